What follows belongs to an exercise in optimizing a design on an open flow for small area, a short achievable clock period and few clock cycles; a production flow would make more cautious choices.
RTL that was checked went through simulation tests only; none was proved equivalent to the original.
Runs are listed by start time; runs that overlapped did not see each other's results, and the first one shown may already differ from the original design.
Not every run is shown, and edits may drop behaviour that the tests do not exercise.
No functional check of the RTL was part of runs 2 to 5, 8 to 11, 14 to 18, 20 to 30, 35, 37 to 43, 45, 47 to 50, 54, 59, 61 to 69 and 72 to 76.
Power and IR drop assume default switching activity.

$ cat flow/design.v
module CORDIC #(parameter integer W = 32)
(
    input wire clk,
    input wire start,
    input wire signed [31:0] x,
    input wire signed [31:0] y,
    output wire signed [W-1:0]phi,
    output wire done
);
wire sigma;
wire signed [31:0] x_shift;
wire signed [31:0] y_shift;
reg [5:0] counter;
reg signed [31:0] x_reg;
reg signed [31:0] y_reg;
reg signed [31:0] z;
wire signed [31:0] atan_table [0:27];
assign atan_table[00] = 32'h3243f6a9; 
assign atan_table[01] = 32'h1dac6705;
assign atan_table[02] = 32'h0fadbafd;
assign atan_table[03] = 32'h07f56ea7;
assign atan_table[04] = 32'h03feab77;
assign atan_table[05] = 32'h01ffd55c;
assign atan_table[06] = 32'h00fffaab;
assign atan_table[07] = 32'h007fff55;
assign atan_table[08] = 32'h003fffeb;
assign atan_table[09] = 32'h001ffffd;
assign atan_table[10] = 32'h00100000;
assign atan_table[11] = 32'h00080000;
assign atan_table[12] = 32'h00040000;
assign atan_table[13] = 32'h00020000;
assign atan_table[14] = 32'h00010000;
assign atan_table[15] = 32'h00008000;
assign atan_table[16] = 32'h00004000;
assign atan_table[17] = 32'h00002000;
assign atan_table[18] = 32'h00001000;
assign atan_table[19] = 32'h00000800;
assign atan_table[20] = 32'h00000400;
assign atan_table[21] = 32'h00000200;
assign atan_table[22] = 32'h00000100;
assign atan_table[23] = 32'h00000080;
assign atan_table[24] = 32'h00000040;
assign atan_table[25] = 32'h00000020;
assign atan_table[26] = 32'h00000010;
assign atan_table[27] = 32'h00000008;
assign sigma = y_reg[31];
assign x_shift = y_reg >>> counter; 
assign y_shift = x_reg >>> counter; 
assign phi = z[31:31-W+1];
assign done = (counter == 28);
always @(posedge clk) begin
    if(start)begin
        x_reg <= x;
        y_reg <= y;
        z <= 0;
        counter <= 0;
    end
    else begin
        if(counter == 28) begin
            x_reg <= x_reg;
            y_reg <= y_reg;
            z <= z;
            counter <= counter;
        end
        else begin
            x_reg <= sigma ? (x_reg - x_shift) : (x_reg + x_shift);
            y_reg <= sigma ? (y_reg + y_shift) : (y_reg - y_shift);
            z <= sigma ? (z - atan_table[counter]) : (z + atan_table[counter]);
            counter <= counter + 1;
        end
    end
end
endmodule
$ cat flow/run.sh
#!/bin/bash
# synth_recipe.tcl (not shown) runs the flow's synth.tcl, then flattens the netlist and writes it again
# the make line also repeats each setting of config.mk as NAME=value (left out here)
make -C /OpenROAD-flow-scripts/flow DESIGN_CONFIG=/design/flow/config.mk WORK_HOME=/design/flow/orfs CLKGATE_MAP_FILE= SYNTH_SCRIPT=/design/flow/synth_recipe.tcl finish
$ cat flow/config.mk
export PLATFORM = sky130hd
export DESIGN_NAME = CORDIC
export DESIGN_NICKNAME = CORDIC
export VERILOG_FILES = /design/flow/design.v
export SDC_FILE = /design/flow/constraint.sdc
export NUM_CORES = 4
export LEC_CHECK = 0
export CAP_MARGIN = 20
export CORE_MARGIN = 2
export CORE_UTILIZATION = 40
export SLEW_MARGIN = 20
$ cat flow/constraint.sdc
create_clock -name core_clock -period 7.5 [get_ports {clk}]
set_input_delay 1.5000 -clock core_clock [delete_from_list [all_inputs] [get_ports {clk}]]
set_output_delay 1.5000 -clock core_clock [all_outputs]
set_load 0.01 [all_outputs]
==> results of run 1 <==
-- per-stage QoR --
step / hold slack [ns] / instance area [µm²]
final: 0.483 / 18300
after global routing: 0.506 / 18300
after CTS: 0.487 / 18200
after detailed placement: 0.476 / 17900
after global placement: 0.465 / 17900
after floorplan: 0.492 / 16300
-- synthesized netlist by cell type (10+ instances only) --
library cell	instances
nand2_1	231
nor2_1	166
a21oi_1	162
o21ai_0	142
ha_1	101
xnor2_1	86
clkbuf_1	76
edfxtp_1	64
xor2_1	56
mux2i_1	53
mux4_2	50
inv_1	47
mux2_2	46
nand3_1	45
nor3_1	45
dfxtp_1	38
nand2b_1	30
o21a_1	30
buf_2	29
a211oi_1	27
a31oi_1	27
a21o_1	26
o22ai_1	26
nor2b_1	24
o211ai_1	23
and2_1	20
or3_1	20
o31ai_1	15
nand4_1	14
or2_2	14
and3_1	13
o21bai_1	13
mux4_1	12
nor3b_1	11
a2111oi_0	10
a221oi_1	10
o32ai_1	10
-- worst max-delay path by stage --
stage	start	endpoint
2_1_floorplan	counter[1]$_SDFFE_PP0N_	x_reg[31]$_DFFE_PP_
3_3_place_gp	counter[0]$_SDFFE_PP0N_	y_reg[31]$_DFFE_PP_
3_5_place_dp	counter[0]$_SDFFE_PP0N_	y_reg[31]$_DFFE_PP_
4_1_cts	counter[0]$_SDFFE_PP0N_	y_reg[31]$_DFFE_PP_
5_1_grt	counter[1]$_SDFFE_PP0N_	y_reg[31]$_DFFE_PP_
6_report	counter[1]$_SDFFE_PP0N_	y_reg[31]$_DFFE_PP_
-- area by class of cell --
cell class	instances	area share, %
multi-input cells	1736	69.9
flip-flops and latches	102	14.8
repair buffers	178	9.17
well taps	525	3.60
clock buffers	9	1.23
inverters	51	1.05
clock inverters	7	0.302
-- kinds of logic after synthesis --
kind of cell | Yosys count | share of synthesized area, %
adders and majority gates | 104 | 8.14
xor gates and xnor gates | 144 | 7.89
buffers and inverters | 182 | 5.24
AOI/OAI and AO/OA | 649 | 26.5
DFF | 102 | 16.5
muxes | 163 | 15.6
and+or+nand+nor | 676 | 20.2
-- what timing repair did --
action,4_1_cts,5_1_grt
gates resized for setup,1,3
hold buffers,0,0
setup buffers,0,3
endpoints found under the setup margin,1,6
-- critical path, cell delays in order (launching register included) --
cell and delay [ns]:
dfxtp_4 0.61, buf_4 0.43, mux4_2 0.60, mux2i_1 0.34
o21ai_0 0.13, a211oi_1 0.35, buf_4 0.19, and2_1 0.17
or4b_1 0.53, nand2b_1 0.27, nor2_1 0.22, a21oi_1 0.11
xnor2_1 0.24, ha_1 0.32, a2111oi_0 0.37, o21ai_0 0.20
o2111ai_1 0.14, nand2_1 0.15, a31oi_1 0.34, a21oi_1 0.12
a41oi_1 0.32, o21ai_0 0.24, xor2_1 0.20, o21ai_1 0.07
-- layer usage --
metal / vias to the layer above / wire length [µm]
met5: - / 0
met4: 0 / 2960
met3: 168 / 4780
met2: 777 / 29000
met1: 8067 / 27100
li1: 7794 / -
==> run summary, run 1 <==
number of flops mapped to enable cells by yosys=64; Worst Setup End Kind=flop; initial antenna violation count=1; maxcap violations=0; largest net degree at the start of global routing=85; Post-Syn Area per Cell=8.05 µm²; Detailed Place HPWL=49100 µm; first-pass GRT wire length=97000 µm; multi-input logic area=12800 µm²; met1 usage=39.2%; final worst setup slack=0.530 ns; CP startpoint kind=flop; CTS buffer count=9; busiest grt layer=met2; Row Count=73; top-area cell type share of the netlist area=11.8%; DR WL/cell=24.5 µm; part of the cycle the worst path needs=92.9%; end of the worst hold path=z[11]$_SDFFE_PP0N_; vias after detailed routing=16800; die area=42300 µm²; final setup vio count=0; Chip Height=206 µm; Starting DRT DRC Count=1536; min-delay src=z[11]$_SDFFE_PP0N_; Sink Count=102; post-route setup TNS=0 ns; final worst path period need=6.97 ns; R2R cell count=23; GRT overflow=0; clk slew on worst S/H paths=0.08 ns; worst skew pair latency=0.41 ns; met2 Resource Use GR=48.5%; # diodes=0; CTS max path bufs=2; post-DR vias/cell=6.44; H-Tree Depth=3; Final Hold Fails=0; TritonCTS clock tree=done; Placer Congestion=0.987; sequential area share after synthesis=16.5%; Pre-antenna DRT Iters=5; Starting Density=40.7%; WL final=63900 µm; launch point of the worst reg-to-reg path=counter[1]$_SDFFE_PP0N_; non-filler cells, final=2608; Worst EP arrival=7.11 ns; fin. max-slew vios=0; Most used DFF post-synth=edfxtp_1; # DRC=0; Synth area leaders=edfxtp_1 12%, ha_1 7.8%, mux4_2 6.9%; Synth-to-Final Area Change=12.2%; Post-Synthesis Cells=2020; Fmax=0.143 GHz; outcome=finished clean; CP Data Required Time=7.64 ns; commonest non-fill, non-tap cells in the layout=231 x nand2_1, 164 x nor2_1, 162 x a21oi_1; pre-CTS setup slack=0.0207 ns; RSZ-0062 raised after global routing=false; FFs w/ async S/R, synth=0%; critical path type=flop to flop; Hold Path Cell Cnt=2; Worst Tran Pin Value=1.15 ns; Final #Nets=2248; Yosys top cell by area=edfxtp_1; Tightest Hold Check Type=flop to flop; post-synthesis cell area=16300 µm²; reg2reg end=y_reg[31]$_DFFE_PP_; utilization after layout=45.7%; Sequential Area=2700 µm²; placed cell count=2589; fill count=3970; Seq cells post-synth=102; share of cells above drive strength 1=12.1%; vias in the first global route=16000; GRT Overall Usage=30.1%; synth unique cells=102; Clock Tree Root=clkbuf_16; r2r setup slk=0.53 ns; Slew HR=22.4%; total core area=39900 µm²; met3 Use GR=5.54%; Post-DRT Antenna Nets=0; commonest non-fill, non-tap cell in the layout=nand2_1; I/O pins=99; Synth Warn #=1; crit path max fanout=28; PortBufs=98; Die X=206 µm; Max Clock Skew=0.0129 ns
Testbench counts, summed over its fixed seeds: cycles 23,200.
Power of run 1 is not shown: the default activity estimate is doubtful for this run.
==> inputs of run 2 (changes only) <==
==> flow/design.v (replaced) <==
module CORDIC #(parameter integer W = 32)
(
    input wire clk,
    input wire start,
    input wire signed [31:0] x,
    input wire signed [31:0] y,
    output wire signed [W-1:0]phi,
    output wire done
);
reg signed [31:0] xr;
reg signed [31:0] yr;
reg [31:0] z;
reg [4:0] cnt;
reg dn;
function [31:0] atan2x(input [4:0] i);
    case (i)
        5'd0: atan2x = 32'h6487ed52;
        5'd1: atan2x = 32'h3b58ce0a;
        5'd2: atan2x = 32'h1f5b75fa;
        5'd3: atan2x = 32'h0feadd4e;
        5'd4: atan2x = 32'h07fd56ee;
        5'd5: atan2x = 32'h03ffaab8;
        5'd6: atan2x = 32'h01fff556;
        5'd7: atan2x = 32'h00fffeaa;
        5'd8: atan2x = 32'h007fffd6;
        5'd9: atan2x = 32'h003ffffa;
        5'd10: atan2x = 32'h00200000;
        5'd11: atan2x = 32'h00100000;
        5'd12: atan2x = 32'h00080000;
        5'd13: atan2x = 32'h00040000;
        5'd14: atan2x = 32'h00020000;
        5'd15: atan2x = 32'h00010000;
        5'd16: atan2x = 32'h00008000;
        5'd17: atan2x = 32'h00004000;
        5'd18: atan2x = 32'h00002000;
        5'd19: atan2x = 32'h00001000;
        5'd20: atan2x = 32'h00000800;
        5'd21: atan2x = 32'h00000400;
        5'd22: atan2x = 32'h00000200;
        5'd23: atan2x = 32'h00000100;
        5'd24: atan2x = 32'h00000080;
        5'd25: atan2x = 32'h00000040;
        5'd26: atan2x = 32'h00000020;
        default: atan2x = 32'h00000000;
    endcase
endfunction
wire d = yr[31];
wire signed [31:0] xs = yr >>> cnt;
wire signed [31:0] ys = xr >>> cnt;
wire [31:0] a = (d | dn) ? 32'h0 : atan2x(cnt);
assign phi = {z[31:4] + {27'd0, ~yr[31]}, z[3:0]};
assign done = dn;
always @(posedge clk) begin
    if (start) begin
        xr  <= x;
        yr  <= y;
        z   <= 32'h906dfdfb;
        cnt <= 5'd0;
        dn  <= 1'b0;
    end else if (!dn) begin
        xr  <= xr + (xs ^ {32{d}}) + {31'd0, d};
        yr  <= yr + (ys ^ {32{~d}}) + {31'd0, ~d};
        z   <= z + a;
        cnt <= cnt + 5'd1;
        dn  <= (cnt == 5'd26);
    end
end
endmodule
--- a/flow/config.mk
+++ b/flow/config.mk
@@ -8,4 +8,5 @@
 export CAP_MARGIN = 20
 export CORE_MARGIN = 2
 export CORE_UTILIZATION = 40
+export SETUP_SLACK_MARGIN = 0
 export SLEW_MARGIN = 20
==> run summary, run 2 <==
r2r setup slk=1.44 ns (was 0.53 ns); die area=37500 µm² (was 42300 µm²); Max stage delay on crit path=0.64 ns (was 0.61 ns); CP startpoint kind=flop (unchanged); fin. max-slew vios=0 (unchanged); Hold Path Cell Cnt=2 (unchanged); busiest grt layer=met2 (unchanged); Starting Density=40.5% (was 40.7%); outcome=finished clean (unchanged); Clock Tree Root=clkbuf_16 (unchanged); crit path max fanout=39 (was 28); Pre-antenna DRT Iters=5 (unchanged); final hold slack=0.529 ns (was 0.483 ns); vias in the first global route=12600 (was 16000); placed cell count=2241 (was 2589); most used cell along the critical path=o21ai_0 (unchanged); sequential area share after synthesis=22.7% (was 16.5%); launch point of the worst reg-to-reg path=cnt[0]$_SDFFE_PP0N_ (was counter[1]$_SDFFE_PP0N_); Top Layer Used=met4 (unchanged); first-pass GRT wire length=70200 µm (was 97000 µm); end of the worst hold path=z[1]$_SDFFE_PP1N_ (was z[11]$_SDFFE_PP0N_); Hold Buf Count CTS=0 (unchanged); Slew HR=32.8% (was 22.4%); CTS buffer count=17 (was 9); clk slew on worst S/H paths=0.07 ns (was 0.08 ns); Sink Count=131 (was 102); met1 usage=31.9% (was 39.2%); PortBufs=97 (was 98); Fmax=0.165 GHz (was 0.143 GHz); Synth area leaders=edfxtp_1 13%, dfxtp_1 9.3%, ha_1 9.1% (was edfxtp_1 12%, ha_1 7.8%, mux4_2 6.9%); initial antenna violation count=1 (unchanged); H-Tree Depth=4 (was 3); critical path type=flop to flop (unchanged); utilization after layout=45.6% (was 45.7%); Tightest Hold Check Type=flop to flop (unchanged); Post-Syn Area per Cell=8.10 µm² (was 8.05 µm²); Yosys top cell by area=edfxtp_1 (unchanged); Final Hold Fails=0 (unchanged); Crit. Startpoint=cnt[0]$_SDFFE_PP0N_ (was counter[1]$_SDFFE_PP0N_); total core area=35500 µm² (was 39900 µm²); WL final=44100 µm (was 63900 µm); commonest non-fill, non-tap cells in the layout=242 x nand2_1, 157 x o21ai_0, 145 x nor2_1 (was 231 x nand2_1, 164 x nor2_1, 162 x a21oi_1); Row Count=69 (was 73); Worst Tran Pin Value=0.999 ns (was 1.15 ns); Worst EP arrival=6.39 ns (was 7.11 ns); final setup vio count=0 (unchanged); final worst setup slack=1.44 ns (was 0.530 ns); synth unique cells=82 (was 102); Final #Nets=1973 (was 2248)
[run 2: changes by cell type after synthesis, sizes merged, moves of 20 or more]
cell / change
a21oi: -24
a21o: +21
mux2: -30
o21ai: +25
nor2: -20
xnor2: +48
dfxtp: +29
nor3: -28
[run 2: area by class of cell]
| type | instances | area [µm²] |
|---|---|---|
| antenna | 1 | 2.50 |
| timing repair buffer | 113 | 1100 |
| clock inverter | 14 | 140 |
| sequential | 131 | 3280 |
| inverter | 45 | 169 |
| tap | 461 | 577 |
| clock buffer | 18 | 439 |
| fill | 3528 | 19300 |
| multi-input combinational | 1491 | 10500 |
[run 2: tightest hold or removal path, delay by kind of cell (launching register included)]
kind | cells | cell delay [ns]
and+or+nand+nor | 1 | 0.06
muxes | 1 | 0.08
DFF | 1 | 0.36
[run 2: logic make-up (layout without fill, tap and decap cells)]
group           Yosys count  in the layout  synth area share, %
xor+xnor                172            172                 10.5
compound gates          514            514                 22.3
simple gates            571            571                 17.7
mux                     125            125                 12.8
other cells               1              2               0.0261
fa+ha+maj               108            108                 9.56
flops                   131            131                 22.7
buf+inv                 153            190                 4.38
[run 2: worst max path at each step]
stage                  endpoint  slack (ns)  cells past startpoint
3_3_place_gp   yr[26]$_DFFE_PP_        1.68                     20
5_1_grt        yr[26]$_DFFE_PP_        1.03                     19
6_report       yr[26]$_DFFE_PP_        1.44                     19
3_5_place_dp   yr[26]$_DFFE_PP_        1.53                     19
4_1_cts        yr[26]$_DFFE_PP_        1.45                     19
2_1_floorplan  xr[30]$_DFFE_PP_        1.98                     22
Power of run 2 is not shown: the default activity estimate is doubtful for this run.
==> inputs of run 3 (changes only) <==
--- a/flow/config.mk
+++ b/flow/config.mk
@@ -8,5 +8,5 @@
 export CAP_MARGIN = 20
 export CORE_MARGIN = 2
 export CORE_UTILIZATION = 40
-export SETUP_SLACK_MARGIN = 0
+export SETUP_SLACK_MARGIN = 3
 export SLEW_MARGIN = 20
==> run summary, run 3 <==
top-area cell type share of the netlist area=13.4% (unchanged); Hold Buf Count CTS=0 (unchanged); GRT Overall Usage=24.2% (was 23.3%); Starting DRT DRC Count=1503 (was 1056); Sink Count=131 (unchanged); # DRC=0 (unchanged); final worst setup slack=2.67 ns (was 1.44 ns); initial antenna violation count=1 (unchanged); Worst Tran Pin Value=0.759 ns (was 0.999 ns); share of cells above drive strength 1=19.3% (was 7.67%); Crit. Startpoint=cnt[0]$_SDFFE_PP0N_ (unchanged); RSZ-0062 raised after global routing=true (was false); Row Count=69 (unchanged); end of the worst hold path=z[3]$_SDFFE_PP1N_ (was z[1]$_SDFFE_PP1N_); # diodes=0 (was 1); Synth area leaders=edfxtp_1 13%, dfxtp_1 9.3%, ha_1 9.1% (unchanged); first-pass GRT wire length=72800 µm (was 70200 µm); clk slew on worst S/H paths=0.07 ns (about the same); commonest non-fill, non-tap cell in the layout=nand2_1 (unchanged); final setup vio count=0 (unchanged); fill count=3320 (was 3528); worst skew pair latency=0.46 ns (about the same); post-synthesis cell area=14400 µm² (unchanged); met1 usage=31.0% (was 31.9%); Pre-antenna DRT Iters=7 (was 5); Synth-to-Final Area Change=25.8% (was 12.6%); total core area=35500 µm² (unchanged); pre-CTS setup slack=1.87 ns (was 1.53 ns); Post-DRT Antenna Nets=0 (unchanged); worst-path cell chain=buf_12 > mux4_2 > and2_1 > a311oi_2 > a21oi_1 > nor2_2 > a21oi_1 > xnor2_1 > ha_1 > a21boi_2 > o31ai_4 > a211oi_2 > o31a_1 > o21ai_2 > a311oi_2 > o31a_1 > or3_1 > a31o_2 (was buf_4 > mux4_2 > nand2_1 > nand2_1 > o21ai_0 > a21oi_1 > xnor2_1 > ha_1 > nor2b_1 > o21ai_0 > a21boi_0 > o21a_1 > o211ai_1 > a31oi_1 > a211o_1 > a41oi_1 > o21ai_0 > or4b_2 > nand3_1); Synth Warn #=1 (unchanged); WP depth=18 (was 19); outcome=finished clean (unchanged); Fmax=0.207 GHz (was 0.165 GHz); Chip Height=194 µm (unchanged); min-delay src=z[3]$_SDFFE_PP1N_ (was z[1]$_SDFFE_PP1N_); met2 Resource Use GR=40.6% (was 37.8%); Post-synth top cells=242 x nand2_1, 157 x o21ai_0, 146 x nor2_1 (unchanged); FFs w/ async S/R, synth=0% (unchanged); Slew HR=49.4% (was 32.8%); CTS max path bufs=2 (unchanged); Die X=194 µm (unchanged); H-Tree Depth=4 (unchanged); DR WL/cell=20.1 µm (was 19.4 µm); delay-heaviest family, CP=compound AO/OA/AOI/OAI gates (unchanged); busiest grt layer=met2 (unchanged); launch point of the worst reg-to-reg path=cnt[0]$_SDFFE_PP0N_ (unchanged); Worst Setup End Kind=flop (unchanged); post-DR vias/cell=5.96 (was 5.82)
[run 3: logic make-up (layout without fill, tap and decap cells)]
logic type               count (synthesis)  in the layout  share of synthesized area, %
AND/OR/NAND/NOR                        571            571                          17.7
AO/OA/AOI/OAI                          514            514                          22.3
XOR/XNOR                               172            172                          10.5
buffers and inverters                  153            299                          4.38
flip-flops                             131            131                          22.7
multiplexers                           125            125                          12.8
adder cells (fa/ha/maj)                108            108                          9.56
other                                    1              1                        0.0261
[run 3: through the flow]
step	utilization (%)	std cells	area (µm²)	hold WS, ns
2_1_floorplan	-	1775	14500	0.473
3_3_place_gp	44.0	2241	15600	0.491
3_5_place_dp	44.0	2241	15600	0.508
4_1_cts	48.7	2343	17300	0.524
5_1_grt	51.0	2382	18100	0.547
6_report	51.0	2382	18100	0.518
[run 3: what timing repair did]
action | in CTS | in global routing
setup endpoints to repair | 71 | 47
pin swaps | 59 | 37
resized for setup | 109 | 111
buffers inserted | 65 | 34
cloned | 5 | 5
[run 3: layout make-up]
class | instances | share of cell area, %
tap | 461 | 3.19
multi-input combinational | 1491 | 62.1
timing repair inverter | 1 | 0.0415
timing repair buffer | 221 | 12.4
inverter | 45 | 1.00
sequential | 131 | 18.1
clock inverter | 13 | 0.706
clock buffer | 19 | 2.39
[run 3: layer usage]
metal / wire length [µm] / share of wire, %
met1: 20000 / 42
met2: 22900 / 48
met3: 3190 / 6.7
met4: 1610 / 3.4
met5: 13 / 0.027
Power of run 3 is not shown: the default activity estimate is doubtful for this run.
--- run 4: outline of the changes from run 3 ---
flow/design.v: 68 -> 438 lines; modules unchanged: 0
  CORDIC: edited, 68 -> 438 lines, shown in part
==> module CORDIC, changes in run 4, first 24 of 474 lines <==
@@ -7,62 +7,432 @@
     output wire signed [W-1:0]phi,
     output wire done
 );
-reg signed [31:0] xr;
-reg signed [31:0] yr;
+reg [31:0] xr;
+reg [31:0] yr;
 reg [31:0] z;
 reg [4:0] cnt;
 reg dn;
-function [31:0] atan2x(input [4:0] i);
-    case (i)
-        5'd0: atan2x = 32'h6487ed52;
-        5'd1: atan2x = 32'h3b58ce0a;
-        5'd2: atan2x = 32'h1f5b75fa;
-        5'd3: atan2x = 32'h0feadd4e;
-        5'd4: atan2x = 32'h07fd56ee;
-        5'd5: atan2x = 32'h03ffaab8;
-        5'd6: atan2x = 32'h01fff556;
-        5'd7: atan2x = 32'h00fffeaa;
-        5'd8: atan2x = 32'h007fffd6;
-        5'd9: atan2x = 32'h003ffffa;
-        5'd10: atan2x = 32'h00200000;
--- a/flow/config.mk
+++ b/flow/config.mk
@@ -8,5 +8,5 @@
 export CAP_MARGIN = 20
 export CORE_MARGIN = 2
 export CORE_UTILIZATION = 40
-export SETUP_SLACK_MARGIN = 3
+export SETUP_SLACK_MARGIN = 4
 export SLEW_MARGIN = 20
==> run summary, run 4 <==
part of the cycle the worst path needs=59.9% (was 64.4%); Hold Buf Count CTS=0 (unchanged); vias after detailed routing=11400 (was 14200); CTS buffer count=9 (was 17); Buffers & Inverters on Critical Path=3 (was 1); placed cell count=1868 (was 2241); Hold Path Cell Cnt=2 (unchanged); Slew HR=45.3% (was 49.4%); R2R cell count=20 (was 18); worst-path cell chain=buf_6 > buf_12 > buf_12 > mux4_2 > mux2i_4 > nand2_1 > o21ai_1 > nand2_1 > o21ai_2 > xnor2_2 > ha_1 > nor2_1 > a21o_1 > a211o_1 > a2111o_1 > a21oi_4 > o41a_4 > a21o_2 > a2111oi_2 > nor2_1 (was buf_12 > mux4_2 > and2_1 > a311oi_2 > a21oi_1 > nor2_2 > a21oi_1 > xnor2_1 > ha_1 > a21boi_2 > o31ai_4 > a211oi_2 > o31a_1 > o21ai_2 > a311oi_2 > o31a_1 > or3_1 > a31o_2); Starting Density=40.8% (was 40.5%); critical path type=flop to flop (unchanged); met3 Use GR=2.55% (was 4.48%); Tightest Hold Check Type=flop to flop (unchanged); xor/xnor share of the synthesized area=11.1% (was 10.5%); Row Count=61 (was 69); Post-Synthesis Cells=1479 (was 1775); Post-Syn Area per Cell=7.71 µm² (was 8.10 µm²); CTS max path bufs=2 (unchanged); CP startpoint kind=flop (unchanged); post-DR vias/cell=5.64 (was 5.96); crit path max fanout=7 (unchanged); outcome=finished clean (unchanged); Detail Route met3 WL=1990 µm (was 3190 µm); Max stage delay on crit path=0.46 ns (was 0.51 ns); post-synthesis cell area=11400 µm² (was 14400 µm²); first-pass GRT wire length=58200 µm (was 72800 µm); Post-synth top cells=219 x nand2_1, 133 x o21ai_0, 121 x nor2_1 (was 242 x nand2_1, 157 x o21ai_0, 146 x nor2_1); Max Clock Skew=0.00741 ns (was 0.0196 ns); Top Layer Used=met4 (was met5); DR WL/cell=18.9 µm (was 20.1 µm); CP Data Required Time=7.75 ns (was 7.71 ns); RSZ-0062 raised after global routing=true (unchanged); Sink Count=102 (was 131); die area=29900 µm² (was 37500 µm²); GRT Overall Usage=24.2% (about the same); largest net degree at the start of global routing=84 (was 78); placed cell areas=12600 µm² (was 15600 µm²); Synth-to-Final Area Change=35.9% (was 25.8%); Final #Nets=1827 (was 2082); WL met2=18600 µm (was 22900 µm); TritonCTS clock tree=done (unchanged); clk slew on worst S/H paths=0.07 ns (about the same); final hold slack=0.527 ns (was 0.518 ns); Synth Warn #=1 (unchanged); WP depth=20 (was 18); sequential area share after synthesis=18.0% (was 22.7%); reg2reg end=xr[30]$_DFF_P_ (was xr[30]$_DFFE_PP_); Worst EP arrival=4.74 ns (was 5.04 ns)
## run 4: cell count changes in the layout (fill, tap and decap cells not counted), moves of 30 or more
cell,previous run,this run
xnor2_1,127,90
dfxtp_1,61,91
a21oi_1,115,71
nor2_1,139,102
o21ai_0,119,73
edfxtp_1,64,1
## run 4: how the worst max path moves through the flow
stage	start	endpoint	slack [ns]
after floorplan	cnt[0]$_SDFFE_PP0N_	z[30]$_SDFF_PP0_	2.99
after global placement	cnt[0]$_SDFFE_PP0N_	z[30]$_SDFF_PP0_	2.03
after detailed placement	cnt[0]$_SDFFE_PP0N_	z[30]$_SDFF_PP0_	1.89
after CTS	cnt[1]$_SDFFE_PP0N_	z[30]$_SDFF_PP0_	3.00
after global routing	cnt[1]$_SDFFE_PP0N_	z[28]$_SDFF_PP1_	2.80
final	cnt[1]$_SDFFE_PP0N_	xr[30]$_DFF_P_	3.00
## run 4: layout make-up
class,count,area [µm²]
Timing Repair inverter,1,11.3
Timing Repair Buffer,247,2460
Sequential cell,102,2080
Inverter,43,205
Clock inverter,6,90.1
Clock buffer,10,229
Multi-Input combinational cell,1238,9940
Fill cell,2581,12400
Tap cell,378,473
## run 4: worst min-delay path, delay by kind of cell, from the launching register on
family	cells	cell delay [ns]
XOR/XNOR	1	0.08
AND/OR/NAND/NOR	1	0.06
flip-flops	1	0.36
## run 4: timing repair
item / in CTS / in global routing
setup endpoints to repair: 114 / 103
gates resized for setup: 273 / 159
pin swaps: 73 / 60
setup buffers: 91 / 42
cloned: 2 / 6
Power of run 4 is not shown: the default activity estimate is doubtful for this run.
==> run 5: too many edits to list; what changed since run 4 <==
flow/design.v: 438 -> 346 lines; modules unchanged: 0
  CORDIC: edited, 438 -> 346 lines, not shown
==> run summary, run 5 <==
outcome=finished clean (unchanged); CP startpoint kind=flop (unchanged); delay-heaviest family, CP=multiplexers (was compound AO/OA/AOI/OAI gates); Max Clock Skew=0.0109 ns (was 0.00741 ns); DR WL/cell=20.1 µm (was 18.9 µm); Crit-path slowest cell=mux4_2 (was dfxtp_4); maxcap violations=0 (unchanged); synth unique cells=70 (was 71); xor/xnor share of the synthesized area=11.0% (was 11.1%); Post-Syn Area per Cell=8.47 µm² (was 7.71 µm²); post-synthesis cell area=12100 µm² (was 11400 µm²); final worst setup slack=2.98 ns (was 3.00 ns); Worst Setup End Kind=flop (unchanged); Top Layer Used=met4 (unchanged); commonest non-fill, non-tap cell in the layout=nand2_1 (unchanged); cell area after layout=15900 µm² (was 15500 µm²); GRT overflow=0 (unchanged); Hold Buf Count CTS=0 (unchanged); initial antenna violation count=0 (unchanged); Final Hold Fails=0 (unchanged); Clock Tree Root=clkbuf_16 (unchanged); # diodes=0 (unchanged); post-synthesis compound-gate area fraction=16.6% (was 20.6%); Starting Density=40.6% (was 40.8%); post-synthesis adder-cell area fraction=17.3% (was 14.7%); Synth-to-Final Area Change=32.0% (was 35.9%); Worst Tran Pin Value=0.855 ns (was 0.820 ns); die area=31600 µm² (was 29900 µm²); post-DR vias/cell=5.78 (was 5.64); CTS max path bufs=2 (unchanged); sequential area share after synthesis=17.0% (was 18.0%); Post-CTS Resized=201 (was 273); CP Data Required Time=7.81 ns (was 7.75 ns); top-area cell type share of the netlist area=16.7% (was 17.7%); GRT Overall Usage=24.5% (was 24.2%); Post-Synthesis Cells=1425 (was 1479); Post-CTS Setup Inserts=43 (was 91); Die X=178 µm (was 173 µm); first-pass GRT wire length=59800 µm (was 58200 µm); Starting DRT DRC Count=851 (was 1114); Pre-antenna DRT Iters=5 (unchanged); M1 WL=16000 µm (was 16100 µm); H-Tree Depth=3 (unchanged); I/O pins=99 (unchanged); part of the cycle the worst path needs=60.3% (was 59.9%); non-filler cells, final=1965 (was 2025); number of flops mapped to enable cells by yosys=1 (unchanged); Post-synth top cells=184 x nand2_1, 128 x o21ai_0, 108 x xnor2_1 (was 219 x nand2_1, 133 x o21ai_0, 121 x nor2_1); Row Count=63 (was 61)
-- run 5: cell count changes in the layout (fill, tap and decap cells not counted), moves of 9 or more --
cell     change
nor2_1       -9
buf_6       +13
mux4_2      +38
mux2i_1     -19
a21oi_2     -14
a21oi_1     -24
inv_1       +25
fa_2        +20
buf_4       -26
nand3_1     -13
nand2_1     -33
-- run 5: layer usage --
metal / track usage, % / vias up
li1: - / 5314
met1: 30.1 / 5545
met2: 41.9 / 398
met3: 4.03 / 94
met4: 11.2 / 0
met5: 0 / -
-- run 5: tightest hold or removal path: cells and delay by family (launching register included) --
family / cells / cell delay (ns)
xor gates and xnor gates: 1 / 0.08
DFF: 1 / 0.37
and+or+nand+nor: 1 / 0.06
-- run 5: worst paths after layout --
path | startpoint | endpoint | slack, ns | cells after the start
max | cnt[1]$_SDFFE_PP0N_ | yr[28]$_DFF_P_ | 2.98 | 16
min | z[31]$_SDFF_PP1_ | z[31]$_SDFF_PP1_ | 0.54 | 2
max reg2reg | cnt[1]$_SDFFE_PP0N_ | yr[28]$_DFF_P_ | 2.98 | 16
min reg2reg | z[31]$_SDFF_PP1_ | z[31]$_SDFF_PP1_ | 0.54 | 2
-- run 5: final cells by class --
cell class / instances / area, µm²
clock buffers: 9 / 225
clock inverters: 7 / 80.1
fillers: 2786 / 13800
inverters: 71 / 287
multi-input cells: 1161 / 10600
flip-flops and latches: 102 / 2070
well taps: 390 / 488
repair buffers: 225 / 2190
Power of run 5 is not shown: the default activity estimate is doubtful for this run.
--- run 6: outline of the changes from run 5 ---
flow/design.v: 346 -> 321 lines; modules unchanged: 0
  CORDIC: edited, 346 -> 74 lines, not shown
  cordic_shr: new, 9 lines, not shown
  cordic_addsub: new, 6 lines, not shown
  cordic_pg: new, 4 lines
  cordic_pfx: new, 137 lines, not shown
  cordic_add: new, 91 lines, not shown
==> module cordic_pg as of run 6 <==
module cordic_pg (input wire [31:0] a, input wire [31:0] b, output wire [31:0] p, output wire [31:0] g);
assign p = a ^ b;
assign g = a & b;
endmodule
--- a/flow/config.mk
+++ b/flow/config.mk
@@ -5,8 +5,11 @@
 export SDC_FILE = /design/flow/constraint.sdc
 export NUM_CORES = 4
 export LEC_CHECK = 0
+export ABC_AREA = 0
 export CAP_MARGIN = 20
 export CORE_MARGIN = 2
 export CORE_UTILIZATION = 40
 export SETUP_SLACK_MARGIN = 4
 export SLEW_MARGIN = 20
+export SYNTH_HIERARCHICAL = 1
+export SYNTH_MINIMUM_KEEP_SIZE = 0
==> run summary, run 6 <==
outcome=finished clean (unchanged); multi-input combinational area share=68.2% (was 66.4%); maxcap violations=0 (unchanged); Die X=188 µm (was 178 µm); Detailed Place HPWL=30300 µm (was 28200 µm); Clock Tree Root=clkbuf_16 (unchanged); Top Layer Used=met4 (unchanged); pre-CTS setup slack=2.27 ns (about the same); M1 WL=19000 µm (was 16000 µm); post-DR vias/cell=6.00 (was 5.78); multi-input logic area=11600 µm² (was 10600 µm²); met3 Use GR=3.84% (was 4.03%); Multi-In Gates=1219 (was 1161); Seq area share=12.6% (was 13.0%); Max Clock Skew=0.0104 ns (was 0.0109 ns); delay-heaviest family, CP=compound AO/OA/AOI/OAI gates (was multiplexers); H-Tree Depth=3 (unchanged); met1 usage=32.6% (was 30.1%); Buffers & Inverters on Critical Path=1 (was 3); Non-clock buffers=221 (was 225); Post-Synthesis Cells=1472 (was 1425); Seq cells post-synth=103 (was 102); final worst setup slack=2.97 ns (was 2.98 ns); CTS max path bufs=2 (unchanged); total core area=33400 µm² (was 29700 µm²); GRT overflow=0 (unchanged); Post-synth top cells=112 x ha_1, 102 x dfxtp_1, 102 x nand2_1 (was 184 x nand2_1, 128 x o21ai_0, 108 x xnor2_1); cell area after layout=17000 µm² (was 15900 µm²); final setup vio count=0 (unchanged); Max stage delay on crit path=0.60 ns (about the same); Detail Route met3 WL=2640 µm (was 2140 µm); largest net degree at the start of global routing=58 (was 93); WP depth=17 (was 16); first-pass GRT wire length=67500 µm (was 59800 µm); worst-path cell chain=mux4_2 > mux2i_4 > o211ai_1 > xor2_1 > ha_1 > ha_2 > or2_4 > ha_4 > o211ai_1 > a21oi_2 > buf_4 > o21ai_4 > a21oi_4 > o21ai_2 > or4b_4 > o311ai_2 > mux2_4 (was buf_12 > mux4_2 > mux4_2 > a211oi_4 > mux2i_1 > fa_2 > nor2b_2 > o21ai_2 > o211ai_1 > a41o_1 > inv_2 > o32ai_4 > buf_6 > a2111oi_4 > fa_2 > o21ai_2); I/O pins=99 (unchanged); Sequential Area=2140 µm² (was 2070 µm²); final-layout clock buffer total=10 (was 9); fill count=3058 (was 2786); Slew HR=46.3% (was 43.0%); Starting Density=40.5% (was 40.6%); top-area cell type share of the netlist area=15.1% (was 16.7%); FFs w/ async S/R, synth=0% (unchanged); placed cell areas=14800 µm² (was 13300 µm²); WL final=43200 µm (was 39500 µm); Chip Height=188 µm (was 178 µm); Synth area leaders=dfxtp_1 15%, mux4_2 11%, ha_1 10% (was dfxtp_1 17%, mux4_2 11%, ha_1 9.5%); Yosys top cell by area=dfxtp_1 (unchanged); Tightest Hold Check Type=flop to flop (unchanged)
[run 6: cells by family (layout without fill, tap and decap cells)]
logic type	Yosys count	in the layout	synth area share, %
adders and majority gates	128	128	12.7
buffers and inverters	151	297	6.15
muxes	200	200	22.3
xor gates and xnor gates	154	154	9.95
other	1	2	0.0277
AOI/OAI and AO/OA	356	356	19.3
and+or+nand+nor	379	379	14.4
DFF	103	103	15.3
[run 6: worst max path at each step]
stage | endpoint | slack, ns | start
finish | yr[14]$_DFF_P_ | 2.97 | xr[31]$_DFF_P_
global route | yr[14]$_DFF_P_ | 2.79 | cnt[0]$_SDFFE_PP0N_
detailed placement | xr[31]$_DFF_P_ | 2.27 | cnt[1]$_SDFFE_PP0N_
global placement | xr[31]$_DFF_P_ | 2.33 | cnt[1]$_SDFFE_PP0N_
floorplan | xr[31]$_DFF_P_ | 3.25 | cnt[0]$_SDFFE_PP0N_
CTS | xr[31]$_DFF_P_ | 2.99 | cnt[0]$_SDFFE_PP0N_
[run 6: stage by stage]
step	util [%]	cells	hold WS [ns]
6_report	50.8	2067	0.574
5_1_grt	50.8	2067	0.614
4_1_cts	48.8	2029	0.580
3_5_place_dp	44.2	1937	0.552
3_3_place_gp	44.2	1937	0.555
2_1_floorplan	-	1473	0.537
[run 6: modules after synthesis, one instance, submodules excluded]
module | flip-flops and latches | copies in the design
CORDIC | 103 | 1
cordic_shr | 0 | 2
cordic_add | 0 | 1
cordic_pfx | 0 | 2
cordic_pg | 0 | 2
cordic_addsub | 0 | 2
Testbench counts for the RTL of run 6, summed over its fixed seeds: cycles 22,400.
Power of run 6 is not shown: the default activity estimate is doubtful for this run.
==> inputs of run 7 (changes only) <==
--- a/flow/config.mk
+++ b/flow/config.mk
@@ -5,7 +5,7 @@
 export SDC_FILE = /design/flow/constraint.sdc
 export NUM_CORES = 4
 export LEC_CHECK = 0
-export ABC_AREA = 0
+export ABC_AREA = 1
 export CAP_MARGIN = 20
 export CORE_MARGIN = 2
 export CORE_UTILIZATION = 40
==> run summary, run 7 <==
DR WL/cell=15.9 µm (was 20.9 µm); share of cells above drive strength 1=24.2% (was 33.6%); worst skew pair latency=0.40 ns (was 0.38 ns); I/O pins=99 (unchanged); RSZ-0062 raised after global routing=true (unchanged); Hold Path Cell Cnt=2 (unchanged); Placer Congestion=0.898 (was 0.954); Starting DRT DRC Count=1287 (was 1239); number of flops mapped to enable cells by yosys=1 (unchanged); Buffers & Inverters on Critical Path=6 (was 1); met2 Resource Use GR=41.9% (was 38.8%); GRT overflow=0 (unchanged); Post-CTS Resized=206 (was 212); Well Taps=461 (was 448); Yosys top cell by area=nand2_1 (was dfxtp_1); end of the worst hold path=z[0]$_SDFF_PP1_ (unchanged); placed cell areas=15400 µm² (was 14800 µm²); outcome=finished clean (unchanged); H-Tree Depth=3 (unchanged); part of the cycle the worst path needs=48.5% (was 60.4%); TritonCTS clock tree=done (unchanged); final worst path period need=3.64 ns (was 4.53 ns); reg2reg end=z[22]$_SDFF_PP1_ (was yr[14]$_DFF_P_); Top Layer Used=met4 (unchanged); Row Count=69 (was 67); clock network area share=1.64% (was 1.61%); maxcap violations=0 (unchanged); min-delay src=z[0]$_SDFF_PP1_ (unchanged); Tightest Hold Check Type=flop to flop (unchanged); synth unique cells=44 (was 90); vias after detailed routing=16000 (was 12400); pre-CTS setup slack=2.83 ns (was 2.27 ns); WP depth=25 (was 17); Post-CTS Setup Inserts=48 (was 73); Seq area share=11.5% (was 12.6%); Chip Height=194 µm (was 188 µm); Worst EP arrival=3.92 ns (was 4.87 ns); # DRC=0 (unchanged); multi-input logic area=12100 µm² (was 11600 µm²); Seq cells post-synth=103 (unchanged); fin. max-slew vios=0 (unchanged); crit path capture=z[22]$_SDFF_PP1_ (was yr[14]$_DFF_P_); WL final=49600 µm (was 43200 µm); fill count=3621 (was 3058); Post-DRT Antenna Nets=0 (unchanged); FF+latch count=103 (unchanged); initial antenna violation count=0 (unchanged); commonest non-fill, non-tap cell in the layout=nand2_1 (was xor2_1); crit path max fanout=7 (was 19); first-pass GRT wire length=75300 µm (was 67500 µm); Die X=194 µm (was 188 µm); CP Data Required Time=7.78 ns (was 7.84 ns); r2r setup slk=3.86 ns (was 2.97 ns); Hold Buf Count CTS=0 (unchanged); Sequential Area=2140 µm² (about the same); Signal inverters=304 (was 60); Sink Count=103 (unchanged); Synth Warn #=7 (unchanged); Post-Syn Area per Cell=5.77 µm² (was 9.21 µm²); FFs w/ async S/R, synth=0% (unchanged); Worst Setup End Kind=flop (unchanged); Detail Route met3 WL=2000 µm (was 2640 µm); PortBufs=98 (unchanged); final worst setup slack=3.86 ns (was 2.97 ns); Slew HR=53.9% (was 46.3%); met3 Use GR=3.00% (was 3.84%); Most used DFF post-synth=dfxtp_1 (unchanged); # diodes=0 (unchanged); clk slew on worst S/H paths=0.09 ns (was 0.08 ns); Worst Tran Pin Value=0.691 ns (was 0.795 ns); busiest grt layer=met2 (unchanged)
run 7: cell count changes after synthesis, moves of 43 or more:
cell	previous run	this run
nand2_1	102	1020
nand3_1	36	376
inv_1	57	283
mux2_2	75	0
xor2_1	96	28
mux4_2	66	0
nand2_2	0	65
mux2i_1	49	0
nand3_2	1	46
nor2_1	82	125
run 7: modules after synthesis, one instance, submodules excluded:
module	cells	times used	cell area, µm²	flip-flops and latches
cordic_shr	386	2	1980	0
CORDIC	695	1	4650	103
cordic_pg	32	2	400	0
cordic_add	173	1	1360	0
cordic_pfx	269	2	1280	0
cordic_addsub	136	2	597	0
run 7: kinds of logic (layout without fill, tap and decap cells):
group | count (synthesis) | after routing | synth area share, %
simple gates | 1724 | 1726 | 53.4
flops | 103 | 103 | 14.3
buf+inv | 402 | 543 | 13.1
xor+xnor | 53 | 53 | 3.20
fa+ha+maj | 128 | 128 | 11.9
other cells | 1 | 2 | 0.0258
compound gates | 103 | 103 | 4.12
run 7: worst reg2reg max path, delay by kind of cell, from the launching register on:
family | cells | cell delay (ns)
buffers and inverters | 6 | 0.48
AO/OA/AOI/OAI | 1 | 0.13
adder cells (fa/ha/maj) | 3 | 0.89
flip-flops | 1 | 0.46
AND/OR/NAND/NOR | 15 | 1.57
run 7: through the flow:
step	hold WS (ns)	utilization (%)	std cells
after detailed placement	0.554	43.2	2979
after global placement	0.552	43.2	2979
final	0.577	52.1	3119
after global routing	0.619	52.1	3119
after CTS	0.584	46.8	3051
after floorplan	0.537	-	2515
Power of run 7 is not shown: the default activity estimate is doubtful for this run.
## Run 8: large edit since run 7, in outline
flow/design.v: 321 -> 466 lines; modules unchanged: 0
  CORDIC: edited, 74 -> 48 lines, not shown
  cordic_pg: edited, 4 -> 4 lines, not shown
  cordic_sum: new, 3 lines, not shown
  cordic_sumn: new, 3 lines, not shown
  cordic_xor: new, 3 lines, not shown
  cordic_shr: edited, 9 -> 8 lines, not shown
  cordic_sk_lv0: new, 66 lines, not shown
  cordic_sk_lv1: new, 66 lines, not shown
  cordic_sk_lv2: new, 66 lines, not shown
  cordic_sk_lv3: new, 66 lines, not shown
  cordic_sk_lv4: new, 66 lines, not shown
  cordic_addsub: edited, 6 -> 17 lines, not shown
  cordic_add: edited, 91 -> 16 lines, not shown
  cordic_ztab: new, 31 lines, not shown
  cordic_fin: new, 3 lines, not shown
  removed: cordic_pfx
--- a/flow/config.mk
+++ b/flow/config.mk
@@ -5,7 +5,7 @@
 export SDC_FILE = /design/flow/constraint.sdc
 export NUM_CORES = 4
 export LEC_CHECK = 0
-export ABC_AREA = 1
+export ABC_AREA = 0
 export CAP_MARGIN = 20
 export CORE_MARGIN = 2
 export CORE_UTILIZATION = 40
==> run summary, run 8 <==
DR WL/cell=18.9 µm (was 15.9 µm); Top Layer Used=met4 (unchanged); Crit-path slowest cell=mux4_2 (was dfxtp_4); part of the cycle the worst path needs=51.3% (was 48.5%); Starting Density=40.6% (was 40.7%); Final Hold Fails=0 (unchanged); Max Clock Skew=0.0114 ns (was 0.0206 ns); GRT overflow=0 (unchanged); # DRC=0 (unchanged); CP Data Required Time=7.78 ns (about the same); PortBufs=98 (unchanged); Die X=199 µm (was 194 µm); CTS max path bufs=2 (unchanged); CTS buffer count=9 (unchanged); fill count=3567 (was 3621); fin. max-slew vios=0 (unchanged); final worst path period need=3.85 ns (was 3.64 ns); Fmax=0.260 GHz (was 0.275 GHz); met1 usage=33.0% (was 32.7%); GRT Overall Usage=24.0% (was 24.7%); Synth Warn #=7 (unchanged); initial antenna violation count=0 (unchanged); met2 Resource Use GR=39.0% (was 41.9%); Synth-to-Final Area Change=21.8% (was 28.0%); Starting DRT DRC Count=1029 (was 1287); utilization after layout=49.4% (was 52.1%); vias after detailed routing=14100 (was 16000); Post-DRT Antenna Nets=0 (unchanged); Detailed Place HPWL=33800 µm (was 35500 µm); Worst Setup End Kind=flop (unchanged); Worst Tran Pin Value=0.804 ns (was 0.691 ns); Chip Height=199 µm (was 194 µm); worst-path cell chain=buf_12 > buf_4 > mux4_2 > mux2_2 > nand2_1 > o211ai_1 > xor2_1 > ha_1 > a21o_1 > a21oi_4 > o21ai_4 > a21oi_4 > o21ai_4 > buf_12 > a21oi_4 > xnor2_1 > mux2_2; M1 WL=22000 µm (was 22400 µm); H-Tree Depth=3 (unchanged); post-route setup TNS=0 ns (unchanged); share of cells above drive strength 1=27.3% (was 24.2%); Row Count=71 (was 69); WL met2=22500 µm (was 23900 µm); die area=39800 µm² (was 37800 µm²); outcome=finished clean (unchanged); busiest grt layer=met2 (unchanged); met3 Use GR=3.24% (was 3.00%); Placer Congestion=0.908 (was 0.898); I/O pins=99 (unchanged); vias in the first global route=13500 (was 14500); Buffers & Inverters on Critical Path=3 (was 6); clk slew on worst S/H paths=0.08 ns (was 0.09 ns); Pre-antenna DRT Iters=5 (was 6)
## run 8: metrics by stage
stage	cells	setup slack, ns	area (µm²)	hold slack, ns
2_1_floorplan	1940	3.76	15400	0.439
3_3_place_gp	2461	2.54	16300	0.454
3_5_place_dp	2461	2.79	16300	0.461
4_1_cts	2540	3.73	17800	0.484
5_1_grt	2574	3.53	18600	0.539
6_report	2574	3.65	18600	0.488
## run 8: path summary, 6_finish.rpt
path | start | endpoint | slack [ns] | cells after the start
worst min register to register | cntn[4]$_SDFFE_PP1N_ | cntn[4]$_SDFFE_PP1N_ | 0.49 | 2
worst max-delay path | cnt[1]$_SDFFE_PP0N_ | xr[26]$_DFF_P_ | 3.65 | 17
worst max register to register | cnt[1]$_SDFFE_PP0N_ | xr[26]$_DFF_P_ | 3.65 | 17
worst min-delay path | cntn[4]$_SDFFE_PP1N_ | cntn[4]$_SDFFE_PP1N_ | 0.49 | 2
## run 8: final cells by class
cell class / count / area, µm² / share of cell area [%]
multi-input combinational: 1323 / 11800 / 63.2
clock buffer: 11 / 253 / 1.36
timing repair inverter: 5 / 53.8 / 0.289
clock inverter: 4 / 80.1 / 0.430
sequential: 108 / 2210 / 11.9
timing repair buffer: 204 / 2020 / 10.8
tap: 511 / 639 / 3.44
inverter: 408 / 1590 / 8.56
## run 8: repair_timing
| action | in CTS | in global routing |
|---|---|---|
| resized for setup | 217 | 133 |
| setup endpoints to repair | 111 | 92 |
| cloned | 7 | 4 |
| buffers inserted | 57 | 30 |
| pin swaps | 42 | 55 |
Power of run 8 is left out: the tool's default activity adds up to more than one toggle a clock period on the data nets, which glitch-free logic cannot reach.
## Run 9: large edit since run 8, in outline
flow/design.v: 466 -> 1071 lines; modules unchanged: 13
  CORDIC: edited, 48 -> 51 lines, not shown
  cordic_bk_lv0: new, 66 lines, not shown
  cordic_bk_lv1: new, 66 lines, not shown
  cordic_bk_lv2: new, 66 lines, not shown
  cordic_bk_lv3: new, 66 lines, not shown
  cordic_bk_lv4: new, 66 lines, not shown
  cordic_bk_lv5: new, 66 lines, not shown
  cordic_bk_lv6: new, 66 lines, not shown
  cordic_bk_lv7: new, 66 lines, not shown
  cordic_bk_lv8: new, 66 lines, not shown
  cordic_add: edited, 16 -> 24 lines, not shown
==> run summary, run 9 <==
outcome=finished clean (unchanged); Starting Density=40.8% (was 40.6%); multi-input logic area=12000 µm² (was 11800 µm²); Seq area share=11.5% (was 11.9%); commonest non-fill, non-tap cell in the layout=inv_1 (unchanged); CTS buffer count=17 (was 9); Row Count=73 (was 71); CTS max path bufs=2 (unchanged); crit path max fanout=8 (unchanged); Fmax=0.254 GHz (was 0.260 GHz); Worst EP arrival=4.27 ns (was 4.13 ns); clk slew on worst S/H paths=0.06 ns (was 0.08 ns); Buffers & Inverters on Critical Path=2 (was 3); Slew HR=33.1% (was 46.4%); worst-path cell chain=buf_8 > mux4_2 > a32oi_1 > o311a_1 > o221ai_1 > xor2_1 > ha_1 > nand2_1 > o21ai_4 > a21oi_4 > o21ai_4 > buf_12 > a21oi_2 > xnor2_1 > mux2_2 (was buf_12 > buf_4 > mux4_2 > mux2_2 > nand2_1 > o211ai_1 > xor2_1 > ha_1 > a21o_1 > a21oi_4 > o21ai_4 > a21oi_4 > o21ai_4 > buf_12 > a21oi_4 > xnor2_1 > mux2_2); TritonCTS clock tree=done (unchanged); Detailed Place HPWL=36100 µm (was 33800 µm); Post-Synthesis Cells=2183 (was 1938); pre-CTS setup slack=2.58 ns (was 2.79 ns); Signal inverters=687 (was 413); utilization after layout=50.8% (was 49.4%); Well Taps=525 (was 511); initial antenna violation count=1 (was 0); post-DR vias/cell=5.23 (was 5.48); GRT overflow=0 (unchanged); Final #Nets=2494 (was 2226); WL final=51100 µm (was 48600 µm); fill count=3850 (was 3567); Post-DRT Antenna Nets=0 (unchanged); share of cells above drive strength 1=28.0% (was 27.3%); die area=42400 µm² (was 39800 µm²); PortBufs=98 (unchanged); Synth Warn #=7 (unchanged); Multi-In Gates=1292 (was 1323); critical path type=flop to flop (unchanged); Chip Height=206 µm (was 199 µm); Clock Tree Root=clkbuf_16 (unchanged); # diodes=1 (was 0); Worst Tran Pin Value=1.00 ns (was 0.804 ns); Sequential Area=2330 µm² (was 2210 µm²); Post-Syn Area per Cell=7.48 µm² (was 7.88 µm²); final-layout clock buffer total=19 (was 11); buffering overhead=10.2% (was 10.8%); clock network area share=3.05% (was 1.79%); most used cell along the critical path=o21ai_4 (was a21oi_4); final worst path period need=3.94 ns (was 3.85 ns); Non-clock buffers=215 (was 204); worst skew pair latency=0.46 ns (was 0.40 ns); top cell category=multi-input combinational cells (unchanged)
## run 9: cell count changes in the layout (fill, tap and decap cells not counted), moves of 10 or more
cell	previous run	this run
a21oi_1	73	57
a21oi_2	69	79
inv_1	394	656
nand2_1	130	120
nor2_1	99	87
o21ai_0	43	28
xnor2_1	111	101
xnor2_2	3	14
xor2_2	2	13
## run 9: path summary, 6_finish.rpt
check                            start                    to  slack [ns]  cells past startpoint
setup / recovery   csx[0]$_SDFFE_PP0N_        xr[23]$_DFF_P_        3.56                     15
hold / removal    cntn[2]$_SDFFE_PP1N_  cntn[2]$_SDFFE_PP1N_        0.47                      1
setup reg to reg   csx[0]$_SDFFE_PP0N_        xr[23]$_DFF_P_        3.56                     15
hold reg to reg   cntn[2]$_SDFFE_PP1N_  cntn[2]$_SDFFE_PP1N_        0.47                      1
## run 9: metal layers
metal	share of wire, %	wire length (µm)	up-vias	track usage [%]
li1	-	-	7251	-
met1	44	22500	7090	31.7
met2	46	23700	544	38.0
met3	6.9	3540	101	4.16
met4	2.5	1270	0	7.30
met5	0	0	-	0
## run 9: metrics by stage
step           cells  cell area, µm²  hold slack (ns)
3_3_place_gp    2718           17300            0.453
5_1_grt         2864           20300            0.519
4_1_cts         2827           19500            0.480
2_1_floorplan   2185           16400            0.439
6_report        2865           20300            0.473
3_5_place_dp    2718           17300            0.466
## run 9: repair_timing
item	CTS	global route
pin swaps	59	57
endpoints found under the setup margin	111	91
hold buffers	0	0
cloned	9	2
setup buffers	68	35
gates resized for setup	292	164
Power of run 9 is left out for the same reason.
--- run 10: outline of the changes from run 9 ---
flow/design.v: 1071 -> 492 lines; modules unchanged: 11
  CORDIC: edited, 51 -> 45 lines, not shown
  cordic_pre: new, 5 lines, not shown
  cordic_pgx: new, 5 lines, not shown
  cordic_shl0: new, 3 lines
  cordic_shl1: new, 3 lines, not shown
  cordic_shl2: new, 3 lines, not shown
  cordic_shl3: new, 3 lines, not shown
  cordic_shl4: new, 3 lines, not shown
  cordic_shr: edited, 8 -> 13 lines, not shown
  cordic_addsub: edited, 17 -> 17 lines, not shown
  cordic_add: edited, 24 -> 15 lines, not shown
  removed: cordic_bk_lv0, cordic_bk_lv1, cordic_bk_lv2, cordic_bk_lv3, cordic_bk_lv4, cordic_bk_lv5, cordic_bk_lv6, cordic_bk_lv7, cordic_bk_lv8
==> module cordic_shl0 as of run 10 <==
module cordic_shl0 (input wire [31:0] a, input wire s, output wire [31:0] o);
assign o = ~(s ? {{1{a[31]}}, a[31:1]} : a);
endmodule
==> run summary, run 10 <==
outcome=finished clean (unchanged); Well Taps=532 (was 525); RSZ-0062 raised after global routing=true (unchanged); Max stage delay on crit path=0.47 ns (was 0.59 ns); buffering overhead=10.8% (was 10.2%); Detailed Place HPWL=30800 µm (was 36100 µm); Hold Buf Count CTS=0 (unchanged); met1 usage=24.8% (was 31.7%); WL met2=22900 µm (was 23700 µm); clk slew on worst S/H paths=0.08 ns (was 0.06 ns); die area=42800 µm² (was 42400 µm²); Crit-path slowest cell=dfxtp_4 (was mux4_2); Multi-In Gates=1354 (was 1292); CTS buffer count=9 (was 17); Final #Nets=2391 (was 2494); final-layout clock buffer total=9 (was 19); WL final=45500 µm (was 51100 µm); PortBufs=98 (unchanged); commonest non-fill, non-tap cell in the layout=inv_1 (unchanged); final worst path period need=3.71 ns (was 3.94 ns); Worst Setup End Kind=flop (unchanged); CP startpoint kind=flop (unchanged); Non-clock buffers=221 (was 215); initial antenna violation count=0 (was 1); Top Layer Used=met4 (unchanged); vias after detailed routing=13600 (was 15000); largest net degree at the start of global routing=63 (was 61); Pre-antenna DRT Iters=5 (unchanged); CTS max path bufs=2 (unchanged); clock network area share=1.47% (was 3.05%); Slew HR=45.7% (was 33.1%); multi-input combinational area share=65.6% (was 58.9%); Fmax=0.269 GHz (was 0.254 GHz); FF+latch count=103 (was 113); post-DR vias/cell=5.05 (was 5.23); Sequential Area=2100 µm² (was 2330 µm²); Synth-to-Final Area Change=25.6% (was 24.6%); part of the cycle the worst path needs=49.5% (was 52.5%); vias in the first global route=12800 (was 14000); first-pass GRT wire length=67400 µm (was 77200 µm); GRT overflow=0 (unchanged); CP Data Required Time=7.78 ns (was 7.83 ns); post-route setup TNS=0 ns (unchanged); Post-Synthesis Cells=2014 (was 2183); total core area=40700 µm² (was 40000 µm²); worst-path cell chain=buf_8 > buf_16 > mux2i_1 > mux2i_1 > mux2i_1 > buf_4 > mux2i_1 > mux2i_2 > xnor2_2 > nand2_2 > nor2_4 > nand2_1 > o21ai_4 > buf_12 > a21oi_2 > xnor2_1 > mux2_4 (was buf_8 > mux4_2 > a32oi_1 > o311a_1 > o221ai_1 > xor2_1 > ha_1 > nand2_1 > o21ai_4 > a21oi_4 > o21ai_4 > buf_12 > a21oi_2 > xnor2_1 > mux2_2); Final Hold Fails=0 (unchanged); TritonCTS clock tree=done (unchanged); busiest grt layer=met2 (unchanged)
==> run 10: worst reg2reg max path: cells and delay by family (launching register included) <==
| kind | cells | cell delay [ns] |
|---|---|---|
| AOI/OAI and AO/OA | 2 | 0.28 |
| xor gates and xnor gates | 2 | 0.38 |
| buffers and inverters | 4 | 0.69 |
| DFF | 1 | 0.47 |
| muxes | 6 | 1.37 |
| and+or+nand+nor | 3 | 0.42 |
==> run 10: worst paths after layout <==
check | start | endpoint | slack, ns | depth (start not counted)
max | cnt[0]$_SDFFE_PP0N_ | xr[18]$_DFF_P_ | 3.79 | 17
min | dn$_SDFF_PP0_ | cnt[1]$_SDFFE_PP0N_ | 0.76 | 2
max reg2reg | cnt[0]$_SDFFE_PP0N_ | xr[18]$_DFF_P_ | 3.79 | 17
min reg2reg | dn$_SDFF_PP0_ | cnt[1]$_SDFFE_PP0N_ | 0.76 | 2
==> run 10: metrics by stage <==
stage / hold WS, ns / worst slack, ns / cells / utilization, %
floorplan: 0.591 / 3.84 / 2016 / -
global placement: 0.700 / 2.78 / 2568 / 42.5
detailed placement: 0.710 / 2.71 / 2568 / 42.5
CTS: 0.745 / 3.76 / 2638 / 45.9
global route: 0.788 / 3.64 / 2699 / 50.8
finish: 0.756 / 3.79 / 2699 / 50.8
==> run 10: what timing repair did <==
| action | in CTS | in global routing |
|---|---|---|
| resized for setup | 213 | 309 |
| endpoints found under the setup margin | 111 | 86 |
| pin swaps | 27 | 49 |
| gates cloned | 4 | 6 |
| setup buffers | 50 | 55 |
Power of run 10 is left out for the same reason.
==> run 11: too many edits to list; what changed since run 10 <==
flow/design.v: 492 -> 822 lines; modules unchanged: 21
  cordic_ks_lv0: new, 66 lines, not shown
  cordic_ks_lv1: new, 66 lines, not shown
  cordic_ks_lv2: new, 66 lines, not shown
  cordic_ks_lv3: new, 66 lines, not shown
  cordic_ks_lv4: new, 66 lines, not shown
  cordic_addsub: edited, 17 -> 17 lines, not shown
==> run summary, run 11 <==
outcome=finished clean (unchanged); Final #Nets=2428 (was 2391); CP Data Required Time=7.79 ns (was 7.78 ns); I/O pins=99 (unchanged); # DRC=0 (unchanged); Synth Warn #=7 (unchanged); # diodes=0 (unchanged); Max Clock Skew=0.0171 ns (was 0.0168 ns); Die X=207 µm (about the same); RSZ-0062 raised after global routing=true (unchanged); clk slew on worst S/H paths=0.09 ns (was 0.08 ns); met2 Resource Use GR=40.1% (was 35.7%); met3 Use GR=2.54% (was 3.09%); critical path type=flop to flop (unchanged); busiest grt layer=met2 (unchanged); TritonCTS clock tree=done (unchanged); Worst Setup End Kind=flop (unchanged); Chip Height=207 µm (about the same); Tightest Hold Check Type=flop to flop (unchanged); Hold Buf Count CTS=0 (unchanged); fill count=3345 (was 3737); post-synthesis cell area=16400 µm² (was 16500 µm²); launch point of the worst reg-to-reg path=cnt[0]$_SDFFE_PP0N_ (unchanged); share of cells above drive strength 1=42.9% (was 30.3%); crit path max fanout=6 (was 8); Hold Path Cell Cnt=2 (unchanged); Post-CTS Resized=341 (was 213); CTS max path bufs=2 (unchanged); Starting DRT DRC Count=1221 (was 742); PortBufs=98 (unchanged); post-DR vias/cell=5.60 (was 5.05); Starting Density=40.4% (about the same); min-delay src=dn$_SDFF_PP0_ (unchanged); Worst EP arrival=4.08 ns (was 3.99 ns); end of the worst hold path=cnt[1]$_SDFFE_PP0N_ (unchanged); Final Hold Fails=0 (unchanged); GRT overflow=0 (unchanged); met1 usage=32.4% (was 24.8%); fin. max-slew vios=0 (unchanged); Post-Syn Area per Cell=8.19 µm² (was 8.18 µm²); Post-CTS Setup Inserts=59 (was 50); die area=42700 µm² (was 42800 µm²); GRT Overall Usage=24.3% (was 20.0%); Fmax=0.264 GHz (was 0.269 GHz); CTS buffer count=9 (unchanged); worst skew pair latency=0.40 ns (about the same); largest net degree at the start of global routing=64 (was 63); commonest non-fill, non-tap cell in the layout=inv_1 (unchanged); r2r setup slk=3.72 ns (was 3.79 ns); Slew HR=37.3% (was 45.7%); vias after detailed routing=15300 (was 13600); CP startpoint kind=flop (unchanged); crit path capture=yr[17]$_DFF_P_ (was xr[18]$_DFF_P_); Clock Tree Root=clkbuf_16 (unchanged); total core area=40700 µm² (unchanged); Placer Congestion=0.973 (was 0.850); Row Count=74 (unchanged); reg2reg end=yr[17]$_DFF_P_ (was xr[18]$_DFF_P_); initial antenna violation count=0 (unchanged); commonest non-fill, non-tap cells in the layout=253 x inv_1, 161 x ha_1, 121 x mux2i_1 (was 458 x inv_1, 201 x mux2i_1, 159 x ha_1); final setup vio count=0 (unchanged); DR WL/cell=21.5 µm (was 16.8 µm); Pre-antenna DRT Iters=6 (was 5); H-Tree Depth=3 (unchanged); maxcap violations=0 (unchanged); post-route setup TNS=0 ns (unchanged); Detailed Place HPWL=38800 µm (was 30800 µm); Worst Tran Pin Value=0.940 ns (was 0.814 ns); first-pass GRT wire length=80000 µm (was 67400 µm); part of the cycle the worst path needs=50.5% (was 49.5%); Sink Count=103 (unchanged)
## run 11: metrics by stage
stage | cells | hold WS, ns | util, % | cell area, µm² | worst slack (ns)
finish | 2736 | 0.647 | 57.1 | 23200 | 3.72
floorplan | 2010 | 0.591 | - | 16500 | 4.21
global route | 2736 | 0.684 | 57.1 | 23200 | 3.63
detailed placement | 2565 | 0.664 | 42.5 | 17300 | 2.85
CTS | 2645 | 0.678 | 48.1 | 19600 | 3.68
global placement | 2565 | 0.652 | 42.5 | 17300 | 2.80
## run 11: worst max-delay path: stages (launching register included)
cell       delay (ns)
dfxtp_4          0.44
buf_6            0.14
clkbuf_16        0.15
buf_6            0.10
mux2i_2          0.26
mux2i_1          0.17
mux2i_1          0.28
mux2i_1          0.18
mux2i_4          0.30
mux2_4           0.37
a21oi_4          0.19
o21ai_2          0.12
a21oi_2          0.26
o21ai_1          0.14
a21oi_2          0.17
xnor2_2          0.09
mux2_4           0.28
## run 11: area by class of cell
class                      instances  area (µm²)  share of cell area (%)
tap                              532         666                    2.86
timing repair buffer             258        2700                    11.6
timing repair inverter             2        15.0                  0.0646
multi-input combinational       1550       16400                    70.6
clock inverter                     7        80.1                   0.345
sequential                       103        2110                    9.06
clock buffer                       9         225                   0.969
inverter                         275        1050                    4.51
## run 11: metal layers
metal	share of wire [%]	wire length, µm
met2	48	28200
met4	5.0	2930
met3	5.3	3140
met1	42	24700
met5	0	0
Power of run 11 is left out for the same reason.
==> inputs of run 12 (changes only) <==
==> flow/design.v: back to that of run 6 <==
--- a/flow/config.mk
+++ b/flow/config.mk
@@ -5,11 +5,11 @@
 export SDC_FILE = /design/flow/constraint.sdc
 export NUM_CORES = 4
 export LEC_CHECK = 0
-export ABC_AREA = 0
+export ABC_AREA = 1
 export CAP_MARGIN = 20
 export CORE_MARGIN = 2
 export CORE_UTILIZATION = 40
-export SETUP_SLACK_MARGIN = 4
+export SETUP_SLACK_MARGIN = 3
 export SLEW_MARGIN = 20
 export SYNTH_HIERARCHICAL = 1
 export SYNTH_MINIMUM_KEEP_SIZE = 0
==> run summary, run 12 <==
PortBufs=98 (unchanged); fin. max-slew vios=0 (unchanged); Chip Height=194 µm (was 207 µm); Yosys top cell by area=nand2_1; Post-Synthesis Cells=2514 (was 2008); Final #Nets=2730 (was 2428); Clock Tree Root=clkbuf_16 (unchanged); most numerous cell in the Yosys netlist=nand2_1; pre-CTS setup slack=2.93 ns (was 2.85 ns); Worst Setup End Kind=output port (was flop); Placer Congestion=0.916 (was 0.973); TritonCTS clock tree=done (unchanged); total core area=35700 µm² (was 40700 µm²); Fmax=0.231 GHz (was 0.264 GHz); outcome=finished clean (unchanged); clk slew on worst S/H paths=0.08 ns (was 0.09 ns); vias in the first global route=14000 (was 14300); busiest grt layer=met2 (unchanged); Synth Warn #=7 (unchanged); initial antenna violation count=0 (unchanged); post-route setup TNS=0 ns (unchanged); Post-CTS Setup Inserts=0 (was 59); H-Tree Depth=3 (unchanged); # diodes=0 (unchanged); final worst setup slack=3.17 ns (was 3.72 ns); CTS max path bufs=2 (unchanged); commonest non-fill, non-tap cells in the layout=1020 x nand2_1, 376 x nand3_1, 281 x inv_1 (was 253 x inv_1, 161 x ha_1, 121 x mux2i_1); WL final=43600 µm (was 59000 µm); worst-path cell chain=ha_1 > nand3_1 > nor2_1 > nand2_1 > nor2_1 > nand3b_1 > nand2_1 > clkdlybuf4s50_1 (was buf_6 > clkbuf_16 > buf_6 > mux2i_2 > mux2i_1 > mux2i_1 > mux2i_1 > mux2i_4 > mux2_4 > a21oi_4 > o21ai_2 > a21oi_2 > o21ai_1 > a21oi_2 > xnor2_2 > mux2_4); delay-heaviest family, CP=simple AND/OR/NAND/NOR gates (was multiplexers); I/O pins=99 (unchanged); final hold slack=0.573 ns (was 0.647 ns); non-filler cells, final=3002 (was 2736); maxcap violations=0 (unchanged); met1 usage=30.8% (was 32.4%); number of flops mapped to enable cells by yosys=1; Most used DFF post-synth=dfxtp_1; Crit-path slowest cell=clkdlybuf4s50_1 (was dfxtp_4); WL met2=20100 µm (was 28200 µm); die area=37800 µm² (was 42700 µm²); placed cell count=2981 (was 2565); Tightest Hold Check Type=flop to flop (unchanged); CP Data Required Time=6.00 ns (was 7.79 ns); Top Layer Used=met4 (unchanged); utilization after layout=44.3% (was 57.1%); Hold Buf Count CTS=0 (unchanged); final worst path period need=4.33 ns (was 3.78 ns); Detailed Place HPWL=34900 µm (was 38800 µm); commonest non-fill, non-tap cell in the layout=nand2_1 (was inv_1)
[run 12: cells by family (layout without fill, tap and decap cells)]
logic type      Yosys count  count (layout)  synth area share (%)
buf+inv                 402             428                  13.1
simple gates           1724            1724                  53.4
flops                   103             103                  14.3
other cells               1               2                0.0258
compound gates          103             103                  4.12
fa+ha+maj               128             128                  11.9
xor+xnor                 53              53                  3.20
[run 12: area by class of cell]
cell class / count / area (µm²) / share of cell area [%]
sequential: 103 / 2080 / 13.2
inverter: 296 / 1140 / 7.25
multi-input combinational: 2010 / 10500 / 66.8
tap: 461 / 577 / 3.65
clock buffer: 10 / 250 / 1.58
clock inverter: 6 / 73.8 / 0.467
timing repair inverter: 1 / 7.51 / 0.0475
timing repair buffer: 115 / 1110 / 7.05
[run 12: path summary, 6_finish.rpt]
path / depth (start not counted) / endpoint / slack (ns) / from
max reg2reg: 26 / z[31]$_SDFF_PP1_ / 3.32 / cnt[0]$_SDFFE_PP0N_
min: 2 / z[0]$_SDFF_PP1_ / 0.57 / z[0]$_SDFF_PP1_
min reg2reg: 2 / z[0]$_SDFF_PP1_ / 0.57 / z[0]$_SDFF_PP1_
max: 8 / phi[21] / 3.17 / z[4]$_SDFF_PP1_
[run 12: modules after synthesis (local to each module, per instance)]
module | flip-flops and latches | cell area [µm²]
cordic_pfx | 0 | 1280
CORDIC | 103 | 4650
cordic_add | 0 | 1360
cordic_shr | 0 | 1980
cordic_addsub | 0 | 597
cordic_pg | 0 | 400
Testbench counts for the RTL of run 12, summed over its fixed seeds: cycles 22,400.
Power of run 12 is not shown: the default activity estimate is doubtful for this run.
==> inputs of run 13 (changes only) <==
--- a/flow/config.mk
+++ b/flow/config.mk
@@ -8,8 +8,8 @@
 export ABC_AREA = 1
 export CAP_MARGIN = 20
 export CORE_MARGIN = 2
-export CORE_UTILIZATION = 40
-export SETUP_SLACK_MARGIN = 3
+export CORE_UTILIZATION = 60
+export SETUP_SLACK_MARGIN = 4
 export SLEW_MARGIN = 20
 export SYNTH_HIERARCHICAL = 1
 export SYNTH_MINIMUM_KEEP_SIZE = 0
==> run summary, run 13 <==
outcome=finished clean (unchanged); Post-synth top cells=1020 x nand2_1, 376 x nand3_1, 283 x inv_1 (unchanged); PortBufs=98 (unchanged); Pre-antenna DRT Iters=6 (was 8); CTS max path bufs=2 (unchanged); most numerous cell in the Yosys netlist=nand2_1 (unchanged); WL final=49900 µm (was 43600 µm); most used cell along the critical path=nand2_1; placed cell areas=15300 µm² (was 15400 µm²); # DRC=0 (unchanged); Worst Setup End Kind=flop (was output port); synth unique cells=44 (unchanged); Synth Area in Simple Gates=53.4% (unchanged); delay-heaviest family, CP=simple AND/OR/NAND/NOR gates (unchanged); largest family of logic cells by synthesized area=simple AND/OR/NAND/NOR gates (unchanged); Max stage delay on crit path=0.39 ns (was 0.53 ns); Buffers & Inverters on Critical Path=7 (was 1); Placer Congestion=0.997 (was 0.916); commonest non-fill, non-tap cells in the layout=925 x nand2_1, 330 x nand3_1, 258 x inv_1 (was 1020 x nand2_1, 376 x nand3_1, 281 x inv_1); Tightest Hold Check Type=flop to flop (unchanged); crit path max fanout=16 (was 4); Chip Height=160 µm (was 194 µm); Max Clock Skew=0.0201 ns (was 0.0174 ns); non-filler cells, final=2956 (was 3002); # diodes=0 (unchanged); Seq cells post-synth=103 (unchanged); pre-CTS setup slack=2.82 ns (was 2.93 ns); Row Count=56 (was 69); CTS buffer count=9 (unchanged); TritonCTS clock tree=done (unchanged); initial antenna violation count=0 (unchanged); fin. max-slew vios=0 (unchanged); post-DR vias/cell=5.71 (was 5.06); vias in the first global route=15100 (was 14000); Worst EP arrival=3.97 ns (was 2.83 ns); final hold slack=0.589 ns (was 0.573 ns); vias after detailed routing=16900 (was 15200); Final Hold Fails=0 (unchanged); commonest non-fill, non-tap cell in the layout=nand2_1 (unchanged); critical path type=flop to flop (was flop to output port); final worst setup slack=3.80 ns (was 3.17 ns); post-synthesis adder-cell area fraction=11.9% (unchanged); first-pass GRT wire length=74600 µm (was 70200 µm); RSZ-0062 raised after global routing=true (unchanged); Synth area leaders=nand2_1 26%, dfxtp_1 14%, nand3_1 13% (unchanged); clk slew on worst S/H paths=0.09 ns (was 0.08 ns); largest net degree at the start of global routing=71 (was 68); final worst path period need=3.70 ns (was 4.33 ns); CP startpoint kind=flop (unchanged)
==> run 13: cell counts after synthesis <==
No cell type changed its count.
==> run 13: path summary, 6_finish.rpt <==
check	from	endpoint	slack [ns]	cells past startpoint
worst max-delay path	cnt[0]$_SDFFE_PP0N_	xr[19]$_DFF_P_	3.80	28
worst min register to register	z[0]$_SDFF_PP1_	z[0]$_SDFF_PP1_	0.59	2
worst max register to register	cnt[0]$_SDFFE_PP0N_	xr[19]$_DFF_P_	3.80	28
worst min-delay path	z[0]$_SDFF_PP1_	z[0]$_SDFF_PP1_	0.59	2
==> run 13: layout make-up <==
class                      instances  area [µm²]  area share, %
multi-input combinational       2010       12100           65.8
clock buffer                      10         229           1.25
timing repair inverter             8         115          0.627
sequential                       103        2150           11.7
inverter                         296        1200           6.53
tap                              319         399           2.17
timing repair buffer             204        2110           11.5
clock inverter                     6        86.3          0.470
==> run 13: cell families (layout without fill, tap and decap cells) <==
group / after synthesis / after routing
adders and majority gates: 128 / 128
other: 1 / 2
buffers and inverters: 402 / 524
and+or+nand+nor: 1724 / 1724
AOI/OAI and AO/OA: 103 / 103
xor gates and xnor gates: 53 / 53
DFF: 103 / 103
==> run 13: metal layers <==
layer | part of all wire (%) | wire length [µm] | vias up | track usage [%]
met2 | 46 | 23000 | 808 | 58.0
met4 | 4.3 | 2150 | 0 | 12.6
met3 | 8.4 | 4210 | 203 | 6.54
met1 | 41 | 20600 | 7739 | 46.6
met5 | 0 | 0 | - | 0
li1 | - | - | 8132 | -
Power of run 13 is not shown: the default activity estimate is doubtful for this run.
## Run 14: large edit since run 13, in outline
flow/design.v: 321 -> 313 lines; modules unchanged: 0
  CORDIC: edited, 74 -> 74 lines, not shown
  cordic_shr: edited, 9 -> 8 lines, not shown
  cordic_addsub: edited, 6 -> 6 lines, not shown
  cordic_pg: edited, 4 -> 4 lines
  cordic_pfx: edited, 137 -> 132 lines, not shown
  cordic_add: edited, 91 -> 89 lines, not shown
==> module cordic_pg as of run 14 <==
module cordic_pg (input wire [31:0] a, input wire [31:0] b, input wire cin, output wire [31:0] p, output wire [31:0] g);
assign p = a ^ b;
assign g = {a[31:1] & b[31:1], (a[0] & b[0]) | ((a[0] ^ b[0]) & cin)};
endmodule
--- a/flow/config.mk
+++ b/flow/config.mk
@@ -8,7 +8,7 @@
 export ABC_AREA = 1
 export CAP_MARGIN = 20
 export CORE_MARGIN = 2
-export CORE_UTILIZATION = 60
+export CORE_UTILIZATION = 40
 export SETUP_SLACK_MARGIN = 4
 export SLEW_MARGIN = 20
 export SYNTH_HIERARCHICAL = 1
==> run summary, run 14 <==
xor/xnor share of the synthesized area=3.32% (was 3.20%); Max stage delay on crit path=0.44 ns (was 0.39 ns); Post-Synthesis Cells=2518 (was 2514); Row Count=69 (was 56); clock network area share=1.53% (was 1.72%); post-synthesis adder-cell area fraction=11.7% (was 11.9%); # DRC=0 (unchanged); top-area cell type share of the netlist area=26.5% (was 26.4%); crit path max fanout=6 (was 16); commonest non-fill, non-tap cells in the layout=947 x nand2_1, 317 x nand3_1, 262 x inv_1 (was 925 x nand2_1, 330 x nand3_1, 258 x inv_1); WL final=49000 µm (was 49900 µm); FFs w/ async S/R, synth=0% (unchanged); Slew HR=58.1% (was 48.0%); largest net degree at the start of global routing=50 (was 71); buffering overhead=11.7% (was 11.5%); Signal inverters=309 (was 304); final setup vio count=0 (unchanged); Post-CTS Resized=137 (was 221); Starting Density=40.7% (was 61.5%); outcome=finished clean (unchanged); share of cells above drive strength 1=23.3% (was 23.8%); Sink Count=103 (unchanged); launch point of the worst reg-to-reg path=cnt[0]$_SDFFE_PP0N_ (unchanged); commonest non-fill, non-tap cell in the layout=nand2_1 (unchanged); Tightest Hold Check Type=flop to flop (unchanged); Starting DRT DRC Count=1289 (was 1829); post-synthesis cell area=14500 µm² (about the same); end of the worst hold path=z[0]$_SDFF_PP1_ (unchanged); Hold Buf Count CTS=0 (unchanged); vias in the first global route=14400 (was 15100); sequential area share after synthesis=14.3% (about the same); Placer Congestion=0.942 (was 0.997); CP Data Required Time=7.79 ns (was 7.78 ns); Max Clock Skew=0.0211 ns (was 0.0201 ns); Worst Tran Pin Value=0.628 ns (was 0.780 ns); number of flops mapped to enable cells by yosys=1 (unchanged); vias after detailed routing=16200 (was 16900); r2r setup slk=3.88 ns (was 3.80 ns); Multi-In Gates=2014 (was 2010); PortBufs=98 (unchanged); most used cell along the critical path=nand2_4 (was nand2_1); final worst path period need=3.62 ns (was 3.70 ns); final hold slack=0.575 ns (was 0.589 ns); Seq cells post-synth=103 (unchanged); RSZ-0062 raised after global routing=true (unchanged); Detailed Place HPWL=34500 µm (was 33300 µm); most numerous cell in the Yosys netlist=nand2_1 (unchanged); Synth Warn #=7 (unchanged); Post-DRT Antenna Nets=0 (unchanged); GRT overflow=0 (unchanged); Final #Nets=2847 (was 2826); Worst Setup End Kind=flop (unchanged); Fmax=0.276 GHz (was 0.271 GHz); total core area=35700 µm² (was 23600 µm²); Seq area share=11.6% (was 11.7%); multi-input logic area=11900 µm² (was 12100 µm²); # diodes=0 (unchanged); final worst setup slack=3.88 ns (was 3.80 ns); H-Tree Depth=3 (unchanged); delay-heaviest family, CP=simple AND/OR/NAND/NOR gates (unchanged); CP startpoint kind=flop (unchanged); R2R cell count=24 (was 28); fill count=3609 (was 1834); initial antenna violation count=1 (was 0); GRT Overall Usage=24.0% (was 35.4%); Post-synth top cells=1024 x nand2_1, 376 x nand3_1, 285 x inv_1 (was 1020 x nand2_1, 376 x nand3_1, 283 x inv_1); multi-input combinational area share=64.6% (was 65.8%); Synth Area in Simple Gates=53.4% (about the same); Non-clock buffers=218 (was 204); Pre-antenna DRT Iters=9 (was 6); maxcap violations=0 (unchanged)
-- run 14: cell types whose count changed in the layout (fill, tap and decap cells not counted), sizes merged --
cell           previous run  this run
clkinvlp                  7        15
clkdlybuf4s15             1         0
clkbuf                   15        20
ha                      112       110
bufinv                    1         0
bufbuf                    1         0
inv                     296       293
or2                      26        24
nand2                  1108      1114
dlygate4sd2              15        11
xor2                     28        30
buf                     105       121
-- run 14: how the worst max path moves through the flow --
| stage | start | to | depth (start not counted) |
|---|---|---|---|
| final | cnt[0]$_SDFFE_PP0N_ | z[31]$_SDFF_PP1_ | 24 |
| after global routing | cnt[0]$_SDFFE_PP0N_ | z[31]$_SDFF_PP1_ | 24 |
| after CTS | z[16]$_SDFF_PP1_ | phi[29] | 7 |
| after detailed placement | cnt[0]$_SDFFE_PP0N_ | z[31]$_SDFF_PP1_ | 23 |
| after global placement | cnt[0]$_SDFFE_PP0N_ | z[31]$_SDFF_PP1_ | 23 |
| after floorplan | cnt[0]$_SDFFE_PP0N_ | z[31]$_SDFF_PP1_ | 26 |
-- run 14: layer usage --
layer	global-route usage (%)	vias to the layer above	routed length, µm
li1	-	8170	-
met1	31.9	7398	22000
met2	39.9	532	22800
met3	3.64	85	2820
met4	7.41	2	1440
met5	0	-	10
-- run 14: tightest hold or removal path: stages, from the launching register on --
cell and delay, ns:
dfxtp_1 0.34, ha_1 0.12, or2_2 0.09
Power of run 14 is not shown: the default activity estimate is doubtful for this run.
==> inputs of run 15 (changes only) <==
--- a/flow/design.v
+++ b/flow/design.v
@@ -13,10 +13,11 @@
 reg [4:0] cnt;
 reg dn;
 reg b27;
+reg [1:0] c0;
 wire d = yr[31];
 wire [31:0] xs, ys, xn, yn, zn;
-cordic_shr u_shx (.a(yr), .s({cnt[4:1], cnt[0]}), .o(xs));
-cordic_shr u_shy (.a(xr), .s({cnt[4:1], cnt[0]}), .o(ys));
+cordic_shr u_shx (.a(yr), .s({cnt[4:1], c0[0]}), .o(xs));
+cordic_shr u_shy (.a(xr), .s({cnt[4:1], ~c0[1]}), .o(ys));
 cordic_addsub u_addx (.a(xr), .b(xs), .inv(d), .o(xn));
 cordic_addsub u_addy (.a(yr), .b(ys), .inv(~d), .o(yn));
 wire [31:0] atab =
@@ -65,10 +66,14 @@
     if (start) begin
         cnt <= 5'd0;
         dn  <= 1'b0;
+        c0[0] <= 1'b0;
+        c0[1] <= 1'b1;
     end else if (!dn) begin
         cnt <= cnt + 5'd1;
         dn  <= (cnt == 5'd26);
         b27 <= ~yn[31];
+        c0[0] <= ~c0[0];
+        c0[1] <= ~c0[1];
     end
 end
 endmodule
@@ -81,14 +86,19 @@
 assign o = l4;
 endmodule
 module cordic_addsub (input wire [31:0] a, input wire [31:0] b, input wire inv, output wire [31:0] o);
-wire [31:0] bx = b ^ {32{inv}};
+wire [31:0] ax;
+cordic_xor u_x (.a(a), .s(inv), .o(ax));
 wire [31:0] p, g;
-cordic_pg u_pg (.a(a), .b(bx), .cin(inv), .p(p), .g(g));
+cordic_pgx u_pg (.a(a), .ax(ax), .b(b), .cin(inv), .p(p), .g(g));
 cordic_pfx u_pfx (.p(p), .g(g), .cin(inv), .o(o));
 endmodule
-module cordic_pg (input wire [31:0] a, input wire [31:0] b, input wire cin, output wire [31:0] p, output wire [31:0] g);
-assign p = a ^ b;
-assign g = {a[31:1] & b[31:1], (a[0] & b[0]) | ((a[0] ^ b[0]) & cin)};
+module cordic_xor (input wire [31:0] a, input wire s, output wire [31:0] o);
+assign o = a ^ {32{s}};
+endmodule
+module cordic_pgx (input wire [31:0] a, input wire [31:0] ax, input wire [31:0] b, input wire cin, output wire [31:0] p, output wire [31:0] g);
+assign p = ax ^ b;
+wire [31:0] g1 = a & ~p;
+assign g = {g1[31:1], g1[0] | (p[0] & cin)};
 endmodule
 module cordic_pfx (input wire [31:0] p, input wire [31:0] g, input wire cin, output wire [31:0] o);
 wire G0_1 = g[1] | (p[1] & g[0]);
==> run summary, run 15 <==
vias after detailed routing=17100 (was 16200); Worst Tran Pin Value=0.807 ns (was 0.628 ns); first-pass GRT wire length=77400 µm (was 73600 µm); GRT Overall Usage=24.4% (was 24.0%); final worst path period need=3.52 ns (was 3.62 ns); Hold Path Cell Cnt=1 (was 2); Sequential Area=2180 µm² (was 2140 µm²); # diodes=0 (unchanged); multi-input logic area=11600 µm² (was 11900 µm²); Slew HR=46.2% (was 58.1%); Synth-to-Final Area Change=19.7% (was 26.8%); outcome=finished clean (unchanged); Worst Setup End Kind=output port (was flop); RSZ-0062 raised after global routing=true (unchanged); crit path max fanout=4 (was 6); commonest non-fill, non-tap cell in the layout=nand2_1 (unchanged); GRT overflow=0 (unchanged); met1 usage=33.4% (was 31.9%); largest net degree at the start of global routing=67 (was 50); r2r setup slk=3.98 ns (was 3.88 ns); critical path type=flop to output port (was flop to flop); R2R cell count=27 (was 24); DR WL/cell=14.2 µm (was 15.7 µm); CP Data Required Time=6.00 ns (was 7.79 ns); Pre-antenna DRT Iters=6 (was 9); Post-Synthesis Cells=2849 (was 2518); worst skew pair latency=0.41 ns (was 0.40 ns); Row Count=71 (was 69); Tightest Hold Check Type=flop to flop (unchanged); part of the cycle the worst path needs=46.9% (was 48.2%); Detail Route met3 WL=2540 µm (was 2820 µm); vias in the first global route=15100 (was 14400); utilization after layout=48.6% (was 51.6%); CP startpoint kind=flop (unchanged); Sink Count=105 (was 103); CTS buffer count=9 (unchanged); Fmax=0.284 GHz (was 0.276 GHz); Worst EP arrival=2.02 ns (was 3.90 ns); Starting DRT DRC Count=1178 (was 1289); PortBufs=98 (unchanged); initial antenna violation count=0 (was 1); final setup vio count=0 (unchanged); Final Hold Fails=0 (unchanged); Chip Height=200 µm (was 195 µm); Starting Density=40.6% (was 40.7%); Post-Syn Area per Cell=5.39 µm² (was 5.77 µm²); WL met2=21900 µm (was 22800 µm); Top Layer Used=met4 (was met5); met2 Resource Use GR=39.1% (was 39.9%); met3 Use GR=3.43% (was 3.64%); CTS max path bufs=2 (unchanged); Final #Nets=3074 (was 2847); share of cells above drive strength 1=17.5% (was 23.3%); # DRC=0 (unchanged); M1 WL=23100 µm (was 22000 µm); total core area=37800 µm² (was 35700 µm²); WL final=49100 µm (was 49000 µm); Placer Congestion=0.968 (was 0.942); fill count=3926 (was 3609); Post-DRT Antenna Nets=0 (unchanged); Die X=200 µm (was 195 µm); post-synthesis cell area=15300 µm² (was 14500 µm²); clk slew on worst S/H paths=0.08 ns (about the same); post-DR vias/cell=4.93 (was 5.19); maxcap violations=0 (unchanged); TritonCTS clock tree=done (unchanged); die area=39900 µm² (was 37800 µm²); final hold slack=0.487 ns (was 0.575 ns); post-route setup TNS=0 ns (unchanged); commonest non-fill, non-tap cells in the layout=1058 x nand2_1, 380 x inv_1, 368 x nand3_1 (was 947 x nand2_1, 317 x nand3_1, 262 x inv_1); Detailed Place HPWL=36500 µm (was 34500 µm)
[run 15: worst paths after layout]
path | to | from
worst min register to register | c0[1]$_SDFFE_PP1N_ | c0[1]$_SDFFE_PP1N_
worst max-delay path | phi[18] | b27$_DFFE_PP_
worst max register to register | z[31]$_SDFF_PP1_ | cnt[1]$_SDFFE_PP0N_
worst min-delay path | c0[1]$_SDFFE_PP1N_ | c0[1]$_SDFFE_PP1N_
[run 15: worst max-delay path, cell delays in order (launching register included)]
cell,delay [ns]
edfxtp_1,0.40
ha_4,0.19
ha_4,0.16
nand3_4,0.11
nor2_4,0.13
buf_6,0.11
nand2_4,0.04
nor2_4,0.12
nand2_1,0.08
xor2_1,0.14
buf_2,0.14
[run 15: layout make-up]
class,instances,area share [%]
clock inverters,5,0.252
inverters,420,9.18
well taps,511,3.48
clock buffers,11,1.27
repair inverters,7,0.293
flip-flops and latches,105,11.9
multi-input cells,2217,63.4
repair buffers,186,10.3
[run 15: stage by stage]
stage | instance area [µm²] | setup slack, ns | std cells
2_1_floorplan | 15300 | 4.10 | 2850
3_3_place_gp | 16200 | 3.08 | 3360
3_5_place_dp | 16200 | 3.04 | 3360
4_1_cts | 17300 | 3.83 | 3427
5_1_grt | 18400 | 3.77 | 3462
6_report | 18400 | 3.98 | 3462
[run 15: timing repair]
item / 4_1_cts / 5_1_grt
pin swaps: 22 / 61
gates cloned: 6 / 3
buffers inserted: 45 / 32
hold endpoints to repair: 0 / 0
setup endpoints to repair: 115 / 82
gates resized for setup: 143 / 205
hold buffers: 0 / 0
Power of run 15 is not shown: the default activity estimate is doubtful for this run.
==> inputs of run 16 (changes only) <==
--- a/flow/design.v
+++ b/flow/design.v
@@ -13,11 +13,10 @@
 reg [4:0] cnt;
 reg dn;
 reg b27;
-reg [1:0] c0;
 wire d = yr[31];
 wire [31:0] xs, ys, xn, yn, zn;
-cordic_shr u_shx (.a(yr), .s({cnt[4:1], c0[0]}), .o(xs));
-cordic_shr u_shy (.a(xr), .s({cnt[4:1], ~c0[1]}), .o(ys));
+cordic_shr u_shx (.a(yr), .s({cnt[4:1], cnt[0]}), .o(xs));
+cordic_shr u_shy (.a(xr), .s({cnt[4:1], cnt[0]}), .o(ys));
 cordic_addsub u_addx (.a(xr), .b(xs), .inv(d), .o(xn));
 cordic_addsub u_addy (.a(yr), .b(ys), .inv(~d), .o(yn));
 wire [31:0] atab =
@@ -66,14 +65,10 @@
     if (start) begin
         cnt <= 5'd0;
         dn  <= 1'b0;
-        c0[0] <= 1'b0;
-        c0[1] <= 1'b1;
     end else if (!dn) begin
         cnt <= cnt + 5'd1;
         dn  <= (cnt == 5'd26);
         b27 <= ~yn[31];
-        c0[0] <= ~c0[0];
-        c0[1] <= ~c0[1];
     end
 end
 endmodule
==> run summary, run 16 <==
CTS max path bufs=2 (unchanged); end of the worst hold path=z[0]$_SDFF_PP1_ (was c0[1]$_SDFFE_PP1N_); Starting Density=40.4% (was 40.6%); Hold Buf Count CTS=0 (unchanged); fill count=3954 (was 3926); Detailed Place HPWL=37600 µm (was 36500 µm); critical path type=flop to flop (was flop to output port); first-pass GRT wire length=79300 µm (was 77400 µm); Post-Synthesis Cells=2835 (was 2849); Synth-to-Final Area Change=23.2% (was 19.7%); RSZ-0062 raised after global routing=true (unchanged); launch point of the worst reg-to-reg path=cnt[1]$_SDFFE_PP0N_ (unchanged); Clock Tree Root=clkbuf_16 (unchanged); Max Clock Skew=0.0125 ns (was 0.0198 ns); final worst setup slack=3.90 ns (was 3.98 ns); Starting DRT DRC Count=1204 (was 1178); outcome=finished clean (unchanged); cell area after layout=18600 µm² (was 18400 µm²); Post-Syn Area per Cell=5.33 µm² (was 5.39 µm²); # DRC=0 (unchanged); commonest non-fill, non-tap cells in the layout=1050 x nand2_1, 382 x inv_1, 357 x nand3_1 (was 1058 x nand2_1, 380 x inv_1, 368 x nand3_1); Non-clock buffers=205 (was 186); worst skew pair latency=0.39 ns (was 0.41 ns); Pre-antenna DRT Iters=5 (was 6); total core area=37400 µm² (was 37800 µm²); clock network area share=1.61% (was 1.52%); maxcap violations=0 (unchanged); H-Tree Depth=3 (unchanged); WL final=51700 µm (was 49100 µm); Fmax=0.278 GHz (was 0.284 GHz); multi-input logic area=11700 µm² (was 11600 µm²); Hold Path Cell Cnt=2 (was 1); CP Data Required Time=7.78 ns (was 6.00 ns); Final #Nets=3083 (was 3074); Multi-In Gates=2204 (was 2217); Crit. Startpoint=cnt[1]$_SDFFE_PP0N_ (was b27$_DFFE_PP_); Die X=198 µm (was 200 µm); min-delay src=z[0]$_SDFF_PP1_ (was c0[1]$_SDFFE_PP1N_); final worst path period need=3.60 ns (was 3.52 ns); Placer Congestion=0.922 (was 0.968); largest net degree at the start of global routing=53 (was 67); FF+latch count=103 (was 105); R2R cell count=26 (was 27); utilization after layout=49.8% (was 48.6%); TritonCTS clock tree=done (unchanged); CTS buffer count=9 (unchanged); post-synthesis cell area=15100 µm² (was 15300 µm²); GRT overflow=0 (unchanged); DR WL/cell=14.9 µm (was 14.2 µm); r2r setup slk=3.90 ns (was 3.98 ns); Seq area share=11.5% (was 11.9%); post-route setup TNS=0 ns (unchanged); Final Hold Fails=0 (unchanged); # diodes=0 (unchanged); fin. max-slew vios=0 (unchanged); Worst Setup End Kind=flop (was output port); multi-input combinational area share=62.9% (was 63.4%); post-DR vias/cell=4.96 (was 4.93); Tightest Hold Check Type=flop to flop (unchanged); crit path max fanout=5 (was 4); Synth Warn #=7 (unchanged); buffering overhead=10.9% (was 10.3%); Worst EP arrival=3.88 ns (was 2.02 ns); Post-DRT Antenna Nets=0 (unchanged); Slew HR=59.6% (was 46.2%); share of cells above drive strength 1=18.8% (was 17.5%); PortBufs=98 (unchanged); Sequential Area=2130 µm² (was 2180 µm²); placed cell areas=16100 µm² (was 16200 µm²); crit path capture=z[31]$_SDFF_PP1_ (was phi[18]); CP startpoint kind=flop (unchanged)
[run 16: repair_timing]
action	4_1_cts	5_1_grt
buffers inserted	40	52
resized for setup	170	256
pin swaps	21	52
endpoints found under the setup margin	112	76
cloned	9	4
[run 16: through the flow]
step / hold WS, ns / std cells
final: 0.577 / 3470
after global routing: 0.623 / 3470
after detailed placement: 0.562 / 3350
after global placement: 0.556 / 3350
after floorplan: 0.537 / 2836
after CTS: 0.586 / 3414
[run 16: metal layers]
metal  routed length (µm)  GRT usage (%)  vias to the layer above
li1                     -              -                     8908
met1                23800           33.8                     7777
met2                24000           42.8                      446
met3                 2450           3.71                       95
met4                 1410           7.24                        0
met5                    0              0                        -
[run 16: critical path: stages, from the launching register on]
cell	delay, ns
dfxtp_4	0.41
clkinvlp_4	0.17
ha_4	0.22
inv_2	0.07
nor2_4	0.05
nand2_4	0.11
nand3_2	0.13
nor2_4	0.14
nand3_1	0.11
nand2_1	0.10
inv_1	0.08
ha_4	0.23
nand2_1	0.07
nand2_2	0.09
nand2_1	0.09
nand2_1	0.08
a21oi_4	0.16
nand2_4	0.10
nand2_2	0.08
nand2_4	0.06
nand2_2	0.06
nand2_2	0.06
nand2_2	0.07
nand2_2	0.05
fa_2	0.33
xnor2_1	0.12
or2_2	0.26
Power of run 16 is not shown: the default activity estimate is doubtful for this run.
==> run 17: too many edits to list; what changed since run 16 <==
flow/design.v: 318 -> 440 lines; modules unchanged: 5
  CORDIC: edited, 74 -> 82 lines, not shown
  cordic_add: edited, 89 -> 135 lines, not shown
  cordic_fin: new, 68 lines, not shown
==> run summary, run 17 <==
outcome=finished clean (unchanged); Hold Path Cell Cnt=2 (unchanged); critical path type=flop to output port (was flop to flop); crit path max fanout=5 (unchanged); post-route setup TNS=0 ns (unchanged); # DRC=0 (unchanged); Pre-antenna DRT Iters=6 (was 5); placed cell count=3479 (was 3350); die area=40600 µm² (was 39400 µm²); pre-CTS setup slack=3.36 ns (was 2.74 ns); I/O pins=99 (unchanged); largest net degree at the start of global routing=104 (was 53); part of the cycle the worst path needs=46.8% (was 48.0%); M1 WL=23000 µm (was 23800 µm); PortBufs=98 (unchanged); TritonCTS clock tree=done (unchanged); Starting DRT DRC Count=1532 (was 1204); Post-DRT Antenna Nets=0 (unchanged); CP Data Required Time=6.00 ns (was 7.78 ns); Synth Warn #=7 (unchanged); Final #Nets=3150 (was 3083); fin. max-slew vios=0 (unchanged); post-synthesis cell area=15600 µm² (was 15100 µm²); Clock Tree Root=clkbuf_16 (unchanged); Post-Synthesis Cells=2962 (was 2835); Placer Congestion=0.955 (was 0.922); cell area after layout=17800 µm² (was 18600 µm²); WL final=50100 µm (was 51700 µm); CTS buffer count=9 (unchanged); vias in the first global route=15900 (was 15200); commonest non-fill, non-tap cells in the layout=1144 x nand2_1, 415 x inv_1, 404 x nand3_1 (was 1050 x nand2_1, 382 x inv_1, 357 x nand3_1); Buffers & Inverters on Critical Path=3 (unchanged); Detail Route met3 WL=2340 µm (was 2450 µm); clk slew on worst S/H paths=0.08 ns (about the same); initial antenna violation count=0 (unchanged); delay-heaviest family, CP=simple AND/OR/NAND/NOR gates (unchanged); Post-Syn Area per Cell=5.27 µm² (was 5.33 µm²); CP startpoint kind=flop (unchanged); final worst path period need=3.51 ns (was 3.60 ns); Detailed Place HPWL=36800 µm (was 37600 µm); commonest non-fill, non-tap cell in the layout=nand2_1 (unchanged); CTS max path bufs=2 (unchanged); placed cell areas=16500 µm² (was 16100 µm²); worst skew pair latency=0.41 ns (was 0.39 ns); fill count=4302 (was 3954); Chip Height=202 µm (was 198 µm); H-Tree Depth=3 (unchanged); Worst Tran Pin Value=0.788 ns (was 0.606 ns); Max stage delay on crit path=0.37 ns (was 0.41 ns); first-pass GRT wire length=79300 µm (about the same); maxcap violations=0 (unchanged); Max Clock Skew=0.0145 ns (was 0.0125 ns); GRT Overall Usage=23.8% (was 25.5%); Sink Count=105 (was 103); final hold slack=0.523 ns (was 0.577 ns); worst-path cell chain=nand2_2 > nor2_4 > nand2_4 > buf_4 > nor2_4 > buf_4 > nand3_1 > nand2_1 > nand2_1 > dlygate4sd2_1; WP depth=10 (was 26); Top Layer Used=met4 (unchanged); Slew HR=47.5% (was 59.6%); post-DR vias/cell=4.98 (was 4.96); final setup vio count=0 (unchanged); utilization after layout=46.2% (was 49.8%); R2R cell count=15 (was 26); GRT overflow=0 (unchanged); Hold Buf Count CTS=0 (unchanged); Final Hold Fails=0 (unchanged); Tightest Hold Check Type=flop to flop (unchanged); Worst EP arrival=2.01 ns (was 3.88 ns); RSZ-0062 raised after global routing=true (unchanged); DR WL/cell=14.1 µm (was 14.9 µm); Die X=202 µm (was 198 µm)
[run 17: changes by cell type in the layout (fill, tap and decap cells not counted), sizes merged, moves of 5 or more]
cell and change:
xnor2 -10, a21oi +21, nor2 +22, nand3b -5, dlygate4sd2 +5, nand3 +27
inv +19, fa -11, buf -51, nand2 +71
[run 17: per-layer routing]
metal / GRT usage (%) / vias up
met3: 3.11 / 88
met4: 6.41 / 0
met1: 31.1 / 7959
li1: - / 9217
met5: 0 / -
met2: 41.0 / 436
[run 17: repair_timing]
item                                    in CTS  in global routing
pin swaps                                    7                  6
setup buffers                               17                 31
endpoints found under the setup margin     112                 72
cloned                                       8                  5
gates resized for setup                     81                 83
endpoints found under the hold margin        0                  0
[run 17: worst paths after layout]
check                              to           startpoint  slack, ns
setup reg to reg     z[16]$_SDFF_PP1_       yr[31]$_DFF_P_       4.04
hold / removal    cnt[0]$_SDFFE_PP0N_  cnt[0]$_SDFFE_PP0N_       0.52
setup / recovery              phi[19]      z[4]$_SDFF_PP1_       3.99
hold reg to reg   cnt[0]$_SDFFE_PP0N_  cnt[0]$_SDFFE_PP0N_       0.52
[run 17: area by class of cell]
class	instances	area, µm²	area share (%)
tap	518	648	3.64
clock buffer	10	250	1.41
timing repair inverter	6	45.0	0.253
timing repair buffer	161	1680	9.46
inverter	436	1730	9.72
clock inverter	6	57.6	0.323
multi-input combinational	2314	11200	63.0
sequential	105	2170	12.2
Power of run 17 is not shown: the default activity estimate is doubtful for this run.
--- run 18: outline of the changes from run 17 ---
flow/design.v: 440 -> 390 lines; modules unchanged: 6
  CORDIC: edited, 82 -> 78 lines, not shown
  cordic_add: edited, 135 -> 89 lines, not shown
==> run summary, run 18 <==
outcome=finished clean (unchanged); GRT Overall Usage=24.8% (was 23.8%); CTS buffer count=9 (unchanged); CP startpoint kind=flop (unchanged); Starting DRT DRC Count=1312 (was 1532); reg2reg end=z[31]$_SDFF_PP1_ (was z[16]$_SDFF_PP1_); post-DR vias/cell=5.04 (was 4.98); Fmax=0.288 GHz (was 0.285 GHz); vias after detailed routing=17500 (was 17700); Slew HR=31.1% (was 47.5%); CP Data Required Time=7.79 ns (was 6.00 ns); Hold Buf Count CTS=0 (unchanged); total core area=37600 µm² (was 38600 µm²); Max Clock Skew=0.0168 ns (was 0.0145 ns); H-Tree Depth=3 (unchanged); post-route setup TNS=0 ns (unchanged); final setup vio count=0 (unchanged); CTS max path bufs=2 (unchanged); fill count=4044 (was 4302); Crit. Startpoint=cnt[1]$_SDFFE_PP0N_ (was z[4]$_SDFF_PP1_); Hold Path Cell Cnt=1 (was 2); launch point of the worst reg-to-reg path=cnt[1]$_SDFFE_PP0N_ (was yr[31]$_DFF_P_); die area=39700 µm² (was 40600 µm²); Clock Tree Root=clkbuf_16 (unchanged); Detailed Place HPWL=36800 µm (about the same); post-synthesis cell area=15200 µm² (was 15600 µm²); DR WL/cell=14.5 µm (was 14.1 µm); commonest non-fill, non-tap cell in the layout=nand2_1 (unchanged); Chip Height=199 µm (was 202 µm); first-pass GRT wire length=79000 µm (was 79300 µm); share of cells above drive strength 1=16.8% (was 12.2%); end of the worst hold path=c0[1]$_SDFFE_PP1N_ (was cnt[0]$_SDFFE_PP0N_); clk slew on worst S/H paths=0.09 ns (was 0.08 ns); Sink Count=105 (unchanged); # DRC=0 (unchanged); GRT overflow=0 (unchanged); Worst EP arrival=3.76 ns (was 2.01 ns); Pre-antenna DRT Iters=5 (was 6); Starting Density=40.5% (about the same); part of the cycle the worst path needs=46.3% (was 46.8%); placed cell areas=16200 µm² (was 16500 µm²); Worst Setup End Kind=flop (was output port); final worst path period need=3.47 ns (was 3.51 ns); cell area after layout=18100 µm² (was 17800 µm²); PortBufs=98 (unchanged); critical path type=flop to flop (was flop to output port); min-delay src=c0[1]$_SDFFE_PP1N_ (was cnt[0]$_SDFFE_PP0N_); Post-Synthesis Cells=2842 (was 2962); I/O pins=99 (unchanged)
-- run 18: critical path: stages (launching register included) --
cell and delay (ns):
dfxtp_4 0.40, buf_4 0.16, ha_4 0.16, inv_2 0.07
nor2_4 0.05, nand2_2 0.11, buf_4 0.14, nand3_1 0.08
nor2_1 0.24, a21oi_1 0.17, ha_1 0.21, a21o_1 0.18
nand3_1 0.08, nand2_2 0.08, a21oi_2 0.19, nand2_4 0.08
nand2_2 0.06, nand2_2 0.06, nand2_2 0.06, nand2_2 0.05
fa_2 0.33, xnor2_1 0.12, or2_2 0.26
-- run 18: layer usage --
metal  wire, µm  vias up  track usage, %
met5          0        -               0
met2      23000      514            41.7
met1      22900     7922            32.6
met3       2710      111            3.36
li1           -     8925               -
met4       1700        0            8.46
-- run 18: area by class of cell --
class,instances,area [µm²],share of cell area (%)
tap,511,639,3.53
clock inverter,7,72.6,0.401
timing repair buffer,195,1840,10.2
inverter,419,1670,9.23
multi-input combinational,2212,11400,62.9
timing repair inverter,7,56.3,0.311
clock buffer,9,225,1.24
sequential,105,2200,12.2
-- run 18: repair_timing --
action	in CTS	in global routing
gates resized for setup	159	167
cloned	8	4
setup endpoints to repair	116	78
hold endpoints to repair	0	0
buffers inserted	52	32
pin swaps	15	31
-- run 18: stage by stage --
stage / worst slack (ns) / util [%] / std cells
finish: 4.03 / 48.1 / 3465
global route: 3.88 / 48.1 / 3465
CTS: 3.87 / 45.8 / 3429
detailed placement: 3.17 / 43.0 / 3353
global placement: 3.26 / 43.0 / 3353
floorplan: 4.09 / - / 2843
Power of run 18 is not shown: the default activity estimate is doubtful for this run.
==> inputs of run 19 (changes only) <==
--- a/flow/design.v
+++ b/flow/design.v
@@ -266,59 +266,105 @@
 wire P0_29 = p[29] & p[28];
 wire G0_31 = g[31] | (p[31] & g[30]);
 wire P0_31 = p[31] & p[30];
+wire G1_2 = g[2] | (p[2] & G0_1);
 wire G1_3 = G0_3 | (P0_3 & G0_1);
+wire G1_6 = g[6] | (p[6] & G0_5);
+wire P1_6 = p[6] & P0_5;
 wire G1_7 = G0_7 | (P0_7 & G0_5);
 wire P1_7 = P0_7 & P0_5;
+wire G1_10 = g[10] | (p[10] & G0_9);
+wire P1_10 = p[10] & P0_9;
 wire G1_11 = G0_11 | (P0_11 & G0_9);
 wire P1_11 = P0_11 & P0_9;
+wire G1_14 = g[14] | (p[14] & G0_13);
+wire P1_14 = p[14] & P0_13;
 wire G1_15 = G0_15 | (P0_15 & G0_13);
 wire P1_15 = P0_15 & P0_13;
+wire G1_18 = g[18] | (p[18] & G0_17);
+wire P1_18 = p[18] & P0_17;
 wire G1_19 = G0_19 | (P0_19 & G0_17);
 wire P1_19 = P0_19 & P0_17;
+wire G1_22 = g[22] | (p[22] & G0_21);
+wire P1_22 = p[22] & P0_21;
 wire G1_23 = G0_23 | (P0_23 & G0_21);
 wire P1_23 = P0_23 & P0_21;
+wire G1_26 = g[26] | (p[26] & G0_25);
+wire P1_26 = p[26] & P0_25;
 wire G1_27 = G0_27 | (P0_27 & G0_25);
 wire P1_27 = P0_27 & P0_25;
+wire G1_30 = g[30] | (p[30] & G0_29);
+wire P1_30 = p[30] & P0_29;
 wire G1_31 = G0_31 | (P0_31 & G0_29);
 wire P1_31 = P0_31 & P0_29;
+wire G2_4 = g[4] | (p[4] & G1_3);
+wire G2_5 = G0_5 | (P0_5 & G1_3);
+wire G2_6 = G1_6 | (P1_6 & G1_3);
 wire G2_7 = G1_7 | (P1_7 & G1_3);
+wire G2_12 = g[12] | (p[12] & G1_11);
+wire P2_12 = p[12] & P1_11;
+wire G2_13 = G0_13 | (P0_13 & G1_11);
+wire P2_13 = P0_13 & P1_11;
+wire G2_14 = G1_14 | (P1_14 & G1_11);
+wire P2_14 = P1_14 & P1_11;
 wire G2_15 = G1_15 | (P1_15 & G1_11);
 wire P2_15 = P1_15 & P1_11;
+wire G2_20 = g[20] | (p[20] & G1_19);
+wire P2_20 = p[20] & P1_19;
+wire G2_21 = G0_21 | (P0_21 & G1_19);
+wire P2_21 = P0_21 & P1_19;
+wire G2_22 = G1_22 | (P1_22 & G1_19);
+wire P2_22 = P1_22 & P1_19;
 wire G2_23 = G1_23 | (P1_23 & G1_19);
 wire P2_23 = P1_23 & P1_19;
+wire G2_28 = g[28] | (p[28] & G1_27);
+wire P2_28 = p[28] & P1_27;
+wire G2_29 = G0_29 | (P0_29 & G1_27);
+wire P2_29 = P0_29 & P1_27;
+wire G2_30 = G1_30 | (P1_30 & G1_27);
+wire P2_30 = P1_30 & P1_27;
 wire G2_31 = G1_31 | (P1_31 & G1_27);
 wire P2_31 = P1_31 & P1_27;
+wire G3_8 = g[8] | (p[8] & G2_7);
+wire G3_9 = G0_9 | (P0_9 & G2_7);
+wire G3_10 = G1_10 | (P1_10 & G2_7);
+wire G3_11 = G1_11 | (P1_11 & G2_7);
+wire G3_12 = G2_12 | (P2_12 & G2_7);
+wire G3_13 = G2_13 | (P2_13 & G2_7);
+wire G3_14 = G2_14 | (P2_14 & G2_7);
 wire G3_15 = G2_15 | (P2_15 & G2_7);
+wire G3_24 = g[24] | (p[24] & G2_23);
+wire P3_24 = p[24] & P2_23;
+wire G3_25 = G0_25 | (P0_25 & G2_23);
+wire P3_25 = P0_25 & P2_23;
+wire G3_26 = G1_26 | (P1_26 & G2_23);
+wire P3_26 = P1_26 & P2_23;
+wire G3_27 = G1_27 | (P1_27 & G2_23);
+wire P3_27 = P1_27 & P2_23;
+wire G3_28 = G2_28 | (P2_28 & G2_23);
+wire P3_28 = P2_28 & P2_23;
+wire G3_29 = G2_29 | (P2_29 & G2_23);
+wire P3_29 = P2_29 & P2_23;
+wire G3_30 = G2_30 | (P2_30 & G2_23);
+wire P3_30 = P2_30 & P2_23;
 wire G3_31 = G2_31 | (P2_31 & G2_23);
 wire P3_31 = P2_31 & P2_23;
+wire G4_16 = g[16] | (p[16] & G3_15);
+wire G4_17 = G0_17 | (P0_17 & G3_15);
+wire G4_18 = G1_18 | (P1_18 & G3_15);
+wire G4_19 = G1_19 | (P1_19 & G3_15);
+wire G4_20 = G2_20 | (P2_20 & G3_15);
+wire G4_21 = G2_21 | (P2_21 & G3_15);
+wire G4_22 = G2_22 | (P2_22 & G3_15);
+wire G4_23 = G2_23 | (P2_23 & G3_15);
+wire G4_24 = G3_24 | (P3_24 & G3_15);
+wire G4_25 = G3_25 | (P3_25 & G3_15);
+wire G4_26 = G3_26 | (P3_26 & G3_15);
+wire G4_27 = G3_27 | (P3_27 & G3_15);
+wire G4_28 = G3_28 | (P3_28 & G3_15);
+wire G4_29 = G3_29 | (P3_29 & G3_15);
+wire G4_30 = G3_30 | (P3_30 & G3_15);
 wire G4_31 = G3_31 | (P3_31 & G3_15);
-wire G5_23 = G2_23 | (P2_23 & G3_15);
-wire G6_11 = G1_11 | (P1_11 & G2_7);
-wire G6_19 = G1_19 | (P1_19 & G3_15);
-wire G6_27 = G1_27 | (P1_27 & G5_23);
-wire G7_5 = G0_5 | (P0_5 & G1_3);
-wire G7_9 = G0_9 | (P0_9 & G2_7);
-wire G7_13 = G0_13 | (P0_13 & G6_11);
-wire G7_17 = G0_17 | (P0_17 & G3_15);
-wire G7_21 = G0_21 | (P0_21 & G6_19);
-wire G7_25 = G0_25 | (P0_25 & G5_23);
-wire G7_29 = G0_29 | (P0_29 & G6_27);
-wire G8_2 = g[2] | (p[2] & G0_1);
-wire G8_4 = g[4] | (p[4] & G1_3);
-wire G8_6 = g[6] | (p[6] & G7_5);
-wire G8_8 = g[8] | (p[8] & G2_7);
-wire G8_10 = g[10] | (p[10] & G7_9);
-wire G8_12 = g[12] | (p[12] & G6_11);
-wire G8_14 = g[14] | (p[14] & G7_13);
-wire G8_16 = g[16] | (p[16] & G3_15);
-wire G8_18 = g[18] | (p[18] & G7_17);
-wire G8_20 = g[20] | (p[20] & G6_19);
-wire G8_22 = g[22] | (p[22] & G7_21);
-wire G8_24 = g[24] | (p[24] & G5_23);
-wire G8_26 = g[26] | (p[26] & G7_25);
-wire G8_28 = g[28] | (p[28] & G6_27);
-wire G8_30 = g[30] | (p[30] & G7_29);
-assign o = p ^ {G8_30, G7_29, G8_28, G6_27, G8_26, G7_25, G8_24, G5_23, G8_22, G7_21, G8_20, G6_19, G8_18, G7_17, G8_16, G3_15, G8_14, G7_13, G8_12, G6_11, G8_10, G7_9, G8_8, G2_7, G8_6, G7_5, G8_4, G1_3, G8_2, G0_1, g[0], cin};
+assign o = p ^ {G4_30, G4_29, G4_28, G4_27, G4_26, G4_25, G4_24, G4_23, G4_22, G4_21, G4_20, G4_19, G4_18, G4_17, G4_16, G3_15, G3_14, G3_13, G3_12, G3_11, G3_10, G3_9, G3_8, G2_7, G2_6, G2_5, G2_4, G1_3, G1_2, G0_1, g[0], cin};
 endmodule
 module cordic_fin (input wire [31:0] a, input wire b, output wire [31:0] o);
 wire [27:0] t = a[31:4];
==> run summary, run 19 <==
I/O pins=99 (unchanged); final setup vio count=0 (unchanged); part of the cycle the worst path needs=46.0% (was 46.3%); Non-clock buffers=166 (was 195); final-layout clock buffer total=10 (was 9); buffering overhead=8.68% (was 10.2%); worst-path cell chain=buf_8 > clkinvlp_4 > buf_4 > nor2_2 > nand3_2 > nor2_4 > buf_4 > xor2_1 > buf_2 (was buf_4 > ha_4 > inv_2 > nor2_4 > nand2_2 > buf_4 > nand3_1 > nor2_1 > a21oi_1 > ha_1 > a21o_1 > nand3_1 > nand2_2 > a21oi_2 > nand2_4 > nand2_2 > nand2_2 > nand2_2 > nand2_2 > fa_2 > xnor2_1 > or2_2); TritonCTS clock tree=done (unchanged); H-Tree Depth=3 (unchanged); Max Clock Skew=0.0168 ns (about the same); multi-input logic area=11300 µm² (was 11400 µm²); # diodes=0 (unchanged); vias after detailed routing=17700 (was 17500); multi-input combinational area share=63.8% (was 62.9%); post-synthesis cell area=15600 µm² (was 15200 µm²); Multi-In Gates=2326 (was 2212); GRT Overall Usage=24.1% (was 24.8%); Synth Warn #=7 (unchanged); Clock Tree Root=clkbuf_16 (unchanged); Row Count=72 (was 71); Post-Syn Area per Cell=5.26 µm² (was 5.36 µm²); Detailed Place HPWL=36800 µm (about the same); WL final=49900 µm (was 50400 µm); fill count=4262 (was 4044); Signal inverters=441 (was 426); Post-CTS Resized=86 (was 159); Max stage delay on crit path=0.37 ns (was 0.40 ns); GRT overflow=0 (unchanged); # DRC=0 (unchanged); CTS buffer count=9 (unchanged); Starting DRT DRC Count=1494 (was 1312); Post-CTS Setup Inserts=21 (was 52); RSZ-0062 raised after global routing=true (unchanged); post-DR vias/cell=4.96 (was 5.04); outcome=finished clean (unchanged); Worst Tran Pin Value=0.559 ns (was 1.03 ns); cell area after layout=17700 µm² (was 18100 µm²); CTS max path bufs=2 (unchanged); Final Hold Fails=0 (unchanged); total core area=38600 µm² (was 37600 µm²); Die X=202 µm (was 199 µm); commonest non-fill, non-tap cells in the layout=1149 x nand2_1, 409 x inv_1, 404 x nand3_1 (was 1052 x nand2_1, 386 x nand3_1, 383 x inv_1); commonest non-fill, non-tap cell in the layout=nand2_1 (unchanged); Synth-to-Final Area Change=13.4% (was 18.8%); share of cells above drive strength 1=12.9% (was 16.8%); Hold Buf Count CTS=0 (unchanged); Sequential Area=2170 µm² (was 2200 µm²); Fmax=0.290 GHz (was 0.288 GHz); top cell category=multi-input combinational cells (unchanged)
[run 19: changes by cell type in the layout (fill, tap and decap cells not counted), moves of 9 or more]
cell / change
a21oi_1: +27
a21oi_2: -11
buf_4: -17
buf_6: -9
dfxtp_4: -10
fa_1: -9
ha_4: -10
inv_1: +26
nand2_1: +97
nand3_1: +18
nor2_1: +37
nor2_2: -13
nor2_4: -10
[run 19: critical path, delay by kind of cell (launching register included)]
family                    cells  cell delay, ns
DFF                           1            0.37
buffers and inverters         5            0.67
xor gates and xnor gates      1            0.13
and+or+nand+nor               3            0.39
[run 19: final timing paths]
path,startpoint,to,slack [ns],cells past startpoint
worst max-delay path,b27$_DFFE_PP_,phi[20],4.05,9
worst min-delay path,c0[1]$_SDFFE_PP1N_,c0[1]$_SDFFE_PP1N_,0.53,1
worst min register to register,c0[1]$_SDFFE_PP1N_,c0[1]$_SDFFE_PP1N_,0.53,1
worst max register to register,cnt[1]$_SDFFE_PP0N_,z[16]$_SDFF_PP1_,4.17,21
[run 19: per-layer routing]
metal / share of wire (%) / up-vias / track usage [%] / wire length [µm]
met2: 45 / 488 / 39.9 / 22500
met4: 2.9 / 0 / 8.74 / 1430
met5: 0 / - / 0 / 0
met3: 4.8 / 80 / 2.40 / 2390
met1: 47 / 7886 / 32.4 / 23600
li1: - / 9252 / - / -
[run 19: per-stage QoR]
stage	std cells	setup WS, ns
final	3572	4.05
after global routing	3572	3.96
after CTS	3535	3.90
after detailed placement	3489	3.41
after global placement	3489	3.40
after floorplan	2972	4.15
Testbench counts for the RTL of run 19, summed over its fixed seeds: cycles 22,400.
Power of run 19 is not shown: the default activity estimate is doubtful for this run.
--- run 20: outline of the changes from run 19 ---
flow/design.v: 436 -> 314 lines; modules unchanged: 5
  CORDIC: edited, 78 -> 51 lines, shown in part
  cordic_add: edited, 135 -> 5 lines
  cordic_pgz: new, 4 lines
  cordic_ztab: new, 31 lines, not shown
  cordic_fin: edited, 68 -> 68 lines, not shown
==> module CORDIC as of run 20, first 18 of 51 lines <==
module CORDIC #(parameter integer W = 32)
(
    input wire clk,
    input wire start,
    input wire signed [31:0] x,
    input wire signed [31:0] y,
    output wire signed [W-1:0]phi,
    output wire done
);
reg [31:0] xr;
reg [31:0] yr;
reg [31:0] z;
reg [4:0] cnt;
reg dn;
reg [0:0] b27;   
reg [1:0] c0;
wire d = yr[31];
wire [31:0] xs, ys, xn, yn, zn;
==> module cordic_add as of run 20 <==
module cordic_add (input wire [31:0] a, input wire [31:0] b, output wire [31:0] o);
wire [31:0] p, g;
cordic_pgz u_pg (.a(a), .b(b), .p(p), .g(g));
cordic_pfx u_pfx (.p(p), .g(g), .cin(1'b0), .o(o));
endmodule
==> module cordic_pgz as of run 20 <==
module cordic_pgz (input wire [31:0] a, input wire [31:0] b, output wire [31:0] p, output wire [31:0] g);
assign p = a ^ b;
assign g = a & b;
endmodule
==> run summary, run 20 <==
outcome=finished clean (unchanged); delay-heaviest family, CP=simple AND/OR/NAND/NOR gates (was buffers and inverters); worst-path cell chain=nand2_4 > nor2_4 > nand2_4 > buf_4 > nor2_4 > nand3_1 > nand2_1 > nand2_1 > clkdlybuf4s15_1 (was buf_8 > clkinvlp_4 > buf_4 > nor2_2 > nand3_2 > nor2_4 > buf_4 > xor2_1 > buf_2); crit path max fanout=5 (unchanged); Crit-path slowest cell=dfxtp_4 (was edfxtp_1); Detailed Place HPWL=37100 µm (was 36800 µm); # DRC=0 (unchanged); Synth Warn #=7 (unchanged); GRT overflow=0 (unchanged); CP startpoint kind=flop (unchanged); total core area=38600 µm² (about the same); share of cells above drive strength 1=12.3% (was 12.9%); Synth-to-Final Area Change=13.1% (was 13.4%); worst skew pair latency=0.41 ns (was 0.40 ns); RSZ-0062 raised after global routing=true (unchanged); Worst Tran Pin Value=0.774 ns (was 0.559 ns); clk slew on worst S/H paths=0.08 ns (about the same); Post-Syn Area per Cell=5.30 µm² (was 5.26 µm²); Max stage delay on crit path=0.38 ns (was 0.37 ns); Worst EP arrival=1.91 ns (was 1.95 ns); post-DR vias/cell=4.93 (was 4.96); post-synthesis cell area=15700 µm² (was 15600 µm²); CTS max path bufs=2 (unchanged); WL final=50100 µm (was 49900 µm); Buffers & Inverters on Critical Path=2 (was 5); Pre-antenna DRT Iters=5 (was 6); H-Tree Depth=3 (unchanged); I/O pins=99 (unchanged); final worst path period need=3.41 ns (was 3.45 ns); M1 WL=23800 µm (was 23600 µm); Detail Route met3 WL=2890 µm (was 2390 µm); Starting Density=40.6% (was 40.5%); Die X=202 µm (about the same); Post-DRT Antenna Nets=0 (unchanged); Final Hold Fails=0 (unchanged); Max Clock Skew=0.0239 ns (was 0.0168 ns); maxcap violations=0 (unchanged); Row Count=72 (unchanged); fin. max-slew vios=0 (unchanged); part of the cycle the worst path needs=45.4% (was 46.0%); Top Layer Used=met4 (unchanged); Slew HR=48.4% (was 62.8%); Fmax=0.293 GHz (was 0.290 GHz); first-pass GRT wire length=79100 µm (was 80300 µm); die area=40800 µm² (was 40700 µm²); post-route setup TNS=0 ns (unchanged); vias after detailed routing=17600 (was 17700); WL met2=22300 µm (was 22500 µm); Placer Congestion=0.958 (was 0.940)
## run 20: final timing paths
path	startpoint	to	slack, ns	cells after the start
min reg2reg	c0[1]$_SDFFE_PP1N_	c0[1]$_SDFFE_PP1N_	0.51	1
max	z[5]$_SDFF_PP1_	phi[24]	4.09	9
max reg2reg	cnt[1]$_SDFFE_PP0N_	z[31]$_SDFF_PP1_	4.25	19
min	c0[1]$_SDFFE_PP1N_	c0[1]$_SDFFE_PP1N_	0.51	1
## run 20: area by class of cell
type / count / area [µm²] / area share [%]
timing repair buffer: 171 / 1690 / 9.52
tap: 518 / 648 / 3.65
multi-input combinational: 2314 / 11200 / 62.9
timing repair inverter: 9 / 73.8 / 0.416
clock inverter: 6 / 65.1 / 0.367
inverter: 427 / 1690 / 9.54
clock buffer: 10 / 239 / 1.35
sequential: 105 / 2170 / 12.2
## run 20: metal layers
layer,track usage [%],vias up
met5,0,-
met4,5.78,0
met3,3.53,64
met2,38.1,505
met1,33.6,7729
li1,-,9270
## run 20: what timing repair did
action,in CTS,in global routing
resized for setup,66,106
buffers inserted,22,38
pin swaps,9,11
setup endpoints to repair,99,87
cloned,7,6
## run 20: stage by stage
step	worst slack (ns)	utilization, %	std cells	hold WS (ns)	area [µm²]
after global routing	3.97	45.9	3560	0.550	17700
final	4.09	45.9	3560	0.509	17700
after floorplan	4.55	-	2959	0.434	15700
after global placement	3.36	42.6	3471	0.448	16500
after detailed placement	3.32	42.6	3471	0.465	16500
after CTS	3.95	44.2	3516	0.587	17100
Power of run 20 is not shown: the default activity estimate is doubtful for this run.
==> inputs of run 21 (changes only) <==
--- a/flow/design.v
+++ b/flow/design.v
@@ -12,7 +12,7 @@
 reg [31:0] z;
 reg [4:0] cnt;
 reg dn;
-reg [0:0] b27;   
+reg [1:0] b27;   
 reg [1:0] c0;
 wire d = yr[31];
 wire [31:0] xs, ys, xn, yn, zn;
@@ -43,7 +43,7 @@
     end else if (!dn) begin
         cnt <= cnt + 5'd1;
         dn  <= (cnt == 5'd26);
-        b27 <= {~yn[31]};
+        b27 <= {yn[31], ~yn[31]};
         c0[0] <= ~c0[0];
         c0[1] <= ~c0[1];
     end
@@ -244,7 +244,7 @@
     ({32{i == 5'd26}} & 32'h00000020);
 assign o = (d | dn) ? 32'h0 : t;
 endmodule
-module cordic_fin (input wire [31:0] a, input wire [0:0] b, output wire [31:0] o);
+module cordic_fin (input wire [31:0] a, input wire [1:0] b, output wire [31:0] o);
 wire [27:0] t = a[31:4];
 wire a0_1 = t[1] & t[0];
 wire a0_3 = t[3] & t[2];
@@ -310,5 +310,5 @@
 wire a4_25 = a3_25 & a3_15;
 wire a4_26 = a3_26 & a3_15;
 wire a4_27 = a3_27 & a3_15;
-assign o = {t ^ {(b[0] & a4_26), (b[0] & a4_25), (b[0] & a4_24), (b[0] & a4_23), (b[0] & a4_22), (b[0] & a4_21), (b[0] & a4_20), (b[0] & a4_19), (b[0] & a4_18), (b[0] & a4_17), (b[0] & a4_16), (b[0] & a3_15), (b[0] & a3_14), (b[0] & a3_13), (b[0] & a3_12), (b[0] & a3_11), (b[0] & a3_10), (b[0] & a3_9), (b[0] & a3_8), (b[0] & a2_7), (b[0] & a2_6), (b[0] & a2_5), (b[0] & a2_4), (b[0] & a1_3), (b[0] & a1_2), (b[0] & a0_1), (b[0] & t[0]), b[0]}, a[3:0]};
+assign o = {t ^ {(~b[1] & a4_26), (~b[1] & a4_25), (~b[1] & a4_24), (~b[1] & a4_23), (~b[1] & a4_22), (~b[1] & a4_21), (~b[1] & a4_20), (~b[1] & a4_19), (~b[1] & a4_18), (~b[1] & a4_17), (~b[1] & a4_16), (~b[1] & a3_15), (~b[1] & a3_14), (~b[1] & a3_13), (b[0] & a3_12), (b[0] & a3_11), (b[0] & a3_10), (b[0] & a3_9), (b[0] & a3_8), (b[0] & a2_7), (b[0] & a2_6), (b[0] & a2_5), (b[0] & a2_4), (b[0] & a1_3), (b[0] & a1_2), (b[0] & a0_1), (b[0] & t[0]), b[0]}, a[3:0]};
 endmodule
==> run summary, run 21 <==
placed cell count=3467 (was 3471); Fmax=0.287 GHz (was 0.293 GHz); CP startpoint kind=flop (unchanged); Detailed Place HPWL=36500 µm (was 37100 µm); R2R cell count=23 (was 19); crit path max fanout=4 (was 5); commonest non-fill, non-tap cell in the layout=nand2_1 (unchanged); maxcap violations=0 (unchanged); Slew HR=59.8% (was 48.4%); Row Count=72 (unchanged); outcome=finished clean (unchanged); Tightest Hold Check Type=flop to flop (unchanged); WP depth=7 (was 9); non-filler cells, final=3545 (was 3560); CP Data Required Time=6.00 ns (about the same); Max stage delay on crit path=0.56 ns (was 0.38 ns); part of the cycle the worst path needs=46.4% (was 45.4%); vias after detailed routing=17500 (was 17600); post-route setup TNS=0 ns (unchanged); pre-CTS setup slack=3.55 ns (was 3.32 ns); first-pass GRT wire length=76600 µm (was 79100 µm); r2r setup slk=4.23 ns (was 4.25 ns); fin. max-slew vios=0 (unchanged); Chip Height=202 µm (unchanged); GRT overflow=0 (unchanged); Crit-path slowest cell=edfxtp_1 (was dfxtp_4); reg2reg end=yr[17]$_DFF_P_ (was z[31]$_SDFF_PP1_); Post-DRT Antenna Nets=0 (unchanged); share of cells above drive strength 1=11.6% (was 12.3%); Starting Density=40.6% (unchanged); Post-Syn Area per Cell=5.31 µm² (was 5.30 µm²); worst skew pair latency=0.39 ns (was 0.41 ns); Final Hold Fails=0 (unchanged); Crit. Startpoint=b27[0]$_DFFE_PP_ (was z[5]$_SDFF_PP1_); clk slew on worst S/H paths=0.08 ns (about the same); fill count=4287 (was 4147); Pre-antenna DRT Iters=6 (was 5); die area=40800 µm² (unchanged); Clock Tree Root=clkbuf_16 (unchanged); total core area=38600 µm² (unchanged); WL final=47700 µm (was 50100 µm); final worst setup slack=4.02 ns (was 4.09 ns); CTS max path bufs=2 (unchanged); Die X=202 µm (unchanged); # diodes=0 (unchanged); DR WL/cell=13.5 µm (was 14.1 µm); RSZ-0062 raised after global routing=true (unchanged); commonest non-fill, non-tap cells in the layout=1156 x nand2_1, 401 x inv_1, 397 x nand3_1 (was 1148 x nand2_1, 399 x inv_1, 395 x nand3_1); Worst EP arrival=1.98 ns (was 1.91 ns)
==> run 21: cell count changes in the layout (fill, tap and decap cells not counted), moves of 6 or more <==
cell / delta
buf_4: -6
clkdlybuf4s15_1: -7
clkdlybuf4s50_1: +6
nand2_1: +8
nand3_2: -6
nor2_1: -7
nor2_2: +6
==> run 21: layout make-up <==
cell class	count	area, µm²	share of cell area [%]
clock buffer	10	250	1.42
clock inverter	6	77.6	0.440
inverter	429	1690	9.59
multi-input combinational	2307	11100	63.0
sequential	106	2190	12.4
tap	518	648	3.67
timing repair buffer	162	1630	9.21
timing repair inverter	7	52.6	0.298
==> run 21: metrics by stage <==
step	hold slack (ns)	area, µm²	utilization (%)
after global placement	0.446	16500	42.7
final	0.479	17600	45.6
after detailed placement	0.470	16500	42.7
after floorplan	0.434	15700	-
after CTS	0.482	17100	44.2
after global routing	0.503	17600	45.6
==> run 21: routing by layer <==
metal / vias up / GRT usage [%] / share of wire, % / wire [µm]
met5: - / 0 / 0 / 0
met3: 84 / 2.81 / 4.4 / 2110
met2: 395 / 39.2 / 47 / 22300
met4: 0 / 8.80 / 3.3 / 1580
li1: 9202 / - / - / -
met1: 7821 / 29.2 / 45 / 21700
==> run 21: repair_timing <==
| item | in CTS | in global routing |
|---|---|---|
| gates cloned | 7 | 4 |
| setup endpoints to repair | 99 | 79 |
| resized for setup | 59 | 84 |
| buffers inserted | 17 | 34 |
| pin swaps | 6 | 10 |
Power of run 21 is not shown: the default activity estimate is doubtful for this run.
==> inputs of run 22 (changes only) <==
--- a/flow/config.mk
+++ b/flow/config.mk
@@ -5,7 +5,7 @@
 export SDC_FILE = /design/flow/constraint.sdc
 export NUM_CORES = 4
 export LEC_CHECK = 0
-export ABC_AREA = 1
+export ABC_AREA = 0
 export CAP_MARGIN = 20
 export CORE_MARGIN = 2
 export CORE_UTILIZATION = 40
==> run summary, run 22 <==
die area=36700 µm² (was 40800 µm²); crit path max fanout=7 (was 4); Detailed Place HPWL=31900 µm (was 36500 µm); Starting DRT DRC Count=1164 (was 1151); R2R cell count=16 (was 23); end of the worst hold path=c0[1]$_SDFFE_PP1N_ (unchanged); RSZ-0062 raised after global routing=true (unchanged); Synth-to-Final Area Change=26.2% (was 12.5%); commonest non-fill, non-tap cell in the layout=nor2_1 (was nand2_1); # diodes=0 (unchanged); Row Count=68 (was 72); Post-DRT Antenna Nets=0 (unchanged); largest net degree at the start of global routing=71 (was 59); initial antenna violation count=0 (unchanged); part of the cycle the worst path needs=58.2% (was 46.4%); Slew HR=47.9% (was 59.8%); Worst Setup End Kind=flop (was output port); outcome=finished clean (unchanged); H-Tree Depth=3 (unchanged); r2r setup slk=3.13 ns (was 4.23 ns); placed cell areas=15000 µm² (was 16500 µm²); most used cell along the critical path=a221o_1 (was nand2_1); Sink Count=106 (unchanged); Pre-antenna DRT Iters=6 (unchanged); non-filler cells, final=2250 (was 3545); reg2reg end=xr[30]$_DFF_P_ (was yr[17]$_DFF_P_); clk slew on worst S/H paths=0.09 ns (was 0.08 ns); PortBufs=98 (unchanged); final worst path period need=4.37 ns (was 3.48 ns); GRT Overall Usage=24.3% (was 22.9%); share of cells above drive strength 1=31.3% (was 11.6%); I/O pins=99 (unchanged); # DRC=0 (unchanged); Final #Nets=1906 (was 3138); worst-path cell chain=buf_6 > buf_4 > mux4_2 > mux2i_4 > o22a_1 > nand3_2 > xor2_2 > nor2_1 > a21o_1 > a31o_1 > a221o_1 > o21a_1 > o21ba_4 > a221o_1 > xor2_1 > mux2_2 (was nand2_4 > nor2_4 > buf_4 > nand2_1 > nand2_1 > inv_1 > clkdlybuf4s50_1); DR WL/cell=20.3 µm (was 13.5 µm); CP Data Required Time=7.79 ns (was 6.00 ns); vias after detailed routing=13300 (was 17500); Max stage delay on crit path=0.52 ns (was 0.56 ns); CTS buffer count=9 (unchanged); Worst Tran Pin Value=0.782 ns (was 0.602 ns); final worst setup slack=3.13 ns (was 4.02 ns); placed cell count=2093 (was 3467); commonest non-fill, non-tap cells in the layout=137 x nor2_1, 126 x xor2_1, 108 x inv_1 (was 1156 x nand2_1, 401 x inv_1, 397 x nand3_1); Worst EP arrival=4.65 ns (was 1.98 ns); Die X=192 µm (was 202 µm); total core area=34600 µm² (was 38600 µm²); final setup vio count=0 (unchanged); worst skew pair latency=0.40 ns (was 0.39 ns)
==> run 22: per-layer routing <==
metal | wire, µm | track usage, % | share of wire, %
met1 | 18800 | 30.4 | 41
met2 | 22200 | 41.4 | 49
met3 | 3190 | 4.31 | 7.0
met4 | 1570 | 9.59 | 3.4
met5 | 0 | 0 | 0
==> run 22: area by class of cell <==
class / count / area, µm²
repair buffers: 251 / 2500
flip-flops and latches: 106 / 2190
clock inverters: 7 / 80.1
clock buffers: 9 / 225
fillers: 3241 / 16900
inverters: 113 / 440
well taps: 455 / 569
multi-input cells: 1309 / 11800
==> run 22: worst max-delay path by stage <==
stage                              from        endpoint  slack, ns
floorplan           cnt[1]$_SDFFE_PP0N_  xr[30]$_DFF_P_       3.43
global placement    cnt[2]$_SDFFE_PP0N_  xr[30]$_DFF_P_       2.35
detailed placement  cnt[2]$_SDFFE_PP0N_  xr[30]$_DFF_P_       2.30
CTS                 cnt[1]$_SDFFE_PP0N_  yr[30]$_DFF_P_       3.18
global route        cnt[3]$_SDFFE_PP0N_  yr[30]$_DFF_P_       2.99
finish              cnt[1]$_SDFFE_PP0N_  xr[30]$_DFF_P_       3.13
==> run 22: what timing repair did <==
item | in CTS | in global routing
gates cloned | 6 | 1
setup buffers | 86 | 48
hold buffers | 0 | 0
gates resized for setup | 199 | 145
hold endpoints to repair | 0 | 0
setup endpoints to repair | 112 | 98
pin swaps | 65 | 71
Power of run 22 is left out: the tool's default activity adds up to more than one toggle a clock period on the data nets, which glitch-free logic cannot reach.
==> inputs of run 23 (changes only) <==
--- a/flow/design.v
+++ b/flow/design.v
@@ -12,7 +12,7 @@
 reg [31:0] z;
 reg [4:0] cnt;
 reg dn;
-reg [1:0] b27;   
+reg [0:0] b27;   
 reg [1:0] c0;
 wire d = yr[31];
 wire [31:0] xs, ys, xn, yn, zn;
@@ -43,7 +43,7 @@
     end else if (!dn) begin
         cnt <= cnt + 5'd1;
         dn  <= (cnt == 5'd26);
-        b27 <= {yn[31], ~yn[31]};
+        b27 <= {~yn[31]};
         c0[0] <= ~c0[0];
         c0[1] <= ~c0[1];
     end
@@ -244,7 +244,7 @@
     ({32{i == 5'd26}} & 32'h00000020);
 assign o = (d | dn) ? 32'h0 : t;
 endmodule
-module cordic_fin (input wire [31:0] a, input wire [1:0] b, output wire [31:0] o);
+module cordic_fin (input wire [31:0] a, input wire [0:0] b, output wire [31:0] o);
 wire [27:0] t = a[31:4];
 wire a0_1 = t[1] & t[0];
 wire a0_3 = t[3] & t[2];
@@ -310,5 +310,5 @@
 wire a4_25 = a3_25 & a3_15;
 wire a4_26 = a3_26 & a3_15;
 wire a4_27 = a3_27 & a3_15;
-assign o = {t ^ {(~b[1] & a4_26), (~b[1] & a4_25), (~b[1] & a4_24), (~b[1] & a4_23), (~b[1] & a4_22), (~b[1] & a4_21), (~b[1] & a4_20), (~b[1] & a4_19), (~b[1] & a4_18), (~b[1] & a4_17), (~b[1] & a4_16), (~b[1] & a3_15), (~b[1] & a3_14), (~b[1] & a3_13), (b[0] & a3_12), (b[0] & a3_11), (b[0] & a3_10), (b[0] & a3_9), (b[0] & a3_8), (b[0] & a2_7), (b[0] & a2_6), (b[0] & a2_5), (b[0] & a2_4), (b[0] & a1_3), (b[0] & a1_2), (b[0] & a0_1), (b[0] & t[0]), b[0]}, a[3:0]};
+assign o = {t ^ {(b[0] & a4_26), (b[0] & a4_25), (b[0] & a4_24), (b[0] & a4_23), (b[0] & a4_22), (b[0] & a4_21), (b[0] & a4_20), (b[0] & a4_19), (b[0] & a4_18), (b[0] & a4_17), (b[0] & a4_16), (b[0] & a3_15), (b[0] & a3_14), (b[0] & a3_13), (b[0] & a3_12), (b[0] & a3_11), (b[0] & a3_10), (b[0] & a3_9), (b[0] & a3_8), (b[0] & a2_7), (b[0] & a2_6), (b[0] & a2_5), (b[0] & a2_4), (b[0] & a1_3), (b[0] & a1_2), (b[0] & a0_1), (b[0] & t[0]), b[0]}, a[3:0]};
 endmodule
--- a/flow/config.mk
+++ b/flow/config.mk
@@ -5,11 +5,11 @@
 export SDC_FILE = /design/flow/constraint.sdc
 export NUM_CORES = 4
 export LEC_CHECK = 0
-export ABC_AREA = 0
+export ABC_AREA = 1
 export CAP_MARGIN = 20
 export CORE_MARGIN = 2
 export CORE_UTILIZATION = 40
-export SETUP_SLACK_MARGIN = 4
+export SETUP_SLACK_MARGIN = 4.5
 export SLEW_MARGIN = 20
 export SYNTH_HIERARCHICAL = 1
 export SYNTH_MINIMUM_KEEP_SIZE = 0
==> run summary, run 23 <==
crit path max fanout=4 (was 7); non-filler cells, final=3736 (was 2250); placed cell areas=16500 µm² (was 15000 µm²); share of cells above drive strength 1=32.2% (was 31.3%); Synth Warn #=7 (unchanged); Chip Height=202 µm (was 192 µm); crit path capture=phi[29] (was xr[30]$_DFF_P_); die area=40800 µm² (was 36700 µm²); vias after detailed routing=19500 (was 13300); maxcap violations=0 (unchanged); worst skew pair latency=0.41 ns (was 0.40 ns); CTS buffer count=9 (unchanged); Detailed Place HPWL=37100 µm (was 31900 µm); first-pass GRT wire length=84100 µm (was 69700 µm); Synth-to-Final Area Change=42.2% (was 26.2%); CP Data Required Time=6.00 ns (was 7.79 ns); reg2reg end=xr[17]$_DFF_P_ (was xr[30]$_DFF_P_); Slew HR=46.7% (was 47.9%); Crit. Startpoint=z[4]$_SDFF_PP1_ (was cnt[1]$_SDFFE_PP0N_); final worst path period need=3.31 ns (was 4.37 ns); most used cell along the critical path=buf_6 (was a221o_1); launch point of the worst reg-to-reg path=cnt[1]$_SDFFE_PP0N_ (unchanged); pre-CTS setup slack=3.32 ns (was 2.30 ns); fill count=3645 (was 3241); GRT Overall Usage=25.5% (was 24.3%); total core area=38600 µm² (was 34600 µm²); r2r setup slk=4.28 ns (was 3.13 ns); WP depth=10 (was 16); largest net degree at the start of global routing=69 (was 71); final hold slack=0.536 ns (was 0.636 ns); RSZ-0062 raised after global routing=true (unchanged); post-synthesis cell area=15700 µm² (was 14100 µm²); Worst EP arrival=1.81 ns (was 4.65 ns); Hold Buf Count CTS=0 (unchanged); H-Tree Depth=3 (unchanged); utilization after layout=57.7% (was 51.3%); Final Hold Fails=0 (unchanged); Worst Tran Pin Value=0.800 ns (was 0.782 ns); Pre-antenna DRT Iters=7 (was 6); GRT overflow=0 (unchanged); initial antenna violation count=0 (unchanged); Worst Setup End Kind=output port (was flop); Max Clock Skew=0.0205 ns (was 0.0178 ns); PortBufs=98 (unchanged); post-route setup TNS=0 ns (unchanged); outcome=finished clean (unchanged); part of the cycle the worst path needs=44.2% (was 58.2%); R2R cell count=26 (was 16); # diodes=0 (unchanged)
-- run 23: routing by layer --
| layer | part of all wire, % | vias to the layer above | track usage [%] |
|---|---|---|---|
| met3 | 7.6 | 197 | 4.21 |
| met4 | 4.2 | 0 | 7.20 |
| met2 | 46 | 849 | 41.2 |
| li1 | - | 9628 | - |
| met1 | 42 | 8827 | 34.9 |
| met5 | 0 | - | 0 |
-- run 23: final cells by class --
cell class	count	area [µm²]	area share (%)
Clock buffer	10	239	1.07
Clock inverter	6	65.1	0.292
Inverter	427	1750	7.86
Multi-Input combinational cell	2317	13800	61.7
Sequential cell	105	2180	9.77
Tap cell	518	648	2.91
Timing Repair Buffer	340	3470	15.5
Timing Repair inverter	13	181	0.813
-- run 23: worst min-delay path by stage --
stage | start | end | slack [ns] | cells past startpoint
5_1_grt | c0[1]$_SDFFE_PP1N_ | c0[1]$_SDFFE_PP1N_ | 0.59 | 2
2_1_floorplan | c0[1]$_SDFFE_PP1N_ | c0[1]$_SDFFE_PP1N_ | 0.43 | 1
3_5_place_dp | c0[1]$_SDFFE_PP1N_ | c0[1]$_SDFFE_PP1N_ | 0.47 | 1
6_report | c0[1]$_SDFFE_PP1N_ | c0[1]$_SDFFE_PP1N_ | 0.54 | 2
3_3_place_gp | c0[1]$_SDFFE_PP1N_ | c0[1]$_SDFFE_PP1N_ | 0.45 | 1
4_1_cts | c0[1]$_SDFFE_PP1N_ | c0[1]$_SDFFE_PP1N_ | 0.54 | 2
Power of run 23 is not shown: the default activity estimate is doubtful for this run.
==> inputs of run 24 (changes only) <==
--- a/flow/design.v
+++ b/flow/design.v
@@ -247,68 +247,113 @@
 module cordic_fin (input wire [31:0] a, input wire [0:0] b, output wire [31:0] o);
 wire [27:0] t = a[31:4];
 wire a0_1 = t[1] & t[0];
+wire a0_2 = t[2] & t[1];
 wire a0_3 = t[3] & t[2];
+wire a0_4 = t[4] & t[3];
 wire a0_5 = t[5] & t[4];
+wire a0_6 = t[6] & t[5];
 wire a0_7 = t[7] & t[6];
+wire a0_8 = t[8] & t[7];
 wire a0_9 = t[9] & t[8];
+wire a0_10 = t[10] & t[9];
 wire a0_11 = t[11] & t[10];
+wire a0_12 = t[12] & t[11];
 wire a0_13 = t[13] & t[12];
+wire a0_14 = t[14] & t[13];
 wire a0_15 = t[15] & t[14];
+wire a0_16 = t[16] & t[15];
 wire a0_17 = t[17] & t[16];
+wire a0_18 = t[18] & t[17];
 wire a0_19 = t[19] & t[18];
+wire a0_20 = t[20] & t[19];
 wire a0_21 = t[21] & t[20];
+wire a0_22 = t[22] & t[21];
 wire a0_23 = t[23] & t[22];
+wire a0_24 = t[24] & t[23];
 wire a0_25 = t[25] & t[24];
+wire a0_26 = t[26] & t[25];
 wire a0_27 = t[27] & t[26];
-wire a1_2 = t[2] & a0_1;
+wire a1_2 = a0_2 & t[0];
 wire a1_3 = a0_3 & a0_1;
-wire a1_6 = t[6] & a0_5;
+wire a1_4 = a0_4 & a0_2;
+wire a1_5 = a0_5 & a0_3;
+wire a1_6 = a0_6 & a0_4;
 wire a1_7 = a0_7 & a0_5;
-wire a1_10 = t[10] & a0_9;
+wire a1_8 = a0_8 & a0_6;
+wire a1_9 = a0_9 & a0_7;
+wire a1_10 = a0_10 & a0_8;
 wire a1_11 = a0_11 & a0_9;
-wire a1_14 = t[14] & a0_13;
+wire a1_12 = a0_12 & a0_10;
+wire a1_13 = a0_13 & a0_11;
+wire a1_14 = a0_14 & a0_12;
 wire a1_15 = a0_15 & a0_13;
-wire a1_18 = t[18] & a0_17;
+wire a1_16 = a0_16 & a0_14;
+wire a1_17 = a0_17 & a0_15;
+wire a1_18 = a0_18 & a0_16;
 wire a1_19 = a0_19 & a0_17;
-wire a1_22 = t[22] & a0_21;
+wire a1_20 = a0_20 & a0_18;
+wire a1_21 = a0_21 & a0_19;
+wire a1_22 = a0_22 & a0_20;
 wire a1_23 = a0_23 & a0_21;
-wire a1_26 = t[26] & a0_25;
+wire a1_24 = a0_24 & a0_22;
+wire a1_25 = a0_25 & a0_23;
+wire a1_26 = a0_26 & a0_24;
 wire a1_27 = a0_27 & a0_25;
-wire a2_4 = t[4] & a1_3;
-wire a2_5 = a0_5 & a1_3;
-wire a2_6 = a1_6 & a1_3;
+wire a2_4 = a1_4 & t[0];
+wire a2_5 = a1_5 & a0_1;
+wire a2_6 = a1_6 & a1_2;
 wire a2_7 = a1_7 & a1_3;
-wire a2_12 = t[12] & a1_11;
-wire a2_13 = a0_13 & a1_11;
-wire a2_14 = a1_14 & a1_11;
+wire a2_8 = a1_8 & a1_4;
+wire a2_9 = a1_9 & a1_5;
+wire a2_10 = a1_10 & a1_6;
+wire a2_11 = a1_11 & a1_7;
+wire a2_12 = a1_12 & a1_8;
+wire a2_13 = a1_13 & a1_9;
+wire a2_14 = a1_14 & a1_10;
 wire a2_15 = a1_15 & a1_11;
-wire a2_20 = t[20] & a1_19;
-wire a2_21 = a0_21 & a1_19;
-wire a2_22 = a1_22 & a1_19;
+wire a2_16 = a1_16 & a1_12;
+wire a2_17 = a1_17 & a1_13;
+wire a2_18 = a1_18 & a1_14;
+wire a2_19 = a1_19 & a1_15;
+wire a2_20 = a1_20 & a1_16;
+wire a2_21 = a1_21 & a1_17;
+wire a2_22 = a1_22 & a1_18;
 wire a2_23 = a1_23 & a1_19;
-wire a3_8 = t[8] & a2_7;
-wire a3_9 = a0_9 & a2_7;
-wire a3_10 = a1_10 & a2_7;
-wire a3_11 = a1_11 & a2_7;
-wire a3_12 = a2_12 & a2_7;
-wire a3_13 = a2_13 & a2_7;
-wire a3_14 = a2_14 & a2_7;
+wire a2_24 = a1_24 & a1_20;
+wire a2_25 = a1_25 & a1_21;
+wire a2_26 = a1_26 & a1_22;
+wire a2_27 = a1_27 & a1_23;
+wire a3_8 = a2_8 & t[0];
+wire a3_9 = a2_9 & a0_1;
+wire a3_10 = a2_10 & a1_2;
+wire a3_11 = a2_11 & a1_3;
+wire a3_12 = a2_12 & a2_4;
+wire a3_13 = a2_13 & a2_5;
+wire a3_14 = a2_14 & a2_6;
 wire a3_15 = a2_15 & a2_7;
-wire a3_24 = t[24] & a2_23;
-wire a3_25 = a0_25 & a2_23;
-wire a3_26 = a1_26 & a2_23;
-wire a3_27 = a1_27 & a2_23;
-wire a4_16 = t[16] & a3_15;
-wire a4_17 = a0_17 & a3_15;
-wire a4_18 = a1_18 & a3_15;
-wire a4_19 = a1_19 & a3_15;
-wire a4_20 = a2_20 & a3_15;
-wire a4_21 = a2_21 & a3_15;
-wire a4_22 = a2_22 & a3_15;
-wire a4_23 = a2_23 & a3_15;
-wire a4_24 = a3_24 & a3_15;
-wire a4_25 = a3_25 & a3_15;
-wire a4_26 = a3_26 & a3_15;
-wire a4_27 = a3_27 & a3_15;
+wire a3_16 = a2_16 & a2_8;
+wire a3_17 = a2_17 & a2_9;
+wire a3_18 = a2_18 & a2_10;
+wire a3_19 = a2_19 & a2_11;
+wire a3_20 = a2_20 & a2_12;
+wire a3_21 = a2_21 & a2_13;
+wire a3_22 = a2_22 & a2_14;
+wire a3_23 = a2_23 & a2_15;
+wire a3_24 = a2_24 & a2_16;
+wire a3_25 = a2_25 & a2_17;
+wire a3_26 = a2_26 & a2_18;
+wire a3_27 = a2_27 & a2_19;
+wire a4_16 = a3_16 & t[0];
+wire a4_17 = a3_17 & a0_1;
+wire a4_18 = a3_18 & a1_2;
+wire a4_19 = a3_19 & a1_3;
+wire a4_20 = a3_20 & a2_4;
+wire a4_21 = a3_21 & a2_5;
+wire a4_22 = a3_22 & a2_6;
+wire a4_23 = a3_23 & a2_7;
+wire a4_24 = a3_24 & a3_8;
+wire a4_25 = a3_25 & a3_9;
+wire a4_26 = a3_26 & a3_10;
+wire a4_27 = a3_27 & a3_11;
 assign o = {t ^ {(b[0] & a4_26), (b[0] & a4_25), (b[0] & a4_24), (b[0] & a4_23), (b[0] & a4_22), (b[0] & a4_21), (b[0] & a4_20), (b[0] & a4_19), (b[0] & a4_18), (b[0] & a4_17), (b[0] & a4_16), (b[0] & a3_15), (b[0] & a3_14), (b[0] & a3_13), (b[0] & a3_12), (b[0] & a3_11), (b[0] & a3_10), (b[0] & a3_9), (b[0] & a3_8), (b[0] & a2_7), (b[0] & a2_6), (b[0] & a2_5), (b[0] & a2_4), (b[0] & a1_3), (b[0] & a1_2), (b[0] & a0_1), (b[0] & t[0]), b[0]}, a[3:0]};
 endmodule
--- a/flow/config.mk
+++ b/flow/config.mk
@@ -9,7 +9,7 @@
 export CAP_MARGIN = 20
 export CORE_MARGIN = 2
 export CORE_UTILIZATION = 40
-export SETUP_SLACK_MARGIN = 4.5
+export SETUP_SLACK_MARGIN = 4
 export SLEW_MARGIN = 20
 export SYNTH_HIERARCHICAL = 1
 export SYNTH_MINIMUM_KEEP_SIZE = 0
==> run summary, run 24 <==
Detailed Place HPWL=36900 µm (was 37100 µm); cell area after layout=17700 µm² (was 22300 µm²); maxcap violations=0 (unchanged); post-synthesis cell area=15700 µm² (about the same); Clock Tree Root=clkbuf_16 (unchanged); CTS buffer count=9 (unchanged); placed cell areas=16500 µm² (about the same); CTS max path bufs=2 (unchanged); final worst setup slack=4.08 ns (was 4.19 ns); # diodes=0 (unchanged); Chip Height=202 µm (about the same); utilization after layout=45.8% (was 57.7%); post-route setup TNS=0 ns (unchanged); commonest non-fill, non-tap cell in the layout=nand2_1 (unchanged); Pre-antenna DRT Iters=7 (unchanged); Fmax=0.292 GHz (was 0.302 GHz); vias in the first global route=16100 (was 16300); Row Count=72 (unchanged); Sequential Area=2160 µm² (was 2180 µm²); Slew HR=50.9% (was 46.7%); initial antenna violation count=0 (unchanged); first-pass GRT wire length=79500 µm (was 84100 µm); vias after detailed routing=18000 (was 19500); Starting DRT DRC Count=1446 (was 1818); commonest non-fill, non-tap cells in the layout=1162 x nand2_1, 392 x inv_1, 391 x nand3_1 (was 974 x nand2_1, 388 x inv_1, 268 x nand3_1); outcome=finished clean (unchanged); multi-input logic area=11300 µm² (was 13800 µm²); critical path type=flop to output port (unchanged); I/O pins=99 (unchanged); RSZ-0062 raised after global routing=true (unchanged); pre-CTS setup slack=3.25 ns (was 3.32 ns); GRT Overall Usage=23.8% (was 25.5%); Final #Nets=3143 (was 3329); Post-Synthesis Cells=2954 (was 2958); H-Tree Depth=3 (unchanged); die area=40800 µm² (about the same); WL final=49700 µm (was 59400 µm); Worst Setup End Kind=output port (unchanged); final setup vio count=0 (unchanged); post-DR vias/cell=5.06 (was 5.22); Final Hold Fails=0 (unchanged); worst skew pair latency=0.41 ns (about the same); Starting Density=40.5% (was 40.6%); total core area=38700 µm² (was 38600 µm²); Hold Buf Count CTS=0 (unchanged); fill count=4228 (was 3645); DR WL/cell=14.0 µm (was 15.9 µm); Tightest Hold Check Type=flop to flop (unchanged); Synth Warn #=7 (unchanged); Synth-to-Final Area Change=13.0% (was 42.2%); Worst EP arrival=1.92 ns (was 1.81 ns); Die X=202 µm (about the same); # DRC=0 (unchanged); largest net degree at the start of global routing=69 (unchanged); final hold slack=0.515 ns (was 0.536 ns); clk slew on worst S/H paths=0.09 ns (was 0.08 ns); non-filler cells, final=3550 (was 3736); final worst path period need=3.42 ns (was 3.31 ns); crit path max fanout=7 (was 4); Post-DRT Antenna Nets=0 (unchanged); TritonCTS clock tree=done (unchanged); part of the cycle the worst path needs=45.6% (was 44.2%); Max Clock Skew=0.0168 ns (was 0.0205 ns); placed cell count=3470 (was 3471); share of cells above drive strength 1=12.3% (was 32.2%); GRT overflow=0 (unchanged); Post-Syn Area per Cell=5.31 µm² (was 5.30 µm²); CP Data Required Time=6.00 ns (about the same); Placer Congestion=0.952 (was 0.958); PortBufs=98 (unchanged); fin. max-slew vios=0 (unchanged)
[run 24: per-layer routing]
layer	wire (µm)	GRT usage (%)	part of all wire (%)	up-vias
li1	-	-	-	9228
met1	23100	31.7	46	8124
met2	22700	39.7	46	497
met3	2500	3.05	5.0	106
met4	1400	7.51	2.8	0
met5	0	0	0	-
[run 24: final cells by class]
class	instances	share of cell area, %
Multi-Input combinational cell	2321	63.5
Tap cell	518	3.65
Sequential cell	105	12.2
Timing Repair Buffer	164	9.21
Timing Repair inverter	8	0.332
Clock inverter	6	0.473
Inverter	418	9.34
Clock buffer	10	1.35
[run 24: what timing repair did]
item | in CTS | in global routing
resized for setup | 81 | 90
setup endpoints to repair | 91 | 74
setup buffers | 23 | 29
pin swaps | 5 | 16
cloned | 7 | 5
[run 24: final timing paths]
kind                                          from                  to  slack, ns  depth (start not counted)
worst min register to register  c0[1]$_SDFFE_PP1N_  c0[1]$_SDFFE_PP1N_       0.52                          1
worst min-delay path            c0[1]$_SDFFE_PP1N_  c0[1]$_SDFFE_PP1N_       0.52                          1
worst max register to register  c0[1]$_SDFFE_PP1N_      yr[17]$_DFF_P_       4.21                         26
worst max-delay path               z[5]$_SDFF_PP1_             phi[31]       4.08                         11
[run 24: worst max-delay path, cell delays in order (launching register included)]
cell and delay [ns]:
dfxtp_4 0.39, nand2_1 0.10, nor2_4 0.16, nand3_4 0.18, nor2_4 0.15, buf_6 0.10
buf_6 0.08, buf_6 0.09, nand2_2 0.03, nand2_1 0.05, nand2_1 0.05, buf_2 0.13
Power of run 24 is not shown: the default activity estimate is doubtful for this run.
==> inputs of run 25 (changes only) <==
--- a/flow/design.v
+++ b/flow/design.v
@@ -13,15 +13,18 @@
 reg [4:0] cnt;
 reg dn;
 reg [0:0] b27;   
+reg dx;
+reg dyn;
+reg zen;
 reg [1:0] c0;
 wire d = yr[31];
 wire [31:0] xs, ys, xn, yn, zn;
 cordic_shr u_shx (.a(yr), .s({cnt[4:1], c0[0]}), .o(xs));
 cordic_shr u_shy (.a(xr), .s({cnt[4:1], ~c0[1]}), .o(ys));
-cordic_addsub u_addx (.a(xr), .b(xs), .inv(d), .o(xn));
-cordic_addsub u_addy (.a(yr), .b(ys), .inv(~d), .o(yn));
+cordic_addsub u_addx (.a(xr), .b(xs), .inv(dx), .o(xn));
+cordic_addsub u_addy (.a(yr), .b(ys), .inv(dyn), .o(yn));
 wire [31:0] za;
-cordic_ztab u_tab (.i(cnt), .d(d), .dn(dn), .o(za));
+cordic_ztab u_tab (.i(cnt), .en(zen), .o(za));
 cordic_add u_addz (.a(z), .b(za), .o(zn));
 cordic_fin u_fin (.a(z), .b(b27), .o(phi));
 assign done = dn;
@@ -36,6 +39,17 @@
         z   <= zn;
     end
     if (start) begin
+        dyn <= ~y[31];
+        dx  <= y[31];
+        zen <= ~y[31];
+    end else begin
+        dyn <= ~yn[31];
+        if (!dn) begin
+            dx  <= yn[31];
+            zen <= ~yn[31] & (cnt != 5'd26);
+        end
+    end
+    if (start) begin
         cnt <= 5'd0;
         dn  <= 1'b0;
         c0[0] <= 1'b0;
@@ -213,7 +227,7 @@
 assign p = a ^ b;
 assign g = a & b;
 endmodule
-module cordic_ztab (input wire [4:0] i, input wire d, input wire dn, output wire [31:0] o);
+module cordic_ztab (input wire [4:0] i, input wire en, output wire [31:0] o);
 wire [31:0] t =
     ({32{i == 5'd0}} & 32'h6487ed52) |
     ({32{i == 5'd1}} & 32'h3b58ce0a) |
@@ -242,7 +256,7 @@
     ({32{i == 5'd24}} & 32'h00000080) |
     ({32{i == 5'd25}} & 32'h00000040) |
     ({32{i == 5'd26}} & 32'h00000020);
-assign o = (d | dn) ? 32'h0 : t;
+assign o = en ? t : 32'h0;
 endmodule
 module cordic_fin (input wire [31:0] a, input wire [0:0] b, output wire [31:0] o);
 wire [27:0] t = a[31:4];
==> run summary, run 25 <==
outcome=finished clean (unchanged); most used cell along the critical path=nand2_1; Worst Setup End Kind=output port (unchanged); Hold Buf Count CTS=0 (unchanged); fill count=4196 (was 4228); Sink Count=108 (was 105); die area=41200 µm² (was 40800 µm²); total core area=38800 µm² (was 38700 µm²); maxcap violations=0 (unchanged); fin. max-slew vios=0 (unchanged); critical path type=flop to output port (unchanged); Final Hold Fails=0 (unchanged); placed cell count=3492 (was 3470); Synth-to-Final Area Change=15.4% (was 13.0%); Post-DRT Antenna Nets=0 (unchanged); Synth Warn #=7 (unchanged); CTS max path bufs=2 (unchanged); Sequential Area=2230 µm² (was 2160 µm²); Placer Congestion=0.982 (was 0.952); cell area after layout=18300 µm² (was 17700 µm²); Final #Nets=3175 (was 3143); first-pass GRT wire length=82600 µm (was 79500 µm); commonest non-fill, non-tap cells in the layout=1151 x nand2_1, 391 x inv_1, 370 x nand3_1 (was 1162 x nand2_1, 392 x inv_1, 391 x nand3_1); CTS buffer count=9 (unchanged); GRT Overall Usage=24.7% (was 23.8%); Starting DRT DRC Count=1518 (was 1446); Clock Tree Root=clkbuf_16 (unchanged); Slew HR=46.9% (was 50.9%); Pre-antenna DRT Iters=8 (was 7); Tightest Hold Check Type=flop to flop (unchanged); WL final=52000 µm (was 49700 µm); vias in the first global route=15900 (was 16100); PortBufs=98 (unchanged); GRT overflow=0 (unchanged); Buffers & Inverters on Critical Path=3 (was 4); Worst EP arrival=2.02 ns (was 1.92 ns); TritonCTS clock tree=done (unchanged); crit path max fanout=7 (unchanged); CP Data Required Time=6.00 ns (about the same); largest net degree at the start of global routing=71 (was 69); busiest grt layer=met2 (unchanged); Max Clock Skew=0.0159 ns (was 0.0168 ns); H-Tree Depth=3 (unchanged); Die X=203 µm (was 202 µm); RSZ-0062 raised after global routing=true (unchanged); met2 Resource Use GR=39.6% (was 39.7%); share of cells above drive strength 1=14.0% (was 12.3%); delay-heaviest family, CP=simple AND/OR/NAND/NOR gates (unchanged); final hold slack=0.516 ns (was 0.515 ns); part of the cycle the worst path needs=47.0% (was 45.6%); post-synthesis cell area=15800 µm² (was 15700 µm²); met3 Use GR=4.17% (was 3.05%); Max stage delay on crit path=0.54 ns (was 0.39 ns); Post-Syn Area per Cell=5.31 µm² (about the same); Fmax=0.284 GHz (was 0.292 GHz); Detailed Place HPWL=38400 µm (was 36900 µm); Row Count=72 (unchanged); Crit-path slowest cell=edfxtp_1 (was dfxtp_4); commonest non-fill, non-tap cell in the layout=nand2_1 (unchanged); final setup vio count=0 (unchanged); Starting Density=40.7% (was 40.5%); non-filler cells, final=3582 (was 3550); CP startpoint kind=flop (unchanged); # diodes=0 (unchanged); Worst Tran Pin Value=0.797 ns (was 0.736 ns); Chip Height=203 µm (was 202 µm); met1 usage=34.0% (was 31.7%); vias after detailed routing=18100 (was 18000); placed cell areas=16600 µm² (was 16500 µm²); final worst path period need=3.52 ns (was 3.42 ns); I/O pins=99 (unchanged)
## run 25: area by class of cell
| cell class | instances | area share (%) |
|---|---|---|
| flip-flops and latches | 108 | 12.2 |
| well taps | 518 | 3.55 |
| clock buffers | 9 | 1.23 |
| multi-input cells | 2339 | 63.5 |
| repair inverters | 7 | 0.411 |
| inverters | 420 | 9.18 |
| clock inverters | 7 | 0.274 |
| repair buffers | 174 | 9.69 |
## run 25: worst paths after layout
| path | endpoint | start | slack, ns | depth (start not counted) |
|---|---|---|---|---|
| setup / recovery | phi[29] | b27$_DFFE_PP_ | 3.98 | 10 |
| hold / removal | c0[1]$_SDFFE_PP1N_ | c0[1]$_SDFFE_PP1N_ | 0.52 | 1 |
| setup reg to reg | yr[17]$_DFF_P_ | c0[1]$_SDFFE_PP1N_ | 4.16 | 27 |
| hold reg to reg | c0[1]$_SDFFE_PP1N_ | c0[1]$_SDFFE_PP1N_ | 0.52 | 1 |
## run 25: repair_timing
item,in CTS,in global routing
gates cloned,9,3
pin swaps,8,30
endpoints found under the setup margin,105,77
resized for setup,107,161
setup buffers,21,41
## run 25: metal layers
| metal | routed length [µm] | vias up |
|---|---|---|
| li1 | - | 9301 |
| met1 | 23900 | 8075 |
| met2 | 23100 | 596 |
| met3 | 3470 | 106 |
| met4 | 1500 | 0 |
| met5 | 0 | - |
Power of run 25 is not shown: the default activity estimate is doubtful for this run.
--- run 26: outline of the changes from run 25 ---
flow/design.v: 373 -> 457 lines; modules unchanged: 9
  cordic_finl0: new, 30 lines, not shown
  cordic_finl1: new, 30 lines, not shown
  cordic_finl2: new, 30 lines, not shown
  cordic_finl3: new, 30 lines, not shown
  cordic_finl4: new, 30 lines, not shown
  cordic_fin: edited, 113 -> 17 lines, not shown
  cordic_finx: new, 30 lines, not shown
==> run summary, run 26 <==
Placer Congestion=0.972 (was 0.982); fill count=4421 (was 4196); commonest non-fill, non-tap cells in the layout=1252 x nand2_1, 463 x inv_1, 402 x nand3_1 (was 1151 x nand2_1, 391 x inv_1, 370 x nand3_1); DR WL/cell=14.2 µm (was 14.5 µm); Chip Height=205 µm (was 203 µm); R2R cell count=29 (was 27); Max Clock Skew=0.0163 ns (was 0.0159 ns); TritonCTS clock tree=done (unchanged); Final Hold Fails=0 (unchanged); post-route setup TNS=0 ns (unchanged); final setup vio count=0 (unchanged); most used cell along the critical path=inv_1 (was nand2_1); # diodes=0 (unchanged); Worst EP arrival=1.88 ns (was 2.02 ns); Post-Synthesis Cells=3125 (was 2977); reg2reg end=zen$_DFFE_PP_ (was yr[17]$_DFF_P_); Synth-to-Final Area Change=12.5% (was 15.4%); Fmax=0.296 GHz (was 0.284 GHz); placed cell areas=17000 µm² (was 16600 µm²); Clock Tree Root=clkbuf_16 (unchanged); outcome=finished clean (unchanged); Crit-path slowest cell=clkdlybuf4s50_1 (was edfxtp_1); Post-Syn Area per Cell=5.18 µm² (was 5.31 µm²); WL final=52700 µm (was 52000 µm); commonest non-fill, non-tap cell in the layout=nand2_1 (unchanged); die area=42100 µm² (was 41200 µm²); post-DR vias/cell=5.03 (was 5.05); I/O pins=99 (unchanged); CP startpoint kind=flop (unchanged); maxcap violations=0 (unchanged); Worst Setup End Kind=output port (unchanged); Top Layer Used=met4 (unchanged); Starting DRT DRC Count=1725 (was 1518); final worst setup slack=4.12 ns (was 3.98 ns); CTS max path bufs=2 (unchanged); Slew HR=45.8% (was 46.9%); vias in the first global route=16200 (was 15900); H-Tree Depth=3 (unchanged); delay-heaviest family, CP=buffers and inverters (was simple AND/OR/NAND/NOR gates); GRT Overall Usage=24.4% (was 24.7%); clk slew on worst S/H paths=0.08 ns (about the same); fin. max-slew vios=0 (unchanged); total core area=39800 µm² (was 38800 µm²); CP Data Required Time=6.00 ns (about the same); Max stage delay on crit path=0.53 ns (was 0.54 ns); Post-DRT Antenna Nets=0 (unchanged); M1 WL=25000 µm (was 23900 µm); Die X=205 µm (was 203 µm); WL met2=23100 µm (about the same)
[run 26: through the flow]
stage | std cells | utilization [%]
detailed placement | 3650 | 42.8
finish | 3708 | 45.7
CTS | 3687 | 44.3
global route | 3708 | 45.7
global placement | 3650 | 42.8
floorplan | 3126 | -
[run 26: what timing repair did]
item	CTS	global route
gates resized for setup	86	94
setup endpoints to repair	94	63
pin swaps	0	4
buffers inserted	16	13
gates cloned	5	8
[run 26: layout make-up]
cell class	count	area [µm²]	area share (%)
Clock buffer	11	233	1.28
Clock inverter	5	62.6	0.344
Inverter	490	1930	10.6
Multi-Input combinational cell	2417	11500	62.9
Sequential cell	108	2280	12.5
Tap cell	525	657	3.61
Timing Repair Buffer	145	1530	8.42
Timing Repair inverter	7	56.3	0.309
[run 26: worst max path at each step]
stage / start / end / slack, ns
after floorplan: cnt[1]$_SDFFE_PP0N_ / zen$_DFFE_PP_ / 4.53
after global placement: cnt[2]$_SDFFE_PP0N_ / dx$_DFFE_PP_ / 3.16
after detailed placement: cnt[2]$_SDFFE_PP0N_ / zen$_DFFE_PP_ / 3.16
after CTS: cnt[1]$_SDFFE_PP0N_ / zen$_DFFE_PP_ / 3.98
after global routing: c0[1]$_SDFFE_PP1N_ / zen$_DFFE_PP_ / 3.90
final: z[4]$_SDFF_PP1_ / phi[6] / 4.12
[run 26: routing by layer]
layer | vias to the layer above | global-route usage, %
met5 | - | 0
met4 | 0 | 7.14
met3 | 83 | 3.29
met2 | 596 | 38.5
met1 | 8347 | 34.3
li1 | 9612 | -
Power of run 26 is not shown: the default activity estimate is doubtful for this run.
==> run 27: too many edits to list; what changed since run 26 <==
flow/design.v: 457 -> 314 lines; modules unchanged: 5
  CORDIC: edited, 65 -> 54 lines, not shown
  cordic_addsub: edited, 7 -> 5 lines, not shown
  cordic_pg: new, 4 lines
  cordic_ztab: edited, 31 -> 31 lines, not shown
  cordic_fin: edited, 17 -> 68 lines, shown in part
  removed: cordic_pgx, cordic_finl0, cordic_finl1, cordic_finl2, cordic_finl3, cordic_finl4, cordic_finx
==> module cordic_pg as of run 27 <==
module cordic_pg (input wire [31:0] a, input wire [31:0] b, input wire cin, output wire [31:0] p, output wire [31:0] g);
assign p = a ^ b;
assign g = {a[31:1] & b[31:1], (a[0] & b[0]) | ((a[0] ^ b[0]) & cin)};
endmodule
==> module cordic_fin, changes in run 27, first 14 of 83 lines <==
@@ -1,17 +1,68 @@
 module cordic_fin (input wire [31:0] a, input wire [0:0] b, output wire [31:0] o);
 wire [27:0] t = a[31:4];
-wire [27:0] f0;
-cordic_finl0 u_f0 (.i(t), .o(f0));
-wire [27:0] f1;
-cordic_finl1 u_f1 (.i(f0), .o(f1));
-wire [27:0] f2;
-cordic_finl2 u_f2 (.i(f1), .o(f2));
-wire [27:0] f3;
-cordic_finl3 u_f3 (.i(f2), .o(f3));
-wire [27:0] f4;
-cordic_finl4 u_f4 (.i(f3), .o(f4));
-wire [27:0] an = f4;
==> run summary, run 27 <==
post-route setup TNS=0 ns (unchanged); Fmax=0.287 GHz (was 0.296 GHz); Synth Warn #=7 (unchanged); delay-heaviest family, CP=buffers and inverters (unchanged); commonest non-fill, non-tap cell in the layout=nand2_1 (unchanged); part of the cycle the worst path needs=46.5% (was 45.1%); outcome=finished clean (unchanged); maxcap violations=0 (unchanged); final setup vio count=0 (unchanged); first-pass GRT wire length=74600 µm (was 82700 µm); Synth-to-Final Area Change=21.6% (was 12.5%); placed cell areas=15800 µm² (was 17000 µm²); GRT overflow=0 (unchanged); # DRC=0 (unchanged); cell area after layout=18300 µm² (was 18200 µm²); crit path max fanout=4 (unchanged); Seq area share=11.8% (was 12.5%); top cell category=multi-input combinational cells (unchanged); PortBufs=98 (unchanged); buffering overhead=11.0% (was 8.42%); FFs w/ async S/R, synth=0%; Signal inverters=312 (was 497); vias in the first global route=14700 (was 16200); CTS buffer count=9 (unchanged); most numerous cell in the Yosys netlist=nand2_1; post-DR vias/cell=5.13 (was 5.03); commonest non-fill, non-tap cells in the layout=988 x nand2_1, 335 x nand3_1, 274 x inv_1 (was 1252 x nand2_1, 463 x inv_1, 402 x nand3_1); Starting Density=40.2% (was 40.6%); Final #Nets=2930 (was 3293); Tightest Hold Check Type=flop to flop (unchanged); Pre-antenna DRT Iters=7 (unchanged); WL final=49300 µm (was 52700 µm); Hold Buf Count CTS=0 (unchanged); Multi-In Gates=2122 (was 2417); RSZ-0062 raised after global routing=true (unchanged); Chip Height=198 µm (was 205 µm); Worst Setup End Kind=output port (unchanged); Buffers & Inverters on Critical Path=4 (was 6); Well Taps=511 (was 525); Sequential Area=2160 µm² (was 2280 µm²); share of cells above drive strength 1=20.6% (was 10.6%); post-synthesis cell area=15000 µm² (was 16200 µm²); final-layout clock buffer total=12 (was 11); largest net degree at the start of global routing=54 (was 71); Starting DRT DRC Count=1297 (was 1725); Post-Syn Area per Cell=5.70 µm² (was 5.18 µm²); pre-CTS setup slack=3.22 ns (was 3.16 ns); number of flops mapped to enable cells by yosys=1; Post-DRT Antenna Nets=0 (unchanged)
-- run 27: Yosys stat by module, one instance, submodules excluded, excerpt --
module | cell area, µm² | times used
cordic_pgz | 400 | 1
cordic_ztab | 676 | 1
cordic_xor | 597 | 2
cordic_shr | 1980 | 2
cordic_fin | 812 | 1
cordic_pg | 412 | 2
CORDIC | 3390 | 1
cordic_pfx | 1270 | 3
cordic_add | 3.75 | 1
-- run 27: cells by family after synthesis --
family | share of synthesized area (%)
buffers and inverters | 13.9
flip-flops | 14.0
XOR/XNOR | 2.62
adder cells (fa/ha/maj) | 9.48
other | 0.0499
AO/OA/AOI/OAI | 4.63
AND/OR/NAND/NOR | 55.3
-- run 27: layer usage --
layer	part of all wire (%)	vias to the layer above	global-route usage (%)
met5	0	-	0
met4	2.4	0	6.27
met3	5.2	90	3.08
met2	45	489	38.2
met1	47	7650	32.8
li1	-	8527	-
-- run 27: what timing repair did --
| item | 4_1_cts | 5_1_grt |
|---|---|---|
| setup buffers | 23 | 60 |
| resized for setup | 83 | 253 |
| endpoints found under the setup margin | 116 | 83 |
| cloned | 12 | 8 |
| pin swaps | 8 | 22 |
-- run 27: final timing paths --
path	start	to	slack, ns	cells past startpoint
worst max-delay path	b27$_DFFE_PP_	phi[22]	4.01	10
worst max register to register	yr[31]$_DFF_P_	yr[17]$_DFF_P_	4.06	29
worst min-delay path	c0[1]$_SDFFE_PP1N_	c0[1]$_SDFFE_PP1N_	0.52	1
worst min register to register	c0[1]$_SDFFE_PP1N_	c0[1]$_SDFFE_PP1N_	0.52	1
Power of run 27 is not shown: the default activity estimate is doubtful for this run.
--- run 28: outline of the changes from run 27 ---
flow/design.v: 314 -> 443 lines; modules unchanged: 9
  cordic_finl0: new, 30 lines, not shown
  cordic_finl1: new, 30 lines, not shown
  cordic_finl2: new, 30 lines, not shown
  cordic_finl3: new, 30 lines, not shown
  cordic_finl4: new, 30 lines, not shown
  cordic_fin: edited, 68 -> 17 lines, not shown
  cordic_finx: new, 30 lines, not shown
==> run summary, run 28 <==
part of the cycle the worst path needs=46.2% (was 46.5%); first-pass GRT wire length=78700 µm (was 74600 µm); I/O pins=99 (unchanged); crit path max fanout=5 (was 4); WL final=50100 µm (was 49300 µm); Seq area share=12.0% (was 11.8%); Sink Count=105 (unchanged); multi-input logic area=11800 µm² (about the same); # diodes=0 (unchanged); top cell category=multi-input combinational cells (unchanged); H-Tree Depth=3 (unchanged); Starting Density=40.8% (was 40.2%); Fmax=0.289 GHz (was 0.287 GHz); Post-Syn Area per Cell=5.54 µm² (was 5.70 µm²); final setup vio count=0 (unchanged); RSZ-0062 raised after global routing=true (unchanged); GRT overflow=0 (unchanged); multi-input combinational area share=64.3% (was 64.7%); total core area=37800 µm² (was 37400 µm²); Top Layer Used=met4 (unchanged); PortBufs=98 (unchanged); final-layout clock buffer total=11 (was 12); post-DR vias/cell=5.06 (was 5.13); M1 WL=23400 µm (was 23300 µm); Final #Nets=3035 (was 2930); Signal inverters=371 (was 312); Non-clock buffers=164 (was 200); Worst Tran Pin Value=0.823 ns (was 0.624 ns); fill count=4104 (was 3971); post-route setup TNS=0 ns (unchanged); CTS buffer count=9 (unchanged); Final Hold Fails=0 (unchanged); Max Clock Skew=0.0143 ns (was 0.0198 ns); # DRC=0 (unchanged); Max stage delay on crit path=0.52 ns (was 0.37 ns); Worst Setup End Kind=output port (unchanged); final worst path period need=3.46 ns (was 3.49 ns); Slew HR=45.1% (was 58.2%); clock network area share=2.02% (was 1.72%); Pre-antenna DRT Iters=6 (was 7); Sequential Area=2210 µm² (was 2160 µm²); TritonCTS clock tree=done (unchanged); critical path type=flop to output port (unchanged); Post-DRT Antenna Nets=0 (unchanged); outcome=finished clean (unchanged); Hold Path Cell Cnt=1 (unchanged); clk slew on worst S/H paths=0.08 ns (about the same); FF+latch count=105 (unchanged); Detailed Place HPWL=36500 µm (was 35200 µm); commonest non-fill, non-tap cells in the layout=1094 x nand2_1, 355 x nand3_1, 340 x inv_1 (was 988 x nand2_1, 335 x nand3_1, 274 x inv_1); Worst EP arrival=1.96 ns (was 1.99 ns); vias after detailed routing=17100 (was 16800); Crit-path slowest cell=clkdlybuf4s50_1 (was edfxtp_1); worst skew pair latency=0.39 ns (was 0.40 ns); maxcap violations=0 (unchanged); WL met2=22400 µm (was 22300 µm); Post-Synthesis Cells=2784 (was 2640); CP startpoint kind=flop (unchanged); Row Count=71 (unchanged); Tightest Hold Check Type=flop to flop (unchanged); post-synthesis cell area=15400 µm² (was 15000 µm²); initial antenna violation count=0 (unchanged); Die X=200 µm (was 198 µm); Starting DRT DRC Count=1526 (was 1297); Placer Congestion=0.911 (was 0.944); die area=40100 µm² (was 39200 µm²); share of cells above drive strength 1=17.4% (was 20.6%); R2R cell count=24 (was 29); GRT Overall Usage=23.8% (was 23.6%); DR WL/cell=14.9 µm (was 15.1 µm); Detail Route met3 WL=2970 µm (was 2590 µm)
==> run 28: per-stage QoR <==
step	hold WS (ns)	utilization [%]	instances	cell area [µm²]	setup slack, ns
after floorplan	0.434	-	2785	15400	4.25
after global placement	0.470	42.9	3296	16200	3.34
after global routing	0.516	48.6	3372	18400	3.88
after detailed placement	0.491	42.9	3296	16200	3.28
final	0.509	48.6	3372	18400	4.04
after CTS	0.506	45.4	3336	17200	3.95
==> run 28: layer usage <==
layer	global-route usage, %	up-vias
li1	-	8817
met1	32.8	7679
met2	38.3	502
met3	3.45	75
met4	7.25	0
met5	0	-
==> run 28: worst max-delay path: cells and delay by family (launching register included) <==
family	cells	cell delay, ns
flip-flops	1	0.39
AND/OR/NAND/NOR	5	0.48
buffers and inverters	4	0.71
==> run 28: timing repair <==
action                                 in CTS  in global routing
endpoints found under the hold margin       0                  0
pin swaps                                   3                 41
resized for setup                         124                203
cloned                                      9                  5
setup buffers                              15                 31
hold buffers                                0                  0
setup endpoints to repair                 110                 65
==> run 28: final timing paths <==
path	end	slack (ns)	start
worst max-delay path	phi[9]	4.04	z[6]$_SDFF_PP1_
worst max register to register	b27$_DFFE_PP_	4.14	yr[31]$_DFF_P_
worst min-delay path	c0[1]$_SDFFE_PP1N_	0.51	c0[1]$_SDFFE_PP1N_
worst min register to register	c0[1]$_SDFFE_PP1N_	0.51	c0[1]$_SDFFE_PP1N_
Power of run 28 is not shown: the default activity estimate is doubtful for this run.
==> inputs of run 29 (changes only) <==
==> flow/design.v: back to that of run 20 <==
--- a/flow/config.mk
+++ b/flow/config.mk
@@ -9,7 +9,7 @@
 export CAP_MARGIN = 20
 export CORE_MARGIN = 2
 export CORE_UTILIZATION = 40
-export SETUP_SLACK_MARGIN = 4
+export SETUP_SLACK_MARGIN = 3.8
 export SLEW_MARGIN = 20
 export SYNTH_HIERARCHICAL = 1
 export SYNTH_MINIMUM_KEEP_SIZE = 0
==> run summary, run 29 <==
Final #Nets=3122 (was 3035); TritonCTS clock tree=done (unchanged); Final Hold Fails=0 (unchanged); Post-DRT Antenna Nets=0 (unchanged); crit path max fanout=5 (unchanged); Clock Tree Root=clkbuf_16 (unchanged); Sink Count=105 (unchanged); PortBufs=98 (unchanged); final setup vio count=0 (unchanged); DR WL/cell=13.9 µm (was 14.9 µm); Die X=202 µm (was 200 µm); worst-path cell chain=inv_2 > nor2_1 > nand3_1 > nor2_4 > nand3b_1 > nand2_1 > clkdlybuf4s50_1 (was nand2_1 > nor2_1 > nand2_1 > inv_1 > inv_1 > inv_1 > nand3_1 > nand2_1 > clkdlybuf4s50_1); placed cell count=3471 (was 3296); clk slew on worst S/H paths=0.09 ns (was 0.08 ns); fill count=4179 (was 4104); Pre-antenna DRT Iters=5 (was 6); RSZ-0062 raised after global routing=true (unchanged); Placer Congestion=0.958 (was 0.911); die area=40800 µm² (was 40100 µm²); Chip Height=202 µm (was 200 µm); H-Tree Depth=3 (unchanged); Max stage delay on crit path=0.54 ns (was 0.52 ns); Synth Warn #=7 (unchanged); worst skew pair latency=0.41 ns (was 0.39 ns); vias in the first global route=15400 (about the same); utilization after layout=44.8% (was 48.6%); Tightest Hold Check Type=flop to flop (unchanged); final worst path period need=3.64 ns (was 3.46 ns); Worst Tran Pin Value=0.770 ns (was 0.823 ns); # diodes=0 (unchanged); final worst setup slack=3.86 ns (was 4.04 ns); GRT overflow=0 (unchanged); Worst Setup End Kind=output port (unchanged); GRT Overall Usage=23.7% (was 23.8%); share of cells above drive strength 1=10.2% (was 17.4%); CP Data Required Time=6.00 ns (about the same); post-DR vias/cell=4.94 (was 5.06); part of the cycle the worst path needs=48.5% (was 46.2%); commonest non-fill, non-tap cells in the layout=1152 x nand2_1, 402 x nand3_1, 400 x inv_1 (was 1094 x nand2_1, 355 x nand3_1, 340 x inv_1); Hold Buf Count CTS=0 (unchanged); Post-Synthesis Cells=2958 (was 2784); Fmax=0.275 GHz (was 0.289 GHz); cell area after layout=17300 µm² (was 18400 µm²); Detailed Place HPWL=37100 µm (was 36500 µm); Starting DRT DRC Count=1467 (was 1526); CTS max path bufs=2 (unchanged); I/O pins=99 (unchanged); total core area=38600 µm² (was 37800 µm²); Row Count=72 (was 71); maxcap violations=0 (unchanged); CTS buffer count=9 (unchanged); initial antenna violation count=0 (unchanged); final hold slack=0.532 ns (was 0.509 ns); outcome=finished clean (unchanged); vias after detailed routing=17400 (was 17100); fin. max-slew vios=0 (unchanged); Post-Syn Area per Cell=5.30 µm² (was 5.54 µm²); CP startpoint kind=flop (unchanged); first-pass GRT wire length=78500 µm (was 78700 µm); Worst EP arrival=2.14 ns (was 1.96 ns); # DRC=0 (unchanged); WL final=48900 µm (was 50100 µm); Buffers & Inverters on Critical Path=2 (was 4); Starting Density=40.6% (was 40.8%); pre-CTS setup slack=3.32 ns (was 3.28 ns); Synth-to-Final Area Change=10.3% (was 19.1%); delay-heaviest family, CP=buffers and inverters (unchanged); Slew HR=48.7% (was 45.1%); non-filler cells, final=3529 (was 3372); Crit-path slowest cell=clkdlybuf4s50_1 (unchanged); placed cell areas=16500 µm² (was 16200 µm²)
[run 29: final cells by class]
cell class / instances / area [µm²] / share of cell area (%)
clock buffer: 10 / 239 / 1.38
clock inverter: 6 / 65.1 / 0.376
inverter: 427 / 1670 / 9.67
multi-input combinational: 2314 / 11100 / 63.9
sequential: 105 / 2150 / 12.4
tap: 518 / 648 / 3.75
timing repair buffer: 142 / 1410 / 8.16
timing repair inverter: 7 / 52.6 / 0.304
[run 29: layer usage]
metal,wire length (µm),vias to the layer above,track usage [%]
met5,0,-,0
met4,1010,0,5.70
met3,2940,56,3.63
met2,21400,542,37.6
met1,23500,7642,33.4
li1,-,9199,-
[run 29: path summary, 6_finish.rpt]
kind	startpoint	endpoint	slack, ns	cells past startpoint
max	b27$_DFFE_PP_	phi[26]	3.86	7
min	c0[1]$_SDFFE_PP1N_	c0[1]$_SDFFE_PP1N_	0.53	1
max reg2reg	cnt[3]$_SDFFE_PP0N_	xr[17]$_DFF_P_	4.08	22
min reg2reg	c0[1]$_SDFFE_PP1N_	c0[1]$_SDFFE_PP1N_	0.53	1
[run 29: timing repair]
item | CTS | global route
pin swaps | 7 | 6
setup endpoints to repair | 77 | 71
gates resized for setup | 34 | 48
gates cloned | 6 | 2
setup buffers | 13 | 21
Power of run 29 is not shown: the default activity estimate is doubtful for this run.
==> inputs of run 30 (changes only) <==
==> flow/flow/run.sh (new file) <==
#!/bin/bash
# The standard layout, with ORFS's power recovery (downsizing of cells on
# paths with positive slack) enabled after the global-route timing repair.
set -euo pipefail
bash standard.sh RECOVER_POWER=100 finish > flow_standard.log 2>&1
==> flow/standard.sh (new file) <==
#!/bin/bash
# synth_recipe.tcl (not shown) runs the flow's synth.tcl, then flattens the netlist and writes it again
# the make line also repeats each setting of config.mk as NAME=value (left out here)
make -C /OpenROAD-flow-scripts/flow DESIGN_CONFIG=/design/flow/config.mk WORK_HOME=/design/flow/orfs CLKGATE_MAP_FILE= SYNTH_SCRIPT=/design/flow/synth_recipe.tcl "${@:-finish}"
--- a/flow/config.mk
+++ b/flow/config.mk
@@ -9,7 +9,7 @@
 export CAP_MARGIN = 20
 export CORE_MARGIN = 2
 export CORE_UTILIZATION = 40
-export SETUP_SLACK_MARGIN = 3.8
+export SETUP_SLACK_MARGIN = 4
 export SLEW_MARGIN = 20
 export SYNTH_HIERARCHICAL = 1
 export SYNTH_MINIMUM_KEEP_SIZE = 0
removed: flow/run.sh
==> run summary, run 30 <==
outcome=complete, but fails checks (was finished clean); Failing Checks=max-capacitance violations, max-slew violations; Slew HR=-8.48% (was 48.7%); placed cell areas=16500 µm² (unchanged); busiest grt layer=met2 (unchanged); WL met2=22100 µm (was 21400 µm); DR WL/cell=14.1 µm (was 13.9 µm); largest net degree at the start of global routing=69 (unchanged); TritonCTS clock tree=done (unchanged); fin. max-slew vios=40 (was 0); reg2reg end=yr[17]$_DFF_P_ (was xr[17]$_DFF_P_); post-synthesis cell area=15700 µm² (unchanged); most used cell along the critical path=nand2_1; Placer Congestion=0.958 (unchanged); cell area after layout=17600 µm² (was 17300 µm²); I/O pins=99 (unchanged); CTS max path bufs=2 (unchanged); Clock Tree Root=clkbuf_16 (unchanged); worst skew pair latency=0.41 ns (about the same); PortBufs=98 (unchanged); Hold Path Cell Cnt=1 (unchanged); Buffers & Inverters on Critical Path=3 (was 2); vias after detailed routing=17600 (was 17400); post-route setup TNS=0 ns (unchanged); Hold Buf Count CTS=0 (unchanged); Post-Syn Area per Cell=5.30 µm² (unchanged); launch point of the worst reg-to-reg path=cnt[4]$_SDFFE_PP0N_ (was cnt[3]$_SDFFE_PP0N_); Die X=202 µm (unchanged); CTS buffer count=9 (unchanged); commonest non-fill, non-tap cell in the layout=nand2_1 (unchanged); Final #Nets=3153 (was 3122); CP startpoint kind=flop (unchanged); Max stage delay on crit path=0.80 ns (was 0.54 ns); Worst Setup End Kind=flop (was output port); WL final=50200 µm (was 48900 µm); commonest non-fill, non-tap cells in the layout=1153 x nand2_1, 399 x inv_1, 396 x nand3_1 (was 1152 x nand2_1, 402 x nand3_1, 400 x inv_1); Detailed Place HPWL=37100 µm (unchanged); Starting Density=40.6% (unchanged); maxcap violations=1 (was 0); end of the worst hold path=c0[1]$_SDFFE_PP1N_ (unchanged); Pre-antenna DRT Iters=6 (was 5); die area=40800 µm² (unchanged); # DRC=0 (unchanged); Final Hold Fails=0 (unchanged); Synth Warn #=7 (unchanged); utilization after layout=45.5% (was 44.8%); first-pass GRT wire length=79100 µm (was 78500 µm); Detail Route met3 WL=3140 µm (was 2940 µm); Fmax=0.236 GHz (was 0.275 GHz)
==> run 30: worst max-delay path by stage <==
| stage | from | to | slack (ns) | cells past startpoint |
|---|---|---|---|---|
| final | cnt[4]$_SDFFE_PP0N_ | yr[17]$_DFF_P_ | 3.27 | 20 |
| after global routing | cnt[4]$_SDFFE_PP0N_ | yr[17]$_DFF_P_ | 2.86 | 20 |
| after CTS | z[7]$_SDFF_PP1_ | phi[17] | 3.95 | 9 |
| after detailed placement | cnt[2]$_SDFFE_PP0N_ | xr[17]$_DFF_P_ | 3.32 | 23 |
| after global placement | cnt[2]$_SDFFE_PP0N_ | xr[17]$_DFF_P_ | 3.36 | 23 |
| after floorplan | cnt[1]$_SDFFE_PP0N_ | yr[17]$_DFF_P_ | 4.55 | 27 |
==> run 30: through the flow <==
stage	setup slack (ns)	cells
finish	3.27	3560
global route	2.86	3560
CTS	3.95	3516
detailed placement	3.32	3471
global placement	3.36	3471
floorplan	4.55	2959
==> run 30: timing repair <==
action,CTS,global route
resized for setup,66,106
pin swaps,9,11
setup buffers,22,38
endpoints found under the setup margin,99,87
gates cloned,7,6
==> run 30: final cells by class <==
| type | count | area, µm² |
|---|---|---|
| fillers | 4178 | 21100 |
| multi-input cells | 2314 | 11100 |
| repair buffers | 171 | 1640 |
| clock inverters | 6 | 65.1 |
| repair inverters | 9 | 68.8 |
| clock buffers | 10 | 239 |
| inverters | 427 | 1690 |
| flip-flops and latches | 105 | 2160 |
| well taps | 518 | 648 |
Power of run 30 is not shown: the default activity estimate is doubtful for this run.
==> inputs of run 31 (changes only) <==
--- a/flow/design.v
+++ b/flow/design.v
@@ -13,6 +13,7 @@
 reg [4:0] cnt;
 reg dn;
 reg [0:0] b27;   
+reg [2:0] ff;
 reg [1:0] c0;
 wire d = yr[31];
 wire [31:0] xs, ys, xn, yn, zn;
@@ -23,7 +24,12 @@
 wire [31:0] za;
 cordic_ztab u_tab (.i(cnt), .d(d), .dn(dn), .o(za));
 cordic_add u_addz (.a(z), .b(za), .o(zn));
-cordic_fin u_fin (.a(z), .b(b27), .o(phi));
+wire b26 = ~d;
+wire [2:0] fnext;
+assign fnext[0] = z[4] & (b26 ? (~z[5] & (&z[10:6])) : (&z[10:5]));
+assign fnext[1] = z[4] & (b26 ? (~z[5] & (&z[17:6])) : (&z[17:5]));
+assign fnext[2] = z[4] & (b26 ? (~z[5] & (&z[24:6])) : (&z[24:5]));
+cordic_fin u_fin (.a(z), .b(b27), .f(ff), .o(phi));
 assign done = dn;
 always @(posedge clk) begin
     if (start) begin
@@ -46,6 +52,7 @@
         b27 <= {~yn[31]};
         c0[0] <= ~c0[0];
         c0[1] <= ~c0[1];
+        if (cnt == 5'd26) ff <= fnext;
     end
 end
 endmodule
@@ -244,71 +251,38 @@
     ({32{i == 5'd26}} & 32'h00000020);
 assign o = (d | dn) ? 32'h0 : t;
 endmodule
-module cordic_fin (input wire [31:0] a, input wire [0:0] b, output wire [31:0] o);
-wire [27:0] t = a[31:4];
-wire a0_1 = t[1] & t[0];
-wire a0_3 = t[3] & t[2];
-wire a0_5 = t[5] & t[4];
-wire a0_7 = t[7] & t[6];
-wire a0_9 = t[9] & t[8];
-wire a0_11 = t[11] & t[10];
-wire a0_13 = t[13] & t[12];
-wire a0_15 = t[15] & t[14];
-wire a0_17 = t[17] & t[16];
-wire a0_19 = t[19] & t[18];
-wire a0_21 = t[21] & t[20];
-wire a0_23 = t[23] & t[22];
-wire a0_25 = t[25] & t[24];
-wire a0_27 = t[27] & t[26];
-wire a1_2 = t[2] & a0_1;
-wire a1_3 = a0_3 & a0_1;
-wire a1_6 = t[6] & a0_5;
-wire a1_7 = a0_7 & a0_5;
-wire a1_10 = t[10] & a0_9;
-wire a1_11 = a0_11 & a0_9;
-wire a1_14 = t[14] & a0_13;
-wire a1_15 = a0_15 & a0_13;
-wire a1_18 = t[18] & a0_17;
-wire a1_19 = a0_19 & a0_17;
-wire a1_22 = t[22] & a0_21;
-wire a1_23 = a0_23 & a0_21;
-wire a1_26 = t[26] & a0_25;
-wire a1_27 = a0_27 & a0_25;
-wire a2_4 = t[4] & a1_3;
-wire a2_5 = a0_5 & a1_3;
-wire a2_6 = a1_6 & a1_3;
-wire a2_7 = a1_7 & a1_3;
-wire a2_12 = t[12] & a1_11;
-wire a2_13 = a0_13 & a1_11;
-wire a2_14 = a1_14 & a1_11;
-wire a2_15 = a1_15 & a1_11;
-wire a2_20 = t[20] & a1_19;
-wire a2_21 = a0_21 & a1_19;
-wire a2_22 = a1_22 & a1_19;
-wire a2_23 = a1_23 & a1_19;
-wire a3_8 = t[8] & a2_7;
-wire a3_9 = a0_9 & a2_7;
-wire a3_10 = a1_10 & a2_7;
-wire a3_11 = a1_11 & a2_7;
-wire a3_12 = a2_12 & a2_7;
-wire a3_13 = a2_13 & a2_7;
-wire a3_14 = a2_14 & a2_7;
-wire a3_15 = a2_15 & a2_7;
-wire a3_24 = t[24] & a2_23;
-wire a3_25 = a0_25 & a2_23;
-wire a3_26 = a1_26 & a2_23;
-wire a3_27 = a1_27 & a2_23;
-wire a4_16 = t[16] & a3_15;
-wire a4_17 = a0_17 & a3_15;
-wire a4_18 = a1_18 & a3_15;
-wire a4_19 = a1_19 & a3_15;
-wire a4_20 = a2_20 & a3_15;
-wire a4_21 = a2_21 & a3_15;
-wire a4_22 = a2_22 & a3_15;
-wire a4_23 = a2_23 & a3_15;
-wire a4_24 = a3_24 & a3_15;
-wire a4_25 = a3_25 & a3_15;
-wire a4_26 = a3_26 & a3_15;
-wire a4_27 = a3_27 & a3_15;
-assign o = {t ^ {(b[0] & a4_26), (b[0] & a4_25), (b[0] & a4_24), (b[0] & a4_23), (b[0] & a4_22), (b[0] & a4_21), (b[0] & a4_20), (b[0] & a4_19), (b[0] & a4_18), (b[0] & a4_17), (b[0] & a4_16), (b[0] & a3_15), (b[0] & a3_14), (b[0] & a3_13), (b[0] & a3_12), (b[0] & a3_11), (b[0] & a3_10), (b[0] & a3_9), (b[0] & a3_8), (b[0] & a2_7), (b[0] & a2_6), (b[0] & a2_5), (b[0] & a2_4), (b[0] & a1_3), (b[0] & a1_2), (b[0] & a0_1), (b[0] & t[0]), b[0]}, a[3:0]};
+module cordic_fin (input wire [31:0] a, input wire b, input wire [2:0] f, output wire [31:0] o);
+assign o[3:0] = a[3:0];
+wire c0 = b;
+assign o[4] = a[4] ^ c0;
+assign o[5] = a[5] ^ (c0 & (&a[4:4]));
+assign o[6] = a[6] ^ (c0 & (&a[5:4]));
+assign o[7] = a[7] ^ (c0 & (&a[6:4]));
+assign o[8] = a[8] ^ (c0 & (&a[7:4]));
+assign o[9] = a[9] ^ (c0 & (&a[8:4]));
+assign o[10] = a[10] ^ (c0 & (&a[9:4]));
+wire c1 = (b & f[0]);
+assign o[11] = a[11] ^ c1;
+assign o[12] = a[12] ^ (c1 & (&a[11:11]));
+assign o[13] = a[13] ^ (c1 & (&a[12:11]));
+assign o[14] = a[14] ^ (c1 & (&a[13:11]));
+assign o[15] = a[15] ^ (c1 & (&a[14:11]));
+assign o[16] = a[16] ^ (c1 & (&a[15:11]));
+assign o[17] = a[17] ^ (c1 & (&a[16:11]));
+wire c2 = (b & f[1]);
+assign o[18] = a[18] ^ c2;
+assign o[19] = a[19] ^ (c2 & (&a[18:18]));
+assign o[20] = a[20] ^ (c2 & (&a[19:18]));
+assign o[21] = a[21] ^ (c2 & (&a[20:18]));
+assign o[22] = a[22] ^ (c2 & (&a[21:18]));
+assign o[23] = a[23] ^ (c2 & (&a[22:18]));
+assign o[24] = a[24] ^ (c2 & (&a[23:18]));
+wire c3 = (b & f[2]);
+assign o[25] = a[25] ^ c3;
+assign o[26] = a[26] ^ (c3 & (&a[25:25]));
+assign o[27] = a[27] ^ (c3 & (&a[26:25]));
+assign o[28] = a[28] ^ (c3 & (&a[27:25]));
+assign o[29] = a[29] ^ (c3 & (&a[28:25]));
+assign o[30] = a[30] ^ (c3 & (&a[29:25]));
+assign o[31] = a[31] ^ (c3 & (&a[30:25]));
 endmodule
==> flow/run.sh (new file) <==
#!/bin/bash
# synth_recipe.tcl (not shown) runs the flow's synth.tcl, then flattens the netlist and writes it again
# the make line also repeats each setting of config.mk as NAME=value (left out here)
make -C /OpenROAD-flow-scripts/flow DESIGN_CONFIG=/design/flow/config.mk WORK_HOME=/design/flow/orfs CLKGATE_MAP_FILE= SYNTH_SCRIPT=/design/flow/synth_recipe.tcl finish
--- a/flow/config.mk
+++ b/flow/config.mk
@@ -9,7 +9,7 @@
 export CAP_MARGIN = 20
 export CORE_MARGIN = 2
 export CORE_UTILIZATION = 40
-export SETUP_SLACK_MARGIN = 4
+export SETUP_SLACK_MARGIN = 4.2
 export SLEW_MARGIN = 20
 export SYNTH_HIERARCHICAL = 1
 export SYNTH_MINIMUM_KEEP_SIZE = 0
removed: flow/flow/run.sh
removed: flow/standard.sh
==> run summary, run 31 <==
Row Count=72 (unchanged); die area=40800 µm² (about the same); GRT overflow=0 (unchanged); worst skew pair latency=0.40 ns (was 0.41 ns); reg2reg end=xr[17]$_DFF_P_ (was yr[17]$_DFF_P_); final hold slack=0.483 ns (was 0.508 ns); GRT Overall Usage=24.2% (was 23.9%); CP Data Required Time=6.00 ns (was 7.84 ns); busiest grt layer=met2 (unchanged); Final Hold Fails=0 (unchanged); commonest non-fill, non-tap cell in the layout=nand2_1 (unchanged); commonest non-fill, non-tap cells in the layout=1152 x nand2_1, 402 x inv_1, 381 x nand3_1 (was 1153 x nand2_1, 399 x inv_1, 396 x nand3_1); Crit-path slowest cell=clkdlybuf4s50_1 (was dfxtp_1); PortBufs=98 (unchanged); Synth-to-Final Area Change=17.5% (was 12.1%); Starting Density=40.5% (was 40.6%); Pre-antenna DRT Iters=6 (unchanged); Max Clock Skew=0.0226 ns (was 0.0233 ns); Post-Syn Area per Cell=5.29 µm² (was 5.30 µm²); Worst EP arrival=1.77 ns (was 4.57 ns); Synth Warn #=7 (unchanged); Max stage delay on crit path=0.53 ns (was 0.80 ns); crit path max fanout=5 (was 36); Hold Path Cell Cnt=1 (unchanged); met1 usage=32.1% (was 33.6%); I/O pins=99 (unchanged); post-route setup TNS=0 ns (unchanged); launch point of the worst reg-to-reg path=cnt[2]$_SDFFE_PP0N_ (was cnt[4]$_SDFFE_PP0N_); Chip Height=202 µm (about the same); DR WL/cell=14.4 µm (was 14.1 µm); final worst setup slack=4.23 ns (was 3.27 ns); RSZ-0062 raised after global routing=true (unchanged); Post-DRT Antenna Nets=0 (unchanged); fin. max-slew vios=0 (was 40); placed cell count=3475 (was 3471); largest net degree at the start of global routing=84 (was 69); vias in the first global route=15900 (was 15500); total core area=38600 µm² (unchanged); Clock Tree Root=clkbuf_16 (unchanged); # DRC=0 (unchanged); final worst path period need=3.27 ns (was 4.23 ns); min-delay src=c0[1]$_SDFFE_PP1N_ (unchanged); Detailed Place HPWL=37100 µm (about the same); outcome=finished clean (was complete, but fails checks); WL final=51700 µm (was 50200 µm); TritonCTS clock tree=done (unchanged); initial antenna violation count=0 (unchanged); end of the worst hold path=c0[1]$_SDFFE_PP1N_ (unchanged); Buffers & Inverters on Critical Path=2 (was 3)
-- run 31: cell type report --
type | count | area (µm²)
clock buffer | 9 | 225
clock inverter | 7 | 80.1
fill | 4173 | 20300
inverter | 431 | 1740
multi-input combinational | 2310 | 11400
sequential | 108 | 2240
tap | 518 | 648
timing repair buffer | 191 | 2010
timing repair inverter | 9 | 70.1
-- run 31: worst max-delay path by stage --
| stage | from | cells past startpoint | slack, ns | to |
|---|---|---|---|---|
| global route | c0[1]$_SDFFE_PP1N_ | 29 | 4.03 | yr[17]$_DFF_P_ |
| detailed placement | cnt[2]$_SDFFE_PP0N_ | 19 | 3.35 | yr[17]$_DFF_P_ |
| CTS | b27$_DFFE_PP_ | 5 | 4.07 | phi[11] |
| finish | b27$_DFFE_PP_ | 3 | 4.23 | phi[4] |
| global placement | cnt[1]$_SDFFE_PP0N_ | 23 | 3.40 | yr[17]$_DFF_P_ |
| floorplan | cnt[1]$_SDFFE_PP0N_ | 27 | 4.54 | yr[17]$_DFF_P_ |
-- run 31: routing by layer --
layer | wire (µm) | part of all wire [%] | vias up
li1 | - | - | 9293
met1 | 23700 | 46 | 8001
met2 | 23700 | 46 | 508
met3 | 2850 | 5.5 | 89
met4 | 1470 | 2.8 | 0
met5 | 0 | 0 | -
-- run 31: repair_timing --
item | in CTS | in global routing
resized for setup | 74 | 153
buffers inserted | 21 | 51
pin swaps | 3 | 18
gates cloned | 8 | 12
setup endpoints to repair | 99 | 80
hold buffers | 0 | 0
Testbench counts for the RTL of run 31, summed over its fixed seeds: cycles 22,400.
Power of run 31 is not shown: the default activity estimate is doubtful for this run.
==> inputs of run 32 (changes only) <==
--- a/flow/config.mk
+++ b/flow/config.mk
@@ -9,7 +9,7 @@
 export CAP_MARGIN = 20
 export CORE_MARGIN = 2
 export CORE_UTILIZATION = 40
-export SETUP_SLACK_MARGIN = 4.2
+export SETUP_SLACK_MARGIN = 4.35
 export SLEW_MARGIN = 20
 export SYNTH_HIERARCHICAL = 1
 export SYNTH_MINIMUM_KEEP_SIZE = 0
==> run summary, run 32 <==
outcome=finished clean (unchanged); met2 Resource Use GR=41.7% (was 41.1%); Synth Warn #=7 (unchanged); RSZ-0062 raised after global routing=true (unchanged); Tightest Hold Check Type=flop to flop (unchanged); PortBufs=98 (unchanged); Final Hold Fails=0 (unchanged); Sink Count=108 (unchanged); vias in the first global route=16000 (was 15900); Final #Nets=3206 (was 3179); Starting DRT DRC Count=1425 (was 1450); largest net degree at the start of global routing=84 (unchanged); Synth-to-Final Area Change=23.5% (was 17.5%); Detailed Place HPWL=37100 µm (unchanged); met3 Use GR=2.97% (was 2.93%); maxcap violations=0 (unchanged); initial antenna violation count=0 (unchanged); Slew HR=42.7% (was 42.3%); placed cell count=3475 (unchanged); Top Layer Used=met4 (unchanged); GRT Overall Usage=24.7% (was 24.2%); share of cells above drive strength 1=18.9% (was 14.2%); final hold slack=0.584 ns (was 0.483 ns); Row Count=72 (unchanged); min-delay src=cnt[0]$_SDFFE_PP0N_ (was c0[1]$_SDFFE_PP1N_); non-filler cells, final=3610 (was 3583); met1 usage=32.7% (was 32.1%); TritonCTS clock tree=done (unchanged); Die X=202 µm (unchanged); Hold Path Cell Cnt=2 (was 1); H-Tree Depth=3 (unchanged); final worst setup slack=4.31 ns (was 4.23 ns); total core area=38600 µm² (unchanged); Placer Congestion=0.964 (unchanged); worst skew pair latency=0.40 ns (about the same); Fmax=0.313 GHz (was 0.306 GHz); crit path max fanout=5 (unchanged); Clock Tree Root=clkbuf_16 (unchanged); CP startpoint kind=flop (unchanged); Chip Height=202 µm (unchanged); cell area after layout=19300 µm² (was 18400 µm²); Hold Buf Count CTS=0 (unchanged); WL met2=25400 µm (was 23700 µm); GRT overflow=0 (unchanged); Pre-antenna DRT Iters=6 (unchanged); launch point of the worst reg-to-reg path=cnt[1]$_SDFFE_PP0N_ (was cnt[2]$_SDFFE_PP0N_); fill count=4093 (was 4173); R2R cell count=18 (was 21); part of the cycle the worst path needs=42.6% (was 43.6%); Worst Setup End Kind=output port (unchanged); Worst Tran Pin Value=0.860 ns (was 0.865 ns); DR WL/cell=15.3 µm (was 14.4 µm); M1 WL=24400 µm (was 23700 µm); commonest non-fill, non-tap cell in the layout=nand2_1 (unchanged); vias after detailed routing=18300 (was 17900); post-DR vias/cell=5.08 (was 4.99); I/O pins=99 (unchanged); pre-CTS setup slack=3.35 ns (unchanged); WL final=55100 µm (was 51700 µm); final setup vio count=0 (unchanged); reg2reg end=xr[17]$_DFF_P_ (unchanged); fin. max-slew vios=0 (unchanged); Max Clock Skew=0.0154 ns (was 0.0226 ns); clk slew on worst S/H paths=0.09 ns (was 0.10 ns); placed cell areas=16500 µm² (unchanged); critical path type=flop to output port (unchanged); # diodes=0 (unchanged); Post-Synthesis Cells=2959 (unchanged); Starting Density=40.5% (unchanged); post-route setup TNS=0 ns (unchanged); # DRC=0 (unchanged)
==> run 32: final cells by class <==
cell class                 instances  area [µm²]  area share [%]
multi-input combinational       2312       11900            61.7
timing repair buffer             214        2350            12.2
sequential                       108        2250            11.6
inverter                         431        1750            9.05
tap                              518         648            3.35
clock buffer                       9         225            1.16
timing repair inverter            11         103           0.530
clock inverter                     7        80.1           0.414
==> run 32: critical path: stages (launching register included) <==
cell and delay (ns):
edfxtp_1 0.39, buf_6 0.16, buf_4 0.14, nand2_4 0.09, inv_4 0.05, ha_4 0.15, xor2_1 0.16, buf_2 0.15
==> run 32: worst max-delay path by stage <==
stage                   startpoint             end  slack (ns)  cells after the start
3_5_place_dp   cnt[2]$_SDFFE_PP0N_  yr[17]$_DFF_P_        3.35                     19
5_1_grt         c0[1]$_SDFFE_PP1N_  yr[27]$_DFF_P_        4.22                     31
2_1_floorplan  cnt[1]$_SDFFE_PP0N_  yr[17]$_DFF_P_        4.54                     27
3_3_place_gp   cnt[1]$_SDFFE_PP0N_  yr[17]$_DFF_P_        3.40                     23
4_1_cts              b27$_DFFE_PP_          phi[9]        4.17                      9
6_report             b27$_DFFE_PP_         phi[19]        4.31                      7
==> run 32: timing repair <==
| action | in CTS | in global routing |
|---|---|---|
| cloned | 11 | 23 |
| endpoints found under the setup margin | 117 | 82 |
| pin swaps | 5 | 45 |
| resized for setup | 126 | 299 |
| buffers inserted | 38 | 47 |
| hold endpoints to repair | 0 | 0 |
Power of run 32 is not shown: the default activity estimate is doubtful for this run.
==> inputs of run 33 (changes only) <==
--- a/flow/config.mk
+++ b/flow/config.mk
@@ -9,7 +9,8 @@
 export CAP_MARGIN = 20
 export CORE_MARGIN = 2
 export CORE_UTILIZATION = 40
-export SETUP_SLACK_MARGIN = 4.35
+export PLACE_DENSITY = 0.75
+export SETUP_SLACK_MARGIN = 4
 export SLEW_MARGIN = 20
 export SYNTH_HIERARCHICAL = 1
 export SYNTH_MINIMUM_KEEP_SIZE = 0
==> run summary, run 33 <==
reg2reg end=xr[17]$_DFF_P_ (unchanged); Placer Congestion=0.952 (was 0.964); Die X=202 µm (unchanged); initial antenna violation count=0 (unchanged); launch point of the worst reg-to-reg path=cnt[2]$_SDFFE_PP0N_ (was cnt[1]$_SDFFE_PP0N_); non-filler cells, final=3534 (was 3610); final worst path period need=3.38 ns (was 3.19 ns); PortBufs=98 (unchanged); Crit. Startpoint=b27$_DFFE_PP_ (unchanged); Chip Height=202 µm (unchanged); cell area after layout=17300 µm² (was 19300 µm²); first-pass GRT wire length=73900 µm (was 82000 µm); met1 usage=29.9% (was 32.7%); post-route setup TNS=0 ns (unchanged); CTS buffer count=9 (unchanged); crit path max fanout=5 (unchanged); CP startpoint kind=flop (unchanged); share of cells above drive strength 1=9.78% (was 18.9%); largest net degree at the start of global routing=68 (was 84); Detailed Place HPWL=33900 µm (was 37100 µm); busiest grt layer=met2 (unchanged); die area=40800 µm² (unchanged); CTS max path bufs=2 (unchanged); Worst EP arrival=1.88 ns (was 1.69 ns); vias after detailed routing=17400 (was 18300); Row Count=72 (unchanged); utilization after layout=44.8% (was 50.1%); final hold slack=0.502 ns (was 0.584 ns); Starting Density=40.5% (unchanged); pre-CTS setup slack=3.37 ns (was 3.35 ns); commonest non-fill, non-tap cells in the layout=1163 x nand2_1, 404 x inv_1, 399 x nand3_1 (was 1120 x nand2_1, 399 x inv_1, 350 x nand3_1); placed cell areas=16500 µm² (unchanged); Final #Nets=3130 (was 3206); M1 WL=20800 µm (was 24400 µm); TritonCTS clock tree=done (unchanged); Fmax=0.296 GHz (was 0.313 GHz); DR WL/cell=12.8 µm (was 15.3 µm); outcome=finished clean (unchanged); placed cell count=3475 (unchanged); final worst setup slack=4.12 ns (was 4.31 ns); WL final=45300 µm (was 55100 µm); # diodes=0 (unchanged); total core area=38600 µm² (unchanged); Max Clock Skew=0.0141 ns (was 0.0154 ns); worst skew pair latency=0.40 ns (about the same); I/O pins=99 (unchanged); maxcap violations=0 (unchanged); Synth-to-Final Area Change=10.6% (was 23.5%); Final Hold Fails=0 (unchanged); WL met2=19900 µm (was 25400 µm); Top Layer Used=met4 (unchanged); fin. max-slew vios=0 (unchanged); Worst Tran Pin Value=0.793 ns (was 0.860 ns); Slew HR=47.1% (was 42.7%); Sink Count=108 (unchanged); Post-Synthesis Cells=2959 (unchanged); R2R cell count=24 (was 18); part of the cycle the worst path needs=45.0% (was 42.6%); final setup vio count=0 (unchanged); Pre-antenna DRT Iters=8 (was 6); GRT Overall Usage=21.9% (was 24.7%); Starting DRT DRC Count=1582 (was 1425); commonest non-fill, non-tap cell in the layout=nand2_1 (unchanged); RSZ-0062 raised after global routing=true (unchanged); met2 Resource Use GR=34.6% (was 41.7%); H-Tree Depth=3 (unchanged); crit path capture=phi[27] (was phi[19]); # DRC=0 (unchanged); vias in the first global route=15000 (was 16000); Hold Buf Count CTS=0 (unchanged); GRT overflow=0 (unchanged)
run 33: worst min-delay path by stage:
stage | cells past startpoint | slack [ns] | end | start
floorplan | 1 | 0.43 | c0[1]$_SDFFE_PP1N_ | c0[1]$_SDFFE_PP1N_
global placement | 1 | 0.47 | c0[1]$_SDFFE_PP1N_ | c0[1]$_SDFFE_PP1N_
detailed placement | 1 | 0.48 | c0[1]$_SDFFE_PP1N_ | c0[1]$_SDFFE_PP1N_
CTS | 1 | 0.50 | c0[1]$_SDFFE_PP1N_ | c0[1]$_SDFFE_PP1N_
global route | 1 | 0.52 | c0[1]$_SDFFE_PP1N_ | c0[1]$_SDFFE_PP1N_
finish | 1 | 0.50 | c0[1]$_SDFFE_PP1N_ | c0[1]$_SDFFE_PP1N_
run 33: what timing repair did:
item                                    4_1_cts  5_1_grt
endpoints found under the setup margin       78       68
hold endpoints to repair                      0        0
pin swaps                                     7        4
gates resized for setup                      35       39
cloned                                        5        1
setup buffers                                 7       30
run 33: worst max-delay path, stage by stage, from the launching register on:
cell	delay, ns
edfxtp_1	0.36
buf_4	0.18
nand2_2	0.13
nor2_4	0.06
nand2_1	0.07
inv_1	0.05
nor2_1	0.08
clkdlybuf4s50_1	0.53
run 33: final cells by class:
type                       count  area (µm²)
clock inverter                 6        93.8
sequential                   108        2220
multi-input combinational   2309       11000
tap                          518         648
clock buffer                  10         229
inverter                     431        1700
fill                        4207       21300
timing repair inverter         6        45.0
timing repair buffer         146        1410
Power of run 33 is not shown: the default activity estimate is doubtful for this run.
==> inputs of run 34 (changes only) <==
--- a/flow/config.mk
+++ b/flow/config.mk
@@ -9,7 +9,6 @@
 export CAP_MARGIN = 20
 export CORE_MARGIN = 2
 export CORE_UTILIZATION = 40
-export PLACE_DENSITY = 0.75
 export SETUP_SLACK_MARGIN = 4
 export SLEW_MARGIN = 20
 export SYNTH_HIERARCHICAL = 1
==> run summary, run 34 <==
final worst path period need=3.40 ns (was 3.38 ns); TritonCTS clock tree=done (unchanged); M1 WL=22900 µm (was 20800 µm); CP Data Required Time=6.00 ns (about the same); min-delay src=c0[1]$_SDFFE_PP1N_ (unchanged); PortBufs=98 (unchanged); Final #Nets=3126 (was 3130); CTS max path bufs=2 (unchanged); CP startpoint kind=flop (unchanged); # DRC=0 (unchanged); Clock Tree Root=clkbuf_16 (unchanged); Final Hold Fails=0 (unchanged); Slew HR=42.8% (was 47.1%); # diodes=0 (unchanged); Post-Syn Area per Cell=5.29 µm² (unchanged); Detailed Place HPWL=37100 µm (was 33900 µm); Fmax=0.294 GHz (was 0.296 GHz); Starting DRT DRC Count=1307 (was 1582); CTS buffer count=9 (unchanged); met3 Use GR=2.64% (was 3.11%); maxcap violations=0 (unchanged); Synth-to-Final Area Change=11.8% (was 10.6%); Worst Setup End Kind=output port (unchanged); DR WL/cell=14.1 µm (was 12.8 µm); vias in the first global route=15700 (was 15000); share of cells above drive strength 1=10.3% (was 9.78%); clk slew on worst S/H paths=0.09 ns (was 0.08 ns); part of the cycle the worst path needs=45.4% (was 45.0%); Crit. Startpoint=b27$_DFFE_PP_ (unchanged); Max stage delay on crit path=0.53 ns (about the same); Worst EP arrival=1.90 ns (was 1.88 ns); Tightest Hold Check Type=flop to flop (unchanged); outcome=finished clean (unchanged); crit path max fanout=5 (unchanged); vias after detailed routing=17600 (was 17400); die area=40800 µm² (unchanged); Post-DRT Antenna Nets=0 (unchanged); WL final=49700 µm (was 45300 µm); met2 Resource Use GR=40.5% (was 34.6%); Hold Buf Count CTS=0 (unchanged); Post-Synthesis Cells=2959 (unchanged); Row Count=72 (unchanged); worst-path cell chain=buf_6 > nand2_2 > inv_1 > ha_1 > clkdlybuf4s50_1 (was buf_4 > nand2_2 > nor2_4 > nand2_1 > inv_1 > nor2_1 > clkdlybuf4s50_1); commonest non-fill, non-tap cell in the layout=nand2_1 (unchanged); met1 usage=31.8% (was 29.9%); Die X=202 µm (unchanged); largest net degree at the start of global routing=84 (was 68); launch point of the worst reg-to-reg path=cnt[1]$_SDFFE_PP0N_ (was cnt[2]$_SDFFE_PP0N_); GRT Overall Usage=23.8% (was 21.9%)
==> run 34: area by class of cell <==
| type | count | area [µm²] |
|---|---|---|
| inverters | 431 | 1700 |
| flip-flops and latches | 108 | 2220 |
| fillers | 4243 | 21100 |
| multi-input cells | 2309 | 11100 |
| clock buffers | 9 | 225 |
| repair buffers | 141 | 1510 |
| clock inverters | 7 | 80.1 |
| well taps | 518 | 648 |
| repair inverters | 7 | 53.8 |
==> run 34: final timing paths <==
path | to | slack [ns] | cells after the start
worst min-delay path | c0[1]$_SDFFE_PP1N_ | 0.49 | 1
worst min register to register | c0[1]$_SDFFE_PP1N_ | 0.49 | 1
worst max-delay path | phi[11] | 4.10 | 5
worst max register to register | xr[17]$_DFF_P_ | 4.28 | 24
==> run 34: timing repair <==
item / 4_1_cts / 5_1_grt
setup buffers: 8 / 19
gates resized for setup: 31 / 66
setup endpoints to repair: 83 / 79
pin swaps: 0 / 1
cloned: 6 / 6
hold endpoints to repair: 0 / 0
==> run 34: critical path, delay by kind of cell (launching register included) <==
family,cells,cell delay (ns)
buffers and inverters,3,0.75
flip-flops,1,0.38
AND/OR/NAND/NOR,1,0.12
adder cells (fa/ha/maj),1,0.26
==> run 34: per-stage QoR <==
stage	cells	setup slack, ns	util, %	cell area, µm²	hold WS (ns)
detailed placement	3475	3.35	42.7	16500	0.479
global placement	3475	3.40	42.7	16500	0.472
CTS	3505	3.95	44.0	17000	0.501
floorplan	2960	4.54	-	15700	0.434
global route	3530	3.93	45.3	17500	0.509
finish	3530	4.10	45.3	17500	0.491
Power of run 34 is not shown: the default activity estimate is doubtful for this run.
==> inputs of run 35 (changes only) <==
--- a/flow/design.v
+++ b/flow/design.v
@@ -211,10 +211,96 @@
 wire G4_31 = G3_31 | (P3_31 & G3_15);
 assign o = p ^ {G4_30, G4_29, G4_28, G4_27, G4_26, G4_25, G4_24, G4_23, G4_22, G4_21, G4_20, G4_19, G4_18, G4_17, G4_16, G3_15, G3_14, G3_13, G3_12, G3_11, G3_10, G3_9, G3_8, G2_7, G2_6, G2_5, G2_4, G1_3, G1_2, G0_1, g[0], cin};
 endmodule
+module cordic_pfxz (input wire [31:0] p, input wire [31:0] g, input wire cin, output wire [31:0] o);
+wire G0_1 = g[1] | (p[1] & g[0]);
+wire G0_3 = g[3] | (p[3] & g[2]);
+wire P0_3 = p[3] & p[2];
+wire G0_5 = g[5] | (p[5] & g[4]);
+wire P0_5 = p[5] & p[4];
+wire G0_7 = g[7] | (p[7] & g[6]);
+wire P0_7 = p[7] & p[6];
+wire G0_9 = g[9] | (p[9] & g[8]);
+wire P0_9 = p[9] & p[8];
+wire G0_11 = g[11] | (p[11] & g[10]);
+wire P0_11 = p[11] & p[10];
+wire G0_13 = g[13] | (p[13] & g[12]);
+wire P0_13 = p[13] & p[12];
+wire G0_15 = g[15] | (p[15] & g[14]);
+wire P0_15 = p[15] & p[14];
+wire G0_17 = g[17] | (p[17] & g[16]);
+wire P0_17 = p[17] & p[16];
+wire G0_19 = g[19] | (p[19] & g[18]);
+wire P0_19 = p[19] & p[18];
+wire G0_21 = g[21] | (p[21] & g[20]);
+wire P0_21 = p[21] & p[20];
+wire G0_23 = g[23] | (p[23] & g[22]);
+wire P0_23 = p[23] & p[22];
+wire G0_25 = g[25] | (p[25] & g[24]);
+wire P0_25 = p[25] & p[24];
+wire G0_27 = g[27] | (p[27] & g[26]);
+wire P0_27 = p[27] & p[26];
+wire G0_29 = g[29] | (p[29] & g[28]);
+wire P0_29 = p[29] & p[28];
+wire G0_31 = g[31] | (p[31] & g[30]);
+wire P0_31 = p[31] & p[30];
+wire G1_3 = G0_3 | (P0_3 & G0_1);
+wire G1_7 = G0_7 | (P0_7 & G0_5);
+wire P1_7 = P0_7 & P0_5;
+wire G1_11 = G0_11 | (P0_11 & G0_9);
+wire P1_11 = P0_11 & P0_9;
+wire G1_15 = G0_15 | (P0_15 & G0_13);
+wire P1_15 = P0_15 & P0_13;
+wire G1_19 = G0_19 | (P0_19 & G0_17);
+wire P1_19 = P0_19 & P0_17;
+wire G1_23 = G0_23 | (P0_23 & G0_21);
+wire P1_23 = P0_23 & P0_21;
+wire G1_27 = G0_27 | (P0_27 & G0_25);
+wire P1_27 = P0_27 & P0_25;
+wire G1_31 = G0_31 | (P0_31 & G0_29);
+wire P1_31 = P0_31 & P0_29;
+wire G2_7 = G1_7 | (P1_7 & G1_3);
+wire G2_15 = G1_15 | (P1_15 & G1_11);
+wire P2_15 = P1_15 & P1_11;
+wire G2_23 = G1_23 | (P1_23 & G1_19);
+wire P2_23 = P1_23 & P1_19;
+wire G2_31 = G1_31 | (P1_31 & G1_27);
+wire P2_31 = P1_31 & P1_27;
+wire G3_15 = G2_15 | (P2_15 & G2_7);
+wire G3_31 = G2_31 | (P2_31 & G2_23);
+wire P3_31 = P2_31 & P2_23;
+wire G4_31 = G3_31 | (P3_31 & G3_15);
+wire G5_23 = G2_23 | (P2_23 & G3_15);
+wire G6_11 = G1_11 | (P1_11 & G2_7);
+wire G6_19 = G1_19 | (P1_19 & G3_15);
+wire G6_27 = G1_27 | (P1_27 & G5_23);
+wire G7_5 = G0_5 | (P0_5 & G1_3);
+wire G7_9 = G0_9 | (P0_9 & G2_7);
+wire G7_13 = G0_13 | (P0_13 & G6_11);
+wire G7_17 = G0_17 | (P0_17 & G3_15);
+wire G7_21 = G0_21 | (P0_21 & G6_19);
+wire G7_25 = G0_25 | (P0_25 & G5_23);
+wire G7_29 = G0_29 | (P0_29 & G6_27);
+wire G8_2 = g[2] | (p[2] & G0_1);
+wire G8_4 = g[4] | (p[4] & G1_3);
+wire G8_6 = g[6] | (p[6] & G7_5);
+wire G8_8 = g[8] | (p[8] & G2_7);
+wire G8_10 = g[10] | (p[10] & G7_9);
+wire G8_12 = g[12] | (p[12] & G6_11);
+wire G8_14 = g[14] | (p[14] & G7_13);
+wire G8_16 = g[16] | (p[16] & G3_15);
+wire G8_18 = g[18] | (p[18] & G7_17);
+wire G8_20 = g[20] | (p[20] & G6_19);
+wire G8_22 = g[22] | (p[22] & G7_21);
+wire G8_24 = g[24] | (p[24] & G5_23);
+wire G8_26 = g[26] | (p[26] & G7_25);
+wire G8_28 = g[28] | (p[28] & G6_27);
+wire G8_30 = g[30] | (p[30] & G7_29);
+assign o = p ^ {G8_30, G7_29, G8_28, G6_27, G8_26, G7_25, G8_24, G5_23, G8_22, G7_21, G8_20, G6_19, G8_18, G7_17, G8_16, G3_15, G8_14, G7_13, G8_12, G6_11, G8_10, G7_9, G8_8, G2_7, G8_6, G7_5, G8_4, G1_3, G8_2, G0_1, g[0], cin};
+endmodule
 module cordic_add (input wire [31:0] a, input wire [31:0] b, output wire [31:0] o);
 wire [31:0] p, g;
 cordic_pgz u_pg (.a(a), .b(b), .p(p), .g(g));
-cordic_pfx u_pfx (.p(p), .g(g), .cin(1'b0), .o(o));
+cordic_pfxz u_pfx (.p(p), .g(g), .cin(1'b0), .o(o));
 endmodule
 module cordic_pgz (input wire [31:0] a, input wire [31:0] b, output wire [31:0] p, output wire [31:0] g);
 assign p = a ^ b;
==> run summary, run 35 <==
GRT Overall Usage=24.5% (was 23.8%); CTS max path bufs=2 (unchanged); outcome=finished clean (unchanged); post-route setup TNS=0 ns (unchanged); Tightest Hold Check Type=flop to flop (unchanged); Die X=199 µm (was 202 µm); crit path max fanout=13 (was 5); Final #Nets=3017 (was 3126); # DRC=0 (unchanged); most used cell along the critical path=nand2_4; WL final=48800 µm (was 49700 µm); commonest non-fill, non-tap cells in the layout=1074 x nand2_1, 386 x nand3_1, 370 x inv_1 (was 1162 x nand2_1, 406 x inv_1, 395 x nand3_1); DR WL/cell=14.3 µm (was 14.1 µm); Fmax=0.295 GHz (was 0.294 GHz); WP depth=24 (was 5); Slew HR=57.4% (was 42.8%); Worst Tran Pin Value=0.639 ns (was 0.858 ns); I/O pins=99 (unchanged); largest net degree at the start of global routing=58 (was 84); Post-DRT Antenna Nets=0 (unchanged); Post-Synthesis Cells=2825 (was 2959); final setup vio count=0 (unchanged); Post-Syn Area per Cell=5.40 µm² (was 5.29 µm²); PortBufs=98 (unchanged); R2R cell count=24 (unchanged); CP Data Required Time=7.80 ns (was 6.00 ns); Worst Setup End Kind=flop (was output port); vias after detailed routing=17000 (was 17600); Detail Route met3 WL=2720 µm (was 2770 µm); placed cell areas=16100 µm² (was 16500 µm²); Top Layer Used=met4 (unchanged); H-Tree Depth=3 (unchanged); Starting DRT DRC Count=1365 (was 1307); vias in the first global route=15400 (was 15700); final hold slack=0.472 ns (was 0.491 ns); Crit-path slowest cell=dfxtp_4 (was clkdlybuf4s50_1); CP startpoint kind=flop (unchanged); placed cell count=3335 (was 3475); Clock Tree Root=clkbuf_16 (unchanged); Worst EP arrival=3.69 ns (was 1.90 ns); Final Hold Fails=0 (unchanged); delay-heaviest family, CP=simple AND/OR/NAND/NOR gates (was buffers and inverters); share of cells above drive strength 1=11.9% (was 10.3%); Synth Warn #=7 (unchanged); total core area=37600 µm² (was 38600 µm²); initial antenna violation count=0 (unchanged); non-filler cells, final=3403 (was 3530); # diodes=0 (unchanged); commonest non-fill, non-tap cell in the layout=nand2_1 (unchanged)
==> run 35: changes by cell type in the layout (fill, tap and decap cells not counted), sizes merged, moves of 5 or more <==
cell	delta
a21oi	-15
buf	+16
ha	+11
inv	-37
nand2	-85
nand3	-12
xnor2	+9
xor2	-5
==> run 35: cell type report <==
| class | count | area, µm² |
|---|---|---|
| Fill cell | 4123 | 20200 |
| Inverter | 395 | 1570 |
| Tap cell | 511 | 639 |
| Clock buffer | 9 | 225 |
| Timing Repair Buffer | 155 | 1650 |
| Timing Repair inverter | 6 | 45.0 |
| Clock inverter | 7 | 76.3 |
| Sequential cell | 108 | 2230 |
| Multi-Input combinational cell | 2212 | 10900 |
==> run 35: final timing paths <==
check	slack [ns]	startpoint	to
setup reg to reg	4.11	cnt[3]$_SDFFE_PP0N_	z[31]$_SDFF_PP1_
setup / recovery	4.11	cnt[3]$_SDFFE_PP0N_	z[31]$_SDFF_PP1_
hold reg to reg	0.47	c0[1]$_SDFFE_PP1N_	c0[1]$_SDFFE_PP1N_
hold / removal	0.47	c0[1]$_SDFFE_PP1N_	c0[1]$_SDFFE_PP1N_
==> run 35: per-layer routing <==
metal / vias to the layer above / global-route usage, %
met1: 7576 / 32.5
met2: 467 / 41.1
li1: 8844 / -
met4: 0 / 6.99
met3: 89 / 3.71
met5: - / 0
==> run 35: timing repair <==
action,in CTS,in global routing
hold buffers,0,0
gates resized for setup,40,79
buffers inserted,14,28
pin swaps,0,7
gates cloned,6,4
setup endpoints to repair,107,60
Power of run 35 is not shown: the default activity estimate is doubtful for this run.
==> inputs of run 36 (changes only) <==
==> flow/design.v: back to that of run 31 <==
--- a/flow/config.mk
+++ b/flow/config.mk
@@ -8,7 +8,7 @@
 export ABC_AREA = 1
 export CAP_MARGIN = 20
 export CORE_MARGIN = 2
-export CORE_UTILIZATION = 40
+export CORE_UTILIZATION = 50
 export SETUP_SLACK_MARGIN = 4
 export SLEW_MARGIN = 20
 export SYNTH_HIERARCHICAL = 1
==> run summary, run 36 <==
Post-CTS Resized=31 (was 40); Starting Density=50.9% (was 40.6%); Worst EP arrival=1.90 ns (was 3.69 ns); vias after detailed routing=17700 (was 17000); fill count=3282 (was 4123); GRT overflow=0 (unchanged); Max Clock Skew=0.00746 ns (was 0.0175 ns); Starting DRT DRC Count=1553 (was 1365); busiest grt layer=met2 (unchanged); CTS max path bufs=2 (unchanged); share of cells above drive strength 1=10.8% (was 11.9%); met1 usage=39.4% (was 32.5%); Synth Warn #=7 (unchanged); crit path max fanout=5 (was 13); H-Tree Depth=3 (unchanged); M1 WL=22300 µm (was 22600 µm); final worst path period need=3.40 ns (was 3.39 ns); TritonCTS clock tree=done (unchanged); Post-CTS Setup Inserts=10 (was 14); CP Data Required Time=6.00 ns (was 7.80 ns); Die X=181 µm (was 199 µm); Worst Tran Pin Value=0.852 ns (was 0.639 ns); total core area=30700 µm² (was 37600 µm²); Pre-antenna DRT Iters=8 (was 6); Synth-to-Final Area Change=11.2% (was 13.7%); outcome=finished clean (unchanged); # DRC=0 (unchanged); WL met2=21800 µm (was 22300 µm); DR WL/cell=14.3 µm (about the same); CP startpoint kind=flop (unchanged); initial antenna violation count=0 (unchanged); largest net degree at the start of global routing=68 (was 58); met2 Resource Use GR=47.8% (was 41.1%); PortBufs=98 (unchanged); Post-DRT Antenna Nets=0 (unchanged); part of the cycle the worst path needs=45.4% (was 45.2%); Max stage delay on crit path=0.52 ns (was 0.39 ns); RSZ-0062 raised after global routing=true (unchanged); I/O pins=99 (unchanged); Chip Height=181 µm (was 199 µm); GRT Overall Usage=29.1% (was 24.5%); reg2reg end=yr[17]$_DFF_P_ (was z[31]$_SDFF_PP1_); Crit-path slowest cell=clkdlybuf4s50_1 (was dfxtp_4); Fmax=0.294 GHz (was 0.295 GHz); clk slew on worst S/H paths=0.08 ns (was 0.09 ns); min-delay src=c0[1]$_SDFFE_PP1N_ (unchanged); post-route setup TNS=0 ns (unchanged); final setup vio count=0 (unchanged); Hold Path Cell Cnt=2 (was 1)
run 36: worst max path at each step:
stage          slack [ns]        endpoint                 from
2_1_floorplan        4.54  yr[17]$_DFF_P_  cnt[1]$_SDFFE_PP0N_
3_3_place_gp         3.25  yr[17]$_DFF_P_  cnt[1]$_SDFFE_PP0N_
3_5_place_dp         3.20  yr[17]$_DFF_P_  cnt[1]$_SDFFE_PP0N_
4_1_cts              4.00         phi[10]        b27$_DFFE_PP_
5_1_grt              3.94  yr[17]$_DFF_P_   c0[1]$_SDFFE_PP1N_
6_report             4.10         phi[11]        b27$_DFFE_PP_
run 36: stage by stage:
| step | hold WS [ns] | cell area (µm²) | instances | setup WS, ns |
|---|---|---|---|---|
| final | 0.567 | 17400 | 3409 | 4.10 |
| after global routing | 0.584 | 17400 | 3409 | 3.94 |
| after CTS | 0.520 | 16900 | 3384 | 4.00 |
| after detailed placement | 0.467 | 16400 | 3352 | 3.20 |
| after global placement | 0.459 | 16400 | 3352 | 3.25 |
| after floorplan | 0.434 | 15700 | 2960 | 4.54 |
run 36: cell type report:
class	instances	area, µm²	area share (%)
timing repair buffer	140	1500	8.64
tap	396	495	2.85
sequential	108	2230	12.8
clock inverter	6	96.3	0.553
inverter	431	1700	9.77
clock buffer	10	229	1.31
timing repair inverter	9	63.8	0.366
multi-input combinational	2309	11100	63.7
run 36: critical path, delay by kind of cell, from the launching register on:
kind,cells,cell delay [ns]
fa+ha+maj,1,0.26
simple gates,1,0.11
flops,1,0.39
buf+inv,3,0.74
Testbench counts for the RTL of run 36, summed over its fixed seeds: cycles 22,400.
Power of run 36 is not shown: the default activity estimate is doubtful for this run.
--- run 37: outline of the changes from run 36 ---
flow/design.v: 288 -> 420 lines; modules unchanged: 8
  cordic_pfx: edited, 132 -> 132 lines, not shown
  cordic_pfxz: new, 132 lines, not shown
  cordic_add: edited, 5 -> 5 lines
==> module cordic_add as of run 37 <==
module cordic_add (input wire [31:0] a, input wire [31:0] b, output wire [31:0] o);
wire [31:0] p, g;
cordic_pgz u_pg (.a(a), .b(b), .p(p), .g(g));
cordic_pfxz u_pfx (.p(p), .g(g), .cin(1'b0), .o(o));
endmodule
--- a/flow/config.mk
+++ b/flow/config.mk
@@ -8,7 +8,7 @@
 export ABC_AREA = 1
 export CAP_MARGIN = 20
 export CORE_MARGIN = 2
-export CORE_UTILIZATION = 50
+export CORE_UTILIZATION = 40
 export SETUP_SLACK_MARGIN = 4
 export SLEW_MARGIN = 20
 export SYNTH_HIERARCHICAL = 1
==> run summary, run 37 <==
Seq area share=12.5% (was 12.8%); Detail Route met3 WL=2690 µm (was 3240 µm); Starting DRT DRC Count=1376 (was 1553); placed cell count=3409 (was 3352); top cell category=multi-input combinational cells (unchanged); Tightest Hold Check Type=flop to flop (unchanged); Worst EP arrival=1.94 ns (was 1.90 ns); final hold slack=0.516 ns (was 0.567 ns); final worst setup slack=4.06 ns (was 4.10 ns); Post-Syn Area per Cell=5.39 µm² (was 5.29 µm²); clock network area share=1.93% (was 1.87%); post-route setup TNS=0 ns (unchanged); Fmax=0.291 GHz (was 0.294 GHz); Pre-antenna DRT Iters=9 (was 8); DR WL/cell=14.5 µm (was 14.3 µm); commonest non-fill, non-tap cells in the layout=1105 x nand2_1, 385 x inv_1, 368 x nand3_1 (was 1162 x nand2_1, 405 x inv_1, 397 x nand3_1); buffering overhead=9.43% (was 8.64%); cell area after layout=17800 µm² (was 17400 µm²); TritonCTS clock tree=done (unchanged); maxcap violations=0 (unchanged); Synth-to-Final Area Change=14.3% (was 11.2%); Crit-path slowest cell=clkdlybuf4s50_1 (unchanged); Slew HR=46.3% (was 43.2%); Detailed Place HPWL=38300 µm (was 35800 µm); H-Tree Depth=3 (unchanged); critical path type=flop to output port (unchanged); Crit. Startpoint=b27$_DFFE_PP_ (unchanged); non-filler cells, final=3491 (was 3409); largest net degree at the start of global routing=68 (unchanged); Post-Synthesis Cells=2891 (was 2959); GRT Overall Usage=24.4% (was 29.1%); outcome=finished clean (unchanged); # diodes=0 (unchanged); Sink Count=108 (unchanged); WL met2=21900 µm (was 21800 µm); WL final=50600 µm (was 48800 µm); CTS buffer count=9 (unchanged); Final #Nets=3109 (was 3127); Synth Warn #=7 (unchanged); Chip Height=201 µm (was 181 µm); clk slew on worst S/H paths=0.08 ns (about the same); post-synthesis cell area=15600 µm² (was 15700 µm²); final worst path period need=3.44 ns (was 3.40 ns); launch point of the worst reg-to-reg path=c0[1]$_SDFFE_PP1N_ (unchanged); PortBufs=98 (unchanged); utilization after layout=46.2% (was 56.6%); pre-CTS setup slack=3.09 ns (was 3.20 ns); part of the cycle the worst path needs=45.8% (was 45.4%); Final Hold Fails=0 (unchanged); Non-clock buffers=166 (was 140); CP Data Required Time=6.00 ns (about the same); Max stage delay on crit path=0.52 ns (about the same); die area=40500 µm² (was 32800 µm²); Placer Congestion=0.944 (was 0.948); I/O pins=99 (unchanged); GRT overflow=0 (unchanged); FF+latch count=108 (unchanged); Die X=201 µm (was 181 µm); CP startpoint kind=flop (unchanged); Clock Tree Root=clkbuf_16 (unchanged); Max Clock Skew=0.00990 ns (was 0.00746 ns); share of cells above drive strength 1=13.3% (was 10.8%); met3 Use GR=2.38% (was 4.15%); final setup vio count=0 (unchanged); fill count=4276 (was 3282); Top Layer Used=met4 (unchanged); total core area=38600 µm² (was 30700 µm²); worst skew pair latency=0.39 ns (about the same); initial antenna violation count=0 (unchanged); multi-input combinational area share=62.5% (was 63.7%); Worst Tran Pin Value=0.805 ns (was 0.852 ns)
==> run 37: changes by cell type in the layout (fill, tap and decap cells not counted), sizes merged, moves of 2 or more <==
| cell | previous run | this run |
|---|---|---|
| o21ai | 16 | 18 |
| xnor2 | 16 | 36 |
| xor2 | 26 | 14 |
| a21oi | 92 | 58 |
| nor3 | 19 | 13 |
| a21boi | 6 | 2 |
| or2 | 24 | 22 |
| nand3 | 447 | 427 |
| inv | 422 | 415 |
| buf | 37 | 66 |
| a21o | 0 | 4 |
| ha | 53 | 75 |
| nor2 | 321 | 343 |
| nand2 | 1256 | 1204 |
==> run 37: final timing paths <==
check / endpoint / slack (ns) / depth (start not counted)
worst max-delay path: phi[11] / 4.06 / 5
worst min-delay path: c0[1]$_SDFFE_PP1N_ / 0.52 / 1
worst max register to register: b27$_DFFE_PP_ / 4.13 / 26
worst min register to register: c0[1]$_SDFFE_PP1N_ / 0.52 / 1
==> run 37: critical path: cells and delay by family (launching register included) <==
kind | cells | cell delay [ns]
adder cells (fa/ha/maj) | 1 | 0.26
flip-flops | 1 | 0.43
AND/OR/NAND/NOR | 1 | 0.11
buffers and inverters | 3 | 0.74
==> run 37: repair_timing <==
action,CTS,global route
gates cloned,8,3
gates resized for setup,38,96
pin swaps,0,9
setup buffers,23,32
endpoints found under the setup margin,89,69
Power of run 37 is not shown: the default activity estimate is doubtful for this run.
==> run 38: too many edits to list; what changed since run 37 <==
flow/design.v: 420 -> 393 lines; modules unchanged: 7
  cordic_shr: edited, 8 -> 13 lines, not shown
  cordic_shl0: new, 3 lines
  cordic_shl1: new, 3 lines, not shown
  cordic_shl2: new, 3 lines, not shown
  cordic_shl3: new, 3 lines, not shown
  cordic_shl4: new, 3 lines, not shown
  cordic_pfx_l0: new, 34 lines, not shown
  cordic_pfx_l1: new, 34 lines, not shown
  cordic_pfx_l2: new, 34 lines, not shown
  cordic_pfx_l3: new, 34 lines, not shown
  cordic_pfx_l4: new, 34 lines, not shown
  cordic_pfx_s: new, 34 lines, not shown
  cordic_pfx: edited, 132 -> 13 lines, not shown
  cordic_add: edited, 5 -> 5 lines, not shown
  removed: cordic_pfxz
==> module cordic_shl0 as of run 38 <==
module cordic_shl0 (input wire [31:0] a, input wire s, output wire [31:0] o);
assign o = s ? {{1{a[31]}}, a[31:1]} : a;
endmodule
==> run summary, run 38 <==
outcome=finished clean (unchanged); Post-Syn Area per Cell=4.92 µm² (was 5.39 µm²); multi-input logic area=11600 µm² (was 11100 µm²); Seq area share=11.9% (was 12.5%); final worst path period need=3.46 ns (was 3.44 ns); Max Clock Skew=0.0165 ns (was 0.00990 ns); CTS max path bufs=2 (unchanged); multi-input combinational area share=61.9% (was 62.5%); CTS buffer count=9 (unchanged); Row Count=74 (was 72); post-route setup TNS=0 ns (unchanged); WL final=47800 µm (was 50600 µm); Post-Synthesis Cells=3346 (was 2891); Sink Count=108 (unchanged); utilization after layout=45.9% (was 46.2%); worst-path cell chain=buf_4 > buf_4 > ha_1 > xor2_1 > clkdlybuf4s50_1 (was buf_6 > nand2_2 > inv_1 > ha_1 > clkdlybuf4s50_1); Starting Density=40.4% (about the same); post-DR vias/cell=4.55 (was 4.95); Chip Height=207 µm (was 201 µm); Placer Congestion=0.942 (was 0.944); TritonCTS clock tree=done (unchanged); Worst Setup End Kind=output port (unchanged); post-synthesis cell area=16500 µm² (was 15600 µm²); Synth-to-Final Area Change=13.6% (was 14.3%); Post-DRT Antenna Nets=0 (unchanged); most used cell along the critical path=buf_4; DR WL/cell=12.1 µm (was 14.5 µm); GRT overflow=0 (unchanged); Max stage delay on crit path=0.56 ns (was 0.52 ns); buffering overhead=9.08% (was 9.43%); initial antenna violation count=0 (unchanged); pre-CTS setup slack=2.92 ns (was 3.09 ns); clock network area share=1.47% (was 1.93%); clk slew on worst S/H paths=0.08 ns (about the same); RSZ-0062 raised after global routing=true (unchanged); Multi-In Gates=2547 (was 2249); first-pass GRT wire length=75700 µm (was 80500 µm); Slew HR=51.9% (was 46.3%); Well Taps=532 (was 518); total core area=40700 µm² (was 38600 µm²); GRT Overall Usage=21.9% (was 24.4%); share of cells above drive strength 1=12.7% (was 13.3%); maxcap violations=0 (unchanged); Detailed Place HPWL=34500 µm (was 38300 µm); PortBufs=98 (unchanged); Signal inverters=576 (was 434); cell area after layout=18700 µm² (was 17800 µm²); worst skew pair latency=0.41 ns (was 0.39 ns); Worst EP arrival=1.96 ns (was 1.94 ns); fill count=4586 (was 4276); Tightest Hold Check Type=flop to flop (unchanged); largest net degree at the start of global routing=56 (was 68); non-filler cells, final=3951 (was 3491); CP Data Required Time=6.00 ns (about the same); placed cell areas=17200 µm² (was 16500 µm²); Non-clock buffers=172 (was 166); Sequential Area=2230 µm² (about the same); I/O pins=99 (unchanged); placed cell count=3870 (was 3409); Worst Tran Pin Value=0.721 ns (was 0.805 ns); final-layout clock buffer total=9 (was 11); Starting DRT DRC Count=1258 (was 1376); final hold slack=0.492 ns (was 0.516 ns); H-Tree Depth=3 (unchanged); Hold Buf Count CTS=0 (unchanged); critical path type=flop to output port (unchanged); final setup vio count=0 (unchanged); Final Hold Fails=0 (unchanged); FF+latch count=108 (unchanged); vias after detailed routing=18000 (was 17300); Buffers & Inverters on Critical Path=3 (unchanged)
==> run 38: per-layer routing <==
| metal | routed length, µm | global-route usage, % |
|---|---|---|
| met4 | 808 | 4.81 |
| met3 | 2390 | 3.45 |
| met5 | 0 | 0 |
| met2 | 20700 | 34.9 |
| met1 | 23900 | 30.9 |
==> run 38: final timing paths <==
check / depth (start not counted) / start / end / slack (ns)
min reg2reg: 1 / cnt[3]$_SDFFE_PP0N_ / cnt[3]$_SDFFE_PP0N_ / 0.49
min: 1 / cnt[3]$_SDFFE_PP0N_ / cnt[3]$_SDFFE_PP0N_ / 0.49
max: 5 / b27$_DFFE_PP_ / phi[5] / 4.04
max reg2reg: 16 / yr[31]$_DFF_P_ / z[22]$_SDFF_PP1_ / 4.19
==> run 38: repair_timing <==
item	CTS	global route
pin swaps	6	29
gates resized for setup	81	140
setup endpoints to repair	103	77
buffers inserted	13	41
cloned	4	7
==> run 38: worst register-to-register path, cell delays in order (launching register included) <==
cell and delay (ns):
dfxtp_4 0.39, buf_12 0.17, nor2_1 0.09, buf_4 0.22, clkinvlp_4 0.29, o21ai_1 0.26
ha_1 0.31, a21oi_2 0.20, o21ai_4 0.11, a21oi_4 0.28, o21ai_1 0.13, buf_6 0.19
a21oi_2 0.16, inv_1 0.05, nand2_1 0.06, nand2_1 0.04, or2_2 0.26
Power of run 38 is not shown: the default activity estimate is doubtful for this run.
==> inputs of run 39 (changes only) <==
--- a/flow/config.mk
+++ b/flow/config.mk
@@ -5,7 +5,7 @@
 export SDC_FILE = /design/flow/constraint.sdc
 export NUM_CORES = 4
 export LEC_CHECK = 0
-export ABC_AREA = 1
+export ABC_AREA = 0
 export CAP_MARGIN = 20
 export CORE_MARGIN = 2
 export CORE_UTILIZATION = 40
==> run summary, run 39 <==
worst skew pair latency=0.39 ns (was 0.41 ns); CTS buffer count=9 (unchanged); Worst Setup End Kind=flop (was output port); most used cell along the critical path=mux2_4 (was buf_4); Post-Syn Area per Cell=8.89 µm² (was 4.92 µm²); Slew HR=51.9% (about the same); DR WL/cell=17.9 µm (was 12.1 µm); Synth Warn #=7 (unchanged); CTS max path bufs=2 (unchanged); Worst EP arrival=4.33 ns (was 1.96 ns); total core area=34700 µm² (was 40700 µm²); CP Data Required Time=7.78 ns (was 6.00 ns); # DRC=0 (unchanged); outcome=finished clean (unchanged); Chip Height=192 µm (was 207 µm); Starting DRT DRC Count=661 (was 1258); WL final=38200 µm (was 47800 µm); GRT overflow=0 (unchanged); Crit. Startpoint=c0[0]$_SDFFE_PP0N_ (was b27$_DFFE_PP_); final worst path period need=4.05 ns (was 3.46 ns); initial antenna violation count=0 (unchanged); commonest non-fill, non-tap cells in the layout=323 x mux2_2, 145 x xor2_1, 103 x nor2_1 (was 1850 x nand2_1, 544 x inv_1, 214 x nor2_1); GRT Overall Usage=20.3% (was 21.9%); Fmax=0.247 GHz (was 0.289 GHz); Starting Density=40.8% (was 40.4%); Post-Synthesis Cells=1594 (was 3346); PortBufs=98 (unchanged); part of the cycle the worst path needs=54.0% (was 46.1%); H-Tree Depth=3 (unchanged); fin. max-slew vios=0 (unchanged); critical path type=flop to flop (was flop to output port); Die X=192 µm (was 207 µm); launch point of the worst reg-to-reg path=c0[0]$_SDFFE_PP0N_ (was yr[31]$_DFF_P_); final hold slack=0.623 ns (was 0.492 ns); delay-heaviest family, CP=multiplexers (was buffers and inverters); clk slew on worst S/H paths=0.08 ns (about the same); vias after detailed routing=11200 (was 18000); Worst Tran Pin Value=0.722 ns (was 0.721 ns); Pre-antenna DRT Iters=8 (was 6); die area=37000 µm² (was 42800 µm²); Max stage delay on crit path=0.37 ns (was 0.56 ns); largest net degree at the start of global routing=73 (was 56); Placer Congestion=0.877 (was 0.942); vias in the first global route=11000 (was 15100); maxcap violations=0 (unchanged); Crit-path slowest cell=dfxtp_4 (was clkdlybuf4s50_1); I/O pins=99 (unchanged); Max Clock Skew=0.0152 ns (was 0.0165 ns); Tightest Hold Check Type=flop to flop (unchanged)
run 39: layout make-up:
class                           count  area [µm²]
Clock buffer                       11         243
Tap cell                          455         569
Sequential cell                   108        2230
Multi-Input combinational cell   1282       11900
Clock inverter                      5        46.3
Timing Repair Buffer              154        1700
Timing Repair inverter              1        11.3
Fill cell                        3246       17500
Inverter                          118         505
run 39: final timing paths:
| kind | to | slack (ns) | cells after the start |
|---|---|---|---|
| worst max-delay path | xr[29]$_DFF_P_ | 3.45 | 18 |
| worst min-delay path | dn$_SDFF_PP0_ | 0.62 | 2 |
| worst max register to register | xr[29]$_DFF_P_ | 3.45 | 18 |
| worst min register to register | dn$_SDFF_PP0_ | 0.62 | 2 |
run 39: layer usage:
metal	vias to the layer above	share of wire [%]	GRT usage, %
li1	5561	-	-
met5	-	0	0
met1	5387	46	26.0
met2	190	49	35.4
met3	44	3.1	2.71
met4	0	2.3	6.34
run 39: per-stage QoR:
| stage | setup slack, ns | util, % | cells | area, µm² |
|---|---|---|---|---|
| 2_1_floorplan | 3.64 | - | 1595 | 14400 |
| 3_3_place_gp | 2.69 | 43.7 | 2067 | 15200 |
| 3_5_place_dp | 2.70 | 43.7 | 2067 | 15200 |
| 4_1_cts | 3.49 | 47.6 | 2117 | 16500 |
| 5_1_grt | 3.35 | 49.4 | 2134 | 17200 |
| 6_report | 3.45 | 49.4 | 2134 | 17200 |
run 39: what timing repair did:
action	CTS	global route
resized for setup	120	90
pin swaps	15	15
gates cloned	3	0
setup buffers	31	17
endpoints found under the setup margin	113	89
Power of run 39 is left out: the tool's default activity adds up to more than one toggle a clock period on the data nets, which glitch-free logic cannot reach.
--- run 40: outline of the changes from run 39 ---
flow/design.v: 393 -> 364 lines; modules unchanged: 7
  CORDIC: edited, 58 -> 70 lines, not shown
  cordic_shr: edited, 13 -> 72 lines, not shown
  cordic_pfx: edited, 13 -> 132 lines, not shown
  removed: cordic_shl0, cordic_shl1, cordic_shl2, cordic_shl3, cordic_shl4, cordic_pfx_l0, cordic_pfx_l1, cordic_pfx_l2, cordic_pfx_l3, cordic_pfx_l4, cordic_pfx_s
--- a/flow/config.mk
+++ b/flow/config.mk
@@ -5,7 +5,7 @@
 export SDC_FILE = /design/flow/constraint.sdc
 export NUM_CORES = 4
 export LEC_CHECK = 0
-export ABC_AREA = 0
+export ABC_AREA = 1
 export CAP_MARGIN = 20
 export CORE_MARGIN = 2
 export CORE_UTILIZATION = 40
==> run summary, run 40 <==
outcome=finished clean (unchanged); clk slew on worst S/H paths=0.06 ns (was 0.08 ns); Non-clock buffers=153 (was 154); GRT Overall Usage=24.6% (was 20.3%); multi-input combinational area share=60.3% (was 69.1%); GRT overflow=0 (unchanged); vias after detailed routing=18000 (was 11200); multi-input logic area=10900 µm² (was 11900 µm²); PortBufs=98 (unchanged); Final Hold Fails=0 (unchanged); clock network area share=3.37% (was 1.68%); # diodes=0 (unchanged); CTS buffer count=17 (was 9); Placer Congestion=0.997 (was 0.877); vias in the first global route=16200 (was 11000); Signal inverters=511 (was 119); critical path type=flop to output port (was flop to flop); commonest non-fill, non-tap cell in the layout=nand2_1 (was mux2_2); Crit-path slowest cell=clkdlybuf4s50_1 (was dfxtp_4); buffering overhead=8.38% (was 9.88%); Chip Height=202 µm (was 192 µm); commonest non-fill, non-tap cells in the layout=1163 x nand2_1, 474 x inv_1, 403 x nand3_1 (was 323 x mux2_2, 145 x xor2_1, 103 x nor2_1); # DRC=0 (unchanged); post-synthesis cell area=15700 µm² (was 14200 µm²); die area=40800 µm² (was 37000 µm²); fin. max-slew vios=0 (unchanged); H-Tree Depth=4 (was 3); Tightest Hold Check Type=flop to flop (unchanged); Max stage delay on crit path=0.53 ns (was 0.37 ns); WL final=51300 µm (was 38200 µm); post-DR vias/cell=4.96 (was 5.24); Final #Nets=3225 (was 1778); non-filler cells, final=3637 (was 2134); initial antenna violation count=0 (unchanged); top cell category=multi-input combinational cells (unchanged); Starting DRT DRC Count=1546 (was 661); maxcap violations=0 (unchanged); Fmax=0.287 GHz (was 0.247 GHz); Clock Tree Root=clkbuf_16 (unchanged); Synth-to-Final Area Change=14.8% (was 21.1%); post-route setup TNS=0 ns (unchanged); final setup vio count=0 (unchanged); worst-path cell chain=buf_4 > nand3_2 > nor2_4 > nand3_1 > nand2_1 > clkdlybuf4s50_1 (was buf_12 > buf_16 > mux2_4 > mux2_4 > mux2_4 > mux2_4 > mux2_4 > xor2_4 > mux2_4 > a21oi_4 > o21ai_4 > a21oi_4 > o21ai_4 > buf_12 > buf_6 > a21oi_4 > xnor2_1 > mux2_4); first-pass GRT wire length=81600 µm (was 59000 µm); Post-Synthesis Cells=3008 (was 1594); largest net degree at the start of global routing=72 (was 73); Synth Warn #=7 (unchanged); Sequential Area=2360 µm² (was 2230 µm²); Slew HR=46.7% (was 51.9%)
run 40: cell count changes in the layout (fill, tap and decap cells not counted), moves of 52 or more:
cell	previous run	this run
nand2_1	64	1163
nand3_1	10	403
inv_1	101	474
mux2_2	323	0
nor2_1	103	294
xor2_1	145	25
a21oi_2	102	6
nand3b_1	1	59
a21oi_1	37	92
mux2_4	52	0
run 40: timing repair:
action	4_1_cts	5_1_grt
buffers inserted	3	45
endpoints found under the setup margin	76	81
pin swaps	2	1
hold endpoints to repair	0	0
gates resized for setup	30	60
gates cloned	5	8
run 40: metal layers:
layer | vias to the layer above | global-route usage (%) | wire length, µm
met2 | 468 | 40.8 | 23600
met3 | 68 | 3.74 | 2900
met1 | 8063 | 33.1 | 23800
met5 | - | 0 | 0
met4 | 0 | 6.80 | 990
li1 | 9423 | - | -
run 40: worst paths after layout:
check	slack, ns	end	from
setup / recovery	4.01	phi[9]	b27$_DFFE_PP_
hold / removal	0.57	sy0[1]$_SDFFE_PP1N_	sy0[1]$_SDFFE_PP1N_
setup reg to reg	4.19	yr[17]$_DFF_P_	sy0[0]$_SDFFE_PP1N_
hold reg to reg	0.57	sy0[1]$_SDFFE_PP1N_	sy0[1]$_SDFFE_PP1N_
run 40: stage by stage:
stage          setup WS [ns]  hold slack (ns)
2_1_floorplan           4.46            0.457
3_3_place_gp            3.63            0.470
3_5_place_dp            3.58            0.473
4_1_cts                 3.89            0.552
5_1_grt                 3.85            0.607
6_report                4.01            0.574
Power of run 40 is not shown: the default activity estimate is doubtful for this run.
==> inputs of run 41 (changes only) <==
--- a/flow/design.v
+++ b/flow/design.v
@@ -16,9 +16,9 @@
 reg [2:0] ff;
 wire d = yr[31];
 wire [31:0] xs, ys, xn, yn, zn;
-reg [1:0] sx0, sx1, sy0, sy1;
-cordic_shr u_shx (.a(yr), .s0({sx0[1], sx0[1], sx0[1], sx0[1], sx0[1], sx0[1], sx0[1], sx0[1], sx0[1], sx0[1], sx0[1], sx0[1], sx0[1], sx0[1], sx0[1], sx0[1], sx0[0], sx0[0], sx0[0], sx0[0], sx0[0], sx0[0], sx0[0], sx0[0], sx0[0], sx0[0], sx0[0], sx0[0], sx0[0], sx0[0], sx0[0], sx0[0]}), .s1({sx1[1], sx1[1], sx1[1], sx1[1], sx1[1], sx1[1], sx1[1], sx1[1], sx1[1], sx1[1], sx1[1], sx1[1], sx1[1], sx1[1], sx1[1], sx1[1], sx1[0], sx1[0], sx1[0], sx1[0], sx1[0], sx1[0], sx1[0], sx1[0], sx1[0], sx1[0], sx1[0], sx1[0], sx1[0], sx1[0], sx1[0], sx1[0]}), .s(cnt[4:2]), .o(xs));
-cordic_shr u_shy (.a(xr), .s0({~sy0[1], ~sy0[1], ~sy0[1], ~sy0[1], ~sy0[1], ~sy0[1], ~sy0[1], ~sy0[1], ~sy0[1], ~sy0[1], ~sy0[1], ~sy0[1], ~sy0[1], ~sy0[1], ~sy0[1], ~sy0[1], ~sy0[0], ~sy0[0], ~sy0[0], ~sy0[0], ~sy0[0], ~sy0[0], ~sy0[0], ~sy0[0], ~sy0[0], ~sy0[0], ~sy0[0], ~sy0[0], ~sy0[0], ~sy0[0], ~sy0[0], ~sy0[0]}), .s1({~sy1[1], ~sy1[1], ~sy1[1], ~sy1[1], ~sy1[1], ~sy1[1], ~sy1[1], ~sy1[1], ~sy1[1], ~sy1[1], ~sy1[1], ~sy1[1], ~sy1[1], ~sy1[1], ~sy1[1], ~sy1[1], ~sy1[0], ~sy1[0], ~sy1[0], ~sy1[0], ~sy1[0], ~sy1[0], ~sy1[0], ~sy1[0], ~sy1[0], ~sy1[0], ~sy1[0], ~sy1[0], ~sy1[0], ~sy1[0], ~sy1[0], ~sy1[0]}), .s(cnt[4:2]), .o(ys));
+reg [3:0] sx0, sx1, sy0, sy1;
+cordic_shr u_shx (.a(yr), .s0({sx0[3], sx0[3], sx0[3], sx0[3], sx0[3], sx0[3], sx0[3], sx0[3], sx0[2], sx0[2], sx0[2], sx0[2], sx0[2], sx0[2], sx0[2], sx0[2], sx0[1], sx0[1], sx0[1], sx0[1], sx0[1], sx0[1], sx0[1], sx0[1], sx0[0], sx0[0], sx0[0], sx0[0], sx0[0], sx0[0], sx0[0], sx0[0]}), .s1({sx1[3], sx1[3], sx1[3], sx1[3], sx1[3], sx1[3], sx1[3], sx1[3], sx1[2], sx1[2], sx1[2], sx1[2], sx1[2], sx1[2], sx1[2], sx1[2], sx1[1], sx1[1], sx1[1], sx1[1], sx1[1], sx1[1], sx1[1], sx1[1], sx1[0], sx1[0], sx1[0], sx1[0], sx1[0], sx1[0], sx1[0], sx1[0]}), .s(cnt[4:2]), .o(xs));
+cordic_shr u_shy (.a(xr), .s0({~sy0[3], ~sy0[3], ~sy0[3], ~sy0[3], ~sy0[3], ~sy0[3], ~sy0[3], ~sy0[3], ~sy0[2], ~sy0[2], ~sy0[2], ~sy0[2], ~sy0[2], ~sy0[2], ~sy0[2], ~sy0[2], ~sy0[1], ~sy0[1], ~sy0[1], ~sy0[1], ~sy0[1], ~sy0[1], ~sy0[1], ~sy0[1], ~sy0[0], ~sy0[0], ~sy0[0], ~sy0[0], ~sy0[0], ~sy0[0], ~sy0[0], ~sy0[0]}), .s1({~sy1[3], ~sy1[3], ~sy1[3], ~sy1[3], ~sy1[3], ~sy1[3], ~sy1[3], ~sy1[3], ~sy1[2], ~sy1[2], ~sy1[2], ~sy1[2], ~sy1[2], ~sy1[2], ~sy1[2], ~sy1[2], ~sy1[1], ~sy1[1], ~sy1[1], ~sy1[1], ~sy1[1], ~sy1[1], ~sy1[1], ~sy1[1], ~sy1[0], ~sy1[0], ~sy1[0], ~sy1[0], ~sy1[0], ~sy1[0], ~sy1[0], ~sy1[0]}), .s(cnt[4:2]), .o(ys));
 cordic_addsub u_addx (.a(xr), .b(xs), .inv(d), .o(xn));
 cordic_addsub u_addy (.a(yr), .b(ys), .inv(~d), .o(yn));
 wire [31:0] za;
@@ -52,6 +52,14 @@
         sx1[1] <= 1'b0;
         sy0[1] <= 1'b1;
         sy1[1] <= 1'b1;
+        sx0[2] <= 1'b0;
+        sx1[2] <= 1'b0;
+        sy0[2] <= 1'b1;
+        sy1[2] <= 1'b1;
+        sx0[3] <= 1'b0;
+        sx1[3] <= 1'b0;
+        sy0[3] <= 1'b1;
+        sy1[3] <= 1'b1;
     end else if (!dn) begin
         cnt <= cnt + 5'd1;
         dn  <= (cnt == 5'd26);
@@ -65,6 +73,14 @@
         sx1[1] <= sx1[1] ^ sx0[1];
         sy0[1] <= ~sy0[1];
         sy1[1] <= ~(~sy1[1] ^ ~sy0[1]);
+        sx0[2] <= ~sx0[2];
+        sx1[2] <= sx1[2] ^ sx0[2];
+        sy0[2] <= ~sy0[2];
+        sy1[2] <= ~(~sy1[2] ^ ~sy0[2]);
+        sx0[3] <= ~sx0[3];
+        sx1[3] <= sx1[3] ^ sx0[3];
+        sy0[3] <= ~sy0[3];
+        sy1[3] <= ~(~sy1[3] ^ ~sy0[3]);
     end
 end
 endmodule
==> run summary, run 41 <==
met3 Use GR=3.48% (was 3.74%); Row Count=73 (was 72); fin. max-slew vios=0 (unchanged); WL met2=21900 µm (was 23600 µm); first-pass GRT wire length=80300 µm (was 81600 µm); Detailed Place HPWL=37900 µm (was 38100 µm); Sink Count=122 (was 114); Synth Warn #=7 (unchanged); final worst path period need=3.46 ns (was 3.49 ns); Slew HR=44.1% (was 46.7%); final worst setup slack=4.04 ns (was 4.01 ns); crit path max fanout=5 (was 6); crit path capture=phi[22] (was phi[9]); vias after detailed routing=18000 (about the same); R2R cell count=16 (was 27); largest net degree at the start of global routing=76 (was 72); Post-Synthesis Cells=3042 (was 3008); WL final=51100 µm (was 51300 µm); Final Hold Fails=0 (unchanged); GRT overflow=0 (unchanged); met2 Resource Use GR=37.9% (was 40.8%); Hold Buf Count CTS=0 (unchanged); utilization after layout=45.9% (was 46.6%); placed cell areas=16900 µm² (was 16700 µm²); Worst EP arrival=1.96 ns (was 1.99 ns); reg2reg end=z[16]$_SDFF_PP1_ (was yr[17]$_DFF_P_); Detail Route met3 WL=2880 µm (was 2900 µm); initial antenna violation count=0 (unchanged); CP startpoint kind=flop (unchanged); Post-Syn Area per Cell=5.23 µm² (was 5.21 µm²); final setup vio count=0 (unchanged); Placer Congestion=0.949 (was 0.997); Tightest Hold Check Type=flop to flop (unchanged); vias in the first global route=15900 (was 16200); PortBufs=98 (unchanged); post-DR vias/cell=4.92 (was 4.96); die area=41400 µm² (was 40800 µm²); launch point of the worst reg-to-reg path=cnt[4]$_SDFFE_PP0N_ (was sy0[0]$_SDFFE_PP1N_); post-synthesis cell area=15900 µm² (was 15700 µm²); commonest non-fill, non-tap cell in the layout=nand2_1 (unchanged); commonest non-fill, non-tap cells in the layout=1165 x nand2_1, 475 x inv_1, 402 x nand3_1 (was 1163 x nand2_1, 474 x inv_1, 403 x nand3_1); non-filler cells, final=3662 (was 3637); Fmax=0.289 GHz (was 0.287 GHz); Worst Tran Pin Value=0.839 ns (was 0.799 ns); met1 usage=33.8% (was 33.1%); placed cell count=3584 (was 3544); Top Layer Used=met4 (unchanged); Final #Nets=3243 (was 3225); M1 WL=25100 µm (was 23800 µm); GRT Overall Usage=24.1% (was 24.6%); CTS buffer count=17 (unchanged); pre-CTS setup slack=3.51 ns (was 3.58 ns); # DRC=0 (unchanged); Crit. Startpoint=b27$_DFFE_PP_ (unchanged); outcome=finished clean (unchanged); Die X=203 µm (was 202 µm); RSZ-0062 raised after global routing=true (unchanged); Post-DRT Antenna Nets=0 (unchanged); Starting Density=40.3% (was 40.6%); Post-CTS Setup Inserts=10 (was 3); Pre-antenna DRT Iters=6 (unchanged); total core area=39500 µm² (was 38600 µm²); share of cells above drive strength 1=8.19% (was 8.11%); CP Data Required Time=6.00 ns (about the same); Clock Tree Root=clkbuf_16 (unchanged); clk slew on worst S/H paths=0.07 ns (was 0.06 ns); busiest grt layer=met2 (unchanged); Max Clock Skew=0.0137 ns (was 0.0126 ns); TritonCTS clock tree=done (unchanged); worst skew pair latency=0.47 ns (about the same); Worst Setup End Kind=output port (unchanged)
-- run 41: final cells by class --
type | count | area [µm²] | area share, %
Clock inverter | 13 | 120 | 0.663
Sequential cell | 122 | 2510 | 13.9
Clock buffer | 19 | 454 | 2.51
Timing Repair Buffer | 141 | 1430 | 7.89
Multi-Input combinational cell | 2329 | 10900 | 60.3
Inverter | 502 | 1940 | 10.7
Tap cell | 525 | 657 | 3.63
Timing Repair inverter | 11 | 80.1 | 0.442
-- run 41: worst max-delay path: stages (launching register included) --
cell             delay [ns]
edfxtp_1               0.45
buf_4                  0.20
nand2_4                0.09
nor2_4                 0.06
nand2_1                0.05
nand2_1                0.04
nand2_1                0.06
clkdlybuf4s50_1        0.53
-- run 41: worst min-delay path by stage --
| stage | start | end | slack [ns] |
|---|---|---|---|
| detailed placement | sy0[1]$_SDFFE_PP1N_ | sy1[1]$_SDFFE_PP1N_ | 0.53 |
| global route | sy0[0]$_SDFFE_PP1N_ | sy0[0]$_SDFFE_PP1N_ | 0.62 |
| finish | sy0[0]$_SDFFE_PP1N_ | sy1[0]$_SDFFE_PP1N_ | 0.56 |
| floorplan | cnt[3]$_SDFFE_PP0N_ | cnt[3]$_SDFFE_PP0N_ | 0.47 |
| global placement | sy0[2]$_SDFFE_PP1N_ | sy1[2]$_SDFFE_PP1N_ | 0.51 |
| CTS | sy0[1]$_SDFFE_PP1N_ | sy1[1]$_SDFFE_PP1N_ | 0.55 |
Power of run 41 is not shown: the default activity estimate is doubtful for this run.
## Run 42: large edit since run 41, in outline
flow/design.v: 380 -> 419 lines; modules unchanged: 7
  CORDIC: edited, 86 -> 55 lines, not shown
  cordic_shr: edited, 72 -> 8 lines, not shown
  cordic_addsub: edited, 7 -> 7 lines
  cordic_pfxl: new, 134 lines, not shown
==> module cordic_addsub as of run 42 <==
module cordic_addsub (input wire [31:0] a, input wire [31:0] b, input wire inv, input wire ld, input wire [31:0] din, output wire [31:0] o);
wire [31:0] ax;
cordic_xor u_x (.a(a), .s(inv), .o(ax));
wire [31:0] p, g;
cordic_pgx u_pg (.a(a), .ax(ax), .b(b), .cin(inv), .p(p), .g(g));
cordic_pfxl u_pfx (.p(p), .g(g), .cin(inv), .ld(ld), .din(din), .o(o));
endmodule
==> run summary, run 42 <==
Fmax=0.293 GHz (was 0.289 GHz); Top Layer Used=met4 (unchanged); Starting Density=40.4% (was 40.3%); post-synthesis cell area=15500 µm² (was 15900 µm²); Synth-to-Final Area Change=13.2% (was 14.0%); Slew HR=36.6% (was 44.1%); I/O pins=99 (unchanged); Max stage delay on crit path=0.53 ns (about the same); die area=40400 µm² (was 41400 µm²); Crit-path slowest cell=clkdlybuf4s50_1 (unchanged); Final #Nets=3100 (was 3243); first-pass GRT wire length=80900 µm (was 80300 µm); R2R cell count=18 (was 16); M1 WL=22500 µm (was 25100 µm); Starting DRT DRC Count=1260 (was 1393); H-Tree Depth=3 (was 4); final worst path period need=3.42 ns (was 3.46 ns); Pre-antenna DRT Iters=8 (was 6); crit path max fanout=5 (unchanged); Row Count=72 (was 73); worst-path cell chain=buf_6 > nand2_2 > inv_2 > ha_1 > clkdlybuf4s50_1 (was buf_4 > nand2_4 > nor2_4 > nand2_1 > nand2_1 > nand2_1 > clkdlybuf4s50_1); CP startpoint kind=flop (unchanged); Hold Buf Count CTS=0 (unchanged); CP Data Required Time=6.00 ns (about the same); met2 Resource Use GR=44.2% (was 37.9%); largest net degree at the start of global routing=80 (was 76); share of cells above drive strength 1=11.1% (was 8.19%); r2r setup slk=4.22 ns (about the same); WL met2=25200 µm (was 21900 µm); TritonCTS clock tree=done (unchanged); # DRC=0 (unchanged); Clock Tree Root=clkbuf_16 (unchanged); WL final=51600 µm (was 51100 µm); Hold Path Cell Cnt=1 (was 2); Tightest Hold Check Type=flop to flop (unchanged); Placer Congestion=0.936 (was 0.949); part of the cycle the worst path needs=45.5% (was 46.1%); outcome=finished clean (unchanged); Worst EP arrival=1.92 ns (was 1.96 ns); maxcap violations=0 (unchanged); Detail Route met3 WL=2350 µm (was 2880 µm); utilization after layout=45.7% (was 45.9%); clk slew on worst S/H paths=0.09 ns (was 0.07 ns); Post-Syn Area per Cell=5.32 µm² (was 5.23 µm²); placed cell count=3439 (was 3584); GRT Overall Usage=24.4% (was 24.1%); # diodes=0 (unchanged); Post-Synthesis Cells=2922 (was 3042); Worst Setup End Kind=output port (unchanged)
==> run 42: worst max-delay path, delay by kind of cell, from the launching register on <==
family / cells / cell delay [ns]
flip-flops: 1 / 0.38
adder cells (fa/ha/maj): 1 / 0.27
buffers and inverters: 3 / 0.76
AND/OR/NAND/NOR: 1 / 0.11
==> run 42: per-stage QoR <==
step	hold slack (ns)	cell area (µm²)
final	0.501	17600
after global placement	0.452	16400
after CTS	0.475	17000
after detailed placement	0.458	16400
after floorplan	0.434	15500
after global routing	0.532	17600
==> run 42: cell type report <==
cell class	instances	area, µm²
clock buffers	11	233
clock inverters	5	76.3
fillers	4237	20900
inverters	431	1720
multi-input cells	2274	11000
flip-flops and latches	108	2230
well taps	518	648
repair buffers	150	1640
repair inverters	7	56.3
==> run 42: how the worst max path moves through the flow <==
stage | startpoint | end | slack (ns) | depth (start not counted)
after floorplan | cnt[1]$_SDFFE_PP0N_ | xr[17]$_DFF_P_ | 4.50 | 23
after global placement | cnt[2]$_SDFFE_PP0N_ | yr[17]$_DFF_P_ | 3.16 | 18
after detailed placement | cnt[2]$_SDFFE_PP0N_ | yr[17]$_DFF_P_ | 3.14 | 18
after CTS | cnt[1]$_SDFFE_PP0N_ | yr[17]$_DFF_P_ | 3.98 | 23
after global routing | cnt[1]$_SDFFE_PP0N_ | yr[17]$_DFF_P_ | 3.93 | 25
final | b27$_DFFE_PP_ | phi[18] | 4.08 | 5
Power of run 42 is not shown: the default activity estimate is doubtful for this run.
==> inputs of run 43 (changes only) <==
--- a/flow/design.v
+++ b/flow/design.v
@@ -380,7 +380,7 @@
     ({32{i == 5'd24}} & 32'h00000080) |
     ({32{i == 5'd25}} & 32'h00000040) |
     ({32{i == 5'd26}} & 32'h00000020);
-assign o = (d | dn) ? 32'h0 : t;
+assign o = d ? 32'h0 : t;
 endmodule
 module cordic_fin (input wire [31:0] a, input wire b, input wire [2:0] f, output wire [31:0] o);
 assign o[3:0] = a[3:0];
==> run summary, run 43 <==
post-synthesis cell area=15500 µm² (about the same); total core area=38500 µm² (unchanged); post-DR vias/cell=5.00 (was 5.07); critical path type=flop to output port (unchanged); CTS buffer count=9 (unchanged); I/O pins=99 (unchanged); worst-path cell chain=buf_4 > nand2_2 > inv_1 > nand3_1 > nand2_1 > nand2_1 > clkdlybuf4s50_1 (was buf_6 > nand2_2 > inv_2 > ha_1 > clkdlybuf4s50_1); Post-Syn Area per Cell=5.30 µm² (was 5.32 µm²); fin. max-slew vios=0 (unchanged); M1 WL=23300 µm (was 22500 µm); launch point of the worst reg-to-reg path=cnt[1]$_SDFFE_PP0N_ (was cnt[4]$_SDFFE_PP0N_); clk slew on worst S/H paths=0.08 ns (was 0.09 ns); r2r setup slk=4.14 ns (was 4.22 ns); Sequential Area=2220 µm² (was 2230 µm²); WL final=50700 µm (was 51600 µm); GRT overflow=0 (unchanged); Worst EP arrival=1.91 ns (was 1.92 ns); RSZ-0062 raised after global routing=true (unchanged); Synth Warn #=7 (unchanged); cell area after layout=17400 µm² (was 17600 µm²); commonest non-fill, non-tap cell in the layout=nand2_1 (unchanged); vias in the first global route=15900 (was 16200); Crit. Startpoint=b27$_DFFE_PP_ (unchanged); Starting DRT DRC Count=1553 (was 1260); Chip Height=201 µm (about the same); maxcap violations=0 (unchanged); largest net degree at the start of global routing=68 (was 80); DR WL/cell=14.5 µm (was 14.7 µm); GRT Overall Usage=24.5% (was 24.4%); Worst Tran Pin Value=0.953 ns (was 0.950 ns); Hold Path Cell Cnt=1 (unchanged); post-route setup TNS=0 ns (unchanged); Die X=201 µm (about the same); Post-DRT Antenna Nets=0 (unchanged); Placer Congestion=0.931 (was 0.936); outcome=finished clean (unchanged); die area=40400 µm² (about the same); Detailed Place HPWL=38000 µm (was 38500 µm); Top Layer Used=met4 (unchanged); multi-input logic area=11000 µm² (about the same); utilization after layout=45.3% (was 45.7%); Post-Synthesis Cells=2930 (was 2922); CP startpoint kind=flop (unchanged); WL met2=23700 µm (was 25200 µm); Crit-path slowest cell=clkdlybuf4s50_1 (unchanged); final setup vio count=0 (unchanged); CTS max path bufs=2 (unchanged); Pre-antenna DRT Iters=6 (was 8); # DRC=0 (unchanged); TritonCTS clock tree=done (unchanged); Final #Nets=3103 (was 3100); min-delay src=c0[1]$_SDFFE_PP1N_ (unchanged); Row Count=72 (unchanged); fill count=4202 (was 4237); CP Data Required Time=6.00 ns (about the same); PortBufs=98 (unchanged); part of the cycle the worst path needs=45.4% (was 45.5%); R2R cell count=24 (was 18); Worst Setup End Kind=output port (unchanged); Detail Route met3 WL=2340 µm (was 2350 µm); Sink Count=108 (unchanged); crit path capture=phi[24] (was phi[18]); H-Tree Depth=3 (unchanged); placed cell areas=16400 µm² (about the same); end of the worst hold path=c0[1]$_SDFFE_PP1N_ (unchanged); vias after detailed routing=17500 (was 17800); Synth-to-Final Area Change=12.3% (was 13.2%); Hold Buf Count CTS=0 (unchanged); reg2reg end=yr[17]$_DFF_P_ (was z[16]$_SDFF_PP1_); worst skew pair latency=0.40 ns (about the same); Tightest Hold Check Type=flop to flop (unchanged)
## run 43: cell type report
class                   count  area share, %
repair buffers            143           8.58
multi-input cells        2282           62.9
repair inverters            6          0.258
clock buffers              10           1.37
flip-flops and latches    108           12.7
inverters                 434           9.84
well taps                 518           3.72
clock inverters             6          0.546
## run 43: critical path, delay by kind of cell, from the launching register on
family	cells	cell delay [ns]
AND/OR/NAND/NOR	4	0.33
buffers and inverters	3	0.81
flip-flops	1	0.37
## run 43: what timing repair did
item	4_1_cts	5_1_grt
endpoints found under the setup margin	69	79
cloned	5	4
pin swaps	3	5
setup buffers	10	22
resized for setup	29	82
## run 43: per-stage QoR
step / hold slack [ns] / worst slack, ns / instances
after floorplan: 0.434 / 4.48 / 2931
after global placement: 0.452 / 3.59 / 3450
after detailed placement: 0.459 / 3.60 / 3450
final: 0.493 / 4.09 / 3507
after CTS: 0.472 / 3.86 / 3481
after global routing: 0.504 / 3.92 / 3507
## run 43: metal layers
| layer | track usage (%) | vias to the layer above |
|---|---|---|
| met2 | 41.9 | 456 |
| met4 | 7.17 | 0 |
| li1 | - | 9149 |
| met5 | 0 | - |
| met1 | 32.3 | 7861 |
| met3 | 2.97 | 83 |
Power of run 43 is not shown: the default activity estimate is doubtful for this run.
==> inputs of run 44 (changes only) <==
--- a/flow/design.v
+++ b/flow/design.v
@@ -17,10 +17,8 @@
 reg [1:0] c0;
 wire d = yr[31];
 wire [31:0] xs, ys, xn, yn, zn;
-cordic_shr u_shx (.a(yr), .s({cnt[4:1], c0[0]}), .o(xs));
-cordic_shr u_shy (.a(xr), .s({cnt[4:1], ~c0[1]}), .o(ys));
-cordic_addsub u_addx (.a(xr), .b(xs), .inv(d), .ld(start), .din(x), .o(xn));
-cordic_addsub u_addy (.a(yr), .b(ys), .inv(~d), .ld(start), .din(y), .o(yn));
+cordic_addsub u_addx (.a(xr), .src(yr), .s({cnt[4:1], c0[0]}), .inv(d), .ld(start), .din(x), .o(xn));
+cordic_addsub u_addy (.a(yr), .src(xr), .s({cnt[4:1], ~c0[1]}), .inv(~d), .ld(start), .din(y), .o(yn));
 wire [31:0] za;
 cordic_ztab u_tab (.i(cnt), .d(d), .dn(dn), .o(za));
 cordic_add u_addz (.a(z), .b(za), .o(zn));
@@ -61,11 +59,11 @@
 wire [31:0] l4 = s[4] ? {{16{l3[31]}}, l3[31:16]} : l3;
 assign o = l4;
 endmodule
-module cordic_addsub (input wire [31:0] a, input wire [31:0] b, input wire inv, input wire ld, input wire [31:0] din, output wire [31:0] o);
+module cordic_addsub (input wire [31:0] a, input wire [31:0] src, input wire [4:0] s, input wire inv, input wire ld, input wire [31:0] din, output wire [31:0] o);
 wire [31:0] ax;
 cordic_xor u_x (.a(a), .s(inv), .o(ax));
 wire [31:0] p, g;
-cordic_pgx u_pg (.a(a), .ax(ax), .b(b), .cin(inv), .p(p), .g(g));
+cordic_shpg u_pg (.a(a), .ax(ax), .src(src), .s(s), .cin(inv), .p(p), .g(g));
 cordic_pfxl u_pfx (.p(p), .g(g), .cin(inv), .ld(ld), .din(din), .o(o));
 endmodule
 module cordic_pfxl (input wire [31:0] p, input wire [31:0] g, input wire cin, input wire ld, input wire [31:0] din, output wire [31:0] o);
@@ -202,6 +200,16 @@
 assign s = p ^ {G4_30, G4_29, G4_28, G4_27, G4_26, G4_25, G4_24, G4_23, G4_22, G4_21, G4_20, G4_19, G4_18, G4_17, G4_16, G3_15, G3_14, G3_13, G3_12, G3_11, G3_10, G3_9, G3_8, G2_7, G2_6, G2_5, G2_4, G1_3, G1_2, G0_1, g[0], cin};
 assign o = ld ? din : s;
 endmodule
+module cordic_shpg (input wire [31:0] a, input wire [31:0] ax, input wire [31:0] src, input wire [4:0] s, input wire cin, output wire [31:0] p, output wire [31:0] g);
+wire [31:0] l0 = s[0] ? {{1{src[31]}}, src[31:1]} : src;
+wire [31:0] l1 = s[1] ? {{2{l0[31]}}, l0[31:2]} : l0;
+wire [31:0] l2 = s[2] ? {{4{l1[31]}}, l1[31:4]} : l1;
+wire [31:0] l3 = s[3] ? {{8{l2[31]}}, l2[31:8]} : l2;
+wire [31:0] l4 = s[4] ? {{16{l3[31]}}, l3[31:16]} : l3;
+assign p = ax ^ l4;
+wire [31:0] g1 = a & ~p;
+assign g = {g1[31:1], g1[0] | (p[0] & cin)};
+endmodule
 module cordic_xor (input wire [31:0] a, input wire s, output wire [31:0] o);
 assign o = a ^ {32{s}};
 endmodule
==> run summary, run 44 <==
GRT overflow=0 (unchanged); WL met2=24300 µm (was 23700 µm); busiest grt layer=met2 (unchanged); die area=39100 µm² (was 40400 µm²); R2R cell count=18 (was 24); Top Layer Used=met4 (unchanged); Placer Congestion=0.950 (was 0.931); launch point of the worst reg-to-reg path=cnt[1]$_SDFFE_PP0N_ (unchanged); non-filler cells, final=3419 (was 3507); GRT Overall Usage=25.2% (was 24.5%); Crit-path slowest cell=clkdlybuf4s50_1 (unchanged); multi-input logic area=10700 µm² (was 11000 µm²); pre-CTS setup slack=3.62 ns (was 3.60 ns); met2 Resource Use GR=45.4% (was 41.9%); reg2reg end=z[16]$_SDFF_PP1_ (was yr[17]$_DFF_P_); initial antenna violation count=0 (unchanged); final setup vio count=0 (unchanged); CTS max path bufs=2 (unchanged); Die X=198 µm (was 201 µm); DR WL/cell=14.6 µm (was 14.5 µm); Sink Count=108 (unchanged); outcome=finished clean (unchanged); crit path max fanout=5 (unchanged); largest net degree at the start of global routing=88 (was 68); final worst path period need=3.42 ns (was 3.41 ns); commonest non-fill, non-tap cell in the layout=nand2_1 (unchanged); total core area=36800 µm² (was 38500 µm²); Worst Tran Pin Value=0.977 ns (was 0.953 ns); vias after detailed routing=17600 (was 17500); utilization after layout=45.4% (was 45.3%); Synth Warn #=7 (unchanged); # diodes=0 (unchanged); clk slew on worst S/H paths=0.09 ns (was 0.08 ns); post-DR vias/cell=5.14 (was 5.00); fill count=4052 (was 4202); # DRC=0 (unchanged); delay-heaviest family, CP=buffers and inverters (unchanged); Worst EP arrival=1.92 ns (was 1.91 ns); Detail Route met3 WL=2700 µm (was 2340 µm); cell area after layout=16700 µm² (was 17400 µm²); Hold Path Cell Cnt=1 (unchanged); part of the cycle the worst path needs=45.6% (was 45.4%); Final Hold Fails=0 (unchanged); RSZ-0062 raised after global routing=true (unchanged); Final #Nets=3065 (was 3103); worst skew pair latency=0.40 ns (about the same); placed cell count=3377 (was 3450); Post-Syn Area per Cell=5.16 µm² (was 5.30 µm²); I/O pins=99 (unchanged)
-- run 44: cell count changes in the layout (fill, tap and decap cells not counted), sizes merged, moves of 5 or more --
| cell | previous run | this run |
|---|---|---|
| nand3 | 483 | 517 |
| clkbuf | 14 | 9 |
| nand3b | 3 | 21 |
| nand2 | 1175 | 1251 |
| inv | 425 | 392 |
| buf | 42 | 28 |
| nor2 | 346 | 222 |
-- run 44: layout make-up --
type,instances,share of cell area [%]
clock inverters,7,0.337
well taps,468,3.51
clock buffers,9,1.35
inverters,402,9.46
flip-flops and latches,108,13.3
repair buffers,125,7.83
multi-input cells,2292,63.9
repair inverters,8,0.360
-- run 44: worst max-delay path by stage --
| stage | startpoint | end | slack, ns | depth (start not counted) |
|---|---|---|---|---|
| 2_1_floorplan | cnt[2]$_SDFFE_PP0N_ | xr[17]$_DFF_P_ | 4.52 | 23 |
| 3_3_place_gp | yr[31]$_DFF_P_ | xr[17]$_DFF_P_ | 3.73 | 14 |
| 3_5_place_dp | yr[31]$_DFF_P_ | xr[17]$_DFF_P_ | 3.62 | 14 |
| 4_1_cts | b27$_DFFE_PP_ | phi[28] | 3.93 | 8 |
| 5_1_grt | c0[1]$_SDFFE_PP1N_ | b27$_DFFE_PP_ | 3.95 | 23 |
| 6_report | b27$_DFFE_PP_ | phi[27] | 4.08 | 7 |
-- run 44: what timing repair did --
action | CTS | global route
gates cloned | 7 | 1
endpoints found under the setup margin | 80 | 73
buffers inserted | 2 | 16
pin swaps | 1 | 4
resized for setup | 29 | 43
Testbench counts for the RTL of run 44, summed over its fixed seeds: cycles 22,400.
Power of run 44 is not shown: the default activity estimate is doubtful for this run.
==> inputs of run 45 (changes only) <==
--- a/flow/design.v
+++ b/flow/design.v
@@ -60,10 +60,8 @@
 assign o = l4;
 endmodule
 module cordic_addsub (input wire [31:0] a, input wire [31:0] src, input wire [4:0] s, input wire inv, input wire ld, input wire [31:0] din, output wire [31:0] o);
-wire [31:0] ax;
-cordic_xor u_x (.a(a), .s(inv), .o(ax));
 wire [31:0] p, g;
-cordic_shpg u_pg (.a(a), .ax(ax), .src(src), .s(s), .cin(inv), .p(p), .g(g));
+cordic_shpg u_pg (.a(a), .src(src), .s(s), .cin(inv), .p(p), .g(g));
 cordic_pfxl u_pfx (.p(p), .g(g), .cin(inv), .ld(ld), .din(din), .o(o));
 endmodule
 module cordic_pfxl (input wire [31:0] p, input wire [31:0] g, input wire cin, input wire ld, input wire [31:0] din, output wire [31:0] o);
@@ -200,7 +198,8 @@
 assign s = p ^ {G4_30, G4_29, G4_28, G4_27, G4_26, G4_25, G4_24, G4_23, G4_22, G4_21, G4_20, G4_19, G4_18, G4_17, G4_16, G3_15, G3_14, G3_13, G3_12, G3_11, G3_10, G3_9, G3_8, G2_7, G2_6, G2_5, G2_4, G1_3, G1_2, G0_1, g[0], cin};
 assign o = ld ? din : s;
 endmodule
-module cordic_shpg (input wire [31:0] a, input wire [31:0] ax, input wire [31:0] src, input wire [4:0] s, input wire cin, output wire [31:0] p, output wire [31:0] g);
+module cordic_shpg (input wire [31:0] a, input wire [31:0] src, input wire [4:0] s, input wire cin, output wire [31:0] p, output wire [31:0] g);
+wire [31:0] ax = a ^ {32{cin}};
 wire [31:0] l0 = s[0] ? {{1{src[31]}}, src[31:1]} : src;
 wire [31:0] l1 = s[1] ? {{2{l0[31]}}, l0[31:2]} : l0;
 wire [31:0] l2 = s[2] ? {{4{l1[31]}}, l1[31:4]} : l1;
@@ -388,7 +387,7 @@
     ({32{i == 5'd24}} & 32'h00000080) |
     ({32{i == 5'd25}} & 32'h00000040) |
     ({32{i == 5'd26}} & 32'h00000020);
-assign o = d ? 32'h0 : t;
+assign o = (d | dn) ? 32'h0 : t;
 endmodule
 module cordic_fin (input wire [31:0] a, input wire b, input wire [2:0] f, output wire [31:0] o);
 assign o[3:0] = a[3:0];
==> run summary, run 45 <==
outcome=finished clean (unchanged); reg2reg end=z[16]$_SDFF_PP1_ (unchanged); CTS max path bufs=2 (unchanged); Tightest Hold Check Type=flop to flop (unchanged); WL final=48500 µm (was 49800 µm); final worst path period need=3.56 ns (was 3.42 ns); Detailed Place HPWL=36200 µm (was 37600 µm); Row Count=71 (was 70); placed cell areas=16100 µm² (was 16000 µm²); vias after detailed routing=16900 (was 17600); initial antenna violation count=0 (unchanged); Die X=198 µm (about the same); fin. max-slew vios=0 (unchanged); worst skew pair latency=0.39 ns (was 0.40 ns); Post-Syn Area per Cell=5.59 µm² (was 5.16 µm²); post-DR vias/cell=5.16 (was 5.14); post-route setup TNS=0 ns (unchanged); H-Tree Depth=3 (unchanged); RSZ-0062 raised after global routing=true (unchanged); final setup vio count=0 (unchanged); Fmax=0.281 GHz (was 0.292 GHz); Starting Density=40.4% (was 40.8%); Max stage delay on crit path=0.55 ns (was 0.53 ns); Chip Height=198 µm (about the same); Buffers & Inverters on Critical Path=3 (unchanged); Clock Tree Root=clkbuf_16 (unchanged); vias in the first global route=14900 (was 15600); die area=39400 µm² (was 39100 µm²); share of cells above drive strength 1=11.8% (was 6.64%); Worst Tran Pin Value=1.06 ns (was 0.977 ns); maxcap violations=0 (unchanged); Max Clock Skew=0.0160 ns (was 0.0161 ns); placed cell count=3220 (was 3377); Sink Count=108 (unchanged); Post-DRT Antenna Nets=0 (unchanged); cell area after layout=16900 µm² (was 16700 µm²); CP startpoint kind=flop (unchanged); TritonCTS clock tree=done (unchanged); Placer Congestion=0.959 (was 0.950); clk slew on worst S/H paths=0.08 ns (was 0.09 ns); Synth-to-Final Area Change=12.0% (was 11.1%); largest net degree at the start of global routing=73 (was 88); WP depth=4 (was 7); part of the cycle the worst path needs=47.5% (was 45.6%); # DRC=0 (unchanged); utilization after layout=45.2% (was 45.4%); total core area=37500 µm² (was 36800 µm²); Crit-path slowest cell=clkdlybuf4s50_1 (unchanged); PortBufs=98 (unchanged)
==> run 45: area by class of cell <==
cell class | instances | area [µm²]
multi-input cells | 2144 | 11000
flip-flops and latches | 108 | 2210
clock buffers | 11 | 233
repair buffers | 135 | 1450
fillers | 4137 | 20500
well taps | 511 | 639
inverters | 349 | 1380
clock inverters | 5 | 36.3
repair inverters | 5 | 37.5
==> run 45: worst min path at each step <==
stage / endpoint / slack [ns] / cells after the start
2_1_floorplan: c0[1]$_SDFFE_PP1N_ / 0.43 / 1
3_3_place_gp: c0[1]$_SDFFE_PP1N_ / 0.45 / 1
3_5_place_dp: c0[1]$_SDFFE_PP1N_ / 0.46 / 1
4_1_cts: c0[1]$_SDFFE_PP1N_ / 0.47 / 1
5_1_grt: c0[1]$_SDFFE_PP1N_ / 0.53 / 1
6_report: c0[1]$_SDFFE_PP1N_ / 0.50 / 1
==> run 45: through the flow <==
step	worst slack [ns]	hold slack (ns)
final	3.94	0.497
after global routing	3.87	0.528
after CTS	3.89	0.474
after detailed placement	3.44	0.461
after global placement	3.51	0.454
after floorplan	4.44	0.434
==> run 45: routing by layer <==
layer	up-vias	wire length (µm)	GRT usage (%)
met3	114	2230	2.54
met2	516	23100	42.0
met5	-	0	0
li1	8629	-	-
met1	7604	21300	29.6
met4	0	1930	9.59
==> run 45: what timing repair did <==
item,CTS,global route
setup endpoints to repair,107,74
hold buffers,0,0
setup buffers,9,12
pin swaps,4,2
cloned,5,6
resized for setup,48,42
Power of run 45 is not shown: the default activity estimate is doubtful for this run.
==> inputs of run 46 (changes only) <==
--- a/flow/design.v
+++ b/flow/design.v
@@ -60,8 +60,10 @@
 assign o = l4;
 endmodule
 module cordic_addsub (input wire [31:0] a, input wire [31:0] src, input wire [4:0] s, input wire inv, input wire ld, input wire [31:0] din, output wire [31:0] o);
+wire [31:0] ax;
+cordic_xor u_x (.a(a), .s(inv), .o(ax));
 wire [31:0] p, g;
-cordic_shpg u_pg (.a(a), .src(src), .s(s), .cin(inv), .p(p), .g(g));
+cordic_shpg u_pg (.a(a), .ax(ax), .src(src), .s(s), .cin(inv), .p(p), .g(g));
 cordic_pfxl u_pfx (.p(p), .g(g), .cin(inv), .ld(ld), .din(din), .o(o));
 endmodule
 module cordic_pfxl (input wire [31:0] p, input wire [31:0] g, input wire cin, input wire ld, input wire [31:0] din, output wire [31:0] o);
@@ -198,8 +200,7 @@
 assign s = p ^ {G4_30, G4_29, G4_28, G4_27, G4_26, G4_25, G4_24, G4_23, G4_22, G4_21, G4_20, G4_19, G4_18, G4_17, G4_16, G3_15, G3_14, G3_13, G3_12, G3_11, G3_10, G3_9, G3_8, G2_7, G2_6, G2_5, G2_4, G1_3, G1_2, G0_1, g[0], cin};
 assign o = ld ? din : s;
 endmodule
-module cordic_shpg (input wire [31:0] a, input wire [31:0] src, input wire [4:0] s, input wire cin, output wire [31:0] p, output wire [31:0] g);
-wire [31:0] ax = a ^ {32{cin}};
+module cordic_shpg (input wire [31:0] a, input wire [31:0] ax, input wire [31:0] src, input wire [4:0] s, input wire cin, output wire [31:0] p, output wire [31:0] g);
 wire [31:0] l0 = s[0] ? {{1{src[31]}}, src[31:1]} : src;
 wire [31:0] l1 = s[1] ? {{2{l0[31]}}, l0[31:2]} : l0;
 wire [31:0] l2 = s[2] ? {{4{l1[31]}}, l1[31:4]} : l1;
==> run summary, run 46 <==
Final Hold Fails=0 (unchanged); # DRC=0 (unchanged); CTS max path bufs=2 (unchanged); met1 usage=31.3% (was 29.6%); largest net degree at the start of global routing=49 (was 73); final hold slack=0.466 ns (was 0.497 ns); Sink Count=108 (unchanged); vias after detailed routing=17800 (was 16900); Worst EP arrival=1.92 ns (was 2.06 ns); placed cell count=3372 (was 3220); min-delay src=c0[1]$_SDFFE_PP1N_ (unchanged); commonest non-fill, non-tap cell in the layout=nand2_1 (unchanged); Max Clock Skew=0.0129 ns (was 0.0160 ns); share of cells above drive strength 1=7.50% (was 11.8%); launch point of the worst reg-to-reg path=cnt[1]$_SDFFE_PP0N_ (was cnt[2]$_SDFFE_PP0N_); post-route setup TNS=0 ns (unchanged); # diodes=0 (unchanged); H-Tree Depth=3 (unchanged); vias in the first global route=15600 (was 14900); critical path type=flop to output port (unchanged); final worst setup slack=4.08 ns (was 3.94 ns); post-DR vias/cell=5.19 (was 5.16); Chip Height=198 µm (about the same); TritonCTS clock tree=done (unchanged); Starting Density=40.3% (was 40.4%); Fmax=0.293 GHz (was 0.281 GHz); GRT overflow=0 (unchanged); CP startpoint kind=flop (unchanged); RSZ-0062 raised after global routing=true (unchanged); Worst Setup End Kind=output port (unchanged); Synth-to-Final Area Change=12.3% (was 12.0%); clk slew on worst S/H paths=0.08 ns (about the same); cell area after layout=16900 µm² (about the same); total core area=37300 µm² (was 37500 µm²); first-pass GRT wire length=79100 µm (was 75300 µm); Post-Synthesis Cells=2902 (was 2706); Post-DRT Antenna Nets=0 (unchanged); pre-CTS setup slack=3.49 ns (was 3.44 ns); worst skew pair latency=0.40 ns (was 0.39 ns); Crit. Startpoint=b27$_DFFE_PP_ (unchanged); Row Count=71 (unchanged); Final #Nets=3074 (was 2871); final worst path period need=3.42 ns (was 3.56 ns); post-synthesis cell area=15000 µm² (was 15100 µm²); commonest non-fill, non-tap cells in the layout=1169 x nand2_1, 513 x nand3_1, 377 x inv_1 (was 924 x nand2_1, 476 x nand3_1, 328 x inv_1); Hold Buf Count CTS=0 (unchanged); part of the cycle the worst path needs=45.6% (was 47.5%); placed cell areas=16000 µm² (was 16100 µm²); die area=39200 µm² (was 39400 µm²); Die X=198 µm (about the same); Starting DRT DRC Count=1701 (was 1490); outcome=finished clean (unchanged); met2 Resource Use GR=44.6% (was 42.0%); Pre-antenna DRT Iters=6 (unchanged); utilization after layout=45.3% (was 45.2%); Slew HR=35.0% (was 29.1%); WL final=50000 µm (was 48500 µm); Post-Syn Area per Cell=5.18 µm² (was 5.59 µm²); Detailed Place HPWL=37400 µm (was 36200 µm); met3 Use GR=3.13% (was 2.54%); GRT Overall Usage=25.1% (was 23.8%); Tightest Hold Check Type=flop to flop (unchanged); PortBufs=98 (unchanged); CP Data Required Time=6.00 ns (about the same); I/O pins=99 (unchanged); Clock Tree Root=clkbuf_16 (unchanged); Placer Congestion=0.944 (was 0.959); fin. max-slew vios=0 (unchanged); r2r setup slk=4.21 ns (was 4.22 ns); crit path max fanout=5 (was 3); maxcap violations=0 (unchanged)
==> run 46: changes by cell type in the layout (fill, tap and decap cells not counted), moves of 27 or more <==
cell     previous run  this run
nand2_1           924      1169
xor2_1             76        22
nand3_2            52         2
inv_1             328       377
nand3_1           476       513
nor2_1            166       195
nor2_2             37         9
nand2_2            86        59
==> run 46: critical path, stage by stage, from the launching register on <==
cell             delay (ns)
edfxtp_1               0.38
buf_12                 0.14
nand2_4                0.07
nor2_4                 0.13
buf_4                  0.12
nor2_1                 0.03
nor2_1                 0.10
clkdlybuf4s50_1        0.53
==> run 46: what timing repair did <==
item / CTS / global route
endpoints found under the setup margin: 104 / 74
pin swaps: 0 / 3
setup buffers: 6 / 31
gates cloned: 6 / 3
gates resized for setup: 34 / 48
==> run 46: layout make-up <==
class | instances | area, µm²
fill | 4090 | 20400
timing repair inverter | 9 | 65.1
inverter | 399 | 1570
sequential | 108 | 2230
clock buffer | 14 | 264
multi-input combinational | 2284 | 10700
tap | 474 | 593
clock inverter | 2 | 17.5
timing repair buffer | 144 | 1460
==> run 46: metal layers <==
metal	vias up	share of wire, %
li1	9166	-
met4	0	3.0
met5	-	0
met1	8037	43
met2	539	49
met3	81	5.4
==> run 46: worst paths after layout <==
kind                              to  cells after the start
setup / recovery             phi[27]                      7
hold / removal    c0[1]$_SDFFE_PP1N_                      1
hold reg to reg   c0[1]$_SDFFE_PP1N_                      1
setup reg to reg    z[16]$_SDFF_PP1_                     17
Testbench counts for the RTL of run 46, summed over its fixed seeds: cycles 22,400.
Power of run 46 is not shown: the default activity estimate is doubtful for this run.
==> inputs of run 47 (changes only) <==
--- a/flow/design.v
+++ b/flow/design.v
@@ -19,9 +19,7 @@
 wire [31:0] xs, ys, xn, yn, zn;
 cordic_addsub u_addx (.a(xr), .src(yr), .s({cnt[4:1], c0[0]}), .inv(d), .ld(start), .din(x), .o(xn));
 cordic_addsub u_addy (.a(yr), .src(xr), .s({cnt[4:1], ~c0[1]}), .inv(~d), .ld(start), .din(y), .o(yn));
-wire [31:0] za;
-cordic_ztab u_tab (.i(cnt), .d(d), .dn(dn), .o(za));
-cordic_add u_addz (.a(z), .b(za), .o(zn));
+cordic_addz u_addz (.a(z), .i(cnt), .d(d), .dn(dn), .o(zn));
 wire b26 = ~d;
 wire [2:0] fnext;
 assign fnext[0] = z[4] & (b26 ? (~z[5] & (&z[10:6])) : (&z[10:5]));
@@ -359,6 +357,44 @@
 assign p = a ^ b;
 assign g = a & b;
 endmodule
+module cordic_zpg (input wire [31:0] a, input wire [4:0] i, input wire d, input wire dn, output wire [31:0] p, output wire [31:0] g);
+wire [31:0] t =
+    ({32{i == 5'd0}} & 32'h6487ed52) |
+    ({32{i == 5'd1}} & 32'h3b58ce0a) |
+    ({32{i == 5'd2}} & 32'h1f5b75fa) |
+    ({32{i == 5'd3}} & 32'h0feadd4e) |
+    ({32{i == 5'd4}} & 32'h07fd56ee) |
+    ({32{i == 5'd5}} & 32'h03ffaab8) |
+    ({32{i == 5'd6}} & 32'h01fff556) |
+    ({32{i == 5'd7}} & 32'h00fffeaa) |
+    ({32{i == 5'd8}} & 32'h007fffd6) |
+    ({32{i == 5'd9}} & 32'h003ffffa) |
+    ({32{i == 5'd10}} & 32'h00200000) |
+    ({32{i == 5'd11}} & 32'h00100000) |
+    ({32{i == 5'd12}} & 32'h00080000) |
+    ({32{i == 5'd13}} & 32'h00040000) |
+    ({32{i == 5'd14}} & 32'h00020000) |
+    ({32{i == 5'd15}} & 32'h00010000) |
+    ({32{i == 5'd16}} & 32'h00008000) |
+    ({32{i == 5'd17}} & 32'h00004000) |
+    ({32{i == 5'd18}} & 32'h00002000) |
+    ({32{i == 5'd19}} & 32'h00001000) |
+    ({32{i == 5'd20}} & 32'h00000800) |
+    ({32{i == 5'd21}} & 32'h00000400) |
+    ({32{i == 5'd22}} & 32'h00000200) |
+    ({32{i == 5'd23}} & 32'h00000100) |
+    ({32{i == 5'd24}} & 32'h00000080) |
+    ({32{i == 5'd25}} & 32'h00000040) |
+    ({32{i == 5'd26}} & 32'h00000020);
+wire [31:0] b = (d | dn) ? 32'h0 : t;
+assign p = a ^ b;
+assign g = a & b;
+endmodule
+module cordic_addz (input wire [31:0] a, input wire [4:0] i, input wire d, input wire dn, output wire [31:0] o);
+wire [31:0] p, g;
+cordic_zpg u_pg (.a(a), .i(i), .d(d), .dn(dn), .p(p), .g(g));
+cordic_pfx u_pfx (.p(p), .g(g), .cin(1'b0), .o(o));
+endmodule
 module cordic_ztab (input wire [4:0] i, input wire d, input wire dn, output wire [31:0] o);
 wire [31:0] t =
     ({32{i == 5'd0}} & 32'h6487ed52) |
==> run summary, run 47 <==
outcome=finished clean (unchanged); first-pass GRT wire length=78800 µm (was 79100 µm); Synth-to-Final Area Change=12.6% (was 12.3%); largest net degree at the start of global routing=54 (was 49); initial antenna violation count=0 (unchanged); post-DR vias/cell=5.17 (was 5.19); I/O pins=99 (unchanged); Pre-antenna DRT Iters=7 (was 6); Fmax=0.291 GHz (was 0.293 GHz); Post-Synthesis Cells=2907 (was 2902); end of the worst hold path=c0[1]$_SDFFE_PP1N_ (unchanged); post-route setup TNS=0 ns (unchanged); Die X=198 µm (about the same); part of the cycle the worst path needs=45.8% (was 45.6%); # DRC=0 (unchanged); Crit. Startpoint=b27$_DFFE_PP_ (unchanged); commonest non-fill, non-tap cells in the layout=1172 x nand2_1, 511 x nand3_1, 376 x inv_1 (was 1169 x nand2_1, 513 x nand3_1, 377 x inv_1); share of cells above drive strength 1=7.72% (was 7.50%); Sink Count=108 (unchanged); GRT overflow=0 (unchanged); Chip Height=198 µm (about the same); GRT Overall Usage=25.1% (about the same); Hold Buf Count CTS=0 (unchanged); Worst EP arrival=1.94 ns (was 1.92 ns); final worst path period need=3.44 ns (was 3.42 ns); Synth Warn #=7 (unchanged); commonest non-fill, non-tap cell in the layout=nand2_1 (unchanged); Row Count=70 (was 71); met3 Use GR=2.90% (was 3.13%); Final #Nets=3079 (was 3074); Post-CTS Setup Inserts=18 (was 6); min-delay src=c0[1]$_SDFFE_PP1N_ (unchanged); busiest grt layer=met2 (unchanged); met1 usage=30.8% (was 31.3%); Detailed Place HPWL=37500 µm (was 37400 µm); post-synthesis cell area=15000 µm² (about the same); clk slew on worst S/H paths=0.08 ns (about the same); Slew HR=38.0% (was 35.0%); Starting Density=40.9% (was 40.3%); launch point of the worst reg-to-reg path=cnt[1]$_SDFFE_PP0N_ (unchanged); RSZ-0062 raised after global routing=true (unchanged); r2r setup slk=4.23 ns (was 4.21 ns); Tightest Hold Check Type=flop to flop (unchanged); Max Clock Skew=0.0184 ns (was 0.0129 ns); Clock Tree Root=clkbuf_16 (unchanged); total core area=36800 µm² (was 37300 µm²); Final Hold Fails=0 (unchanged); final setup vio count=0 (unchanged); worst skew pair latency=0.40 ns (about the same); CP startpoint kind=flop (unchanged); crit path max fanout=3 (was 5); maxcap violations=0 (unchanged); Starting DRT DRC Count=1197 (was 1701); reg2reg end=z[16]$_SDFF_PP1_ (unchanged); CTS buffer count=9 (unchanged); Post-Syn Area per Cell=5.17 µm² (was 5.18 µm²); Hold Path Cell Cnt=1 (unchanged); Placer Congestion=0.940 (was 0.944); critical path type=flop to output port (unchanged); CP Data Required Time=6.00 ns (about the same); Post-CTS Resized=44 (was 34); WL final=50300 µm (was 50000 µm); met2 Resource Use GR=44.4% (was 44.6%); CTS max path bufs=2 (unchanged); TritonCTS clock tree=done (unchanged); fin. max-slew vios=0 (unchanged); DR WL/cell=14.6 µm (about the same); Post-DRT Antenna Nets=0 (unchanged); # diodes=0 (unchanged); die area=39100 µm² (was 39200 µm²); PortBufs=98 (unchanged)
[run 47: metal layers]
layer	vias up	wire (µm)
met5	-	0
li1	9170	-
met2	509	24300
met3	88	2770
met4	0	1420
met1	7992	21800
[run 47: cell type report]
cell class | instances | area (µm²)
Timing Repair inverter | 9 | 66.3
Inverter | 399 | 1570
Clock buffer | 12 | 246
Timing Repair Buffer | 146 | 1480
Tap cell | 468 | 586
Multi-Input combinational cell | 2289 | 10700
Sequential cell | 108 | 2230
Clock inverter | 4 | 48.8
Fill cell | 4050 | 19900
[run 47: how the worst max path moves through the flow]
stage                            end  slack (ns)  cells past startpoint
floorplan             xr[17]$_DFF_P_        4.41                     23
global placement    z[16]$_SDFF_PP1_        3.25                     15
detailed placement  z[16]$_SDFF_PP1_        3.24                     15
CTS                          phi[18]        3.92                      5
global route          yr[17]$_DFF_P_        3.94                     23
finish                        phi[4]        4.06                      4
[run 47: worst max-delay path: stages, from the launching register on]
cell	delay, ns
edfxtp_1	0.42
buf_12	0.16
buf_4	0.15
ha_1	0.27
clkdlybuf4s50_1	0.53
[run 47: through the flow]
stage	worst slack [ns]	cell area [µm²]	std cells	hold slack (ns)	utilization, %
floorplan	4.41	15000	2907	0.434	-
CTS	3.92	16500	3411	0.579	45.0
finish	4.06	16900	3435	0.528	46.0
global route	3.94	16900	3435	0.548	46.0
detailed placement	3.24	16000	3370	0.487	43.4
global placement	3.25	16000	3370	0.453	43.4
Power of run 47 is not shown: the default activity estimate is doubtful for this run.
==> inputs of run 48 (changes only) <==
--- a/flow/design.v
+++ b/flow/design.v
@@ -386,7 +386,7 @@
     ({32{i == 5'd24}} & 32'h00000080) |
     ({32{i == 5'd25}} & 32'h00000040) |
     ({32{i == 5'd26}} & 32'h00000020);
-wire [31:0] b = (d | dn) ? 32'h0 : t;
+wire [31:0] b = d ? 32'h0 : t;
 assign p = a ^ b;
 assign g = a & b;
 endmodule
@@ -424,7 +424,7 @@
     ({32{i == 5'd24}} & 32'h00000080) |
     ({32{i == 5'd25}} & 32'h00000040) |
     ({32{i == 5'd26}} & 32'h00000020);
-assign o = (d | dn) ? 32'h0 : t;
+assign o = d ? 32'h0 : t;
 endmodule
 module cordic_fin (input wire [31:0] a, input wire b, input wire [2:0] f, output wire [31:0] o);
 assign o[3:0] = a[3:0];
==> run summary, run 48 <==
Post-Synthesis Cells=2915 (was 2907); fin. max-slew vios=0 (unchanged); Worst Setup End Kind=output port (unchanged); PortBufs=98 (unchanged); die area=39200 µm² (was 39100 µm²); Placer Congestion=0.948 (was 0.940); vias after detailed routing=17800 (about the same); # diodes=0 (unchanged); Hold Buf Count CTS=0 (unchanged); clk slew on worst S/H paths=0.09 ns (was 0.08 ns); post-DR vias/cell=5.18 (was 5.17); fill count=4107 (was 4050); Die X=198 µm (about the same); Pre-antenna DRT Iters=6 (was 7); Starting Density=40.3% (was 40.9%); final setup vio count=0 (unchanged); # DRC=0 (unchanged); CTS max path bufs=2 (unchanged); met3 Use GR=3.42% (was 2.90%); vias in the first global route=16000 (was 15900); Top Layer Used=met4 (unchanged); outcome=finished clean (unchanged); commonest non-fill, non-tap cells in the layout=1172 x nand2_1, 516 x nand3_1, 375 x inv_1 (was 1172 x nand2_1, 511 x nand3_1, 376 x inv_1); Post-DRT Antenna Nets=0 (unchanged); Fmax=0.293 GHz (was 0.291 GHz); delay-heaviest family, CP=buffers and inverters (unchanged); final worst path period need=3.42 ns (was 3.44 ns); first-pass GRT wire length=79100 µm (was 78800 µm); part of the cycle the worst path needs=45.6% (was 45.8%); Detail Route met3 WL=2650 µm (was 2770 µm); post-synthesis cell area=15000 µm² (about the same); total core area=37300 µm² (was 36800 µm²); Crit. Startpoint=b27$_DFFE_PP_ (unchanged); TritonCTS clock tree=done (unchanged); Max Clock Skew=0.0163 ns (was 0.0184 ns); Max stage delay on crit path=0.53 ns (about the same); Slew HR=38.2% (was 38.0%); DR WL/cell=14.4 µm (was 14.6 µm); Buffers & Inverters on Critical Path=2 (was 3); largest net degree at the start of global routing=78 (was 54); CP Data Required Time=6.00 ns (about the same); launch point of the worst reg-to-reg path=yr[31]$_DFF_P_ (was cnt[1]$_SDFFE_PP0N_); Worst Tran Pin Value=0.926 ns (was 0.928 ns); RSZ-0062 raised after global routing=true (unchanged); CTS buffer count=9 (unchanged); Tightest Hold Check Type=flop to flop (unchanged); crit path max fanout=5 (was 3); critical path type=flop to output port (unchanged); maxcap violations=0 (unchanged)
==> run 48: area by class of cell <==
| cell class | instances | area [µm²] | share of cell area (%) |
|---|---|---|---|
| inverter | 398 | 1570 | 9.24 |
| sequential | 108 | 2230 | 13.1 |
| timing repair buffer | 145 | 1490 | 8.76 |
| clock inverter | 5 | 82.6 | 0.487 |
| clock buffer | 11 | 253 | 1.49 |
| timing repair inverter | 8 | 57.6 | 0.340 |
| tap | 474 | 593 | 3.50 |
| multi-input combinational | 2296 | 10700 | 63.0 |
==> run 48: final timing paths <==
kind,endpoint,slack [ns],depth (start not counted)
max,phi[10],4.08,6
min,c0[1]$_SDFFE_PP1N_,0.49,1
max reg2reg,xr[17]$_DFF_P_,4.20,23
min reg2reg,c0[1]$_SDFFE_PP1N_,0.49,1
==> run 48: what timing repair did <==
item,CTS,global route
gates cloned,7,2
pin swaps,1,4
hold endpoints to repair,0,0
gates resized for setup,34,42
setup buffers,8,30
endpoints found under the setup margin,109,78
==> run 48: stage by stage <==
stage               hold slack, ns  utilization [%]  instance area, µm²  instances  setup slack [ns]
finish                       0.495             45.4               16900       3445              4.08
global route                 0.509             45.4               16900       3445              3.92
CTS                          0.478             44.3               16500       3413              3.93
detailed placement           0.465             42.8               16000       3382              3.34
global placement             0.451             42.8               16000       3382              3.36
floorplan                    0.434                -               15000       2915              4.48
Power of run 48 is not shown: the default activity estimate is doubtful for this run.
==> inputs of run 49 (changes only) <==
--- a/flow/design.v
+++ b/flow/design.v
@@ -19,7 +19,9 @@
 wire [31:0] xs, ys, xn, yn, zn;
 cordic_addsub u_addx (.a(xr), .src(yr), .s({cnt[4:1], c0[0]}), .inv(d), .ld(start), .din(x), .o(xn));
 cordic_addsub u_addy (.a(yr), .src(xr), .s({cnt[4:1], ~c0[1]}), .inv(~d), .ld(start), .din(y), .o(yn));
-cordic_addz u_addz (.a(z), .i(cnt), .d(d), .dn(dn), .o(zn));
+wire [31:0] za;
+cordic_ztab u_tab (.i(cnt), .d(d), .dn(dn), .o(za));
+cordic_add u_addz (.a(z), .b(za), .o(zn));
 wire b26 = ~d;
 wire [2:0] fnext;
 assign fnext[0] = z[4] & (b26 ? (~z[5] & (&z[10:6])) : (&z[10:5]));
@@ -58,10 +60,8 @@
 assign o = l4;
 endmodule
 module cordic_addsub (input wire [31:0] a, input wire [31:0] src, input wire [4:0] s, input wire inv, input wire ld, input wire [31:0] din, output wire [31:0] o);
-wire [31:0] ax;
-cordic_xor u_x (.a(a), .s(inv), .o(ax));
 wire [31:0] p, g;
-cordic_shpg u_pg (.a(a), .ax(ax), .src(src), .s(s), .cin(inv), .p(p), .g(g));
+cordic_shpg u_pg (.a(a), .src(src), .s(s), .cin(inv), .p(p), .g(g));
 cordic_pfxl u_pfx (.p(p), .g(g), .cin(inv), .ld(ld), .din(din), .o(o));
 endmodule
 module cordic_pfxl (input wire [31:0] p, input wire [31:0] g, input wire cin, input wire ld, input wire [31:0] din, output wire [31:0] o);
@@ -198,23 +198,15 @@
 assign s = p ^ {G4_30, G4_29, G4_28, G4_27, G4_26, G4_25, G4_24, G4_23, G4_22, G4_21, G4_20, G4_19, G4_18, G4_17, G4_16, G3_15, G3_14, G3_13, G3_12, G3_11, G3_10, G3_9, G3_8, G2_7, G2_6, G2_5, G2_4, G1_3, G1_2, G0_1, g[0], cin};
 assign o = ld ? din : s;
 endmodule
-module cordic_shpg (input wire [31:0] a, input wire [31:0] ax, input wire [31:0] src, input wire [4:0] s, input wire cin, output wire [31:0] p, output wire [31:0] g);
-wire [31:0] l0 = s[0] ? {{1{src[31]}}, src[31:1]} : src;
+module cordic_shpg (input wire [31:0] a, input wire [31:0] src, input wire [4:0] s, input wire cin, output wire [31:0] p, output wire [31:0] g);
+wire [31:0] sx = src ^ {32{cin}};
+wire [31:0] l0 = s[0] ? {{1{sx[31]}}, sx[31:1]} : sx;
 wire [31:0] l1 = s[1] ? {{2{l0[31]}}, l0[31:2]} : l0;
 wire [31:0] l2 = s[2] ? {{4{l1[31]}}, l1[31:4]} : l1;
 wire [31:0] l3 = s[3] ? {{8{l2[31]}}, l2[31:8]} : l2;
 wire [31:0] l4 = s[4] ? {{16{l3[31]}}, l3[31:16]} : l3;
-assign p = ax ^ l4;
-wire [31:0] g1 = a & ~p;
-assign g = {g1[31:1], g1[0] | (p[0] & cin)};
-endmodule
-module cordic_xor (input wire [31:0] a, input wire s, output wire [31:0] o);
-assign o = a ^ {32{s}};
-endmodule
-module cordic_pgx (input wire [31:0] a, input wire [31:0] ax, input wire [31:0] b, input wire cin, output wire [31:0] p, output wire [31:0] g);
-assign p = ax ^ b;
-wire [31:0] g1 = a & ~p;
-assign g = {g1[31:1], g1[0] | (p[0] & cin)};
+assign p = a ^ l4;
+assign g = {a[31:1] & l4[31:1], (a[0] & l4[0]) | (p[0] & cin)};
 endmodule
 module cordic_pfx (input wire [31:0] p, input wire [31:0] g, input wire cin, output wire [31:0] o);
 wire G0_1 = g[1] | (p[1] & g[0]);
@@ -357,44 +349,6 @@
 assign p = a ^ b;
 assign g = a & b;
 endmodule
-module cordic_zpg (input wire [31:0] a, input wire [4:0] i, input wire d, input wire dn, output wire [31:0] p, output wire [31:0] g);
-wire [31:0] t =
-    ({32{i == 5'd0}} & 32'h6487ed52) |
-    ({32{i == 5'd1}} & 32'h3b58ce0a) |
-    ({32{i == 5'd2}} & 32'h1f5b75fa) |
-    ({32{i == 5'd3}} & 32'h0feadd4e) |
-    ({32{i == 5'd4}} & 32'h07fd56ee) |
-    ({32{i == 5'd5}} & 32'h03ffaab8) |
-    ({32{i == 5'd6}} & 32'h01fff556) |
-    ({32{i == 5'd7}} & 32'h00fffeaa) |
-    ({32{i == 5'd8}} & 32'h007fffd6) |
-    ({32{i == 5'd9}} & 32'h003ffffa) |
-    ({32{i == 5'd10}} & 32'h00200000) |
-    ({32{i == 5'd11}} & 32'h00100000) |
-    ({32{i == 5'd12}} & 32'h00080000) |
-    ({32{i == 5'd13}} & 32'h00040000) |
-    ({32{i == 5'd14}} & 32'h00020000) |
-    ({32{i == 5'd15}} & 32'h00010000) |
-    ({32{i == 5'd16}} & 32'h00008000) |
-    ({32{i == 5'd17}} & 32'h00004000) |
-    ({32{i == 5'd18}} & 32'h00002000) |
-    ({32{i == 5'd19}} & 32'h00001000) |
-    ({32{i == 5'd20}} & 32'h00000800) |
-    ({32{i == 5'd21}} & 32'h00000400) |
-    ({32{i == 5'd22}} & 32'h00000200) |
-    ({32{i == 5'd23}} & 32'h00000100) |
-    ({32{i == 5'd24}} & 32'h00000080) |
-    ({32{i == 5'd25}} & 32'h00000040) |
-    ({32{i == 5'd26}} & 32'h00000020);
-wire [31:0] b = d ? 32'h0 : t;
-assign p = a ^ b;
-assign g = a & b;
-endmodule
-module cordic_addz (input wire [31:0] a, input wire [4:0] i, input wire d, input wire dn, output wire [31:0] o);
-wire [31:0] p, g;
-cordic_zpg u_pg (.a(a), .i(i), .d(d), .dn(dn), .p(p), .g(g));
-cordic_pfx u_pfx (.p(p), .g(g), .cin(1'b0), .o(o));
-endmodule
 module cordic_ztab (input wire [4:0] i, input wire d, input wire dn, output wire [31:0] o);
 wire [31:0] t =
     ({32{i == 5'd0}} & 32'h6487ed52) |
==> run summary, run 49 <==
end of the worst hold path=c0[1]$_SDFFE_PP1N_ (unchanged); Crit. Startpoint=yr[31]$_DFF_P_ (was b27$_DFFE_PP_); WL met2=23100 µm (was 23900 µm); Placer Congestion=0.976 (was 0.948); Most used DFF post-synth=dfxtp_1; Tightest Hold Check Type=flop to flop (unchanged); GRT Overall Usage=25.3% (was 25.2%); Final Hold Fails=0 (unchanged); met3 Use GR=3.87% (was 3.42%); Slew HR=39.6% (was 38.2%); post-DR vias/cell=5.26 (was 5.18); clk slew on worst S/H paths=0.09 ns (about the same); Hold Buf Count CTS=0 (unchanged); largest net degree at the start of global routing=78 (unchanged); FFs w/ async S/R, synth=0%; met1 usage=31.5% (was 30.7%); commonest non-fill, non-tap cell in the layout=nand2_1 (unchanged); Post-synth top cells=832 x nand2_1, 558 x nand3_1, 292 x inv_1; min-delay src=c0[1]$_SDFFE_PP1N_ (unchanged); CTS buffer count=9 (unchanged); H-Tree Depth=3 (unchanged); Yosys top cell by area=nand2_1; r2r setup slk=3.97 ns (was 4.20 ns); Post-DRT Antenna Nets=0 (unchanged); RSZ-0062 raised after global routing=true (unchanged); crit path capture=b27$_DFFE_PP_ (was phi[10]); Hold Path Cell Cnt=1 (unchanged); vias in the first global route=14500 (was 16000); sequential area share after synthesis=15.6%; Post-Synthesis Cells=2522 (was 2915); Max Clock Skew=0.0152 ns (was 0.0163 ns); post-synthesis mux area share=0%; Detailed Place HPWL=34700 µm (was 37300 µm); maxcap violations=0 (unchanged); critical path type=flop to flop (was flop to output port); CP Data Required Time=7.66 ns (was 6.00 ns); reg2reg end=b27$_DFFE_PP_ (was xr[17]$_DFF_P_); TritonCTS clock tree=done (unchanged); Fmax=0.284 GHz (was 0.293 GHz); post-synthesis compound-gate area fraction=7.28%; Detail Route met3 WL=2700 µm (was 2650 µm); Crit-path slowest cell=dfxtp_4 (was clkdlybuf4s50_1); number of flops mapped to enable cells by yosys=4; M1 WL=20800 µm (was 21400 µm); part of the cycle the worst path needs=47.0% (was 45.6%); Top Layer Used=met4 (unchanged); Worst Setup End Kind=flop (was output port); GRT overflow=0 (unchanged); CP startpoint kind=flop (unchanged); Starting DRT DRC Count=1455 (was 1314); worst skew pair latency=0.40 ns (was 0.39 ns); # diodes=0 (unchanged); launch point of the worst reg-to-reg path=yr[31]$_DFF_P_ (unchanged); fin. max-slew vios=0 (unchanged); CTS max path bufs=2 (unchanged); most used cell along the critical path=nand3_2; met2 Resource Use GR=43.8% (was 44.9%); Pre-antenna DRT Iters=8 (was 6); post-route setup TNS=0 ns (unchanged); Sink Count=108 (unchanged); Post-CTS Resized=57 (was 34); die area=36800 µm² (was 39200 µm²); share of cells above drive strength 1=14.6% (was 7.51%); total core area=34600 µm² (was 37300 µm²); final setup vio count=0 (unchanged); Row Count=68 (was 71); most numerous cell in the Yosys netlist=nand2_1; Final #Nets=2796 (was 3083); Max stage delay on crit path=0.42 ns (was 0.53 ns); largest family of logic cells by synthesized area=simple AND/OR/NAND/NOR gates; outcome=finished clean (unchanged)
-- run 49: changes by cell type in the layout (fill, tap and decap cells not counted), sizes merged, moves of 8 or more --
cell	before	now
nand3b	21	3
nand2	1244	883
nand3	518	561
inv	385	291
o21ai	27	46
ha	51	117
buf	47	72
or2	22	30
a21oi	100	131
nor2	230	164
-- run 49: per-stage QoR --
step / area, µm² / utilization [%] / cells / hold WS, ns / setup WS (ns)
final: 17200 / 49.6 / 3073 / 0.467 / 3.97
after CTS: 16000 / 46.1 / 3032 / 0.470 / 3.83
after detailed placement: 15200 / 43.8 / 2987 / 0.455 / 3.06
after floorplan: 14100 / - / 2523 / 0.434 / 4.05
after global placement: 15200 / 43.8 / 2987 / 0.450 / 3.10
after global routing: 17200 / 49.6 / 3073 / 0.519 / 3.83
-- run 49: layout make-up --
| type | instances | area, µm² |
|---|---|---|
| Tap cell | 455 | 569 |
| Clock inverter | 7 | 121 |
| Timing Repair Buffer | 174 | 1790 |
| Fill cell | 3635 | 17400 |
| Clock buffer | 9 | 225 |
| Multi-Input combinational cell | 2012 | 11000 |
| Timing Repair inverter | 6 | 46.3 |
| Sequential cell | 108 | 2220 |
| Inverter | 302 | 1220 |
-- run 49: critical path, delay by kind of cell (launching register included) --
family	cells	cell delay, ns
and+or+nand+nor	19	1.74
DFF	1	0.42
buffers and inverters	4	0.55
adders and majority gates	2	0.41
AOI/OAI and AO/OA	1	0.16
Power of run 49 is not shown: the default activity estimate is doubtful for this run.
==> run 50: too many edits to list; what changed since run 49 <==
flow/design.v: 417 -> 558 lines; modules unchanged: 6
  CORDIC: edited, 53 -> 50 lines, not shown
  cordic_addsub: edited, 5 -> 7 lines, not shown
  cordic_shpg: edited, 10 -> 10 lines, not shown
  cordic_xor: new, 3 lines
  cordic_pgx: new, 5 lines
  cordic_pfxz: new, 134 lines, not shown
  cordic_add: edited, 5 -> 5 lines, not shown
==> module cordic_xor as of run 50 <==
module cordic_xor (input wire [31:0] a, input wire s, output wire [31:0] o);
assign o = a ^ {32{s}};
endmodule
==> module cordic_pgx as of run 50 <==
module cordic_pgx (input wire [31:0] a, input wire [31:0] ax, input wire [31:0] b, input wire cin, output wire [31:0] p, output wire [31:0] g);
assign p = ax ^ b;
wire [31:0] g1 = a & ~p;
assign g = {g1[31:1], g1[0] | (p[0] & cin)};
endmodule
==> run summary, run 50 <==
TritonCTS clock tree=done (unchanged); Detail Route met3 WL=2480 µm (was 2700 µm); fin. max-slew vios=0 (unchanged); CTS max path bufs=2 (unchanged); utilization after layout=45.8% (was 49.6%); # DRC=0 (unchanged); fill count=4058 (was 3635); Worst Tran Pin Value=0.934 ns (was 0.905 ns); delay-heaviest family, CP=buffers and inverters (was simple AND/OR/NAND/NOR gates); I/O pins=99 (unchanged); vias after detailed routing=17600 (was 16200); crit path max fanout=5 (was 7); worst-path cell chain=buf_6 > nand2_4 > inv_1 > ha_1 > clkdlybuf4s50_1; Final #Nets=3060 (was 2796); Slew HR=37.7% (was 39.6%); Detailed Place HPWL=37900 µm (was 34700 µm); final worst setup slack=4.08 ns (was 3.97 ns); outcome=finished clean (unchanged); placed cell areas=15900 µm² (was 15200 µm²); # diodes=0 (unchanged); met1 usage=32.2% (was 31.5%); cell area after layout=16800 µm² (was 17200 µm²); post-DR vias/cell=5.16 (was 5.26); Sink Count=108 (unchanged); DR WL/cell=14.8 µm (was 15.7 µm); Post-Syn Area per Cell=5.17 µm² (was 5.60 µm²); Max Clock Skew=0.0121 ns (was 0.0152 ns); met2 Resource Use GR=45.5% (was 43.8%); Final Hold Fails=0 (unchanged); CP Data Required Time=6.00 ns (was 7.66 ns); vias in the first global route=15900 (was 14500); GRT Overall Usage=25.9% (was 25.3%); Starting Density=40.7% (was 40.8%); pre-CTS setup slack=3.34 ns (was 3.06 ns); Post-DRT Antenna Nets=0 (unchanged); CP startpoint kind=flop (unchanged); M1 WL=21900 µm (was 20800 µm); busiest grt layer=met2 (unchanged); commonest non-fill, non-tap cells in the layout=1160 x nand2_1, 525 x nand3_1, 367 x inv_1 (was 796 x nand2_1, 476 x nand3_1, 284 x inv_1); H-Tree Depth=3 (unchanged); post-synthesis cell area=14900 µm² (was 14100 µm²); GRT overflow=0 (unchanged); WL final=50400 µm (was 48200 µm); Synth Warn #=7 (unchanged); worst skew pair latency=0.40 ns (about the same); Die X=197 µm (was 192 µm); placed cell count=3351 (was 2987); Crit-path slowest cell=clkdlybuf4s50_1 (was dfxtp_4); Tightest Hold Check Type=flop to flop (unchanged); die area=38800 µm² (was 36800 µm²); Clock Tree Root=clkbuf_16 (unchanged); Starting DRT DRC Count=1511 (was 1455); post-route setup TNS=0 ns (unchanged); final worst path period need=3.42 ns (was 3.53 ns); first-pass GRT wire length=80800 µm (was 73700 µm); Synth-to-Final Area Change=12.5% (was 21.7%); Pre-antenna DRT Iters=7 (was 8); final setup vio count=0 (unchanged); clk slew on worst S/H paths=0.08 ns (was 0.09 ns); share of cells above drive strength 1=6.92% (was 14.6%); final hold slack=0.479 ns (was 0.467 ns); Row Count=70 (was 68); commonest non-fill, non-tap cell in the layout=nand2_1 (unchanged); Worst EP arrival=1.92 ns (was 3.69 ns); critical path type=flop to output port (was flop to flop); maxcap violations=0 (unchanged); Max stage delay on crit path=0.53 ns (was 0.42 ns); Hold Buf Count CTS=0 (unchanged); non-filler cells, final=3414 (was 3073); Buffers & Inverters on Critical Path=3 (was 4); Post-Synthesis Cells=2882 (was 2522)
## run 50: cell count changes in the layout (fill, tap and decap cells not counted), sizes merged, moves of 14 or more
| cell | delta |
|---|---|
| nand2 | +346 |
| inv | +87 |
| ha | -64 |
| nor2 | +53 |
| nand3 | -30 |
| or2 | -25 |
| buf | -23 |
| nand3b | +18 |
| a21oi | -14 |
| o21ai | -14 |
## run 50: final cells by class
cell class	instances	area, µm²	area share [%]
clock buffer	13	260	1.55
clock inverter	3	46.3	0.276
inverter	390	1530	9.12
multi-input combinational	2278	10600	63.2
sequential	108	2220	13.3
tap	468	586	3.50
timing repair buffer	147	1470	8.78
timing repair inverter	7	52.6	0.314
## run 50: final timing paths
kind,from,to,slack (ns),depth (start not counted)
worst max-delay path,b27$_DFFE_PP_,phi[25],4.08,5
worst min-delay path,c0[1]$_SDFFE_PP1N_,c0[1]$_SDFFE_PP1N_,0.48,1
worst max register to register,cnt[2]$_SDFFE_PP0N_,z[16]$_DFF_P_,4.18,15
worst min register to register,c0[1]$_SDFFE_PP1N_,c0[1]$_SDFFE_PP1N_,0.48,1
## run 50: repair_timing
action | 4_1_cts | 5_1_grt
gates cloned | 7 | 1
buffers inserted | 15 | 24
pin swaps | 0 | 1
resized for setup | 35 | 33
endpoints found under the setup margin | 87 | 53
Power of run 50 is not shown: the default activity estimate is doubtful for this run.
==> inputs of run 51 (changes only) <==
==> flow/design.v: back to that of run 44 <==
--- a/flow/config.mk
+++ b/flow/config.mk
@@ -9,7 +9,7 @@
 export CAP_MARGIN = 20
 export CORE_MARGIN = 2
 export CORE_UTILIZATION = 40
-export SETUP_SLACK_MARGIN = 4
+export SETUP_SLACK_MARGIN = 3.9
 export SLEW_MARGIN = 20
 export SYNTH_HIERARCHICAL = 1
 export SYNTH_MINIMUM_KEEP_SIZE = 0
==> run summary, run 51 <==
utilization after layout=45.2% (was 45.8%); post-synthesis cell area=15000 µm² (was 14900 µm²); DR WL/cell=14.5 µm (was 14.8 µm); die area=39100 µm² (was 38800 µm²); Synth-to-Final Area Change=10.6% (was 12.5%); I/O pins=99 (unchanged); part of the cycle the worst path needs=47.0% (was 45.7%); CTS buffer count=9 (unchanged); final worst path period need=3.53 ns (was 3.42 ns); busiest grt layer=met2 (unchanged); CP Data Required Time=6.00 ns (about the same); Hold Buf Count CTS=0 (unchanged); vias in the first global route=15500 (was 15900); clk slew on worst S/H paths=0.09 ns (was 0.08 ns); Clock Tree Root=clkbuf_16 (unchanged); WL final=49700 µm (was 50400 µm); Die X=198 µm (was 197 µm); Final Hold Fails=0 (unchanged); Max stage delay on crit path=0.52 ns (was 0.53 ns); PortBufs=98 (unchanged); final setup vio count=0 (unchanged); placed cell count=3377 (was 3351); final worst setup slack=3.97 ns (was 4.08 ns); Final #Nets=3064 (was 3060); CP startpoint kind=flop (unchanged); Pre-antenna DRT Iters=8 (was 7); crit path max fanout=5 (unchanged); critical path type=flop to output port (unchanged); total core area=36800 µm² (was 36600 µm²); cell area after layout=16600 µm² (was 16800 µm²); GRT overflow=0 (unchanged); largest net degree at the start of global routing=88 (was 62); Post-DRT Antenna Nets=0 (unchanged); Detailed Place HPWL=37600 µm (was 37900 µm); # DRC=0 (unchanged); commonest non-fill, non-tap cell in the layout=nand2_1 (unchanged); non-filler cells, final=3418 (was 3414); worst skew pair latency=0.40 ns (about the same); Worst EP arrival=2.03 ns (was 1.92 ns); pre-CTS setup slack=3.62 ns (was 3.34 ns); RSZ-0062 raised after global routing=true (unchanged); # diodes=0 (unchanged); Crit-path slowest cell=clkdlybuf4s50_1 (unchanged); commonest non-fill, non-tap cells in the layout=1180 x nand2_1, 514 x nand3_1, 384 x inv_1 (was 1160 x nand2_1, 525 x nand3_1, 367 x inv_1); Worst Setup End Kind=output port (unchanged); fin. max-slew vios=0 (unchanged); placed cell areas=16000 µm² (was 15900 µm²); TritonCTS clock tree=done (unchanged); final hold slack=0.473 ns (was 0.479 ns); maxcap violations=0 (unchanged); Starting Density=40.8% (was 40.7%); fill count=4065 (was 4058); Sink Count=108 (unchanged); Max Clock Skew=0.0156 ns (was 0.0121 ns); share of cells above drive strength 1=6.41% (was 6.92%); Starting DRT DRC Count=1424 (was 1511); Tightest Hold Check Type=flop to flop (unchanged); CTS max path bufs=2 (unchanged); post-DR vias/cell=5.13 (was 5.16); Fmax=0.284 GHz (was 0.292 GHz); H-Tree Depth=3 (unchanged); outcome=finished clean (unchanged); met3 Use GR=3.19% (was 3.15%); Sequential Area=2220 µm² (about the same); Post-Synthesis Cells=2910 (was 2882); Post-Syn Area per Cell=5.16 µm² (was 5.17 µm²); met2 Resource Use GR=45.1% (was 45.5%); Slew HR=34.4% (was 37.7%); vias after detailed routing=17500 (was 17600); Placer Congestion=0.950 (was 0.947); Chip Height=198 µm (was 197 µm)
==> run 51: cell types whose count changed in the layout (fill, tap and decap cells not counted), moves of 11 or more <==
cell,before,now
buf_4,37,15
nand2_1,1160,1180
inv_1,367,384
or2_2,5,22
a21oi_1,111,99
nand3_1,525,514
==> run 51: routing by layer <==
layer	wire, µm	vias up
met5	0	-
met4	1320	0
met3	2710	75
met2	24400	515
met1	21300	7821
li1	-	9137
==> run 51: path summary, 6_finish.rpt <==
check,cells after the start,start,slack [ns],to
hold reg to reg,1,c0[1]$_SDFFE_PP1N_,0.47,c0[1]$_SDFFE_PP1N_
setup / recovery,5,b27$_DFFE_PP_,3.97,phi[25]
setup reg to reg,21,cnt[2]$_SDFFE_PP0N_,4.16,xr[17]$_DFF_P_
hold / removal,1,c0[1]$_SDFFE_PP1N_,0.47,c0[1]$_SDFFE_PP1N_
==> run 51: area by class of cell <==
cell class              instances  share of cell area, %
repair inverters                8                  0.361
clock inverters                 7                  0.339
well taps                     468                   3.52
flip-flops and latches        108                   13.3
repair buffers                124                   7.63
inverters                     402                   9.44
clock buffers                   9                   1.36
multi-input cells            2292                   64.0
==> run 51: timing repair <==
action                                  4_1_cts  5_1_grt
pin swaps                                     0        0
endpoints found under the setup margin       58       62
resized for setup                            24       22
buffers inserted                              1       16
gates cloned                                  7        1
==> run 51: worst max-delay path: cells and delay by family, from the launching register on <==
kind / cells / cell delay, ns
fa+ha+maj: 1 / 0.28
flops: 1 / 0.42
simple gates: 1 / 0.12
buf+inv: 3 / 0.79
Testbench counts for the RTL of run 51, summed over its fixed seeds: cycles 22,400.
Power of run 51 is not shown: the default activity estimate is doubtful for this run.
==> inputs of run 52 (changes only) <==
--- a/flow/config.mk
+++ b/flow/config.mk
@@ -8,8 +8,8 @@
 export ABC_AREA = 1
 export CAP_MARGIN = 20
 export CORE_MARGIN = 2
-export CORE_UTILIZATION = 40
-export SETUP_SLACK_MARGIN = 3.9
+export CORE_UTILIZATION = 45
+export SETUP_SLACK_MARGIN = 4
 export SLEW_MARGIN = 20
 export SYNTH_HIERARCHICAL = 1
 export SYNTH_MINIMUM_KEEP_SIZE = 0
==> run summary, run 52 <==
part of the cycle the worst path needs=45.6% (was 47.0%); crit path max fanout=5 (unchanged); CTS buffer count=9 (unchanged); post-synthesis cell area=15000 µm² (unchanged); vias in the first global route=15600 (was 15500); worst skew pair latency=0.39 ns (was 0.40 ns); # diodes=0 (unchanged); Starting Density=45.9% (was 40.8%); commonest non-fill, non-tap cells in the layout=1177 x nand2_1, 512 x nand3_1, 384 x inv_1 (was 1180 x nand2_1, 514 x nand3_1, 384 x inv_1); Detailed Place HPWL=37200 µm (was 37600 µm); final worst setup slack=4.08 ns (was 3.97 ns); Max Clock Skew=0.00830 ns (was 0.0156 ns); # DRC=0 (unchanged); Post-Synthesis Cells=2910 (unchanged); die area=34900 µm² (was 39100 µm²); maxcap violations=0 (unchanged); min-delay src=c0[1]$_SDFFE_PP1N_ (unchanged); outcome=finished clean (unchanged); Sink Count=108 (unchanged); commonest non-fill, non-tap cell in the layout=nand2_1 (unchanged); total core area=32700 µm² (was 36800 µm²); fill count=3612 (was 4065); GRT overflow=0 (unchanged); DR WL/cell=14.5 µm (about the same); Post-Syn Area per Cell=5.16 µm² (unchanged); clk slew on worst S/H paths=0.08 ns (was 0.09 ns); Row Count=66 (was 70); multi-input logic area=10700 µm² (was 10600 µm²); Synth-to-Final Area Change=11.4% (was 10.6%); utilization after layout=51.2% (was 45.2%); Worst Tran Pin Value=0.919 ns (was 0.982 ns); Slew HR=38.7% (was 34.4%); Fmax=0.292 GHz (was 0.284 GHz); post-route setup TNS=0 ns (unchanged); largest net degree at the start of global routing=89 (was 88); Post-DRT Antenna Nets=0 (unchanged); RSZ-0062 raised after global routing=true (unchanged); Die X=187 µm (was 198 µm); share of cells above drive strength 1=7.06% (was 6.41%); most used cell along the critical path=nand2_1; Clock Tree Root=clkbuf_16 (unchanged); Pre-antenna DRT Iters=6 (was 8); post-DR vias/cell=5.17 (was 5.13); PortBufs=98 (unchanged); final setup vio count=0 (unchanged); pre-CTS setup slack=3.66 ns (was 3.62 ns); Final Hold Fails=0 (unchanged); Worst Setup End Kind=output port (unchanged); Tightest Hold Check Type=flop to flop (unchanged)
run 52: metal layers:
metal	vias to the layer above	global-route usage [%]	routed length [µm]
met5	-	0	0
met4	0	9.10	1260
met3	72	3.72	2310
met2	475	49.2	24000
met1	7892	33.5	21600
li1	9147	-	-
run 52: path summary, 6_finish.rpt:
path                        end  cells after the start
max                     phi[30]                      8
max reg2reg    z[16]$_SDFF_PP1_                     15
min reg2reg  c0[1]$_SDFFE_PP1N_                      1
min          c0[1]$_SDFFE_PP1N_                      1
run 52: final cells by class:
class	instances	share of cell area, %
Multi-Input combinational cell	2292	64.0
Inverter	402	9.42
Timing Repair Buffer	133	8.01
Sequential cell	108	13.3
Tap cell	442	3.30
Clock inverter	5	0.209
Timing Repair inverter	8	0.359
Clock buffer	11	1.45
run 52: stage by stage:
step           hold slack [ns]  instance area [µm²]  instances
2_1_floorplan            0.434                15000       2911
3_3_place_gp             0.446                16000       3351
3_5_place_dp             0.458                16000       3351
4_1_cts                  0.471                16400       3376
5_1_grt                  0.518                16700       3401
6_report                 0.469                16700       3401
run 52: repair_timing:
action                     4_1_cts  5_1_grt
cloned                           5        3
setup endpoints to repair       72       66
hold buffers                     0        0
setup buffers                    4       22
resized for setup               30       41
pin swaps                        0        4
run 52: critical path, delay by kind of cell (launching register included):
kind | cells | cell delay [ns]
AND/OR/NAND/NOR | 5 | 0.32
flip-flops | 1 | 0.38
buffers and inverters | 3 | 0.82
Power of run 52 is not shown: the default activity estimate is doubtful for this run.
==> inputs of run 53 (changes only) <==
--- a/flow/config.mk
+++ b/flow/config.mk
@@ -8,8 +8,8 @@
 export ABC_AREA = 1
 export CAP_MARGIN = 20
 export CORE_MARGIN = 2
-export CORE_UTILIZATION = 45
-export SETUP_SLACK_MARGIN = 4
+export CORE_UTILIZATION = 40
+export SETUP_SLACK_MARGIN = 4.1
 export SLEW_MARGIN = 20
 export SYNTH_HIERARCHICAL = 1
 export SYNTH_MINIMUM_KEEP_SIZE = 0
==> run summary, run 53 <==
die area=39100 µm² (was 34900 µm²); Chip Height=198 µm (was 187 µm); GRT Overall Usage=25.2% (was 27.4%); WP depth=7 (was 8); final worst path period need=3.33 ns (was 3.42 ns); worst skew pair latency=0.40 ns (was 0.39 ns); launch point of the worst reg-to-reg path=yr[31]$_DFF_P_ (was cnt[2]$_SDFFE_PP0N_); met2 Resource Use GR=45.3% (was 49.2%); Crit-path slowest cell=clkdlybuf4s50_1 (unchanged); Sequential Area=2220 µm² (about the same); busiest grt layer=met2 (unchanged); fill count=4044 (was 3612); Slew HR=34.8% (was 38.7%); CP Data Required Time=6.00 ns (about the same); WL met2=24500 µm (was 24000 µm); Final Hold Fails=0 (unchanged); Max Clock Skew=0.0174 ns (was 0.00830 ns); Synth-to-Final Area Change=12.2% (was 11.4%); Detailed Place HPWL=37600 µm (was 37200 µm); crit path max fanout=5 (unchanged); I/O pins=99 (unchanged); Placer Congestion=0.950 (was 0.972); initial antenna violation count=0 (unchanged); met3 Use GR=3.13% (was 3.72%); min-delay src=c0[1]$_SDFFE_PP1N_ (unchanged); CP startpoint kind=flop (unchanged); Starting Density=40.8% (was 45.9%); final setup vio count=0 (unchanged); clk slew on worst S/H paths=0.09 ns (was 0.08 ns); share of cells above drive strength 1=7.40% (was 7.06%); most used cell along the critical path=nand2_1 (unchanged); outcome=finished clean (unchanged); Clock Tree Root=clkbuf_16 (unchanged); vias in the first global route=15600 (about the same); Post-DRT Antenna Nets=0 (unchanged); total core area=36800 µm² (was 32700 µm²); commonest non-fill, non-tap cells in the layout=1175 x nand2_1, 513 x nand3_1, 383 x inv_1 (was 1177 x nand2_1, 512 x nand3_1, 384 x inv_1); TritonCTS clock tree=done (unchanged); Hold Path Cell Cnt=1 (unchanged); Tightest Hold Check Type=flop to flop (unchanged); Buffers & Inverters on Critical Path=2 (was 3); vias after detailed routing=17600 (about the same); PortBufs=98 (unchanged); Worst Tran Pin Value=0.976 ns (was 0.919 ns); H-Tree Depth=3 (unchanged); first-pass GRT wire length=79100 µm (was 78800 µm); Post-Syn Area per Cell=5.16 µm² (unchanged); post-route setup TNS=0 ns (unchanged); M1 WL=21800 µm (was 21600 µm); r2r setup slk=4.26 ns (was 4.21 ns); CTS max path bufs=2 (unchanged); # diodes=0 (unchanged); Post-Synthesis Cells=2910 (unchanged); Pre-antenna DRT Iters=6 (unchanged); Final #Nets=3075 (was 3073); Top Layer Used=met4 (unchanged); post-DR vias/cell=5.15 (was 5.17); Sink Count=108 (unchanged); Fmax=0.301 GHz (was 0.292 GHz); reg2reg end=xr[17]$_DFF_P_ (was z[16]$_SDFF_PP1_); Die X=198 µm (was 187 µm); GRT overflow=0 (unchanged); Crit. Startpoint=b27$_DFFE_PP_ (unchanged); Worst EP arrival=1.83 ns (was 1.92 ns); Max stage delay on crit path=0.52 ns (was 0.53 ns); Row Count=70 (was 66); RSZ-0062 raised after global routing=true (unchanged); R2R cell count=23 (was 15); # DRC=0 (unchanged); fin. max-slew vios=0 (unchanged); crit path capture=phi[29] (was phi[30])
==> run 53: cell count changes in the layout (fill, tap and decap cells not counted), moves of 2 or more <==
cell | before | now
buf_12 | 4 | 8
buf_6 | 8 | 5
clkdlybuf4s50_1 | 89 | 72
clkinv_4 | 1 | 3
dfxtp_2 | 2 | 4
dlygate4sd2_1 | 4 | 15
dlymetal6s2s_1 | 4 | 10
inv_8 | 2 | 4
nand2_1 | 1177 | 1175
nand2_2 | 61 | 64
nor2_1 | 207 | 204
nor2_2 | 8 | 11
==> run 53: per-stage QoR <==
step	instance area [µm²]	setup slack (ns)	instances	util (%)	hold slack [ns]
global placement	16000	3.73	3377	43.5	0.457
global route	16900	4.00	3429	45.8	0.505
finish	16900	4.17	3429	45.8	0.477
floorplan	15000	4.52	2911	-	0.434
detailed placement	16000	3.62	3377	43.5	0.469
CTS	16500	3.96	3408	44.8	0.482
==> run 53: layout make-up <==
type | instances | share of cell area, %
multi-input combinational | 2292 | 63.5
tap | 468 | 3.47
timing repair buffer | 135 | 8.43
timing repair inverter | 8 | 0.356
clock inverter | 7 | 0.334
sequential | 108 | 13.2
inverter | 402 | 9.36
clock buffer | 9 | 1.34
==> run 53: what timing repair did <==
action                     4_1_cts  5_1_grt
resized for setup               52       53
setup endpoints to repair      101       79
cloned                           8        1
setup buffers                    7       20
hold buffers                     0        0
pin swaps                        3        3
Power of run 53 is not shown: the default activity estimate is doubtful for this run.
==> inputs of run 54 (changes only) <==
--- a/flow/design.v
+++ b/flow/design.v
@@ -59,15 +59,16 @@
 wire [31:0] l4 = s[4] ? {{16{l3[31]}}, l3[31:16]} : l3;
 assign o = l4;
 endmodule
-module cordic_addsub (input wire [31:0] a, input wire [31:0] src, input wire [4:0] s, input wire inv, input wire ld, input wire [31:0] din, output wire [31:0] o);
-wire [31:0] ax;
-cordic_xor u_x (.a(a), .s(inv), .o(ax));
-wire [31:0] p, g;
-cordic_shpg u_pg (.a(a), .ax(ax), .src(src), .s(s), .cin(inv), .p(p), .g(g));
-cordic_pfxl u_pfx (.p(p), .g(g), .cin(inv), .ld(ld), .din(din), .o(o));
-endmodule
-module cordic_pfxl (input wire [31:0] p, input wire [31:0] g, input wire cin, input wire ld, input wire [31:0] din, output wire [31:0] o);
-wire [31:0] s;
+module cordic_addsub1 (input wire [31:0] a, input wire [31:0] ax, input wire [31:0] src, input wire [4:0] s, input wire cin, input wire ld, input wire [31:0] din, output wire [31:0] o);
+wire [31:0] l0 = s[0] ? {{1{src[31]}}, src[31:1]} : src;
+wire [31:0] l1 = s[1] ? {{2{l0[31]}}, l0[31:2]} : l0;
+wire [31:0] l2 = s[2] ? {{4{l1[31]}}, l1[31:4]} : l1;
+wire [31:0] l3 = s[3] ? {{8{l2[31]}}, l2[31:8]} : l2;
+wire [31:0] l4 = s[4] ? {{16{l3[31]}}, l3[31:16]} : l3;
+wire [31:0] p = ax ^ l4;
+wire [31:0] g1 = a & ~p;
+wire [31:0] g = {g1[31:1], g1[0] | (p[0] & cin)};
+wire [31:0] sm;
 wire G0_1 = g[1] | (p[1] & g[0]);
 wire G0_3 = g[3] | (p[3] & g[2]);
 wire P0_3 = p[3] & p[2];
@@ -197,18 +198,13 @@
 wire G4_29 = G3_29 | (P3_29 & G3_15);
 wire G4_30 = G3_30 | (P3_30 & G3_15);
 wire G4_31 = G3_31 | (P3_31 & G3_15);
-assign s = p ^ {G4_30, G4_29, G4_28, G4_27, G4_26, G4_25, G4_24, G4_23, G4_22, G4_21, G4_20, G4_19, G4_18, G4_17, G4_16, G3_15, G3_14, G3_13, G3_12, G3_11, G3_10, G3_9, G3_8, G2_7, G2_6, G2_5, G2_4, G1_3, G1_2, G0_1, g[0], cin};
-assign o = ld ? din : s;
+assign sm = p ^ {G4_30, G4_29, G4_28, G4_27, G4_26, G4_25, G4_24, G4_23, G4_22, G4_21, G4_20, G4_19, G4_18, G4_17, G4_16, G3_15, G3_14, G3_13, G3_12, G3_11, G3_10, G3_9, G3_8, G2_7, G2_6, G2_5, G2_4, G1_3, G1_2, G0_1, g[0], cin};
+assign o = ld ? din : sm;
 endmodule
-module cordic_shpg (input wire [31:0] a, input wire [31:0] ax, input wire [31:0] src, input wire [4:0] s, input wire cin, output wire [31:0] p, output wire [31:0] g);
-wire [31:0] l0 = s[0] ? {{1{src[31]}}, src[31:1]} : src;
-wire [31:0] l1 = s[1] ? {{2{l0[31]}}, l0[31:2]} : l0;
-wire [31:0] l2 = s[2] ? {{4{l1[31]}}, l1[31:4]} : l1;
-wire [31:0] l3 = s[3] ? {{8{l2[31]}}, l2[31:8]} : l2;
-wire [31:0] l4 = s[4] ? {{16{l3[31]}}, l3[31:16]} : l3;
-assign p = ax ^ l4;
-wire [31:0] g1 = a & ~p;
-assign g = {g1[31:1], g1[0] | (p[0] & cin)};
+module cordic_addsub (input wire [31:0] a, input wire [31:0] src, input wire [4:0] s, input wire inv, input wire ld, input wire [31:0] din, output wire [31:0] o);
+wire [31:0] ax;
+cordic_xor u_x (.a(a), .s(inv), .o(ax));
+cordic_addsub1 u_a (.a(a), .ax(ax), .src(src), .s(s), .cin(inv), .ld(ld), .din(din), .o(o));
 endmodule
 module cordic_xor (input wire [31:0] a, input wire s, output wire [31:0] o);
 assign o = a ^ {32{s}};
--- a/flow/config.mk
+++ b/flow/config.mk
@@ -9,7 +9,7 @@
 export CAP_MARGIN = 20
 export CORE_MARGIN = 2
 export CORE_UTILIZATION = 40
-export SETUP_SLACK_MARGIN = 4.1
+export SETUP_SLACK_MARGIN = 4
 export SLEW_MARGIN = 20
 export SYNTH_HIERARCHICAL = 1
 export SYNTH_MINIMUM_KEEP_SIZE = 0
==> run summary, run 54 <==
GRT overflow=0 (unchanged); Hold Path Cell Cnt=1 (unchanged); met3 Use GR=2.54% (was 3.13%); fin. max-slew vios=0 (unchanged); M1 WL=21300 µm (was 21800 µm); Tightest Hold Check Type=flop to flop (unchanged); GRT Overall Usage=25.2% (about the same); number of flops mapped to enable cells by yosys=4; Chip Height=198 µm (about the same); synth unique cells=49; min-delay src=c0[1]$_SDFFE_PP1N_ (unchanged); non-filler cells, final=3435 (was 3429); Max Clock Skew=0.0109 ns (was 0.0174 ns); Synth-to-Final Area Change=12.0% (was 12.2%); sequential area share after synthesis=14.6%; vias in the first global route=15900 (was 15600); CTS buffer count=9 (unchanged); cell area after layout=16900 µm² (about the same); commonest non-fill, non-tap cell in the layout=nand2_1 (unchanged); final setup vio count=0 (unchanged); Post-DRT Antenna Nets=0 (unchanged); total core area=37400 µm² (was 36800 µm²); busiest grt layer=met2 (unchanged); WL met2=24300 µm (was 24500 µm); Seq cells post-synth=108; Crit. Startpoint=b27$_DFFE_PP_ (unchanged); CP startpoint kind=flop (unchanged); clk slew on worst S/H paths=0.09 ns (about the same); Yosys top cell by area=nand2_1; # diodes=0 (unchanged); placed cell areas=16100 µm² (was 16000 µm²); met2 Resource Use GR=44.6% (was 45.3%); Detail Route met3 WL=2310 µm (was 2700 µm); Row Count=71 (was 70); Pre-antenna DRT Iters=6 (unchanged); maxcap violations=0 (unchanged); Starting DRT DRC Count=1472 (was 1477); utilization after layout=45.2% (was 45.8%); reg2reg end=b27$_DFFE_PP_ (was xr[17]$_DFF_P_); outcome=finished clean (unchanged); r2r setup slk=4.19 ns (was 4.26 ns); first-pass GRT wire length=79400 µm (was 79100 µm); Placer Congestion=0.937 (was 0.950); RSZ-0062 raised after global routing=true (unchanged); critical path type=flop to output port (unchanged); # DRC=0 (unchanged); launch point of the worst reg-to-reg path=yr[31]$_DFF_P_ (unchanged); Die X=198 µm (about the same); CP Data Required Time=6.00 ns (about the same); Sink Count=108 (unchanged); final worst setup slack=4.06 ns (was 4.17 ns); TritonCTS clock tree=done (unchanged); final worst path period need=3.44 ns (was 3.33 ns); Final #Nets=3028 (was 3075); CTS max path bufs=2 (unchanged); H-Tree Depth=3 (unchanged); end of the worst hold path=c0[1]$_SDFFE_PP1N_ (unchanged); vias after detailed routing=17800 (was 17600); worst skew pair latency=0.40 ns (about the same); post-synthesis cell area=15100 µm² (was 15000 µm²); R2R cell count=22 (was 23); Worst EP arrival=1.94 ns (was 1.83 ns); commonest non-fill, non-tap cells in the layout=1196 x nand2_1, 471 x nand3_1, 307 x inv_1 (was 1175 x nand2_1, 513 x nand3_1, 383 x inv_1); met1 usage=30.5% (was 31.2%); Top Layer Used=met4 (unchanged); top-area cell type share of the netlist area=29.9%; Final Hold Fails=0 (unchanged); PortBufs=98 (unchanged); Hold Buf Count CTS=0 (unchanged); Post-synth top cells=1202 x nand2_1, 472 x nand3_1, 318 x inv_1; part of the cycle the worst path needs=45.9% (was 44.4%)
-- run 54: area by class of cell --
type	count	area (µm²)
Timing Repair inverter	10	72.6
Sequential cell	108	2220
Fill cell	4149	20500
Inverter	342	1350
Timing Repair Buffer	136	1380
Clock inverter	5	45.0
Tap cell	511	639
Clock buffer	11	243
Multi-Input combinational cell	2312	10900
-- run 54: cells by family (layout without fill, tap and decap cells) --
family | count (synthesis) | after routing | share of synthesized area (%)
buffers and inverters | 453 | 504 | 13.4
adder cells (fa/ha/maj) | 43 | 43 | 3.57
other | 2 | 3 | 0.0498
AND/OR/NAND/NOR | 2039 | 2039 | 58.9
flip-flops | 108 | 108 | 14.6
XOR/XNOR | 32 | 32 | 1.96
AO/OA/AOI/OAI | 195 | 195 | 7.50
-- run 54: critical path, stage by stage, from the launching register on --
cell	delay, ns
edfxtp_1	0.38
buf_6	0.16
nand2_4	0.09
inv_1	0.09
ha_1	0.28
clkdlybuf4s50_1	0.52
-- run 54: timing repair --
item,in CTS,in global routing
pin swaps,1,2
setup endpoints to repair,89,73
buffers inserted,9,16
resized for setup,40,36
cloned,8,4
-- run 54: per-module statistics from Yosys, one instance, submodules excluded, a selection --
module | cell area [µm²] | times used | cells inside
cordic_pgz | 400 | 1 | 32
cordic_pfx | 1270 | 1 | 268
cordic_fin | 613 | 1 | 127
cordic_addsub1 | 4100 | 2 | 903
cordic_ztab | 657 | 1 | 146
cordic_add | 3.75 | 1 | 1
CORDIC | 2760 | 1 | 220
cordic_xor | 597 | 2 | 136
Power of run 54 is not shown: the default activity estimate is doubtful for this run.
==> inputs of run 55 (changes only) <==
==> flow/design.v: back to that of run 44 <==
--- a/flow/config.mk
+++ b/flow/config.mk
@@ -9,7 +9,7 @@
 export CAP_MARGIN = 20
 export CORE_MARGIN = 2
 export CORE_UTILIZATION = 40
-export SETUP_SLACK_MARGIN = 4
+export SETUP_SLACK_MARGIN = 4.3
 export SLEW_MARGIN = 20
 export SYNTH_HIERARCHICAL = 1
 export SYNTH_MINIMUM_KEEP_SIZE = 0
==> run summary, run 55 <==
TritonCTS clock tree=done (unchanged); Starting Density=40.8% (was 40.3%); Well Taps=468 (was 511); Pre-antenna DRT Iters=7 (was 6); final hold slack=0.458 ns (was 0.551 ns); post-route setup TNS=0 ns (unchanged); Row Count=70 (was 71); crit path capture=phi[15] (was phi[25]); Fmax=0.313 GHz (was 0.291 GHz); critical path type=flop to output port (unchanged); Detailed Place HPWL=37600 µm (was 37800 µm); r2r setup slk=4.38 ns (was 4.19 ns); final-layout clock buffer total=9 (was 11); Final Hold Fails=0 (unchanged); reg2reg end=z[16]$_SDFF_PP1_ (was b27$_DFFE_PP_); vias after detailed routing=18100 (was 17800); Placer Congestion=0.950 (was 0.937); worst skew pair latency=0.40 ns (about the same); utilization after layout=48.4% (was 45.2%); placed cell count=3377 (was 3381); Hold Path Cell Cnt=1 (unchanged); Synth Warn #=7 (unchanged); I/O pins=99 (unchanged); outcome=finished clean (unchanged); commonest non-fill, non-tap cell in the layout=nand2_1 (unchanged); part of the cycle the worst path needs=42.6% (was 45.9%); FF+latch count=108 (unchanged); Post-DRT Antenna Nets=0 (unchanged); final setup vio count=0 (unchanged); WL final=52900 µm (was 50000 µm); total core area=36800 µm² (was 37400 µm²); Multi-In Gates=2294 (was 2312); Sequential Area=2240 µm² (was 2220 µm²); fill count=3968 (was 4149); Final #Nets=3127 (was 3028); Worst EP arrival=1.69 ns (was 1.94 ns); initial antenna violation count=0 (unchanged); CTS buffer count=9 (unchanged); Synth-to-Final Area Change=18.4% (was 12.0%); Post-CTS Setup Inserts=33 (was 9); share of cells above drive strength 1=12.3% (was 8.41%); final worst setup slack=4.31 ns (was 4.06 ns); clock network area share=1.58% (was 1.70%); buffering overhead=10.5% (was 8.19%); Signal inverters=412 (was 352); DR WL/cell=15.2 µm (was 14.6 µm); Worst Setup End Kind=output port (unchanged); post-DR vias/cell=5.19 (about the same); multi-input logic area=11200 µm² (was 10900 µm²); Slew HR=41.5% (was 56.5%); cell area after layout=17800 µm² (was 16900 µm²); PortBufs=98 (unchanged); Worst Tran Pin Value=0.877 ns (was 0.652 ns); CTS max path bufs=2 (unchanged); # DRC=0 (unchanged); Chip Height=198 µm (about the same); R2R cell count=16 (was 22); first-pass GRT wire length=80100 µm (was 79400 µm); launch point of the worst reg-to-reg path=cnt[1]$_SDFFE_PP0N_ (was yr[31]$_DFF_P_); GRT overflow=0 (unchanged); largest net degree at the start of global routing=88 (was 67); vias in the first global route=15900 (about the same); CP Data Required Time=6.00 ns (about the same); fin. max-slew vios=0 (unchanged); crit path max fanout=5 (was 4); RSZ-0062 raised after global routing=true (unchanged); Post-Syn Area per Cell=5.16 µm² (was 5.25 µm²); CP startpoint kind=flop (unchanged); Post-CTS Resized=89 (was 40); post-synthesis cell area=15000 µm² (was 15100 µm²); # diodes=0 (unchanged)
-- run 55: cell types whose count changed in the layout (fill, tap and decap cells not counted), sizes merged, moves of 18 or more --
cell    delta
nor2      +42
nand3     +38
o21ai     -26
and2      -18
o211ai    -20
buf       +48
inv       +62
-- run 55: critical path: stages, from the launching register on --
cell and delay (ns):
edfxtp_1 0.43, buf_12 0.17, nand2_4 0.08, nor2_4 0.05, buf_4 0.13, nand2_1 0.05, nand2_1 0.05, nand2_1 0.06
dlygate4sd2_1 0.27
-- run 55: worst min-delay path by stage --
stage	endpoint	from	slack [ns]
final	c0[1]$_SDFFE_PP1N_	c0[1]$_SDFFE_PP1N_	0.46
after global routing	c0[1]$_SDFFE_PP1N_	c0[1]$_SDFFE_PP1N_	0.47
after CTS	c0[1]$_SDFFE_PP1N_	c0[1]$_SDFFE_PP1N_	0.48
after detailed placement	c0[1]$_SDFFE_PP1N_	c0[1]$_SDFFE_PP1N_	0.47
after global placement	c0[1]$_SDFFE_PP1N_	c0[1]$_SDFFE_PP1N_	0.46
after floorplan	c0[1]$_SDFFE_PP1N_	c0[1]$_SDFFE_PP1N_	0.43
-- run 55: per-layer routing --
| metal | track usage (%) | up-vias | wire (µm) |
|---|---|---|---|
| met2 | 45.8 | 552 | 25800 |
| met4 | 8.77 | 0 | 1800 |
| met5 | 0 | - | 0 |
| met1 | 31.5 | 8147 | 22400 |
| met3 | 3.34 | 105 | 2990 |
| li1 | - | 9274 | - |
Testbench counts for the RTL of run 55, summed over its fixed seeds: cycles 22,400.
Power of run 55 is not shown: the default activity estimate is doubtful for this run.
==> inputs of run 56 (changes only) <==
--- a/flow/config.mk
+++ b/flow/config.mk
@@ -9,7 +9,7 @@
 export CAP_MARGIN = 20
 export CORE_MARGIN = 2
 export CORE_UTILIZATION = 40
-export SETUP_SLACK_MARGIN = 4.3
+export SETUP_SLACK_MARGIN = 4.2
 export SLEW_MARGIN = 20
 export SYNTH_HIERARCHICAL = 1
 export SYNTH_MINIMUM_KEEP_SIZE = 0
==> run summary, run 56 <==
commonest non-fill, non-tap cell in the layout=nand2_1 (unchanged); Detailed Place HPWL=37600 µm (unchanged); TritonCTS clock tree=done (unchanged); Final Hold Fails=0 (unchanged); met3 Use GR=3.29% (was 3.34%); worst skew pair latency=0.39 ns (was 0.40 ns); outcome=finished clean (unchanged); final setup vio count=0 (unchanged); Worst EP arrival=1.74 ns (was 1.69 ns); Post-CTS Resized=72 (was 89); CTS max path bufs=2 (unchanged); first-pass GRT wire length=79500 µm (was 80100 µm); final worst setup slack=4.26 ns (was 4.31 ns); vias in the first global route=15700 (was 15900); die area=39100 µm² (unchanged); largest net degree at the start of global routing=88 (unchanged); Top Layer Used=met4 (unchanged); Sink Count=108 (unchanged); # diodes=0 (unchanged); Starting DRT DRC Count=1371 (was 1446); CTS buffer count=9 (unchanged); Tightest Hold Check Type=flop to flop (unchanged); share of cells above drive strength 1=8.93% (was 12.3%); WL met2=25000 µm (was 25800 µm); Fmax=0.309 GHz (was 0.313 GHz); final worst path period need=3.24 ns (was 3.19 ns); crit path max fanout=5 (unchanged); Synth-to-Final Area Change=14.4% (was 18.4%); H-Tree Depth=3 (unchanged); Clock Tree Root=clkbuf_16 (unchanged); Crit-path slowest cell=edfxtp_1 (unchanged); initial antenna violation count=0 (unchanged); Final #Nets=3094 (was 3127); Post-Synthesis Cells=2910 (unchanged); Slew HR=37.2% (was 41.5%); Placer Congestion=0.950 (unchanged); met2 Resource Use GR=45.8% (about the same); Pre-antenna DRT Iters=6 (was 7); CP startpoint kind=flop (unchanged); GRT Overall Usage=25.4% (was 25.6%); M1 WL=21700 µm (was 22400 µm); post-synthesis cell area=15000 µm² (unchanged); busiest grt layer=met2 (unchanged); commonest non-fill, non-tap cells in the layout=1166 x nand2_1, 503 x nand3_1, 381 x inv_1 (was 1143 x nand2_1, 482 x nand3_1, 379 x inv_1); I/O pins=99 (unchanged); Row Count=70 (unchanged); DR WL/cell=14.9 µm (was 15.2 µm); # DRC=0 (unchanged); Max Clock Skew=0.0145 ns (was 0.0175 ns)
## run 56: stage by stage
stage,cells,utilization [%],hold slack [ns],instance area (µm²)
2_1_floorplan,2911,-,0.434,15000
3_3_place_gp,3377,43.5,0.457,16000
3_5_place_dp,3377,43.5,0.469,16000
4_1_cts,3419,45.1,0.482,16600
5_1_grt,3448,46.7,0.525,17200
6_report,3448,46.7,0.497,17200
## run 56: cell type report
class                      instances  area (µm²)
fill                            4020       19600
multi-input combinational       2292       10900
tap                              468         586
clock buffer                       9         225
timing repair inverter             8        60.1
timing repair buffer             154        1580
sequential                       108        2230
clock inverter                     7        56.3
inverter                         402        1580
## run 56: path summary, 6_finish.rpt
| path | slack, ns | endpoint | depth (start not counted) | startpoint |
|---|---|---|---|---|
| setup / recovery | 4.26 | phi[26] | 6 | b27$_DFFE_PP_ |
| hold / removal | 0.50 | c0[1]$_SDFFE_PP1N_ | 1 | c0[1]$_SDFFE_PP1N_ |
| setup reg to reg | 4.36 | z[16]$_SDFF_PP1_ | 15 | cnt[1]$_SDFFE_PP0N_ |
| hold reg to reg | 0.50 | c0[1]$_SDFFE_PP1N_ | 1 | c0[1]$_SDFFE_PP1N_ |
## run 56: worst register-to-register path, delay by kind of cell, from the launching register on
kind / cells / cell delay [ns]
buffers and inverters: 1 / 0.19
adder cells (fa/ha/maj): 2 / 0.58
AND/OR/NAND/NOR: 10 / 1.49
AO/OA/AOI/OAI: 2 / 0.37
flip-flops: 1 / 0.40
Power of run 56 is not shown: the default activity estimate is doubtful for this run.
==> inputs of run 57 (changes only) <==
--- a/flow/config.mk
+++ b/flow/config.mk
@@ -9,7 +9,7 @@
 export CAP_MARGIN = 20
 export CORE_MARGIN = 2
 export CORE_UTILIZATION = 40
-export SETUP_SLACK_MARGIN = 4.2
+export SETUP_SLACK_MARGIN = 4.25
 export SLEW_MARGIN = 20
 export SYNTH_HIERARCHICAL = 1
 export SYNTH_MINIMUM_KEEP_SIZE = 0
==> run summary, run 57 <==
GRT overflow=0 (unchanged); CTS buffer count=9 (unchanged); worst skew pair latency=0.40 ns (was 0.39 ns); fin. max-slew vios=0 (unchanged); Hold Buf Count CTS=0 (unchanged); share of cells above drive strength 1=9.86% (was 8.93%); CP startpoint kind=flop (unchanged); Fmax=0.312 GHz (was 0.309 GHz); Post-Syn Area per Cell=5.16 µm² (unchanged); vias in the first global route=15700 (about the same); Chip Height=198 µm (unchanged); H-Tree Depth=3 (unchanged); R2R cell count=22 (was 15); Synth Warn #=7 (unchanged); Worst Setup End Kind=output port (unchanged); PortBufs=98 (unchanged); Final #Nets=3097 (was 3094); clk slew on worst S/H paths=0.09 ns (about the same); critical path type=flop to output port (unchanged); launch point of the worst reg-to-reg path=cnt[1]$_SDFFE_PP0N_ (unchanged); WL final=52000 µm (was 51400 µm); first-pass GRT wire length=79300 µm (was 79500 µm); commonest non-fill, non-tap cells in the layout=1163 x nand2_1, 493 x nand3_1, 381 x inv_1 (was 1166 x nand2_1, 503 x nand3_1, 381 x inv_1); crit path max fanout=5 (unchanged); CP Data Required Time=6.00 ns (about the same); # diodes=0 (unchanged); final setup vio count=0 (unchanged); end of the worst hold path=c0[1]$_SDFFE_PP1N_ (unchanged); TritonCTS clock tree=done (unchanged); die area=39100 µm² (unchanged); GRT Overall Usage=25.3% (was 25.4%); Worst Tran Pin Value=0.994 ns (was 0.940 ns); non-filler cells, final=3451 (was 3448); Post-DRT Antenna Nets=0 (unchanged); RSZ-0062 raised after global routing=true (unchanged); placed cell count=3377 (unchanged); post-route setup TNS=0 ns (unchanged); post-synthesis cell area=15000 µm² (unchanged); initial antenna violation count=0 (unchanged); CTS max path bufs=2 (unchanged); Clock Tree Root=clkbuf_16 (unchanged); I/O pins=99 (unchanged); total core area=36800 µm² (unchanged); Starting Density=40.8% (unchanged); Row Count=70 (unchanged); Max stage delay on crit path=0.39 ns (was 0.42 ns); reg2reg end=yr[17]$_DFF_P_ (was z[16]$_SDFF_PP1_); Post-Synthesis Cells=2910 (unchanged); post-DR vias/cell=5.18 (was 5.17); crit path capture=phi[15] (was phi[26]); Placer Congestion=0.950 (unchanged); Pre-antenna DRT Iters=6 (unchanged); Die X=198 µm (unchanged); Tightest Hold Check Type=flop to flop (unchanged); maxcap violations=0 (unchanged); DR WL/cell=15.1 µm (was 14.9 µm); commonest non-fill, non-tap cell in the layout=nand2_1 (unchanged); Detailed Place HPWL=37600 µm (unchanged); outcome=finished clean (unchanged); Starting DRT DRC Count=1515 (was 1371); worst-path cell chain=buf_12 > nand2_4 > nor2_4 > buf_4 > nand2_1 > nand2_1 > nand2_1 > dlygate4sd2_1 (was buf_12 > nand2_4 > inv_2 > ha_1 > xor2_1 > clkdlybuf4s15_1); Sink Count=108 (unchanged); final worst path period need=3.20 ns (was 3.24 ns); largest net degree at the start of global routing=88 (unchanged); Synth-to-Final Area Change=15.8% (was 14.4%); Max Clock Skew=0.0151 ns (was 0.0145 ns); Crit. Startpoint=b27$_DFFE_PP_ (unchanged); Hold Path Cell Cnt=1 (unchanged); most used cell along the critical path=nand2_1; Slew HR=33.7% (was 37.2%); Worst EP arrival=1.70 ns (was 1.74 ns)
-- run 57: layout make-up --
| type | count | area [µm²] |
|---|---|---|
| Timing Repair inverter | 9 | 67.6 |
| Timing Repair Buffer | 156 | 1680 |
| Clock buffer | 9 | 225 |
| Sequential cell | 108 | 2230 |
| Fill cell | 3996 | 19400 |
| Tap cell | 468 | 586 |
| Clock inverter | 7 | 56.3 |
| Multi-Input combinational cell | 2292 | 11000 |
| Inverter | 402 | 1580 |
-- run 57: timing repair --
action	CTS	global route
cloned	7	8
setup endpoints to repair	114	81
resized for setup	71	125
buffers inserted	13	30
pin swaps	3	13
-- run 57: metrics by stage --
step                hold slack (ns)  instance area [µm²]  worst slack, ns  utilization, %
floorplan                     0.434                15000             4.52               -
global placement              0.457                16000             3.73            43.5
detailed placement            0.469                16000             3.62            43.5
CTS                           0.482                16500             4.11            44.9
global route                  0.475                17400             4.18            47.3
finish                        0.455                17400             4.30            47.3
-- run 57: metal layers --
metal  global-route usage (%)  up-vias  routed length, µm
met4                     8.86        0               1850
met2                     45.2      565              25100
met1                     31.1     8020              21900
met5                        0        -                  0
met3                     3.39       96               3090
li1                         -     9203                  -
-- run 57: critical path: cells and delay by family, from the launching register on --
family	cells	cell delay [ns]
flops	1	0.39
buf+inv	3	0.56
simple gates	5	0.34
Power of run 57 is not shown: the default activity estimate is doubtful for this run.
==> inputs of run 58 (changes only) <==
--- a/flow/config.mk
+++ b/flow/config.mk
@@ -9,7 +9,7 @@
 export CAP_MARGIN = 20
 export CORE_MARGIN = 2
 export CORE_UTILIZATION = 40
-export SETUP_SLACK_MARGIN = 4.25
+export SETUP_SLACK_MARGIN = 4.15
 export SLEW_MARGIN = 20
 export SYNTH_HIERARCHICAL = 1
 export SYNTH_MINIMUM_KEEP_SIZE = 0
==> run summary, run 58 <==
Slew HR=36.3% (was 33.7%); Starting Density=40.8% (unchanged); Crit. Startpoint=b27$_DFFE_PP_ (unchanged); post-synthesis cell area=15000 µm² (unchanged); # diodes=0 (unchanged); maxcap violations=0 (unchanged); WP depth=3 (was 8); delay-heaviest family, CP=buffers and inverters (unchanged); CTS buffer count=9 (unchanged); Final #Nets=3096 (was 3097); part of the cycle the worst path needs=44.2% (was 42.7%); WL final=51300 µm (was 52000 µm); Crit-path slowest cell=clkdlybuf4s50_1 (was edfxtp_1); Tightest Hold Check Type=flop to flop (unchanged); initial antenna violation count=0 (unchanged); end of the worst hold path=c0[1]$_SDFFE_PP1N_ (unchanged); I/O pins=99 (unchanged); worst-path cell chain=buf_12 > ha_1 > clkdlybuf4s50_1 (was buf_12 > nand2_4 > nor2_4 > buf_4 > nand2_1 > nand2_1 > nand2_1 > dlygate4sd2_1); CTS max path bufs=2 (unchanged); Pre-antenna DRT Iters=8 (was 6); CP Data Required Time=6.00 ns (about the same); final setup vio count=0 (unchanged); clk slew on worst S/H paths=0.09 ns (about the same); min-delay src=c0[1]$_SDFFE_PP1N_ (unchanged); critical path type=flop to output port (unchanged); crit path max fanout=5 (unchanged); Worst Setup End Kind=output port (unchanged); fin. max-slew vios=0 (unchanged); RSZ-0062 raised after global routing=true (unchanged); post-route setup TNS=0 ns (unchanged); vias after detailed routing=17800 (was 17900); total core area=36800 µm² (unchanged); post-DR vias/cell=5.15 (was 5.18); first-pass GRT wire length=79400 µm (was 79300 µm); Hold Buf Count CTS=0 (unchanged); commonest non-fill, non-tap cell in the layout=nand2_1 (unchanged); worst skew pair latency=0.40 ns (about the same); commonest non-fill, non-tap cells in the layout=1170 x nand2_1, 507 x nand3_1, 381 x inv_1 (was 1163 x nand2_1, 493 x nand3_1, 381 x inv_1); DR WL/cell=14.9 µm (was 15.1 µm); Starting DRT DRC Count=1445 (was 1515); Worst EP arrival=1.81 ns (was 1.70 ns); # DRC=0 (unchanged); final worst path period need=3.31 ns (was 3.20 ns); Sink Count=108 (unchanged); CP startpoint kind=flop (unchanged); R2R cell count=22 (unchanged); Worst Tran Pin Value=0.954 ns (was 0.994 ns); Post-Synthesis Cells=2910 (unchanged); vias in the first global route=15700 (about the same); share of cells above drive strength 1=8.48% (was 9.86%); Chip Height=198 µm (unchanged); fill count=4034 (was 3996); H-Tree Depth=3 (unchanged); launch point of the worst reg-to-reg path=c0[0]$_SDFFE_PP0N_ (was cnt[1]$_SDFFE_PP0N_); Die X=198 µm (unchanged); outcome=finished clean (unchanged); r2r setup slk=4.36 ns (was 4.40 ns); Clock Tree Root=clkbuf_16 (unchanged); Post-Syn Area per Cell=5.16 µm² (unchanged); GRT Overall Usage=25.4% (was 25.3%); Sequential Area=2230 µm² (about the same); Placer Congestion=0.950 (unchanged); Hold Path Cell Cnt=1 (unchanged); multi-input logic area=10800 µm² (was 11000 µm²); TritonCTS clock tree=done (unchanged); Detailed Place HPWL=37600 µm (unchanged); Buffers & Inverters on Critical Path=2 (was 3); largest net degree at the start of global routing=88 (unchanged); Row Count=70 (unchanged); Final Hold Fails=0 (unchanged); crit path capture=phi[4] (was phi[15])
## run 58: changes by cell type in the layout (fill, tap and decap cells not counted), sizes merged
cell,previous run,this run
clkdlybuf4s50,69,70
dlymetal6s2s,0,2
buf,53,55
clkinv,8,9
clkbuf,22,14
dlygate4sd2,18,24
clkinvlp,17,16
clkdlybuf4s15,3,0
inv,393,392
## run 58: repair_timing
action,in CTS,in global routing
pin swaps,4,5
setup endpoints to repair,104,69
endpoints found under the hold margin,0,0
setup buffers,16,29
gates resized for setup,66,71
cloned,8,4
## run 58: layout make-up
cell class	count	area share, %
multi-input combinational	2292	63.0
sequential	108	13.0
timing repair buffer	156	9.41
inverter	402	9.23
tap	468	3.41
clock buffer	9	1.31
timing repair inverter	8	0.350
clock inverter	7	0.328
## run 58: through the flow
step | hold WS, ns | instance area [µm²] | util, % | std cells | setup slack (ns)
finish | 0.492 | 17200 | 46.6 | 3450 | 4.19
global route | 0.523 | 17200 | 46.6 | 3450 | 4.14
CTS | 0.482 | 16500 | 45.0 | 3417 | 4.00
detailed placement | 0.469 | 16000 | 43.5 | 3377 | 3.62
global placement | 0.457 | 16000 | 43.5 | 3377 | 3.73
floorplan | 0.434 | 15000 | - | 2911 | 4.52
## run 58: metal layers
layer	share of wire [%]	GRT usage (%)
met2	48	45.6
met4	3.2	7.94
met1	43	31.2
met5	0	0
met3	5.7	3.39
Power of run 58 is not shown: the default activity estimate is doubtful for this run.
==> inputs of run 59 (changes only) <==
==> flow/design.v: back to that of run 50 <==
--- a/flow/config.mk
+++ b/flow/config.mk
@@ -9,7 +9,7 @@
 export CAP_MARGIN = 20
 export CORE_MARGIN = 2
 export CORE_UTILIZATION = 40
-export SETUP_SLACK_MARGIN = 4.15
+export SETUP_SLACK_MARGIN = 4.2
 export SLEW_MARGIN = 20
 export SYNTH_HIERARCHICAL = 1
 export SYNTH_MINIMUM_KEEP_SIZE = 0
==> run summary, run 59 <==
outcome=finished clean (unchanged); Worst EP arrival=1.86 ns (was 1.81 ns); Final #Nets=3090 (was 3096); buffering overhead=10.5% (was 9.41%); Starting DRT DRC Count=1936 (was 1445); delay-heaviest family, CP=buffers and inverters (unchanged); # DRC=0 (unchanged); Detailed Place HPWL=37900 µm (was 37600 µm); post-route setup TNS=0 ns (unchanged); CP startpoint kind=flop (unchanged); final setup vio count=0 (unchanged); Fmax=0.297 GHz (was 0.302 GHz); Chip Height=197 µm (was 198 µm); post-DR vias/cell=5.22 (was 5.15); clock network area share=1.78% (was 1.64%); Tightest Hold Check Type=flop to flop (unchanged); fill count=4024 (was 4034); Worst Setup End Kind=output port (unchanged); Max Clock Skew=0.00846 ns (was 0.0156 ns); Pre-antenna DRT Iters=6 (was 8); met1 usage=32.7% (was 31.2%); Final Hold Fails=0 (unchanged); critical path type=flop to output port (unchanged); Worst Tran Pin Value=0.933 ns (was 0.954 ns); r2r setup slk=4.33 ns (was 4.36 ns); CP Data Required Time=6.00 ns (about the same); Crit-path slowest cell=edfxtp_1 (was clkdlybuf4s50_1); Post-Synthesis Cells=2882 (was 2910); Placer Congestion=0.947 (was 0.950); part of the cycle the worst path needs=44.9% (was 44.2%); Multi-In Gates=2278 (was 2292); FF+latch count=108 (unchanged); Post-DRT Antenna Nets=0 (unchanged); post-synthesis cell area=14900 µm² (was 15000 µm²); Sink Count=108 (unchanged); multi-input combinational area share=62.1% (was 63.0%); Buffers & Inverters on Critical Path=4 (was 2); WL met2=24900 µm (was 24800 µm); clk slew on worst S/H paths=0.08 ns (was 0.09 ns); WL final=51800 µm (was 51300 µm); Synth-to-Final Area Change=15.8% (was 14.2%); Post-Syn Area per Cell=5.17 µm² (was 5.16 µm²); share of cells above drive strength 1=8.97% (was 8.48%); first-pass GRT wire length=81700 µm (was 79400 µm); Max stage delay on crit path=0.38 ns (was 0.54 ns); Row Count=70 (unchanged); Hold Buf Count CTS=0 (unchanged); Top Layer Used=met4 (unchanged); multi-input logic area=10700 µm² (was 10800 µm²)
[run 59: final timing paths]
kind / start / end / cells after the start
worst min-delay path: c0[1]$_SDFFE_PP1N_ / c0[1]$_SDFFE_PP1N_ / 1
worst max register to register: c0[0]$_SDFFE_PP0N_ / xr[17]$_DFF_P_ / 20
worst max-delay path: b27$_DFFE_PP_ / phi[19] / 7
worst min register to register: c0[1]$_SDFFE_PP1N_ / c0[1]$_SDFFE_PP1N_ / 1
[run 59: stage by stage]
step	instances	setup slack [ns]	hold WS, ns	instance area, µm²	util, %
6_report	3444	4.14	0.478	17300	47.1
5_1_grt	3444	4.04	0.490	17300	47.1
4_1_cts	3402	4.09	0.476	16600	45.3
3_5_place_dp	3351	3.34	0.464	15900	43.4
3_3_place_gp	3351	3.37	0.450	15900	43.4
2_1_floorplan	2883	4.52	0.434	14900	-
[run 59: timing repair]
item                                    in CTS  in global routing
gates cloned                                 7                  5
endpoints found under the setup margin     108                 53
resized for setup                           75                 62
pin swaps                                    1                  5
buffers inserted                            28                 37
[run 59: worst reg2reg max path: stages (launching register included)]
cell     delay [ns]
dfxtp_4        0.50
buf_6          0.22
nand2_1        0.09
nand3_1        0.11
nand3_1        0.17
nand3_1        0.15
nand3_1        0.18
nand2_1        0.13
nand2_1        0.06
nand2_1        0.16
nor2_1         0.06
inv_1          0.05
nand2_1        0.10
a21oi_4        0.17
nand2_4        0.10
nand2_4        0.09
nand2_4        0.14
ha_1           0.22
nor2_1         0.11
xor2_1         0.15
o21ai_0        0.09
Power of run 59 is not shown: the default activity estimate is doubtful for this run.
==> inputs of run 60 (changes only) <==
==> flow/design.v: back to that of run 46 <==
==> run summary, run 60 <==
Well Taps=474 (was 468); initial antenna violation count=0 (unchanged); first-pass GRT wire length=79600 µm (was 81700 µm); Seq area share=12.7% (was 13.0%); Sink Count=108 (unchanged); Signal inverters=409 (was 397); Non-clock buffers=184 (was 177); Multi-In Gates=2284 (was 2278); die area=39200 µm² (was 38800 µm²); Tightest Hold Check Type=flop to flop (unchanged); Row Count=71 (was 70); CP Data Required Time=6.00 ns (about the same); crit path max fanout=4 (unchanged); end of the worst hold path=c0[1]$_SDFFE_PP1N_ (unchanged); clk slew on worst S/H paths=0.08 ns (about the same); Post-DRT Antenna Nets=0 (unchanged); CTS buffer count=9 (unchanged); I/O pins=99 (unchanged); commonest non-fill, non-tap cells in the layout=1161 x nand2_1, 498 x nand3_1, 372 x inv_1 (was 1151 x nand2_1, 519 x nand3_1, 364 x inv_1); Synth-to-Final Area Change=16.9% (was 15.8%); Starting Density=40.3% (was 40.7%); outcome=finished clean (unchanged); Die X=198 µm (was 197 µm); commonest non-fill, non-tap cell in the layout=nand2_1 (unchanged); GRT overflow=0 (unchanged); FF+latch count=108 (unchanged); Top Layer Used=met4 (unchanged); Post-Syn Area per Cell=5.18 µm² (was 5.17 µm²); r2r setup slk=4.30 ns (was 4.33 ns); R2R cell count=21 (was 20); Sequential Area=2240 µm² (unchanged); # DRC=0 (unchanged); Starting DRT DRC Count=1745 (was 1936); critical path type=flop to output port (unchanged); part of the cycle the worst path needs=45.4% (was 44.9%); Worst Setup End Kind=output port (unchanged); vias in the first global route=15700 (was 16000); PortBufs=98 (unchanged); DR WL/cell=15.0 µm (about the same); Detail Route met3 WL=3440 µm (was 2960 µm); # diodes=0 (unchanged); post-synthesis cell area=15000 µm² (was 14900 µm²); multi-input logic area=10900 µm² (was 10700 µm²); GRT Overall Usage=25.3% (was 26.2%); clock network area share=1.60% (was 1.78%); final setup vio count=0 (unchanged); post-DR vias/cell=5.22 (about the same); post-route setup TNS=0 ns (unchanged); Hold Path Cell Cnt=1 (unchanged); Detailed Place HPWL=37400 µm (was 37900 µm); Final #Nets=3115 (was 3090); Worst Tran Pin Value=0.974 ns (was 0.933 ns); buffering overhead=10.8% (was 10.5%); fin. max-slew vios=0 (unchanged); WL met2=25300 µm (was 24900 µm); Post-CTS Setup Inserts=15 (was 28); largest net degree at the start of global routing=49 (was 62); reg2reg end=xr[17]$_DFF_P_ (unchanged); Pre-antenna DRT Iters=6 (unchanged); fill count=4053 (was 4024); worst skew pair latency=0.40 ns (about the same); maxcap violations=0 (unchanged); H-Tree Depth=3 (unchanged); multi-input combinational area share=62.0% (was 62.1%); Placer Congestion=0.944 (was 0.947); CTS max path bufs=2 (unchanged); Slew HR=35.0% (was 37.8%); TritonCTS clock tree=done (unchanged); final-layout clock buffer total=14 (was 13); vias after detailed routing=18100 (was 18000); RSZ-0062 raised after global routing=true (unchanged)
==> run 60: worst max-delay path by stage <==
| stage | startpoint | endpoint | slack [ns] | cells after the start |
|---|---|---|---|---|
| final | b27$_DFFE_PP_ | phi[11] | 4.09 | 5 |
| after global routing | b27$_DFFE_PP_ | phi[11] | 4.03 | 5 |
| after CTS | b27$_DFFE_PP_ | phi[28] | 3.99 | 8 |
| after detailed placement | c0[0]$_SDFFE_PP0N_ | xr[17]$_DFF_P_ | 3.49 | 22 |
| after global placement | cnt[3]$_SDFFE_PP0N_ | yr[17]$_DFF_P_ | 3.50 | 21 |
| after floorplan | cnt[1]$_SDFFE_PP0N_ | xr[17]$_DFF_P_ | 4.51 | 24 |
==> run 60: critical path, stage by stage (launching register included) <==
cell	delay [ns]
edfxtp_1	0.42
buf_12	0.16
nand2_4	0.09
inv_1	0.05
ha_1	0.26
clkdlybuf4s50_1	0.53
==> run 60: per-stage QoR <==
stage,hold slack [ns],instances,utilization (%),worst slack [ns],area [µm²]
after detailed placement,0.456,3372,42.9,3.49,16000
final,0.492,3475,47.1,4.09,17600
after global placement,0.457,3372,42.9,3.50,16000
after CTS,0.467,3409,44.5,3.99,16600
after floorplan,0.434,2903,-,4.51,15000
after global routing,0.505,3475,47.1,4.03,17600
==> run 60: per-layer routing <==
metal	vias up	track usage, %
li1	9265	-
met3	116	3.25
met1	8121	31.5
met5	-	0
met4	0	8.05
met2	634	45.1
Testbench counts for the RTL of run 60, summed over its fixed seeds: cycles 22,400.
Power of run 60 is not shown: the default activity estimate is doubtful for this run.
==> inputs of run 61 (changes only) <==
==> flow/design.v: back to that of run 54 <==
==> run summary, run 61 <==
outcome=finished clean (unchanged); Post-Synthesis Cells=2872 (was 2902); Synth-to-Final Area Change=15.2% (was 16.9%); Max Clock Skew=0.0108 ns (was 0.0115 ns); Row Count=71 (unchanged); final worst path period need=3.23 ns (was 3.41 ns); crit path max fanout=4 (unchanged); GRT overflow=0 (unchanged); Pre-antenna DRT Iters=5 (was 6); utilization after layout=46.5% (was 47.1%); Worst EP arrival=1.73 ns (was 1.91 ns); most numerous cell in the Yosys netlist=nand2_1; Detailed Place HPWL=37800 µm (was 37400 µm); CP Data Required Time=6.00 ns (about the same); post-synthesis cell area=15100 µm² (was 15000 µm²); Fmax=0.310 GHz (was 0.294 GHz); commonest non-fill, non-tap cell in the layout=nand2_1 (unchanged); Seq cells post-synth=108; Yosys top cell by area=nand2_1; top-area cell type share of the netlist area=29.9%; part of the cycle the worst path needs=43.0% (was 45.4%); Hold Buf Count CTS=0 (unchanged); maxcap violations=0 (unchanged); Sink Count=108 (unchanged); Tightest Hold Check Type=flop to flop (unchanged); CTS buffer count=9 (unchanged); Clock Tree Root=clkbuf_16 (unchanged); Post-synth top cells=1202 x nand2_1, 472 x nand3_1, 318 x inv_1; worst skew pair latency=0.40 ns (about the same); fin. max-slew vios=0 (unchanged); Post-DRT Antenna Nets=0 (unchanged); pre-CTS setup slack=3.28 ns (was 3.49 ns); Die X=198 µm (about the same); # diodes=0 (unchanged); fill count=4111 (was 4053); vias after detailed routing=18000 (was 18100); number of flops mapped to enable cells by yosys=4; GRT Overall Usage=25.4% (was 25.3%); Placer Congestion=0.937 (was 0.944); critical path type=flop to output port (unchanged); CP startpoint kind=flop (unchanged); FFs w/ async S/R, synth=0%; Chip Height=198 µm (about the same); I/O pins=99 (unchanged); DR WL/cell=14.7 µm (was 15.0 µm); post-DR vias/cell=5.19 (was 5.22); sequential area share after synthesis=14.6%; non-filler cells, final=3472 (was 3475); first-pass GRT wire length=80200 µm (was 79600 µm)
[run 61: worst paths after layout]
kind,end,slack (ns),cells after the start,startpoint
setup reg to reg,b27$_DFFE_PP_,4.37,25,cnt[1]$_SDFFE_PP0N_
setup / recovery,phi[26],4.27,6,b27$_DFFE_PP_
hold / removal,c0[1]$_SDFFE_PP1N_,0.53,1,c0[1]$_SDFFE_PP1N_
hold reg to reg,c0[1]$_SDFFE_PP1N_,0.53,1,c0[1]$_SDFFE_PP1N_
[run 61: cells by family after synthesis]
logic type                 after synthesis  synth area share (%)
xor gates and xnor gates                32                  1.96
buffers and inverters                  453                  13.4
other                                    2                0.0498
DFF                                    108                  14.6
AOI/OAI and AO/OA                      195                  7.50
and+or+nand+nor                       2039                  58.9
adders and majority gates               43                  3.57
[run 61: cell type report]
class	count	area, µm²	area share (%)
timing repair buffer	170	1660	9.54
clock buffer	11	243	1.40
inverter	342	1360	7.85
tap	511	639	3.68
sequential	108	2230	12.9
timing repair inverter	12	91.3	0.526
clock inverter	5	45.0	0.259
multi-input combinational	2313	11100	63.9
[run 61: timing repair]
item | CTS | global route
buffers inserted | 20 | 39
endpoints found under the setup margin | 113 | 76
cloned | 9 | 6
endpoints found under the hold margin | 0 | 0
pin swaps | 3 | 2
resized for setup | 79 | 75
[run 61: metal layers]
layer	vias up	global-route usage [%]	share of wire (%)
li1	9253	-	-
met1	8132	31.0	43
met2	540	45.2	48
met3	103	2.38	4.9
met4	0	11.4	4.0
met5	-	0	0
Power of run 61 is not shown: the default activity estimate is doubtful for this run.
--- run 62: outline of the changes from run 61 ---
flow/design.v: 423 -> 427 lines; modules unchanged: 8
  cordic_addsub: edited, 5 -> 7 lines
  cordic_pfxl: new, 134 lines, not shown
  cordic_shpg: new, 10 lines, not shown
  cordic_pfx: edited, 132 -> 132 lines, not shown
  removed: cordic_addsub1
==> module cordic_addsub as of run 62 <==
module cordic_addsub (input wire [31:0] a, input wire [31:0] src, input wire [4:0] s, input wire inv, input wire ld, input wire [31:0] din, output wire [31:0] o);
wire [31:0] ax;
cordic_xor u_x (.a(a), .s(inv), .o(ax));
wire [31:0] p, g;
cordic_shpg u_pg (.a(a), .ax(ax), .src(src), .s(s), .cin(inv), .p(p), .g(g));
cordic_pfxl u_pfx (.p(p), .g(g), .cin(inv), .ld(ld), .din(din), .o(o));
endmodule
==> run summary, run 62 <==
Starting DRT DRC Count=1484 (was 1521); CTS max path bufs=2 (unchanged); final worst setup slack=4.27 ns (about the same); post-DR vias/cell=5.16 (was 5.19); Top Layer Used=met4 (unchanged); met3 Use GR=3.16% (was 2.38%); multi-input logic area=10800 µm² (was 11100 µm²); CP Data Required Time=6.00 ns (about the same); Worst Setup End Kind=output port (unchanged); largest net degree at the start of global routing=50 (was 67); WL final=51800 µm (was 51100 µm); Post-Synthesis Cells=2916 (was 2872); part of the cycle the worst path needs=43.1% (was 43.0%); Post-Syn Area per Cell=5.13 µm² (was 5.25 µm²); crit path max fanout=5 (was 4); total core area=36700 µm² (was 37400 µm²); post-synthesis cell area=15000 µm² (was 15100 µm²); Sequential Area=2230 µm² (about the same); Detailed Place HPWL=38600 µm (was 37800 µm); pre-CTS setup slack=3.55 ns (was 3.28 ns); H-Tree Depth=3 (unchanged); Worst Tran Pin Value=0.754 ns (was 0.573 ns); worst skew pair latency=0.39 ns (was 0.40 ns); non-filler cells, final=3447 (was 3472); RSZ-0062 raised after global routing=true (unchanged); M1 WL=22700 µm (was 21800 µm); first-pass GRT wire length=80900 µm (was 80200 µm); Hold Buf Count CTS=0 (unchanged); final setup vio count=0 (unchanged); GRT overflow=0 (unchanged); fin. max-slew vios=0 (unchanged); fill count=4017 (was 4111); final worst path period need=3.23 ns (about the same); Synth Warn #=7 (unchanged); vias in the first global route=15900 (was 16000); Sink Count=108 (unchanged); PortBufs=98 (unchanged); critical path type=flop to output port (unchanged); placed cell count=3382 (was 3381); Max Clock Skew=0.0133 ns (was 0.0108 ns); GRT Overall Usage=25.8% (was 25.4%); utilization after layout=46.7% (was 46.5%); Placer Congestion=0.961 (was 0.937); Row Count=70 (was 71); clk slew on worst S/H paths=0.08 ns (was 0.09 ns); final hold slack=0.545 ns (was 0.531 ns); Slew HR=49.3% (was 61.6%); busiest grt layer=met2 (unchanged); outcome=finished clean (unchanged); cell area after layout=17100 µm² (was 17400 µm²); Fmax=0.309 GHz (was 0.310 GHz); Clock Tree Root=clkbuf_16 (unchanged); met2 Resource Use GR=47.2% (was 45.2%); Pre-antenna DRT Iters=6 (was 5); Final Hold Fails=0 (unchanged); Post-DRT Antenna Nets=0 (unchanged); Tightest Hold Check Type=flop to flop (unchanged); maxcap violations=0 (unchanged); placed cell areas=15900 µm² (was 16100 µm²); WL met2=25500 µm (was 24700 µm); commonest non-fill, non-tap cell in the layout=nand2_1 (unchanged); initial antenna violation count=0 (unchanged); Starting Density=40.8% (was 40.3%); Chip Height=197 µm (was 198 µm); commonest non-fill, non-tap cells in the layout=1171 x nand2_1, 515 x nand3_1, 357 x inv_1 (was 1188 x nand2_1, 467 x nand3_1, 305 x inv_1); share of cells above drive strength 1=9.06% (was 10.6%); Worst EP arrival=1.73 ns (about the same); Die X=197 µm (was 198 µm); die area=39000 µm² (was 39300 µm²); Final #Nets=3078 (was 3065); met1 usage=32.0% (was 31.0%)
==> run 62: changes by cell type in the layout (fill, tap and decap cells not counted), moves of 8 or more <==
cell,previous run,this run
a21oi_1,80,96
and2_1,16,0
inv_1,305,357
o211ai_1,21,1
a21boi_0,9,1
nor2_1,149,201
nand3_1,467,515
nand3_2,11,3
o21ai_1,17,5
nor2_2,18,7
nand2_1,1188,1171
nand2_2,59,75
buf_4,57,33
==> run 62: final timing paths <==
path                                         start            endpoint  slack [ns]  cells past startpoint
worst min-delay path            c0[1]$_SDFFE_PP1N_  c0[1]$_SDFFE_PP1N_        0.55                      1
worst min register to register  c0[1]$_SDFFE_PP1N_  c0[1]$_SDFFE_PP1N_        0.55                      1
worst max register to register  c0[1]$_SDFFE_PP1N_       b27$_DFFE_PP_        4.34                     24
worst max-delay path                 b27$_DFFE_PP_             phi[12]        4.27                      6
==> run 62: final cells by class <==
cell class,instances,area share (%)
Multi-Input combinational cell,2311,63.3
Sequential cell,108,13.0
Timing Repair Buffer,149,9.37
Inverter,387,8.86
Tap cell,468,3.42
Clock buffer,13,1.59
Timing Repair inverter,8,0.336
Clock inverter,3,0.146
==> run 62: repair_timing <==
action                                  4_1_cts  5_1_grt
pin swaps                                     3        7
gates cloned                                  7        7
buffers inserted                              9       25
endpoints found under the setup margin      110       78
resized for setup                            69       68
==> run 62: critical path: stages, from the launching register on <==
cell and delay [ns]:
edfxtp_1 0.42, buf_12 0.17, nand2_4 0.09, inv_1 0.05, ha_1 0.18, xor2_1 0.15
dlygate4sd2_1 0.28
Power of run 62 is not shown: the default activity estimate is doubtful for this run.
==> inputs of run 63 (changes only) <==
--- a/flow/config.mk
+++ b/flow/config.mk
@@ -9,7 +9,7 @@
 export CAP_MARGIN = 20
 export CORE_MARGIN = 2
 export CORE_UTILIZATION = 40
-export SETUP_SLACK_MARGIN = 4.2
+export SETUP_SLACK_MARGIN = 4.3
 export SLEW_MARGIN = 20
 export SYNTH_HIERARCHICAL = 1
 export SYNTH_MINIMUM_KEEP_SIZE = 0
==> run summary, run 63 <==
outcome=finished clean (unchanged); Worst Tran Pin Value=0.753 ns (was 0.754 ns); commonest non-fill, non-tap cells in the layout=1140 x nand2_1, 484 x nand3_1, 356 x inv_1 (was 1171 x nand2_1, 515 x nand3_1, 357 x inv_1); GRT overflow=0 (unchanged); placed cell count=3382 (unchanged); vias in the first global route=16000 (was 15900); Post-Syn Area per Cell=5.13 µm² (unchanged); post-DR vias/cell=5.18 (was 5.16); TritonCTS clock tree=done (unchanged); total core area=36700 µm² (unchanged); # DRC=0 (unchanged); Clock Tree Root=clkbuf_16 (unchanged); DR WL/cell=15.2 µm (was 15.0 µm); post-route setup TNS=0 ns (unchanged); pre-CTS setup slack=3.55 ns (unchanged); Slew HR=49.4% (was 49.3%); cell area after layout=17800 µm² (was 17100 µm²); CP startpoint kind=flop (unchanged); CTS buffer count=9 (unchanged); Detailed Place HPWL=38600 µm (unchanged); Sink Count=108 (unchanged); Final #Nets=3106 (was 3078); utilization after layout=48.6% (was 46.7%); Starting DRT DRC Count=1461 (was 1484); crit path max fanout=5 (unchanged); Post-DRT Antenna Nets=0 (unchanged); critical path type=flop to output port (unchanged); part of the cycle the worst path needs=43.2% (was 43.1%); share of cells above drive strength 1=12.7% (was 9.06%); worst skew pair latency=0.39 ns (about the same); Post-Synthesis Cells=2916 (unchanged); Hold Buf Count CTS=0 (unchanged); final worst setup slack=4.26 ns (was 4.27 ns); non-filler cells, final=3475 (was 3447); Placer Congestion=0.961 (unchanged); clk slew on worst S/H paths=0.08 ns (about the same); CP Data Required Time=6.00 ns (about the same); # diodes=0 (unchanged); Synth Warn #=7 (unchanged); final worst path period need=3.24 ns (was 3.23 ns); maxcap violations=0 (unchanged); final hold slack=0.515 ns (was 0.545 ns); placed cell areas=15900 µm² (unchanged); Starting Density=40.8% (unchanged); PortBufs=98 (unchanged); Final Hold Fails=0 (unchanged); Tightest Hold Check Type=flop to flop (unchanged); Die X=197 µm (unchanged); GRT Overall Usage=26.0% (was 25.8%); Worst EP arrival=1.74 ns (was 1.73 ns); RSZ-0062 raised after global routing=true (unchanged); WL final=52800 µm (was 51800 µm); commonest non-fill, non-tap cell in the layout=nand2_1 (unchanged); Max Clock Skew=0.0132 ns (was 0.0133 ns); die area=39000 µm² (unchanged); final setup vio count=0 (unchanged); vias after detailed routing=18000 (was 17800); CTS max path bufs=2 (unchanged); Synth-to-Final Area Change=19.2% (was 14.5%); Row Count=70 (unchanged); initial antenna violation count=0 (unchanged); fin. max-slew vios=0 (unchanged); H-Tree Depth=3 (unchanged); Fmax=0.309 GHz (about the same); post-synthesis cell area=15000 µm² (unchanged); Worst Setup End Kind=output port (unchanged); largest net degree at the start of global routing=50 (unchanged); Pre-antenna DRT Iters=7 (was 6); first-pass GRT wire length=81300 µm (was 80900 µm); I/O pins=99 (unchanged); Chip Height=197 µm (unchanged)
-- run 63: timing repair --
| item | in CTS | in global routing |
|---|---|---|
| gates cloned | 9 | 8 |
| gates resized for setup | 89 | 174 |
| pin swaps | 3 | 24 |
| setup buffers | 9 | 50 |
| endpoints found under the setup margin | 115 | 83 |
-- run 63: cell type report --
cell class	count	area (µm²)
clock buffers	13	272
clock inverters	3	25.0
fillers	3931	18900
inverters	387	1520
multi-input cells	2313	11200
flip-flops and latches	108	2240
well taps	468	586
repair buffers	174	1880
repair inverters	9	67.6
-- run 63: worst paths after layout --
check                           start                 end  slack [ns]  cells after the start
setup / recovery        b27$_DFFE_PP_             phi[10]        4.26                      9
hold / removal     c0[1]$_SDFFE_PP1N_  c0[1]$_SDFFE_PP1N_        0.52                      1
setup reg to reg  cnt[1]$_SDFFE_PP0N_       b27$_DFFE_PP_        4.34                     26
hold reg to reg    c0[1]$_SDFFE_PP1N_  c0[1]$_SDFFE_PP1N_        0.52                      1
-- run 63: metal layers --
metal / global-route usage [%] / wire, µm / up-vias
met5: 0 / 0 / -
met4: 7.38 / 1300 / 0
met3: 2.63 / 2220 / 70
met2: 47.5 / 26200 / 478
met1: 32.2 / 23000 / 8164
li1: - / - / 9305
-- run 63: worst max-delay path, cell delays in order, from the launching register on --
cell            delay [ns]
edfxtp_1              0.38
buf_12                0.16
nand3_4               0.11
nor2_4                0.17
buf_4                 0.14
buf_4                 0.09
nand2_1               0.04
nand2_1               0.05
nand2_1               0.04
dlymetal6s2s_1        0.16
Power of run 63 is not shown: the default activity estimate is doubtful for this run.
==> inputs of run 64 (changes only) <==
==> flow/design.v: back to that of run 54 <==
==> run summary, run 64 <==
final setup vio count=0 (unchanged); R2R cell count=25 (was 26); vias after detailed routing=18200 (was 18000); Max Clock Skew=0.0114 ns (was 0.0132 ns); GRT Overall Usage=25.7% (was 26.0%); r2r setup slk=4.38 ns (was 4.34 ns); post-synthesis adder-cell area fraction=3.57%; GRT overflow=0 (unchanged); most used cell along the critical path=buf_6 (was nand2_1); Fmax=0.313 GHz (was 0.309 GHz); Synth Warn #=7 (unchanged); share of cells above drive strength 1=13.1% (was 12.7%); post-synthesis compound-gate area fraction=7.50%; placed cell count=3381 (was 3382); Synth-to-Final Area Change=18.1% (was 19.2%); Synth area leaders=nand2_1 30%, nand3_1 16%, dfxtp_1 14%; post-DR vias/cell=5.22 (was 5.18); largest family of logic cells by synthesized area=simple AND/OR/NAND/NOR gates; part of the cycle the worst path needs=42.6% (was 43.2%); Hold Path Cell Cnt=1 (unchanged); Buffers & Inverters on Critical Path=4 (unchanged); Most used DFF post-synth=dfxtp_1; Post-Syn Area per Cell=5.25 µm² (was 5.13 µm²); crit path capture=phi[9] (was phi[10]); Tightest Hold Check Type=flop to flop (unchanged); post-route setup TNS=0 ns (unchanged); Starting Density=40.3% (was 40.8%); post-synthesis cell area=15100 µm² (was 15000 µm²); WL final=52200 µm (was 52800 µm); final worst path period need=3.20 ns (was 3.24 ns); Sink Count=108 (unchanged); FFs w/ async S/R, synth=0%; Hold Buf Count CTS=0 (unchanged); Post-CTS Setup Inserts=25 (was 9); most numerous cell in the Yosys netlist=nand2_1; Synth Area in Simple Gates=58.9%; fin. max-slew vios=0 (unchanged); final hold slack=0.528 ns (was 0.515 ns); delay-heaviest family, CP=buffers and inverters (unchanged); maxcap violations=0 (unchanged); worst skew pair latency=0.40 ns (was 0.39 ns); Yosys top cell by area=nand2_1; Max stage delay on crit path=0.35 ns (was 0.38 ns); synth unique cells=49; launch point of the worst reg-to-reg path=cnt[1]$_SDFFE_PP0N_ (unchanged); non-filler cells, final=3488 (was 3475); CTS buffer count=9 (unchanged); outcome=finished clean (unchanged); H-Tree Depth=3 (unchanged); clk slew on worst S/H paths=0.09 ns (was 0.08 ns); Slew HR=57.6% (was 49.4%); CTS max path bufs=2 (unchanged); reg2reg end=b27$_DFFE_PP_ (unchanged); Row Count=71 (was 70); critical path type=flop to output port (unchanged); Die X=198 µm (was 197 µm); vias in the first global route=16100 (was 16000); min-delay src=c0[1]$_SDFFE_PP1N_ (unchanged); commonest non-fill, non-tap cells in the layout=1168 x nand2_1, 452 x nand3_1, 305 x inv_1 (was 1140 x nand2_1, 484 x nand3_1, 356 x inv_1); Final Hold Fails=0 (unchanged); Detailed Place HPWL=37800 µm (was 38600 µm); WP depth=9 (unchanged); initial antenna violation count=0 (unchanged); fill count=4064 (was 3931); Worst Tran Pin Value=0.632 ns (was 0.753 ns); Post-DRT Antenna Nets=0 (unchanged); I/O pins=99 (unchanged); Final #Nets=3081 (was 3106); end of the worst hold path=c0[1]$_SDFFE_PP1N_ (unchanged); Post-CTS Resized=109 (was 89); post-synthesis mux area share=0%
-- run 64: worst register-to-register path: cells and delay by family, from the launching register on --
| family | cells | cell delay, ns |
|---|---|---|
| simple gates | 21 | 2.02 |
| buf+inv | 4 | 0.50 |
| flops | 1 | 0.39 |
-- run 64: per-layer routing --
layer | routed length (µm) | part of all wire [%] | track usage, %
met1 | 21900 | 42 | 31.1
met3 | 2750 | 5.3 | 3.12
met2 | 25200 | 48 | 45.3
met4 | 2280 | 4.4 | 12.0
met5 | 0 | 0 | 0
-- run 64: cell type report --
type | count | area (µm²) | area share (%)
timing repair inverter | 14 | 101 | 0.569
tap | 511 | 639 | 3.59
multi-input combinational | 2312 | 11300 | 63.6
clock buffer | 11 | 243 | 1.36
sequential | 108 | 2240 | 12.5
inverter | 342 | 1370 | 7.67
clock inverter | 5 | 45.0 | 0.253
timing repair buffer | 185 | 1850 | 10.4
-- run 64: metrics by stage --
stage | setup WS (ns) | instance area, µm²
2_1_floorplan | 4.51 | 15100
3_3_place_gp | 3.28 | 16100
3_5_place_dp | 3.28 | 16100
4_1_cts | 4.16 | 16800
5_1_grt | 4.17 | 17800
6_report | 4.30 | 17800
-- run 64: cell families (layout without fill, tap and decap cells) --
kind of cell,Yosys count,count (layout)
and+or+nand+nor,2039,2039
other,2,3
adders and majority gates,43,43
DFF,108,108
xor gates and xnor gates,32,32
buffers and inverters,453,557
AOI/OAI and AO/OA,195,195
Power of run 64 is not shown: the default activity estimate is doubtful for this run.
==> inputs of run 65 (changes only) <==
--- a/flow/design.v
+++ b/flow/design.v
@@ -69,7 +69,7 @@
 wire [31:0] g1 = a & ~p;
 wire [31:0] g = {g1[31:1], g1[0] | (p[0] & cin)};
 wire [31:0] sm;
-wire G0_1 = g[1] | (p[1] & g[0]);
+wire G0_1 = g[1] | ((p[1] | g[1]) & g[0]);
 wire G0_3 = g[3] | (p[3] & g[2]);
 wire P0_3 = p[3] & p[2];
 wire G0_5 = g[5] | (p[5] & g[4]);
@@ -100,7 +100,7 @@
 wire P0_29 = p[29] & p[28];
 wire G0_31 = g[31] | (p[31] & g[30]);
 wire P0_31 = p[31] & p[30];
-wire G1_2 = g[2] | (p[2] & G0_1);
+wire G1_2 = g[2] | ((p[2] | g[2]) & G0_1);
 wire G1_3 = G0_3 | (P0_3 & G0_1);
 wire G1_6 = g[6] | (p[6] & G0_5);
 wire P1_6 = p[6] & P0_5;
@@ -130,7 +130,7 @@
 wire P1_30 = p[30] & P0_29;
 wire G1_31 = G0_31 | (P0_31 & G0_29);
 wire P1_31 = P0_31 & P0_29;
-wire G2_4 = g[4] | (p[4] & G1_3);
+wire G2_4 = g[4] | ((p[4] | g[4]) & G1_3);
 wire G2_5 = G0_5 | (P0_5 & G1_3);
 wire G2_6 = G1_6 | (P1_6 & G1_3);
 wire G2_7 = G1_7 | (P1_7 & G1_3);
@@ -158,7 +158,7 @@
 wire P2_30 = P1_30 & P1_27;
 wire G2_31 = G1_31 | (P1_31 & G1_27);
 wire P2_31 = P1_31 & P1_27;
-wire G3_8 = g[8] | (p[8] & G2_7);
+wire G3_8 = g[8] | ((p[8] | g[8]) & G2_7);
 wire G3_9 = G0_9 | (P0_9 & G2_7);
 wire G3_10 = G1_10 | (P1_10 & G2_7);
 wire G3_11 = G1_11 | (P1_11 & G2_7);
@@ -182,7 +182,7 @@
 wire P3_30 = P2_30 & P2_23;
 wire G3_31 = G2_31 | (P2_31 & G2_23);
 wire P3_31 = P2_31 & P2_23;
-wire G4_16 = g[16] | (p[16] & G3_15);
+wire G4_16 = g[16] | ((p[16] | g[16]) & G3_15);
 wire G4_17 = G0_17 | (P0_17 & G3_15);
 wire G4_18 = G1_18 | (P1_18 & G3_15);
 wire G4_19 = G1_19 | (P1_19 & G3_15);
@@ -215,7 +215,7 @@
 assign g = {g1[31:1], g1[0] | (p[0] & cin)};
 endmodule
 module cordic_pfx (input wire [31:0] p, input wire [31:0] g, input wire cin, output wire [31:0] o);
-wire G0_1 = g[1] | (p[1] & g[0]);
+wire G0_1 = g[1] | ((p[1] | g[1]) & g[0]);
 wire G0_3 = g[3] | (p[3] & g[2]);
 wire P0_3 = p[3] & p[2];
 wire G0_5 = g[5] | (p[5] & g[4]);
@@ -246,7 +246,7 @@
 wire P0_29 = p[29] & p[28];
 wire G0_31 = g[31] | (p[31] & g[30]);
 wire P0_31 = p[31] & p[30];
-wire G1_2 = g[2] | (p[2] & G0_1);
+wire G1_2 = g[2] | ((p[2] | g[2]) & G0_1);
 wire G1_3 = G0_3 | (P0_3 & G0_1);
 wire G1_6 = g[6] | (p[6] & G0_5);
 wire P1_6 = p[6] & P0_5;
@@ -276,7 +276,7 @@
 wire P1_30 = p[30] & P0_29;
 wire G1_31 = G0_31 | (P0_31 & G0_29);
 wire P1_31 = P0_31 & P0_29;
-wire G2_4 = g[4] | (p[4] & G1_3);
+wire G2_4 = g[4] | ((p[4] | g[4]) & G1_3);
 wire G2_5 = G0_5 | (P0_5 & G1_3);
 wire G2_6 = G1_6 | (P1_6 & G1_3);
 wire G2_7 = G1_7 | (P1_7 & G1_3);
@@ -304,7 +304,7 @@
 wire P2_30 = P1_30 & P1_27;
 wire G2_31 = G1_31 | (P1_31 & G1_27);
 wire P2_31 = P1_31 & P1_27;
-wire G3_8 = g[8] | (p[8] & G2_7);
+wire G3_8 = g[8] | ((p[8] | g[8]) & G2_7);
 wire G3_9 = G0_9 | (P0_9 & G2_7);
 wire G3_10 = G1_10 | (P1_10 & G2_7);
 wire G3_11 = G1_11 | (P1_11 & G2_7);
@@ -328,7 +328,7 @@
 wire P3_30 = P2_30 & P2_23;
 wire G3_31 = G2_31 | (P2_31 & G2_23);
 wire P3_31 = P2_31 & P2_23;
-wire G4_16 = g[16] | (p[16] & G3_15);
+wire G4_16 = g[16] | ((p[16] | g[16]) & G3_15);
 wire G4_17 = G0_17 | (P0_17 & G3_15);
 wire G4_18 = G1_18 | (P1_18 & G3_15);
 wire G4_19 = G1_19 | (P1_19 & G3_15);
--- a/flow/config.mk
+++ b/flow/config.mk
@@ -9,7 +9,7 @@
 export CAP_MARGIN = 20
 export CORE_MARGIN = 2
 export CORE_UTILIZATION = 40
-export SETUP_SLACK_MARGIN = 4.3
+export SETUP_SLACK_MARGIN = 4.2
 export SLEW_MARGIN = 20
 export SYNTH_HIERARCHICAL = 1
 export SYNTH_MINIMUM_KEEP_SIZE = 0
==> run summary, run 65 <==
outcome=finished clean (unchanged); WL final=52500 µm (was 52200 µm); number of flops mapped to enable cells by yosys=4 (unchanged); utilization after layout=46.7% (was 47.7%); Fmax=0.303 GHz (was 0.313 GHz); R2R cell count=23 (was 25); Final #Nets=3047 (was 3081); die area=39300 µm² (about the same); post-synthesis cell area=15100 µm² (about the same); Post-Syn Area per Cell=5.25 µm² (about the same); Starting DRT DRC Count=1633 (was 1560); Most used DFF post-synth=dfxtp_1 (unchanged); total core area=37400 µm² (unchanged); commonest non-fill, non-tap cell in the layout=nand2_1 (unchanged); Tightest Hold Check Type=flop to flop (unchanged); Post-Synthesis Cells=2870 (was 2872); Buffers & Inverters on Critical Path=4 (unchanged); Worst Tran Pin Value=0.860 ns (was 0.632 ns); # diodes=0 (unchanged); critical path type=flop to output port (unchanged); Max Clock Skew=0.0176 ns (was 0.0114 ns); Crit-path slowest cell=edfxtp_1 (unchanged); Detailed Place HPWL=38200 µm (was 37800 µm); met3 Use GR=3.49% (was 3.12%); fin. max-slew vios=0 (unchanged); PortBufs=98 (unchanged); first-pass GRT wire length=79800 µm (was 80800 µm); Synth Warn #=7 (unchanged); final setup vio count=0 (unchanged); crit path max fanout=4 (unchanged); end of the worst hold path=c0[1]$_SDFFE_PP1N_ (unchanged); Die X=198 µm (about the same); Seq cells post-synth=108 (unchanged); final hold slack=0.543 ns (was 0.528 ns); Pre-antenna DRT Iters=7 (was 6); vias in the first global route=15700 (was 16100); Yosys top cell by area=nand2_1 (unchanged); placed cell count=3381 (unchanged); post-synthesis compound-gate area fraction=7.70% (was 7.50%); pre-CTS setup slack=3.20 ns (was 3.28 ns); TritonCTS clock tree=done (unchanged); CTS buffer count=9 (unchanged); RSZ-0062 raised after global routing=true (unchanged); WL met2=24200 µm (was 25200 µm); largest net degree at the start of global routing=63 (was 66); post-synthesis mux area share=0% (unchanged); Chip Height=198 µm (about the same); busiest grt layer=met2 (unchanged); Detail Route met3 WL=3780 µm (was 2750 µm)
-- run 65: worst max path at each step --
| stage | depth (start not counted) | from | to |
|---|---|---|---|
| global route | 21 | c0[1]$_SDFFE_PP1N_ | b27$_DFFE_PP_ |
| global placement | 21 | c0[1]$_SDFFE_PP1N_ | b27$_DFFE_PP_ |
| detailed placement | 21 | c0[1]$_SDFFE_PP1N_ | b27$_DFFE_PP_ |
| finish | 6 | b27$_DFFE_PP_ | phi[5] |
| floorplan | 22 | cnt[1]$_SDFFE_PP0N_ | z[28]$_SDFF_PP1_ |
| CTS | 22 | c0[1]$_SDFFE_PP1N_ | b27$_DFFE_PP_ |
-- run 65: modules after synthesis, one instance, submodules excluded, a selection --
module          times used  cells  area [µm²]  flip-flops and latches
cordic_addsub1           2    903        4100                       0
CORDIC                   1    220        2760                     108
cordic_pfx               1    266        1260                       0
cordic_ztab              1    146         657                       0
cordic_fin               1    127         613                       0
cordic_xor               2    136         597                       0
cordic_pgz               1     32         400                       0
cordic_add               1      1        3.75                       0
-- run 65: cell type report --
| cell class | count | area (µm²) |
|---|---|---|
| Tap cell | 511 | 639 |
| Multi-Input combinational cell | 2317 | 11200 |
| Inverter | 335 | 1330 |
| Fill cell | 4067 | 19900 |
| Clock inverter | 7 | 73.8 |
| Timing Repair Buffer | 160 | 1660 |
| Timing Repair inverter | 12 | 88.8 |
| Clock buffer | 9 | 225 |
| Sequential cell | 108 | 2230 |
Power of run 65 is not shown: the default activity estimate is doubtful for this run.
--- run 66: outline of the changes from run 65 ---
flow/design.v: 423 -> 422 lines; modules unchanged: 7
  CORDIC: edited, 53 -> 48 lines, not shown
  cordic_addsub: edited, 5 -> 7 lines
  cordic_pfxl: new, 134 lines, not shown
  cordic_shpg: new, 10 lines, not shown
  cordic_pfx: edited, 132 -> 132 lines, not shown
  removed: cordic_addsub1
==> module cordic_addsub as of run 66 <==
module cordic_addsub (input wire [31:0] a, input wire [31:0] src, input wire [4:0] s, input wire inv, input wire ld, input wire [31:0] din, output wire [31:0] o);
wire [31:0] ax;
cordic_xor u_x (.a(a), .s(inv), .o(ax));
wire [31:0] p, g;
cordic_shpg u_pg (.a(a), .ax(ax), .src(src), .s(s), .cin(inv), .p(p), .g(g));
cordic_pfxl u_pfx (.p(p), .g(g), .cin(inv), .ld(ld), .din(din), .o(o));
endmodule
==> run summary, run 66 <==
Post-DRT Antenna Nets=0 (unchanged); post-DR vias/cell=5.15 (was 5.24); largest net degree at the start of global routing=71 (was 63); utilization after layout=47.1% (was 46.7%); Worst Tran Pin Value=0.966 ns (was 0.860 ns); Tightest Hold Check Type=flop to flop (unchanged); DR WL/cell=15.1 µm (was 15.2 µm); Post-Synthesis Cells=2902 (was 2870); Synth Warn #=7 (unchanged); clk slew on worst S/H paths=0.08 ns (about the same); Hold Buf Count CTS=0 (unchanged); Pre-antenna DRT Iters=6 (was 7); Max Clock Skew=0.0114 ns (was 0.0176 ns); CTS buffer count=9 (unchanged); commonest non-fill, non-tap cell in the layout=nand2_1 (unchanged); post-route setup TNS=0 ns (unchanged); fin. max-slew vios=0 (unchanged); Placer Congestion=0.939 (was 0.970); Worst EP arrival=1.76 ns (was 1.80 ns); Detailed Place HPWL=37700 µm (was 38200 µm); final worst path period need=3.26 ns (was 3.30 ns); PortBufs=98 (unchanged); final setup vio count=0 (unchanged); part of the cycle the worst path needs=43.4% (was 44.0%); share of cells above drive strength 1=8.85% (was 11.4%); CP Data Required Time=6.00 ns (about the same); crit path max fanout=4 (unchanged); vias after detailed routing=17800 (was 18100); multi-input logic area=10900 µm² (was 11200 µm²); maxcap violations=0 (unchanged); first-pass GRT wire length=81100 µm (was 79800 µm); Slew HR=35.6% (was 42.5%); # DRC=0 (unchanged); I/O pins=99 (unchanged); H-Tree Depth=3 (unchanged); Synth-to-Final Area Change=15.6% (was 15.9%); Clock Tree Root=clkbuf_16 (unchanged); die area=38900 µm² (was 39300 µm²); Final #Nets=3097 (was 3047); initial antenna violation count=0 (unchanged); Sequential Area=2190 µm² (was 2230 µm²); Worst Setup End Kind=output port (unchanged); worst skew pair latency=0.40 ns (about the same); WL final=52000 µm (was 52500 µm); Die X=197 µm (was 198 µm); Starting Density=40.7% (was 40.3%); r2r setup slk=4.28 ns (was 4.26 ns); commonest non-fill, non-tap cells in the layout=1168 x nand2_1, 511 x nand3_1, 380 x inv_1 (was 1174 x nand2_1, 463 x nand3_1, 298 x inv_1); # diodes=0 (unchanged); RSZ-0062 raised after global routing=true (unchanged); Post-Syn Area per Cell=5.15 µm² (was 5.25 µm²); Starting DRT DRC Count=1496 (was 1633); outcome=finished clean (unchanged); Row Count=70 (was 71); TritonCTS clock tree=done (unchanged); vias in the first global route=16100 (was 15700); GRT overflow=0 (unchanged); GRT Overall Usage=25.9% (was 25.5%); fill count=3995 (was 4067); total core area=36700 µm² (was 37400 µm²); Final Hold Fails=0 (unchanged); Chip Height=197 µm (was 198 µm); Fmax=0.307 GHz (was 0.303 GHz); post-synthesis cell area=14900 µm² (was 15100 µm²); CTS max path bufs=2 (unchanged); CP startpoint kind=flop (unchanged); critical path type=flop to output port (unchanged); Sink Count=106 (was 108)
==> run 66: layer usage <==
layer | wire length [µm] | track usage [%]
met3 | 2790 | 2.36
met5 | 0 | 0
met1 | 22500 | 32.4
met4 | 2070 | 11.3
met2 | 24700 | 45.2
==> run 66: stage by stage <==
stage	hold WS, ns	worst slack [ns]	instance area (µm²)	instances
after floorplan	0.510	4.49	14900	2903
after global placement	0.633	3.42	15900	3369
after detailed placement	0.623	3.44	15900	3369
after CTS	0.646	4.05	16500	3410
after global routing	0.655	4.02	17300	3451
final	0.631	4.24	17300	3451
==> run 66: timing repair <==
item	CTS	global route
endpoints found under the setup margin	116	77
resized for setup	72	91
pin swaps	1	10
gates cloned	6	8
setup buffers	19	33
==> run 66: worst max-delay path: stages (launching register included) <==
cell           delay (ns)
edfxtp_1             0.38
buf_6                0.15
buf_6                0.13
nand2_4              0.08
inv_2                0.06
ha_1                 0.27
dlygate4sd2_1        0.28
==> run 66: cell type report <==
cell class	count	share of cell area, %
multi-input cells	2289	63.0
flip-flops and latches	106	12.7
repair buffers	162	9.66
inverters	401	9.10
well taps	468	3.39
clock buffers	11	1.53
repair inverters	9	0.362
clock inverters	5	0.333
==> run 66: final timing paths <==
kind,from,endpoint,cells after the start
max,b27$_DFFE_PP_,phi[25],6
min reg2reg,dn$_SDFF_PP0_,cnt[0]$_SDFFE_PP0N_,1
max reg2reg,cnt[3]$_SDFFE_PP0N_,xr[17]$_DFF_P_,21
min,dn$_SDFF_PP0_,cnt[0]$_SDFFE_PP0N_,1
Power of run 66 is not shown: the default activity estimate is doubtful for this run.
==> inputs of run 67 (changes only) <==
--- a/flow/design.v
+++ b/flow/design.v
@@ -14,10 +14,11 @@
 reg dn;
 reg [0:0] b27;   
 reg [2:0] ff;
+reg [1:0] c0;
 wire d = yr[31];
 wire [31:0] xs, ys, xn, yn, zn;
-cordic_addsub u_addx (.a(xr), .src(yr), .s({cnt[4:1], cnt[0]}), .inv(d), .ld(start), .din(x), .o(xn));
-cordic_addsub u_addy (.a(yr), .src(xr), .s({cnt[4:1], cnt[0]}), .inv(~d), .ld(start), .din(y), .o(yn));
+cordic_addsub u_addx (.a(xr), .src(yr), .s({cnt[4:1], c0[0]}), .inv(d), .ld(start), .din(x), .o(xn));
+cordic_addsub u_addy (.a(yr), .src(xr), .s({cnt[4:1], ~c0[1]}), .inv(~d), .ld(start), .din(y), .o(yn));
 wire [31:0] za;
 cordic_ztab u_tab (.i(cnt), .d(d), .dn(dn), .o(za));
 cordic_add u_addz (.a(z), .b(za), .o(zn));
@@ -38,10 +39,14 @@
     if (start) begin
         cnt <= 5'd0;
         dn  <= 1'b0;
+        c0[0] <= 1'b0;
+        c0[1] <= 1'b1;
     end else if (!dn) begin
         cnt <= cnt + 5'd1;
         dn  <= (cnt == 5'd26);
         b27 <= {~yn[31]};
+        c0[0] <= ~c0[0];
+        c0[1] <= ~c0[1];
         if (cnt == 5'd26) ff <= fnext;
     end
 end
@@ -345,10 +350,96 @@
 wire G4_31 = G3_31 | (P3_31 & G3_15);
 assign o = p ^ {G4_30, G4_29, G4_28, G4_27, G4_26, G4_25, G4_24, G4_23, G4_22, G4_21, G4_20, G4_19, G4_18, G4_17, G4_16, G3_15, G3_14, G3_13, G3_12, G3_11, G3_10, G3_9, G3_8, G2_7, G2_6, G2_5, G2_4, G1_3, G1_2, G0_1, g[0], cin};
 endmodule
+module cordic_pfxz (input wire [31:0] p, input wire [31:0] g, input wire cin, output wire [31:0] o);
+wire G0_1 = g[1] | (p[1] & g[0]);
+wire G0_3 = g[3] | (p[3] & g[2]);
+wire P0_3 = p[3] & p[2];
+wire G0_5 = g[5] | (p[5] & g[4]);
+wire P0_5 = p[5] & p[4];
+wire G0_7 = g[7] | (p[7] & g[6]);
+wire P0_7 = p[7] & p[6];
+wire G0_9 = g[9] | (p[9] & g[8]);
+wire P0_9 = p[9] & p[8];
+wire G0_11 = g[11] | (p[11] & g[10]);
+wire P0_11 = p[11] & p[10];
+wire G0_13 = g[13] | (p[13] & g[12]);
+wire P0_13 = p[13] & p[12];
+wire G0_15 = g[15] | (p[15] & g[14]);
+wire P0_15 = p[15] & p[14];
+wire G0_17 = g[17] | (p[17] & g[16]);
+wire P0_17 = p[17] & p[16];
+wire G0_19 = g[19] | (p[19] & g[18]);
+wire P0_19 = p[19] & p[18];
+wire G0_21 = g[21] | (p[21] & g[20]);
+wire P0_21 = p[21] & p[20];
+wire G0_23 = g[23] | (p[23] & g[22]);
+wire P0_23 = p[23] & p[22];
+wire G0_25 = g[25] | (p[25] & g[24]);
+wire P0_25 = p[25] & p[24];
+wire G0_27 = g[27] | (p[27] & g[26]);
+wire P0_27 = p[27] & p[26];
+wire G0_29 = g[29] | (p[29] & g[28]);
+wire P0_29 = p[29] & p[28];
+wire G0_31 = g[31] | (p[31] & g[30]);
+wire P0_31 = p[31] & p[30];
+wire G1_3 = G0_3 | (P0_3 & G0_1);
+wire G1_7 = G0_7 | (P0_7 & G0_5);
+wire P1_7 = P0_7 & P0_5;
+wire G1_11 = G0_11 | (P0_11 & G0_9);
+wire P1_11 = P0_11 & P0_9;
+wire G1_15 = G0_15 | (P0_15 & G0_13);
+wire P1_15 = P0_15 & P0_13;
+wire G1_19 = G0_19 | (P0_19 & G0_17);
+wire P1_19 = P0_19 & P0_17;
+wire G1_23 = G0_23 | (P0_23 & G0_21);
+wire P1_23 = P0_23 & P0_21;
+wire G1_27 = G0_27 | (P0_27 & G0_25);
+wire P1_27 = P0_27 & P0_25;
+wire G1_31 = G0_31 | (P0_31 & G0_29);
+wire P1_31 = P0_31 & P0_29;
+wire G2_7 = G1_7 | (P1_7 & G1_3);
+wire G2_15 = G1_15 | (P1_15 & G1_11);
+wire P2_15 = P1_15 & P1_11;
+wire G2_23 = G1_23 | (P1_23 & G1_19);
+wire P2_23 = P1_23 & P1_19;
+wire G2_31 = G1_31 | (P1_31 & G1_27);
+wire P2_31 = P1_31 & P1_27;
+wire G3_15 = G2_15 | (P2_15 & G2_7);
+wire G3_31 = G2_31 | (P2_31 & G2_23);
+wire P3_31 = P2_31 & P2_23;
+wire G4_31 = G3_31 | (P3_31 & G3_15);
+wire G5_23 = G2_23 | (P2_23 & G3_15);
+wire G6_11 = G1_11 | (P1_11 & G2_7);
+wire G6_19 = G1_19 | (P1_19 & G3_15);
+wire G6_27 = G1_27 | (P1_27 & G5_23);
+wire G7_5 = G0_5 | (P0_5 & G1_3);
+wire G7_9 = G0_9 | (P0_9 & G2_7);
+wire G7_13 = G0_13 | (P0_13 & G6_11);
+wire G7_17 = G0_17 | (P0_17 & G3_15);
+wire G7_21 = G0_21 | (P0_21 & G6_19);
+wire G7_25 = G0_25 | (P0_25 & G5_23);
+wire G7_29 = G0_29 | (P0_29 & G6_27);
+wire G8_2 = g[2] | (p[2] & G0_1);
+wire G8_4 = g[4] | (p[4] & G1_3);
+wire G8_6 = g[6] | (p[6] & G7_5);
+wire G8_8 = g[8] | (p[8] & G2_7);
+wire G8_10 = g[10] | (p[10] & G7_9);
+wire G8_12 = g[12] | (p[12] & G6_11);
+wire G8_14 = g[14] | (p[14] & G7_13);
+wire G8_16 = g[16] | (p[16] & G3_15);
+wire G8_18 = g[18] | (p[18] & G7_17);
+wire G8_20 = g[20] | (p[20] & G6_19);
+wire G8_22 = g[22] | (p[22] & G7_21);
+wire G8_24 = g[24] | (p[24] & G5_23);
+wire G8_26 = g[26] | (p[26] & G7_25);
+wire G8_28 = g[28] | (p[28] & G6_27);
+wire G8_30 = g[30] | (p[30] & G7_29);
+assign o = p ^ {G8_30, G7_29, G8_28, G6_27, G8_26, G7_25, G8_24, G5_23, G8_22, G7_21, G8_20, G6_19, G8_18, G7_17, G8_16, G3_15, G8_14, G7_13, G8_12, G6_11, G8_10, G7_9, G8_8, G2_7, G8_6, G7_5, G8_4, G1_3, G8_2, G0_1, g[0], cin};
+endmodule
 module cordic_add (input wire [31:0] a, input wire [31:0] b, output wire [31:0] o);
 wire [31:0] p, g;
 cordic_pgz u_pg (.a(a), .b(b), .p(p), .g(g));
-cordic_pfx u_pfx (.p(p), .g(g), .cin(1'b0), .o(o));
+cordic_pfxz u_pfx (.p(p), .g(g), .cin(1'b0), .o(o));
 endmodule
 module cordic_pgz (input wire [31:0] a, input wire [31:0] b, output wire [31:0] p, output wire [31:0] g);
 assign p = a ^ b;
==> run summary, run 67 <==
Max Clock Skew=0.0137 ns (was 0.0114 ns); I/O pins=99 (unchanged); fin. max-slew vios=0 (unchanged); vias in the first global route=15500 (was 16100); Synth-to-Final Area Change=21.1% (was 15.6%); Worst EP arrival=1.85 ns (was 1.76 ns); non-filler cells, final=3355 (was 3451); Worst Setup End Kind=output port (unchanged); Sink Count=108 (was 106); Hold Path Cell Cnt=1 (unchanged); GRT overflow=0 (unchanged); CTS max path bufs=2 (unchanged); clk slew on worst S/H paths=0.09 ns (was 0.08 ns); # diodes=0 (unchanged); reg2reg end=z[31]$_SDFF_PP1_ (was xr[17]$_DFF_P_); Worst Tran Pin Value=0.920 ns (was 0.966 ns); first-pass GRT wire length=79900 µm (was 81100 µm); min-delay src=c0[1]$_SDFFE_PP1N_ (was dn$_SDFF_PP0_); Tightest Hold Check Type=flop to flop (unchanged); final worst path period need=3.35 ns (was 3.26 ns); R2R cell count=26 (was 21); WL met2=25000 µm (was 24700 µm); commonest non-fill, non-tap cell in the layout=nand2_1 (unchanged); H-Tree Depth=3 (unchanged); WL final=51900 µm (was 52000 µm); initial antenna violation count=0 (unchanged); share of cells above drive strength 1=13.7% (was 8.85%); GRT Overall Usage=25.9% (about the same); post-synthesis cell area=14600 µm² (was 14900 µm²); final worst setup slack=4.15 ns (was 4.24 ns); PortBufs=98 (unchanged); outcome=finished clean (unchanged); end of the worst hold path=c0[1]$_SDFFE_PP1N_ (was cnt[0]$_SDFFE_PP0N_); busiest grt layer=met2 (unchanged); Slew HR=38.6% (was 35.6%); Post-DRT Antenna Nets=0 (unchanged); Final #Nets=3012 (was 3097); TritonCTS clock tree=done (unchanged); M1 WL=22100 µm (was 22500 µm); met2 Resource Use GR=46.3% (was 45.2%); placed cell count=3244 (was 3369); Post-Syn Area per Cell=5.26 µm² (was 5.15 µm²); Hold Buf Count CTS=0 (unchanged); met1 usage=32.2% (was 32.4%); launch point of the worst reg-to-reg path=cnt[1]$_SDFFE_PP0N_ (was cnt[3]$_SDFFE_PP0N_); commonest non-fill, non-tap cells in the layout=1057 x nand2_1, 482 x nand3_1, 341 x inv_1 (was 1168 x nand2_1, 511 x nand3_1, 380 x inv_1); final hold slack=0.452 ns (was 0.631 ns); CTS buffer count=9 (unchanged); fill count=3864 (was 3995)
run 67: area by class of cell:
type / instances / area [µm²] / area share (%)
inverters: 366 / 1450 / 8.16
flip-flops and latches: 108 / 2240 / 12.7
well taps: 468 / 586 / 3.31
multi-input cells: 2195 / 11100 / 62.5
repair inverters: 7 / 52.6 / 0.297
clock buffers: 10 / 250 / 1.41
repair buffers: 195 / 2020 / 11.4
clock inverters: 6 / 50.0 / 0.283
run 67: per-stage QoR:
step | cell area, µm² | total power [W]
after detailed placement | 15600 | 0.00707
after global placement | 15600 | 0.00695
final | 17700 | 0.00810
after global routing | 17700 | 0.00911
after floorplan | 14600 | 0.00582
after CTS | 16400 | 0.00765
run 67: worst max-delay path by stage:
stage | end | start | cells after the start | slack, ns
final | phi[19] | b27$_DFFE_PP_ | 7 | 4.15
after global routing | z[31]$_SDFF_PP1_ | cnt[1]$_SDFFE_PP0N_ | 26 | 3.98
after detailed placement | xr[17]$_DFF_P_ | cnt[1]$_SDFFE_PP0N_ | 23 | 3.30
after floorplan | z[31]$_SDFF_PP1_ | cnt[1]$_SDFFE_PP0N_ | 26 | 4.29
after global placement | b27$_DFFE_PP_ | cnt[1]$_SDFFE_PP0N_ | 19 | 3.36
after CTS | yr[17]$_DFF_P_ | cnt[4]$_SDFFE_PP0N_ | 20 | 4.02
run 67: worst max-delay path: stages (launching register included):
cell           delay, ns
edfxtp_1            0.38
buf_6               0.16
buf_4               0.15
nand2_4             0.07
inv_2               0.06
ha_1                0.18
xor2_1              0.16
dlygate4sd2_1       0.28
## Run 68: large edit since run 67, in outline
flow/design.v: 513 -> 453 lines; modules unchanged: 9
  CORDIC: edited, 53 -> 46 lines, not shown
  cordic_add: edited, 5 -> 5 lines
  cordic_fin: edited, 35 -> 68 lines, not shown
  removed: cordic_pfxz
==> module cordic_add as of run 68 <==
module cordic_add (input wire [31:0] a, input wire [31:0] b, output wire [31:0] o);
wire [31:0] p, g;
cordic_pgz u_pg (.a(a), .b(b), .p(p), .g(g));
cordic_pfx u_pfx (.p(p), .g(g), .cin(1'b0), .o(o));
endmodule
==> run summary, run 68 <==
r2r setup slk=4.38 ns (was 4.16 ns); Die X=198 µm (was 195 µm); H-Tree Depth=3 (unchanged); Worst Setup End Kind=output port (unchanged); CP Data Required Time=6.00 ns (about the same); # diodes=0 (unchanged); Pre-antenna DRT Iters=5 (was 7); GRT overflow=0 (unchanged); die area=39100 µm² (was 38100 µm²); met2 Resource Use GR=45.2% (was 46.3%); maxcap violations=0 (unchanged); CTS max path bufs=2 (unchanged); worst skew pair latency=0.40 ns (about the same); Tightest Hold Check Type=flop to flop (unchanged); outcome=finished clean (unchanged); launch point of the worst reg-to-reg path=cnt[1]$_SDFFE_PP0N_ (unchanged); Post-CTS Setup Inserts=48 (was 25); Sink Count=105 (was 108); fin. max-slew vios=0 (unchanged); Synth-to-Final Area Change=18.4% (was 21.1%); worst-path cell chain=buf_4 > buf_6 > nand2_2 > nor2_2 > nand2_2 > nor2_4 > buf_6 > buf_6 > nand4_1 > nand2_1 > buf_2 (was buf_6 > buf_4 > nand2_4 > inv_2 > ha_1 > xor2_1 > dlygate4sd2_1); Post-DRT Antenna Nets=0 (unchanged); Post-Synthesis Cells=2909 (was 2776); vias after detailed routing=18300 (was 17500); critical path type=flop to output port (unchanged); vias in the first global route=15900 (was 15500); first-pass GRT wire length=79200 µm (was 79900 µm); Worst Tran Pin Value=0.882 ns (was 0.920 ns); utilization after layout=48.3% (was 48.8%); reg2reg end=z[28]$_SDFF_PP1_ (was z[31]$_SDFF_PP1_); WL final=52200 µm (was 51900 µm); GRT Overall Usage=25.2% (was 25.9%); post-DR vias/cell=5.22 (about the same); Final #Nets=3151 (was 3012); DR WL/cell=14.9 µm (was 15.5 µm); TritonCTS clock tree=done (unchanged); met3 Use GR=3.39% (was 3.45%); largest net degree at the start of global routing=61 (was 75); min-delay src=c0[1]$_SDFFE_PP1N_ (unchanged); Post-Syn Area per Cell=5.16 µm² (was 5.26 µm²); most used cell along the critical path=buf_6; pre-CTS setup slack=3.29 ns (was 3.30 ns); total core area=36800 µm² (was 36300 µm²); Crit-path slowest cell=edfxtp_1 (unchanged); clk slew on worst S/H paths=0.09 ns (about the same); post-route setup TNS=0 ns (unchanged); Fmax=0.291 GHz (was 0.299 GHz); Detailed Place HPWL=37200 µm (was 36700 µm); PortBufs=98 (unchanged)
## run 68: worst max path at each step
stage | from | endpoint | slack, ns
after floorplan | cnt[2]$_SDFFE_PP0N_ | xr[17]$_DFF_P_ | 4.52
after global placement | cnt[1]$_SDFFE_PP0N_ | b27$_DFFE_PP_ | 3.38
after detailed placement | cnt[1]$_SDFFE_PP0N_ | yr[17]$_DFF_P_ | 3.29
after CTS | b27$_DFFE_PP_ | phi[20] | 4.04
after global routing | b27$_DFFE_PP_ | phi[23] | 3.97
final | b27$_DFFE_PP_ | phi[23] | 4.07
## run 68: critical path: cells and delay by family (launching register included)
kind / cells / cell delay, ns
simple gates: 6 / 0.51
buf+inv: 5 / 0.57
flops: 1 / 0.45
## run 68: cell type report
class	count	area [µm²]
inverter	398	1580
clock buffer	9	225
sequential	105	2190
tap	468	586
fill	3918	19000
timing repair inverter	8	60.1
timing repair buffer	214	2080
multi-input combinational	2299	11000
clock inverter	7	60.1
## run 68: through the flow
| step | cells | instance area [µm²] |
|---|---|---|
| floorplan | 2910 | 15000 |
| global placement | 3373 | 15900 |
| detailed placement | 3373 | 15900 |
| CTS | 3447 | 16800 |
| global route | 3508 | 17800 |
| finish | 3508 | 17800 |
## run 68: layer usage
metal / up-vias / part of all wire, %
met4: 0 / 3.8
met5: - / 0
li1: 9328 / -
met1: 8286 / 42
met2: 560 / 48
met3: 125 / 5.6
Power of run 68 is not shown: the default activity estimate is doubtful for this run.
==> inputs of run 69 (changes only) <==
==> flow/design.v: back to that of run 62 <==
--- a/flow/config.mk
+++ b/flow/config.mk
@@ -9,6 +9,7 @@
 export CAP_MARGIN = 20
 export CORE_MARGIN = 2
 export CORE_UTILIZATION = 40
+export PLACE_DENSITY = 0.7
 export SETUP_SLACK_MARGIN = 4.2
 export SLEW_MARGIN = 20
 export SYNTH_HIERARCHICAL = 1
==> run summary, run 69 <==
WL final=48500 µm (was 52200 µm); cell area after layout=17100 µm² (was 17800 µm²); Crit-path slowest cell=edfxtp_1 (unchanged); initial antenna violation count=0 (unchanged); Post-Synthesis Cells=2916 (was 2909); outcome=finished clean (unchanged); # DRC=0 (unchanged); Row Count=70 (unchanged); non-filler cells, final=3464 (was 3508); worst skew pair latency=0.40 ns (about the same); Sink Count=108 (was 105); Clock Tree Root=clkbuf_16 (unchanged); total core area=36700 µm² (was 36800 µm²); Worst Tran Pin Value=0.985 ns (was 0.882 ns); CTS buffer count=9 (unchanged); vias after detailed routing=17800 (was 18300); final hold slack=0.551 ns (was 0.493 ns); Slew HR=34.2% (was 41.1%); GRT Overall Usage=24.0% (was 25.2%); critical path type=flop to output port (unchanged); post-DR vias/cell=5.15 (was 5.22); post-route setup TNS=0 ns (unchanged); share of cells above drive strength 1=9.48% (was 12.5%); Starting DRT DRC Count=1670 (was 1416); most used cell along the critical path=nand2_1 (was buf_6); fill count=4011 (was 3918); commonest non-fill, non-tap cell in the layout=nand2_1 (unchanged); Max stage delay on crit path=0.47 ns (was 0.45 ns); fin. max-slew vios=0 (unchanged); final setup vio count=0 (unchanged); I/O pins=99 (unchanged); largest net degree at the start of global routing=65 (was 61); Post-DRT Antenna Nets=0 (unchanged); Post-CTS Setup Inserts=21 (was 48); utilization after layout=46.6% (was 48.3%); TritonCTS clock tree=done (unchanged); Hold Buf Count CTS=0 (unchanged); crit path max fanout=4 (was 3); Pre-antenna DRT Iters=6 (was 5); Post-Syn Area per Cell=5.13 µm² (was 5.16 µm²); first-pass GRT wire length=76300 µm (was 79200 µm); Synth-to-Final Area Change=14.2% (was 18.4%); Placer Congestion=0.985 (was 0.973); Worst Setup End Kind=output port (unchanged); Starting Density=40.8% (about the same); PortBufs=98 (unchanged); Final Hold Fails=0 (unchanged); part of the cycle the worst path needs=45.0% (was 45.7%); Max Clock Skew=0.0211 ns (was 0.0118 ns)
## run 69: changes by cell type in the layout (fill, tap and decap cells not counted), sizes merged, moves of 10 or more
| cell | delta |
|---|---|
| clkbuf | +11 |
| dlygate4sd2 | +10 |
| ha | -12 |
| nand2 | +15 |
| buf | -73 |
| inv | -10 |
## run 69: final cells by class
cell class / instances / area, µm² / share of cell area (%)
inverter: 387 / 1530 / 8.93
sequential: 108 / 2220 / 13.0
tap: 468 / 586 / 3.43
timing repair buffer: 165 / 1600 / 9.38
clock buffer: 10 / 229 / 1.34
multi-input combinational: 2312 / 10800 / 63.1
timing repair inverter: 8 / 60.1 / 0.351
clock inverter: 6 / 72.6 / 0.425
## run 69: worst paths after layout
| check | start | to | slack [ns] | cells past startpoint |
|---|---|---|---|---|
| worst max-delay path | b27$_DFFE_PP_ | phi[15] | 4.12 | 9 |
| worst min-delay path | c0[1]$_SDFFE_PP1N_ | c0[1]$_SDFFE_PP1N_ | 0.55 | 1 |
| worst max register to register | cnt[0]$_SDFFE_PP0N_ | z[16]$_SDFF_PP1_ | 4.32 | 16 |
| worst min register to register | c0[1]$_SDFFE_PP1N_ | c0[1]$_SDFFE_PP1N_ | 0.55 | 1 |
## run 69: layer usage
metal	wire [µm]	up-vias	track usage [%]
met4	1610	0	8.05
met5	0	-	0
met2	21800	652	39.8
met3	3640	129	3.96
li1	-	9278	-
met1	21400	7770	31.5
Power of run 69 is not shown: the default activity estimate is doubtful for this run.
==> inputs of run 70 (changes only) <==
==> flow/design.v: back to that of run 44 <==
--- a/flow/config.mk
+++ b/flow/config.mk
@@ -8,8 +8,7 @@
 export ABC_AREA = 1
 export CAP_MARGIN = 20
 export CORE_MARGIN = 2
-export CORE_UTILIZATION = 40
-export PLACE_DENSITY = 0.7
+export CORE_UTILIZATION = 35
 export SETUP_SLACK_MARGIN = 4.2
 export SLEW_MARGIN = 20
 export SYNTH_HIERARCHICAL = 1
==> run summary, run 70 <==
outcome=finished clean (unchanged); most used cell along the critical path=nand2_1 (unchanged); multi-input logic area=10800 µm² (about the same); Max stage delay on crit path=0.35 ns (was 0.47 ns); critical path type=flop to output port (unchanged); post-DR vias/cell=5.11 (was 5.15); Final Hold Fails=0 (unchanged); placed cell areas=16100 µm² (was 15900 µm²); initial antenna violation count=0 (unchanged); fin. max-slew vios=0 (unchanged); largest net degree at the start of global routing=66 (was 65); utilization after layout=41.1% (was 46.6%); RSZ-0062 raised after global routing=true (unchanged); Buffers & Inverters on Critical Path=4 (unchanged); Post-DRT Antenna Nets=0 (unchanged); final-layout clock buffer total=9 (was 10); WL final=52600 µm (was 48500 µm); Chip Height=211 µm (was 197 µm); final setup vio count=0 (unchanged); non-filler cells, final=3534 (was 3464); Signal inverters=410 (was 395); Non-clock buffers=169 (was 165); r2r setup slk=4.34 ns (was 4.32 ns); FF+latch count=108 (unchanged); cell area after layout=17300 µm² (was 17100 µm²); Post-Synthesis Cells=2910 (was 2916); I/O pins=99 (unchanged); worst skew pair latency=0.42 ns (was 0.40 ns); part of the cycle the worst path needs=43.9% (was 45.0%); crit path max fanout=4 (unchanged); R2R cell count=16 (unchanged); die area=44600 µm² (was 39000 µm²); Detailed Place HPWL=38300 µm (was 35000 µm); Slew HR=33.5% (was 34.2%); Max Clock Skew=0.0211 ns (about the same); DR WL/cell=14.9 µm (was 14.0 µm); # diodes=0 (unchanged); PortBufs=98 (unchanged); Final #Nets=3109 (was 3095); commonest non-fill, non-tap cell in the layout=nand2_1 (unchanged); Crit-path slowest cell=edfxtp_1 (unchanged); TritonCTS clock tree=done (unchanged); Seq area share=12.9% (was 13.0%); # DRC=0 (unchanged); Row Count=75 (was 70); Worst Setup End Kind=output port (unchanged); Pre-antenna DRT Iters=8 (was 6); fill count=4700 (was 4011); GRT overflow=0 (unchanged); Clock Tree Root=clkbuf_16 (unchanged); Synth Warn #=7 (unchanged); Crit. Startpoint=b27$_DFFE_PP_ (unchanged); Placer Congestion=0.919 (was 0.985); vias in the first global route=15900 (was 15400); Tightest Hold Check Type=flop to flop (unchanged); Sequential Area=2240 µm² (was 2220 µm²); post-route setup TNS=0 ns (unchanged); Worst EP arrival=1.80 ns (was 1.88 ns); WP depth=9 (unchanged); delay-heaviest family, CP=buffers and inverters (unchanged); post-synthesis cell area=15000 µm² (about the same); top cell category=multi-input combinational cells (unchanged); vias after detailed routing=18000 (was 17800); first-pass GRT wire length=81000 µm (was 76300 µm); buffering overhead=9.59% (was 9.38%); Fmax=0.303 GHz (was 0.296 GHz); launch point of the worst reg-to-reg path=cnt[2]$_SDFFE_PP0N_ (was cnt[0]$_SDFFE_PP0N_); placed cell count=3448 (was 3380); clock network area share=1.69% (was 1.76%); CTS max path bufs=2 (unchanged); clk slew on worst S/H paths=0.09 ns (about the same)
[run 70: stage by stage]
stage                     setup slack (ns)  hold slack (ns)
after floorplan                       4.52            0.434
after global placement                3.48            0.453
after detailed placement              3.39            0.464
after CTS                             4.01            0.479
after global routing                  4.09            0.493
final                                 4.20            0.459
[run 70: metal layers]
layer | up-vias | global-route usage (%) | share of wire (%) | routed length, µm
met5 | - | 0 | 0 | 0
met4 | 0 | 7.55 | 3.1 | 1620
met3 | 100 | 2.78 | 5.5 | 2900
met2 | 515 | 40.0 | 48 | 25000
met1 | 8209 | 28.8 | 44 | 23000
li1 | 9223 | - | - | -
[run 70: worst min-delay path by stage]
stage	start	slack, ns	end
after detailed placement	c0[1]$_SDFFE_PP1N_	0.46	c0[1]$_SDFFE_PP1N_
after floorplan	c0[1]$_SDFFE_PP1N_	0.43	c0[1]$_SDFFE_PP1N_
after global routing	c0[1]$_SDFFE_PP1N_	0.49	c0[1]$_SDFFE_PP1N_
final	c0[1]$_SDFFE_PP1N_	0.46	c0[1]$_SDFFE_PP1N_
after CTS	c0[1]$_SDFFE_PP1N_	0.48	c0[1]$_SDFFE_PP1N_
after global placement	c0[1]$_SDFFE_PP1N_	0.45	c0[1]$_SDFFE_PP1N_
[run 70: repair_timing]
item,in CTS,in global routing
setup endpoints to repair,113,73
gates cloned,8,4
setup buffers,22,36
pin swaps,3,8
resized for setup,78,78
Testbench counts for the RTL of run 70, summed over its fixed seeds: cycles 22,400.
Power of run 70 is not shown: the default activity estimate is doubtful for this run.
==> inputs of run 71 (changes only) <==
--- a/flow/config.mk
+++ b/flow/config.mk
@@ -8,7 +8,8 @@
 export ABC_AREA = 1
 export CAP_MARGIN = 20
 export CORE_MARGIN = 2
-export CORE_UTILIZATION = 35
+export CORE_UTILIZATION = 40
+export PLACE_DENSITY = 0.7
 export SETUP_SLACK_MARGIN = 4.2
 export SLEW_MARGIN = 20
 export SYNTH_HIERARCHICAL = 1
==> run summary, run 71 <==
Max Clock Skew=0.0194 ns (was 0.0211 ns); largest net degree at the start of global routing=63 (was 66); I/O pins=99 (unchanged); RSZ-0062 raised after global routing=true (unchanged); Starting Density=40.8% (was 35.7%); initial antenna violation count=0 (unchanged); Synth Warn #=7 (unchanged); Hold Path Cell Cnt=1 (unchanged); maxcap violations=0 (unchanged); pre-CTS setup slack=3.41 ns (was 3.39 ns); Non-clock buffers=162 (was 169); # DRC=0 (unchanged); buffering overhead=9.94% (was 9.59%); final worst path period need=3.36 ns (was 3.30 ns); Row Count=70 (was 75); CTS max path bufs=2 (unchanged); vias after detailed routing=17800 (was 18000); total core area=36800 µm² (was 42100 µm²); met2 Resource Use GR=40.0% (about the same); fin. max-slew vios=0 (unchanged); worst skew pair latency=0.39 ns (was 0.42 ns); final setup vio count=0 (unchanged); multi-input logic area=10900 µm² (was 10800 µm²); Tightest Hold Check Type=flop to flop (unchanged); WL final=48000 µm (was 52600 µm); CP startpoint kind=flop (unchanged); commonest non-fill, non-tap cell in the layout=nand2_1 (unchanged); Die X=198 µm (was 211 µm); DR WL/cell=13.9 µm (was 14.9 µm); die area=39100 µm² (was 44600 µm²); busiest grt layer=met2 (unchanged); R2R cell count=25 (was 16); clk slew on worst S/H paths=0.09 ns (about the same); Starting DRT DRC Count=1735 (was 1366); Slew HR=38.4% (was 33.5%); M1 WL=20800 µm (was 23000 µm); outcome=finished clean (unchanged); share of cells above drive strength 1=9.27% (was 9.35%); FF+latch count=108 (unchanged); GRT overflow=0 (unchanged); Placer Congestion=0.977 (was 0.919); Signal inverters=411 (was 410); WL met2=21800 µm (was 25000 µm); met3 Use GR=2.78% (about the same); PortBufs=98 (unchanged); Pre-antenna DRT Iters=8 (unchanged); Top Layer Used=met4 (unchanged); Final #Nets=3103 (was 3109); utilization after layout=47.1% (was 41.1%); CP Data Required Time=6.00 ns (about the same); CTS buffer count=9 (unchanged); Final Hold Fails=0 (unchanged); GRT Overall Usage=23.5% (was 22.8%); clock network area share=1.60% (was 1.69%); Sink Count=108 (unchanged); TritonCTS clock tree=done (unchanged); Well Taps=468 (was 539); Detailed Place HPWL=34500 µm (was 38300 µm); Worst Setup End Kind=output port (unchanged); post-synthesis cell area=15000 µm² (unchanged); Sequential Area=2240 µm² (unchanged); post-DR vias/cell=5.15 (was 5.11); Post-Synthesis Cells=2910 (unchanged); commonest non-fill, non-tap cells in the layout=1167 x nand2_1, 506 x nand3_1, 381 x inv_1 (was 1170 x nand2_1, 507 x nand3_1, 381 x inv_1); Fmax=0.298 GHz (was 0.303 GHz); vias in the first global route=15300 (was 15900); Post-Syn Area per Cell=5.16 µm² (unchanged); launch point of the worst reg-to-reg path=c0[1]$_SDFFE_PP1N_ (was cnt[2]$_SDFFE_PP0N_); final worst setup slack=4.14 ns (was 4.20 ns); Worst EP arrival=1.86 ns (was 1.80 ns); Post-DRT Antenna Nets=0 (unchanged)
[run 71: repair_timing]
item | 4_1_cts | 5_1_grt
hold buffers | 0 | 0
setup endpoints to repair | 116 | 75
pin swaps | 1 | 8
gates cloned | 8 | 8
buffers inserted | 17 | 32
resized for setup | 77 | 73
[run 71: worst max-delay path: stages, from the launching register on]
cell and delay, ns:
edfxtp_1 0.40, buf_6 0.17, buf_4 0.15, nand2_4 0.08
inv_2 0.05, ha_1 0.18, xor2_1 0.15, dlygate4sd2_1 0.28
[run 71: per-stage QoR]
step / area (µm²) / cells
2_1_floorplan: 15000 / 2911
3_3_place_gp: 16000 / 3376
3_5_place_dp: 16000 / 3376
4_1_cts: 16600 / 3417
5_1_grt: 17300 / 3457
6_report: 17300 / 3457
[run 71: how the worst max path moves through the flow]
| stage | start | endpoint | slack (ns) |
|---|---|---|---|
| final | b27$_DFFE_PP_ | phi[19] | 4.14 |
| after global routing | c0[0]$_SDFFE_PP0N_ | xr[17]$_DFF_P_ | 4.03 |
| after CTS | cnt[2]$_SDFFE_PP0N_ | xr[17]$_DFF_P_ | 4.06 |
| after detailed placement | cnt[1]$_SDFFE_PP0N_ | xr[17]$_DFF_P_ | 3.41 |
| after global placement | cnt[1]$_SDFFE_PP0N_ | xr[17]$_DFF_P_ | 3.43 |
| after floorplan | cnt[2]$_SDFFE_PP0N_ | xr[17]$_DFF_P_ | 4.52 |
Power of run 71 is not shown: the default activity estimate is doubtful for this run.
==> inputs of run 72 (changes only) <==
--- a/flow/design.v
+++ b/flow/design.v
@@ -14,11 +14,12 @@
 reg dn;
 reg [0:0] b27;   
 reg [2:0] ff;
+reg [1:0] c1;
 reg [1:0] c0;
 wire d = yr[31];
 wire [31:0] xs, ys, xn, yn, zn;
-cordic_addsub u_addx (.a(xr), .src(yr), .s({cnt[4:1], c0[0]}), .inv(d), .ld(start), .din(x), .o(xn));
-cordic_addsub u_addy (.a(yr), .src(xr), .s({cnt[4:1], ~c0[1]}), .inv(~d), .ld(start), .din(y), .o(yn));
+cordic_addsub u_addx (.a(xr), .src(yr), .s({cnt[4:2], c1[0], c0[0]}), .inv(d), .ld(start), .din(x), .o(xn));
+cordic_addsub u_addy (.a(yr), .src(xr), .s({cnt[4:2], ~c1[1], ~c0[1]}), .inv(~d), .ld(start), .din(y), .o(yn));
 wire [31:0] za;
 cordic_ztab u_tab (.i(cnt), .d(d), .dn(dn), .o(za));
 cordic_add u_addz (.a(z), .b(za), .o(zn));
@@ -41,12 +42,16 @@
         dn  <= 1'b0;
         c0[0] <= 1'b0;
         c0[1] <= 1'b1;
+        c1[0] <= 1'b0;
+        c1[1] <= 1'b1;
     end else if (!dn) begin
         cnt <= cnt + 5'd1;
         dn  <= (cnt == 5'd26);
         b27 <= {~yn[31]};
         c0[0] <= ~c0[0];
         c0[1] <= ~c0[1];
+        c1[0] <= c1[0] ^ c0[0];
+        c1[1] <= c1[1] ^ ~c0[1];
         if (cnt == 5'd26) ff <= fnext;
     end
 end
--- a/flow/config.mk
+++ b/flow/config.mk
@@ -9,8 +9,7 @@
 export CAP_MARGIN = 20
 export CORE_MARGIN = 2
 export CORE_UTILIZATION = 40
-export PLACE_DENSITY = 0.7
-export SETUP_SLACK_MARGIN = 4.2
+export SETUP_SLACK_MARGIN = 4.3
 export SLEW_MARGIN = 20
 export SYNTH_HIERARCHICAL = 1
 export SYNTH_MINIMUM_KEEP_SIZE = 0
==> run summary, run 72 <==
Worst Tran Pin Value=0.895 ns (was 0.924 ns); Pre-antenna DRT Iters=5 (was 8); RSZ-0062 raised after global routing=true (unchanged); Final #Nets=3131 (was 3103); Chip Height=198 µm (about the same); Clock Tree Root=clkbuf_16 (unchanged); CTS buffer count=9 (unchanged); Starting Density=40.3% (was 40.8%); Placer Congestion=0.927 (was 0.977); largest net degree at the start of global routing=83 (was 63); Starting DRT DRC Count=1162 (was 1735); Post-Syn Area per Cell=5.16 µm² (about the same); first-pass GRT wire length=80500 µm (was 74800 µm); Die X=198 µm (about the same); Post-CTS Setup Inserts=36 (was 17); worst-path cell chain=buf_6 > buf_4 > nand2_4 > nor2_4 > buf_4 > nor2_1 > nor2_1 > clkbuf_2 (was buf_6 > buf_4 > nand2_4 > inv_2 > ha_1 > xor2_1 > dlygate4sd2_1); delay-heaviest family, CP=buffers and inverters (unchanged); Synth Warn #=7 (unchanged); initial antenna violation count=0 (unchanged); Synth-to-Final Area Change=17.8% (was 15.3%); outcome=finished clean (unchanged); Sequential Area=2290 µm² (was 2240 µm²); final setup vio count=0 (unchanged); CP startpoint kind=flop (unchanged); commonest non-fill, non-tap cells in the layout=1153 x nand2_1, 490 x nand3_1, 379 x inv_1 (was 1167 x nand2_1, 506 x nand3_1, 381 x inv_1); post-synthesis cell area=15100 µm² (was 15000 µm²); total core area=37400 µm² (was 36800 µm²); post-DR vias/cell=5.07 (was 5.15); I/O pins=99 (unchanged); Final Hold Fails=0 (unchanged); Tightest Hold Check Type=flop to flop (unchanged); PortBufs=98 (unchanged); maxcap violations=0 (unchanged); Post-Synthesis Cells=2920 (was 2910); Detailed Place HPWL=37500 µm (was 34500 µm); Hold Buf Count CTS=0 (unchanged); r2r setup slk=4.43 ns (was 4.35 ns); WL final=51300 µm (was 48000 µm); GRT Overall Usage=25.7% (was 23.5%); vias in the first global route=16000 (was 15300); share of cells above drive strength 1=11.9% (was 9.27%); Row Count=71 (was 70); die area=39300 µm² (was 39100 µm²); final worst path period need=3.19 ns (was 3.36 ns); Max Clock Skew=0.0178 ns (was 0.0194 ns); GRT overflow=0 (unchanged); TritonCTS clock tree=done (unchanged); clk slew on worst S/H paths=0.09 ns (about the same); part of the cycle the worst path needs=42.6% (was 44.8%)
==> run 72: final timing paths <==
path	depth (start not counted)	start	to
worst max-delay path	8	b27$_DFFE_PP_	phi[13]
worst min-delay path	2	c0[1]$_SDFFE_PP1N_	c0[1]$_SDFFE_PP1N_
worst max register to register	15	cnt[2]$_SDFFE_PP0N_	z[16]$_SDFF_PP1_
worst min register to register	2	c0[1]$_SDFFE_PP1N_	c0[1]$_SDFFE_PP1N_
==> run 72: area by class of cell <==
| class | count | share of cell area (%) |
|---|---|---|
| inverter | 405 | 9.11 |
| sequential | 110 | 12.9 |
| timing repair buffer | 178 | 10.1 |
| multi-input combinational | 2299 | 62.2 |
| clock buffer | 9 | 1.27 |
| clock inverter | 7 | 0.416 |
| tap | 511 | 3.60 |
| timing repair inverter | 9 | 0.402 |
==> run 72: stage by stage <==
| stage | hold WS, ns | cell area [µm²] | worst slack (ns) | util, % |
|---|---|---|---|---|
| 3_5_place_dp | 0.483 | 16100 | 3.20 | 43.1 |
| 3_3_place_gp | 0.469 | 16100 | 3.15 | 43.1 |
| 4_1_cts | 0.507 | 17000 | 4.14 | 45.4 |
| 6_report | 0.533 | 17800 | 4.31 | 47.5 |
| 2_1_floorplan | 0.457 | 15100 | 4.52 | - |
| 5_1_grt | 0.567 | 17800 | 4.23 | 47.5 |
==> run 72: metal layers <==
layer	global-route usage [%]	part of all wire (%)	up-vias
met5	0	0	-
met4	11.4	4.1	0
met3	3.00	5.2	121
met2	45.7	48	524
met1	30.9	42	7954
li1	-	-	9287
Power of run 72 is not shown: the default activity estimate is doubtful for this run.
==> inputs of run 73 (changes only) <==
--- a/flow/config.mk
+++ b/flow/config.mk
@@ -9,7 +9,7 @@
 export CAP_MARGIN = 20
 export CORE_MARGIN = 2
 export CORE_UTILIZATION = 40
-export SETUP_SLACK_MARGIN = 4.3
+export SETUP_SLACK_MARGIN = 4.2
 export SLEW_MARGIN = 20
 export SYNTH_HIERARCHICAL = 1
 export SYNTH_MINIMUM_KEEP_SIZE = 0
==> run summary, run 73 <==
GRT Overall Usage=25.5% (was 25.7%); Pre-antenna DRT Iters=6 (was 5); Max Clock Skew=0.0165 ns (was 0.0178 ns); Detailed Place HPWL=37500 µm (unchanged); CP startpoint kind=flop (unchanged); placed cell count=3431 (unchanged); fill count=4062 (was 4036); non-filler cells, final=3524 (was 3528); Post-Synthesis Cells=2920 (unchanged); total core area=37400 µm² (unchanged); final setup vio count=0 (unchanged); critical path type=flop to output port (unchanged); Final Hold Fails=0 (unchanged); RSZ-0062 raised after global routing=true (unchanged); Sink Count=110 (unchanged); CTS buffer count=9 (unchanged); # diodes=0 (unchanged); Slew HR=39.4% (was 40.2%); Buffers & Inverters on Critical Path=1 (was 4); worst-path cell chain=clkdlybuf4s50_1 (was buf_6 > buf_4 > nand2_4 > nor2_4 > buf_4 > nor2_1 > nor2_1 > clkbuf_2); Starting Density=40.3% (unchanged); post-synthesis cell area=15100 µm² (unchanged); placed cell areas=16100 µm² (unchanged); post-route setup TNS=0 ns (unchanged); vias after detailed routing=17900 (about the same); Synth Warn #=7 (unchanged); Crit-path slowest cell=dfxtp_1 (was edfxtp_1); maxcap violations=0 (unchanged); DR WL/cell=14.4 µm (was 14.6 µm); H-Tree Depth=3 (unchanged); Die X=198 µm (unchanged); Synth-to-Final Area Change=16.0% (was 17.8%); delay-heaviest family, CP=flip-flops (was buffers and inverters); Sequential Area=2280 µm² (was 2290 µm²); commonest non-fill, non-tap cells in the layout=1170 x nand2_1, 501 x nand3_1, 381 x inv_1 (was 1153 x nand2_1, 490 x nand3_1, 379 x inv_1); I/O pins=99 (unchanged); Row Count=71 (unchanged); share of cells above drive strength 1=9.92% (was 11.9%); crit path max fanout=7 (was 5); CP Data Required Time=6.00 ns (about the same); Placer Congestion=0.927 (unchanged); Chip Height=198 µm (unchanged); Post-Syn Area per Cell=5.16 µm² (unchanged); largest net degree at the start of global routing=83 (unchanged); Fmax=0.311 GHz (was 0.313 GHz); part of the cycle the worst path needs=42.9% (was 42.6%); WL final=50600 µm (was 51300 µm); outcome=finished clean (unchanged); post-DR vias/cell=5.08 (was 5.07); clk slew on worst S/H paths=0.09 ns (about the same); CTS max path bufs=2 (unchanged); PortBufs=98 (unchanged); vias in the first global route=15900 (was 16000); first-pass GRT wire length=79900 µm (was 80500 µm); Starting DRT DRC Count=1242 (was 1162); Worst Tran Pin Value=0.907 ns (was 0.895 ns); Clock Tree Root=clkbuf_16 (unchanged); final worst path period need=3.22 ns (was 3.19 ns); Post-DRT Antenna Nets=0 (unchanged); Final #Nets=3127 (was 3131); commonest non-fill, non-tap cell in the layout=nand2_1 (unchanged); cell area after layout=17500 µm² (was 17800 µm²); Worst Setup End Kind=output port (unchanged); # DRC=0 (unchanged); GRT overflow=0 (unchanged); fin. max-slew vios=0 (unchanged); TritonCTS clock tree=done (unchanged); initial antenna violation count=0 (unchanged); Tightest Hold Check Type=flop to flop (unchanged); worst skew pair latency=0.40 ns (was 0.41 ns); die area=39300 µm² (unchanged); Worst EP arrival=1.72 ns (was 1.69 ns); Max stage delay on crit path=0.67 ns (was 0.35 ns); multi-input logic area=10900 µm² (was 11000 µm²)
## run 73: area by class of cell
cell class	instances	share of cell area (%)
timing repair inverter	8	0.344
clock buffer	9	1.29
sequential	110	13.0
inverter	405	9.09
clock inverter	7	0.422
tap	511	3.66
timing repair buffer	175	9.98
multi-input combinational	2299	62.2
## run 73: final timing paths
kind                       start                 end  slack [ns]  cells after the start
max                dn$_SDFF_PP0_                done        4.28                      1
min           c0[1]$_SDFFE_PP1N_  c0[1]$_SDFFE_PP1N_        0.49                      2
max reg2reg  cnt[2]$_SDFFE_PP0N_       b27$_DFFE_PP_        4.36                     21
min reg2reg   c0[1]$_SDFFE_PP1N_  c0[1]$_SDFFE_PP1N_        0.49                      2
## run 73: through the flow
step	hold WS (ns)	setup WS (ns)	utilization, %
final	0.490	4.28	46.7
after global routing	0.525	4.11	46.7
after CTS	0.507	4.04	44.8
after detailed placement	0.483	3.20	43.1
after global placement	0.469	3.15	43.1
after floorplan	0.457	4.52	-
## run 73: what timing repair did
action / CTS / global route
pin swaps: 3 / 7
resized for setup: 81 / 78
endpoints found under the setup margin: 105 / 67
hold buffers: 0 / 0
gates cloned: 9 / 2
buffers inserted: 15 / 51
## run 73: per-layer routing
layer | global-route usage [%] | wire (µm)
met1 | 31.2 | 21800
met2 | 45.1 | 24400
met3 | 2.37 | 2290
met4 | 11.4 | 2130
met5 | 0 | 0
Power of run 73 is not shown: the default activity estimate is doubtful for this run.
==> inputs of run 74 (changes only) <==
--- a/flow/design.v
+++ b/flow/design.v
@@ -14,12 +14,11 @@
 reg dn;
 reg [0:0] b27;   
 reg [2:0] ff;
-reg [1:0] c1;
 reg [1:0] c0;
 wire d = yr[31];
 wire [31:0] xs, ys, xn, yn, zn;
-cordic_addsub u_addx (.a(xr), .src(yr), .s({cnt[4:2], c1[0], c0[0]}), .inv(d), .ld(start), .din(x), .o(xn));
-cordic_addsub u_addy (.a(yr), .src(xr), .s({cnt[4:2], ~c1[1], ~c0[1]}), .inv(~d), .ld(start), .din(y), .o(yn));
+cordic_addsub u_addx (.a(xr), .src(yr), .s({cnt[4:2], cnt[1], c0[0]}), .inv(d), .ld(start), .din(x), .o(xn));
+cordic_addsub u_addy (.a(yr), .src(xr), .s({cnt[4:2], cnt[1], ~c0[1]}), .inv(~d), .ld(start), .din(y), .o(yn));
 wire [31:0] za;
 cordic_ztab u_tab (.i(cnt), .d(d), .dn(dn), .o(za));
 cordic_add u_addz (.a(z), .b(za), .o(zn));
@@ -42,16 +41,12 @@
         dn  <= 1'b0;
         c0[0] <= 1'b0;
         c0[1] <= 1'b1;
-        c1[0] <= 1'b0;
-        c1[1] <= 1'b1;
     end else if (!dn) begin
         cnt <= cnt + 5'd1;
         dn  <= (cnt == 5'd26);
         b27 <= {~yn[31]};
         c0[0] <= ~c0[0];
         c0[1] <= ~c0[1];
-        c1[0] <= c1[0] ^ c0[0];
-        c1[1] <= c1[1] ^ ~c0[1];
         if (cnt == 5'd26) ff <= fnext;
     end
 end
@@ -202,8 +197,8 @@
 wire G4_29 = G3_29 | (P3_29 & G3_15);
 wire G4_30 = G3_30 | (P3_30 & G3_15);
 wire G4_31 = G3_31 | (P3_31 & G3_15);
-assign s = p ^ {G4_30, G4_29, G4_28, G4_27, G4_26, G4_25, G4_24, G4_23, G4_22, G4_21, G4_20, G4_19, G4_18, G4_17, G4_16, G3_15, G3_14, G3_13, G3_12, G3_11, G3_10, G3_9, G3_8, G2_7, G2_6, G2_5, G2_4, G1_3, G1_2, G0_1, g[0], cin};
-assign o = ld ? din : s;
+wire [31:0] cv = {G4_30, G4_29, G4_28, G4_27, G4_26, G4_25, G4_24, G4_23, G4_22, G4_21, G4_20, G4_19, G4_18, G4_17, G4_16, G3_15, G3_14, G3_13, G3_12, G3_11, G3_10, G3_9, G3_8, G2_7, G2_6, G2_5, G2_4, G1_3, G1_2, G0_1, g[0], cin};
+assign o = (ld ? din : p) ^ (cv & {32{~ld}});
 endmodule
 module cordic_shpg (input wire [31:0] a, input wire [31:0] ax, input wire [31:0] src, input wire [4:0] s, input wire cin, output wire [31:0] p, output wire [31:0] g);
 wire [31:0] l0 = s[0] ? {{1{src[31]}}, src[31:1]} : src;
==> run summary, run 74 <==
cell area after layout=17500 µm² (about the same); commonest non-fill, non-tap cells in the layout=1248 x nand2_1, 488 x nand3_1, 376 x inv_1 (was 1170 x nand2_1, 501 x nand3_1, 381 x inv_1); RSZ-0062 raised after global routing=true (unchanged); Final Hold Fails=0 (unchanged); Max stage delay on crit path=0.42 ns (was 0.67 ns); DR WL/cell=14.3 µm (was 14.4 µm); GRT overflow=0 (unchanged); worst-path cell chain=buf_12 > nand2_4 > inv_1 > ha_1 > xor2_1 > dlygate4sd2_1 (was clkdlybuf4s50_1); delay-heaviest family, CP=buffers and inverters (was flip-flops); # diodes=0 (unchanged); Final #Nets=3167 (was 3127); Max Clock Skew=0.00926 ns (was 0.0165 ns); Slew HR=36.1% (was 39.4%); Starting Density=40.3% (about the same); CTS max path bufs=2 (unchanged); fill count=4054 (was 4062); utilization after layout=46.7% (about the same); WL final=51100 µm (was 50600 µm); # DRC=0 (unchanged); Post-CTS Setup Inserts=11 (was 15); CTS buffer count=9 (unchanged); vias after detailed routing=18100 (was 17900); Top Layer Used=met4 (unchanged); Detailed Place HPWL=38100 µm (was 37500 µm); placed cell count=3486 (was 3431); largest net degree at the start of global routing=69 (was 83); Crit-path slowest cell=edfxtp_1 (was dfxtp_1); outcome=finished clean (unchanged); Post-DRT Antenna Nets=0 (unchanged); Worst EP arrival=1.73 ns (was 1.72 ns); Post-Synthesis Cells=2984 (was 2920); CP Data Required Time=6.00 ns (about the same); Starting DRT DRC Count=1443 (was 1242); met3 Use GR=2.54% (was 2.37%); busiest grt layer=met2 (unchanged); Placer Congestion=0.931 (was 0.927); final setup vio count=0 (unchanged); Power, Total=0.00782 W; WL met2=25000 µm (was 24400 µm); Fmax=0.310 GHz (was 0.311 GHz); H-Tree Depth=3 (unchanged); Buffers & Inverters on Critical Path=3 (was 1); final worst path period need=3.23 ns (was 3.22 ns); worst skew pair latency=0.39 ns (was 0.40 ns); Synth-to-Final Area Change=15.8% (was 16.0%); post-route setup TNS=0 ns (unchanged); Hold Buf Count CTS=0 (unchanged); met2 Resource Use GR=45.9% (was 45.1%); Tightest Hold Check Type=flop to flop (unchanged); PortBufs=98 (unchanged); total core area=37500 µm² (was 37400 µm²); crit path max fanout=5 (was 7); post-synthesis cell area=15100 µm² (about the same); initial antenna violation count=0 (unchanged); Row Count=71 (unchanged); post-DR vias/cell=5.06 (was 5.08); Synth Warn #=7 (unchanged); critical path type=flop to output port (unchanged); clk slew on worst S/H paths=0.08 ns (was 0.09 ns); Post-Syn Area per Cell=5.07 µm² (was 5.16 µm²); Chip Height=198 µm (about the same); Die X=198 µm (about the same); GRT Overall Usage=25.7% (was 25.5%); part of the cycle the worst path needs=43.1% (was 42.9%); fin. max-slew vios=0 (unchanged); first-pass GRT wire length=80800 µm (was 79900 µm); M1 WL=22300 µm (was 21800 µm); share of cells above drive strength 1=9.11% (was 9.92%); maxcap violations=0 (unchanged); Sink Count=108 (was 110); Worst Tran Pin Value=0.956 ns (was 0.907 ns)
## run 74: power groups by stage
stage,registers (W),clock network [W],logic [W]
4_1_cts,0.00134,0.000520,0.00567
2_1_floorplan,0.00111,0,0.00461
5_1_grt,0.00137,0.000542,0.00689
3_5_place_dp,0.00137,0,0.00561
3_3_place_gp,0.00137,0,0.00549
6_report,0.00134,0.000500,0.00597
## run 74: layout make-up
cell class | count | area, µm² | area share, %
clock inverter | 5 | 42.5 | 0.243
clock buffer | 11 | 243 | 1.39
sequential | 108 | 2230 | 12.8
multi-input combinational | 2357 | 11000 | 62.6
timing repair buffer | 172 | 1740 | 9.94
inverter | 402 | 1580 | 9.03
timing repair inverter | 8 | 60.1 | 0.343
tap | 511 | 639 | 3.65
## run 74: final timing paths
| check | to | slack [ns] | startpoint | cells after the start |
|---|---|---|---|---|
| worst max-delay path | phi[12] | 4.27 | b27$_DFFE_PP_ | 6 |
| worst max register to register | z[22]$_SDFF_PP1_ | 4.38 | cnt[1]$_SDFFE_PP0N_ | 19 |
| worst min-delay path | c0[1]$_SDFFE_PP1N_ | 0.51 | c0[1]$_SDFFE_PP1N_ | 1 |
| worst min register to register | c0[1]$_SDFFE_PP1N_ | 0.51 | c0[1]$_SDFFE_PP1N_ | 1 |
## run 74: through the flow
stage / setup slack, ns / hold WS, ns
2_1_floorplan: 4.54 / 0.434
3_3_place_gp: 3.52 / 0.452
3_5_place_dp: 3.51 / 0.459
4_1_cts: 4.04 / 0.593
5_1_grt: 4.12 / 0.552
6_report: 4.27 / 0.512
==> inputs of run 75 (changes only) <==
--- a/flow/design.v
+++ b/flow/design.v
@@ -68,7 +68,7 @@
 endmodule
 module cordic_pfxl (input wire [31:0] p, input wire [31:0] g, input wire cin, input wire ld, input wire [31:0] din, output wire [31:0] o);
 wire [31:0] s;
-wire G0_1 = g[1] | (p[1] & g[0]);
+wire G0_1 = g[1] | ((p[1] | g[1]) & g[0]);
 wire G0_3 = g[3] | (p[3] & g[2]);
 wire P0_3 = p[3] & p[2];
 wire G0_5 = g[5] | (p[5] & g[4]);
@@ -99,7 +99,7 @@
 wire P0_29 = p[29] & p[28];
 wire G0_31 = g[31] | (p[31] & g[30]);
 wire P0_31 = p[31] & p[30];
-wire G1_2 = g[2] | (p[2] & G0_1);
+wire G1_2 = g[2] | ((p[2] | g[2]) & G0_1);
 wire G1_3 = G0_3 | (P0_3 & G0_1);
 wire G1_6 = g[6] | (p[6] & G0_5);
 wire P1_6 = p[6] & P0_5;
@@ -129,7 +129,7 @@
 wire P1_30 = p[30] & P0_29;
 wire G1_31 = G0_31 | (P0_31 & G0_29);
 wire P1_31 = P0_31 & P0_29;
-wire G2_4 = g[4] | (p[4] & G1_3);
+wire G2_4 = g[4] | ((p[4] | g[4]) & G1_3);
 wire G2_5 = G0_5 | (P0_5 & G1_3);
 wire G2_6 = G1_6 | (P1_6 & G1_3);
 wire G2_7 = G1_7 | (P1_7 & G1_3);
@@ -157,7 +157,7 @@
 wire P2_30 = P1_30 & P1_27;
 wire G2_31 = G1_31 | (P1_31 & G1_27);
 wire P2_31 = P1_31 & P1_27;
-wire G3_8 = g[8] | (p[8] & G2_7);
+wire G3_8 = g[8] | ((p[8] | g[8]) & G2_7);
 wire G3_9 = G0_9 | (P0_9 & G2_7);
 wire G3_10 = G1_10 | (P1_10 & G2_7);
 wire G3_11 = G1_11 | (P1_11 & G2_7);
@@ -181,7 +181,7 @@
 wire P3_30 = P2_30 & P2_23;
 wire G3_31 = G2_31 | (P2_31 & G2_23);
 wire P3_31 = P2_31 & P2_23;
-wire G4_16 = g[16] | (p[16] & G3_15);
+wire G4_16 = g[16] | ((p[16] | g[16]) & G3_15);
 wire G4_17 = G0_17 | (P0_17 & G3_15);
 wire G4_18 = G1_18 | (P1_18 & G3_15);
 wire G4_19 = G1_19 | (P1_19 & G3_15);
@@ -219,7 +219,7 @@
 assign g = {g1[31:1], g1[0] | (p[0] & cin)};
 endmodule
 module cordic_pfx (input wire [31:0] p, input wire [31:0] g, input wire cin, output wire [31:0] o);
-wire G0_1 = g[1] | (p[1] & g[0]);
+wire G0_1 = g[1] | ((p[1] | g[1]) & g[0]);
 wire G0_3 = g[3] | (p[3] & g[2]);
 wire P0_3 = p[3] & p[2];
 wire G0_5 = g[5] | (p[5] & g[4]);
@@ -250,7 +250,7 @@
 wire P0_29 = p[29] & p[28];
 wire G0_31 = g[31] | (p[31] & g[30]);
 wire P0_31 = p[31] & p[30];
-wire G1_2 = g[2] | (p[2] & G0_1);
+wire G1_2 = g[2] | ((p[2] | g[2]) & G0_1);
 wire G1_3 = G0_3 | (P0_3 & G0_1);
 wire G1_6 = g[6] | (p[6] & G0_5);
 wire P1_6 = p[6] & P0_5;
@@ -280,7 +280,7 @@
 wire P1_30 = p[30] & P0_29;
 wire G1_31 = G0_31 | (P0_31 & G0_29);
 wire P1_31 = P0_31 & P0_29;
-wire G2_4 = g[4] | (p[4] & G1_3);
+wire G2_4 = g[4] | ((p[4] | g[4]) & G1_3);
 wire G2_5 = G0_5 | (P0_5 & G1_3);
 wire G2_6 = G1_6 | (P1_6 & G1_3);
 wire G2_7 = G1_7 | (P1_7 & G1_3);
@@ -308,7 +308,7 @@
 wire P2_30 = P1_30 & P1_27;
 wire G2_31 = G1_31 | (P1_31 & G1_27);
 wire P2_31 = P1_31 & P1_27;
-wire G3_8 = g[8] | (p[8] & G2_7);
+wire G3_8 = g[8] | ((p[8] | g[8]) & G2_7);
 wire G3_9 = G0_9 | (P0_9 & G2_7);
 wire G3_10 = G1_10 | (P1_10 & G2_7);
 wire G3_11 = G1_11 | (P1_11 & G2_7);
@@ -332,7 +332,7 @@
 wire P3_30 = P2_30 & P2_23;
 wire G3_31 = G2_31 | (P2_31 & G2_23);
 wire P3_31 = P2_31 & P2_23;
-wire G4_16 = g[16] | (p[16] & G3_15);
+wire G4_16 = g[16] | ((p[16] | g[16]) & G3_15);
 wire G4_17 = G0_17 | (P0_17 & G3_15);
 wire G4_18 = G1_18 | (P1_18 & G3_15);
 wire G4_19 = G1_19 | (P1_19 & G3_15);
==> run summary, run 75 <==
WP depth=8 (was 6); Non-clock buffers=169 (was 172); Tightest Hold Check Type=flop to flop (unchanged); crit path capture=phi[16] (was phi[12]); most used cell along the critical path=nand2_1; RSZ-0062 raised after global routing=true (unchanged); fill count=4116 (was 4054); vias in the first global route=16100 (was 16000); vias after detailed routing=18200 (was 18100); Post-Synthesis Cells=2982 (was 2984); Detail Route met3 WL=3110 µm (was 2290 µm); Starting Density=40.4% (was 40.3%); post-DR vias/cell=5.09 (was 5.06); GRT overflow=0 (unchanged); post-route setup TNS=0 ns (unchanged); outcome=finished clean (unchanged); die area=39400 µm² (about the same); # DRC=0 (unchanged); part of the cycle the worst path needs=43.1% (about the same); Synth Warn #=7 (unchanged); Worst Setup End Kind=output port (unchanged); placed cell count=3484 (was 3486); commonest non-fill, non-tap cell in the layout=nand2_1 (unchanged); Seq area share=12.7% (was 12.8%); Max stage delay on crit path=0.38 ns (was 0.42 ns); share of cells above drive strength 1=8.83% (was 9.11%); worst-path cell chain=buf_12 > nand2_4 > nor2_4 > buf_4 > nand3_1 > nand2_1 > nand2_1 > dlygate4sd2_1 (was buf_12 > nand2_4 > inv_1 > ha_1 > xor2_1 > dlygate4sd2_1); total core area=37400 µm² (was 37500 µm²); Clock Tree Root=clkbuf_16 (unchanged); Final Hold Fails=0 (unchanged); crit path max fanout=5 (unchanged); launch point of the worst reg-to-reg path=cnt[3]$_SDFFE_PP0N_ (was cnt[1]$_SDFFE_PP0N_); Crit-path slowest cell=edfxtp_1 (unchanged); CTS buffer count=9 (unchanged); Post-Syn Area per Cell=5.07 µm² (about the same); clock network area share=1.62% (was 1.63%); Sequential Area=2230 µm² (about the same); final setup vio count=0 (unchanged); CP startpoint kind=flop (unchanged); PortBufs=98 (unchanged); post-synthesis cell area=15100 µm² (about the same); Starting DRT DRC Count=1466 (was 1443); Final #Nets=3157 (was 3167); initial antenna violation count=0 (unchanged); Row Count=71 (unchanged); critical path type=flop to output port (unchanged); # diodes=0 (unchanged); Post-CTS Setup Inserts=15 (was 11); top cell category=multi-input combinational cells (unchanged); R2R cell count=18 (was 19); Hold Buf Count CTS=0 (unchanged); Detailed Place HPWL=38400 µm (was 38100 µm); first-pass GRT wire length=81800 µm (was 80800 µm); final worst path period need=3.24 ns (was 3.23 ns); Crit. Startpoint=b27$_DFFE_PP_ (unchanged); Pre-antenna DRT Iters=8 (was 6); placed cell areas=16100 µm² (was 16200 µm²); buffering overhead=10.4% (was 9.94%); Worst EP arrival=1.74 ns (was 1.73 ns); Die X=198 µm (about the same); multi-input combinational area share=62.5% (was 62.6%); reg2reg end=z[16]$_SDFF_PP1_ (was z[22]$_SDFF_PP1_); Sink Count=108 (unchanged); M1 WL=22800 µm (was 22300 µm); clk slew on worst S/H paths=0.09 ns (was 0.08 ns); FF+latch count=108 (unchanged); WL met2=25800 µm (was 25000 µm); non-filler cells, final=3569 (was 3574); Placer Congestion=0.947 (was 0.931); Slew HR=45.6% (was 36.1%); Worst Tran Pin Value=0.810 ns (was 0.956 ns)
run 75: per-stage QoR:
step | hold slack [ns] | total power, W | setup WS [ns] | utilization, %
after floorplan | 0.434 | 0.00579 | 4.59 | -
after global placement | 0.452 | 0.00696 | 3.33 | 43.2
after detailed placement | 0.466 | 0.00709 | 3.31 | 43.2
after CTS | 0.604 | 0.00765 | 4.10 | 44.9
after global routing | 0.539 | 0.00892 | 4.10 | 46.9
final | 0.523 | 0.00794 | 4.26 | 46.9
run 75: routing by layer:
layer / vias up / GRT usage, %
met1: 8089 / 32.4
met3: 93 / 3.65
li1: 9422 / -
met2: 580 / 47.0
met5: - / 0
met4: 0 / 7.46
run 75: how the worst min path moves through the flow:
| stage | end | start | slack (ns) | depth (start not counted) |
|---|---|---|---|---|
| CTS | c0[1]$_SDFFE_PP1N_ | c0[1]$_SDFFE_PP1N_ | 0.60 | 1 |
| detailed placement | c0[1]$_SDFFE_PP1N_ | c0[1]$_SDFFE_PP1N_ | 0.47 | 1 |
| global placement | c0[1]$_SDFFE_PP1N_ | c0[1]$_SDFFE_PP1N_ | 0.45 | 1 |
| finish | c0[1]$_SDFFE_PP1N_ | c0[1]$_SDFFE_PP1N_ | 0.52 | 1 |
| global route | c0[1]$_SDFFE_PP1N_ | c0[1]$_SDFFE_PP1N_ | 0.54 | 1 |
| floorplan | c0[1]$_SDFFE_PP1N_ | c0[1]$_SDFFE_PP1N_ | 0.43 | 1 |
==> inputs of run 76 (changes only) <==
==> flow/design.v: back to that of run 74 <==
--- a/flow/config.mk
+++ b/flow/config.mk
@@ -9,7 +9,7 @@
 export CAP_MARGIN = 20
 export CORE_MARGIN = 2
 export CORE_UTILIZATION = 40
-export SETUP_SLACK_MARGIN = 4.2
+export SETUP_SLACK_MARGIN = 4.3
 export SLEW_MARGIN = 20
 export SYNTH_HIERARCHICAL = 1
 export SYNTH_MINIMUM_KEEP_SIZE = 0
==> run summary, run 76 <==
post-route setup TNS=0 ns (unchanged); Post-DRT Antenna Nets=0 (unchanged); placed cell areas=16200 µm² (was 16100 µm²); post-DR vias/cell=5.12 (was 5.09); part of the cycle the worst path needs=42.7% (was 43.1%); final hold slack=0.477 ns (was 0.523 ns); Worst EP arrival=1.70 ns (was 1.74 ns); Flop+latch power=0.00134 W (was 0.00135 W); Sink Count=108 (unchanged); GRT overflow=0 (unchanged); clk slew on worst S/H paths=0.08 ns (was 0.09 ns); pre-CTS setup slack=3.51 ns (was 3.31 ns); Post-Syn Area per Cell=5.07 µm² (about the same); Max Clock Skew=0.00976 ns (was 0.0142 ns); Starting DRT DRC Count=1464 (was 1466); Final #Nets=3176 (was 3157); Die X=198 µm (about the same); worst skew pair latency=0.39 ns (was 0.41 ns); largest net degree at the start of global routing=69 (was 65); final worst path period need=3.20 ns (was 3.24 ns); CTS max path bufs=2 (unchanged); Placer Congestion=0.931 (was 0.947); I/O pins=99 (unchanged); RSZ-0062 raised after global routing=true (unchanged); Power, Total=0.00809 W (was 0.00794 W); first-pass GRT wire length=81200 µm (was 81800 µm); Detailed Place HPWL=38100 µm (was 38400 µm); Synth Warn #=7 (unchanged); Post-Synthesis Cells=2984 (was 2982); Hold Buf Count CTS=0 (unchanged); # DRC=0 (unchanged); Max stage delay on crit path=0.42 ns (was 0.38 ns); P_clk=0.000501 W (was 0.000520 W); Row Count=71 (unchanged); Starting Density=40.3% (was 40.4%); critical path type=flop to output port (unchanged); placed cell count=3486 (was 3484); Final Hold Fails=0 (unchanged); cell area after layout=18000 µm² (was 17600 µm²); commonest non-fill, non-tap cell in the layout=nand2_1 (unchanged); commonest non-fill, non-tap cells in the layout=1220 x nand2_1, 454 x nand3_1, 373 x inv_1 (was 1254 x nand2_1, 492 x nand3_1, 363 x inv_1); Chip Height=198 µm (about the same); WL final=52000 µm (was 53300 µm); initial antenna violation count=0 (unchanged); die area=39400 µm² (about the same); TritonCTS clock tree=done (unchanged); final worst setup slack=4.30 ns (was 4.26 ns); outcome=finished clean (unchanged); Synth-to-Final Area Change=19.2% (was 16.2%)
run 76: routing by layer:
metal	part of all wire [%]	wire length (µm)	vias up	global-route usage [%]
li1	-	-	9455	-
met4	3.0	1570	0	8.73
met5	0	0	-	0
met1	43	22500	8270	32.3
met3	4.9	2540	83	2.63
met2	49	25400	542	46.1
run 76: worst max-delay path, delay by kind of cell (launching register included):
kind                     cells  cell delay (ns)
flip-flops                   1             0.42
adder cells (fa/ha/maj)      1             0.26
buffers and inverters        3             0.51
AND/OR/NAND/NOR              1             0.10
run 76: cell type report:
class	instances	area [µm²]
repair buffers	179	1850
repair inverters	9	71.3
flip-flops and latches	108	2240
multi-input cells	2358	11400
clock buffers	11	243
fillers	4015	19500
inverters	402	1590
well taps	511	639
clock inverters	5	42.5
run 76: final timing paths:
kind                             from            endpoint  slack (ns)  cells after the start
setup / recovery        b27$_DFFE_PP_             phi[18]        4.30                      5
hold / removal     c0[1]$_SDFFE_PP1N_  c0[1]$_SDFFE_PP1N_        0.48                      1
setup reg to reg  cnt[1]$_SDFFE_PP0N_    z[22]$_SDFF_PP1_        4.45                     17
hold reg to reg    c0[1]$_SDFFE_PP1N_  c0[1]$_SDFFE_PP1N_        0.48                      1
run 76: timing repair:
| item | 4_1_cts | 5_1_grt |
|---|---|---|
| setup endpoints to repair | 117 | 86 |
| hold endpoints to repair | 0 | 0 |
| setup buffers | 22 | 45 |
| gates resized for setup | 82 | 202 |
| gates cloned | 8 | 6 |
| pin swaps | 3 | 25 |

-- what the ideal ports hide --
Ports are ideal in the flow. The routed layouts listed here were re-timed in OpenROAD. Step 1 sets driving cells, clkbuf_16 on the clock port and buf_2 on the other inputs (assumed; they add their load-dependent delay and slew). Step 2 also shifts input and output timing later by t, the mid clock arrival at the registers, as if the neighbouring blocks saw the same clock. Slacks: no drivers / after step 1 / after step 2; pairs: no drivers / after step 1.
| run | t, ns | slack for setup (ns) | cell pins on the clock port's net |
|---|---|---|---|
| run 1 | 0.462 | 0.530 / 0.530 / 0.530 | 1 |
| run 2 | 0.508 | 1.442 / 1.442 / 1.442 | 1 |
| run 3 | 0.503 | 2.668 / 2.668 / 2.668 | 1 |
| run 4 | 0.414 | 3.004 / 3.004 / 3.004 | 1 |
| run 5 | 0.426 | 2.976 / 2.976 / 2.976 | 1 |
| run 6 | 0.432 | 2.969 / 2.969 / 2.969 | 1 |
| run 7 | 0.446 | 3.863 / 3.863 / 3.863 | 1 |
| run 8 | 0.443 | 3.651 / 3.651 / 3.651 | 1 |
| run 9 | 0.504 | 3.560 / 3.560 / 3.560 | 1 |
| run 10 | 0.452 | 3.787 / 3.738 / 3.787 | 1 |
| run 11 | 0.450 | 3.716 / 3.664 / 3.716 | 1 |
| run 12 | 0.437 | 3.175 / 3.123 / 3.316 | 1 |
| run 13 | 0.426 | 3.803 / 3.803 / 3.803 | 1 |
| run 14 | 0.446 | 3.882 / 3.882 / 3.882 | 1 |
| run 15 | 0.451 | 3.979 / 3.924 / 3.980 | 1 |
| run 16 | 0.440 | 3.899 / 3.895 / 3.899 | 1 |
| run 17 | 0.456 | 3.986 / 3.931 / 4.037 | 1 |
| run 18 | 0.444 | 4.031 / 4.002 / 4.031 | 1 |
| run 19 | 0.446 | 4.048 / 3.992 / 4.167 | 1 |
| run 20 | 0.455 | 4.092 / 4.035 / 4.251 | 1 |
| run 21 | 0.436 | 4.019 / 3.965 / 4.229 | 1 |
| run 22 | 0.441 | 3.133 / 3.133 / 3.133 | 1 |
| run 23 | 0.456 | 4.186 / 4.129 / 4.278 | 1 |
| run 24 | 0.458 | 4.081 / 4.024 / 4.209 | 1 |
| run 25 | 0.456 | 3.976 / 3.923 / 4.164 | 1 |
| run 26 | 0.453 | 4.117 / 4.062 / 4.161 | 1 |
| run 27 | 0.445 | 4.010 / 3.957 / 4.058 | 1 |
| run 28 | 0.433 | 4.035 / 3.985 / 4.136 | 1 |
| run 29 | 0.450 | 3.860 / 3.806 / 4.082 | 1 |
| run 30 | 0.454 | 3.272 / 3.261 / 3.272 | 1 |
| run 31 | 0.444 | 4.233 / 4.182 / 4.352 | 1 |
| run 32 | 0.444 | 4.309 / 4.257 / 4.422 | 1 |
| run 33 | 0.442 | 4.122 / 4.069 / 4.149 | 1 |
| run 34 | 0.441 | 4.097 / 4.046 / 4.276 | 1 |
| run 35 | 0.451 | 4.107 / 4.060 / 4.107 | 1 |
| run 36 | 0.446 | 4.095 / 4.040 / 4.169 | 1 |
| run 37 | 0.435 | 4.064 / 4.011 / 4.126 | 1 |
| run 38 | 0.453 | 4.043 / 3.988 / 4.076 | 1 |
| run 39 | 0.435 | 3.449 / 3.449 / 3.449 | 1 |
| run 40 | 0.520 | 4.014 / 3.957 / 4.192 | 1 |
| run 41 | 0.524 | 4.040 / 3.984 / 4.222 | 1 |
| run 42 | 0.449 | 4.084 / 4.026 / 4.215 | 1 |
| run 43 | 0.455 | 4.094 / 4.037 / 4.138 | 1 |
| run 44 | 0.443 | 4.078 / 4.027 / 3.904 | 1 |
| run 45 | 0.444 | 3.935 / 3.876 / 4.224 | 1 |
| run 46 | 0.448 | 4.081 / 4.025 / 4.209 | 1 |
| run 47 | 0.452 | 4.063 / 4.006 / 4.111 | 1 |
| run 48 | 0.445 | 4.082 / 4.023 / 4.202 | 1 |
| run 49 | 0.448 | 3.973 / 3.973 / 3.973 | 1 |
| run 50 | 0.448 | 4.076 / 4.020 / 4.184 | 1 |
| run 51 | 0.442 | 3.973 / 3.921 / 3.705 | 1 |
| run 52 | 0.438 | 4.079 / 4.024 / 4.206 | 1 |
| run 53 | 0.439 | 4.173 / 4.123 / 3.898 | 1 |
| run 54 | 0.453 | 4.060 / 4.001 / 4.100 | 1 |
| run 55 | 0.444 | 4.307 / 4.255 / 4.065 | 1 |
| run 56 | 0.442 | 4.263 / 4.208 / 3.920 | 1 |
| run 57 | 0.440 | 4.299 / 4.248 / 3.887 | 1 |
| run 58 | 0.442 | 4.187 / 4.136 / 3.924 | 1 |
| run 59 | 0.449 | 4.136 / 4.079 / 4.214 | 1 |
| run 60 | 0.448 | 4.093 / 4.036 / 4.220 | 1 |
| run 61 | 0.451 | 4.273 / 4.216 / 4.091 | 1 |
| run 62 | 0.441 | 4.266 / 4.212 / 4.249 | 1 |
| run 63 | 0.446 | 4.262 / 4.204 / 4.241 | 1 |
| run 64 | 0.453 | 4.304 / 4.244 / 4.232 | 1 |
| run 65 | 0.454 | 4.198 / 4.140 / 4.090 | 1 |
| run 66 | 0.451 | 4.244 / 4.189 / 4.085 | 1 |
| run 67 | 0.450 | 4.153 / 4.098 / 4.095 | 1 |
| run 68 | 0.446 | 4.069 / 4.016 / 4.239 | 1 |
| run 69 | 0.438 | 4.123 / 4.070 / 4.325 | 1 |
| run 70 | 0.466 | 4.204 / 4.146 / 4.126 | 1 |
| run 71 | 0.440 | 4.140 / 4.082 / 4.353 | 1 |
| run 72 | 0.451 | 4.308 / 4.253 / 4.060 | 1 |
| run 73 | 0.451 | 4.284 / 4.229 / 4.025 | 1 |
| run 74 | 0.444 | 4.271 / 4.214 / 4.203 | 1 |
| run 75 | 0.461 | 4.264 / 4.207 / 4.099 | 1 |
| run 76 | 0.444 | 4.295 / 4.237 / 4.214 | 1 |
The setup slack of run 57, which loses most, moves by -0.051 ns with the drivers and by -0.412 ns with both steps.
